What follows belongs to an exercise in optimizing a design on an open flow for small area and a short achievable clock period; a production flow would make more cautious choices. At most, simulation tests tie the RTL to the original design; equivalence was not proved. The runs stand in the order in which they began. Some may have run side by side, so a run need not build on the results above it, and the first need not be the original design. The series may have gaps, and a smaller design here may also do less where the tests do not look. No functional check of the RTL was part of runs 2 to 6. Power figures rest on the tool's default switching activity, not on a simulated workload.

`flow/config.mk`:
```
export PLATFORM = sky130hd
export DESIGN_NAME = top_FFT
export DESIGN_NICKNAME = top_FFT
export VERILOG_FILES = /design/flow/design.v
export SDC_FILE = /design/flow/constraint.sdc
export NUM_CORES = 4
export LEC_CHECK = 0
export CAP_MARGIN = 20
export CORE_MARGIN = 2
export CORE_UTILIZATION = 40
export SLEW_MARGIN = 20
```
`flow/constraint.sdc`:
```
create_clock -name core_clock -period 10.0 [get_ports {clk}]
set_input_delay 2.0000 -clock core_clock [delete_from_list [all_inputs] [get_ports {clk}]]
set_output_delay 2.0000 -clock core_clock [all_outputs]
set_load 0.01 [all_outputs]
```
`flow/design.v`:
```
module counter_4bit(
    input clk, rstn,
    output reg [4-1:0] out
);
    always @ (posedge clk) begin
        if( !rstn) out <= 4'b0;
        else       out <= out + 1;
    end
endmodule
module counter_3bit(
    input clk, rstn,
    output reg [3-1:0] out
);
    always @ (posedge clk) begin
        if( !rstn) out <= 3'b0;
        else       out <= out + 1;
    end
endmodule
module counter_2bit(
    input clk, rstn,
    output reg [2-1:0] out
);
    always @ (posedge clk) begin
        if( !rstn) out <= 2'b0;
        else       out <= out + 1;
    end
endmodule
module Butterfly(
    output [24-1:0] C1, C2,
    input [24-1:0] A, B
);
    assign C1[23:12] = ({A[23], A[23:12]} + {B[23], B[23:12]}) >> 1;
    assign C1[11:0] = ({A[11], A[11:0]} + {B[11], B[11:0]}) >> 1;
    assign C2[23:12] = ({A[23], A[23:12]} - {B[23], B[23:12]}) >> 1;
    assign C2[11:0] = ({A[11], A[11:0]} - {B[11], B[11:0]}) >> 1;
endmodule
module Twiddle_Factor(
    output [24-1:0] out,
    input [24-1:0] C, T
);
    wire signed [12-1:0] Cr, Ci, Tr, Ti;
    assign Cr = C[23:12];
    assign Ci = C[11:0];
    assign Tr = T[23:12];
    assign Ti = T[11:0];
    wire signed [25-1:0] O_r, O_i;
    assign O_r = Cr * Tr - Ci * Ti;  
    assign O_i = Cr * Ti + Ci * Tr;  
    assign out[23:12] = O_r[21:10];
    assign out[11:0] = O_i[21:10];
endmodule
module top_FFT(
    output reg [24-1:0] out,
    input [24-1:0] in,
    input clk, reset
);
    reg [24-1:0] a_0, a_1, a_2, a_3, a_4, a_5, a_6, a_7;
    reg [24-1:0] b_0, b_1, b_2, b_3;
    reg [24-1:0] c_0, c_1;
    reg [24-1:0] d_0;
    reg [24-1:0] in_q0, in_q1, in_q2, in_q3, in_q4;
    reg [24-1:0] stage_out_0, stage_out_1, stage_out_2;
    reg [24-1:0] mux_out1, mux_out2, mux_out3, mux_out4, mux_out5, mux_out6, mux_out7, mux_out8;
    reg enable1, enable1_1, enable2, enable3;
    wire [4-1:0] mux_sel1;
    wire [3-1:0] mux_sel2;
    wire [2-1:0] mux_sel3;
    wire [24-1:0] but_out1, but_out2, but_out3, but_out4, but_out5, but_out6, but_out7, but_out8;
    wire [24-1:0] mul_out1, mul_out2, mul_out3;
    reg [24-1:0] twiddle_0, twiddle_1, twiddle_2;
    always @ (posedge clk) begin
        if (!reset) begin
            enable1 <= 1'b0;
        end else begin
            enable1 <= 1'b1;
        end
    end
    always @ (posedge clk) begin
        if (!reset) begin
            enable1_1 <= 1'b0;
        end else begin
            if (enable1 == 1'b1) 
                enable1_1 <= 1'b1;
        end
    end 
    counter_4bit counter1(.clk(clk), .rstn(enable1_1), .out(mux_sel1));  
    always @ (*) begin
        if ( mux_sel1[3] == 1'b0) begin
            mux_out1 = a_7;
            mux_out2 = in_q1;
            stage_out_0 = mul_out1;
        end else begin
            mux_out1 = but_out1;
            mux_out2 = but_out2;
            stage_out_0 = mux_out1;
        end
    end
    always @ (posedge clk) begin
        if (!reset) begin
            enable2 <= 1'b0;
        end else begin
           if (mux_sel1 == 4'b1000)
                enable2 <= 1'b1;
        end
    end
    counter_3bit counter2(.clk(clk), .rstn(enable2), .out(mux_sel2));
    always @ (*) begin
        if (mux_sel2[2] == 1'b0) begin
            mux_out3 = b_3;
            mux_out4 = in_q2;
            stage_out_1 = mul_out2;
        end else begin
            mux_out3 = but_out3;
            mux_out4 = but_out4;
            stage_out_1 = mux_out3;
        end
    end
    always @ (posedge clk) begin
        if (!reset) begin
            enable3 <= 1'b0;
        end else begin
            if ( mux_sel2 == 3'b100 )
                enable3 <= 1'b1;        
        end
    end
    counter_2bit counter3(.clk(clk), .rstn(enable3), .out(mux_sel3));
    always @ (*) begin
        if (mux_sel3[1] == 1'b0 ) begin
            mux_out5 = c_1;
            mux_out6 = in_q3;
            stage_out_2 = mul_out3;
        end else begin
            mux_out5 = but_out5;
            mux_out6 = but_out6;
            stage_out_2 = mux_out5;
        end
    end
    always @ (*) begin
        if (mux_sel3[0] == 1'b1) begin
            mux_out7 = d_0;
            mux_out8 = in_q4;
        end else begin
            mux_out7 = but_out7;
            mux_out8 = but_out8;
        end
    end
    Butterfly BU1(.C1(but_out1), .C2(but_out2), .A(a_7), .B(in_q1));
    Butterfly BU2(.C1(but_out3), .C2(but_out4), .A(b_3), .B(in_q2));
    Butterfly BU3(.C1(but_out5), .C2(but_out6), .A(c_1), .B(in_q3));
    Butterfly BU4(.C1(but_out7), .C2(but_out8), .A(d_0), .B(in_q4));
    Twiddle_Factor TU1(.out(mul_out1), .C(mux_out1), .T(twiddle_0));
    Twiddle_Factor TU2(.out(mul_out2), .C(mux_out3), .T(twiddle_1));
    Twiddle_Factor TU3(.out(mul_out3), .C(mux_out5), .T(twiddle_2));
    always @ (*) begin
        case (mux_sel1[2:0])
            3'b000: begin
                twiddle_0 = 24'h400000;
            end
            3'b001: begin
                twiddle_0 = 24'h3B2E78;
            end
            3'b010: begin
                twiddle_0 = 24'h2D4D2C;
            end
            3'b011: begin
                twiddle_0 = 24'h188C4E;
            end
            3'b100: begin
                twiddle_0 = 24'h000C00;
            end
            3'b101: begin
                twiddle_0 = 24'hE78C4E;
            end
            3'b110: begin
                twiddle_0 = 24'hD2CD2C;
            end
            3'b111: begin
                twiddle_0 = 24'hC4EE78;
            end
            default: begin
                twiddle_0 = 24'h400000;
            end
        endcase
    end
    always @ (*) begin
        case (mux_sel2[1:0]) 
            2'b00: begin
                twiddle_1 = 24'h400000;
            end
            2'b01: begin
                twiddle_1 = 24'h2D4D2C;
            end
            2'b10: begin
                twiddle_1 = 24'h000C00;
            end
            2'b11: begin
                twiddle_1 = 24'hD2CD2C;
            end
            default: begin
                twiddle_1 = 24'h400000;
            end
        endcase
    end
    always @ (*) begin
        case (mux_sel3[0])
            1'b0: begin
                twiddle_2 = 24'h400000;
            end
            1'b1: begin
                twiddle_2 = 24'h000C00;
            end
            default: begin
                twiddle_2 = 24'h400000;
            end
        endcase
    end
    always @ (posedge clk) begin
        if (!reset) begin
            in_q0 <= 24'b0;
        end else begin
            in_q0 <= in;
        end
    end
    always @ (posedge clk) begin
        if (!reset) begin
            in_q1 <= 24'b0;
        end else begin
            in_q1 <= in_q0;
        end
    end
    always @ (posedge clk) begin
        if (!reset) begin
            in_q2 <= 24'b0;
        end else begin
            in_q2 <= stage_out_0;
        end
    end
    always @ (posedge clk) begin
        if (!reset) begin
            in_q3 <= 24'b0;
        end else begin
            in_q3 <= stage_out_1;
        end
    end
    always @ (posedge clk) begin
        if (!reset) begin
            in_q4 <= 24'b0;
        end else begin
            in_q4 <= stage_out_2;
        end
    end
    always @ (posedge clk) begin
        if (!reset) begin
            a_0 <= 24'b0;
            a_1 <= 24'b0;
            a_2 <= 24'b0;
            a_3 <= 24'b0;
            a_4 <= 24'b0;
            a_5 <= 24'b0;
            a_6 <= 24'b0;
            a_7 <= 24'b0;
        end else begin
            a_0 <= mux_out2;
            a_1 <= a_0;
            a_2 <= a_1;
            a_3 <= a_2;
            a_4 <= a_3;
            a_5 <= a_4;
            a_6 <= a_5;
            a_7 <= a_6;
        end
    end
    always @ (posedge clk) begin
        if (!reset) begin
            b_0 <= 24'b0;
            b_1 <= 24'b0;
            b_2 <= 24'b0;
            b_3 <= 24'b0;
        end else begin
            b_0 <= mux_out4;
            b_1 <= b_0;
            b_2 <= b_1;
            b_3 <= b_2;
        end
    end
    always @ (posedge clk) begin
        if (!reset) begin
            c_0 <= 24'b0;
            c_1 <= 24'b0;
        end else begin
            c_0 <= mux_out6;
            c_1 <= c_0;
        end
    end
    always @ (posedge clk) begin
        if (!reset) begin
            d_0 <= 24'b0;
        end else begin
            d_0 <= mux_out8;
        end
    end
    assign out = mux_out7;
endmodule
```
`flow/run.sh`:
```
#!/bin/bash
# synth_recipe.tcl (not shown) runs the flow's synth.tcl, then flattens the netlist and writes it again
# the make line also repeats each setting of config.mk as NAME=value (left out here)
make -C /OpenROAD-flow-scripts/flow DESIGN_CONFIG=/design/flow/config.mk WORK_HOME=/design/flow/orfs CLKGATE_MAP_FILE= SYNTH_SCRIPT=/design/flow/synth_recipe.tcl finish
```
==> run summary, run 1 <==
- Hold Buf Count CTS: 0
- Gr usage total: 0.198
- Number of synthesized register bits: slightly above 500
- Critical path arrival: around 10 ns
- CP top delay family: adder cells
- Critical path's slowest cell: o21ai_1
- Nets@finish: 8114
- Clk latency of the worst-skew pair: ~0.7 ns
- Yosys cell types: 92
- RD Place Congestion: about 0.89
- First-pass GRT wire length: between 200000 and 250000 um
- CTS tree: yes
- Final Non-Filler Cells: approximately 8400
- CTS root buf: clkbuf_16
- CTS Buf Count: 54
- Worst path bufs/invs: 5
- Slew margin rel.: 0.268
- RSZ-0062 raised after global routing: no
- TNS Setup: 0 ns
- Cell Area, Synth: 0.0589 mm^2
- Site row count: 140
- Max-cap viol count: 0
- Final max-slew violation count: 0
- Wirelength per Cell: 17.3 um
- Area delta synth->final: 7.73%
- Detailed placement HPWL: 118000 um
- Clk_skew: between 0.07 and 0.08 ns
- Number of H-tree levels: 2
- Final Total Pwr: 6.50 mW
- Leakage: 31.8 nW
- Setup CP Type: reg2reg
- GRT overflow: 0
- Peak VDD IR: 0.138 mV
- Clk slew on worst S/H paths: 0.08 ns
- Worst Hold Depth: 1
- Synth Instances: 6516
- Ports: 50
- Pin count of the biggest net entering global routing: ~170
- Antenna Violating Nets Remaining: 0
- I/O Buffers: between 40 and 50
- Initial core utilization: 0.404
- Max stage delay on crit path: 0.59 ns
- Filler cell count: 14419
- Min Tclk post-route: 9.45 ns
- Startpoint types: flop
- Depth of the most critical reg-to-reg path: 32
- Vias in the first global route: 43086
- Drt total wl: 146000 um
- Vias: 41057
- CP Data Required Time: roughly 11 ns
- Cell depth of the worst setup path: 32
- Iter 0 DRT Violations: 2102
- Number of synthesized flops with an enable pin: 0
- Asr flop ratio synth: 0
- Fraction of layout cells with a size suffix above 1: 0.0353
- Routed vias/inst: about 5
- Worst slew pin tran: 1.10 ns
- Post-CTS Setup Bufs: 0
- TritonRoute pass-1 iters: 7
- Die H: between 300 and 400 um
- Yosys warns: 5
- Die Area: 0.150 mm^2
- Clock buffer depth: 3
- Syn Area/Cell: around 9.0 um^2
- Min-delay worst type: reg2reg
- DRC viols: 0
- FMAX: 106 MHz
- Placed insts: 8341
- Die width: just under 400 um
- Main synth FF type: dfxtp_1
- CP Max Fanout: 9
- Outcome: finished clean
- Power density cells: 102 mW/mm^2
- Initial antenna violation count: 5
- Final hold vios: 0
- CP Capture Type: flop
- Number of clock sinks: 510
- Final setup fails: 0
- Seq/Total Area, Yosys: 0.173
- Core Box Area: 0.146 mm^2
- Tcrit/Tclk final: 0.945
- CP dominant cell by count: fa_1
- PostCTS Resize Cnt: 0
-- kinds of logic (layout without fill, tap and decap cells) --
kind of cell	Yosys count	count (layout)	synth area share
XOR/XNOR	271	271	0.0408
adder cells (fa/ha/maj)	1608	1608	0.449
buffers and inverters	1688	1695	0.108
other	1	3	0.0000637
flip-flops	510	510	0.173
AND/OR/NAND/NOR	1697	1697	0.147
multiplexers	32	32	0.00620
AO/OA/AOI/OAI	709	709	0.0755
-- synthesized netlist by cell type, types with 9 or more instances --
cell type  instances  share of area
a211oi_1           9         0.0011
a21boi_0          20         0.0025
a21o_1            42         0.0054
a21oi_1          257          0.022
a221oi_1          11         0.0016
a31oi_1           20         0.0021
a41oi_1           10         0.0015
and2_1           570          0.061
and3_1            14         0.0015
buf_1             34         0.0022
clkbuf_1         185          0.012
dfxtp_1          510           0.17
fa_1             847           0.29
ha_1             761           0.16
inv_1           1460          0.093
mux2_2            12         0.0023
mux2i_1           17         0.0029
nand2_1          399          0.025
nand2b_1          57         0.0061
nand3_1           42         0.0036
nand3b_1          15         0.0019
nand4_1           14         0.0015
nor2_1           368          0.023
nor2b_1           74         0.0079
nor3_1            59         0.0050
nor3b_1           10         0.0013
o211ai_1          15         0.0019
o21a_1            30         0.0038
o21ai_0          142          0.012
o21ai_1           14         0.0012
o21bai_1          45         0.0057
o311ai_0          10         0.0015
o31a_1            11         0.0016
o31ai_1            9         0.0011
or2_2             19         0.0020
or3_1             22         0.0023
or4_1              9         0.0011
xnor2_1          222          0.033
xor2_1            47         0.0070
-- area by class of cell --
type / count / area (um^2) / area share
antenna: 1 / 2.50 / 0.0000394
clock buffer: 76 / 1540 / 0.0242
clock inverter: 24 / 327 / 0.00515
inverter: 1467 / 5510 / 0.0868
multi-input combinational: 4319 / 42400 / 0.668
sequential: 510 / 10200 / 0.161
tap: 1917 / 2400 / 0.0378
timing repair buffer: 128 / 1100 / 0.0173
-- power by group --
part	leakage, nW	total [mW]	switching [mW]	internal (mW)
combinational	26.7	2.08	1.17	0.915
sequential	4.15	2.31	0.135	2.18
clock	0.905	2.10	0.894	1.21
total	31.8	6.50	2.20	4.30
-- worst paths after layout --
path / start / slack [ns] / end
max: a_7[12] / 0.55 / in_q2[11]
min: a_5[9] / 0.38 / a_6[9]
max reg2reg: a_7[12] / 0.55 / in_q2[11]
min reg2reg: a_5[9] / 0.38 / a_6[9]
-- routing by layer --
layer  vias to the layer above  global-route usage  routed length (um)
met5                         -                   0                  25
met4                         4              0.0628                5380
met3                       199              0.0276                6600
met2                       791               0.336               69500
met1                     20231               0.261               64200
li1                      19832                   -                   -
-- metrics by stage --
stage / worst slack, ns / cell area [um^2] / util / hold WS (ns)
2_1_floorplan: 1.11 / 58900 / - / 0.411
3_3_place_gp: 0.651 / 61600 / 0.422 / 0.412
3_5_place_dp: 0.525 / 61600 / 0.422 / 0.417
4_1_cts: 0.534 / 63500 / 0.435 / 0.379
5_1_grt: 0.0833 / 63500 / 0.435 / 0.399
6_report: 0.548 / 63500 / 0.435 / 0.380
-- placed cells by master, fill, tap and decap left out, types with 22 or more instances in the layout --
master / synthesis / routed
buf_4: 0 / 78
nor3_1: 59 / 59
and2_1: 570 / 570
nor2_1: 368 / 368
nand3_1: 42 / 42
fa_1: 847 / 847
nor2b_1: 74 / 74
ha_1: 761 / 761
nand2_1: 399 / 399
a21o_1: 42 / 42
nand2b_1: 57 / 57
xnor2_1: 222 / 222
a21oi_1: 257 / 257
clkbuf_16: 0 / 55
o21ai_0: 142 / 141
dfxtp_1: 510 / 505
xor2_1: 47 / 47
o21bai_1: 45 / 45
or3_1: 22 / 22
o21a_1: 30 / 30
inv_1: 1460 / 1457
clkdlybuf4s50_1: 0 / 48
==> run 2, diff against run 1 <==
==> flow/design.v (replaced) <==
module fft_ctrl(
    input clk, reset,
    output reg [3:0] cnt,
    output reg u,
    output reg s1, s2, s3, s4,
    output s1n, s2n, s3n,
    output [2:0] t1n,
    output [1:0] t2n,
    output t3n
);
    reg f2n, f3n;
    wire [2:0] c2n = cnt[2:0] - 3'd1;
    assign s1n = cnt[3];
    assign t1n = cnt[2:0];
    assign s2n = f2n & c2n[2];
    assign t2n = f2n ? c2n[1:0] : 2'd0;
    assign s3n = f3n & ~cnt[1];
    assign t3n = f3n & cnt[0];
    wire s4n = t3n;
    always @(posedge clk) begin
        if (!reset) begin
            cnt <= 4'd0;
            u <= 1'b0;
            f2n <= 1'b0;
            f3n <= 1'b0;
        end else begin
            cnt <= cnt + 4'd1;
            if (cnt == 4'd6) u <= 1'b1;
            if (cnt == 4'd8) f2n <= 1'b1;
            if (cnt == 4'd13) f3n <= 1'b1;
        end
        s1 <= s1n; s2 <= s2n; s3 <= s3n; s4 <= s4n;
    end
endmodule
module Butterfly(
    output [24-1:0] C1, C2,
    input [24-1:0] A, B
);
    wire [12:0] sr = {A[23], A[23:12]} + {B[23], B[23:12]};
    wire [12:0] si = {A[11], A[11:0]} + {B[11], B[11:0]};
    wire [12:0] dr = {A[23], A[23:12]} - {B[23], B[23:12]};
    wire [12:0] di = {A[11], A[11:0]} - {B[11], B[11:0]};
    assign C1 = {sr[12:1], si[12:1]};
    assign C2 = {dr[12:1], di[12:1]};
endmodule
module Twiddle1(output [23:0] out, input [23:0] C, input [2:0] k);
    reg signed [11:0] Tr, Ti;
    always @(*) case (k)
        3'd0: begin Tr = 12'h400; Ti = 12'h000; end
        3'd1: begin Tr = 12'h3B2; Ti = 12'hE78; end
        3'd2: begin Tr = 12'h2D4; Ti = 12'hD2C; end
        3'd3: begin Tr = 12'h188; Ti = 12'hC4E; end
        3'd4: begin Tr = 12'h000; Ti = 12'hC00; end
        3'd5: begin Tr = 12'hE78; Ti = 12'hC4E; end
        3'd6: begin Tr = 12'hD2C; Ti = 12'hD2C; end
        default: begin Tr = 12'hC4E; Ti = 12'hE78; end
    endcase
    wire signed [11:0] Cr = C[23:12], Ci = C[11:0];
    wire signed [24:0] Or = Cr * Tr - Ci * Ti;
    wire signed [24:0] Oi = Cr * Ti + Ci * Tr;
    assign out = {Or[21:10], Oi[21:10]};
endmodule
module Twiddle2(output [23:0] out, input [23:0] C, input [1:0] k);
    reg signed [11:0] Tr, Ti;
    always @(*) case (k)
        2'd0: begin Tr = 12'h400; Ti = 12'h000; end
        2'd1: begin Tr = 12'h2D4; Ti = 12'hD2C; end
        2'd2: begin Tr = 12'h000; Ti = 12'hC00; end
        default: begin Tr = 12'hD2C; Ti = 12'hD2C; end
    endcase
    wire signed [11:0] Cr = C[23:12], Ci = C[11:0];
    wire signed [24:0] Or = Cr * Tr - Ci * Ti;
    wire signed [24:0] Oi = Cr * Ti + Ci * Tr;
    assign out = {Or[21:10], Oi[21:10]};
endmodule
module Twiddle3(output [23:0] out, input [23:0] C, input k);
    wire [11:0] Cr = C[23:12], Ci = C[11:0];
    assign out = k ? {Ci, 12'd0 - Cr} : C;
endmodule
module top_FFT(
    output [24-1:0] out,
    input  [24-1:0] in,
    input clk, reset
);
    wire [3:0] cnt;           
    wire       u;             
    wire       s1, s2, s3, s4;        
    wire       s1n, s2n, s3n;         
    wire [2:0] t1n;
    wire [1:0] t2n;
    wire       t3n;
    fft_ctrl ctrl(.clk(clk), .reset(reset), .cnt(cnt), .u(u),
                  .s1(s1), .s2(s2), .s3(s3), .s4(s4),
                  .s1n(s1n), .s2n(s2n), .s3n(s3n),
                  .t1n(t1n), .t2n(t2n), .t3n(t3n));
    wire m = reset & u;
    reg [23:0] r_in, r12, r23, r34, r_out;
    reg [23:0] a0, a1, a2, a3, a4, a5, a6, a7;
    reg [23:0] b0, b1, b2, b3;
    reg [23:0] c0, c1;
    reg [23:0] d0;
    wire [23:0] sum1, dif1, sum2, dif2, sum3, dif3, sum4, dif4;
    Butterfly bf1(.C1(sum1), .C2(dif1), .A(a7), .B(r_in));
    Butterfly bf2(.C1(sum2), .C2(dif2), .A(b3), .B(r12));
    Butterfly bf3(.C1(sum3), .C2(dif3), .A(c1), .B(r23));
    Butterfly bf4(.C1(sum4), .C2(dif4), .A(d0), .B(r34));
    wire [23:0] tw1, tw2, tw3;
    Twiddle1 mul1(.out(tw1), .C(a6), .k(t1n));
    Twiddle2 mul2(.out(tw2), .C(b2), .k(t2n));
    Twiddle3 mul3(.out(tw3), .C(c0), .k(t3n));
    always @(posedge clk) begin
        r_in <= reset ? in : 24'd0;
        r12 <= reset ? (s1 ? sum1 : a7) : 24'd0;
        a0 <= s1 ? dif1 : r_in;
        a1 <= a0; a2 <= a1; a3 <= a2; a4 <= a3; a5 <= a4; a6 <= a5;
        a7 <= m ? (s1n ? a6 : tw1) : 24'd0;
        r23 <= s2 ? sum2 : b3;
        b0 <= s2 ? dif2 : r12;
        b1 <= b0; b2 <= b1;
        b3 <= m ? (s2n ? b2 : tw2) : 24'd0;
        r34 <= s3 ? sum3 : c1;
        c0 <= s3 ? dif3 : r23;
        c1 <= m ? (s3n ? c0 : tw3) : 24'd0;
        r_out <= s4 ? d0 : sum4;
        d0 <= m ? (s4 ? r34 : dif4) : 24'd0;
    end
    assign out = r_out;
endmodule
==> run summary, run 2 <==
- Outcome: finished clean
- PostCTS Resize Cnt: 0 (unchanged)
- RD Place Congestion: 0.921 (+3.1%)
- First-pass GRT wire length: 211000 um (-11%)
- Final max-slew violation count: 0 (unchanged)
- Clk latency of the worst-skew pair: 0.61 ns (-0.07 ns)
- Area delta synth->final: 8.10%
- CTS root buf: clkbuf_16
- Ant. Diodes: 0 (-1)
- Syn Area/Cell: 9.25 um^2 (+2.3%)
- Clk slew on worst S/H paths: 0.08 ns (about the same)
- CP dominant cell by count: fa_1
- Detailed placement HPWL: 105000 um (-11%)
- Fraction of layout cells with a size suffix above 1: 0.0309 (-0.00432)
- RSZ-0062 raised after global routing: no
- TritonRoute pass-1 iters: 5 (-2)
- Gr usage total: 0.198 (-0.000786)
- Number of synthesized register bits: 491 (-3.7%)
- Seq/Total Area, Yosys: 0.186 (+0.0126)
- Initial core utilization: 0.403 (-0.000981)
- TNS Setup: 0 ns (unchanged)
- Max-cap viol count: 0 (unchanged)
- CP Max Fanout: 17 (+8)
- Number of clock sinks: 491 (-3.7%)
- Cell area after layout: 0.0572 mm^2 (-9.9%)
- CTS tree: yes
- Vias in the first global route: 38370 (-11%)
- I/O Buffers: 49 (unchanged)
- Clk_skew: 0.0379 ns (-0.0324 ns)
- Commonest non-fill, non-tap cell in the layout: inv_1
- Startpoint types: flop
- Tcrit/Tclk final: 0.876 (-0.0687)
- Hold path startpoint: a5[17]
- Min-delay worst type: reg2reg
- Ports: 50 (unchanged)
- Setup CP Type: reg2reg
- Max stage delay on crit path: 0.54 ns (-0.05 ns)
- Wirelength per Cell: 17.3 um (about the same)
- Drt total wl: 129000 um (-11%)
- Commonest cells after routing, fill and taps aside: inv_1, fa_1, ha_1
- CP Data Required Time: 10.49 ns (-0.09 ns)
- Number of synthesized flops with an enable pin: 0 (unchanged)
- Hold Buf Count CTS: 0 (unchanged)
- Dpl cell area: 0.0552 mm^2 (-10%)
- FMAX: 114 MHz (+7.8%)
- Worst slew pin tran: 1.15 ns (+0.0513 ns)
- Nets@finish: 7175 (-12%)
- Pin count of the biggest net entering global routing: 95 (-43%)
- Synth area leader: fa_1
- Largest cells by area after synthesis: fa_1, dfxtp_1, ha_1
- Cell Area, Synth: 0.0529 mm^2 (-10%)
- Vias: 36246 (-12%)
- Final hold vios: 0 (unchanged)
- Die H: 368 um (-5.2%)
- Yosys warns: 4 (-1)
- CTS Buf Count: 52 (-3.7%)
- Clock buffer depth: 3 (unchanged)
- Crit path launch: ctrl.cnt[0]
- Number of H-tree levels: 2 (unchanged)
- Synth cell count leaders: inv_1, fa_1, ha_1, dfxtp_1, nand2_1
- Yosys cell types: 77 (-16%)
- DRC viols: 0 (unchanged)
- Final setup fails: 0 (unchanged)
- Die Area: 0.135 mm^2 (-10%)
- Min Tclk post-route: 8.76 ns (-0.687 ns)
- Area share of the largest cell type after synthesis: 0.308 (+0.0203)
- Critical path arrival: 9.26 ns (-0.77 ns)
- Site row count: 133 (-5.0%)
- Most numerous cell in the Yosys netlist: inv_1
- Core Box Area: 0.131 mm^2 (-10%)
- CP Capture Type: flop
- Die width: 368 um (-5.2%)
- Min Hold Slack: 0.316 ns (-0.0650 ns)
- Iter 0 DRT Violations: 2141 (+1.9%)
- Critical path's slowest cell: a31oi_1
- Synth Instances: 5719 (-12%)
- Reg-to-Reg Start: ctrl.cnt[0]
- Initial antenna violation count: 5 (unchanged)
- Slew margin rel.: 0.233 (-0.0343)
- GRT overflow: 0 (unchanged)
- Post-CTS Setup Bufs: 0 (unchanged)
- Antenna Violating Nets Remaining: 0 (unchanged)
- Asr flop ratio synth: 0 (unchanged)
- Routed vias/inst: 4.85 (-0.32%)
- Main synth FF type: dfxtp_1
-- run 2: area by class of cell --
cell class / instances / area, um^2
sequential: 491 / 9840
clock inverter: 30 / 443
timing repair buffer: 98 / 853
clock buffer: 66 / 1480
multi-input combinational: 3762 / 37600
fill: 12699 / 74100
tap: 1755 / 2200
inverter: 1275 / 4790
-- run 2: metrics by stage --
| step | setup slack [ns] | util | std cells |
|---|---|---|---|
| 6_report | 1.24 | 0.435 | 7477 |
| 3_5_place_dp | 1.36 | 0.421 | 7381 |
| 2_1_floorplan | 2.26 | - | 5719 |
| 4_1_cts | 1.32 | 0.435 | 7477 |
| 5_1_grt | 0.750 | 0.435 | 7477 |
| 3_3_place_gp | 1.51 | 0.421 | 7381 |
-- run 2: worst paths after layout --
kind	to	slack, ns	cells past startpoint
setup / recovery	a7[11]	1.24	29
hold / removal	a6[17]	0.32	0
hold reg to reg	a6[17]	0.32	0
setup reg to reg	a7[11]	1.24	29
-- run 2: worst max-delay path: cells and delay by family (launching register included) --
family / cells / cell delay, ns
AND/OR/NAND/NOR: 4 / 1.06
buffers and inverters: 6 / 0.63
adder cells (fa/ha/maj): 10 / 4.27
AO/OA/AOI/OAI: 8 / 1.99
flip-flops: 1 / 0.50
XOR/XNOR: 1 / 0.16
-- run 2: layer usage --
layer,vias up,wire length (um),part of all wire,GRT usage
li1,17459,-,-,-
met1,17773,59400,0.46,0.277
met2,828,57900,0.45,0.314
met3,182,7150,0.055,0.0279
met4,4,4500,0.035,0.0627
met5,-,27,0.00021,0
-- run 2: kinds of logic (layout without fill, tap and decap cells) --
kind of cell,count (synthesis),after routing,share of synthesized area
AOI/OAI and AO/OA,683,683,0.0789
xor gates and xnor gates,250,250,0.0414
adders and majority gates,1469,1469,0.463
buffers and inverters,1466,1469,0.104
DFF,491,491,0.186
muxes,24,24,0.00457
and+or+nand+nor,1336,1336,0.122
Power of run 2 is not shown: the default activity estimate is doubtful for this run.
==> run 3, diff against run 2 <==
==> flow/design.v (replaced) <==
module fft_ctrl(
    input clk, reset,
    output m,                         
    output reg s1, s2, s3, s4,        
    output reg mul1t, mul1p,          
    output reg [2:0] k1t, k1p,
    output reg mul2t, mul2p,
    output reg [1:0] k2t, k2p,
    output reg mul3t                  
);
    reg [3:0] q;
    reg g6, g7, g8, g12, g13;
    assign m = reset & g6;
    wire [3:0] qm1 = q - 4'd1;
    wire [3:0] qp1 = q + 4'd1;
    wire [2:0] qm2 = q[2:0] - 3'd2;
    always @(posedge clk) begin
        if (!reset) begin
            q <= 4'd1;
            g6 <= 1'b0;
            g12 <= 1'b0;
        end else begin
            q <= q + 4'd1;
            if (q == 4'd7) g6 <= 1'b1;
            if (q == 4'd13) g12 <= 1'b1;
        end
        g7 <= g6; g8 <= g7; g13 <= g12;
        s1 <= qm1[3];
        mul1t <= ~q[3];  k1t <= q[2:0];
        mul1p <= ~qp1[3]; k1p <= qp1[2:0];
        s2 <= g8 & qm2[2];
        mul2t <= g7 & ~qm1[2];  k2t <= g7 ? qm1[1:0] : 2'd0;
        mul2p <= g6 & ~q[2];    k2p <= g6 ? q[1:0] : 2'd0;
        s3 <= g13 & qp1[1];
        s4 <= g13 & qp1[0];
        mul3t <= g12 & q[1] & q[0];
    end
endmodule
module Butterfly(
    output [24-1:0] C1, C2,
    input [24-1:0] A, B
);
    wire [12:0] sr = {A[23], A[23:12]} + {B[23], B[23:12]};
    wire [12:0] si = {A[11], A[11:0]} + {B[11], B[11:0]};
    wire [12:0] dr = {A[23], A[23:12]} - {B[23], B[23:12]};
    wire [12:0] di = {A[11], A[11:0]} - {B[11], B[11:0]};
    assign C1 = {sr[12:1], si[12:1]};
    assign C2 = {dr[12:1], di[12:1]};
endmodule
module TwPrep(output [27:0] out, input [23:0] C, input mul, input [2:0] k);
    wire signed [13:0] Cr = {{2{C[23]}}, C[23:12]};
    wire signed [13:0] Ci = {{2{C[11]}}, C[11:0]};
    reg  signed [13:0] U, V;
    always @(*) begin
        case (k)
            3'd0, 3'd1, 3'd2: begin U = Cr;  V = Ci;  end
            3'd3:             begin U = Ci;  V = Cr;  end
            3'd7:             begin U = -Cr; V = Ci;  end
            default:          begin U = Ci;  V = -Cr; end
        endcase
    end
    wire m2 = (k[1:0] == 2'd2);
    wire signed [13:0] S = U + V;
    wire signed [13:0] D = V - U;
    assign out = !mul ? {Cr, Ci} : m2 ? {S, D} : {U, V};
endmodule
module TwMul(output [23:0] out, input [27:0] P, input mul, input [2:0] k);
    wire [13:0] A = P[27:14], B = P[13:0];
    wire m1 = k[0];                  
    wire m2 = (k[1:0] == 2'd2);      
    wire neg = k[1] & k[0];          
    wire [21:0] a = {{8{A[13]}}, A};
    wire [21:0] b = {{8{B[13]}}, B};
    wire [21:0] r3 = m2 ? (a << 8) : (a << 4);
    wire [21:0] r4 = m2 ? (a << 4) : (a << 1);
    wire [21:0] r5 = m2 ? (a << 2) : (b << 9);
    wire [21:0] r6 = m2 ? 22'd0 : (b << 7);
    wire [21:0] r7 = m2 ? 22'd0 : (b << 3);
    wire [21:0] pr = (a << 10) - (a << 6) - r3 + r4 + r5 - r6 + r7;
    wire [21:0] x = m2 ? b : (b ^ {22{neg}});
    wire [21:0] y = a ^ {22{~neg}};
    wire [21:0] i3 = m2 ? (x << 8) : (x << 4);
    wire [21:0] i4 = m2 ? (x << 4) : (x << 1);
    wire [21:0] i5 = m2 ? (x << 2) : (y << 9);
    wire [21:0] i6 = m2 ? 22'd0 : (y << 7);
    wire [21:0] i7 = m2 ? 22'd0 : (y << 3);
    wire [21:0] corr = m2 ? 22'd0 : neg ? 22'd946 : 22'd392;
    wire [21:0] pi = (x << 10) - (x << 6) - i3 + i4 + i5 - i6 + i7 + corr;
    assign out = (mul & (m1 | m2)) ? {pr[21:10], pi[21:10]} : {A[11:0], B[11:0]};
endmodule
module Twiddle3(output [23:0] out, input [23:0] C, input k);
    wire [11:0] Cr = C[23:12], Ci = C[11:0];
    assign out = k ? {Ci, 12'd0 - Cr} : C;
endmodule
module top_FFT(
    output [24-1:0] out,
    input  [24-1:0] in,
    input clk, reset
);
    wire m, s1, s2, s3, s4, mul1t, mul1p, mul2t, mul2p, mul3t;
    wire [2:0] k1t, k1p;
    wire [1:0] k2t, k2p;
    fft_ctrl ctrl(.clk(clk), .reset(reset), .m(m),
                  .s1(s1), .s2(s2), .s3(s3), .s4(s4),
                  .mul1t(mul1t), .mul1p(mul1p), .k1t(k1t), .k1p(k1p),
                  .mul2t(mul2t), .mul2p(mul2p), .k2t(k2t), .k2p(k2p),
                  .mul3t(mul3t));
    reg [23:0] r_in, r12, r23, r34, r_out;
    reg [23:0] a0, a1, a2, a3, a4, a5, a7;
    reg [27:0] a6;
    reg [23:0] b0, b1, b3;
    reg [27:0] b2;
    reg [23:0] c0, c1;
    reg [23:0] d0;
    wire [23:0] sum1, dif1, sum2, dif2, sum3, dif3, sum4, dif4;
    Butterfly bf1(.C1(sum1), .C2(dif1), .A(a7), .B(r_in));
    Butterfly bf2(.C1(sum2), .C2(dif2), .A(b3), .B(r12));
    Butterfly bf3(.C1(sum3), .C2(dif3), .A(c1), .B(r23));
    Butterfly bf4(.C1(sum4), .C2(dif4), .A(d0), .B(r34));
    wire [27:0] p1, p2;
    wire [23:0] tw1, tw2, tw3;
    TwPrep prep1(.out(p1), .C(a5), .mul(mul1p), .k(k1p));
    TwMul  mult1(.out(tw1), .P(a6), .mul(mul1t), .k(k1t));
    TwPrep prep2(.out(p2), .C(b1), .mul(mul2p), .k({k2p, 1'b0}));
    TwMul  mult2(.out(tw2), .P(b2), .mul(mul2t), .k({k2t, 1'b0}));
    Twiddle3 mult3(.out(tw3), .C(c0), .k(mul3t));
    always @(posedge clk) begin
        r_in <= reset ? in : 24'd0;
        r12 <= reset ? (s1 ? sum1 : a7) : 24'd0;
        a0 <= s1 ? dif1 : r_in;
        a1 <= a0; a2 <= a1; a3 <= a2; a4 <= a3; a5 <= a4;
        a6 <= p1;
        a7 <= m ? tw1 : 24'd0;
        r23 <= s2 ? sum2 : b3;
        b0 <= s2 ? dif2 : r12;
        b1 <= b0;
        b2 <= p2;
        b3 <= m ? tw2 : 24'd0;
        r34 <= s3 ? sum3 : c1;
        c0 <= s3 ? dif3 : r23;
        c1 <= m ? tw3 : 24'd0;
        r_out <= s4 ? d0 : sum4;
        d0 <= m ? (s4 ? r34 : dif4) : 24'd0;
    end
    assign out = r_out;
endmodule
==> run summary, run 3 <==
- Final hold vios: 0 (unchanged)
- Startpoint types: flop
- Ports: 50 (unchanged)
- Vias: 28858 (-20%)
- CTS tree: yes
- DRC viols: 0 (unchanged)
- Clock buffer depth: 3 (unchanged)
- Seq/Total Area, Yosys: 0.270 (+0.0841)
- Clk latency of the worst-skew pair: 0.60 ns (about the same)
- Area delta synth->final: 8.68%
- Regs by FF count: a6 x28, b2 x28
- Fraction of layout cells with a size suffix above 1: 0.0354 (+0.00446)
- Hold Buf Count CTS: 0 (unchanged)
- Die Area: 0.0978 mm^2 (-28%)
- Commonest cells after routing, fill and taps aside: inv_1, dfxtp_1, nand2_1
- Number of synthesized flops with an enable pin: 0 (unchanged)
- Wirelength per Cell: 16.6 um (-3.9%)
- Detailed placement HPWL: 75300 um (-28%)
- Number of synthesized register bits: 514 (+4.7%)
- Asr flop ratio synth: 0 (unchanged)
- Min Tclk post-route: 6.56 ns (-2.20 ns)
- I/O Buffers: 49 (unchanged)
- RD Place Congestion: 0.874 (-5.1%)
- TritonRoute pass-1 iters: 6 (+1)
- Filler cell count: 9505 (-25%)
- Final setup fails: 0 (unchanged)
- CTS Buf Count: 51 (-1.9%)
- Cell Area, Synth: 0.0381 mm^2 (-28%)
- Min-delay worst type: reg2reg
- Die H: 313 um (-15%)
- Tcrit/Tclk final: 0.656 (-0.220)
- Outcome: finished clean
- Yosys warns: 3 (-1)
- Site row count: 113 (-15%)
- Nets@finish: 5087 (-29%)
- Core Box Area: 0.0947 mm^2 (-28%)
- Initial antenna violation count: 10 (+5)
- First-pass GRT wire length: 151000 um (-29%)
- Setup CP Type: reg2reg
- CP Max Fanout: 25 (+8)
- Die width: 313 um (-15%)
- Number of H-tree levels: 2 (unchanged)
- Multi-input combinational cell area: 0.0245 mm^2 (-35%)
- Yosys cell types: 78 (+1.3%)
- Final max-slew violation count: 0 (unchanged)
- GRT overflow: 0 (unchanged)
- FMAX: 152 MHz (+34%)
- Initial core utilization: 0.402 (about the same)
- Commonest non-fill, non-tap cell in the layout: inv_1
- Antenna Violating Nets Remaining: 0 (unchanged)
- Post-CTS Setup Bufs: 0 (unchanged)
- Clk slew on worst S/H paths: 0.07 ns (about the same)
- Synth cell count leaders: inv_1, dfxtp_1, nand2_1, ha_1, a21oi_1
- CP Data Required Time: 10.51 ns (+0.02 ns)
- Vias in the first global route: 28054 (-27%)
- CTS root buf: clkbuf_16
- TNS Setup: 0 ns (unchanged)
- Synth Instances: 4448 (-22%)
- Clk_skew: 0.0281 ns (-0.00982 ns)
- Iter 0 DRT Violations: 2015 (-5.9%)
- Number of clock sinks: 514 (+4.7%)
- Pin count of the biggest net entering global routing: 92 (-3.2%)
- Most numerous cell in the Yosys netlist: inv_1
- Main synth FF type: dfxtp_1
- Largest cells by area after synthesis: dfxtp_1, fa_1, ha_1
- Reg area: 0.0103 mm^2 (+4.7%)
- Worst slew pin tran: 1.02 ns (-0.127 ns)
- Drt total wl: 94600 um (-27%)
- Synth area leader: dfxtp_1
- Area share of the largest cell type after synthesis: 0.270 (-0.0382)
- Slew margin rel.: 0.319 (+0.0859)
- Critical path arrival: 7.08 ns (-2.18 ns)
- Min Hold Slack: 0.313 ns (-0.00215 ns)
- RSZ-0062 raised after global routing: no
- CP Capture Type: flop
- Syn Area/Cell: 8.57 um^2 (-7.3%)
- Gr usage total: 0.193 (-0.00447)
- Final core utilization: 0.437 (+0.00191)
- PostCTS Resize Cnt: 0 (unchanged)
- Max-cap viol count: 0 (unchanged)
- Routed vias/inst: 5.06 (+4.4%)
==> run 3: cell types whose count changed after synthesis, moves of 33 or more <==
| cell | before | now |
|---|---|---|
| fa_1 | 814 | 294 |
| nand2b_1 | 75 | 42 |
| inv_1 | 1269 | 707 |
| o211ai_1 | 8 | 41 |
| nor2b_1 | 76 | 40 |
| ha_1 | 655 | 365 |
| and2_1 | 245 | 45 |
| mux2i_1 | 23 | 64 |
| o21ai_0 | 90 | 179 |
| nand2_1 | 444 | 380 |
| clkbuf_1 | 179 | 143 |
| o21bai_1 | 40 | 81 |
| a21oi_1 | 238 | 349 |
==> run 3: cells by family (layout without fill, tap and decap cells) <==
logic type	Yosys count	count (layout)	synth area share
AOI/OAI and AO/OA	980	980	0.157
adders and majority gates	659	659	0.274
and+or+nand+nor	1071	1071	0.129
buffers and inverters	878	864	0.0869
xor gates and xnor gates	258	258	0.0593
other	1	5	0.0000984
muxes	87	87	0.0236
DFF	514	514	0.270
==> run 3: worst paths after layout <==
path	to	cells after the start	slack, ns	from
max	a7[11]	21	3.44	ctrl.k1t[1]
min	a5[7]	0	0.31	a4[7]
max reg2reg	a7[11]	21	3.44	ctrl.k1t[1]
min reg2reg	a5[7]	0	0.31	a4[7]
==> run 3: per-layer routing <==
metal  wire length [um]  vias up  track usage  part of all wire
met2              42700      620        0.313              0.45
met5                 13        -            0           0.00014
met1              43500    13635        0.262              0.46
li1                   -    14455            -                 -
met4               3680        2       0.0712             0.039
met3               4660      146       0.0276             0.049
==> run 3: worst max-delay path, stage by stage (launching register included) <==
cell and delay, ns:
dfxtp_1 0.83, and2_2 0.72, xnor2_1 0.36, nand2_1 0.18, o21ai_0 0.15, xor2_1 0.18
ha_1 0.23, a21o_1 0.17, fa_1 0.42, fa_1 0.54, fa_1 0.42, ha_1 0.36
a21oi_1 0.18, o21bai_1 0.08, a21o_1 0.19, a21oi_1 0.21, a2bb2oi_1 0.24, o311ai_1 0.21
a41o_1 0.30, a21oi_1 0.18, xnor2_1 0.08, a211oi_1 0.24
==> run 3: through the flow <==
step	area, um^2	std cells	setup WS, ns
3_3_place_gp	39700	5614	3.26
6_report	41400	5703	3.44
4_1_cts	41400	5701	3.05
5_1_grt	41400	5701	3.00
3_5_place_dp	39700	5614	3.11
2_1_floorplan	38100	4450	4.25
==> run 3: layout make-up <==
class | instances | area share
Antenna cell | 2 | 0.000121
Clock buffer | 61 | 0.0332
Clock inverter | 26 | 0.00800
Inverter | 708 | 0.0642
Multi-Input combinational cell | 3058 | 0.592
Sequential cell | 514 | 0.249
Tap cell | 1265 | 0.0382
Timing Repair Buffer | 69 | 0.0155
Power of run 3 is not shown: default switching activity piles up to over one toggle a cycle in this logic, so the estimate is an artifact.
==> run 4, diff against run 3 <==
==> flow/design.v (replaced) <==
module fft_ctrl(
    input clk, reset,
    output m,
    output reg s1, s2, s3, s4,
    output reg mul1t, mul1p,
    output reg [2:0] k1t, k1p,
    output reg mul2t, mul2p,
    output reg [1:0] k2t, k2p,
    output reg s3n, k3t
);
    reg [3:0] q;
    reg g6, g7, g8, g12, g13;
    assign m = reset & g6;            
    wire [3:0] qm1 = q - 4'd1;
    wire [3:0] qp1 = q + 4'd1;
    wire [2:0] qm2 = q[2:0] - 3'd2;
    always @(posedge clk) begin
        if (!reset) begin
            q <= 4'd1;
            g6 <= 1'b0;
            g12 <= 1'b0;
        end else begin
            q <= q + 4'd1;
            if (q == 4'd7) g6 <= 1'b1;
            if (q == 4'd13) g12 <= 1'b1;
        end
        g7 <= g6; g8 <= g7; g13 <= g12;
        s1 <= qm1[3];
        mul1t <= ~q[3];   k1t <= q[2:0];
        mul1p <= ~qp1[3]; k1p <= qp1[2:0];
        s2 <= g8 & qm2[2];
        mul2t <= ~(g7 & qm1[2]); k2t <= g7 ? qm1[1:0] : 2'd0;
        mul2p <= ~(g6 & q[2]);   k2p <= g6 ? q[1:0] : 2'd0;
        s3 <= g13 & qp1[1];
        s4 <= g13 & qp1[0];
        s3n <= g12 & ~q[1];
        k3t <= g12 & q[0];
    end
endmodule
module Butterfly(
    output [24-1:0] C1, C2,
    input [12:0] Xr, Xi, Yr, Yi,
    input [23:0] R
);
    wire [12:0] sr = Xr + Yr;
    wire [12:0] si = Xi + Yi;
    wire [12:0] dr = Xr - {R[23], R[23:12]};
    wire [12:0] di = Xi - {R[11], R[11:0]};
    assign C1 = {sr[12:1], si[12:1]};
    assign C2 = {dr[12:1], di[12:1]};
endmodule
module Butterfly4(
    output [24-1:0] C1, C2,
    input [24-1:0] A, B
);
    wire [12:0] sr = {A[23], A[23:12]} + {B[23], B[23:12]};
    wire [12:0] si = {A[11], A[11:0]} + {B[11], B[11:0]};
    wire [12:0] dr = {A[23], A[23:12]} - {B[23], B[23:12]};
    wire [12:0] di = {A[11], A[11:0]} - {B[11], B[11:0]};
    assign C1 = {sr[12:1], si[12:1]};
    assign C2 = {dr[12:1], di[12:1]};
endmodule
module TwPrep(output [25:0] out, input [23:0] C, input mul, input [2:0] k);
    wire [12:0] Cr = {C[23], C[23:12]};
    wire [12:0] Ci = {C[11], C[11:0]};
    wire [12:0] nCr = ~Cr;
    wire k6 = k[2];
    wire [12:0] S = (k6 ? nCr : Cr) + Ci + {12'd0, k6};
    wire [12:0] D = nCr + (k6 ? ~Ci : Ci) + 13'd1;
    reg [12:0] A, B;
    always @(*) begin
        if (!mul) begin A = Cr; B = Ci; end
        else case (k)
            3'd0, 3'd1: begin A = Cr;  B = Ci;  end
            3'd3:       begin A = Ci;  B = Cr;  end
            3'd4, 3'd5: begin A = Ci;  B = nCr; end
            3'd7:       begin A = nCr; B = Ci;  end
            default:    begin A = S;   B = D;   end
        endcase
    end
    assign out = {A, B};
endmodule
module TwTap1(output [49:0] out, input [25:0] P, input mul, input [2:0] k);
    wire [11:0] Sr, Cr, Si, Ci;
    wire cr, ci;
    tw1_tree t(.A(P[25:13]), .B(P[12:0]), .k(k), .Sr(Sr), .Cr(Cr), .cr(cr),
               .Si(Si), .Ci(Ci), .ci(ci));
    wire [12:0] xr = mul ? {Sr, cr} : P[25:13];
    wire [12:0] xi = mul ? {Si, ci} : P[12:0];
    assign out = {xr, Cr, xi, Ci};
endmodule
module TwTap2(output [49:0] out, input [25:0] P, input mul, input [2:0] k);
    wire [11:0] Sr, Cr, Si, Ci;
    wire cr, ci;
    tw2_tree t(.A(P[25:13]), .B(P[12:0]), .k(k), .Sr(Sr), .Cr(Cr), .cr(cr),
               .Si(Si), .Ci(Ci), .ci(ci));
    wire [12:0] xr = mul ? {Sr, cr} : P[25:13];
    wire [12:0] xi = mul ? {Si, ci} : P[12:0];
    assign out = {xr, Cr, xi, Ci};
endmodule
module TwTap3(output [25:0] out, input [23:0] C, input raw, input k);
    wire [11:0] Cr = C[23:12], Ci = C[11:0];
    assign out = raw ? {C[23], Cr, C[11], Ci} :
                 k   ? {Ci, 1'b0, ~Cr, 1'b1} : {Cr, 1'b0, Ci, 1'b0};
endmodule
module tw1_tree(input [12:0] A, B, input [2:0] k,
    output [11:0] Sr, Cr, output cr, output [11:0] Si, Ci, output ci);
    wire [12:0] nA = ~A, nB = ~B;
    wire mI = (k[1:0] == 2'd0);
    wire m1p = (k[1:0] == 2'd1);
    wire m1n = (k[1:0] == 2'd3);
    wire m2 = (k[1:0] == 2'd2);
    wire rp1 = (mI & A[0]) | (m1p & A[0]) | (m1n & A[0]) | (m2 & A[0]);
    wire rp2 = (mI & A[1]) | (m1p & A[1]) | (m1n & A[1]) | (m2 & A[1]);
    wire rp3 = (mI & A[2]) | (m1p & A[2]) | (m1n & A[2]) | (m2 & A[2]);
    wire rp4 = (mI & A[3]) | (m1p & A[3]) | (m1n & A[3]) | (m2 & A[3]);
    wire rp5 = (mI & A[4]) | (m1p & A[4]) | (m1n & A[4]) | (m2 & A[4]);
    wire rp6 = (mI & A[5]) | (m1p & A[5]) | (m1n & A[5]) | (m2 & A[5]);
    wire rp7 = (mI & A[6]) | (m1p & A[6]) | (m1n & A[6]) | (m2 & A[6]);
    wire rp8 = (mI & A[7]) | (m1p & A[7]) | (m1n & A[7]) | (m2 & A[7]);
    wire rp9 = (mI & A[8]) | (m1p & A[8]) | (m1n & A[8]) | (m2 & A[8]);
    wire rp10 = (mI & A[9]) | (m1p & A[9]) | (m1n & A[9]) | (m2 & A[9]);
    wire rp11 = (mI & A[10]) | (m1p & A[10]) | (m1n & A[10]) | (m2 & A[10]);
    wire rp12 = (mI & A[11]) | (m1p & A[11]) | (m1n & A[11]) | (m2 & A[11]);
    wire rp13 = (m1p & nA[0]) | (m1n & nA[0]);
    wire rp14 = (m1p & nA[1]) | (m1n & nA[1]);
    wire rp15 = (m1p & nA[2]) | (m1n & nA[2]) | (m2 & nA[0]);
    wire rp16 = (m1p & nA[3]) | (m1n & nA[3]) | (m2 & nA[1]);
    wire rp17 = (m1p & nA[4]) | (m1n & nA[4]) | (m2 & nA[2]);
    wire rp18 = (m1p & nA[5]) | (m1n & nA[5]) | (m2 & nA[3]);
    wire rp19 = (m1p & nA[6]) | (m1n & nA[6]) | (m2 & nA[4]);
    wire rp20 = (m1p & nA[7]) | (m1n & nA[7]) | (m2 & nA[5]);
    wire rp21 = (m1p & nA[8]) | (m1n & nA[8]) | (m2 & nA[6]);
    wire rp22 = (m1p & nA[9]) | (m1n & nA[9]) | (m2 & nA[7]);
    wire rp23 = (m1p & nA[10]) | (m1n & nA[10]) | (m2 & nA[8]);
    wire rp24 = (m1p & nA[11]) | (m1n & nA[11]) | (m2 & nA[9]);
    wire rp25 = (m1p & A[12]) | (m1n & A[12]) | (m2 & nA[10]);
    wire rp26 = (m2 & nA[11]);
    wire rp27 = (m2 & A[12]);
    wire rp28 = (m1p & nA[0]) | (m1n & nA[0]);
    wire rp29 = (m1p & nA[1]) | (m1n & nA[1]);
    wire rp30 = (m1p & nA[2]) | (m1n & nA[2]) | (m2 & nA[0]);
    wire rp31 = (m1p & nA[3]) | (m1n & nA[3]) | (m2 & nA[1]);
    wire rp32 = (m1p & nA[4]) | (m1n & nA[4]) | (m2 & nA[2]);
    wire rp33 = (m1p & nA[5]) | (m1n & nA[5]) | (m2 & nA[3]);
    wire rp34 = (m1p & nA[6]) | (m1n & nA[6]) | (m2 & nA[4]);
    wire rp35 = (m1p & nA[7]) | (m1n & nA[7]) | (m2 & nA[5]);
    wire rp36 = (m1p & nA[8]) | (m1n & nA[8]) | (m2 & nA[6]);
    wire rp37 = (m1p & nA[9]) | (m1n & nA[9]) | (m2 & nA[7]);
    wire rp38 = (m1p & nA[10]) | (m1n & nA[10]) | (m2 & nA[8]);
    wire rp39 = (m1p & nA[11]) | (m1n & nA[11]) | (m2 & nA[9]);
    wire rp40 = (m1p & A[12]) | (m1n & A[12]) | (m2 & nA[10]);
    wire rp41 = (m2 & nA[11]);
    wire rp42 = (m2 & A[12]);
    wire rp43 = (m1p & A[0]) | (m1n & A[0]);
    wire rp44 = (m1p & A[1]) | (m1n & A[1]);
    wire rp45 = (m1p & A[2]) | (m1n & A[2]);
    wire rp46 = (m1p & A[3]) | (m1n & A[3]) | (m2 & A[0]);
    wire rp47 = (m1p & A[4]) | (m1n & A[4]) | (m2 & A[1]);
    wire rp48 = (m1p & A[5]) | (m1n & A[5]) | (m2 & A[2]);
    wire rp49 = (m1p & A[6]) | (m1n & A[6]) | (m2 & A[3]);
    wire rp50 = (m1p & A[7]) | (m1n & A[7]) | (m2 & A[4]);
    wire rp51 = (m1p & A[8]) | (m1n & A[8]) | (m2 & A[5]);
    wire rp52 = (m1p & A[9]) | (m1n & A[9]) | (m2 & A[6]);
    wire rp53 = (m1p & A[10]) | (m1n & A[10]) | (m2 & A[7]);
    wire rp54 = (m1p & A[11]) | (m1n & A[11]) | (m2 & A[8]);
    wire rp55 = (m1p & nA[12]) | (m1n & nA[12]) | (m2 & A[9]);
    wire rp56 = (m2 & A[10]);
    wire rp57 = (m2 & A[11]);
    wire rp58 = (m2 & nA[12]);
    wire rp59 = (m2 & A[0]);
    wire rp60 = (m2 & A[1]);
    wire rp61 = (m2 & A[2]);
    wire rp62 = (m2 & A[3]);
    wire rp63 = (m2 & A[4]);
    wire rp64 = (m2 & A[5]);
    wire rp65 = (m2 & A[6]);
    wire rp66 = (m1p & B[0]) | (m1n & B[0]) | (m2 & A[7]);
    wire rp67 = (m1p & B[1]) | (m1n & B[1]) | (m2 & A[8]);
    wire rp68 = (m1p & B[2]) | (m1n & B[2]) | (m2 & A[9]);
    wire rp69 = (m1p & B[3]) | (m1n & B[3]) | (m2 & A[10]);
    wire rp70 = (m1p & B[4]) | (m1n & B[4]) | (m2 & A[11]);
    wire rp71 = (m1p & B[5]) | (m1n & B[5]) | (m2 & nA[12]);
    wire rp72 = (m1p & B[6]) | (m1n & B[6]);
    wire rp73 = (m1p & B[7]) | (m1n & B[7]);
    wire rp74 = (m1p & B[8]) | (m1n & B[8]);
    wire rp75 = (m1p & B[9]) | (m1n & B[9]);
    wire rp76 = (m1p & B[10]) | (m1n & B[10]);
    wire rp77 = (m1p & B[11]) | (m1n & B[11]);
    wire rp78 = (m1p & nB[12]) | (m1n & nB[12]);
    wire rp79 = (m1p & nB[0]) | (m1n & nB[0]);
    wire rp80 = (m1p & nB[1]) | (m1n & nB[1]);
    wire rp81 = (m1p & nB[2]) | (m1n & nB[2]);
    wire rp82 = (m1p & nB[3]) | (m1n & nB[3]);
    wire rp83 = (m1p & nB[4]) | (m1n & nB[4]);
    wire rp84 = (m1p & nB[5]) | (m1n & nB[5]);
    wire rp85 = (m1p & nB[6]) | (m1n & nB[6]);
    wire rp86 = (m1p & nB[7]) | (m1n & nB[7]);
    wire rp87 = (m1p & nB[8]) | (m1n & nB[8]);
    wire rp88 = (m1p & nB[9]) | (m1n & nB[9]);
    wire rp89 = (m1p & nB[10]) | (m1n & nB[10]);
    wire rp90 = (m1p & nB[11]) | (m1n & nB[11]);
    wire rp91 = (m1p & B[12]) | (m1n & B[12]);
    wire rp92 = (m1p & B[0]) | (m1n & B[0]);
    wire rp93 = (m1p & B[1]) | (m1n & B[1]);
    wire rp94 = (m1p & B[2]) | (m1n & B[2]);
    wire rp95 = (m1p & B[3]) | (m1n & B[3]);
    wire rp96 = (m1p & B[4]) | (m1n & B[4]);
    wire rp97 = (m1p & B[5]) | (m1n & B[5]);
    wire rp98 = (m1p & B[6]) | (m1n & B[6]);
    wire rp99 = (m1p & B[7]) | (m1n & B[7]);
    wire rp100 = (m1p & B[8]) | (m1n & B[8]);
    wire rp101 = (m1p & B[9]) | (m1n & B[9]);
    wire rp102 = (m1p & B[10]) | (m1n & B[10]);
    wire rp103 = (m1p & B[11]) | (m1n & B[11]);
    wire rp104 = (m1p & nB[12]) | (m1n & nB[12]);
    reg [21:0] rK105;
    always @(*) case (k)
        3'd0: rK105 = 22'd0;
        3'd1: rK105 = 22'd1204432;
        3'd2: rK105 = 22'd2801984;
        3'd3: rK105 = 22'd1204432;
        3'd4: rK105 = 22'd0;
        3'd5: rK105 = 22'd1204824;
        3'd6: rK105 = 22'd2801984;
        3'd7: rK105 = 22'd1205378;
        default: rK105 = 22'd0;
    endcase
    wire rs106 = rp14 ^ rp31;
    wire rc107 = rp14 & rp31;
    wire rs108 = rp15 ^ rp32 ^ rp50;
    wire rc109 = (rp15 & rp32) | (rp15 & rp50) | (rp32 & rp50);
    wire rs110 = rp16 ^ rp33 ^ rp51;
    wire rc111 = (rp16 & rp33) | (rp16 & rp51) | (rp33 & rp51);
    wire rs112 = rp1 ^ rp17 ^ rp34;
    wire rc113 = (rp1 & rp17) | (rp1 & rp34) | (rp17 & rp34);
    wire rs114 = rp52 ^ rp67;
    wire rc115 = rp52 & rp67;
    wire rs116 = rp2 ^ rp18 ^ rp35;
    wire rc117 = (rp2 & rp18) | (rp2 & rp35) | (rp18 & rp35);
    wire rs118 = rp53 ^ rp68;
    wire rc119 = rp53 & rp68;
    wire rs120 = rp3 ^ rp19 ^ rp36;
    wire rc121 = (rp3 & rp19) | (rp3 & rp36) | (rp19 & rp36);
    wire rs122 = rp54 ^ rp69;
    wire rc123 = rp54 & rp69;
    wire rs124 = rp4 ^ rp20 ^ rp37;
    wire rc125 = (rp4 & rp20) | (rp4 & rp37) | (rp20 & rp37);
    wire rs126 = rp55 ^ rp70 ^ rp85;
    wire rc127 = (rp55 & rp70) | (rp55 & rp85) | (rp70 & rp85);
    wire rs128 = rp5 ^ rp21 ^ rp38;
    wire rc129 = (rp5 & rp21) | (rp5 & rp38) | (rp21 & rp38);
    wire rs130 = rp56 ^ rp71 ^ rp86;
    wire rc131 = (rp56 & rp71) | (rp56 & rp86) | (rp71 & rp86);
    wire rs132 = rp6 ^ rp22 ^ rp39;
    wire rc133 = (rp6 & rp22) | (rp6 & rp39) | (rp22 & rp39);
    wire rs134 = rp57 ^ rp72 ^ rp87;
    wire rc135 = (rp57 & rp72) | (rp57 & rp87) | (rp72 & rp87);
    wire rs136 = rp7 ^ rp23 ^ rp40;
    wire rc137 = (rp7 & rp23) | (rp7 & rp40) | (rp23 & rp40);
    wire rs138 = rp8 ^ rp24;
    wire rc139 = rp8 & rp24;
    wire rs140 = rp28 ^ rp46;
    wire rc141 = rp28 & rp46;
    wire rs142 = rp29 ^ rp47;
    wire rc143 = rp29 & rp47;
    wire rs144 = rp13 ^ rp30 ^ rp48;
    wire rc145 = (rp13 & rp30) | (rp13 & rp48) | (rp30 & rp48);
    wire rs146 = rp63 ^ rp95;
    wire rc147 = rp63 & rp95;
    wire rs148 = rp49 ^ rp64 ^ rp79;
    wire rc149 = (rp49 & rp64) | (rp49 & rp79) | (rp64 & rp79);
    wire rs150 = rp96 ^ rK105[7] ^ rs106;
    wire rc151 = (rp96 & rK105[7]) | (rp96 & rs106) | (rK105[7] & rs106);
    wire rs152 = rp65 ^ rp80 ^ rp97;
    wire rc153 = (rp65 & rp80) | (rp65 & rp97) | (rp80 & rp97);
    wire rs154 = rK105[8] ^ rs108 ^ rc107;
    wire rc155 = (rK105[8] & rs108) | (rK105[8] & rc107) | (rs108 & rc107);
    wire rs156 = rp66 ^ rp81 ^ rp98;
    wire rc157 = (rp66 & rp81) | (rp66 & rp98) | (rp81 & rp98);
    wire rs158 = rK105[9] ^ rs110 ^ rc109;
    wire rc159 = (rK105[9] & rs110) | (rK105[9] & rc109) | (rs110 & rc109);
    wire rs160 = rp82 ^ rp99 ^ rK105[10];
    wire rc161 = (rp82 & rp99) | (rp82 & rK105[10]) | (rp99 & rK105[10]);
    wire rs162 = rs112 ^ rs114 ^ rc111;
    wire rc163 = (rs112 & rs114) | (rs112 & rc111) | (rs114 & rc111);
    wire rs164 = rp83 ^ rp100 ^ rs116;
    wire rc165 = (rp83 & rp100) | (rp83 & rs116) | (rp100 & rs116);
    wire rs166 = rs118 ^ rc113 ^ rc115;
    wire rc167 = (rs118 & rc113) | (rs118 & rc115) | (rc113 & rc115);
    wire rs168 = rp84 ^ rp101 ^ rs120;
    wire rc169 = (rp84 & rp101) | (rp84 & rs120) | (rp101 & rs120);
    wire rs170 = rs122 ^ rc117 ^ rc119;
    wire rc171 = (rs122 & rc117) | (rs122 & rc119) | (rc117 & rc119);
    wire rs172 = rp102 ^ rK105[13] ^ rs124;
    wire rc173 = (rp102 & rK105[13]) | (rp102 & rs124) | (rK105[13] & rs124);
    wire rs174 = rs126 ^ rc121 ^ rc123;
    wire rc175 = (rs126 & rc121) | (rs126 & rc123) | (rc121 & rc123);
    wire rs176 = rp103 ^ rK105[14] ^ rs128;
    wire rc177 = (rp103 & rK105[14]) | (rp103 & rs128) | (rK105[14] & rs128);
    wire rs178 = rs130 ^ rc125 ^ rc127;
    wire rc179 = (rs130 & rc125) | (rs130 & rc127) | (rc125 & rc127);
    wire rs180 = rp104 ^ rK105[15] ^ rs132;
    wire rc181 = (rp104 & rK105[15]) | (rp104 & rs132) | (rK105[15] & rs132);
    wire rs182 = rs134 ^ rc129 ^ rc131;
    wire rc183 = (rs134 & rc129) | (rs134 & rc131) | (rc129 & rc131);
    wire rs184 = rp58 ^ rp73 ^ rp88;
    wire rc185 = (rp58 & rp73) | (rp58 & rp88) | (rp73 & rp88);
    wire rs186 = rs136 ^ rc133 ^ rc135;
    wire rc187 = (rs136 & rc133) | (rs136 & rc135) | (rc133 & rc135);
    wire rs188 = rp41 ^ rp74 ^ rp89;
    wire rc189 = (rp41 & rp74) | (rp41 & rp89) | (rp74 & rp89);
    wire rs190 = rK105[17] ^ rs138 ^ rc137;
    wire rc191 = (rK105[17] & rs138) | (rK105[17] & rc137) | (rs138 & rc137);
    wire rs192 = rp9 ^ rp25 ^ rp42;
    wire rc193 = (rp9 & rp25) | (rp9 & rp42) | (rp25 & rp42);
    wire rs194 = rp75 ^ rp90 ^ rc139;
    wire rc195 = (rp75 & rp90) | (rp75 & rc139) | (rp90 & rc139);
    wire rs196 = rp10 ^ rp26 ^ rp76;
    wire rc197 = (rp10 & rp26) | (rp10 & rp76) | (rp26 & rp76);
    wire rs198 = rp91 ^ rK105[19];
    wire rc199 = rp91 & rK105[19];
    wire rs200 = rp11 ^ rp27 ^ rp77;
    wire rc201 = (rp11 & rp27) | (rp11 & rp77) | (rp27 & rp77);
    wire rs202 = rp45 ^ rp60;
    wire rc203 = rp45 & rp60;
    wire rs204 = rp61 ^ rp93 ^ rK105[4];
    wire rc205 = (rp61 & rp93) | (rp61 & rK105[4]) | (rp93 & rK105[4]);
    wire rs206 = rp62 ^ rp94 ^ rs142;
    wire rc207 = (rp62 & rp94) | (rp62 & rs142) | (rp94 & rs142);
    wire rs208 = rK105[6] ^ rs144 ^ rs146;
    wire rc209 = (rK105[6] & rs144) | (rK105[6] & rs146) | (rs144 & rs146);
    wire rs210 = rs148 ^ rs150 ^ rc145;
    wire rc211 = (rs148 & rs150) | (rs148 & rc145) | (rs150 & rc145);
    wire rs212 = rs152 ^ rs154 ^ rc149;
    wire rc213 = (rs152 & rs154) | (rs152 & rc149) | (rs154 & rc149);
    wire rs214 = rs156 ^ rs158 ^ rc153;
    wire rc215 = (rs156 & rs158) | (rs156 & rc153) | (rs158 & rc153);
    wire rs216 = rs160 ^ rs162 ^ rc157;
    wire rc217 = (rs160 & rs162) | (rs160 & rc157) | (rs162 & rc157);
    wire rs218 = rs164 ^ rs166 ^ rc161;
    wire rc219 = (rs164 & rs166) | (rs164 & rc161) | (rs166 & rc161);
    wire rs220 = rs168 ^ rs170 ^ rc165;
    wire rc221 = (rs168 & rs170) | (rs168 & rc165) | (rs170 & rc165);
    wire rs222 = rs172 ^ rs174 ^ rc169;
    wire rc223 = (rs172 & rs174) | (rs172 & rc169) | (rs174 & rc169);
    wire rs224 = rs176 ^ rs178 ^ rc173;
    wire rc225 = (rs176 & rs178) | (rs176 & rc173) | (rs178 & rc173);
    wire rs226 = rs180 ^ rs182 ^ rc177;
    wire rc227 = (rs180 & rs182) | (rs180 & rc177) | (rs182 & rc177);
    wire rs228 = rs184 ^ rs186 ^ rc181;
    wire rc229 = (rs184 & rs186) | (rs184 & rc181) | (rs186 & rc181);
    wire rs230 = rs188 ^ rs190 ^ rc185;
    wire rc231 = (rs188 & rs190) | (rs188 & rc185) | (rs190 & rc185);
    wire rs232 = rs192 ^ rs194 ^ rc189;
    wire rc233 = (rs192 & rs194) | (rs192 & rc189) | (rs194 & rc189);
    wire rs234 = rs196 ^ rs198 ^ rc193;
    wire rc235 = (rs196 & rs198) | (rs196 & rc193) | (rs198 & rc193);
    wire rs236 = rK105[20] ^ rs200 ^ rc197;
    wire rc237 = (rK105[20] & rs200) | (rK105[20] & rc197) | (rs200 & rc197);
    wire rs238 = rp12 ^ rp78 ^ rK105[21];
    wire rc239 = (rp12 & rp78) | (rp12 & rK105[21]) | (rp78 & rK105[21]);
    wire rs240 = rp92 ^ rK105[3];
    wire rc241 = rp92 & rK105[3];
    wire rs242 = rs140 ^ rs204 ^ rc203;
    wire rc243 = (rs140 & rs204) | (rs140 & rc203) | (rs204 & rc203);
    wire rs244 = rc141 ^ rs206 ^ rc205;
    wire rc245 = (rc141 & rs206) | (rc141 & rc205) | (rs206 & rc205);
    wire rs246 = rc143 ^ rs208 ^ rc207;
    wire rc247 = (rc143 & rs208) | (rc143 & rc207) | (rs208 & rc207);
    wire rs248 = rc147 ^ rs210 ^ rc209;
    wire rc249 = (rc147 & rs210) | (rc147 & rc209) | (rs210 & rc209);
    wire rs250 = rc151 ^ rs212 ^ rc211;
    wire rc251 = (rc151 & rs212) | (rc151 & rc211) | (rs212 & rc211);
    wire rs252 = rc155 ^ rs214 ^ rc213;
    wire rc253 = (rc155 & rs214) | (rc155 & rc213) | (rs214 & rc213);
    wire rs254 = rc159 ^ rs216 ^ rc215;
    wire rc255 = (rc159 & rs216) | (rc159 & rc215) | (rs216 & rc215);
    wire rs256 = rc163 ^ rs218 ^ rc217;
    wire rc257 = (rc163 & rs218) | (rc163 & rc217) | (rs218 & rc217);
    wire rs258 = rc167 ^ rs220 ^ rc219;
    wire rc259 = (rc167 & rs220) | (rc167 & rc219) | (rs220 & rc219);
    wire rs260 = rc171 ^ rs222 ^ rc221;
    wire rc261 = (rc171 & rs222) | (rc171 & rc221) | (rs222 & rc221);
    wire rs262 = rc175 ^ rs224 ^ rc223;
    wire rc263 = (rc175 & rs224) | (rc175 & rc223) | (rs224 & rc223);
    wire rs264 = rc179 ^ rs226 ^ rc225;
    wire rc265 = (rc179 & rs226) | (rc179 & rc225) | (rs226 & rc225);
    wire rs266 = rc183 ^ rs228 ^ rc227;
    wire rc267 = (rc183 & rs228) | (rc183 & rc227) | (rs228 & rc227);
    wire rs268 = rc187 ^ rs230 ^ rc229;
    wire rc269 = (rc187 & rs230) | (rc187 & rc229) | (rs230 & rc229);
    wire rs270 = rc191 ^ rs232 ^ rc231;
    wire rc271 = (rc191 & rs232) | (rc191 & rc231) | (rs232 & rc231);
    wire rs272 = rc195 ^ rs234 ^ rc233;
    wire rc273 = (rc195 & rs234) | (rc195 & rc233) | (rs234 & rc233);
    wire rs274 = rc199 ^ rs236 ^ rc235;
    wire rc275 = (rc199 & rs236) | (rc199 & rc235) | (rs236 & rc235);
    wire rs276 = rc201 ^ rs238 ^ rc237;
    wire rc277 = (rc201 & rs238) | (rc201 & rc237) | (rs238 & rc237);
    wire [10:0] rlo = {1'b0, {rs252, rs250, rs248, rs246, rs244, rs242, rs202, rp44, rp43, 1'b0}} + {1'b0, {rc251, rc249, rc247, rc245, rc243, rc241, rs240, rp59, rK105[1], 1'b0}};
    assign cr = rlo[10];
    assign Sr = {rs276, rs274, rs272, rs270, rs268, rs266, rs264, rs262, rs260, rs258, rs256, rs254};
    assign Cr = {rc275, rc273, rc271, rc269, rc267, rc265, rc263, rc261, rc259, rc257, rc255, rc253};
    wire ip278 = (mI & B[0]) | (m1p & B[0]) | (m1n & nB[0]) | (m2 & B[0]);
    wire ip279 = (mI & B[1]) | (m1p & B[1]) | (m1n & nB[1]) | (m2 & B[1]);
    wire ip280 = (mI & B[2]) | (m1p & B[2]) | (m1n & nB[2]) | (m2 & B[2]);
    wire ip281 = (mI & B[3]) | (m1p & B[3]) | (m1n & nB[3]) | (m2 & B[3]);
    wire ip282 = (mI & B[4]) | (m1p & B[4]) | (m1n & nB[4]) | (m2 & B[4]);
    wire ip283 = (mI & B[5]) | (m1p & B[5]) | (m1n & nB[5]) | (m2 & B[5]);
    wire ip284 = (mI & B[6]) | (m1p & B[6]) | (m1n & nB[6]) | (m2 & B[6]);
    wire ip285 = (mI & B[7]) | (m1p & B[7]) | (m1n & nB[7]) | (m2 & B[7]);
    wire ip286 = (mI & B[8]) | (m1p & B[8]) | (m1n & nB[8]) | (m2 & B[8]);
    wire ip287 = (mI & B[9]) | (m1p & B[9]) | (m1n & nB[9]) | (m2 & B[9]);
    wire ip288 = (mI & B[10]) | (m1p & B[10]) | (m1n & nB[10]) | (m2 & B[10]);
    wire ip289 = (mI & B[11]) | (m1p & B[11]) | (m1n & nB[11]) | (m2 & B[11]);
    wire ip290 = (m1p & nB[0]) | (m1n & B[0]);
    wire ip291 = (m1p & nB[1]) | (m1n & B[1]);
    wire ip292 = (m1p & nB[2]) | (m1n & B[2]) | (m2 & nB[0]);
    wire ip293 = (m1p & nB[3]) | (m1n & B[3]) | (m2 & nB[1]);
    wire ip294 = (m1p & nB[4]) | (m1n & B[4]) | (m2 & nB[2]);
    wire ip295 = (m1p & nB[5]) | (m1n & B[5]) | (m2 & nB[3]);
    wire ip296 = (m1p & nB[6]) | (m1n & B[6]) | (m2 & nB[4]);
    wire ip297 = (m1p & nB[7]) | (m1n & B[7]) | (m2 & nB[5]);
    wire ip298 = (m1p & nB[8]) | (m1n & B[8]) | (m2 & nB[6]);
    wire ip299 = (m1p & nB[9]) | (m1n & B[9]) | (m2 & nB[7]);
    wire ip300 = (m1p & nB[10]) | (m1n & B[10]) | (m2 & nB[8]);
    wire ip301 = (m1p & nB[11]) | (m1n & B[11]) | (m2 & nB[9]);
    wire ip302 = (m1p & B[12]) | (m1n & nB[12]) | (m2 & nB[10]);
    wire ip303 = (m2 & nB[11]);
    wire ip304 = (m2 & B[12]);
    wire ip305 = (m1p & nB[0]) | (m1n & B[0]);
    wire ip306 = (m1p & nB[1]) | (m1n & B[1]);
    wire ip307 = (m1p & nB[2]) | (m1n & B[2]) | (m2 & nB[0]);
    wire ip308 = (m1p & nB[3]) | (m1n & B[3]) | (m2 & nB[1]);
    wire ip309 = (m1p & nB[4]) | (m1n & B[4]) | (m2 & nB[2]);
    wire ip310 = (m1p & nB[5]) | (m1n & B[5]) | (m2 & nB[3]);
    wire ip311 = (m1p & nB[6]) | (m1n & B[6]) | (m2 & nB[4]);
    wire ip312 = (m1p & nB[7]) | (m1n & B[7]) | (m2 & nB[5]);
    wire ip313 = (m1p & nB[8]) | (m1n & B[8]) | (m2 & nB[6]);
    wire ip314 = (m1p & nB[9]) | (m1n & B[9]) | (m2 & nB[7]);
    wire ip315 = (m1p & nB[10]) | (m1n & B[10]) | (m2 & nB[8]);
    wire ip316 = (m1p & nB[11]) | (m1n & B[11]) | (m2 & nB[9]);
    wire ip317 = (m1p & B[12]) | (m1n & nB[12]) | (m2 & nB[10]);
    wire ip318 = (m2 & nB[11]);
    wire ip319 = (m2 & B[12]);
    wire ip320 = (m1p & B[0]) | (m1n & nB[0]);
    wire ip321 = (m1p & B[1]) | (m1n & nB[1]);
    wire ip322 = (m1p & B[2]) | (m1n & nB[2]);
    wire ip323 = (m1p & B[3]) | (m1n & nB[3]) | (m2 & B[0]);
    wire ip324 = (m1p & B[4]) | (m1n & nB[4]) | (m2 & B[1]);
    wire ip325 = (m1p & B[5]) | (m1n & nB[5]) | (m2 & B[2]);
    wire ip326 = (m1p & B[6]) | (m1n & nB[6]) | (m2 & B[3]);
    wire ip327 = (m1p & B[7]) | (m1n & nB[7]) | (m2 & B[4]);
    wire ip328 = (m1p & B[8]) | (m1n & nB[8]) | (m2 & B[5]);
    wire ip329 = (m1p & B[9]) | (m1n & nB[9]) | (m2 & B[6]);
    wire ip330 = (m1p & B[10]) | (m1n & nB[10]) | (m2 & B[7]);
    wire ip331 = (m1p & B[11]) | (m1n & nB[11]) | (m2 & B[8]);
    wire ip332 = (m1p & nB[12]) | (m1n & B[12]) | (m2 & B[9]);
    wire ip333 = (m2 & B[10]);
    wire ip334 = (m2 & B[11]);
    wire ip335 = (m2 & nB[12]);
    wire ip336 = (m2 & B[0]);
    wire ip337 = (m2 & B[1]);
    wire ip338 = (m2 & B[2]);
    wire ip339 = (m2 & B[3]);
    wire ip340 = (m2 & B[4]);
    wire ip341 = (m2 & B[5]);
    wire ip342 = (m2 & B[6]);
    wire ip343 = (m1p & nA[0]) | (m1n & A[0]) | (m2 & B[7]);
    wire ip344 = (m1p & nA[1]) | (m1n & A[1]) | (m2 & B[8]);
    wire ip345 = (m1p & nA[2]) | (m1n & A[2]) | (m2 & B[9]);
    wire ip346 = (m1p & nA[3]) | (m1n & A[3]) | (m2 & B[10]);
    wire ip347 = (m1p & nA[4]) | (m1n & A[4]) | (m2 & B[11]);
    wire ip348 = (m1p & nA[5]) | (m1n & A[5]) | (m2 & nB[12]);
    wire ip349 = (m1p & nA[6]) | (m1n & A[6]);
    wire ip350 = (m1p & nA[7]) | (m1n & A[7]);
    wire ip351 = (m1p & nA[8]) | (m1n & A[8]);
    wire ip352 = (m1p & nA[9]) | (m1n & A[9]);
    wire ip353 = (m1p & nA[10]) | (m1n & A[10]);
    wire ip354 = (m1p & nA[11]) | (m1n & A[11]);
    wire ip355 = (m1p & A[12]) | (m1n & nA[12]);
    wire ip356 = (m1p & A[0]) | (m1n & nA[0]);
    wire ip357 = (m1p & A[1]) | (m1n & nA[1]);
    wire ip358 = (m1p & A[2]) | (m1n & nA[2]);
    wire ip359 = (m1p & A[3]) | (m1n & nA[3]);
    wire ip360 = (m1p & A[4]) | (m1n & nA[4]);
    wire ip361 = (m1p & A[5]) | (m1n & nA[5]);
    wire ip362 = (m1p & A[6]) | (m1n & nA[6]);
    wire ip363 = (m1p & A[7]) | (m1n & nA[7]);
    wire ip364 = (m1p & A[8]) | (m1n & nA[8]);
    wire ip365 = (m1p & A[9]) | (m1n & nA[9]);
    wire ip366 = (m1p & A[10]) | (m1n & nA[10]);
    wire ip367 = (m1p & A[11]) | (m1n & nA[11]);
    wire ip368 = (m1p & nA[12]) | (m1n & A[12]);
    wire ip369 = (m1p & nA[0]) | (m1n & A[0]);
    wire ip370 = (m1p & nA[1]) | (m1n & A[1]);
    wire ip371 = (m1p & nA[2]) | (m1n & A[2]);
    wire ip372 = (m1p & nA[3]) | (m1n & A[3]);
    wire ip373 = (m1p & nA[4]) | (m1n & A[4]);
    wire ip374 = (m1p & nA[5]) | (m1n & A[5]);
    wire ip375 = (m1p & nA[6]) | (m1n & A[6]);
    wire ip376 = (m1p & nA[7]) | (m1n & A[7]);
    wire ip377 = (m1p & nA[8]) | (m1n & A[8]);
    wire ip378 = (m1p & nA[9]) | (m1n & A[9]);
    wire ip379 = (m1p & nA[10]) | (m1n & A[10]);
    wire ip380 = (m1p & nA[11]) | (m1n & A[11]);
    wire ip381 = (m1p & A[12]) | (m1n & nA[12]);
    reg [21:0] iK382;
    always @(*) case (k)
        3'd0: iK382 = 22'd0;
        3'd1: iK382 = 22'd1204824;
        3'd2: iK382 = 22'd2801984;
        3'd3: iK382 = 22'd1205378;
        3'd4: iK382 = 22'd1024;
        3'd5: iK382 = 22'd1205770;
        3'd6: iK382 = 22'd2802708;
        3'd7: iK382 = 22'd1205770;
        default: iK382 = 22'd0;
    endcase
    wire is383 = ip291 ^ ip308;
    wire ic384 = ip291 & ip308;
    wire is385 = ip292 ^ ip309 ^ ip327;
    wire ic386 = (ip292 & ip309) | (ip292 & ip327) | (ip309 & ip327);
    wire is387 = ip293 ^ ip310 ^ ip328;
    wire ic388 = (ip293 & ip310) | (ip293 & ip328) | (ip310 & ip328);
    wire is389 = ip278 ^ ip294 ^ ip311;
    wire ic390 = (ip278 & ip294) | (ip278 & ip311) | (ip294 & ip311);
    wire is391 = ip329 ^ ip344;
    wire ic392 = ip329 & ip344;
    wire is393 = ip279 ^ ip295 ^ ip312;
    wire ic394 = (ip279 & ip295) | (ip279 & ip312) | (ip295 & ip312);
    wire is395 = ip330 ^ ip345;
    wire ic396 = ip330 & ip345;
    wire is397 = ip280 ^ ip296 ^ ip313;
    wire ic398 = (ip280 & ip296) | (ip280 & ip313) | (ip296 & ip313);
    wire is399 = ip331 ^ ip346;
    wire ic400 = ip331 & ip346;
    wire is401 = ip281 ^ ip297 ^ ip314;
    wire ic402 = (ip281 & ip297) | (ip281 & ip314) | (ip297 & ip314);
    wire is403 = ip332 ^ ip347 ^ ip362;
    wire ic404 = (ip332 & ip347) | (ip332 & ip362) | (ip347 & ip362);
    wire is405 = ip282 ^ ip298 ^ ip315;
    wire ic406 = (ip282 & ip298) | (ip282 & ip315) | (ip298 & ip315);
    wire is407 = ip333 ^ ip348 ^ ip363;
    wire ic408 = (ip333 & ip348) | (ip333 & ip363) | (ip348 & ip363);
    wire is409 = ip283 ^ ip299 ^ ip316;
    wire ic410 = (ip283 & ip299) | (ip283 & ip316) | (ip299 & ip316);
    wire is411 = ip334 ^ ip349 ^ ip364;
    wire ic412 = (ip334 & ip349) | (ip334 & ip364) | (ip349 & ip364);
    wire is413 = ip284 ^ ip300 ^ ip317;
    wire ic414 = (ip284 & ip300) | (ip284 & ip317) | (ip300 & ip317);
    wire is415 = ip285 ^ ip301;
    wire ic416 = ip285 & ip301;
    wire is417 = ip305 ^ ip323;
    wire ic418 = ip305 & ip323;
    wire is419 = ip306 ^ ip324;
    wire ic420 = ip306 & ip324;
    wire is421 = ip290 ^ ip307 ^ ip325;
    wire ic422 = (ip290 & ip307) | (ip290 & ip325) | (ip307 & ip325);
    wire is423 = ip340 ^ ip372;
    wire ic424 = ip340 & ip372;
    wire is425 = ip326 ^ ip341 ^ ip356;
    wire ic426 = (ip326 & ip341) | (ip326 & ip356) | (ip341 & ip356);
    wire is427 = ip373 ^ iK382[7] ^ is383;
    wire ic428 = (ip373 & iK382[7]) | (ip373 & is383) | (iK382[7] & is383);
    wire is429 = ip342 ^ ip357 ^ ip374;
    wire ic430 = (ip342 & ip357) | (ip342 & ip374) | (ip357 & ip374);
    wire is431 = iK382[8] ^ is385 ^ ic384;
    wire ic432 = (iK382[8] & is385) | (iK382[8] & ic384) | (is385 & ic384);
    wire is433 = ip343 ^ ip358 ^ ip375;
    wire ic434 = (ip343 & ip358) | (ip343 & ip375) | (ip358 & ip375);
    wire is435 = iK382[9] ^ is387 ^ ic386;
    wire ic436 = (iK382[9] & is387) | (iK382[9] & ic386) | (is387 & ic386);
    wire is437 = ip359 ^ ip376 ^ iK382[10];
    wire ic438 = (ip359 & ip376) | (ip359 & iK382[10]) | (ip376 & iK382[10]);
    wire is439 = is389 ^ is391 ^ ic388;
    wire ic440 = (is389 & is391) | (is389 & ic388) | (is391 & ic388);
    wire is441 = ip360 ^ ip377 ^ is393;
    wire ic442 = (ip360 & ip377) | (ip360 & is393) | (ip377 & is393);
    wire is443 = is395 ^ ic390 ^ ic392;
    wire ic444 = (is395 & ic390) | (is395 & ic392) | (ic390 & ic392);
    wire is445 = ip361 ^ ip378 ^ is397;
    wire ic446 = (ip361 & ip378) | (ip361 & is397) | (ip378 & is397);
    wire is447 = is399 ^ ic394 ^ ic396;
    wire ic448 = (is399 & ic394) | (is399 & ic396) | (ic394 & ic396);
    wire is449 = ip379 ^ iK382[13] ^ is401;
    wire ic450 = (ip379 & iK382[13]) | (ip379 & is401) | (iK382[13] & is401);
    wire is451 = is403 ^ ic398 ^ ic400;
    wire ic452 = (is403 & ic398) | (is403 & ic400) | (ic398 & ic400);
    wire is453 = ip380 ^ iK382[14] ^ is405;
    wire ic454 = (ip380 & iK382[14]) | (ip380 & is405) | (iK382[14] & is405);
    wire is455 = is407 ^ ic402 ^ ic404;
    wire ic456 = (is407 & ic402) | (is407 & ic404) | (ic402 & ic404);
    wire is457 = ip381 ^ iK382[15] ^ is409;
    wire ic458 = (ip381 & iK382[15]) | (ip381 & is409) | (iK382[15] & is409);
    wire is459 = is411 ^ ic406 ^ ic408;
    wire ic460 = (is411 & ic406) | (is411 & ic408) | (ic406 & ic408);
    wire is461 = ip335 ^ ip350 ^ ip365;
    wire ic462 = (ip335 & ip350) | (ip335 & ip365) | (ip350 & ip365);
    wire is463 = is413 ^ ic410 ^ ic412;
    wire ic464 = (is413 & ic410) | (is413 & ic412) | (ic410 & ic412);
    wire is465 = ip318 ^ ip351 ^ ip366;
    wire ic466 = (ip318 & ip351) | (ip318 & ip366) | (ip351 & ip366);
    wire is467 = iK382[17] ^ is415 ^ ic414;
    wire ic468 = (iK382[17] & is415) | (iK382[17] & ic414) | (is415 & ic414);
    wire is469 = ip286 ^ ip302 ^ ip319;
    wire ic470 = (ip286 & ip302) | (ip286 & ip319) | (ip302 & ip319);
    wire is471 = ip352 ^ ip367 ^ ic416;
    wire ic472 = (ip352 & ip367) | (ip352 & ic416) | (ip367 & ic416);
    wire is473 = ip287 ^ ip303 ^ ip353;
    wire ic474 = (ip287 & ip303) | (ip287 & ip353) | (ip303 & ip353);
    wire is475 = ip368 ^ iK382[19];
    wire ic476 = ip368 & iK382[19];
    wire is477 = ip288 ^ ip304 ^ ip354;
    wire ic478 = (ip288 & ip304) | (ip288 & ip354) | (ip304 & ip354);
    wire is479 = ip322 ^ ip337;
    wire ic480 = ip322 & ip337;
    wire is481 = ip338 ^ ip370 ^ iK382[4];
    wire ic482 = (ip338 & ip370) | (ip338 & iK382[4]) | (ip370 & iK382[4]);
    wire is483 = ip339 ^ ip371 ^ is419;
    wire ic484 = (ip339 & ip371) | (ip339 & is419) | (ip371 & is419);
    wire is485 = iK382[6] ^ is421 ^ is423;
    wire ic486 = (iK382[6] & is421) | (iK382[6] & is423) | (is421 & is423);
    wire is487 = is425 ^ is427 ^ ic422;
    wire ic488 = (is425 & is427) | (is425 & ic422) | (is427 & ic422);
    wire is489 = is429 ^ is431 ^ ic426;
    wire ic490 = (is429 & is431) | (is429 & ic426) | (is431 & ic426);
    wire is491 = is433 ^ is435 ^ ic430;
    wire ic492 = (is433 & is435) | (is433 & ic430) | (is435 & ic430);
    wire is493 = is437 ^ is439 ^ ic434;
    wire ic494 = (is437 & is439) | (is437 & ic434) | (is439 & ic434);
    wire is495 = is441 ^ is443 ^ ic438;
    wire ic496 = (is441 & is443) | (is441 & ic438) | (is443 & ic438);
    wire is497 = is445 ^ is447 ^ ic442;
    wire ic498 = (is445 & is447) | (is445 & ic442) | (is447 & ic442);
    wire is499 = is449 ^ is451 ^ ic446;
    wire ic500 = (is449 & is451) | (is449 & ic446) | (is451 & ic446);
    wire is501 = is453 ^ is455 ^ ic450;
    wire ic502 = (is453 & is455) | (is453 & ic450) | (is455 & ic450);
    wire is503 = is457 ^ is459 ^ ic454;
    wire ic504 = (is457 & is459) | (is457 & ic454) | (is459 & ic454);
    wire is505 = is461 ^ is463 ^ ic458;
    wire ic506 = (is461 & is463) | (is461 & ic458) | (is463 & ic458);
    wire is507 = is465 ^ is467 ^ ic462;
    wire ic508 = (is465 & is467) | (is465 & ic462) | (is467 & ic462);
    wire is509 = is469 ^ is471 ^ ic466;
    wire ic510 = (is469 & is471) | (is469 & ic466) | (is471 & ic466);
    wire is511 = is473 ^ is475 ^ ic470;
    wire ic512 = (is473 & is475) | (is473 & ic470) | (is475 & ic470);
    wire is513 = iK382[20] ^ is477 ^ ic474;
    wire ic514 = (iK382[20] & is477) | (iK382[20] & ic474) | (is477 & ic474);
    wire is515 = ip289 ^ ip355 ^ iK382[21];
    wire ic516 = (ip289 & ip355) | (ip289 & iK382[21]) | (ip355 & iK382[21]);
    wire is517 = ip321 ^ ip336;
    wire ic518 = ip321 & ip336;
    wire is519 = ip369 ^ iK382[3] ^ is479;
    wire ic520 = (ip369 & iK382[3]) | (ip369 & is479) | (iK382[3] & is479);
    wire is521 = is417 ^ is481 ^ ic480;
    wire ic522 = (is417 & is481) | (is417 & ic480) | (is481 & ic480);
    wire is523 = ic418 ^ is483 ^ ic482;
    wire ic524 = (ic418 & is483) | (ic418 & ic482) | (is483 & ic482);
    wire is525 = ic420 ^ is485 ^ ic484;
    wire ic526 = (ic420 & is485) | (ic420 & ic484) | (is485 & ic484);
    wire is527 = ic424 ^ is487 ^ ic486;
    wire ic528 = (ic424 & is487) | (ic424 & ic486) | (is487 & ic486);
    wire is529 = ic428 ^ is489 ^ ic488;
    wire ic530 = (ic428 & is489) | (ic428 & ic488) | (is489 & ic488);
    wire is531 = ic432 ^ is491 ^ ic490;
    wire ic532 = (ic432 & is491) | (ic432 & ic490) | (is491 & ic490);
    wire is533 = ic436 ^ is493 ^ ic492;
    wire ic534 = (ic436 & is493) | (ic436 & ic492) | (is493 & ic492);
    wire is535 = ic440 ^ is495 ^ ic494;
    wire ic536 = (ic440 & is495) | (ic440 & ic494) | (is495 & ic494);
    wire is537 = ic444 ^ is497 ^ ic496;
    wire ic538 = (ic444 & is497) | (ic444 & ic496) | (is497 & ic496);
    wire is539 = ic448 ^ is499 ^ ic498;
    wire ic540 = (ic448 & is499) | (ic448 & ic498) | (is499 & ic498);
    wire is541 = ic452 ^ is501 ^ ic500;
    wire ic542 = (ic452 & is501) | (ic452 & ic500) | (is501 & ic500);
    wire is543 = ic456 ^ is503 ^ ic502;
    wire ic544 = (ic456 & is503) | (ic456 & ic502) | (is503 & ic502);
    wire is545 = ic460 ^ is505 ^ ic504;
    wire ic546 = (ic460 & is505) | (ic460 & ic504) | (is505 & ic504);
    wire is547 = ic464 ^ is507 ^ ic506;
    wire ic548 = (ic464 & is507) | (ic464 & ic506) | (is507 & ic506);
    wire is549 = ic468 ^ is509 ^ ic508;
    wire ic550 = (ic468 & is509) | (ic468 & ic508) | (is509 & ic508);
    wire is551 = ic472 ^ is511 ^ ic510;
    wire ic552 = (ic472 & is511) | (ic472 & ic510) | (is511 & ic510);
    wire is553 = ic476 ^ is513 ^ ic512;
    wire ic554 = (ic476 & is513) | (ic476 & ic512) | (is513 & ic512);
    wire is555 = ic478 ^ is515 ^ ic514;
    wire ic556 = (ic478 & is515) | (ic478 & ic514) | (is515 & ic514);
    wire [10:0] ilo = {1'b0, {is531, is529, is527, is525, is523, is521, is519, iK382[2], ip320, 1'b0}} + {1'b0, {ic530, ic528, ic526, ic524, ic522, ic520, ic518, is517, iK382[1], 1'b0}};
    assign ci = ilo[10];
    assign Si = {is555, is553, is551, is549, is547, is545, is543, is541, is539, is537, is535, is533};
    assign Ci = {ic554, ic552, ic550, ic548, ic546, ic544, ic542, ic540, ic538, ic536, ic534, ic532};
endmodule
module tw2_tree(input [12:0] A, B, input [2:0] k,
    output [11:0] Sr, Cr, output cr, output [11:0] Si, Ci, output ci);
    wire [12:0] nA = ~A, nB = ~B;
    wire mI = (k[1:0] == 2'd0);
    wire m2 = (k[1:0] == 2'd2);
    wire rp1 = (mI & A[0]) | (m2 & A[0]);
    wire rp2 = (mI & A[1]) | (m2 & A[1]);
    wire rp3 = (mI & A[2]) | (m2 & A[2]);
    wire rp4 = (mI & A[3]) | (m2 & A[3]);
    wire rp5 = (mI & A[4]) | (m2 & A[4]);
    wire rp6 = (mI & A[5]) | (m2 & A[5]);
    wire rp7 = (mI & A[6]) | (m2 & A[6]);
    wire rp8 = (mI & A[7]) | (m2 & A[7]);
    wire rp9 = (mI & A[8]) | (m2 & A[8]);
    wire rp10 = (mI & A[9]) | (m2 & A[9]);
    wire rp11 = (mI & A[10]) | (m2 & A[10]);
    wire rp12 = (mI & A[11]) | (m2 & A[11]);
    wire rp13 = (m2 & nA[0]);
    wire rp14 = (m2 & nA[1]);
    wire rp15 = (m2 & nA[2]);
    wire rp16 = (m2 & nA[3]);
    wire rp17 = (m2 & nA[4]);
    wire rp18 = (m2 & nA[5]);
    wire rp19 = (m2 & nA[6]);
    wire rp20 = (m2 & nA[7]);
    wire rp21 = (m2 & nA[8]);
    wire rp22 = (m2 & nA[9]);
    wire rp23 = (m2 & nA[10]);
    wire rp24 = (m2 & nA[11]);
    wire rp25 = (m2 & A[12]);
    wire rp26 = (m2 & nA[0]);
    wire rp27 = (m2 & nA[1]);
    wire rp28 = (m2 & nA[2]);
    wire rp29 = (m2 & nA[3]);
    wire rp30 = (m2 & nA[4]);
    wire rp31 = (m2 & nA[5]);
    wire rp32 = (m2 & nA[6]);
    wire rp33 = (m2 & nA[7]);
    wire rp34 = (m2 & nA[8]);
    wire rp35 = (m2 & nA[9]);
    wire rp36 = (m2 & nA[10]);
    wire rp37 = (m2 & nA[11]);
    wire rp38 = (m2 & A[12]);
    wire rp39 = (m2 & A[0]);
    wire rp40 = (m2 & A[1]);
    wire rp41 = (m2 & A[2]);
    wire rp42 = (m2 & A[3]);
    wire rp43 = (m2 & A[4]);
    wire rp44 = (m2 & A[5]);
    wire rp45 = (m2 & A[6]);
    wire rp46 = (m2 & A[7]);
    wire rp47 = (m2 & A[8]);
    wire rp48 = (m2 & A[9]);
    wire rp49 = (m2 & A[10]);
    wire rp50 = (m2 & A[11]);
    wire rp51 = (m2 & nA[12]);
    wire rp52 = (m2 & A[0]);
    wire rp53 = (m2 & A[1]);
    wire rp54 = (m2 & A[2]);
    wire rp55 = (m2 & A[3]);
    wire rp56 = (m2 & A[4]);
    wire rp57 = (m2 & A[5]);
    wire rp58 = (m2 & A[6]);
    wire rp59 = (m2 & A[7]);
    wire rp60 = (m2 & A[8]);
    wire rp61 = (m2 & A[9]);
    wire rp62 = (m2 & A[10]);
    wire rp63 = (m2 & A[11]);
    wire rp64 = (m2 & nA[12]);
    reg [21:0] rK65;
    always @(*) case (k)
        3'd0: rK65 = 22'd0;
        3'd2: rK65 = 22'd2801984;
        3'd4: rK65 = 22'd0;
        3'd6: rK65 = 22'd2801984;
        default: rK65 = 22'd0;
    endcase
    wire rs66 = rp13 ^ rp28;
    wire rc67 = rp13 & rp28;
    wire rs68 = rp14 ^ rp29;
    wire rc69 = rp14 & rp29;
    wire rs70 = rp1 ^ rp15 ^ rp30;
    wire rc71 = (rp1 & rp15) | (rp1 & rp30) | (rp15 & rp30);
    wire rs72 = rp2 ^ rp16 ^ rp31;
    wire rc73 = (rp2 & rp16) | (rp2 & rp31) | (rp16 & rp31);
    wire rs74 = rp3 ^ rp17 ^ rp32;
    wire rc75 = (rp3 & rp17) | (rp3 & rp32) | (rp17 & rp32);
    wire rs76 = rp4 ^ rp18 ^ rp33;
    wire rc77 = (rp4 & rp18) | (rp4 & rp33) | (rp18 & rp33);
    wire rs78 = rp5 ^ rp19 ^ rp34;
    wire rc79 = (rp5 & rp19) | (rp5 & rp34) | (rp19 & rp34);
    wire rs80 = rp49 ^ rp64;
    wire rc81 = rp49 & rp64;
    wire rs82 = rp6 ^ rp20 ^ rp35;
    wire rc83 = (rp6 & rp20) | (rp6 & rp35) | (rp20 & rp35);
    wire rs84 = rp50 ^ rK65[15];
    wire rc85 = rp50 & rK65[15];
    wire rs86 = rp7 ^ rp21 ^ rp36;
    wire rc87 = (rp7 & rp21) | (rp7 & rp36) | (rp21 & rp36);
    wire rs88 = rp8 ^ rp22;
    wire rc89 = rp8 & rp22;
    wire rs90 = rp26 ^ rp41;
    wire rc91 = rp26 & rp41;
    wire rs92 = rp27 ^ rp42;
    wire rc93 = rp27 & rp42;
    wire rs94 = rp43 ^ rp58 ^ rK65[8];
    wire rc95 = (rp43 & rp58) | (rp43 & rK65[8]) | (rp58 & rK65[8]);
    wire rs96 = rp44 ^ rp59 ^ rs68;
    wire rc97 = (rp44 & rp59) | (rp44 & rs68) | (rp59 & rs68);
    wire rs98 = rp45 ^ rp60 ^ rs70;
    wire rc99 = (rp45 & rp60) | (rp45 & rs70) | (rp60 & rs70);
    wire rs100 = rp46 ^ rp61 ^ rs72;
    wire rc101 = (rp46 & rp61) | (rp46 & rs72) | (rp61 & rs72);
    wire rs102 = rp47 ^ rp62 ^ rs74;
    wire rc103 = (rp47 & rp62) | (rp47 & rs74) | (rp62 & rs74);
    wire rs104 = rp48 ^ rp63 ^ rs76;
    wire rc105 = (rp48 & rp63) | (rp48 & rs76) | (rp63 & rs76);
    wire rs106 = rK65[14] ^ rs78 ^ rs80;
    wire rc107 = (rK65[14] & rs78) | (rK65[14] & rs80) | (rs78 & rs80);
    wire rs108 = rs82 ^ rs84 ^ rc79;
    wire rc109 = (rs82 & rs84) | (rs82 & rc79) | (rs84 & rc79);
    wire rs110 = rp51 ^ rs86 ^ rc83;
    wire rc111 = (rp51 & rs86) | (rp51 & rc83) | (rs86 & rc83);
    wire rs112 = rp37 ^ rK65[17] ^ rs88;
    wire rc113 = (rp37 & rK65[17]) | (rp37 & rs88) | (rK65[17] & rs88);
    wire rs114 = rp9 ^ rp23 ^ rp38;
    wire rc115 = (rp9 & rp23) | (rp9 & rp38) | (rp23 & rp38);
    wire rs116 = rp10 ^ rp24;
    wire rc117 = rp10 & rp24;
    wire rs118 = rp56 ^ rK65[6];
    wire rc119 = rp56 & rK65[6];
    wire rs120 = rp57 ^ rs92 ^ rc91;
    wire rc121 = (rp57 & rs92) | (rp57 & rc91) | (rs92 & rc91);
    wire rs122 = rs66 ^ rs94 ^ rc93;
    wire rc123 = (rs66 & rs94) | (rs66 & rc93) | (rs94 & rc93);
    wire rs124 = rc67 ^ rs96 ^ rc95;
    wire rc125 = (rc67 & rs96) | (rc67 & rc95) | (rs96 & rc95);
    wire rs126 = rc69 ^ rs98 ^ rc97;
    wire rc127 = (rc69 & rs98) | (rc69 & rc97) | (rs98 & rc97);
    wire rs128 = rc71 ^ rs100 ^ rc99;
    wire rc129 = (rc71 & rs100) | (rc71 & rc99) | (rs100 & rc99);
    wire rs130 = rc73 ^ rs102 ^ rc101;
    wire rc131 = (rc73 & rs102) | (rc73 & rc101) | (rs102 & rc101);
    wire rs132 = rc75 ^ rs104 ^ rc103;
    wire rc133 = (rc75 & rs104) | (rc75 & rc103) | (rs104 & rc103);
    wire rs134 = rc77 ^ rs106 ^ rc105;
    wire rc135 = (rc77 & rs106) | (rc77 & rc105) | (rs106 & rc105);
    wire rs136 = rc81 ^ rs108 ^ rc107;
    wire rc137 = (rc81 & rs108) | (rc81 & rc107) | (rs108 & rc107);
    wire rs138 = rc85 ^ rs110 ^ rc109;
    wire rc139 = (rc85 & rs110) | (rc85 & rc109) | (rs110 & rc109);
    wire rs140 = rc87 ^ rs112 ^ rc111;
    wire rc141 = (rc87 & rs112) | (rc87 & rc111) | (rs112 & rc111);
    wire rs142 = rc89 ^ rs114 ^ rc113;
    wire rc143 = (rc89 & rs114) | (rc89 & rc113) | (rs114 & rc113);
    wire rs144 = rK65[19] ^ rs116 ^ rc115;
    wire rc145 = (rK65[19] & rs116) | (rK65[19] & rc115) | (rs116 & rc115);
    wire rs146 = rp11 ^ rp25 ^ rc117;
    wire rc147 = (rp11 & rp25) | (rp11 & rc117) | (rp25 & rc117);
    wire rs148 = rp12 ^ rK65[21];
    wire rc149 = rp12 & rK65[21];
    wire [10:0] rlo = {1'b0, {rs124, rs122, rs120, rs90, rp40, rp39, rp53, rp52, 1'b0, 1'b0}} + {1'b0, {rc123, rc121, rc119, rs118, rp55, rp54, 1'b0, 1'b0, 1'b0, 1'b0}};
    assign cr = rlo[10];
    assign Sr = {rs148, rs146, rs144, rs142, rs140, rs138, rs136, rs134, rs132, rs130, rs128, rs126};
    assign Cr = {rc147, rc145, rc143, rc141, rc139, rc137, rc135, rc133, rc131, rc129, rc127, rc125};
    wire ip150 = (mI & B[0]) | (m2 & B[0]);
    wire ip151 = (mI & B[1]) | (m2 & B[1]);
    wire ip152 = (mI & B[2]) | (m2 & B[2]);
    wire ip153 = (mI & B[3]) | (m2 & B[3]);
    wire ip154 = (mI & B[4]) | (m2 & B[4]);
    wire ip155 = (mI & B[5]) | (m2 & B[5]);
    wire ip156 = (mI & B[6]) | (m2 & B[6]);
    wire ip157 = (mI & B[7]) | (m2 & B[7]);
    wire ip158 = (mI & B[8]) | (m2 & B[8]);
    wire ip159 = (mI & B[9]) | (m2 & B[9]);
    wire ip160 = (mI & B[10]) | (m2 & B[10]);
    wire ip161 = (mI & B[11]) | (m2 & B[11]);
    wire ip162 = (m2 & nB[0]);
    wire ip163 = (m2 & nB[1]);
    wire ip164 = (m2 & nB[2]);
    wire ip165 = (m2 & nB[3]);
    wire ip166 = (m2 & nB[4]);
    wire ip167 = (m2 & nB[5]);
    wire ip168 = (m2 & nB[6]);
    wire ip169 = (m2 & nB[7]);
    wire ip170 = (m2 & nB[8]);
    wire ip171 = (m2 & nB[9]);
    wire ip172 = (m2 & nB[10]);
    wire ip173 = (m2 & nB[11]);
    wire ip174 = (m2 & B[12]);
    wire ip175 = (m2 & nB[0]);
    wire ip176 = (m2 & nB[1]);
    wire ip177 = (m2 & nB[2]);
    wire ip178 = (m2 & nB[3]);
    wire ip179 = (m2 & nB[4]);
    wire ip180 = (m2 & nB[5]);
    wire ip181 = (m2 & nB[6]);
    wire ip182 = (m2 & nB[7]);
    wire ip183 = (m2 & nB[8]);
    wire ip184 = (m2 & nB[9]);
    wire ip185 = (m2 & nB[10]);
    wire ip186 = (m2 & nB[11]);
    wire ip187 = (m2 & B[12]);
    wire ip188 = (m2 & B[0]);
    wire ip189 = (m2 & B[1]);
    wire ip190 = (m2 & B[2]);
    wire ip191 = (m2 & B[3]);
    wire ip192 = (m2 & B[4]);
    wire ip193 = (m2 & B[5]);
    wire ip194 = (m2 & B[6]);
    wire ip195 = (m2 & B[7]);
    wire ip196 = (m2 & B[8]);
    wire ip197 = (m2 & B[9]);
    wire ip198 = (m2 & B[10]);
    wire ip199 = (m2 & B[11]);
    wire ip200 = (m2 & nB[12]);
    wire ip201 = (m2 & B[0]);
    wire ip202 = (m2 & B[1]);
    wire ip203 = (m2 & B[2]);
    wire ip204 = (m2 & B[3]);
    wire ip205 = (m2 & B[4]);
    wire ip206 = (m2 & B[5]);
    wire ip207 = (m2 & B[6]);
    wire ip208 = (m2 & B[7]);
    wire ip209 = (m2 & B[8]);
    wire ip210 = (m2 & B[9]);
    wire ip211 = (m2 & B[10]);
    wire ip212 = (m2 & B[11]);
    wire ip213 = (m2 & nB[12]);
    reg [21:0] iK214;
    always @(*) case (k)
        3'd0: iK214 = 22'd0;
        3'd2: iK214 = 22'd2801984;
        3'd4: iK214 = 22'd1024;
        3'd6: iK214 = 22'd2802708;
        default: iK214 = 22'd0;
    endcase
    wire is215 = ip162 ^ ip177;
    wire ic216 = ip162 & ip177;
    wire is217 = ip163 ^ ip178;
    wire ic218 = ip163 & ip178;
    wire is219 = ip150 ^ ip164 ^ ip179;
    wire ic220 = (ip150 & ip164) | (ip150 & ip179) | (ip164 & ip179);
    wire is221 = ip194 ^ ip209;
    wire ic222 = ip194 & ip209;
    wire is223 = ip151 ^ ip165 ^ ip180;
    wire ic224 = (ip151 & ip165) | (ip151 & ip180) | (ip165 & ip180);
    wire is225 = ip195 ^ ip210;
    wire ic226 = ip195 & ip210;
    wire is227 = ip152 ^ ip166 ^ ip181;
    wire ic228 = (ip152 & ip166) | (ip152 & ip181) | (ip166 & ip181);
    wire is229 = ip196 ^ ip211;
    wire ic230 = ip196 & ip211;
    wire is231 = ip153 ^ ip167 ^ ip182;
    wire ic232 = (ip153 & ip167) | (ip153 & ip182) | (ip167 & ip182);
    wire is233 = ip197 ^ ip212;
    wire ic234 = ip197 & ip212;
    wire is235 = ip154 ^ ip168 ^ ip183;
    wire ic236 = (ip154 & ip168) | (ip154 & ip183) | (ip168 & ip183);
    wire is237 = ip198 ^ ip213 ^ iK214[14];
    wire ic238 = (ip198 & ip213) | (ip198 & iK214[14]) | (ip213 & iK214[14]);
    wire is239 = ip155 ^ ip169 ^ ip184;
    wire ic240 = (ip155 & ip169) | (ip155 & ip184) | (ip169 & ip184);
    wire is241 = ip199 ^ iK214[15];
    wire ic242 = ip199 & iK214[15];
    wire is243 = ip156 ^ ip170 ^ ip185;
    wire ic244 = (ip156 & ip170) | (ip156 & ip185) | (ip170 & ip185);
    wire is245 = ip157 ^ ip171;
    wire ic246 = ip157 & ip171;
    wire is247 = ip175 ^ ip190;
    wire ic248 = ip175 & ip190;
    wire is249 = ip176 ^ ip191;
    wire ic250 = ip176 & ip191;
    wire is251 = ip192 ^ ip207 ^ iK214[8];
    wire ic252 = (ip192 & ip207) | (ip192 & iK214[8]) | (ip207 & iK214[8]);
    wire is253 = ip193 ^ ip208 ^ is217;
    wire ic254 = (ip193 & ip208) | (ip193 & is217) | (ip208 & is217);
    wire is255 = iK214[10] ^ is219 ^ is221;
    wire ic256 = (iK214[10] & is219) | (iK214[10] & is221) | (is219 & is221);
    wire is257 = is223 ^ is225 ^ ic220;
    wire ic258 = (is223 & is225) | (is223 & ic220) | (is225 & ic220);
    wire is259 = is227 ^ is229 ^ ic224;
    wire ic260 = (is227 & is229) | (is227 & ic224) | (is229 & ic224);
    wire is261 = is231 ^ is233 ^ ic228;
    wire ic262 = (is231 & is233) | (is231 & ic228) | (is233 & ic228);
    wire is263 = is235 ^ is237 ^ ic232;
    wire ic264 = (is235 & is237) | (is235 & ic232) | (is237 & ic232);
    wire is265 = is239 ^ is241 ^ ic236;
    wire ic266 = (is239 & is241) | (is239 & ic236) | (is241 & ic236);
    wire is267 = ip200 ^ is243 ^ ic240;
    wire ic268 = (ip200 & is243) | (ip200 & ic240) | (is243 & ic240);
    wire is269 = ip186 ^ iK214[17] ^ is245;
    wire ic270 = (ip186 & iK214[17]) | (ip186 & is245) | (iK214[17] & is245);
    wire is271 = ip158 ^ ip172 ^ ip187;
    wire ic272 = (ip158 & ip172) | (ip158 & ip187) | (ip172 & ip187);
    wire is273 = ip159 ^ ip173;
    wire ic274 = ip159 & ip173;
    wire is275 = ip188 ^ ip203;
    wire ic276 = ip188 & ip203;
    wire is277 = ip189 ^ ip204;
    wire ic278 = ip189 & ip204;
    wire is279 = ip205 ^ iK214[6] ^ is247;
    wire ic280 = (ip205 & iK214[6]) | (ip205 & is247) | (iK214[6] & is247);
    wire is281 = ip206 ^ is249 ^ ic248;
    wire ic282 = (ip206 & is249) | (ip206 & ic248) | (is249 & ic248);
    wire is283 = is215 ^ is251 ^ ic250;
    wire ic284 = (is215 & is251) | (is215 & ic250) | (is251 & ic250);
    wire is285 = ic216 ^ is253 ^ ic252;
    wire ic286 = (ic216 & is253) | (ic216 & ic252) | (is253 & ic252);
    wire is287 = ic218 ^ is255 ^ ic254;
    wire ic288 = (ic218 & is255) | (ic218 & ic254) | (is255 & ic254);
    wire is289 = ic222 ^ is257 ^ ic256;
    wire ic290 = (ic222 & is257) | (ic222 & ic256) | (is257 & ic256);
    wire is291 = ic226 ^ is259 ^ ic258;
    wire ic292 = (ic226 & is259) | (ic226 & ic258) | (is259 & ic258);
    wire is293 = ic230 ^ is261 ^ ic260;
    wire ic294 = (ic230 & is261) | (ic230 & ic260) | (is261 & ic260);
    wire is295 = ic234 ^ is263 ^ ic262;
    wire ic296 = (ic234 & is263) | (ic234 & ic262) | (is263 & ic262);
    wire is297 = ic238 ^ is265 ^ ic264;
    wire ic298 = (ic238 & is265) | (ic238 & ic264) | (is265 & ic264);
    wire is299 = ic242 ^ is267 ^ ic266;
    wire ic300 = (ic242 & is267) | (ic242 & ic266) | (is267 & ic266);
    wire is301 = ic244 ^ is269 ^ ic268;
    wire ic302 = (ic244 & is269) | (ic244 & ic268) | (is269 & ic268);
    wire is303 = ic246 ^ is271 ^ ic270;
    wire ic304 = (ic246 & is271) | (ic246 & ic270) | (is271 & ic270);
    wire is305 = iK214[19] ^ is273 ^ ic272;
    wire ic306 = (iK214[19] & is273) | (iK214[19] & ic272) | (is273 & ic272);
    wire is307 = ip160 ^ ip174 ^ ic274;
    wire ic308 = (ip160 & ip174) | (ip160 & ic274) | (ip174 & ic274);
    wire is309 = ip161 ^ iK214[21];
    wire ic310 = ip161 & iK214[21];
    wire [10:0] ilo = {1'b0, {is285, is283, is281, is279, is277, iK214[4], ip202, ip201, 1'b0, 1'b0}} + {1'b0, {ic284, ic282, ic280, ic278, ic276, is275, 1'b0, iK214[2], 1'b0, 1'b0}};
    assign ci = ilo[10];
    assign Si = {is309, is307, is305, is303, is301, is299, is297, is295, is293, is291, is289, is287};
    assign Ci = {ic308, ic306, ic304, ic302, ic300, ic298, ic296, ic294, ic292, ic290, ic288, ic286};
endmodule
module top_FFT(
    output [24-1:0] out,
    input  [24-1:0] in,
    input clk, reset
);
    wire m, s1, s2, s3, s4, mul1t, mul1p, mul2t, mul2p, s3n, k3t;
    wire [2:0] k1t, k1p;
    wire [1:0] k2t, k2p;
    fft_ctrl ctrl(.clk(clk), .reset(reset), .m(m),
                  .s1(s1), .s2(s2), .s3(s3), .s4(s4),
                  .mul1t(mul1t), .mul1p(mul1p), .k1t(k1t), .k1p(k1p),
                  .mul2t(mul2t), .mul2p(mul2p), .k2t(k2t), .k2p(k2p),
                  .s3n(s3n), .k3t(k3t));
    reg [23:0] r_in, r12, r23, r34, r_out;
    reg [23:0] a0, a1, a2, a3, a4, a5;
    reg [25:0] a6;
    reg [49:0] a7;
    reg [23:0] b0, b1;
    reg [25:0] b2;
    reg [49:0] b3;
    reg [23:0] c0;
    reg [25:0] c1;
    reg [23:0] d0;
    wire [12:0] a7xr = a7[49:37], a7xi = a7[24:12];
    wire [11:0] a7cr = a7[36:25], a7ci = a7[11:0];
    wire [12:0] b3xr = b3[49:37], b3xi = b3[24:12];
    wire [11:0] b3cr = b3[36:25], b3ci = b3[11:0];
    wire [12:0] c1xr = c1[25:13], c1xi = c1[12:0];
    wire [23:0] sum1, dif1, sum2, dif2, sum3, dif3, sum4, dif4;
    Butterfly bf1(.C1(sum1), .C2(dif1), .Xr(a7xr), .Xi(a7xi),
                  .Yr(s1 ? {r_in[23], r_in[23:12]} : {a7cr, a7xr[0]}),
                  .Yi(s1 ? {r_in[11], r_in[11:0]}  : {a7ci, a7xi[0]}), .R(r_in));
    Butterfly bf2(.C1(sum2), .C2(dif2), .Xr(b3xr), .Xi(b3xi),
                  .Yr(s2 ? {r12[23], r12[23:12]} : {b3cr, b3xr[0]}),
                  .Yi(s2 ? {r12[11], r12[11:0]}  : {b3ci, b3xi[0]}), .R(r12));
    Butterfly bf3(.C1(sum3), .C2(dif3), .Xr(c1xr), .Xi(c1xi),
                  .Yr(s3 ? {r23[23], r23[23:12]} : {12'd0, c1xr[0]}),
                  .Yi(s3 ? {r23[11], r23[11:0]}  : {12'd0, c1xi[0]}), .R(r23));
    Butterfly4 bf4(.C1(sum4), .C2(dif4), .A(d0), .B(r34));
    wire [25:0] p1, p2, t3;
    wire [49:0] t1, t2;
    TwPrep prep1(.out(p1), .C(a5), .mul(mul1p), .k(k1p));
    TwTap1 tap1(.out(t1), .P(a6), .mul(mul1t), .k(k1t));
    TwPrep prep2(.out(p2), .C(b1), .mul(mul2p), .k({k2p, 1'b0}));
    TwTap2 tap2(.out(t2), .P(b2), .mul(mul2t), .k({k2t, 1'b0}));
    TwTap3 tap3(.out(t3), .C(c0), .raw(s3n), .k(k3t));
    always @(posedge clk) begin
        r_in <= reset ? in : 24'd0;
        r12 <= reset ? sum1 : 24'd0;
        a0 <= s1 ? dif1 : r_in;
        a1 <= a0; a2 <= a1; a3 <= a2; a4 <= a3; a5 <= a4;
        a6 <= p1;
        a7 <= m ? t1 : 50'd0;
        r23 <= sum2;
        b0 <= s2 ? dif2 : r12;
        b1 <= b0;
        b2 <= p2;
        b3 <= m ? t2 : 50'd0;
        r34 <= sum3;
        c0 <= s3 ? dif3 : r23;
        c1 <= m ? t3 : 26'd0;
        r_out <= s4 ? d0 : sum4;
        d0 <= m ? (s4 ? r34 : dif4) : 24'd0;
    end
    assign out = r_out;
endmodule
==> run summary, run 4 <==
- Outcome: finished clean
- Regs by FF count: a7 x50, b3 x50
- Largest cells by area after synthesis: dfxtp_1, fa_1, ha_1
- Leakage: 18.6 nW
- Vias in the first global route: 26505 (-5.5%)
- Cell Int Power: 6.46 mW
- Die width: 307 um (-2.0%)
- Detailed placement HPWL: 71100 um (-5.6%)
- Clk slew on worst S/H paths: 0.07 ns (about the same)
- Crit path launch: tap1.t.rK105[20]
- Clk latency of the worst-skew pair: 0.61 ns (about the same)
- Syn Area/Cell: 8.96 um^2 (+4.5%)
- Most numerous cell in the Yosys netlist: dfxtp_1
- Cell Area, Synth: 0.0366 mm^2 (-3.9%)
- Hold path startpoint: a1[0]
- Peak VDD IR: roughly 0.19 mV
- Main synth FF type: dfxtp_1
- Area delta synth->final: 9.97%
- Fraction of layout cells with a size suffix above 1: 0.0566 (+0.0212)
- Tcrit/Tclk final: 0.534 (-0.123)
- Number of clock sinks: 581 (+13%)
- Critical path arrival: 5.80 ns (-1.28 ns)
- Pin count of the biggest net entering global routing: 73 (-21%)
- Power density cells: 272 mW/mm^2
- CTS tree: yes
- GRT overflow: 0 (unchanged)
- CP Data Required Time: 10.46 ns (-0.05 ns)
- Switch share: 0.410
- Die H: 307 um (-2.0%)
- PostCTS Resize Cnt: 0 (unchanged)
- Vias: 27055 (-6.2%)
- Power share of the clock group: 0.228
- Initial core utilization: 0.405 (+0.00263)
- Post-CTS Setup Bufs: 0 (unchanged)
- Iter 0 DRT Violations: 2255 (+12%)
- Logic pwr share: 0.481
- Initial antenna violation count: 2 (-8)
- Reg-to-Reg Start: tap1.t.rK105[20]
- Final max-slew violation count: 0 (unchanged)
- Ports: 50 (unchanged)
- Dpl cell area: 0.0380 mm^2 (-4.2%)
- Startpoint types: flop
- First-pass GRT wire length: 148000 um (-2.0%)
- Die Area: 0.0940 mm^2 (-3.9%)
- Yosys warns: 5 (+2)
- Setup CP Type: reg2reg
- Reg power frac: 0.290
- DRC viols: 0 (unchanged)
- FMAX: 187 MHz (+23%)
- Slew margin rel.: 0.242 (-0.0770)
- Switching power: 4.48 mW
- RSZ-0062 raised after global routing: no
- Min-delay worst type: reg2reg
- Ant. Diodes: 0 (-2)
- Clock buffer depth: 3 (unchanged)
- Synth cell count leaders: dfxtp_1, inv_1, nor2_1, ha_1, nand2_1
- TNS Setup: 0 ns (unchanged)
- Nets@finish: 4586 (-9.8%)
- Number of H-tree levels: 3 (+1)
- Max-cap viol count: 0 (unchanged)
- Site row count: 110 (-2.7%)
- Number of synthesized register bits: 581 (+13%)
- CTS root buf: clkbuf_16
- Filler cell count: 8721 (-8.2%)
- CP Capture Type: flop
- Drt total wl: 92900 um (-1.8%)
- Core Box Area: 0.0904 mm^2 (-4.5%)
- Hold Buf Count CTS: 0 (unchanged)
- Antenna Violating Nets Remaining: 0 (unchanged)
- Asr flop ratio synth: 0 (unchanged)
- Synth Instances: 4089 (-8.1%)
- CP Max Fanout: 61 (+140%)
- Final Non-Filler Cells: 5260 (-7.8%)
- Min Tclk post-route: 5.34 ns (-1.23 ns)
- Gr usage total: 0.198 (+0.00537)
- Clk_skew: 0.0201 ns (-0.00796 ns)
- I/O Buffers: 49 (unchanged)
- Seq/Total Area, Yosys: 0.318 (+0.0476)
- Number of synthesized flops with an enable pin: 0 (unchanged)
- Wirelength per Cell: 17.7 um (+6.5%)
- CTS Buf Count: 66 (+29%)
- Final setup fails: 0 (unchanged)
- Final Total Pwr: 10.9 mW
- Commonest non-fill, non-tap cell in the layout: dfxtp_1
- Area share of the largest cell type after synthesis: 0.318 (+0.0476)
- TritonRoute pass-1 iters: 5 (-1)
- RD Place Congestion: 0.882 (+0.86%)
- Cell area after layout: 0.0403 mm^2 (-2.8%)
- Commonest cells after routing, fill and taps aside: dfxtp_1, inv_1, nor2_1
- Placed insts: 5143 (-8.4%)
- Yosys cell types: 87 (+12%)
- Worst slew pin tran: 1.13 ns (+0.111 ns)
- Routed vias/inst: 5.14 (+1.6%)
- Final hold vios: 0 (unchanged)
- Synth area leader: dfxtp_1
-- run 4: cell types whose count changed in the layout (fill, tap and decap cells not counted), moves of 65 or more --
cell     change
a21oi_1    -116
fa_1        -69
inv_1      -204
ha_1        -65
nand2_1    -102
dfxtp_1     +65
-- run 4: critical path, cell delays in order (launching register included) --
cell	delay (ns)
dfxtp_2	0.77
buf_4	0.63
inv_2	0.45
nand3_1	0.18
o21ai_0	0.23
fa_1	0.61
inv_1	0.05
fa_1	0.52
inv_1	0.05
fa_1	0.50
inv_1	0.05
fa_1	0.49
inv_1	0.04
ha_1	0.27
o21ai_0	0.08
a21oi_1	0.06
nor2_1	0.09
a21oi_1	0.07
-- run 4: cells by family after synthesis --
group,count (synthesis),synth area share
AND/OR/NAND/NOR,1020,0.131
multiplexers,149,0.0424
XOR/XNOR,292,0.0698
AO/OA/AOI/OAI,816,0.141
flip-flops,581,0.318
adder cells (fa/ha/maj),526,0.226
buffers and inverters,705,0.0728
-- run 4: metrics by stage --
stage / hold slack (ns) / setup slack (ns) / utilization
global route: 0.320 / 4.40 / 0.445
global placement: 0.310 / 4.81 / 0.421
floorplan: 0.310 / 5.76 / -
finish: 0.320 / 4.66 / 0.445
CTS: 0.318 / 4.78 / 0.445
detailed placement: 0.312 / 4.78 / 0.421
-- run 4: metal layers --
layer	share of wire	up-vias	global-route usage
met3	0.059	99	0.0336
met5	0	-	0
met4	0.018	0	0.0465
met2	0.44	633	0.307
li1	-	13435	-
met1	0.49	12888	0.288
-- run 4: final cells by class --
type | instances | area, um^2 | area share
Clock buffer | 88 | 1880 | 0.0466
Clock inverter | 29 | 370 | 0.00920
Inverter | 510 | 1910 | 0.0475
Multi-Input combinational cell | 2803 | 22300 | 0.555
Sequential cell | 581 | 11600 | 0.289
Tap cell | 1176 | 1470 | 0.0365
Timing Repair Buffer | 73 | 666 | 0.0165
-- run 4: power by group through the flow --
| stage | clock, mW | combinational [mW] | sequential (mW) |
|---|---|---|---|
| after floorplan | 0 | 4.27 | 2.86 |
| after global placement | 0 | 5.20 | 3.21 |
| after detailed placement | 0 | 5.28 | 3.21 |
| after CTS | 2.55 | 5.32 | 3.16 |
| after global routing | 2.65 | 6.18 | 3.21 |
| final | 2.50 | 5.27 | 3.18 |
-- run 4: path summary, 6_finish.rpt --
check        endpoint  slack, ns  depth (start not counted)
max            a7[37]       4.66                         17
min             a2[0]       0.32                          0
max reg2reg    a7[37]       4.66                         17
min reg2reg     a2[0]       0.32                          0
==> run 5, diff against run 4 <==
--- a/flow/config.mk
+++ b/flow/config.mk
@@ -5,7 +5,8 @@
 export SDC_FILE = /design/flow/constraint.sdc
 export NUM_CORES = 4
 export LEC_CHECK = 0
-export CAP_MARGIN = 20
+export CAP_MARGIN = 40
 export CORE_MARGIN = 2
 export CORE_UTILIZATION = 40
-export SLEW_MARGIN = 20
+export SETUP_SLACK_MARGIN = 5
+export SLEW_MARGIN = 60
==> run summary, run 5 <==
- Regs by FF count: a7 x50, b3 x50
- RSZ-0062 raised after global routing: no
- CP Capture Type: flop
- Routed vias/inst: 5.14 (-0.12%)
- Nets@finish: 4586 (unchanged)
- Final max-slew violation count: 0 (unchanged)
- Seq/Total Area, Yosys: 0.318 (unchanged)
- Cell Area, Synth: 0.0366 mm^2 (unchanged)
- Filler cell count: 8723 (+0.023%)
- CP Data Required Time: 10.47 ns (about the same)
- Area share of the largest cell type after synthesis: 0.318 (unchanged)
- Synth Instances: 4089 (unchanged)
- First-pass GRT wire length: 148000 um (+0.43%)
- Hold path startpoint: b0[0]
- GRT overflow: 0 (unchanged)
- R2R setup slack: 5.25 ns (+0.59 ns)
- Drt total wl: 93100 um (+0.17%)
- Yosys warns: 5 (unchanged)
- Detailed placement HPWL: 71100 um (about the same)
- Area delta synth->final: 10.3%
- Crit path launch: tap1.t.rK105[20]
- Min-delay worst type: reg2reg
- Post-CTS Setup Bufs: 0 (unchanged)
- CTS tree: yes
- Min Hold Slack: 0.319 ns (-0.000949 ns)
- Asr flop ratio synth: 0 (unchanged)
- Main synth FF type: dfxtp_1
- Depth of the most critical reg-to-reg path: 17 (unchanged)
- Initial core utilization: 0.405 (unchanged)
- CP Max Fanout: 61 (unchanged)
- Site row count: 110 (unchanged)
- FMAX: 211 MHz (+12%)
- I/O Buffers: 49 (unchanged)
- Clock buffer depth: 3 (unchanged)
- Vias in the first global route: 26402 (-0.39%)
- Power density cells: 272 mW/mm^2 (+0.17%)
- Ports: 50 (unchanged)
- CTS root buf: clkbuf_16
- Slew margin rel.: 0.580 (+0.337)
- Most numerous cell in the Yosys netlist: dfxtp_1
- Gr usage total: 0.199 (+0.000769)
- Reg-to-reg critical path endpoint: a7[37]
- Syn Area/Cell: 8.96 um^2 (unchanged)
- Number of synthesized flops with an enable pin: 0 (unchanged)
- Synth cell count leaders: dfxtp_1, inv_1, nor2_1, ha_1, nand2_1
- Antenna Violating Nets Remaining: 0 (unchanged)
- TritonRoute pass-1 iters: 6 (+1)
- DRC viols: 0 (unchanged)
- Worst setup margin: 5.25 ns (+0.588 ns)
- Leakage: 18.6 nW (+0.24%)
- Clk_skew: 0.0303 ns (+0.0102 ns)
- Final setup fails: 0 (unchanged)
- Outcome: finished clean
- Cell area after layout: 0.0404 mm^2 (+0.34%)
- Critical path arrival: 5.21 ns (-0.59 ns)
- Number of H-tree levels: 3 (unchanged)
- Setup CP Type: reg2reg
- Commonest non-fill, non-tap cell in the layout: dfxtp_1
- Die H: 307 um (unchanged)
- Clk slew on worst S/H paths: 0.06 ns (about the same)
- Die Area: 0.0940 mm^2 (unchanged)
- Die width: 307 um (unchanged)
- Number of synthesized register bits: 581 (unchanged)
- Iter 0 DRT Violations: 2160 (-4.2%)
- Pin count of the biggest net entering global routing: 73 (unchanged)
- CTS Buf Count: 66 (unchanged)
- Dpl cell area: 0.0381 mm^2 (+0.21%)
- Min Tclk post-route: 4.75 ns (-0.588 ns)
- Initial antenna violation count: 2 (unchanged)
- Startpoint types: flop
- RD Place Congestion: 0.882 (unchanged)
- Worst slew pin tran: 0.629 ns (-0.503 ns)
- Number of clock sinks: 581 (unchanged)
- Synth area leader: dfxtp_1
- Final hold vios: 0 (unchanged)
- Yosys cell types: 87 (unchanged)
- Max-cap viol count: 0 (unchanged)
- Final Total Pwr: 11.0 mW (+0.51%)
- Commonest cells after routing, fill and taps aside: dfxtp_1, inv_1, nor2_1
- Fraction of layout cells with a size suffix above 1: 0.0629 (+0.00635)
- Hold Path End: b1[0]
- Tcrit/Tclk final: 0.475 (-0.0588)
- TNS Setup: 0 ns (unchanged)
- Reg-to-Reg Start: tap1.t.rK105[20]
- Placement Setup Slack: 5.01 ns (+0.223 ns)
- Core Box Area: 0.0904 mm^2 (unchanged)
- Peak VDD IR: 0.188 mV (-2.2%)
- Largest cells by area after synthesis: dfxtp_1, fa_1, ha_1
- Worst Hold Depth: 0 (unchanged)
- Clk latency of the worst-skew pair: 0.62 ns (about the same)
- Wirelength per Cell: 17.7 um (+0.13%)
- Vias: 27033 (-0.081%)
-- run 5: cell counts after synthesis --
Identical to the previous run, type by type.
-- run 5: power breakdown --
| part | internal [mW] | leakage (nW) | switching (mW) |
|---|---|---|---|
| registers | 2.68 | 4.77 | 0.503 |
| clock network | 1.53 | 1.11 | 1.01 |
| logic | 2.30 | 12.8 | 2.97 |
| total | 6.51 | 18.6 | 4.49 |
-- run 5: how the worst max path moves through the flow --
stage,depth (start not counted),endpoint
3_5_place_dp,17,a7[37]
4_1_cts,17,a7[37]
6_report,17,a7[37]
5_1_grt,17,a7[37]
3_3_place_gp,17,a7[37]
2_1_floorplan,18,a7[12]
-- run 5: layout make-up --
cell class                 instances  area, um^2  share of cell area
multi-input combinational       2803       22400               0.554
sequential                       581       11700               0.289
inverter                         510        1920              0.0475
clock buffer                      84        1810              0.0448
tap                             1176        1470              0.0364
timing repair buffer              73         693              0.0172
clock inverter                    34         464              0.0115
antenna                            1        2.50           0.0000619
-- run 5: worst max-delay path: stages (launching register included) --
cell and delay [ns]:
dfxtp_4 0.59, buf_6 0.45, inv_4 0.27, nand3_1 0.15
o21ai_0 0.21, fa_1 0.60, inv_1 0.06, fa_1 0.52
inv_1 0.05, fa_1 0.50, inv_1 0.05, fa_1 0.49
inv_1 0.04, ha_1 0.27, o21ai_0 0.07, a21oi_1 0.05
nor2_1 0.09, a21oi_1 0.07
-- run 5: stage by stage --
stage / util / cells
floorplan: - / 4089
global placement: 0.421 / 5143
detailed placement: 0.421 / 5143
CTS: 0.447 / 5261
global route: 0.447 / 5261
finish: 0.447 / 5262
-- run 5: timing repair --
action	4_1_cts	5_1_grt
setup endpoints to repair	1	6
hold buffers	0	0
cloned	0	0
resized for setup	1	1
-- run 5: kinds of logic (layout without fill, tap and decap cells) --
| logic type | Yosys count | after routing | share of synthesized area |
|---|---|---|---|
| muxes | 149 | 149 | 0.0424 |
| DFF | 581 | 581 | 0.318 |
| and+or+nand+nor | 1020 | 1020 | 0.131 |
| other | 0 | 1 | 0 |
| adders and majority gates | 526 | 526 | 0.226 |
| buffers and inverters | 705 | 701 | 0.0728 |
| xor gates and xnor gates | 292 | 292 | 0.0698 |
| AOI/OAI and AO/OA | 816 | 816 | 0.141 |
-- run 5: per-layer routing --
metal	wire [um]	vias to the layer above	global-route usage
met1	45800	12908	0.292
met5	0	-	0
met3	5240	105	0.0315
met2	40300	600	0.305
met4	1670	0	0.0506
li1	-	13420	-
==> run 6, diff against run 5 <==
==> flow/design.v (replaced) <==
module fft_ctrl(
    input clk, reset,
    output m,
    output reg s1, s2, s3, s4,
    output reg [2:0] k1t, k1p,
    output reg [1:0] k2t, k2p,
    output reg s3n, k3t
);
    reg [3:0] q;
    reg g6, g7, g8, g12, g13;
    assign m = reset & g6;            
    wire [3:0] qm1 = q - 4'd1;
    wire [3:0] qp1 = q + 4'd1;
    wire [2:0] qm2 = q[2:0] - 3'd2;
    always @(posedge clk) begin
        if (!reset) begin
            q <= 4'd1;
            g6 <= 1'b0;
            g12 <= 1'b0;
        end else begin
            q <= q + 4'd1;
            if (q == 4'd7) g6 <= 1'b1;
            if (q == 4'd13) g12 <= 1'b1;
        end
        g7 <= g6; g8 <= g7; g13 <= g12;
        s1 <= qm1[3];
        k1t <= q[3] ? 3'd0 : q[2:0];
        k1p <= qp1[3] ? 3'd0 : qp1[2:0];
        s2 <= g8 & qm2[2];
        k2t <= (g7 & ~qm1[2]) ? qm1[1:0] : 2'd0;
        k2p <= (g6 & ~q[2]) ? q[1:0] : 2'd0;
        s3 <= g13 & qp1[1];
        s4 <= g13 & qp1[0];
        s3n <= g12 & ~q[1];
        k3t <= g12 & q[0];
    end
endmodule
module Butterfly(
    output [24-1:0] C1, C2,
    input [12:0] Xr, Xi, Yr, Yi,
    input [23:0] R
);
    wire [12:0] sr = Xr + Yr;
    wire [12:0] si = Xi + Yi;
    wire [12:0] dr = Xr - {R[23], R[23:12]};
    wire [12:0] di = Xi - {R[11], R[11:0]};
    assign C1 = {sr[12:1], si[12:1]};
    assign C2 = {dr[12:1], di[12:1]};
endmodule
module Butterfly4(
    output [24-1:0] C1, C2,
    input [24-1:0] A, B
);
    wire [12:0] sr = {A[23], A[23:12]} + {B[23], B[23:12]};
    wire [12:0] si = {A[11], A[11:0]} + {B[11], B[11:0]};
    wire [12:0] dr = {A[23], A[23:12]} - {B[23], B[23:12]};
    wire [12:0] di = {A[11], A[11:0]} - {B[11], B[11:0]};
    assign C1 = {sr[12:1], si[12:1]};
    assign C2 = {dr[12:1], di[12:1]};
endmodule
module TwPrep(output [25:0] out, input [23:0] C, input [2:0] k);
    wire [12:0] Cr = {C[23], C[23:12]};
    wire [12:0] Ci = {C[11], C[11:0]};
    wire [12:0] nCr = ~Cr;
    wire k6 = k[2];
    wire [12:0] S = (k6 ? nCr : Cr) + Ci + {12'd0, k6};
    wire [12:0] D = nCr + (k6 ? ~Ci : Ci) + 13'd1;
    reg [12:0] A, B;
    always @(*) begin
        case (k)
            3'd0, 3'd1: begin A = Cr;  B = Ci;  end
            3'd3:       begin A = Ci;  B = Cr;  end
            3'd4, 3'd5: begin A = Ci;  B = nCr; end
            3'd7:       begin A = nCr; B = Ci;  end
            default:    begin A = S;   B = D;   end
        endcase
    end
    assign out = {A, B};
endmodule
module TwTap3(output [25:0] out, input [23:0] C, input raw, input k);
    wire [11:0] Cr = C[23:12], Ci = C[11:0];
    assign out = raw ? {C[23], Cr, C[11], Ci} :
                 k   ? {Ci, 1'b0, ~Cr, 1'b1} : {Cr, 1'b0, Ci, 1'b0};
endmodule
module FA(input a, b, c, output s, co);
    assign s = a ^ b ^ c;
    assign co = (a & b) | (a & c) | (b & c);
endmodule
module HA(input a, b, output s, co);
    assign s = a ^ b;
    assign co = a & b;
endmodule
module tw1_tree(input [12:0] A, B, input [2:0] k,
    output [11:0] Sr, Cr, output cr, output [11:0] Si, Ci, output ci);
    wire [12:0] nA = ~A, nB = ~B;
    wire mI = (k[1:0] == 2'd0);
    wire m1p = (k[1:0] == 2'd1);
    wire m1n = (k[1:0] == 2'd3);
    wire m2 = (k[1:0] == 2'd2);
    wire m1 = m1p | m1n;
    wire rp1 = A[0];
    wire rp2 = A[1];
    wire rp3 = A[2];
    wire rp4 = A[3];
    wire rp5 = A[4];
    wire rp6 = A[5];
    wire rp7 = A[6];
    wire rp8 = A[7];
    wire rp9 = A[8];
    wire rp10 = A[9];
    wire rp11 = A[10];
    wire rp12 = A[11];
    wire rp13 = (m1 & nA[0]);
    wire rp14 = (m1 & nA[1]);
    wire rp15 = (m1 & nA[2]) | (m2 & nA[0]);
    wire rp16 = (m1 & nA[3]) | (m2 & nA[1]);
    wire rp17 = (m1 & nA[4]) | (m2 & nA[2]);
    wire rp18 = (m1 & nA[5]) | (m2 & nA[3]);
    wire rp19 = (m1 & nA[6]) | (m2 & nA[4]);
    wire rp20 = (m1 & nA[7]) | (m2 & nA[5]);
    wire rp21 = (m1 & nA[8]) | (m2 & nA[6]);
    wire rp22 = (m1 & nA[9]) | (m2 & nA[7]);
    wire rp23 = (m1 & nA[10]) | (m2 & nA[8]);
    wire rp24 = (m1 & nA[11]) | (m2 & nA[9]);
    wire rp25 = (m1 & A[12]) | (m2 & nA[10]);
    wire rp26 = (m2 & nA[11]);
    wire rp27 = (m2 & A[12]);
    wire rp28 = (m1 & nA[0]);
    wire rp29 = (m1 & nA[1]);
    wire rp30 = (m1 & nA[2]) | (m2 & nA[0]);
    wire rp31 = (m1 & nA[3]) | (m2 & nA[1]);
    wire rp32 = (m1 & nA[4]) | (m2 & nA[2]);
    wire rp33 = (m1 & nA[5]) | (m2 & nA[3]);
    wire rp34 = (m1 & nA[6]) | (m2 & nA[4]);
    wire rp35 = (m1 & nA[7]) | (m2 & nA[5]);
    wire rp36 = (m1 & nA[8]) | (m2 & nA[6]);
    wire rp37 = (m1 & nA[9]) | (m2 & nA[7]);
    wire rp38 = (m1 & nA[10]) | (m2 & nA[8]);
    wire rp39 = (m1 & nA[11]) | (m2 & nA[9]);
    wire rp40 = (m1 & A[12]) | (m2 & nA[10]);
    wire rp41 = (m2 & nA[11]);
    wire rp42 = (m2 & A[12]);
    wire rp43 = (m1 & A[0]);
    wire rp44 = (m1 & A[1]);
    wire rp45 = (m1 & A[2]);
    wire rp46 = (m1 & A[3]) | (m2 & A[0]);
    wire rp47 = (m1 & A[4]) | (m2 & A[1]);
    wire rp48 = (m1 & A[5]) | (m2 & A[2]);
    wire rp49 = (m1 & A[6]) | (m2 & A[3]);
    wire rp50 = (m1 & A[7]) | (m2 & A[4]);
    wire rp51 = (m1 & A[8]) | (m2 & A[5]);
    wire rp52 = (m1 & A[9]) | (m2 & A[6]);
    wire rp53 = (m1 & A[10]) | (m2 & A[7]);
    wire rp54 = (m1 & A[11]) | (m2 & A[8]);
    wire rp55 = (m1 & nA[12]) | (m2 & A[9]);
    wire rp56 = (m2 & A[10]);
    wire rp57 = (m2 & A[11]);
    wire rp58 = (m2 & nA[12]);
    wire rp59 = (m2 & A[0]);
    wire rp60 = (m2 & A[1]);
    wire rp61 = (m2 & A[2]);
    wire rp62 = (m2 & A[3]);
    wire rp63 = (m2 & A[4]);
    wire rp64 = (m2 & A[5]);
    wire rp65 = (m2 & A[6]);
    wire rp66 = (m1 & B[0]) | (m2 & A[7]);
    wire rp67 = (m1 & B[1]) | (m2 & A[8]);
    wire rp68 = (m1 & B[2]) | (m2 & A[9]);
    wire rp69 = (m1 & B[3]) | (m2 & A[10]);
    wire rp70 = (m1 & B[4]) | (m2 & A[11]);
    wire rp71 = (m1 & B[5]) | (m2 & nA[12]);
    wire rp72 = (m1 & B[6]);
    wire rp73 = (m1 & B[7]);
    wire rp74 = (m1 & B[8]);
    wire rp75 = (m1 & B[9]);
    wire rp76 = (m1 & B[10]);
    wire rp77 = (m1 & B[11]);
    wire rp78 = (m1 & nB[12]);
    wire rp79 = (m1 & nB[0]);
    wire rp80 = (m1 & nB[1]);
    wire rp81 = (m1 & nB[2]);
    wire rp82 = (m1 & nB[3]);
    wire rp83 = (m1 & nB[4]);
    wire rp84 = (m1 & nB[5]);
    wire rp85 = (m1 & nB[6]);
    wire rp86 = (m1 & nB[7]);
    wire rp87 = (m1 & nB[8]);
    wire rp88 = (m1 & nB[9]);
    wire rp89 = (m1 & nB[10]);
    wire rp90 = (m1 & nB[11]);
    wire rp91 = (m1 & B[12]);
    wire rp92 = (m1 & B[0]);
    wire rp93 = (m1 & B[1]);
    wire rp94 = (m1 & B[2]);
    wire rp95 = (m1 & B[3]);
    wire rp96 = (m1 & B[4]);
    wire rp97 = (m1 & B[5]);
    wire rp98 = (m1 & B[6]);
    wire rp99 = (m1 & B[7]);
    wire rp100 = (m1 & B[8]);
    wire rp101 = (m1 & B[9]);
    wire rp102 = (m1 & B[10]);
    wire rp103 = (m1 & B[11]);
    wire rp104 = (m1 & nB[12]);
    wire rk105 = (k == 3'd7);
    wire rk106 = (k == 3'd5);
    wire rk107 = (k == 3'd1) | (k == 3'd3) | (k == 3'd5);
    wire rk108 = (k == 3'd1) | (k == 3'd2) | (k == 3'd3) | (k == 3'd5) | (k == 3'd6);
    wire rk109 = (k == 3'd1) | (k == 3'd3) | (k == 3'd7);
    wire rk110 = (k == 3'd2) | (k == 3'd6);
    wire rk111 = (k == 3'd5);
    wire rk112 = (k == 3'd7);
    wire rk113 = (k == 3'd1) | (k == 3'd3) | (k == 3'd5) | (k == 3'd7);
    wire rk114 = (k == 3'd1) | (k == 3'd2) | (k == 3'd3) | (k == 3'd5) | (k == 3'd6) | (k == 3'd7);
    wire rk115 = (k == 3'd2) | (k == 3'd6);
    wire rk116 = (k == 3'd1) | (k == 3'd2) | (k == 3'd3) | (k == 3'd5) | (k == 3'd6) | (k == 3'd7);
    wire rk117 = (k == 3'd2) | (k == 3'd6);
    wire rk118 = (k == 3'd1) | (k == 3'd3) | (k == 3'd5) | (k == 3'd7);
    wire rk119 = (k == 3'd2) | (k == 3'd6);
    wire rs120, rc121;
    HA urs120(.a(rp14), .b(rp31), .s(rs120), .co(rc121));
    wire rs122, rc123;
    FA urs122(.a(rp15), .b(rp32), .c(rp50), .s(rs122), .co(rc123));
    wire rs124, rc125;
    FA urs124(.a(rp16), .b(rp33), .c(rp51), .s(rs124), .co(rc125));
    wire rs126, rc127;
    FA urs126(.a(rp1), .b(rp17), .c(rp34), .s(rs126), .co(rc127));
    wire rs128, rc129;
    HA urs128(.a(rp52), .b(rp67), .s(rs128), .co(rc129));
    wire rs130, rc131;
    FA urs130(.a(rp2), .b(rp18), .c(rp35), .s(rs130), .co(rc131));
    wire rs132, rc133;
    HA urs132(.a(rp53), .b(rp68), .s(rs132), .co(rc133));
    wire rs134, rc135;
    FA urs134(.a(rp3), .b(rp19), .c(rp36), .s(rs134), .co(rc135));
    wire rs136, rc137;
    HA urs136(.a(rp54), .b(rp69), .s(rs136), .co(rc137));
    wire rs138, rc139;
    FA urs138(.a(rp4), .b(rp20), .c(rp37), .s(rs138), .co(rc139));
    wire rs140, rc141;
    FA urs140(.a(rp55), .b(rp70), .c(rp85), .s(rs140), .co(rc141));
    wire rs142, rc143;
    FA urs142(.a(rp5), .b(rp21), .c(rp38), .s(rs142), .co(rc143));
    wire rs144, rc145;
    FA urs144(.a(rp56), .b(rp71), .c(rp86), .s(rs144), .co(rc145));
    wire rs146, rc147;
    FA urs146(.a(rp6), .b(rp22), .c(rp39), .s(rs146), .co(rc147));
    wire rs148, rc149;
    FA urs148(.a(rp57), .b(rp72), .c(rp87), .s(rs148), .co(rc149));
    wire rs150, rc151;
    FA urs150(.a(rp7), .b(rp23), .c(rp40), .s(rs150), .co(rc151));
    wire rs152, rc153;
    HA urs152(.a(rp8), .b(rp24), .s(rs152), .co(rc153));
    wire rs154, rc155;
    HA urs154(.a(rp28), .b(rp46), .s(rs154), .co(rc155));
    wire rs156, rc157;
    HA urs156(.a(rp29), .b(rp47), .s(rs156), .co(rc157));
    wire rs158, rc159;
    FA urs158(.a(rp13), .b(rp30), .c(rp48), .s(rs158), .co(rc159));
    wire rs160, rc161;
    HA urs160(.a(rp63), .b(rp95), .s(rs160), .co(rc161));
    wire rs162, rc163;
    FA urs162(.a(rp49), .b(rp64), .c(rp79), .s(rs162), .co(rc163));
    wire rs164, rc165;
    FA urs164(.a(rp96), .b(rk109), .c(rs120), .s(rs164), .co(rc165));
    wire rs166, rc167;
    FA urs166(.a(rp65), .b(rp80), .c(rp97), .s(rs166), .co(rc167));
    wire rs168, rc169;
    FA urs168(.a(rk110), .b(rs122), .c(rc121), .s(rs168), .co(rc169));
    wire rs170, rc171;
    FA urs170(.a(rp66), .b(rp81), .c(rp98), .s(rs170), .co(rc171));
    wire rs172, rc173;
    FA urs172(.a(rk111), .b(rs124), .c(rc123), .s(rs172), .co(rc173));
    wire rs174, rc175;
    FA urs174(.a(rp82), .b(rp99), .c(rk112), .s(rs174), .co(rc175));
    wire rs176, rc177;
    FA urs176(.a(rs126), .b(rs128), .c(rc125), .s(rs176), .co(rc177));
    wire rs178, rc179;
    FA urs178(.a(rp83), .b(rp100), .c(rs130), .s(rs178), .co(rc179));
    wire rs180, rc181;
    FA urs180(.a(rs132), .b(rc127), .c(rc129), .s(rs180), .co(rc181));
    wire rs182, rc183;
    FA urs182(.a(rp84), .b(rp101), .c(rs134), .s(rs182), .co(rc183));
    wire rs184, rc185;
    FA urs184(.a(rs136), .b(rc131), .c(rc133), .s(rs184), .co(rc185));
    wire rs186, rc187;
    FA urs186(.a(rp102), .b(rk113), .c(rs138), .s(rs186), .co(rc187));
    wire rs188, rc189;
    FA urs188(.a(rs140), .b(rc135), .c(rc137), .s(rs188), .co(rc189));
    wire rs190, rc191;
    FA urs190(.a(rp103), .b(rk114), .c(rs142), .s(rs190), .co(rc191));
    wire rs192, rc193;
    FA urs192(.a(rs144), .b(rc139), .c(rc141), .s(rs192), .co(rc193));
    wire rs194, rc195;
    FA urs194(.a(rp104), .b(rk115), .c(rs146), .s(rs194), .co(rc195));
    wire rs196, rc197;
    FA urs196(.a(rs148), .b(rc143), .c(rc145), .s(rs196), .co(rc197));
    wire rs198, rc199;
    FA urs198(.a(rp58), .b(rp73), .c(rp88), .s(rs198), .co(rc199));
    wire rs200, rc201;
    FA urs200(.a(rs150), .b(rc147), .c(rc149), .s(rs200), .co(rc201));
    wire rs202, rc203;
    FA urs202(.a(rp41), .b(rp74), .c(rp89), .s(rs202), .co(rc203));
    wire rs204, rc205;
    FA urs204(.a(rk116), .b(rs152), .c(rc151), .s(rs204), .co(rc205));
    wire rs206, rc207;
    FA urs206(.a(rp9), .b(rp25), .c(rp42), .s(rs206), .co(rc207));
    wire rs208, rc209;
    FA urs208(.a(rp75), .b(rp90), .c(rc153), .s(rs208), .co(rc209));
    wire rs210, rc211;
    FA urs210(.a(rp10), .b(rp26), .c(rp76), .s(rs210), .co(rc211));
    wire rs212, rc213;
    HA urs212(.a(rp91), .b(rk117), .s(rs212), .co(rc213));
    wire rs214, rc215;
    FA urs214(.a(rp11), .b(rp27), .c(rp77), .s(rs214), .co(rc215));
    wire rs216, rc217;
    HA urs216(.a(rp45), .b(rp60), .s(rs216), .co(rc217));
    wire rs218, rc219;
    FA urs218(.a(rp61), .b(rp93), .c(rk107), .s(rs218), .co(rc219));
    wire rs220, rc221;
    FA urs220(.a(rp62), .b(rp94), .c(rs156), .s(rs220), .co(rc221));
    wire rs222, rc223;
    FA urs222(.a(rk108), .b(rs158), .c(rs160), .s(rs222), .co(rc223));
    wire rs224, rc225;
    FA urs224(.a(rs162), .b(rs164), .c(rc159), .s(rs224), .co(rc225));
    wire rs226, rc227;
    FA urs226(.a(rs166), .b(rs168), .c(rc163), .s(rs226), .co(rc227));
    wire rs228, rc229;
    FA urs228(.a(rs170), .b(rs172), .c(rc167), .s(rs228), .co(rc229));
    wire rs230, rc231;
    FA urs230(.a(rs174), .b(rs176), .c(rc171), .s(rs230), .co(rc231));
    wire rs232, rc233;
    FA urs232(.a(rs178), .b(rs180), .c(rc175), .s(rs232), .co(rc233));
    wire rs234, rc235;
    FA urs234(.a(rs182), .b(rs184), .c(rc179), .s(rs234), .co(rc235));
    wire rs236, rc237;
    FA urs236(.a(rs186), .b(rs188), .c(rc183), .s(rs236), .co(rc237));
    wire rs238, rc239;
    FA urs238(.a(rs190), .b(rs192), .c(rc187), .s(rs238), .co(rc239));
    wire rs240, rc241;
    FA urs240(.a(rs194), .b(rs196), .c(rc191), .s(rs240), .co(rc241));
    wire rs242, rc243;
    FA urs242(.a(rs198), .b(rs200), .c(rc195), .s(rs242), .co(rc243));
    wire rs244, rc245;
    FA urs244(.a(rs202), .b(rs204), .c(rc199), .s(rs244), .co(rc245));
    wire rs246, rc247;
    FA urs246(.a(rs206), .b(rs208), .c(rc203), .s(rs246), .co(rc247));
    wire rs248, rc249;
    FA urs248(.a(rs210), .b(rs212), .c(rc207), .s(rs248), .co(rc249));
    wire rs250, rc251;
    FA urs250(.a(rk118), .b(rs214), .c(rc211), .s(rs250), .co(rc251));
    wire rs252, rc253;
    FA urs252(.a(rp12), .b(rp78), .c(rk119), .s(rs252), .co(rc253));
    wire rs254, rc255;
    HA urs254(.a(rp92), .b(rk106), .s(rs254), .co(rc255));
    wire rs256, rc257;
    FA urs256(.a(rs154), .b(rs218), .c(rc217), .s(rs256), .co(rc257));
    wire rs258, rc259;
    FA urs258(.a(rc155), .b(rs220), .c(rc219), .s(rs258), .co(rc259));
    wire rs260, rc261;
    FA urs260(.a(rc157), .b(rs222), .c(rc221), .s(rs260), .co(rc261));
    wire rs262, rc263;
    FA urs262(.a(rc161), .b(rs224), .c(rc223), .s(rs262), .co(rc263));
    wire rs264, rc265;
    FA urs264(.a(rc165), .b(rs226), .c(rc225), .s(rs264), .co(rc265));
    wire rs266, rc267;
    FA urs266(.a(rc169), .b(rs228), .c(rc227), .s(rs266), .co(rc267));
    wire rs268, rc269;
    FA urs268(.a(rc173), .b(rs230), .c(rc229), .s(rs268), .co(rc269));
    wire rs270, rc271;
    FA urs270(.a(rc177), .b(rs232), .c(rc231), .s(rs270), .co(rc271));
    wire rs272, rc273;
    FA urs272(.a(rc181), .b(rs234), .c(rc233), .s(rs272), .co(rc273));
    wire rs274, rc275;
    FA urs274(.a(rc185), .b(rs236), .c(rc235), .s(rs274), .co(rc275));
    wire rs276, rc277;
    FA urs276(.a(rc189), .b(rs238), .c(rc237), .s(rs276), .co(rc277));
    wire rs278, rc279;
    FA urs278(.a(rc193), .b(rs240), .c(rc239), .s(rs278), .co(rc279));
    wire rs280, rc281;
    FA urs280(.a(rc197), .b(rs242), .c(rc241), .s(rs280), .co(rc281));
    wire rs282, rc283;
    FA urs282(.a(rc201), .b(rs244), .c(rc243), .s(rs282), .co(rc283));
    wire rs284, rc285;
    FA urs284(.a(rc205), .b(rs246), .c(rc245), .s(rs284), .co(rc285));
    wire rs286, rc287;
    FA urs286(.a(rc209), .b(rs248), .c(rc247), .s(rs286), .co(rc287));
    wire rs288, rc289;
    FA urs288(.a(rc213), .b(rs250), .c(rc249), .s(rs288), .co(rc289));
    wire rs290, rc291;
    FA urs290(.a(rc215), .b(rs252), .c(rc251), .s(rs290), .co(rc291));
    wire [10:0] rlo = {1'b0, {rs266, rs264, rs262, rs260, rs258, rs256, rs216, rp44, rp43, 1'b0}} + {1'b0, {rc265, rc263, rc261, rc259, rc257, rc255, rs254, rp59, rk105, 1'b0}};
    assign cr = rlo[10];
    assign Sr = {rs290, rs288, rs286, rs284, rs282, rs280, rs278, rs276, rs274, rs272, rs270, rs268};
    assign Cr = {rc289, rc287, rc285, rc283, rc281, rc279, rc277, rc275, rc273, rc271, rc269, rc267};
    wire ip292 = ((mI | m1p | m2) & B[0]) | (m1n & nB[0]);
    wire ip293 = ((mI | m1p | m2) & B[1]) | (m1n & nB[1]);
    wire ip294 = ((mI | m1p | m2) & B[2]) | (m1n & nB[2]);
    wire ip295 = ((mI | m1p | m2) & B[3]) | (m1n & nB[3]);
    wire ip296 = ((mI | m1p | m2) & B[4]) | (m1n & nB[4]);
    wire ip297 = ((mI | m1p | m2) & B[5]) | (m1n & nB[5]);
    wire ip298 = ((mI | m1p | m2) & B[6]) | (m1n & nB[6]);
    wire ip299 = ((mI | m1p | m2) & B[7]) | (m1n & nB[7]);
    wire ip300 = ((mI | m1p | m2) & B[8]) | (m1n & nB[8]);
    wire ip301 = ((mI | m1p | m2) & B[9]) | (m1n & nB[9]);
    wire ip302 = ((mI | m1p | m2) & B[10]) | (m1n & nB[10]);
    wire ip303 = ((mI | m1p | m2) & B[11]) | (m1n & nB[11]);
    wire ip304 = (m1p & nB[0]) | (m1n & B[0]);
    wire ip305 = (m1p & nB[1]) | (m1n & B[1]);
    wire ip306 = (m1p & nB[2]) | (m1n & B[2]) | (m2 & nB[0]);
    wire ip307 = (m1p & nB[3]) | (m1n & B[3]) | (m2 & nB[1]);
    wire ip308 = (m1p & nB[4]) | (m1n & B[4]) | (m2 & nB[2]);
    wire ip309 = (m1p & nB[5]) | (m1n & B[5]) | (m2 & nB[3]);
    wire ip310 = (m1p & nB[6]) | (m1n & B[6]) | (m2 & nB[4]);
    wire ip311 = (m1p & nB[7]) | (m1n & B[7]) | (m2 & nB[5]);
    wire ip312 = (m1p & nB[8]) | (m1n & B[8]) | (m2 & nB[6]);
    wire ip313 = (m1p & nB[9]) | (m1n & B[9]) | (m2 & nB[7]);
    wire ip314 = (m1p & nB[10]) | (m1n & B[10]) | (m2 & nB[8]);
    wire ip315 = (m1p & nB[11]) | (m1n & B[11]) | (m2 & nB[9]);
    wire ip316 = (m1p & B[12]) | (m1n & nB[12]) | (m2 & nB[10]);
    wire ip317 = (m2 & nB[11]);
    wire ip318 = (m2 & B[12]);
    wire ip319 = (m1p & nB[0]) | (m1n & B[0]);
    wire ip320 = (m1p & nB[1]) | (m1n & B[1]);
    wire ip321 = (m1p & nB[2]) | (m1n & B[2]) | (m2 & nB[0]);
    wire ip322 = (m1p & nB[3]) | (m1n & B[3]) | (m2 & nB[1]);
    wire ip323 = (m1p & nB[4]) | (m1n & B[4]) | (m2 & nB[2]);
    wire ip324 = (m1p & nB[5]) | (m1n & B[5]) | (m2 & nB[3]);
    wire ip325 = (m1p & nB[6]) | (m1n & B[6]) | (m2 & nB[4]);
    wire ip326 = (m1p & nB[7]) | (m1n & B[7]) | (m2 & nB[5]);
    wire ip327 = (m1p & nB[8]) | (m1n & B[8]) | (m2 & nB[6]);
    wire ip328 = (m1p & nB[9]) | (m1n & B[9]) | (m2 & nB[7]);
    wire ip329 = (m1p & nB[10]) | (m1n & B[10]) | (m2 & nB[8]);
    wire ip330 = (m1p & nB[11]) | (m1n & B[11]) | (m2 & nB[9]);
    wire ip331 = (m1p & B[12]) | (m1n & nB[12]) | (m2 & nB[10]);
    wire ip332 = (m2 & nB[11]);
    wire ip333 = (m2 & B[12]);
    wire ip334 = (m1p & B[0]) | (m1n & nB[0]);
    wire ip335 = (m1p & B[1]) | (m1n & nB[1]);
    wire ip336 = (m1p & B[2]) | (m1n & nB[2]);
    wire ip337 = (m1p & B[3]) | (m1n & nB[3]) | (m2 & B[0]);
    wire ip338 = (m1p & B[4]) | (m1n & nB[4]) | (m2 & B[1]);
    wire ip339 = (m1p & B[5]) | (m1n & nB[5]) | (m2 & B[2]);
    wire ip340 = (m1p & B[6]) | (m1n & nB[6]) | (m2 & B[3]);
    wire ip341 = (m1p & B[7]) | (m1n & nB[7]) | (m2 & B[4]);
    wire ip342 = (m1p & B[8]) | (m1n & nB[8]) | (m2 & B[5]);
    wire ip343 = (m1p & B[9]) | (m1n & nB[9]) | (m2 & B[6]);
    wire ip344 = (m1p & B[10]) | (m1n & nB[10]) | (m2 & B[7]);
    wire ip345 = (m1p & B[11]) | (m1n & nB[11]) | (m2 & B[8]);
    wire ip346 = (m1p & nB[12]) | (m1n & B[12]) | (m2 & B[9]);
    wire ip347 = (m2 & B[10]);
    wire ip348 = (m2 & B[11]);
    wire ip349 = (m2 & nB[12]);
    wire ip350 = (m2 & B[0]);
    wire ip351 = (m2 & B[1]);
    wire ip352 = (m2 & B[2]);
    wire ip353 = (m2 & B[3]);
    wire ip354 = (m2 & B[4]);
    wire ip355 = (m2 & B[5]);
    wire ip356 = (m2 & B[6]);
    wire ip357 = (m1p & nA[0]) | (m1n & A[0]) | (m2 & B[7]);
    wire ip358 = (m1p & nA[1]) | (m1n & A[1]) | (m2 & B[8]);
    wire ip359 = (m1p & nA[2]) | (m1n & A[2]) | (m2 & B[9]);
    wire ip360 = (m1p & nA[3]) | (m1n & A[3]) | (m2 & B[10]);
    wire ip361 = (m1p & nA[4]) | (m1n & A[4]) | (m2 & B[11]);
    wire ip362 = (m1p & nA[5]) | (m1n & A[5]) | (m2 & nB[12]);
    wire ip363 = (m1p & nA[6]) | (m1n & A[6]);
    wire ip364 = (m1p & nA[7]) | (m1n & A[7]);
    wire ip365 = (m1p & nA[8]) | (m1n & A[8]);
    wire ip366 = (m1p & nA[9]) | (m1n & A[9]);
    wire ip367 = (m1p & nA[10]) | (m1n & A[10]);
    wire ip368 = (m1p & nA[11]) | (m1n & A[11]);
    wire ip369 = (m1p & A[12]) | (m1n & nA[12]);
    wire ip370 = (m1p & A[0]) | (m1n & nA[0]);
    wire ip371 = (m1p & A[1]) | (m1n & nA[1]);
    wire ip372 = (m1p & A[2]) | (m1n & nA[2]);
    wire ip373 = (m1p & A[3]) | (m1n & nA[3]);
    wire ip374 = (m1p & A[4]) | (m1n & nA[4]);
    wire ip375 = (m1p & A[5]) | (m1n & nA[5]);
    wire ip376 = (m1p & A[6]) | (m1n & nA[6]);
    wire ip377 = (m1p & A[7]) | (m1n & nA[7]);
    wire ip378 = (m1p & A[8]) | (m1n & nA[8]);
    wire ip379 = (m1p & A[9]) | (m1n & nA[9]);
    wire ip380 = (m1p & A[10]) | (m1n & nA[10]);
    wire ip381 = (m1p & A[11]) | (m1n & nA[11]);
    wire ip382 = (m1p & nA[12]) | (m1n & A[12]);
    wire ip383 = (m1p & nA[0]) | (m1n & A[0]);
    wire ip384 = (m1p & nA[1]) | (m1n & A[1]);
    wire ip385 = (m1p & nA[2]) | (m1n & A[2]);
    wire ip386 = (m1p & nA[3]) | (m1n & A[3]);
    wire ip387 = (m1p & nA[4]) | (m1n & A[4]);
    wire ip388 = (m1p & nA[5]) | (m1n & A[5]);
    wire ip389 = (m1p & nA[6]) | (m1n & A[6]);
    wire ip390 = (m1p & nA[7]) | (m1n & A[7]);
    wire ip391 = (m1p & nA[8]) | (m1n & A[8]);
    wire ip392 = (m1p & nA[9]) | (m1n & A[9]);
    wire ip393 = (m1p & nA[10]) | (m1n & A[10]);
    wire ip394 = (m1p & nA[11]) | (m1n & A[11]);
    wire ip395 = (m1p & A[12]) | (m1n & nA[12]);
    wire ik396 = (k == 3'd3) | (k == 3'd5) | (k == 3'd7);
    wire ik397 = (k == 3'd6);
    wire ik398 = (k == 3'd1) | (k == 3'd5) | (k == 3'd7);
    wire ik399 = (k == 3'd1) | (k == 3'd6);
    wire ik400 = (k == 3'd1) | (k == 3'd2);
    wire ik401 = (k == 3'd3);
    wire ik402 = (k == 3'd2);
    wire ik403 = (k == 3'd1) | (k == 3'd5) | (k == 3'd7);
    wire ik404 = (k == 3'd3) | (k == 3'd4) | (k == 3'd5) | (k == 3'd6) | (k == 3'd7);
    wire ik405 = (k == 3'd1) | (k == 3'd3) | (k == 3'd5) | (k == 3'd7);
    wire ik406 = (k == 3'd1) | (k == 3'd2) | (k == 3'd3) | (k == 3'd5) | (k == 3'd6) | (k == 3'd7);
    wire ik407 = (k == 3'd2) | (k == 3'd6);
    wire ik408 = (k == 3'd1) | (k == 3'd2) | (k == 3'd3) | (k == 3'd5) | (k == 3'd6) | (k == 3'd7);
    wire ik409 = (k == 3'd2) | (k == 3'd6);
    wire ik410 = (k == 3'd1) | (k == 3'd3) | (k == 3'd5) | (k == 3'd7);
    wire ik411 = (k == 3'd2) | (k == 3'd6);
    wire is412, ic413;
    HA uis412(.a(ip305), .b(ip322), .s(is412), .co(ic413));
    wire is414, ic415;
    FA uis414(.a(ip306), .b(ip323), .c(ip341), .s(is414), .co(ic415));
    wire is416, ic417;
    FA uis416(.a(ip307), .b(ip324), .c(ip342), .s(is416), .co(ic417));
    wire is418, ic419;
    FA uis418(.a(ip292), .b(ip308), .c(ip325), .s(is418), .co(ic419));
    wire is420, ic421;
    HA uis420(.a(ip343), .b(ip358), .s(is420), .co(ic421));
    wire is422, ic423;
    FA uis422(.a(ip293), .b(ip309), .c(ip326), .s(is422), .co(ic423));
    wire is424, ic425;
    HA uis424(.a(ip344), .b(ip359), .s(is424), .co(ic425));
    wire is426, ic427;
    FA uis426(.a(ip294), .b(ip310), .c(ip327), .s(is426), .co(ic427));
    wire is428, ic429;
    HA uis428(.a(ip345), .b(ip360), .s(is428), .co(ic429));
    wire is430, ic431;
    FA uis430(.a(ip295), .b(ip311), .c(ip328), .s(is430), .co(ic431));
    wire is432, ic433;
    FA uis432(.a(ip346), .b(ip361), .c(ip376), .s(is432), .co(ic433));
    wire is434, ic435;
    FA uis434(.a(ip296), .b(ip312), .c(ip329), .s(is434), .co(ic435));
    wire is436, ic437;
    FA uis436(.a(ip347), .b(ip362), .c(ip377), .s(is436), .co(ic437));
    wire is438, ic439;
    FA uis438(.a(ip297), .b(ip313), .c(ip330), .s(is438), .co(ic439));
    wire is440, ic441;
    FA uis440(.a(ip348), .b(ip363), .c(ip378), .s(is440), .co(ic441));
    wire is442, ic443;
    FA uis442(.a(ip298), .b(ip314), .c(ip331), .s(is442), .co(ic443));
    wire is444, ic445;
    HA uis444(.a(ip299), .b(ip315), .s(is444), .co(ic445));
    wire is446, ic447;
    HA uis446(.a(ip319), .b(ip337), .s(is446), .co(ic447));
    wire is448, ic449;
    HA uis448(.a(ip320), .b(ip338), .s(is448), .co(ic449));
    wire is450, ic451;
    FA uis450(.a(ip304), .b(ip321), .c(ip339), .s(is450), .co(ic451));
    wire is452, ic453;
    HA uis452(.a(ip354), .b(ip386), .s(is452), .co(ic453));
    wire is454, ic455;
    FA uis454(.a(ip340), .b(ip355), .c(ip370), .s(is454), .co(ic455));
    wire is456, ic457;
    FA uis456(.a(ip387), .b(ik401), .c(is412), .s(is456), .co(ic457));
    wire is458, ic459;
    FA uis458(.a(ip356), .b(ip371), .c(ip388), .s(is458), .co(ic459));
    wire is460, ic461;
    FA uis460(.a(ik402), .b(is414), .c(ic413), .s(is460), .co(ic461));
    wire is462, ic463;
    FA uis462(.a(ip357), .b(ip372), .c(ip389), .s(is462), .co(ic463));
    wire is464, ic465;
    FA uis464(.a(ik403), .b(is416), .c(ic415), .s(is464), .co(ic465));
    wire is466, ic467;
    FA uis466(.a(ip373), .b(ip390), .c(ik404), .s(is466), .co(ic467));
    wire is468, ic469;
    FA uis468(.a(is418), .b(is420), .c(ic417), .s(is468), .co(ic469));
    wire is470, ic471;
    FA uis470(.a(ip374), .b(ip391), .c(is422), .s(is470), .co(ic471));
    wire is472, ic473;
    FA uis472(.a(is424), .b(ic419), .c(ic421), .s(is472), .co(ic473));
    wire is474, ic475;
    FA uis474(.a(ip375), .b(ip392), .c(is426), .s(is474), .co(ic475));
    wire is476, ic477;
    FA uis476(.a(is428), .b(ic423), .c(ic425), .s(is476), .co(ic477));
    wire is478, ic479;
    FA uis478(.a(ip393), .b(ik405), .c(is430), .s(is478), .co(ic479));
    wire is480, ic481;
    FA uis480(.a(is432), .b(ic427), .c(ic429), .s(is480), .co(ic481));
    wire is482, ic483;
    FA uis482(.a(ip394), .b(ik406), .c(is434), .s(is482), .co(ic483));
    wire is484, ic485;
    FA uis484(.a(is436), .b(ic431), .c(ic433), .s(is484), .co(ic485));
    wire is486, ic487;
    FA uis486(.a(ip395), .b(ik407), .c(is438), .s(is486), .co(ic487));
    wire is488, ic489;
    FA uis488(.a(is440), .b(ic435), .c(ic437), .s(is488), .co(ic489));
    wire is490, ic491;
    FA uis490(.a(ip349), .b(ip364), .c(ip379), .s(is490), .co(ic491));
    wire is492, ic493;
    FA uis492(.a(is442), .b(ic439), .c(ic441), .s(is492), .co(ic493));
    wire is494, ic495;
    FA uis494(.a(ip332), .b(ip365), .c(ip380), .s(is494), .co(ic495));
    wire is496, ic497;
    FA uis496(.a(ik408), .b(is444), .c(ic443), .s(is496), .co(ic497));
    wire is498, ic499;
    FA uis498(.a(ip300), .b(ip316), .c(ip333), .s(is498), .co(ic499));
    wire is500, ic501;
    FA uis500(.a(ip366), .b(ip381), .c(ic445), .s(is500), .co(ic501));
    wire is502, ic503;
    FA uis502(.a(ip301), .b(ip317), .c(ip367), .s(is502), .co(ic503));
    wire is504, ic505;
    HA uis504(.a(ip382), .b(ik409), .s(is504), .co(ic505));
    wire is506, ic507;
    FA uis506(.a(ip302), .b(ip318), .c(ip368), .s(is506), .co(ic507));
    wire is508, ic509;
    HA uis508(.a(ip336), .b(ip351), .s(is508), .co(ic509));
    wire is510, ic511;
    FA uis510(.a(ip352), .b(ip384), .c(ik399), .s(is510), .co(ic511));
    wire is512, ic513;
    FA uis512(.a(ip353), .b(ip385), .c(is448), .s(is512), .co(ic513));
    wire is514, ic515;
    FA uis514(.a(ik400), .b(is450), .c(is452), .s(is514), .co(ic515));
    wire is516, ic517;
    FA uis516(.a(is454), .b(is456), .c(ic451), .s(is516), .co(ic517));
    wire is518, ic519;
    FA uis518(.a(is458), .b(is460), .c(ic455), .s(is518), .co(ic519));
    wire is520, ic521;
    FA uis520(.a(is462), .b(is464), .c(ic459), .s(is520), .co(ic521));
    wire is522, ic523;
    FA uis522(.a(is466), .b(is468), .c(ic463), .s(is522), .co(ic523));
    wire is524, ic525;
    FA uis524(.a(is470), .b(is472), .c(ic467), .s(is524), .co(ic525));
    wire is526, ic527;
    FA uis526(.a(is474), .b(is476), .c(ic471), .s(is526), .co(ic527));
    wire is528, ic529;
    FA uis528(.a(is478), .b(is480), .c(ic475), .s(is528), .co(ic529));
    wire is530, ic531;
    FA uis530(.a(is482), .b(is484), .c(ic479), .s(is530), .co(ic531));
    wire is532, ic533;
    FA uis532(.a(is486), .b(is488), .c(ic483), .s(is532), .co(ic533));
    wire is534, ic535;
    FA uis534(.a(is490), .b(is492), .c(ic487), .s(is534), .co(ic535));
    wire is536, ic537;
    FA uis536(.a(is494), .b(is496), .c(ic491), .s(is536), .co(ic537));
    wire is538, ic539;
    FA uis538(.a(is498), .b(is500), .c(ic495), .s(is538), .co(ic539));
    wire is540, ic541;
    FA uis540(.a(is502), .b(is504), .c(ic499), .s(is540), .co(ic541));
    wire is542, ic543;
    FA uis542(.a(ik410), .b(is506), .c(ic503), .s(is542), .co(ic543));
    wire is544, ic545;
    FA uis544(.a(ip303), .b(ip369), .c(ik411), .s(is544), .co(ic545));
    wire is546, ic547;
    HA uis546(.a(ip335), .b(ip350), .s(is546), .co(ic547));
    wire is548, ic549;
    FA uis548(.a(ip383), .b(ik398), .c(is508), .s(is548), .co(ic549));
    wire is550, ic551;
    FA uis550(.a(is446), .b(is510), .c(ic509), .s(is550), .co(ic551));
    wire is552, ic553;
    FA uis552(.a(ic447), .b(is512), .c(ic511), .s(is552), .co(ic553));
    wire is554, ic555;
    FA uis554(.a(ic449), .b(is514), .c(ic513), .s(is554), .co(ic555));
    wire is556, ic557;
    FA uis556(.a(ic453), .b(is516), .c(ic515), .s(is556), .co(ic557));
    wire is558, ic559;
    FA uis558(.a(ic457), .b(is518), .c(ic517), .s(is558), .co(ic559));
    wire is560, ic561;
    FA uis560(.a(ic461), .b(is520), .c(ic519), .s(is560), .co(ic561));
    wire is562, ic563;
    FA uis562(.a(ic465), .b(is522), .c(ic521), .s(is562), .co(ic563));
    wire is564, ic565;
    FA uis564(.a(ic469), .b(is524), .c(ic523), .s(is564), .co(ic565));
    wire is566, ic567;
    FA uis566(.a(ic473), .b(is526), .c(ic525), .s(is566), .co(ic567));
    wire is568, ic569;
    FA uis568(.a(ic477), .b(is528), .c(ic527), .s(is568), .co(ic569));
    wire is570, ic571;
    FA uis570(.a(ic481), .b(is530), .c(ic529), .s(is570), .co(ic571));
    wire is572, ic573;
    FA uis572(.a(ic485), .b(is532), .c(ic531), .s(is572), .co(ic573));
    wire is574, ic575;
    FA uis574(.a(ic489), .b(is534), .c(ic533), .s(is574), .co(ic575));
    wire is576, ic577;
    FA uis576(.a(ic493), .b(is536), .c(ic535), .s(is576), .co(ic577));
    wire is578, ic579;
    FA uis578(.a(ic497), .b(is538), .c(ic537), .s(is578), .co(ic579));
    wire is580, ic581;
    FA uis580(.a(ic501), .b(is540), .c(ic539), .s(is580), .co(ic581));
    wire is582, ic583;
    FA uis582(.a(ic505), .b(is542), .c(ic541), .s(is582), .co(ic583));
    wire is584, ic585;
    FA uis584(.a(ic507), .b(is544), .c(ic543), .s(is584), .co(ic585));
    wire [10:0] ilo = {1'b0, {is560, is558, is556, is554, is552, is550, is548, ik397, ip334, 1'b0}} + {1'b0, {ic559, ic557, ic555, ic553, ic551, ic549, ic547, is546, ik396, 1'b0}};
    assign ci = ilo[10];
    assign Si = {is584, is582, is580, is578, is576, is574, is572, is570, is568, is566, is564, is562};
    assign Ci = {ic583, ic581, ic579, ic577, ic575, ic573, ic571, ic569, ic567, ic565, ic563, ic561};
endmodule
module tw2_tree(input [12:0] A, B, input [2:0] k,
    output [11:0] Sr, Cr, output cr, output [11:0] Si, Ci, output ci);
    wire [12:0] nA = ~A, nB = ~B;
    wire mI = (k[1:0] == 2'd0);
    wire m2 = (k[1:0] == 2'd2);
    wire rp586 = A[0];
    wire rp587 = A[1];
    wire rp588 = A[2];
    wire rp589 = A[3];
    wire rp590 = A[4];
    wire rp591 = A[5];
    wire rp592 = A[6];
    wire rp593 = A[7];
    wire rp594 = A[8];
    wire rp595 = A[9];
    wire rp596 = A[10];
    wire rp597 = A[11];
    wire rp598 = (m2 & nA[0]);
    wire rp599 = (m2 & nA[1]);
    wire rp600 = (m2 & nA[2]);
    wire rp601 = (m2 & nA[3]);
    wire rp602 = (m2 & nA[4]);
    wire rp603 = (m2 & nA[5]);
    wire rp604 = (m2 & nA[6]);
    wire rp605 = (m2 & nA[7]);
    wire rp606 = (m2 & nA[8]);
    wire rp607 = (m2 & nA[9]);
    wire rp608 = (m2 & nA[10]);
    wire rp609 = (m2 & nA[11]);
    wire rp610 = (m2 & A[12]);
    wire rp611 = (m2 & nA[0]);
    wire rp612 = (m2 & nA[1]);
    wire rp613 = (m2 & nA[2]);
    wire rp614 = (m2 & nA[3]);
    wire rp615 = (m2 & nA[4]);
    wire rp616 = (m2 & nA[5]);
    wire rp617 = (m2 & nA[6]);
    wire rp618 = (m2 & nA[7]);
    wire rp619 = (m2 & nA[8]);
    wire rp620 = (m2 & nA[9]);
    wire rp621 = (m2 & nA[10]);
    wire rp622 = (m2 & nA[11]);
    wire rp623 = (m2 & A[12]);
    wire rp624 = (m2 & A[0]);
    wire rp625 = (m2 & A[1]);
    wire rp626 = (m2 & A[2]);
    wire rp627 = (m2 & A[3]);
    wire rp628 = (m2 & A[4]);
    wire rp629 = (m2 & A[5]);
    wire rp630 = (m2 & A[6]);
    wire rp631 = (m2 & A[7]);
    wire rp632 = (m2 & A[8]);
    wire rp633 = (m2 & A[9]);
    wire rp634 = (m2 & A[10]);
    wire rp635 = (m2 & A[11]);
    wire rp636 = (m2 & nA[12]);
    wire rp637 = (m2 & A[0]);
    wire rp638 = (m2 & A[1]);
    wire rp639 = (m2 & A[2]);
    wire rp640 = (m2 & A[3]);
    wire rp641 = (m2 & A[4]);
    wire rp642 = (m2 & A[5]);
    wire rp643 = (m2 & A[6]);
    wire rp644 = (m2 & A[7]);
    wire rp645 = (m2 & A[8]);
    wire rp646 = (m2 & A[9]);
    wire rp647 = (m2 & A[10]);
    wire rp648 = (m2 & A[11]);
    wire rp649 = (m2 & nA[12]);
    wire rk650 = (k == 3'd2) | (k == 3'd6);
    wire rk651 = (k == 3'd2) | (k == 3'd6);
    wire rk652 = (k == 3'd2) | (k == 3'd6);
    wire rk653 = (k == 3'd2) | (k == 3'd6);
    wire rk654 = (k == 3'd2) | (k == 3'd6);
    wire rk655 = (k == 3'd2) | (k == 3'd6);
    wire rk656 = (k == 3'd2) | (k == 3'd6);
    wire rs657, rc658;
    HA urs657(.a(rp598), .b(rp613), .s(rs657), .co(rc658));
    wire rs659, rc660;
    HA urs659(.a(rp599), .b(rp614), .s(rs659), .co(rc660));
    wire rs661, rc662;
    FA urs661(.a(rp586), .b(rp600), .c(rp615), .s(rs661), .co(rc662));
    wire rs663, rc664;
    FA urs663(.a(rp587), .b(rp601), .c(rp616), .s(rs663), .co(rc664));
    wire rs665, rc666;
    FA urs665(.a(rp588), .b(rp602), .c(rp617), .s(rs665), .co(rc666));
    wire rs667, rc668;
    FA urs667(.a(rp589), .b(rp603), .c(rp618), .s(rs667), .co(rc668));
    wire rs669, rc670;
    FA urs669(.a(rp590), .b(rp604), .c(rp619), .s(rs669), .co(rc670));
    wire rs671, rc672;
    HA urs671(.a(rp634), .b(rp649), .s(rs671), .co(rc672));
    wire rs673, rc674;
    FA urs673(.a(rp591), .b(rp605), .c(rp620), .s(rs673), .co(rc674));
    wire rs675, rc676;
    HA urs675(.a(rp635), .b(rk653), .s(rs675), .co(rc676));
    wire rs677, rc678;
    FA urs677(.a(rp592), .b(rp606), .c(rp621), .s(rs677), .co(rc678));
    wire rs679, rc680;
    HA urs679(.a(rp593), .b(rp607), .s(rs679), .co(rc680));
    wire rs681, rc682;
    HA urs681(.a(rp611), .b(rp626), .s(rs681), .co(rc682));
    wire rs683, rc684;
    HA urs683(.a(rp612), .b(rp627), .s(rs683), .co(rc684));
    wire rs685, rc686;
    FA urs685(.a(rp628), .b(rp643), .c(rk651), .s(rs685), .co(rc686));
    wire rs687, rc688;
    FA urs687(.a(rp629), .b(rp644), .c(rs659), .s(rs687), .co(rc688));
    wire rs689, rc690;
    FA urs689(.a(rp630), .b(rp645), .c(rs661), .s(rs689), .co(rc690));
    wire rs691, rc692;
    FA urs691(.a(rp631), .b(rp646), .c(rs663), .s(rs691), .co(rc692));
    wire rs693, rc694;
    FA urs693(.a(rp632), .b(rp647), .c(rs665), .s(rs693), .co(rc694));
    wire rs695, rc696;
    FA urs695(.a(rp633), .b(rp648), .c(rs667), .s(rs695), .co(rc696));
    wire rs697, rc698;
    FA urs697(.a(rk652), .b(rs669), .c(rs671), .s(rs697), .co(rc698));
    wire rs699, rc700;
    FA urs699(.a(rs673), .b(rs675), .c(rc670), .s(rs699), .co(rc700));
    wire rs701, rc702;
    FA urs701(.a(rp636), .b(rs677), .c(rc674), .s(rs701), .co(rc702));
    wire rs703, rc704;
    FA urs703(.a(rp622), .b(rk654), .c(rs679), .s(rs703), .co(rc704));
    wire rs705, rc706;
    FA urs705(.a(rp594), .b(rp608), .c(rp623), .s(rs705), .co(rc706));
    wire rs707, rc708;
    HA urs707(.a(rp595), .b(rp609), .s(rs707), .co(rc708));
    wire rs709, rc710;
    HA urs709(.a(rp641), .b(rk650), .s(rs709), .co(rc710));
    wire rs711, rc712;
    FA urs711(.a(rp642), .b(rs683), .c(rc682), .s(rs711), .co(rc712));
    wire rs713, rc714;
    FA urs713(.a(rs657), .b(rs685), .c(rc684), .s(rs713), .co(rc714));
    wire rs715, rc716;
    FA urs715(.a(rc658), .b(rs687), .c(rc686), .s(rs715), .co(rc716));
    wire rs717, rc718;
    FA urs717(.a(rc660), .b(rs689), .c(rc688), .s(rs717), .co(rc718));
    wire rs719, rc720;
    FA urs719(.a(rc662), .b(rs691), .c(rc690), .s(rs719), .co(rc720));
    wire rs721, rc722;
    FA urs721(.a(rc664), .b(rs693), .c(rc692), .s(rs721), .co(rc722));
    wire rs723, rc724;
    FA urs723(.a(rc666), .b(rs695), .c(rc694), .s(rs723), .co(rc724));
    wire rs725, rc726;
    FA urs725(.a(rc668), .b(rs697), .c(rc696), .s(rs725), .co(rc726));
    wire rs727, rc728;
    FA urs727(.a(rc672), .b(rs699), .c(rc698), .s(rs727), .co(rc728));
    wire rs729, rc730;
    FA urs729(.a(rc676), .b(rs701), .c(rc700), .s(rs729), .co(rc730));
    wire rs731, rc732;
    FA urs731(.a(rc678), .b(rs703), .c(rc702), .s(rs731), .co(rc732));
    wire rs733, rc734;
    FA urs733(.a(rc680), .b(rs705), .c(rc704), .s(rs733), .co(rc734));
    wire rs735, rc736;
    FA urs735(.a(rk655), .b(rs707), .c(rc706), .s(rs735), .co(rc736));
    wire rs737, rc738;
    FA urs737(.a(rp596), .b(rp610), .c(rc708), .s(rs737), .co(rc738));
    wire rs739, rc740;
    HA urs739(.a(rp597), .b(rk656), .s(rs739), .co(rc740));
    wire [10:0] rlo = {1'b0, {rs715, rs713, rs711, rs681, rp625, rp624, rp638, rp637, 1'b0, 1'b0}} + {1'b0, {rc714, rc712, rc710, rs709, rp640, rp639, 1'b0, 1'b0, 1'b0, 1'b0}};
    assign cr = rlo[10];
    assign Sr = {rs739, rs737, rs735, rs733, rs731, rs729, rs727, rs725, rs723, rs721, rs719, rs717};
    assign Cr = {rc738, rc736, rc734, rc732, rc730, rc728, rc726, rc724, rc722, rc720, rc718, rc716};
    wire ip741 = B[0];
    wire ip742 = B[1];
    wire ip743 = B[2];
    wire ip744 = B[3];
    wire ip745 = B[4];
    wire ip746 = B[5];
    wire ip747 = B[6];
    wire ip748 = B[7];
    wire ip749 = B[8];
    wire ip750 = B[9];
    wire ip751 = B[10];
    wire ip752 = B[11];
    wire ip753 = (m2 & nB[0]);
    wire ip754 = (m2 & nB[1]);
    wire ip755 = (m2 & nB[2]);
    wire ip756 = (m2 & nB[3]);
    wire ip757 = (m2 & nB[4]);
    wire ip758 = (m2 & nB[5]);
    wire ip759 = (m2 & nB[6]);
    wire ip760 = (m2 & nB[7]);
    wire ip761 = (m2 & nB[8]);
    wire ip762 = (m2 & nB[9]);
    wire ip763 = (m2 & nB[10]);
    wire ip764 = (m2 & nB[11]);
    wire ip765 = (m2 & B[12]);
    wire ip766 = (m2 & nB[0]);
    wire ip767 = (m2 & nB[1]);
    wire ip768 = (m2 & nB[2]);
    wire ip769 = (m2 & nB[3]);
    wire ip770 = (m2 & nB[4]);
    wire ip771 = (m2 & nB[5]);
    wire ip772 = (m2 & nB[6]);
    wire ip773 = (m2 & nB[7]);
    wire ip774 = (m2 & nB[8]);
    wire ip775 = (m2 & nB[9]);
    wire ip776 = (m2 & nB[10]);
    wire ip777 = (m2 & nB[11]);
    wire ip778 = (m2 & B[12]);
    wire ip779 = (m2 & B[0]);
    wire ip780 = (m2 & B[1]);
    wire ip781 = (m2 & B[2]);
    wire ip782 = (m2 & B[3]);
    wire ip783 = (m2 & B[4]);
    wire ip784 = (m2 & B[5]);
    wire ip785 = (m2 & B[6]);
    wire ip786 = (m2 & B[7]);
    wire ip787 = (m2 & B[8]);
    wire ip788 = (m2 & B[9]);
    wire ip789 = (m2 & B[10]);
    wire ip790 = (m2 & B[11]);
    wire ip791 = (m2 & nB[12]);
    wire ip792 = (m2 & B[0]);
    wire ip793 = (m2 & B[1]);
    wire ip794 = (m2 & B[2]);
    wire ip795 = (m2 & B[3]);
    wire ip796 = (m2 & B[4]);
    wire ip797 = (m2 & B[5]);
    wire ip798 = (m2 & B[6]);
    wire ip799 = (m2 & B[7]);
    wire ip800 = (m2 & B[8]);
    wire ip801 = (m2 & B[9]);
    wire ip802 = (m2 & B[10]);
    wire ip803 = (m2 & B[11]);
    wire ip804 = (m2 & nB[12]);
    wire ik805 = (k == 3'd6);
    wire ik806 = (k == 3'd6);
    wire ik807 = (k == 3'd2);
    wire ik808 = (k == 3'd2);
    wire ik809 = (k == 3'd4) | (k == 3'd6);
    wire ik810 = (k == 3'd2) | (k == 3'd6);
    wire ik811 = (k == 3'd2) | (k == 3'd6);
    wire ik812 = (k == 3'd2) | (k == 3'd6);
    wire ik813 = (k == 3'd2) | (k == 3'd6);
    wire ik814 = (k == 3'd2) | (k == 3'd6);
    wire is815, ic816;
    HA uis815(.a(ip753), .b(ip768), .s(is815), .co(ic816));
    wire is817, ic818;
    HA uis817(.a(ip754), .b(ip769), .s(is817), .co(ic818));
    wire is819, ic820;
    FA uis819(.a(ip741), .b(ip755), .c(ip770), .s(is819), .co(ic820));
    wire is821, ic822;
    HA uis821(.a(ip785), .b(ip800), .s(is821), .co(ic822));
    wire is823, ic824;
    FA uis823(.a(ip742), .b(ip756), .c(ip771), .s(is823), .co(ic824));
    wire is825, ic826;
    HA uis825(.a(ip786), .b(ip801), .s(is825), .co(ic826));
    wire is827, ic828;
    FA uis827(.a(ip743), .b(ip757), .c(ip772), .s(is827), .co(ic828));
    wire is829, ic830;
    HA uis829(.a(ip787), .b(ip802), .s(is829), .co(ic830));
    wire is831, ic832;
    FA uis831(.a(ip744), .b(ip758), .c(ip773), .s(is831), .co(ic832));
    wire is833, ic834;
    HA uis833(.a(ip788), .b(ip803), .s(is833), .co(ic834));
    wire is835, ic836;
    FA uis835(.a(ip745), .b(ip759), .c(ip774), .s(is835), .co(ic836));
    wire is837, ic838;
    FA uis837(.a(ip789), .b(ip804), .c(ik810), .s(is837), .co(ic838));
    wire is839, ic840;
    FA uis839(.a(ip746), .b(ip760), .c(ip775), .s(is839), .co(ic840));
    wire is841, ic842;
    HA uis841(.a(ip790), .b(ik811), .s(is841), .co(ic842));
    wire is843, ic844;
    FA uis843(.a(ip747), .b(ip761), .c(ip776), .s(is843), .co(ic844));
    wire is845, ic846;
    HA uis845(.a(ip748), .b(ip762), .s(is845), .co(ic846));
    wire is847, ic848;
    HA uis847(.a(ip766), .b(ip781), .s(is847), .co(ic848));
    wire is849, ic850;
    HA uis849(.a(ip767), .b(ip782), .s(is849), .co(ic850));
    wire is851, ic852;
    FA uis851(.a(ip783), .b(ip798), .c(ik808), .s(is851), .co(ic852));
    wire is853, ic854;
    FA uis853(.a(ip784), .b(ip799), .c(is817), .s(is853), .co(ic854));
    wire is855, ic856;
    FA uis855(.a(ik809), .b(is819), .c(is821), .s(is855), .co(ic856));
    wire is857, ic858;
    FA uis857(.a(is823), .b(is825), .c(ic820), .s(is857), .co(ic858));
    wire is859, ic860;
    FA uis859(.a(is827), .b(is829), .c(ic824), .s(is859), .co(ic860));
    wire is861, ic862;
    FA uis861(.a(is831), .b(is833), .c(ic828), .s(is861), .co(ic862));
    wire is863, ic864;
    FA uis863(.a(is835), .b(is837), .c(ic832), .s(is863), .co(ic864));
    wire is865, ic866;
    FA uis865(.a(is839), .b(is841), .c(ic836), .s(is865), .co(ic866));
    wire is867, ic868;
    FA uis867(.a(ip791), .b(is843), .c(ic840), .s(is867), .co(ic868));
    wire is869, ic870;
    FA uis869(.a(ip777), .b(ik812), .c(is845), .s(is869), .co(ic870));
    wire is871, ic872;
    FA uis871(.a(ip749), .b(ip763), .c(ip778), .s(is871), .co(ic872));
    wire is873, ic874;
    HA uis873(.a(ip750), .b(ip764), .s(is873), .co(ic874));
    wire is875, ic876;
    HA uis875(.a(ip779), .b(ip794), .s(is875), .co(ic876));
    wire is877, ic878;
    HA uis877(.a(ip780), .b(ip795), .s(is877), .co(ic878));
    wire is879, ic880;
    FA uis879(.a(ip796), .b(ik807), .c(is847), .s(is879), .co(ic880));
    wire is881, ic882;
    FA uis881(.a(ip797), .b(is849), .c(ic848), .s(is881), .co(ic882));
    wire is883, ic884;
    FA uis883(.a(is815), .b(is851), .c(ic850), .s(is883), .co(ic884));
    wire is885, ic886;
    FA uis885(.a(ic816), .b(is853), .c(ic852), .s(is885), .co(ic886));
    wire is887, ic888;
    FA uis887(.a(ic818), .b(is855), .c(ic854), .s(is887), .co(ic888));
    wire is889, ic890;
    FA uis889(.a(ic822), .b(is857), .c(ic856), .s(is889), .co(ic890));
    wire is891, ic892;
    FA uis891(.a(ic826), .b(is859), .c(ic858), .s(is891), .co(ic892));
    wire is893, ic894;
    FA uis893(.a(ic830), .b(is861), .c(ic860), .s(is893), .co(ic894));
    wire is895, ic896;
    FA uis895(.a(ic834), .b(is863), .c(ic862), .s(is895), .co(ic896));
    wire is897, ic898;
    FA uis897(.a(ic838), .b(is865), .c(ic864), .s(is897), .co(ic898));
    wire is899, ic900;
    FA uis899(.a(ic842), .b(is867), .c(ic866), .s(is899), .co(ic900));
    wire is901, ic902;
    FA uis901(.a(ic844), .b(is869), .c(ic868), .s(is901), .co(ic902));
    wire is903, ic904;
    FA uis903(.a(ic846), .b(is871), .c(ic870), .s(is903), .co(ic904));
    wire is905, ic906;
    FA uis905(.a(ik813), .b(is873), .c(ic872), .s(is905), .co(ic906));
    wire is907, ic908;
    FA uis907(.a(ip751), .b(ip765), .c(ic874), .s(is907), .co(ic908));
    wire is909, ic910;
    HA uis909(.a(ip752), .b(ik814), .s(is909), .co(ic910));
    wire [10:0] ilo = {1'b0, {is885, is883, is881, is879, is877, ik806, ip793, ip792, 1'b0, 1'b0}} + {1'b0, {ic884, ic882, ic880, ic878, ic876, is875, 1'b0, ik805, 1'b0, 1'b0}};
    assign ci = ilo[10];
    assign Si = {is909, is907, is905, is903, is901, is899, is897, is895, is893, is891, is889, is887};
    assign Ci = {ic908, ic906, ic904, ic902, ic900, ic898, ic896, ic894, ic892, ic890, ic888, ic886};
endmodule
module top_FFT(
    output [24-1:0] out,
    input  [24-1:0] in,
    input clk, reset
);
    wire m, s1, s2, s3, s4, s3n, k3t;
    wire [2:0] k1t, k1p;
    wire [1:0] k2t, k2p;
    fft_ctrl ctrl(.clk(clk), .reset(reset), .m(m),
                  .s1(s1), .s2(s2), .s3(s3), .s4(s4),
                  .k1t(k1t), .k1p(k1p), .k2t(k2t), .k2p(k2p),
                  .s3n(s3n), .k3t(k3t));
    reg [23:0] r_in, r12, r23, r34, r_out;
    reg [23:0] a0, a1, a2, a3, a4, a5;
    reg [25:0] a6;
    reg [49:0] a7;
    reg [23:0] b0, b1;
    reg [25:0] b2;
    reg [49:0] b3;
    reg [23:0] c0;
    reg [25:0] c1;
    reg [23:0] d0;
    wire [11:0] a7sr = a7[49:38], a7cr = a7[36:25], a7si = a7[24:13], a7ci = a7[11:0];
    wire        a7nr = a7[37],    a7ni = a7[12];
    wire [11:0] b3sr = b3[49:38], b3cr = b3[36:25], b3si = b3[24:13], b3ci = b3[11:0];
    wire        b3nr = b3[37],    b3ni = b3[12];
    wire [12:0] c1xr = c1[25:13], c1xi = c1[12:0];
    wire [23:0] sum1, dif1, sum2, dif2, sum3, dif3, sum4, dif4;
    Butterfly bf1(.C1(sum1), .C2(dif1),
                  .Xr(s1 ? {a7sr[11], a7sr} : {a7sr, a7nr}),
                  .Xi(s1 ? {a7si[11], a7si} : {a7si, a7ni}),
                  .Yr(s1 ? {r_in[23], r_in[23:12]} : {a7cr, a7nr}),
                  .Yi(s1 ? {r_in[11], r_in[11:0]}  : {a7ci, a7ni}), .R(r_in));
    Butterfly bf2(.C1(sum2), .C2(dif2),
                  .Xr(s2 ? {b3sr[11], b3sr} : {b3sr, b3nr}),
                  .Xi(s2 ? {b3si[11], b3si} : {b3si, b3ni}),
                  .Yr(s2 ? {r12[23], r12[23:12]} : {b3cr, b3nr}),
                  .Yi(s2 ? {r12[11], r12[11:0]}  : {b3ci, b3ni}), .R(r12));
    Butterfly bf3(.C1(sum3), .C2(dif3), .Xr(c1xr), .Xi(c1xi),
                  .Yr(s3 ? {r23[23], r23[23:12]} : {12'd0, c1xr[0]}),
                  .Yi(s3 ? {r23[11], r23[11:0]}  : {12'd0, c1xi[0]}), .R(r23));
    Butterfly4 bf4(.C1(sum4), .C2(dif4), .A(d0), .B(r34));
    wire [25:0] p1, p2, t3;
    wire [11:0] t1sr, t1cr, t1si, t1ci, t2sr, t2cr, t2si, t2ci;
    wire t1nr, t1ni, t2nr, t2ni;
    TwPrep prep1(.out(p1), .C(m ? a5 : 24'd0), .k(k1p));
    tw1_tree tree1(.A(a6[25:13]), .B(a6[12:0]), .k(k1t),
                   .Sr(t1sr), .Cr(t1cr), .cr(t1nr), .Si(t1si), .Ci(t1ci), .ci(t1ni));
    TwPrep prep2(.out(p2), .C(m ? b1 : 24'd0), .k({k2p, 1'b0}));
    tw2_tree tree2(.A(b2[25:13]), .B(b2[12:0]), .k({k2t, 1'b0}),
                   .Sr(t2sr), .Cr(t2cr), .cr(t2nr), .Si(t2si), .Ci(t2ci), .ci(t2ni));
    TwTap3 tap3(.out(t3), .C(c0), .raw(s3n), .k(k3t));
    always @(posedge clk) begin
        r_in <= reset ? in : 24'd0;
        r12 <= sum1;
        a0 <= s1 ? dif1 : r_in;
        a1 <= a0; a2 <= a1; a3 <= a2; a4 <= a3; a5 <= a4;
        a6 <= p1;
        a7 <= {t1sr, t1nr, t1cr, t1si, t1ni, t1ci};
        r23 <= reset ? sum2 : 24'd0;
        b0 <= s2 ? dif2 : r12;
        b1 <= b0;
        b2 <= p2;
        b3 <= {t2sr, t2nr, t2cr, t2si, t2ni, t2ci};
        r34 <= sum3;
        c0 <= s3 ? dif3 : r23;
        c1 <= m ? t3 : 26'd0;
        r_out <= s4 ? d0 : sum4;
        d0 <= m ? (s4 ? r34 : dif4) : 24'd0;
    end
    assign out = r_out;
endmodule
==> run summary, run 6 <==
- Startpoint types: primary input
- Final core utilization: 0.446 (-0.00126)
- Mux share of post-synthesis cell area: 0.0467 (+0.00430)
- Initial antenna violation count: 3 (+1)
- Largest family of logic cells by synthesized area: adder cells
- Area delta synth->final: 10.3% (about the same)
- Placement Setup Slack: 4.10 ns (-0.908 ns)
- Clock buffer depth: 3 (unchanged)
- Number of synthesized flops with an enable pin: 0 (unchanged)
- Asr flop ratio synth: 0 (unchanged)
- Synth cell count leaders: dfxtp_1, inv_1, nand2_1, ha_1, nor2_1
- I/O Buffers: 49 (unchanged)
- CTS Buf Count: 59 (-11%)
- RSZ-0062 raised after global routing: yes
- Yosys cell types: 89 (+2.3%)
- Hold path startpoint: a0[8]
- Power density cells: 276 mW/mm^2 (+1.4%)
- Antenna Violating Nets Remaining: 0 (unchanged)
- RD Place Congestion: 0.878 (-0.41%)
- Adder-Cell Fraction of Synth Area: 0.229 (+0.00342)
- FMAX: 209 MHz (-0.68%)
- Reg-to-Reg Start: ctrl.k1t[1]
- Main synth FF type: dfxtp_1
- CTS root buf: clkbuf_16
- Worst setup margin: 5.22 ns (-0.0326 ns)
- Placed insts: 5118 (-0.49%)
- First-pass GRT wire length: 141000 um (-4.6%)
- Simple-gate share of the synthesized area: 0.140 (+0.00907)
- Gr usage total: 0.188 (-0.0110)
- R2R setup slack: 5.32 ns (+0.07 ns)
- Initial core utilization: 0.404 (-0.00106)
- Clk_skew: 0.0389 ns (+0.00858 ns)
- Xor-xnor portion of the synthesized cell area: 0.0619 (-0.00793)
- Ports: 50 (unchanged)
- Cell Area, Synth: 0.0364 mm^2 (-0.72%)
- Min Tclk post-route: 4.78 ns (+0.0326 ns)
- Clk slew on worst S/H paths: 0.06 ns (about the same)
- Vias in the first global route: 26973 (+2.2%)
- Tcrit/Tclk final: 0.478 (+0.00326)
- Pin count of the biggest net entering global routing: 83 (+14%)
- Vias: 27105 (+0.27%)
- Yosys warns: 3 (-2)
- Filler cell count: 8811 (+1.0%)
- Detailed placement HPWL: 68400 um (-3.8%)
- Die width: 306 um (-0.36%)
- DRC viols: 0 (unchanged)
- Seq/Total Area, Yosys: 0.310 (-0.00762)
- Number of H-tree levels: 2 (-1)
- Final hold vios: 0 (unchanged)
- Slew margin rel.: 0.598 (+0.0180)
- Clk latency of the worst-skew pair: 0.65 ns (+0.03 ns)
- Setup CP Type: in2reg
- Worst slew pin tran: 0.599 ns (-0.0304 ns)
- Drt total wl: 88000 um (-5.5%)
- Commonest non-fill, non-tap cell in the layout: dfxtp_1
- Commonest cells after routing, fill and taps aside: dfxtp_1, inv_1, nand2_1, ha_1, nor2_1
- Iter 0 DRT Violations: 1686 (-22%)
- Number of synthesized register bits: 563 (-3.1%)
- Outcome: finished clean
- CP Capture Type: flop
- CTS tree: yes
- Peak VDD IR: 0.266 mV (+41%)
- Site row count: 110 (unchanged)
- Wirelength per Cell: 16.8 um (-4.8%)
- TNS Setup: 0 ns (unchanged)
- Critical path arrival: 5.32 ns (+0.11 ns)
- Syn Area/Cell: 9.00 um^2 (+0.46%)
- Max-cap viol count: 0 (unchanged)
- Fraction of layout cells with a size suffix above 1: 0.0684 (+0.00545)
- Most numerous cell in the Yosys netlist: dfxtp_1
- Crit path launch: reset
- Synth area leader: dfxtp_1
- Area share of the largest cell type after synthesis: 0.310 (-0.00762)
- Post-CTS Setup Bufs: 0 (unchanged)
- Routed vias/inst: 5.18 (+0.92%)
- Min-delay worst type: reg2reg
- Final Non-Filler Cells: 5228 (-0.65%)
- Die H: 306 um (-0.36%)
- Synth Instances: 4041 (-1.2%)
- Ant. Diodes: 0 (-1)
- Die Area: 0.0933 mm^2 (-0.71%)
- Regs by FF count: a7 x50, b3 x50
- Nets@finish: 4560 (-0.57%)
- Number of clock sinks: 563 (-3.1%)
- CP Max Fanout: 53 (-13%)
- Leakage: 18.1 nW (-2.8%)
- GRT overflow: 0 (unchanged)
- Final setup fails: 0 (unchanged)
- Core Box Area: 0.0900 mm^2 (-0.46%)
- TritonRoute pass-1 iters: 6 (unchanged)
- Final max-slew violation count: 0 (unchanged)
- Largest cells by area after synthesis: dfxtp_1, fa_1, ha_1
- CP Data Required Time: 10.54 ns (+0.07 ns)
- Compound-Gate Fraction of Synth Area: 0.144 (+0.00294)
==> run 6: power by group <==
part	internal [mW]	switching, mW	total, mW
Sequential	2.95	0.493	3.44
Clock	1.38	0.958	2.34
Combinational	2.24	3.04	5.29
==> run 6: repair_timing <==
item,CTS,global route
hold buffers,0,0
resized for setup,2,4
pin swaps,0,1
setup endpoints to repair,10,13
gates cloned,0,1
endpoints found under the hold margin,0,0
==> run 6: metal layers <==
layer  up-vias  share of wire  track usage
met5         -        0.00015            0
met4         2          0.031       0.0619
met3       147          0.036       0.0200
met2       480           0.48        0.329
met1     12895           0.45        0.242
li1      13581              -            -
==> run 6: cell families (layout without fill, tap and decap cells) <==
family | after synthesis | after routing
DFF | 563 | 563
and+or+nand+nor | 1065 | 1066
muxes | 158 | 158
buffers and inverters | 661 | 671
adders and majority gates | 530 | 530
xor gates and xnor gates | 257 | 257
AOI/OAI and AO/OA | 807 | 807
==> run 6: worst max-delay path: stages <==
cell      delay (ns)
buf_2           0.08
clkbuf_8        0.36
and2_4          0.35
buf_8           0.31
nand2_1         0.13
xor2_1          0.16
ha_1            0.20
inv_1           0.07
fa_1            0.45
a21o_1          0.17
a21oi_1         0.22
o21bai_1        0.15
a31o_2          0.28
o311ai_0        0.30
==> run 6: stage by stage <==
| stage | instance area, um^2 | total power [mW] | hold WS (ns) |
|---|---|---|---|
| finish | 40100 | 11.1 | 0.323 |
| global route | 40100 | 12.1 | 0.326 |
| CTS | 40100 | 11.2 | 0.324 |
| detailed placement | 37900 | 8.82 | 0.312 |
| global placement | 37800 | 8.74 | 0.310 |
| floorplan | 36400 | 7.16 | 0.310 |
==> run 6: area by class of cell <==
cell class                 instances  area (um^2)  area share
timing repair buffer              72          746      0.0186
tap                             1176         1470      0.0367
multi-input combinational       2818        22700       0.565
clock inverter                    35          493      0.0123
sequential                       563        11300       0.281
inverter                         491         1850      0.0460
clock buffer                      73         1610      0.0401
==> run 6: worst paths after layout <==
check / endpoint / depth (start not counted)
max reg2reg: a7[37] / 15
min: a1[8] / 0
max: b2[8] / 14
min reg2reg: a1[8] / 0
==> run 7, diff against run 6 <==
--- a/flow/design.v
+++ b/flow/design.v
@@ -3,36 +3,49 @@
     output m,
     output reg s1, s2, s3, s4,
     output reg [2:0] k1t, k1p,
+    output reg mI1, m1p1, m1n1, m11, m21,
     output reg [1:0] k2t, k2p,
     output reg s3n, k3t
 );
     reg [3:0] q;
+    reg g5;
     reg g6, g7, g8, g12, g13;
-    assign m = reset & g6;            
+    assign m = reset & g5;            
     wire [3:0] qm1 = q - 4'd1;
     wire [3:0] qp1 = q + 4'd1;
     wire [2:0] qm2 = q[2:0] - 3'd2;
+    wire [2:0] n1t = q[3] ? 3'd0 : q[2:0];
     always @(posedge clk) begin
         if (!reset) begin
             q <= 4'd1;
-            g6 <= 1'b0;
+            g5 <= 1'b0;
             g12 <= 1'b0;
+            g6 <= 1'b0; g7 <= 1'b0; g8 <= 1'b0; g13 <= 1'b0;
+            s1 <= 1'b0; s2 <= 1'b0; s3 <= 1'b0; s4 <= 1'b0;
+            k1t <= 3'd0; k1p <= 3'd0; k2t <= 2'd0; k2p <= 2'd0;
+            mI1 <= 1'b1; m1p1 <= 1'b0; m1n1 <= 1'b0; m11 <= 1'b0; m21 <= 1'b0;
+            s3n <= 1'b0; k3t <= 1'b0;
         end else begin
             q <= q + 4'd1;
-            if (q == 4'd7) g6 <= 1'b1;
+            if (q == 4'd6) g5 <= 1'b1;
             if (q == 4'd13) g12 <= 1'b1;
+            g6 <= g5; g7 <= g6; g8 <= g7; g13 <= g12;
+            s1 <= qm1[3];
+            k1t <= n1t;
+            mI1 <= (n1t[1:0] == 2'd0);
+            m1p1 <= (n1t[1:0] == 2'd1);
+            m1n1 <= (n1t[1:0] == 2'd3);
+            m11 <= n1t[0];
+            m21 <= (n1t[1:0] == 2'd2);
+            k1p <= qp1[3] ? 3'd0 : qp1[2:0];
+            s2 <= g8 & qm2[2];
+            k2t <= (g7 & ~qm1[2]) ? qm1[1:0] : 2'd0;
+            k2p <= (g5 & ~qp1[2]) ? qp1[1:0] : 2'd0;
+            s3 <= g13 & qp1[1];
+            s4 <= g13 & qp1[0];
+            s3n <= g12 & ~q[1];
+            k3t <= g12 & q[0];
         end
-        g7 <= g6; g8 <= g7; g13 <= g12;
-        s1 <= qm1[3];
-        k1t <= q[3] ? 3'd0 : q[2:0];
-        k1p <= qp1[3] ? 3'd0 : qp1[2:0];
-        s2 <= g8 & qm2[2];
-        k2t <= (g7 & ~qm1[2]) ? qm1[1:0] : 2'd0;
-        k2p <= (g6 & ~q[2]) ? q[1:0] : 2'd0;
-        s3 <= g13 & qp1[1];
-        s4 <= g13 & qp1[0];
-        s3n <= g12 & ~q[1];
-        k3t <= g12 & q[0];
     end
 endmodule
 module Butterfly(
@@ -58,13 +71,17 @@
     assign C1 = {sr[12:1], si[12:1]};
     assign C2 = {dr[12:1], di[12:1]};
 endmodule
-module TwPrep(output [25:0] out, input [23:0] C, input [2:0] k);
+module PrepAdd(output [12:0] S, D, input [23:0] C, input k6);
+    wire [12:0] Cr = {C[23], C[23:12]};
+    wire [12:0] Ci = {C[11], C[11:0]};
+    assign S = (k6 ? ~Cr : Cr) + Ci + {12'd0, k6};
+    assign D = ~Cr + (k6 ? ~Ci : Ci) + 13'd1;
+endmodule
+module TwPrep(output [25:0] out, input [23:0] C, input [2:0] k,
+              input [12:0] S, D);
     wire [12:0] Cr = {C[23], C[23:12]};
     wire [12:0] Ci = {C[11], C[11:0]};
     wire [12:0] nCr = ~Cr;
-    wire k6 = k[2];
-    wire [12:0] S = (k6 ? nCr : Cr) + Ci + {12'd0, k6};
-    wire [12:0] D = nCr + (k6 ? ~Ci : Ci) + 13'd1;
     reg [12:0] A, B;
     always @(*) begin
         case (k)
@@ -90,14 +107,9 @@
     assign s = a ^ b;
     assign co = a & b;
 endmodule
-module tw1_tree(input [12:0] A, B, input [2:0] k,
+module tw1_tree(input [12:0] A, B, input [2:0] k, input mI, m1p, m1n, m2, m1,
     output [11:0] Sr, Cr, output cr, output [11:0] Si, Ci, output ci);
     wire [12:0] nA = ~A, nB = ~B;
-    wire mI = (k[1:0] == 2'd0);
-    wire m1p = (k[1:0] == 2'd1);
-    wire m1n = (k[1:0] == 2'd3);
-    wire m2 = (k[1:0] == 2'd2);
-    wire m1 = m1p | m1n;
     wire rp1 = A[0];
     wire rp2 = A[1];
     wire rp3 = A[2];
@@ -692,11 +704,9 @@
     assign Si = {is584, is582, is580, is578, is576, is574, is572, is570, is568, is566, is564, is562};
     assign Ci = {ic583, ic581, ic579, ic577, ic575, ic573, ic571, ic569, ic567, ic565, ic563, ic561};
 endmodule
-module tw2_tree(input [12:0] A, B, input [2:0] k,
+module tw2_tree(input [12:0] A, B, input [2:0] k, input mI, m2,
     output [11:0] Sr, Cr, output cr, output [11:0] Si, Ci, output ci);
     wire [12:0] nA = ~A, nB = ~B;
-    wire mI = (k[1:0] == 2'd0);
-    wire m2 = (k[1:0] == 2'd2);
     wire rp586 = A[0];
     wire rp587 = A[1];
     wire rp588 = A[2];
@@ -1036,19 +1046,20 @@
     input  [24-1:0] in,
     input clk, reset
 );
-    wire m, s1, s2, s3, s4, s3n, k3t;
+    wire m, s1, s2, s3, s4, s3n, k3t, mI1, m1p1, m1n1, m11, m21;
     wire [2:0] k1t, k1p;
     wire [1:0] k2t, k2p;
     fft_ctrl ctrl(.clk(clk), .reset(reset), .m(m),
                   .s1(s1), .s2(s2), .s3(s3), .s4(s4),
                   .k1t(k1t), .k1p(k1p), .k2t(k2t), .k2p(k2p),
+                  .mI1(mI1), .m1p1(m1p1), .m1n1(m1n1), .m11(m11), .m21(m21),
                   .s3n(s3n), .k3t(k3t));
     reg [23:0] r_in, r12, r23, r34, r_out;
     reg [23:0] a0, a1, a2, a3, a4, a5;
     reg [25:0] a6;
     reg [49:0] a7;
-    reg [23:0] b0, b1;
-    reg [25:0] b2;
+    reg [23:0] b0;
+    reg [25:0] b1, b2;
     reg [49:0] b3;
     reg [23:0] c0;
     reg [25:0] c1;
@@ -1076,24 +1087,29 @@
     wire [25:0] p1, p2, t3;
     wire [11:0] t1sr, t1cr, t1si, t1ci, t2sr, t2cr, t2si, t2ci;
     wire t1nr, t1ni, t2nr, t2ni;
-    TwPrep prep1(.out(p1), .C(m ? a5 : 24'd0), .k(k1p));
+    wire sel_a = (k1p[1:0] == 2'd2);
+    wire [12:0] pS, pD;
+    PrepAdd padd(.S(pS), .D(pD), .C(sel_a ? a5 : b0), .k6(sel_a ? k1p[2] : k2p[1]));
+    TwPrep prep1(.out(p1), .C(a5), .k(k1p), .S(pS), .D(pD));
     tw1_tree tree1(.A(a6[25:13]), .B(a6[12:0]), .k(k1t),
+                   .mI(mI1), .m1p(m1p1), .m1n(m1n1), .m1(m11), .m2(m21),
                    .Sr(t1sr), .Cr(t1cr), .cr(t1nr), .Si(t1si), .Ci(t1ci), .ci(t1ni));
-    TwPrep prep2(.out(p2), .C(m ? b1 : 24'd0), .k({k2p, 1'b0}));
+    TwPrep prep2(.out(p2), .C(b0), .k({k2p, 1'b0}), .S(pS), .D(pD));
     tw2_tree tree2(.A(b2[25:13]), .B(b2[12:0]), .k({k2t, 1'b0}),
+                   .mI(~k2t[0]), .m2(k2t[0]),
                    .Sr(t2sr), .Cr(t2cr), .cr(t2nr), .Si(t2si), .Ci(t2ci), .ci(t2ni));
     TwTap3 tap3(.out(t3), .C(c0), .raw(s3n), .k(k3t));
     always @(posedge clk) begin
         r_in <= reset ? in : 24'd0;
         r12 <= sum1;
         a0 <= s1 ? dif1 : r_in;
-        a1 <= a0; a2 <= a1; a3 <= a2; a4 <= a3; a5 <= a4;
+        a1 <= a0; a2 <= a1; a3 <= a2; a4 <= a3; a5 <= m ? a4 : 24'd0;
         a6 <= p1;
         a7 <= {t1sr, t1nr, t1cr, t1si, t1ni, t1ci};
-        r23 <= reset ? sum2 : 24'd0;
+        r23 <= sum2;
         b0 <= s2 ? dif2 : r12;
-        b1 <= b0;
-        b2 <= p2;
+        b1 <= p2;
+        b2 <= m ? b1 : 26'd0;
         b3 <= {t2sr, t2nr, t2cr, t2si, t2ni, t2ci};
         r34 <= sum3;
         c0 <= s3 ? dif3 : r23;
==> run summary, run 7 <==
- Outcome: finished clean
- Hold Buf Count CTS: 0 (unchanged)
- Number of synthesized register bits: 570 (+1.2%)
- Pin count of the biggest net entering global routing: 90 (+8.4%)
- Ports: 50 (unchanged)
- TNS Setup: 0 ns (unchanged)
- CP Max Fanout: 33 (-38%)
- Vias in the first global route: 25596 (-5.1%)
- Syn Area/Cell: 9.14 um^2 (+1.6%)
- Leakage: 18.1 nW (-0.23%)
- Filler cell count: 8678 (-1.5%)
- Number of H-tree levels: 3 (+1)
- First-pass GRT wire length: 139000 um (-1.5%)
- Final Total Pwr: 9.51 mW (-14%)
- Site row count: 109 (-0.91%)
- Clock buffer depth: 3 (unchanged)
- Worst slew pin tran: 0.593 ns (-0.00629 ns)
- Startpoint types: flop
- Post-CTS Setup Bufs: 0 (unchanged)
- Gr usage total: 0.193 (+0.00483)
- Area delta synth->final: 10.9%
- Die Area: 0.0911 mm^2 (-2.4%)
- Multi-input combinational cell area: 0.0215 mm^2 (-5.0%)
- Worst Hold Depth: 0 (unchanged)
- Number of synthesized flops with an enable pin: 0 (unchanged)
- Clk slew on worst S/H paths: 0.07 ns (about the same)
- Commonest cells after routing, fill and taps aside: dfxtp_1, inv_1, nor2_1
- GRT overflow: 0 (unchanged)
- Slew margin rel.: 0.602 (+0.00423)
- CP Capture Type: flop
- Peak VDD IR: 0.137 mV (-48%)
- Die width: 302 um (-1.2%)
- Core Box Area: 0.0881 mm^2 (-2.1%)
- RSZ-0062 raised after global routing: no
- RD Place Congestion: 0.902 (+2.7%)
- DRC viols: 0 (unchanged)
- Drt total wl: 86900 um (-1.2%)
- Power density cells: 242 mW/mm^2 (-12%)
- CTS tree: yes
- Final hold vios: 0 (unchanged)
- Wirelength per Cell: 17.1 um (+1.6%)
- Synth cell count leaders: dfxtp_1, inv_1, nor2_1, ha_1, nand2_1
- I/O Buffers: 49 (unchanged)
- Routed vias/inst: 5.09 (-1.9%)
- Max-cap viol count: 0 (unchanged)
- Setup CP Type: reg2reg
- Most numerous cell in the Yosys netlist: dfxtp_1
- Tcrit/Tclk final: 0.465 (-0.0127)
- Min-delay worst type: reg2reg
- Vias: 25854 (-4.6%)
- Min Hold Slack: 0.319 ns (-0.00390 ns)
- Yosys warns: 3 (unchanged)
- Synth Instances: 3882 (-3.9%)
- Synth area leader: dfxtp_1
- Initial core utilization: 0.403 (-0.00113)
- Initial antenna violation count: 2 (-1)
- Commonest non-fill, non-tap cell in the layout: dfxtp_1
- Clk latency of the worst-skew pair: 0.62 ns (-0.03 ns)
- Regs by FF count: a7 x50, b3 x50
- Die H: 302 um (-1.2%)
- Yosys cell types: 89 (unchanged)
- Largest cells by area after synthesis: dfxtp_1, fa_1, ha_1
- PostCTS Resize Cnt: 0 (-2)
- Final setup fails: 0 (unchanged)
- CTS root buf: clkbuf_16
- Iter 0 DRT Violations: 2068 (+23%)
- Fraction of layout cells with a size suffix above 1: 0.0715 (+0.00312)
- Main synth FF type: dfxtp_1
- CTS Buf Count: 66 (+12%)
- Cell Area, Synth: 0.0355 mm^2 (-2.4%)
- Final max-slew violation count: 0 (unchanged)
- Critical path arrival: 5.16 ns (-0.16 ns)
- Area share of the largest cell type after synthesis: 0.322 (+0.0116)
- Min Tclk post-route: 4.65 ns (-0.127 ns)
- Number of clock sinks: 570 (+1.2%)
- Antenna Violating Nets Remaining: 0 (unchanged)
- Seq/Total Area, Yosys: 0.322 (+0.0116)
- Clk_skew: 0.0521 ns (+0.0132 ns)
- Reg area: 0.0114 mm^2 (+1.2%)
- Asr flop ratio synth: 0 (unchanged)
- Detailed placement HPWL: 67000 um (-1.9%)
- Depth of the most critical reg-to-reg path: 16 (+1)
- CP Data Required Time: 10.51 ns (-0.03 ns)
- Nets@finish: 4398 (-3.6%)
- FMAX: 215 MHz (+2.7%)
- TritonRoute pass-1 iters: 6 (unchanged)
==> run 7: stage by stage <==
step	util	instance area, um^2	std cells	setup slack, ns
finish	0.447	39400	5083	5.35
CTS	0.447	39300	5081	5.40
global placement	0.420	37000	4958	5.45
global route	0.447	39400	5082	5.12
detailed placement	0.421	37100	4961	5.43
floorplan	-	35500	3882	5.96
==> run 7: logic make-up (layout without fill, tap and decap cells) <==
group           after synthesis  in the layout  synth area share
simple gates                973            973             0.131
compound gates              742            742             0.135
buf+inv                     681            716            0.0728
flops                       570            570             0.322
fa+ha+maj                   507            507             0.227
mux                         235            235            0.0702
xor+xnor                    174            174            0.0429
other cells                   0              1                 0
==> run 7: power by group <==
group / leakage, nW / internal (mW) / total, mW / switching (mW)
sequential: 4.69 / 2.78 / 3.17 / 0.394
combinational: 12.3 / 1.60 / 3.85 / 2.25
clock: 1.10 / 1.48 / 2.49 / 1.00
total: 18.1 / 5.86 / 9.51 / 3.65
==> run 7: worst paths after layout <==
| path | start | endpoint | slack (ns) |
|---|---|---|---|
| worst min-delay path | a2[9] | a3[9] | 0.32 |
| worst min register to register | a2[9] | a3[9] | 0.32 |
| worst max-delay path | ctrl.m21 | a7[37] | 5.35 |
| worst max register to register | ctrl.m21 | a7[37] | 5.35 |
==> run 7: worst max-delay path, stage by stage, from the launching register on <==
cell and delay [ns]:
dfxtp_1 0.31, buf_4 0.32, clkinv_1 0.33, buf_4 0.32, o22ai_1 0.29, inv_1 0.11
fa_1 0.52, inv_1 0.05, fa_1 0.48, fa_1 0.53, inv_1 0.06, fa_1 0.50
inv_1 0.04, ha_1 0.29, nor3_1 0.18, nor2_1 0.07, o41a_1 0.10
==> run 7: area by class of cell <==
type,instances,share of cell area
Multi-Input combinational cell,2631,0.547
Sequential cell,570,0.290
Inverter,519,0.0495
Clock buffer,91,0.0474
Tap cell,1165,0.0370
Timing Repair Buffer,77,0.0188
Clock inverter,29,0.0104
Antenna cell,1,0.0000636
==> run 7: layer usage <==
metal | track usage | vias up | part of all wire
li1 | - | 12972 | -
met1 | 0.264 | 12178 | 0.47
met2 | 0.316 | 573 | 0.46
met3 | 0.0238 | 131 | 0.042
met4 | 0.0653 | 0 | 0.029
met5 | 0 | - | 0
==> run 8, diff against run 7 <==
--- a/flow/design.v
+++ b/flow/design.v
@@ -3,49 +3,36 @@
     output m,
     output reg s1, s2, s3, s4,
     output reg [2:0] k1t, k1p,
-    output reg mI1, m1p1, m1n1, m11, m21,
-    output reg [1:0] k2t, k2p,
+    output reg [1:0] k2t, k2p,        
     output reg s3n, k3t
 );
     reg [3:0] q;
-    reg g5;
-    reg g6, g7, g8, g12, g13;
-    assign m = reset & g5;            
+    reg g5, g6, g7, g8, g12, g13;
+    assign m = reset & g6;            
     wire [3:0] qm1 = q - 4'd1;
     wire [3:0] qp1 = q + 4'd1;
     wire [2:0] qm2 = q[2:0] - 3'd2;
-    wire [2:0] n1t = q[3] ? 3'd0 : q[2:0];
     always @(posedge clk) begin
         if (!reset) begin
             q <= 4'd1;
             g5 <= 1'b0;
             g12 <= 1'b0;
-            g6 <= 1'b0; g7 <= 1'b0; g8 <= 1'b0; g13 <= 1'b0;
-            s1 <= 1'b0; s2 <= 1'b0; s3 <= 1'b0; s4 <= 1'b0;
-            k1t <= 3'd0; k1p <= 3'd0; k2t <= 2'd0; k2p <= 2'd0;
-            mI1 <= 1'b1; m1p1 <= 1'b0; m1n1 <= 1'b0; m11 <= 1'b0; m21 <= 1'b0;
-            s3n <= 1'b0; k3t <= 1'b0;
         end else begin
             q <= q + 4'd1;
             if (q == 4'd6) g5 <= 1'b1;
             if (q == 4'd13) g12 <= 1'b1;
-            g6 <= g5; g7 <= g6; g8 <= g7; g13 <= g12;
-            s1 <= qm1[3];
-            k1t <= n1t;
-            mI1 <= (n1t[1:0] == 2'd0);
-            m1p1 <= (n1t[1:0] == 2'd1);
-            m1n1 <= (n1t[1:0] == 2'd3);
-            m11 <= n1t[0];
-            m21 <= (n1t[1:0] == 2'd2);
-            k1p <= qp1[3] ? 3'd0 : qp1[2:0];
-            s2 <= g8 & qm2[2];
-            k2t <= (g7 & ~qm1[2]) ? qm1[1:0] : 2'd0;
-            k2p <= (g5 & ~qp1[2]) ? qp1[1:0] : 2'd0;
-            s3 <= g13 & qp1[1];
-            s4 <= g13 & qp1[0];
-            s3n <= g12 & ~q[1];
-            k3t <= g12 & q[0];
         end
+        g6 <= g5; g7 <= g6; g8 <= g7; g13 <= g12;
+        s1 <= qm1[3];
+        k1t <= q[3] ? 3'd0 : q[2:0];
+        k1p <= qp1[3] ? 3'd0 : qp1[2:0];
+        s2 <= g8 & qm2[2];
+        k2t <= (g7 & ~qm1[2]) ? qm1[1:0] : 2'd0;
+        k2p <= (g5 & ~qp1[2]) ? qp1[1:0] : 2'd0;
+        s3 <= g13 & qp1[1];
+        s4 <= g13 & qp1[0];
+        s3n <= g12 & ~q[1];
+        k3t <= g12 & q[0];
     end
 endmodule
 module Butterfly(
@@ -107,9 +94,14 @@
     assign s = a ^ b;
     assign co = a & b;
 endmodule
-module tw1_tree(input [12:0] A, B, input [2:0] k, input mI, m1p, m1n, m2, m1,
+module tw1_tree(input [12:0] A, B, input [2:0] k,
     output [11:0] Sr, Cr, output cr, output [11:0] Si, Ci, output ci);
     wire [12:0] nA = ~A, nB = ~B;
+    wire mI = (k[1:0] == 2'd0);
+    wire m1p = (k[1:0] == 2'd1);
+    wire m1n = (k[1:0] == 2'd3);
+    wire m2 = (k[1:0] == 2'd2);
+    wire m1 = m1p | m1n;
     wire rp1 = A[0];
     wire rp2 = A[1];
     wire rp3 = A[2];
@@ -704,9 +696,11 @@
     assign Si = {is584, is582, is580, is578, is576, is574, is572, is570, is568, is566, is564, is562};
     assign Ci = {ic583, ic581, ic579, ic577, ic575, ic573, ic571, ic569, ic567, ic565, ic563, ic561};
 endmodule
-module tw2_tree(input [12:0] A, B, input [2:0] k, input mI, m2,
+module tw2_tree(input [12:0] A, B, input [2:0] k,
     output [11:0] Sr, Cr, output cr, output [11:0] Si, Ci, output ci);
     wire [12:0] nA = ~A, nB = ~B;
+    wire mI = (k[1:0] == 2'd0);
+    wire m2 = (k[1:0] == 2'd2);
     wire rp586 = A[0];
     wire rp587 = A[1];
     wire rp588 = A[2];
@@ -1046,13 +1040,12 @@
     input  [24-1:0] in,
     input clk, reset
 );
-    wire m, s1, s2, s3, s4, s3n, k3t, mI1, m1p1, m1n1, m11, m21;
+    wire m, s1, s2, s3, s4, s3n, k3t;
     wire [2:0] k1t, k1p;
     wire [1:0] k2t, k2p;
     fft_ctrl ctrl(.clk(clk), .reset(reset), .m(m),
                   .s1(s1), .s2(s2), .s3(s3), .s4(s4),
                   .k1t(k1t), .k1p(k1p), .k2t(k2t), .k2p(k2p),
-                  .mI1(mI1), .m1p1(m1p1), .m1n1(m1n1), .m11(m11), .m21(m21),
                   .s3n(s3n), .k3t(k3t));
     reg [23:0] r_in, r12, r23, r34, r_out;
     reg [23:0] a0, a1, a2, a3, a4, a5;
@@ -1087,29 +1080,29 @@
     wire [25:0] p1, p2, t3;
     wire [11:0] t1sr, t1cr, t1si, t1ci, t2sr, t2cr, t2si, t2ci;
     wire t1nr, t1ni, t2nr, t2ni;
+    wire [23:0] a5m = m ? a5 : 24'd0;
+    wire [23:0] b0m = m ? b0 : 24'd0;
     wire sel_a = (k1p[1:0] == 2'd2);
     wire [12:0] pS, pD;
-    PrepAdd padd(.S(pS), .D(pD), .C(sel_a ? a5 : b0), .k6(sel_a ? k1p[2] : k2p[1]));
-    TwPrep prep1(.out(p1), .C(a5), .k(k1p), .S(pS), .D(pD));
+    PrepAdd padd(.S(pS), .D(pD), .C(sel_a ? a5m : b0m), .k6(sel_a ? k1p[2] : k2p[1]));
+    TwPrep prep1(.out(p1), .C(a5m), .k(k1p), .S(pS), .D(pD));
     tw1_tree tree1(.A(a6[25:13]), .B(a6[12:0]), .k(k1t),
-                   .mI(mI1), .m1p(m1p1), .m1n(m1n1), .m1(m11), .m2(m21),
                    .Sr(t1sr), .Cr(t1cr), .cr(t1nr), .Si(t1si), .Ci(t1ci), .ci(t1ni));
-    TwPrep prep2(.out(p2), .C(b0), .k({k2p, 1'b0}), .S(pS), .D(pD));
+    TwPrep prep2(.out(p2), .C(b0m), .k({k2p, 1'b0}), .S(pS), .D(pD));
     tw2_tree tree2(.A(b2[25:13]), .B(b2[12:0]), .k({k2t, 1'b0}),
-                   .mI(~k2t[0]), .m2(k2t[0]),
                    .Sr(t2sr), .Cr(t2cr), .cr(t2nr), .Si(t2si), .Ci(t2ci), .ci(t2ni));
     TwTap3 tap3(.out(t3), .C(c0), .raw(s3n), .k(k3t));
     always @(posedge clk) begin
         r_in <= reset ? in : 24'd0;
         r12 <= sum1;
         a0 <= s1 ? dif1 : r_in;
-        a1 <= a0; a2 <= a1; a3 <= a2; a4 <= a3; a5 <= m ? a4 : 24'd0;
+        a1 <= a0; a2 <= a1; a3 <= a2; a4 <= a3; a5 <= a4;
         a6 <= p1;
         a7 <= {t1sr, t1nr, t1cr, t1si, t1ni, t1ci};
-        r23 <= sum2;
+        r23 <= reset ? sum2 : 24'd0;
         b0 <= s2 ? dif2 : r12;
         b1 <= p2;
-        b2 <= m ? b1 : 26'd0;
+        b2 <= b1;
         b3 <= {t2sr, t2nr, t2cr, t2si, t2ni, t2ci};
         r34 <= sum3;
         c0 <= s3 ? dif3 : r23;
==> run summary, run 8 <==
- Final max-slew violation count: 0 (unchanged)
- Nets@finish: 4301 (-2.2%)
- Yosys cell types: 79 (-11%)
- CP dominant cell by count: fa_1
- Clk slew on worst S/H paths: 0.07 ns (about the same)
- FMAX: 212 MHz (-1.4%)
- Routed vias/inst: 5.08 (-0.14%)
- Worst slew pin tran: 0.608 ns (+0.0148 ns)
- TNS Setup: 0 ns (unchanged)
- Setup CP Type: reg2reg
- Synth cell count leaders: dfxtp_1, inv_1, nand2_1, ha_1, nor2_1
- Most numerous cell in the Yosys netlist: dfxtp_1
- Regs by FF count: a7 x50, b3 x50
- Number of synthesized flops with an enable pin: 0 (unchanged)
- Seq/Total Area, Yosys: 0.328 (+0.00656)
- CP Max Fanout: 54 (+64%)
- Placed insts: 4850 (-2.2%)
- Clk latency of the worst-skew pair: 0.64 ns (+0.02 ns)
- Yosys warns: 3 (unchanged)
- TritonRoute pass-1 iters: 6 (unchanged)
- Worst path bufs/invs: 4 (-3)
- Drt total wl: 85200 um (-2.0%)
- CP Capture Type: flop
- Min-delay worst type: reg2reg
- Initial core utilization: 0.404 (+0.00151)
- CTS Buf Count: 60 (-9.1%)
- Asr flop ratio synth: 0 (unchanged)
- Cell Area, Synth: 0.0345 mm^2 (-2.7%)
- Vias: 25203 (-2.5%)
- Die width: 298 um (-1.3%)
- Largest cells by area after synthesis: dfxtp_1, fa_1, ha_1
- Max-cap viol count: 0 (unchanged)
- I/O Buffers: 49 (unchanged)
- CP top delay family: adder cells
- Clk_skew: 0.0285 ns (-0.0236 ns)
- Ports: 50 (unchanged)
- Number of clock sinks: 566 (-0.70%)
- Critical path arrival: 5.22 ns (+0.06 ns)
- Syn Area/Cell: 9.12 um^2 (-0.19%)
- CTS root buf: clkbuf_16
- Die H: 298 um (-1.3%)
- Fraction of layout cells with a size suffix above 1: 0.0673 (-0.00417)
- Peak VDD IR: 0.262 mV (+91%)
- Slew margin rel.: 0.594 (-0.00758)
- Min Tclk post-route: 4.72 ns (+0.0637 ns)
- Wirelength per Cell: 17.2 um (+0.44%)
- Outcome: finished clean
- Main synth FF type: dfxtp_1
- Commonest cells after routing, fill and taps aside: dfxtp_1, inv_1, nand2_1
- Die Area: 0.0887 mm^2 (-2.7%)
- CTS tree: yes
- Final hold vios: 0 (unchanged)
- DRC viols: 0 (unchanged)
- Detailed placement HPWL: 65800 um (-1.9%)
- CP cell instances: buf_6, clkinv_1, or3_1, o21ai_0, ha_1, xor2_1, fa_1, fa_1, inv_1, fa_1, inv_1, ha_1, o21ai_0, a21oi_1
- RD Place Congestion: 0.895 (-0.73%)
- Iter 0 DRT Violations: 1589 (-23%)
- Clock buffer depth: 3 (unchanged)
- Core Box Area: 0.0854 mm^2 (-3.1%)
- Area share of the largest cell type after synthesis: 0.328 (+0.00656)
- Startpoint types: flop
- Final Total Pwr: 10.0 mW (+5.3%)
- Critical path's slowest cell: clkinv_1
- Antenna Violating Nets Remaining: 0 (unchanged)
- Number of synthesized register bits: 566 (-0.70%)
- Hold Buf Count CTS: 0 (unchanged)
- Synth Instances: 3785 (-2.5%)
- Pin count of the biggest net entering global routing: 84 (-6.7%)
- Synth area leader: dfxtp_1
- First-pass GRT wire length: 135000 um (-3.0%)
- Power density cells: 262 mW/mm^2 (+8.4%)
- Gr usage total: 0.191 (-0.00179)
- Min Hold Slack: 0.306 ns (-0.0132 ns)
- Site row count: 107 (-1.8%)
- Initial antenna violation count: 1 (-1)
- RSZ-0062 raised after global routing: no
- Commonest non-fill, non-tap cell in the layout: dfxtp_1
- Ant. Diodes: 0 (-1)
- Final Non-Filler Cells: 4962 (-2.4%)
- Final setup fails: 0 (unchanged)
- Tcrit/Tclk final: 0.472 (+0.00637)
- Vias in the first global route: 24592 (-3.9%)
- Leakage: 17.2 nW (-4.6%)
- GRT overflow: 0 (unchanged)
- CP Data Required Time: 10.50 ns (about the same)
- Number of H-tree levels: 2 (-1)
- Area delta synth->final: 10.8%
- Max stage delay on crit path: 0.58 ns (+0.05 ns)
[run 8: cell types whose count changed after synthesis, sizes merged, moves of 19 or more]
cell	before	now
inv	517	464
mux2i	128	66
mux2	107	86
and3	78	29
nor2	290	266
nand2	262	327
nand2b	50	69
nand3	47	28
o21ai	167	206
nor3	65	40
xnor2	120	165
[run 8: logic make-up (layout without fill, tap and decap cells)]
family | after synthesis | after routing | share of synthesized area
AND/OR/NAND/NOR | 944 | 944 | 0.127
AO/OA/AOI/OAI | 764 | 764 | 0.139
buffers and inverters | 621 | 654 | 0.0676
flip-flops | 566 | 566 | 0.328
adder cells (fa/ha/maj) | 506 | 506 | 0.232
XOR/XNOR | 232 | 232 | 0.0588
multiplexers | 152 | 152 | 0.0475
[run 8: through the flow]
step	util	area [um^2]	setup slack [ns]
after floorplan	-	34500	5.00
after global placement	0.422	36100	3.91
after detailed placement	0.423	36100	4.36
after CTS	0.447	38200	5.03
after global routing	0.448	38300	5.00
final	0.448	38300	5.28
[run 8: area by class of cell]
cell class                      instances  area (um^2)
Sequential cell                       566        11300
Fill cell                            8387        47200
Timing Repair Buffer                   75          772
Multi-Input combinational cell       2598        20900
Clock inverter                         27          298
Clock buffer                           83         1710
Inverter                              469         1760
Tap cell                             1144         1430
[run 8: repair_timing]
item / in CTS / in global routing
buffers inserted: 0 / 0
resized for setup: 0 / 10
setup endpoints to repair: 0 / 14
hold endpoints to repair: 0 / 0
[run 8: worst paths after layout]
path	start	endpoint	slack, ns	depth (start not counted)
worst max-delay path	ctrl.k1t[1]	a7[37]	5.28	14
worst min-delay path	a4[16]	a5[16]	0.31	0
worst max register to register	ctrl.k1t[1]	a7[37]	5.28	14
worst min register to register	a4[16]	a5[16]	0.31	0
[run 8: per-layer routing]
layer | track usage | wire, um
met5 | 0 | 0
met4 | 0.0638 | 2620
met3 | 0.0224 | 3770
met2 | 0.316 | 39700
met1 | 0.259 | 39100
[run 8: power by group]
part | internal, mW | switching (mW) | leakage, nW | total (mW)
registers | 2.88 | 0.517 | 4.66 | 3.40
logic | 1.88 | 2.51 | 11.6 | 4.38
clock network | 1.30 | 0.937 | 0.981 | 2.24
==> run 9, diff against run 8 <==
==> flow/design.v: back to that of run 7 <==
==> flow/flow/run.sh (new file) <==
#!/bin/bash
# Layout flow: standard.sh (unchanged synthesis and ORFS steps) with
#  - port buffers of a plain buffer cell instead of the default delay cell,
#  - clock tree synthesis without dummy loads,
#  - the resizer's setup repair aiming at a larger slack margin,
#  - after synthesis, inverters pushed through full adders (flow/bubble.py;
#    registers and all other cells untouched).
# Each tool's output goes to a log file in this folder.
set -euo pipefail
export BUFFER_PORTS_ARGS="-buffer_cell sky130_fd_sc_hd__buf_2"
export CTS_ARGS="-sink_clustering_enable -repair_clock_nets -dont_use_dummy_load"
export SETUP_SLACK_MARGIN=6.5
R=orfs/results/sky130hd/top_FFT/base
bash standard.sh synth > synth.log 2>&1
python3 flow/bubble.py $R/1_2_yosys.v $R/1_2_yosys_bub.v > bubble.log 2>&1
cp $R/1_2_yosys.v $R/1_2_yosys_presub.v
mv $R/1_2_yosys_bub.v $R/1_2_yosys.v
rm -f $R/1_synth.odb
bash standard.sh > standard.log 2>&1
==> flow/flow/bubble.py (new file) <==
#!/usr/bin/env python3
"""Push inverters through full adders in a synthesized sky130 netlist.

A full adder is self-dual: FA(~a, ~b, ~c) = (~sum, ~cout).  Yosys's adder
extraction leaves many inverters between full adders.  This pass chooses,
for every full adder, whether to implement it on complemented signals, so as
to minimize the number of distinct inverted signals, then rebuilds the data
inverters (one per signal that is needed inverted).  Registers, ports and
all other cells are left as they are.

usage: bubble.py IN.v OUT.v
"""
import re, sys, collections

OUTPINS = {'X', 'Y', 'Q', 'Q_N', 'SUM', 'COUT', 'HI', 'LO'}
src = open(sys.argv[1]).read()

m = re.search(r'^module\s+(\S+)\s*\(', src, re.M)
start = m.start()
body_start = src.index(';', m.end()) + 1
end = src.index('endmodule', body_start)
header = src[:body_start]
body = src[body_start:end]
tail = src[end:]

# statements
stmts = [s.strip() for s in body.split(';')]
decls, cells, others = [], [], []
cell_re = re.compile(r'^(sky130_fd_sc_hd__\w+)\s+(\S+)\s*\((.*)\)$', re.S)
pin_re = re.compile(r'\.(\w+)\(\s*((?:\\\S+\s*)|[^()\s]*(?:\[\d+\])?)\s*\)')
ports_in, ports_out = set(), set()
for s in stmts:
    if not s:
        continue
    cm = cell_re.match(s)
    if cm:
        pins = {}
        for p, n in pin_re.findall(cm.group(3)):
            pins[p] = n.strip()
        cells.append([cm.group(1), cm.group(2), pins])
        continue
    w = s.split()[0]
    if w in ('wire', 'input', 'output', 'inout', 'reg'):
        decls.append(s)
        if w in ('input', 'output'):
            # input [23:0] in  /  input clk
            mm = re.match(r'(input|output)\s*(\[(\d+):(\d+)\])?\s*(\S+)', s)
            name = mm.group(5)
            if mm.group(2):
                hi, lo = int(mm.group(3)), int(mm.group(4))
                names = [f"{name}[{i}]" for i in range(min(hi, lo), max(hi, lo) + 1)]
            else:
                names = [name]
            (ports_in if w == 'input' else ports_out).update(names)
            if not mm.group(2):
                (ports_in if w == 'input' else ports_out).add(name)
    else:
        others.append(s)

def is_inv(t):
    return re.fullmatch(r'sky130_fd_sc_hd__inv_\d+', t) is not None
def is_fa(t):
    return re.fullmatch(r'sky130_fd_sc_hd__fa_\d+', t) is not None

# nets referenced in assigns count as (fixed) loads of their RHS
assign_re = re.compile(r'^assign\s+(.*?)\s*=\s*(.*)$', re.S)
assign_rhs = []
for s in others:
    am = assign_re.match(s)
    if am:
        assign_rhs.append(am.group(2).strip())

driver = {}
for c in cells:
    for p, n in c[2].items():
        if p in OUTPINS:
            driver[n] = c

# removable inverters: output drives an internal net, not a port, not in assigns
assign_nets = set()
for s in others:
    for tok in re.findall(r'\\\S+|[A-Za-z_][\w$]*(?:\[\d+\])?', s):
        assign_nets.add(tok)
removable = set()
for c in cells:
    if is_inv(c[0]):
        y = c[2].get('Y')
        a = c[2].get('A')
        if y is None or a is None:
            continue
        if y in ports_out or y in assign_nets or y in ports_in:
            continue
        removable.add(id(c))

def base(net):
    pol = 0
    seen = 0
    while True:
        d = driver.get(net)
        if d is not None and id(d) in removable:
            net = d[2]['A']
            pol ^= 1
            seen += 1
            if seen > 50:
                raise SystemExit("inverter loop")
        else:
            return net, pol

# loads: (cell, pin) of every input pin of kept cells
loads = []   # entries: [cell, pin, base, pol]
for c in cells:
    if id(c) in removable:
        continue
    for p, n in c[2].items():
        if p in OUTPINS or n == '' or n.startswith("1'b"):
            continue
        b, pol = base(n)
        loads.append([c, p, b, pol])

fas = [c for c in cells if is_fa(c[0])]
fa_idx = {id(c): i for i, c in enumerate(fas)}
flip = [0] * len(fas)
fa_out_bases = [[c[2][p] for p in ('SUM', 'COUT') if p in c[2]] for c in fas]
fa_in_loads = [[] for _ in fas]
cnt = collections.defaultdict(lambda: [0, 0])
for L in loads:
    c, p, b, pol = L
    cnt[b][pol] += 1
    if id(c) in fa_idx:
        fa_in_loads[fa_idx[id(c)]].append(L)
def drv_flip(b):
    d = driver.get(b)
    if d is not None and id(d) in fa_idx:
        return flip[fa_idx[id(d)]]
    return 0
# physical polarity wanted = logical pol ^ flip(driver of base) ^ flip(load fa)
# cnt holds physical polarities; initially no flips
def cost_of(b):
    return 1 if cnt[b][1] > 0 else 0
before = sum(cost_of(b) for b in cnt)

def flip_delta(i, apply=False):
    touched = set()
    changes = []
    for L in fa_in_loads[i]:
        b = L[2]
        touched.add(b)
    for b in fa_out_bases[i]:
        touched.add(b)
    old = sum(cost_of(b) for b in touched)
    saved = {b: list(cnt[b]) for b in touched}
    for L in fa_in_loads[i]:
        b = L[2]
        cur = L[3] ^ drv_flip(b) ^ flip[i]
        cnt[b][cur] -= 1
        cnt[b][cur ^ 1] += 1
    for b in fa_out_bases[i]:
        cnt[b][0], cnt[b][1] = cnt[b][1], cnt[b][0]
    new = sum(cost_of(b) for b in touched)
    if not apply:
        for b in touched:
            cnt[b] = saved[b]
    return new - old

changed = True
passes = 0
while changed and passes < 20:
    changed = False
    passes += 1
    for i in range(len(fas)):
        d = flip_delta(i)
        if d < 0:
            flip_delta(i, apply=True)
            flip[i] ^= 1
            changed = True
after = sum(cost_of(b) for b in cnt)

# rebuild
newcells = []
invs = {}
k = 0
def inv_of(b):
    global k
    if b not in invs:
        k += 1
        nn = f"bub_n{k}"
        invs[b] = nn
    return invs[b]
for L in loads:
    c, p, b, pol = L
    phys = pol ^ drv_flip(b) ^ (flip[fa_idx[id(c)]] if id(c) in fa_idx else 0)
    c[2][p] = inv_of(b) if phys else b
out = [header]
for d in decls:
    out.append("  " + d + " ;")
for b, nn in invs.items():
    out.append(f"  wire {nn};")
for c in cells:
    if id(c) in removable:
        continue
    pins = ", ".join(f".{p}({n}{' ' if n.startswith(chr(92)) else ''})" for p, n in c[2].items())
    out.append(f"  {c[0]} {c[1]} ({pins});")
for b, nn in invs.items():
    bb = b + (' ' if b.startswith('\\') else '')
    out.append(f"  sky130_fd_sc_hd__inv_1 {nn}_i (.A({bb}), .Y({nn}));")
for s in others:
    out.append("  " + s + " ;")
out.append(tail)
open(sys.argv[2], 'w').write("\n".join(out))
nrem = len(removable)
print(f"full adders {len(fas)}, flipped {sum(flip)}; inverters {nrem} -> {len(invs)} "
      f"(cost before {before}, after {after}), passes {passes}")
==> flow/standard.sh (new file) <==
#!/bin/bash
# synth_recipe.tcl (not shown) runs the flow's synth.tcl, then flattens the netlist and writes it again
# the make line also repeats each setting of config.mk as NAME=value (left out here)
make -C /OpenROAD-flow-scripts/flow DESIGN_CONFIG=/design/flow/config.mk WORK_HOME=/design/flow/orfs CLKGATE_MAP_FILE= SYNTH_SCRIPT=/design/flow/synth_recipe.tcl "${@:-finish}"
--- a/flow/config.mk
+++ b/flow/config.mk
@@ -8,5 +8,4 @@
 export CAP_MARGIN = 40
 export CORE_MARGIN = 2
 export CORE_UTILIZATION = 40
-export SETUP_SLACK_MARGIN = 5
 export SLEW_MARGIN = 60
removed: flow/run.sh
==> run summary, run 9 <==
- Initial core utilization: 0.403 (-0.00133)
- Placed insts: 4792 (-1.2%)
- Detailed placement HPWL: 66800 um (+1.6%)
- Tcrit/Tclk final: 0.370 (-0.101)
- Number of clock sinks: 570 (+0.71%)
- Max-cap viol count: 0 (unchanged)
- Final setup fails: 0 (unchanged)
- RSZ-0062 raised after global routing: yes
- Worst slew pin tran: 0.638 ns (+0.0306 ns)
- Worst Hold Depth: 0 (unchanged)
- Clk latency of the worst-skew pair: 0.62 ns (-0.02 ns)
- Ant. Diodes: 0 (unchanged)
- Initial antenna violation count: 1 (unchanged)
- FMAX: 270 MHz (+27%)
- Gr usage total: 0.196 (+0.00517)
- CTS Buf Count: 69 (+15%)
- Slew margin rel.: 0.574 (-0.0204)
- Syn Area/Cell: 9.37 um^2 (+2.6%)
- Clock buffer depth: 3 (unchanged)
- Ports: 50 (unchanged)
- Regs by FF count: a7 x50, b3 x50
- Final max-slew violation count: 0 (unchanged)
- Depth of the most critical reg-to-reg path: 10 (-4)
- Antenna Violating Nets Remaining: 0 (unchanged)
- Filler cell count: 8281 (-1.3%)
- R2R setup slack: 6.30 ns (+1.01 ns)
- Yosys warns: 3 (unchanged)
- Nets@finish: 4282 (-0.44%)
- Outcome: finished clean
- Drt total wl: 88200 um (+3.5%)
- Leakage: 17.9 nW (+3.9%)
- Routed vias/inst: 5.21 (+2.6%)
- Die Area: 0.0896 mm^2 (+1.1%)
- Placement Setup Slack: 5.60 ns (+1.24 ns)
- Min Tclk post-route: 3.70 ns (-1.01 ns)
- TritonRoute pass-1 iters: 6 (unchanged)
- GRT overflow: 0 (unchanged)
- Setup CP Type: reg2reg
- Critical path arrival: 4.22 ns (-1.00 ns)
- CTS tree: yes
- Worst setup margin: 6.30 ns (+1.01 ns)
- Fraction of layout cells with a size suffix above 1: 0.103 (+0.0354)
- Peak VDD IR: 0.182 mV (-30%)
- Cell Area, Synth: 0.0349 mm^2 (+1.1%)
- Clk_skew: 0.115 ns (+0.0868 ns)
- CP Max Fanout: 8 (-85%)
- I/O Buffers: 49 (unchanged)
- Power density cells: 239 mW/mm^2 (-8.8%)
- Vias: 25557 (+1.4%)
- Dpl cell area: 0.0363 mm^2 (+0.31%)
- Commonest non-fill, non-tap cell in the layout: dfxtp_1
- Area delta synth->final: 11.1%
- Pin count of the biggest net entering global routing: 90 (+7.1%)
- Iter 0 DRT Violations: 1500 (-5.6%)
- Final Non-Filler Cells: 4902 (-1.2%)
- Clk slew on worst S/H paths: 0.07 ns (about the same)
- CTS root buf: clkbuf_16
- CP Data Required Time: 10.52 ns (+0.02 ns)
- First-pass GRT wire length: 139000 um (+3.2%)
- Core Box Area: 0.0866 mm^2 (+1.4%)
- RD Place Congestion: 0.873 (-2.5%)
- Number of H-tree levels: 3 (+1)
- Min Hold Slack: 0.302 ns (-0.00401 ns)
- Min-delay worst type: reg2reg
- Site row count: 108 (+0.93%)
- Synth Instances: 3727 (-1.5%)
- Die width: 299 um (+0.53%)
- Cell area after layout: 0.0388 mm^2 (+1.4%)
- Final hold vios: 0 (unchanged)
- CP Capture Type: flop
- Wirelength per Cell: 18.0 um (+4.8%)
- DRC viols: 0 (unchanged)
- Commonest cells after routing, fill and taps aside: dfxtp_1, inv_1, nor2_1
- Die H: 299 um (+0.53%)
- Hold Buf Count CTS: 0 (unchanged)
- Vias in the first global route: 25656 (+4.3%)
- Startpoint types: flop
- TNS Setup: 0 ns (unchanged)
==> run 9: through the flow <==
step	total power, mW	utilization
6_report	9.27	0.448
5_1_grt	9.95	0.448
4_1_cts	9.29	0.444
3_5_place_dp	7.11	0.419
2_1_floorplan	5.89	-
3_3_place_gp	7.06	0.418
==> run 9: timing repair <==
item	4_1_cts	5_1_grt
setup endpoints to repair	59	31
gates resized for setup	50	29
cloned	5	2
pin swaps	4	9
buffers inserted	17	17
==> run 9: layout make-up <==
class,instances,area [um^2],share of cell area
Inverter,364,1390,0.0358
Timing Repair Buffer,113,1050,0.0271
Tap cell,1155,1450,0.0373
Sequential cell,570,11500,0.296
Multi-Input combinational cell,2631,21700,0.560
Clock buffer,69,1730,0.0445
==> run 9: critical path, cell delays in order (launching register included) <==
cell and delay, ns:
dfxtp_1 0.73, a21oi_1 0.20, fa_1 0.56, inv_1 0.06, fa_1 0.51, fa_1 0.43
fa_1 0.47, ha_1 0.30, nor3_1 0.18, nor2_1 0.07, o41a_1 0.10
==> run 9: report_power, final <==
part	switching [mW]	internal [mW]
logic	2.27	1.72
clock network	0.872	1.20
registers	0.417	2.78
total	3.56	5.71
==> run 9: per-layer routing <==
layer	part of all wire	vias up	track usage	wire length, um
li1	-	12670	-	-
met1	0.45	12130	0.258	39400
met2	0.47	588	0.329	41700
met3	0.048	169	0.0288	4200
met4	0.034	0	0.0693	2960
met5	0	-	0	0
==> run 9: final timing paths <==
| check | from | endpoint |
|---|---|---|
| max | a6[20] | a7[37] |
| min | a0[10] | a1[10] |
| max reg2reg | a6[20] | a7[37] |
| min reg2reg | a0[10] | a1[10] |
==> run 10, diff against run 9 <==
--- a/flow/config.mk
+++ b/flow/config.mk
@@ -8,4 +8,6 @@
 export CAP_MARGIN = 40
 export CORE_MARGIN = 2
 export CORE_UTILIZATION = 40
+export CTS_CLUSTER_DIAMETER = 80
+export CTS_CLUSTER_SIZE = 24
 export SLEW_MARGIN = 60
==> run summary, run 10 <==
- Max-cap viol count: 0 (unchanged)
- CP Capture Type: flop
- Syn Area/Cell: 9.37 um^2 (unchanged)
- Detailed placement HPWL: 66800 um (unchanged)
- Placed insts: 4792 (unchanged)
- Tcrit/Tclk final: 0.370 (unchanged)
- Area delta synth->final: 11.1% (unchanged)
- TNS Setup: 0 ns (unchanged)
- Site row count: 108 (unchanged)
- Min-delay worst type: reg2reg
- Slew margin rel.: 0.574 (unchanged)
- Die Area: 0.0896 mm^2 (unchanged)
- Die H: 299 um (unchanged)
- Worst path bufs/invs: 1 (unchanged)
- CTS tree: yes
- Final Non-Filler Cells: 4902 (unchanged)
- Ant. Diodes: 0 (unchanged)
- Vias in the first global route: 25656 (unchanged)
- Initial core utilization: 0.403 (unchanged)
- Final max-slew violation count: 0 (unchanged)
- Leakage: 17.9 nW (unchanged)
- Outcome: finished clean
- Clk latency of the worst-skew pair: 0.62 ns (about the same)
- Setup CP Type: reg2reg
- TritonRoute pass-1 iters: 6 (unchanged)
- Startpoint types: flop
- Gr usage total: 0.196 (unchanged)
- Commonest cells after routing, fill and taps aside: dfxtp_1, inv_1, nor2_1
- Initial antenna violation count: 1 (unchanged)
- Critical path arrival: 4.22 ns (about the same)
- Drt total wl: 88200 um (unchanged)
- Core Box Area: 0.0866 mm^2 (unchanged)
- CTS Buf Count: 69 (unchanged)
- Max stage delay on crit path: 0.73 ns (about the same)
- Pin count of the biggest net entering global routing: 90 (unchanged)
- Wirelength per Cell: 18.0 um (unchanged)
- First-pass GRT wire length: 139000 um (unchanged)
- DRC viols: 0 (unchanged)
- Routed vias/inst: 5.21 (unchanged)
- Peak VDD IR: 0.182 mV (unchanged)
- Ports: 50 (unchanged)
- CP cell instances: a21oi_1, fa_1, inv_1, fa_1, fa_1, fa_1, ha_1, nor3_1, nor2_1, o41a_1
- Clock buffer depth: 3 (unchanged)
- Clk slew on worst S/H paths: 0.07 ns (about the same)
- Number of H-tree levels: 3 (unchanged)
- Final hold vios: 0 (unchanged)
- CP Data Required Time: 10.52 ns (about the same)
- Die width: 299 um (unchanged)
- Vias: 25557 (unchanged)
- RSZ-0062 raised after global routing: yes
- Worst slew pin tran: 0.638 ns (unchanged)
- Number of clock sinks: 570 (unchanged)
- Fraction of layout cells with a size suffix above 1: 0.103 (unchanged)
- Power density cells: 239 mW/mm^2 (unchanged)
- Critical path's slowest cell: dfxtp_1
- Min Tclk post-route: 3.70 ns (unchanged)
- FMAX: 270 MHz (unchanged)
- CP top delay family: adder cells
- Synth Instances: 3727 (unchanged)
- RD Place Congestion: 0.873 (unchanged)
- Final Total Pwr: 9.27 mW (unchanged)
- Final setup fails: 0 (unchanged)
- GRT overflow: 0 (unchanged)
- Commonest non-fill, non-tap cell in the layout: dfxtp_1
- Filler cell count: 8281 (unchanged)
- Iter 0 DRT Violations: 1500 (unchanged)
- Nets@finish: 4282 (unchanged)
- Clk_skew: 0.115 ns (unchanged)
- CTS root buf: clkbuf_16
- Antenna Violating Nets Remaining: 0 (unchanged)
- Yosys warns: 3 (unchanged)
- Cell Area, Synth: 0.0349 mm^2 (unchanged)
- CP dominant cell by count: fa_1
- Regs by FF count: a7 x50, b3 x50
- I/O Buffers: 49 (unchanged)
- CP Max Fanout: 8 (unchanged)
run 10: power breakdown:
| part | internal (mW) | switching (mW) |
|---|---|---|
| clock | 1.20 | 0.872 |
| combinational | 1.72 | 2.27 |
| sequential | 2.78 | 0.417 |
run 10: final cells by class:
class | count | area, um^2 | area share
Timing Repair Buffer | 113 | 1050 | 0.0271
Clock buffer | 69 | 1730 | 0.0445
Tap cell | 1155 | 1450 | 0.0373
Inverter | 364 | 1390 | 0.0358
Multi-Input combinational cell | 2631 | 21700 | 0.560
Sequential cell | 570 | 11500 | 0.296
run 10: final timing paths:
| kind | slack, ns | cells past startpoint | startpoint | endpoint |
|---|---|---|---|---|
| max | 6.30 | 10 | a6[20] | a7[37] |
| min | 0.30 | 0 | a0[10] | a1[10] |
| max reg2reg | 6.30 | 10 | a6[20] | a7[37] |
| min reg2reg | 0.30 | 0 | a0[10] | a1[10] |
run 10: routing by layer:
metal / vias to the layer above / part of all wire / global-route usage
met3: 169 / 0.048 / 0.0288
met4: 0 / 0.034 / 0.0693
met2: 588 / 0.47 / 0.329
met5: - / 0 / 0
li1: 12670 / - / -
met1: 12130 / 0.45 / 0.258
run 10: timing repair:
action,4_1_cts,5_1_grt
pin swaps,4,9
endpoints found under the setup margin,59,31
hold buffers,0,0
buffers inserted,17,17
resized for setup,50,29
gates cloned,5,2
run 10: stage by stage:
| stage | worst slack (ns) | hold WS [ns] | cell area, um^2 | util |
|---|---|---|---|---|
| after global placement | 5.36 | 0.310 | 36200 | 0.418 |
| final | 6.30 | 0.302 | 38800 | 0.448 |
| after CTS | 6.24 | 0.300 | 38500 | 0.444 |
| after global routing | 6.15 | 0.305 | 38800 | 0.448 |
| after floorplan | 6.35 | 0.310 | 35100 | - |
| after detailed placement | 5.60 | 0.312 | 36300 | 0.419 |
==> run 11, diff against run 10 <==
==> flow/config.mk (replaced) <==
export PLATFORM = sky130hd
export DESIGN_NAME = top_FFT
export DESIGN_NICKNAME = top_FFT
export VERILOG_FILES = /design/flow/design.v
export SDC_FILE = /design/flow/constraint.sdc
export NUM_CORES = 4
export LEC_CHECK = 0
export CAP_MARGIN = 20
export CORE_MARGIN = 2
export CORE_UTILIZATION = 40
export SLEW_MARGIN = 20
==> run summary, run 11 <==
- Outcome: finished clean
- Syn Area/Cell: 9.37 um^2 (unchanged)
- First-pass GRT wire length: 140000 um (+0.69%)
- Final setup fails: 0 (unchanged)
- Setup CP Type: reg2reg
- Clock buffer depth: 3 (unchanged)
- Initial core utilization: 0.403 (unchanged)
- Core Box Area: 0.0866 mm^2 (unchanged)
- Peak VDD IR: 0.221 mV (+21%)
- Max-cap viol count: 0 (unchanged)
- Fraction of layout cells with a size suffix above 1: 0.111 (+0.00824)
- Slew margin rel.: 0.362 (-0.212)
- Initial antenna violation count: 1 (unchanged)
- Cell Int Power: 5.71 mW (+0.10%)
- I/O Buffers: 49 (unchanged)
- Switch share: 0.385 (+0.00137)
- CP Max Fanout: 8 (unchanged)
- Nets@finish: 4310 (+0.65%)
- Vias in the first global route: 25598 (-0.23%)
- Iter 0 DRT Violations: 1749 (+17%)
- RD Place Congestion: 0.873 (unchanged)
- Commonest cells after routing, fill and taps aside: dfxtp_1, inv_1, nor2_1
- Yosys warns: 3 (unchanged)
- Pin count of the biggest net entering global routing: 90 (unchanged)
- Clk_skew: 0.0763 ns (-0.0389 ns)
- Min Hold Slack: 0.304 ns (+0.00202 ns)
- Vias: 25892 (+1.3%)
- Worst setup margin: 6.27 ns (-0.0270 ns)
- Max stage delay on crit path: 0.60 ns (-0.13 ns)
- Final max-slew violation count: 0 (unchanged)
- CP dominant cell by count: fa_1
- Cell area after layout: 0.0390 mm^2 (+0.59%)
- Detailed placement HPWL: 66700 um (about the same)
- Ports: 50 (unchanged)
- CTS root buf: clkbuf_16
- Die Area: 0.0896 mm^2 (unchanged)
- Placement Setup Slack: 5.30 ns (-0.302 ns)
- Min Tclk post-route: 3.73 ns (+0.0270 ns)
- Ant. Diodes: 0 (unchanged)
- RSZ-0062 raised after global routing: yes
- Clk latency of the worst-skew pair: 0.62 ns (about the same)
- Min-delay worst type: reg2reg
- Regs by FF count: a7 x50, b3 x50
- Leakage: 18.0 nW (+0.50%)
- Cell Area, Synth: 0.0349 mm^2 (unchanged)
- Final hold vios: 0 (unchanged)
- Tcrit/Tclk final: 0.373 (+0.00270)
- Placed insts: 4790 (-0.042%)
- DRC viols: 0 (unchanged)
- Clk slew on worst S/H paths: 0.06 ns (about the same)
- Wirelength per Cell: 18.2 um (+1.3%)
- Power density cells: 238 mW/mm^2 (-0.26%)
- Reg power frac: 0.345 (about the same)
- FMAX: 268 MHz (-0.72%)
- TNS Setup: 0 ns (unchanged)
- Die width: 299 um (unchanged)
- CTS Buf Count: 67 (-2.9%)
- Routed vias/inst: 5.25 (+0.74%)
- Gr usage total: 0.198 (+0.00164)
- GRT overflow: 0 (unchanged)
- Critical path arrival: 4.19 ns (-0.03 ns)
- Worst slew pin tran: 0.953 ns (+0.315 ns)
- Drt total wl: 89900 um (+1.9%)
- Number of clock sinks: 570 (unchanged)
- CP Capture Type: flop
- Logic pwr share: 0.435 (+0.005)
- Synth Instances: 3727 (unchanged)
- CP Data Required Time: 10.46 ns (-0.06 ns)
- Switching power: 3.58 mW (+0.69%)
- CP top delay family: adder cells
- Power share of the clock group: 0.220 (-0.004)
- Site row count: 108 (unchanged)
- Area delta synth->final: 11.8%
- CTS tree: yes
- Final Non-Filler Cells: 4930 (+0.57%)
- R2R setup slack: 6.27 ns (-0.03 ns)
- Startpoint types: flop
- CP cell instances: buf_12, a22o_1, a21oi_2, inv_1, fa_1, fa_1, fa_1, fa_1, ha_4, a21o_1, a31o_2
- Commonest non-fill, non-tap cell in the layout: dfxtp_1
- Critical path's slowest cell: fa_1
- Dpl cell area: 0.0362 mm^2 (-0.15%)
- Worst path bufs/invs: 2 (+1)
- Die H: 299 um (unchanged)
- Number of H-tree levels: 3 (unchanged)
- TritonRoute pass-1 iters: 7 (+1)
- Antenna Violating Nets Remaining: 0 (unchanged)
run 11: power groups by stage:
stage | logic (mW) | clock network, mW | registers (mW)
2_1_floorplan | 2.93 | 0 | 2.96
3_3_place_gp | 3.82 | 0 | 3.23
3_5_place_dp | 3.86 | 0 | 3.24
4_1_cts | 3.96 | 2.11 | 3.20
5_1_grt | 4.54 | 2.20 | 3.25
6_report | 4.04 | 2.05 | 3.21
run 11: path summary, 6_finish.rpt:
path,end,depth (start not counted),from
setup / recovery,a7[12],11,ctrl.m1p1
hold / removal,a1[10],0,a0[10]
setup reg to reg,a7[12],11,ctrl.m1p1
hold reg to reg,a1[10],0,a0[10]
run 11: routing by layer:
metal  routed length (um)  global-route usage
met4                 2880              0.0574
met2                42700               0.337
met5                    0                   0
met3                 4310              0.0285
met1                39900               0.261
run 11: area by class of cell:
class,count,area (um^2)
fill,8254,47600
multi-input combinational,2631,21700
sequential,570,11500
clock buffer,67,1680
tap,1155,1450
inverter,364,1400
timing repair buffer,138,1270
timing repair inverter,5,37.5
run 11: repair_timing:
action / in CTS / in global routing
endpoints found under the setup margin: 86 / 33
buffers inserted: 26 / 33
resized for setup: 60 / 52
cloned: 8 / 6
hold buffers: 0 / 0
pin swaps: 4 / 22
run 11: worst register-to-register path: stages, from the launching register on:
cell     delay (ns)
dfxtp_4        0.35
buf_12         0.14
a22o_1         0.23
a21oi_2        0.15
inv_1          0.08
fa_1           0.48
fa_1           0.60
fa_1           0.44
fa_1           0.55
ha_4           0.22
a21o_1         0.15
a31o_2         0.20
run 11: per-stage QoR:
step	util	power (mW)
4_1_cts	0.444	9.28
2_1_floorplan	-	5.89
6_report	0.450	9.30
3_5_place_dp	0.418	7.10
5_1_grt	0.450	9.99
3_3_place_gp	0.418	7.06
==> run 12, diff against run 11 <==
--- a/flow/design.v
+++ b/flow/design.v
@@ -108,7 +108,7 @@
     assign co = a & b;
 endmodule
 module tw1_tree(input [12:0] A, B, input [2:0] k, input mI, m1p, m1n, m2, m1,
-    output [11:0] Sr, Cr, output cr, output [11:0] Si, Ci, output ci);
+    output [11:0] Sr, Cr, output [2:0] cr, output [11:0] Si, Ci, output [2:0] ci);
     wire [12:0] nA = ~A, nB = ~B;
     wire rp1 = A[0];
     wire rp2 = A[1];
@@ -401,8 +401,10 @@
     FA urs288(.a(rc213), .b(rs250), .c(rc249), .s(rs288), .co(rc289));
     wire rs290, rc291;
     FA urs290(.a(rc215), .b(rs252), .c(rc251), .s(rs290), .co(rc291));
-    wire [10:0] rlo = {1'b0, {rs266, rs264, rs262, rs260, rs258, rs256, rs216, rp44, rp43, 1'b0}} + {1'b0, {rc265, rc263, rc261, rc259, rc257, rc255, rs254, rp59, rk105, 1'b0}};
-    assign cr = rlo[10];
+    wire [5:0] rlb = {1'b0, {rs256, rs216, rp44, rp43, 1'b0}} + {1'b0, {rc255, rs254, rp59, rk105, 1'b0}};
+    wire [5:0] rlg = {1'b0, {rs266, rs264, rs262, rs260, rs258}} + {1'b0, {rc265, rc263, rc261, rc259, rc257}};
+    wire [4:0] rlp = {rs266, rs264, rs262, rs260, rs258} ^ {rc265, rc263, rc261, rc259, rc257};
+    assign cr = {rlg[5], &rlp, rlb[5]};
     assign Sr = {rs290, rs288, rs286, rs284, rs282, rs280, rs278, rs276, rs274, rs272, rs270, rs268};
     assign Cr = {rc289, rc287, rc285, rc283, rc281, rc279, rc277, rc275, rc273, rc271, rc269, rc267};
     wire ip292 = ((mI | m1p | m2) & B[0]) | (m1n & nB[0]);
@@ -699,8 +701,10 @@
     FA uis582(.a(ic505), .b(is542), .c(ic541), .s(is582), .co(ic583));
     wire is584, ic585;
     FA uis584(.a(ic507), .b(is544), .c(ic543), .s(is584), .co(ic585));
-    wire [10:0] ilo = {1'b0, {is560, is558, is556, is554, is552, is550, is548, ik397, ip334, 1'b0}} + {1'b0, {ic559, ic557, ic555, ic553, ic551, ic549, ic547, is546, ik396, 1'b0}};
-    assign ci = ilo[10];
+    wire [5:0] ilb = {1'b0, {is550, is548, ik397, ip334, 1'b0}} + {1'b0, {ic549, ic547, is546, ik396, 1'b0}};
+    wire [5:0] ilg = {1'b0, {is560, is558, is556, is554, is552}} + {1'b0, {ic559, ic557, ic555, ic553, ic551}};
+    wire [4:0] ilp = {is560, is558, is556, is554, is552} ^ {ic559, ic557, ic555, ic553, ic551};
+    assign ci = {ilg[5], &ilp, ilb[5]};
     assign Si = {is584, is582, is580, is578, is576, is574, is572, is570, is568, is566, is564, is562};
     assign Ci = {ic583, ic581, ic579, ic577, ic575, ic573, ic571, ic569, ic567, ic565, ic563, ic561};
 endmodule
@@ -1057,15 +1061,16 @@
     reg [23:0] r_in, r12, r23, r34, r_out;
     reg [23:0] a0, a1, a2, a3, a4, a5;
     reg [25:0] a6;
-    reg [49:0] a7;
+    reg [53:0] a7;
     reg [23:0] b0;
     reg [25:0] b1, b2;
     reg [49:0] b3;
     reg [23:0] c0;
     reg [25:0] c1;
     reg [23:0] d0;
-    wire [11:0] a7sr = a7[49:38], a7cr = a7[36:25], a7si = a7[24:13], a7ci = a7[11:0];
-    wire        a7nr = a7[37],    a7ni = a7[12];
+    wire [11:0] a7sr = a7[53:42], a7cr = a7[38:27], a7si = a7[26:15], a7ci = a7[11:0];
+    wire        a7nr = a7[41] | (a7[40] & a7[39]);
+    wire        a7ni = a7[14] | (a7[13] & a7[12]);
     wire [11:0] b3sr = b3[49:38], b3cr = b3[36:25], b3si = b3[24:13], b3ci = b3[11:0];
     wire        b3nr = b3[37],    b3ni = b3[12];
     wire [12:0] c1xr = c1[25:13], c1xi = c1[12:0];
@@ -1086,7 +1091,8 @@
     Butterfly4 bf4(.C1(sum4), .C2(dif4), .A(d0), .B(r34));
     wire [25:0] p1, p2, t3;
     wire [11:0] t1sr, t1cr, t1si, t1ci, t2sr, t2cr, t2si, t2ci;
-    wire t1nr, t1ni, t2nr, t2ni;
+    wire [2:0] t1nr, t1ni;
+    wire t2nr, t2ni;
     wire sel_a = (k1p[1:0] == 2'd2);
     wire [12:0] pS, pD;
     PrepAdd padd(.S(pS), .D(pD), .C(sel_a ? a5 : b0), .k6(sel_a ? k1p[2] : k2p[1]));
--- a/flow/config.mk
+++ b/flow/config.mk
@@ -5,7 +5,7 @@
 export SDC_FILE = /design/flow/constraint.sdc
 export NUM_CORES = 4
 export LEC_CHECK = 0
-export CAP_MARGIN = 20
+export CAP_MARGIN = 40
 export CORE_MARGIN = 2
 export CORE_UTILIZATION = 40
-export SLEW_MARGIN = 20
+export SLEW_MARGIN = 60
==> run summary, run 12 <==
- Site row count: 107 (-0.93%)
- Leakage: 17.7 nW (-1.7%)
- Worst path bufs/invs: 2 (unchanged)
- Power density cells: 240 mW/mm^2 (+0.76%)
- Outcome: finished clean
- Switching power: 3.55 mW (-0.95%)
- Final setup fails: 0 (unchanged)
- Placed insts: 4669 (-2.5%)
- Vias in the first global route: 24514 (-4.2%)
- Reg power frac: 0.343 (-0.002)
- Vias: 24746 (-4.4%)
- CTS Buf Count: 67 (unchanged)
- Final Total Pwr: 9.33 mW (+0.35%)
- Clk_skew: 0.0834 ns (+0.00707 ns)
- RSZ-0062 raised after global routing: yes
- Startpoint types: flop
- Min Tclk post-route: 3.58 ns (-0.151 ns)
- Slew margin rel.: 0.601 (+0.239)
- Commonest non-fill, non-tap cell in the layout: dfxtp_1
- Nets@finish: 4205 (-2.4%)
- Clk latency of the worst-skew pair: 0.61 ns (about the same)
- Max-cap viol count: 0 (unchanged)
- Clock buffer depth: 3 (unchanged)
- Detailed placement HPWL: 64700 um (-3.0%)
- Cell Int Power: 5.78 mW (+1.2%)
- Number of clock sinks: 574 (+0.70%)
- Fraction of layout cells with a size suffix above 1: 0.127 (+0.0160)
- CP top delay family: adder cells
- First-pass GRT wire length: 135000 um (-3.5%)
- Iter 0 DRT Violations: 1589 (-9.1%)
- Initial antenna violation count: 3 (+2)
- Max reg flops: 54
- Logic pwr share: 0.439 (+0.004)
- GRT overflow: 0 (unchanged)
- Synth Instances: 3602 (-3.4%)
- Gr usage total: 0.192 (-0.00558)
- TritonRoute pass-1 iters: 6 (-1)
- CTS tree: yes
- CTS root buf: clkbuf_16
- FMAX: 279 MHz (+4.2%)
- Regs by FF count: a7 x54, b3 x50
- CP Capture Type: flop
- Peak VDD IR: 0.173 mV (-22%)
- CP cell instances: buf_12, nor2b_4, a211oi_2, inv_1, fa_1, fa_1, fa_1, fa_1, ha_4, a21o_1, a21oi_2, o21ai_1
- Antenna Violating Nets Remaining: 0 (unchanged)
- Commonest cells after routing, fill and taps aside: dfxtp_1, inv_1, nor2_1
- Drt total wl: 86400 um (-3.9%)
- Syn Area/Cell: 9.54 um^2 (+1.8%)
- DRC viols: 0 (unchanged)
- Setup CP Type: reg2reg
- Area delta synth->final: 13.1%
- Tcrit/Tclk final: 0.358 (-0.0151)
- Die Area: 0.0882 mm^2 (-1.6%)
- Initial core utilization: 0.403 (+0.000455)
- Cell Area, Synth: 0.0344 mm^2 (-1.6%)
- Yosys warns: 3 (unchanged)
- Routed vias/inst: 5.14 (-2.1%)
- Worst slew pin tran: 0.594 ns (-0.359 ns)
- CP dominant cell by count: fa_1
- Number of H-tree levels: 3 (unchanged)
- Die H: 297 um (-0.79%)
- Pin count of the biggest net entering global routing: 73 (-19%)
- Final hold vios: 0 (unchanged)
- Power share of the clock group: 0.218 (-0.002)
- TNS Setup: 0 ns (unchanged)
- Ports: 50 (unchanged)
- Critical path arrival: 4.07 ns (-0.12 ns)
- CP Max Fanout: 10 (+2)
- Wirelength per Cell: 17.9 um (-1.6%)
- Clk slew on worst S/H paths: 0.06 ns (about the same)
- Reg with most FFs: a7
- RD Place Congestion: 0.888 (+1.7%)
- Die width: 297 um (-0.79%)
- CP Data Required Time: 10.49 ns (+0.03 ns)
- Core Box Area: 0.0851 mm^2 (-1.7%)
- I/O Buffers: 49 (unchanged)
- Min-delay worst type: reg2reg
- Critical path's slowest cell: fa_1
- Final max-slew violation count: 0 (unchanged)
- Max stage delay on crit path: 0.55 ns (-0.05 ns)
- Switch share: 0.380 (-0.00499)
- Final Non-Filler Cells: 4815 (-2.3%)
==> run 12: path summary, 6_finish.rpt <==
| kind | cells past startpoint | slack [ns] | from | endpoint |
|---|---|---|---|---|
| setup / recovery | 12 | 6.42 | ctrl.m1n1 | a7[14] |
| hold reg to reg | 0 | 0.29 | a0[18] | a1[18] |
| hold / removal | 0 | 0.29 | a0[18] | a1[18] |
| setup reg to reg | 12 | 6.42 | ctrl.m1n1 | a7[14] |
==> run 12: timing repair <==
action / CTS / global route
hold buffers: 0 / 0
pin swaps: 20 / 38
endpoints found under the hold margin: 0 / 0
resized for setup: 84 / 62
buffers inserted: 27 / 36
endpoints found under the setup margin: 75 / 50
cloned: 7 / 8
==> run 12: metal layers <==
metal	global-route usage	routed length [um]	vias to the layer above
li1	-	-	12264
met1	0.263	39800	11720
met2	0.314	39800	598
met3	0.0228	3930	164
met4	0.0681	2850	0
met5	0	0	-
==> run 12: worst reg2reg max path, cell delays in order (launching register included) <==
cell and delay, ns:
dfxtp_4 0.35, buf_12 0.13, nor2b_4 0.13, a211oi_2 0.19
inv_1 0.08, fa_1 0.55, fa_1 0.44, fa_1 0.47
fa_1 0.54, ha_4 0.21, a21o_1 0.17, a21oi_2 0.12
o21ai_1 0.07
==> run 12: power groups by stage <==
stage          sequential [mW]  combinational, mW  clock (mW)
3_5_place_dp              3.23               3.77           0
5_1_grt                   3.24               4.59        2.18
2_1_floorplan             2.98               2.90           0
3_3_place_gp              3.24               3.72           0
4_1_cts                   3.19               3.91        2.10
6_report                  3.20               4.10        2.03
==> run 12: cell type report <==
cell class / instances / area, um^2
Clock buffer: 67 / 1680
Fill cell: 8164 / 46300
Tap cell: 1144 / 1430
Inverter: 347 / 1340
Sequential cell: 574 / 11500
Timing Repair Buffer: 152 / 1530
Multi-Input combinational cell: 2530 / 21300
Antenna cell: 1 / 2.50
==> run 12: stage by stage <==
step | hold slack, ns | cell area (um^2) | util | setup slack (ns)
3_3_place_gp | 0.310 | 35700 | 0.419 | 5.65
5_1_grt | 0.308 | 38900 | 0.456 | 6.31
6_report | 0.291 | 38900 | 0.456 | 6.42
4_1_cts | 0.292 | 38100 | 0.448 | 6.32
3_5_place_dp | 0.312 | 35700 | 0.419 | 5.81
2_1_floorplan | 0.310 | 34500 | - | 6.34
==> run 13, diff against run 12 <==
--- a/flow/config.mk
+++ b/flow/config.mk
@@ -5,6 +5,7 @@
 export SDC_FILE = /design/flow/constraint.sdc
 export NUM_CORES = 4
 export LEC_CHECK = 0
+export ABC_CLOCK_PERIOD_IN_PS = 3500
 export CAP_MARGIN = 40
 export CORE_MARGIN = 2
 export CORE_UTILIZATION = 40
==> run summary, run 13 <==
- Antenna Violating Nets Remaining: 0 (unchanged)
- Worst slew pin tran: 0.594 ns (unchanged)
- CP Capture Type: flop
- Syn Area/Cell: 9.54 um^2 (unchanged)
- Max stage delay on crit path: 0.55 ns (about the same)
- Max reg flops: 54 (unchanged)
- RSZ-0062 raised after global routing: yes
- CP dominant cell by count: fa_1
- Clk latency of the worst-skew pair: 0.61 ns (about the same)
- Tcrit/Tclk final: 0.358 (unchanged)
- Power density cells: 240 mW/mm^2 (unchanged)
- Min Tclk post-route: 3.58 ns (unchanged)
- CTS tree: yes
- CP Max Fanout: 10 (unchanged)
- First-pass GRT wire length: 135000 um (unchanged)
- TNS Setup: 0 ns (unchanged)
- Area delta synth->final: 13.1% (unchanged)
- Clock buffer depth: 3 (unchanged)
- Commonest non-fill, non-tap cell in the layout: dfxtp_1
- Core Box Area: 0.0851 mm^2 (unchanged)
- Peak VDD IR: 0.173 mV (unchanged)
- CP cell instances: buf_12, nor2b_4, a211oi_2, inv_1, fa_1, fa_1, fa_1, fa_1, ha_4, a21o_1, a21oi_2, o21ai_1
- Min-delay worst type: reg2reg
- Site row count: 107 (unchanged)
- Vias in the first global route: 24514 (unchanged)
- Die width: 297 um (unchanged)
- Clk_skew: 0.0834 ns (unchanged)
- Detailed placement HPWL: 64700 um (unchanged)
- Routed vias/inst: 5.14 (unchanged)
- Slew margin rel.: 0.601 (unchanged)
- Drt total wl: 86400 um (unchanged)
- CP Data Required Time: 10.49 ns (about the same)
- Final Non-Filler Cells: 4815 (unchanged)
- Setup CP Type: reg2reg
- FMAX: 279 MHz (unchanged)
- Gr usage total: 0.192 (unchanged)
- Max-cap viol count: 0 (unchanged)
- Filler cell count: 8164 (unchanged)
- RD Place Congestion: 0.888 (unchanged)
- Cell Area, Synth: 0.0344 mm^2 (unchanged)
- Leakage: 17.7 nW (unchanged)
- Regs by FF count: a7 x54, b3 x50
- Vias: 24746 (unchanged)
- Startpoint types: flop
- Nets@finish: 4205 (unchanged)
- Final max-slew violation count: 0 (unchanged)
- Initial antenna violation count: 3 (unchanged)
- Die H: 297 um (unchanged)
- I/O Buffers: 49 (unchanged)
- Commonest cells after routing, fill and taps aside: dfxtp_1, inv_1, nor2_1
- Fraction of layout cells with a size suffix above 1: 0.127 (unchanged)
- Initial core utilization: 0.403 (unchanged)
- Die Area: 0.0882 mm^2 (unchanged)
- Min Hold Slack: 0.291 ns (unchanged)
- Number of H-tree levels: 3 (unchanged)
- GRT overflow: 0 (unchanged)
- Worst path bufs/invs: 2 (unchanged)
- CP top delay family: adder cells
- Number of clock sinks: 574 (unchanged)
- Pin count of the biggest net entering global routing: 73 (unchanged)
- Ports: 50 (unchanged)
- Final setup fails: 0 (unchanged)
- TritonRoute pass-1 iters: 6 (unchanged)
- Clk slew on worst S/H paths: 0.06 ns (about the same)
- Synth Instances: 3602 (unchanged)
- Iter 0 DRT Violations: 1589 (unchanged)
- Final hold vios: 0 (unchanged)
- Critical path's slowest cell: fa_1
- CTS root buf: clkbuf_16
- Placed insts: 4669 (unchanged)
- Reg with most FFs: a7
- DRC viols: 0 (unchanged)
- Outcome: finished clean
- Yosys warns: 3 (unchanged)
- Wirelength per Cell: 17.9 um (unchanged)
- Critical path arrival: 4.07 ns (about the same)
- CTS Buf Count: 67 (unchanged)
[run 13: path summary, 6_finish.rpt]
path	endpoint	startpoint	slack [ns]	depth (start not counted)
setup / recovery	a7[14]	ctrl.m1n1	6.42	12
hold / removal	a1[18]	a0[18]	0.29	0
setup reg to reg	a7[14]	ctrl.m1n1	6.42	12
hold reg to reg	a1[18]	a0[18]	0.29	0
[run 13: cell type report]
type / instances / area [um^2] / area share
multi-input combinational: 2530 / 21300 / 0.549
sequential: 574 / 11500 / 0.297
clock buffer: 67 / 1680 / 0.0431
timing repair buffer: 152 / 1530 / 0.0394
tap: 1144 / 1430 / 0.0368
inverter: 347 / 1340 / 0.0346
antenna: 1 / 2.50 / 0.0000644
[run 13: power breakdown]
part	switching [mW]	internal, mW
Sequential	0.408	2.79
Combinational	2.28	1.82
Clock	0.862	1.17
[run 13: per-layer routing]
metal	track usage	wire (um)	vias to the layer above
li1	-	-	12264
met1	0.263	39800	11720
met2	0.314	39800	598
met3	0.0228	3930	164
met4	0.0681	2850	0
met5	0	0	-
[run 13: worst reg2reg max path, delay by kind of cell, from the launching register on]
kind,cells,cell delay (ns)
fa+ha+maj,5,2.21
buf+inv,2,0.21
simple gates,1,0.13
flops,1,0.35
compound gates,4,0.55
[run 13: repair_timing]
action                     CTS  global route
setup buffers               27            36
pin swaps                   20            38
gates cloned                 7             8
hold buffers                 0             0
resized for setup           84            62
setup endpoints to repair   75            50
[run 13: per-stage QoR]
stage | power (mW) | util | area (um^2) | setup slack (ns)
finish | 9.33 | 0.456 | 38900 | 6.42
global route | 10.0 | 0.456 | 38900 | 6.31
CTS | 9.21 | 0.448 | 38100 | 6.32
detailed placement | 7.00 | 0.419 | 35700 | 5.81
global placement | 6.96 | 0.419 | 35700 | 5.65
floorplan | 5.87 | - | 34500 | 6.34
==> run 14, diff against run 13 <==
--- a/flow/flow/run.sh
+++ b/flow/flow/run.sh
@@ -8,7 +8,7 @@
 # Each tool's output goes to a log file in this folder.
 set -euo pipefail
 export BUFFER_PORTS_ARGS="-buffer_cell sky130_fd_sc_hd__buf_2"
-export CTS_ARGS="-sink_clustering_enable -repair_clock_nets -dont_use_dummy_load"
+export CTS_ARGS="-sink_clustering_enable -repair_clock_nets -dont_use_dummy_load -sink_clustering_size 24 -sink_clustering_max_diameter 100"
 export SETUP_SLACK_MARGIN=6.5
 R=orfs/results/sky130hd/top_FFT/base
 bash standard.sh synth > synth.log 2>&1
--- a/flow/config.mk
+++ b/flow/config.mk
@@ -5,7 +5,6 @@
 export SDC_FILE = /design/flow/constraint.sdc
 export NUM_CORES = 4
 export LEC_CHECK = 0
-export ABC_CLOCK_PERIOD_IN_PS = 3500
 export CAP_MARGIN = 40
 export CORE_MARGIN = 2
 export CORE_UTILIZATION = 40
==> run summary, run 14 <==
- Outcome: finished clean
- Leakage: 17.2 nW (-2.7%)
- Die Area: 0.0882 mm^2 (unchanged)
- Setup CP Type: reg2reg
- Number of clock sinks: 574 (unchanged)
- Clk_skew: 0.0859 ns (+0.00244 ns)
- DRC viols: 0 (unchanged)
- CP Data Required Time: 10.53 ns (+0.04 ns)
- Die H: 297 um (unchanged)
- Commonest non-fill, non-tap cell in the layout: dfxtp_1
- Worst Hold Depth: 0 (unchanged)
- First-pass GRT wire length: 134000 um (-1.1%)
- Syn Area/Cell: 9.54 um^2 (unchanged)
- Final hold vios: 0 (unchanged)
- Final Non-Filler Cells: 4767 (-1.0%)
- Clk latency of the worst-skew pair: 0.64 ns (+0.03 ns)
- CP Max Fanout: 10 (unchanged)
- Worst slew pin tran: 0.631 ns (+0.0376 ns)
- Area delta synth->final: 10.2%
- Gr usage total: 0.188 (-0.00397)
- Site row count: 107 (unchanged)
- Final max-slew violation count: 0 (unchanged)
- Antenna Violating Nets Remaining: 0 (unchanged)
- Ant. Diodes: 0 (-1)
- Yosys warns: 3 (unchanged)
- Startpoint types: flop
- TNS Setup: 0 ns (unchanged)
- Tcrit/Tclk final: 0.359 (+0.00102)
- Initial antenna violation count: 3 (unchanged)
- Slew margin rel.: 0.576 (-0.0253)
- FMAX: 279 MHz (-0.28%)
- Number of H-tree levels: 1 (-2)
- Min-delay worst type: reg2reg
- Clock buffer depth: 3 (unchanged)
- Worst setup margin: 6.41 ns (-0.0102 ns)
- Nets@finish: 4158 (-1.1%)
- RSZ-0062 raised after global routing: yes
- Ports: 50 (unchanged)
- Pin count of the biggest net entering global routing: 73 (unchanged)
- Vias in the first global route: 24145 (-1.5%)
- Routed vias/inst: 5.12 (-0.34%)
- Fraction of layout cells with a size suffix above 1: 0.118 (-0.00939)
- GRT overflow: 0 (unchanged)
- Reg with most FFs: a7
- Depth of the most critical reg-to-reg path: 12 (unchanged)
- CTS Buf Count: 29 (-57%)
- Synth Instances: 3602 (unchanged)
- Max reg flops: 54 (unchanged)
- Critical path arrival: 4.12 ns (+0.05 ns)
- Placed insts: 4669 (unchanged)
- Peak VDD IR: 0.201 mV (+16%)
- RD Place Congestion: 0.888 (unchanged)
- Commonest cells after routing, fill and taps aside: dfxtp_1, inv_1, nor2_1
- Regs by FF count: a7 x54, b3 x50
- Detailed placement HPWL: 64700 um (unchanged)
- I/O Buffers: 49 (unchanged)
- CTS root buf: clkbuf_16
- Clk slew on worst S/H paths: 0.10 ns (+0.04 ns)
- Min Tclk post-route: 3.59 ns (+0.0102 ns)
- Die width: 297 um (unchanged)
- Iter 0 DRT Violations: 1541 (-3.0%)
- CP Capture Type: flop
- Vias: 24415 (-1.3%)
- Cell Area, Synth: 0.0344 mm^2 (unchanged)
- Max-cap viol count: 0 (unchanged)
- Initial core utilization: 0.403 (unchanged)
- Power density cells: 226 mW/mm^2 (-5.8%)
- Core Box Area: 0.0851 mm^2 (unchanged)
- CTS tree: yes
- Placement Setup Slack: 5.81 ns (unchanged)
- Final setup fails: 0 (unchanged)
- TritonRoute pass-1 iters: 5 (-1)
- Wirelength per Cell: 17.9 um (about the same)
- Drt total wl: 85500 um (-0.94%)
## run 14: where the power goes
part           internal, mW  switching (mW)  total, mW
registers              2.79           0.408       3.19
logic                  1.84            2.31       4.15
clock network         0.514           0.715       1.23
## run 14: area by class of cell
cell class	count	area [um^2]
clock buffer	29	726
fill	8266	47300
inverter	347	1320
multi-input combinational	2530	21400
sequential	574	11500
tap	1144	1430
timing repair buffer	143	1450
## run 14: metrics by stage
stage | hold WS (ns) | area [um^2] | power [mW] | utilization
after floorplan | 0.310 | 34500 | 5.87 | -
after global placement | 0.310 | 35700 | 6.96 | 0.419
after detailed placement | 0.312 | 35700 | 7.00 | 0.419
after CTS | 0.294 | 37100 | 8.38 | 0.436
after global routing | 0.288 | 37900 | 9.23 | 0.445
final | 0.285 | 37900 | 8.57 | 0.445
## run 14: per-layer routing
metal,up-vias,global-route usage,wire (um)
met4,0,0.0541,2530
li1,12150,-,-
met2,513,0.311,39700
met5,-,0,0
met3,136,0.0179,3390
met1,11616,0.263,39900
## run 14: final timing paths
path	from	to	slack (ns)
setup / recovery	ctrl.m1n1	a7[14]	6.41
hold / removal	a2[14]	a3[14]	0.28
setup reg to reg	ctrl.m1n1	a7[14]	6.41
hold reg to reg	a2[14]	a3[14]	0.28
## run 14: timing repair
item                                    CTS  global route
setup buffers                            25            29
resized for setup                        82            73
pin swaps                                20            43
gates cloned                              7             7
hold buffers                              0             0
endpoints found under the setup margin   76            51
## run 14: worst max-delay path, stage by stage, from the launching register on
cell and delay, ns:
dfxtp_4 0.36, buf_12 0.13, nor2b_4 0.13, a211oi_2 0.20, inv_1 0.08, fa_1 0.55, fa_1 0.44, fa_1 0.47
fa_1 0.54, ha_4 0.21, a21o_1 0.17, a21oi_2 0.12, o21ai_1 0.07
==> run 15, diff against run 14 <==
--- a/flow/design.v
+++ b/flow/design.v
@@ -108,7 +108,7 @@
     assign co = a & b;
 endmodule
 module tw1_tree(input [12:0] A, B, input [2:0] k, input mI, m1p, m1n, m2, m1,
-    output [11:0] Sr, Cr, output [2:0] cr, output [11:0] Si, Ci, output [2:0] ci);
+    output [11:0] Sr, Cr, output [4:0] cr, output [11:0] Si, Ci, output [4:0] ci);
     wire [12:0] nA = ~A, nB = ~B;
     wire rp1 = A[0];
     wire rp2 = A[1];
@@ -401,10 +401,12 @@
     FA urs288(.a(rc213), .b(rs250), .c(rc249), .s(rs288), .co(rc289));
     wire rs290, rc291;
     FA urs290(.a(rc215), .b(rs252), .c(rc251), .s(rs290), .co(rc291));
-    wire [5:0] rlb = {1'b0, {rs256, rs216, rp44, rp43, 1'b0}} + {1'b0, {rc255, rs254, rp59, rk105, 1'b0}};
-    wire [5:0] rlg = {1'b0, {rs266, rs264, rs262, rs260, rs258}} + {1'b0, {rc265, rc263, rc261, rc259, rc257}};
-    wire [4:0] rlp = {rs266, rs264, rs262, rs260, rs258} ^ {rc265, rc263, rc261, rc259, rc257};
-    assign cr = {rlg[5], &rlp, rlb[5]};
+    wire [3:0] rg0 = {1'b0, {rp44, rp43, 1'b0}} + {1'b0, {rp59, rk105, 1'b0}};
+    wire [3:0] rg1 = {1'b0, {rs258, rs256, rs216}} + {1'b0, {rc257, rc255, rs254}};
+    wire [2:0] rq1 = {rs258, rs256, rs216} ^ {rc257, rc255, rs254};
+    wire [4:0] rg2 = {1'b0, {rs266, rs264, rs262, rs260}} + {1'b0, {rc265, rc263, rc261, rc259}};
+    wire [3:0] rq2 = {rs266, rs264, rs262, rs260} ^ {rc265, rc263, rc261, rc259};
+    assign cr = {rg2[4], &rq2, rg1[3], &rq1, rg0[3]};
     assign Sr = {rs290, rs288, rs286, rs284, rs282, rs280, rs278, rs276, rs274, rs272, rs270, rs268};
     assign Cr = {rc289, rc287, rc285, rc283, rc281, rc279, rc277, rc275, rc273, rc271, rc269, rc267};
     wire ip292 = ((mI | m1p | m2) & B[0]) | (m1n & nB[0]);
@@ -701,10 +703,12 @@
     FA uis582(.a(ic505), .b(is542), .c(ic541), .s(is582), .co(ic583));
     wire is584, ic585;
     FA uis584(.a(ic507), .b(is544), .c(ic543), .s(is584), .co(ic585));
-    wire [5:0] ilb = {1'b0, {is550, is548, ik397, ip334, 1'b0}} + {1'b0, {ic549, ic547, is546, ik396, 1'b0}};
-    wire [5:0] ilg = {1'b0, {is560, is558, is556, is554, is552}} + {1'b0, {ic559, ic557, ic555, ic553, ic551}};
-    wire [4:0] ilp = {is560, is558, is556, is554, is552} ^ {ic559, ic557, ic555, ic553, ic551};
-    assign ci = {ilg[5], &ilp, ilb[5]};
+    wire [3:0] ig0 = {1'b0, {ik397, ip334, 1'b0}} + {1'b0, {is546, ik396, 1'b0}};
+    wire [3:0] ig1 = {1'b0, {is552, is550, is548}} + {1'b0, {ic551, ic549, ic547}};
+    wire [2:0] iq1 = {is552, is550, is548} ^ {ic551, ic549, ic547};
+    wire [4:0] ig2 = {1'b0, {is560, is558, is556, is554}} + {1'b0, {ic559, ic557, ic555, ic553}};
+    wire [3:0] iq2 = {is560, is558, is556, is554} ^ {ic559, ic557, ic555, ic553};
+    assign ci = {ig2[4], &iq2, ig1[3], &iq1, ig0[3]};
     assign Si = {is584, is582, is580, is578, is576, is574, is572, is570, is568, is566, is564, is562};
     assign Ci = {ic583, ic581, ic579, ic577, ic575, ic573, ic571, ic569, ic567, ic565, ic563, ic561};
 endmodule
@@ -1061,16 +1065,16 @@
     reg [23:0] r_in, r12, r23, r34, r_out;
     reg [23:0] a0, a1, a2, a3, a4, a5;
     reg [25:0] a6;
-    reg [53:0] a7;
+    reg [57:0] a7;
     reg [23:0] b0;
     reg [25:0] b1, b2;
     reg [49:0] b3;
     reg [23:0] c0;
     reg [25:0] c1;
     reg [23:0] d0;
-    wire [11:0] a7sr = a7[53:42], a7cr = a7[38:27], a7si = a7[26:15], a7ci = a7[11:0];
-    wire        a7nr = a7[41] | (a7[40] & a7[39]);
-    wire        a7ni = a7[14] | (a7[13] & a7[12]);
+    wire [11:0] a7sr = a7[57:46], a7cr = a7[40:29], a7si = a7[28:17], a7ci = a7[11:0];
+    wire        a7nr = a7[45] | (a7[44] & (a7[43] | (a7[42] & a7[41])));
+    wire        a7ni = a7[16] | (a7[15] & (a7[14] | (a7[13] & a7[12])));
     wire [11:0] b3sr = b3[49:38], b3cr = b3[36:25], b3si = b3[24:13], b3ci = b3[11:0];
     wire        b3nr = b3[37],    b3ni = b3[12];
     wire [12:0] c1xr = c1[25:13], c1xi = c1[12:0];
@@ -1091,7 +1095,7 @@
     Butterfly4 bf4(.C1(sum4), .C2(dif4), .A(d0), .B(r34));
     wire [25:0] p1, p2, t3;
     wire [11:0] t1sr, t1cr, t1si, t1ci, t2sr, t2cr, t2si, t2ci;
-    wire [2:0] t1nr, t1ni;
+    wire [4:0] t1nr, t1ni;
     wire t2nr, t2ni;
     wire sel_a = (k1p[1:0] == 2'd2);
     wire [12:0] pS, pD;
--- a/flow/flow/run.sh
+++ b/flow/flow/run.sh
@@ -8,7 +8,7 @@
 # Each tool's output goes to a log file in this folder.
 set -euo pipefail
 export BUFFER_PORTS_ARGS="-buffer_cell sky130_fd_sc_hd__buf_2"
-export CTS_ARGS="-sink_clustering_enable -repair_clock_nets -dont_use_dummy_load -sink_clustering_size 24 -sink_clustering_max_diameter 100"
+export CTS_ARGS="-sink_clustering_enable -repair_clock_nets -dont_use_dummy_load"
 export SETUP_SLACK_MARGIN=6.5
 R=orfs/results/sky130hd/top_FFT/base
 bash standard.sh synth > synth.log 2>&1
==> run summary, run 15 <==
- CTS root buf: clkbuf_16
- Fraction of layout cells with a size suffix above 1: 0.118 (+0.000162)
- Tcrit/Tclk final: 0.362 (+0.00304)
- RSZ-0062 raised after global routing: yes
- Iter 0 DRT Violations: 1594 (+3.4%)
- Clk latency of the worst-skew pair: 0.62 ns (-0.02 ns)
- Leakage: 17.7 nW (+2.6%)
- Depth of the most critical reg-to-reg path: 13 (+1)
- Drt total wl: 85700 um (+0.19%)
- Setup CP Type: reg2reg
- Core Box Area: 0.0853 mm^2 (+0.16%)
- Outcome: finished clean
- CP Data Required Time: 10.49 ns (-0.04 ns)
- DRT met1 WL: 38200 um (-4.5%)
- Vias: 24700 (+1.2%)
- DRC viols: 0 (unchanged)
- Min-delay worst type: reg2reg
- Hold Buf Count CTS: 0 (unchanged)
- CTS Buf Count: 68 (+130%)
- Met3 WL: 4000 um (+18%)
- CP Capture Type: flop
- Filler cell count: 8191 (-0.91%)
- Peak VDD IR: 0.186 mV (-7.7%)
- Synth Instances: 3598 (-0.11%)
- First-pass GRT wire length: 135000 um (+1.1%)
- Slew margin rel.: 0.639 (+0.0629)
- Ports: 50 (unchanged)
- Max reg flops: 58 (+7.4%)
- Hold Path End: a1[21]
- Min Tclk post-route: 3.62 ns (+0.0304 ns)
- Worst Hold Depth: 0 (unchanged)
- Reg area: 0.0116 mm^2 (+0.79%)
- Initial antenna violation count: 5 (+2)
- Die width: 297 um (+0.13%)
- Commonest cells after routing, fill and taps aside: dfxtp_1, inv_1, nor2_1
- Site row count: 107 (unchanged)
- Final hold vios: 0 (unchanged)
- Reg-to-reg critical path endpoint: a7[45]
- Power density cells: 238 mW/mm^2 (+5.1%)
- Routed vias/inst: 5.15 (+0.49%)
- Cell Area, Synth: 0.0344 mm^2 (+0.26%)
- Die Area: 0.0885 mm^2 (+0.26%)
- Regs by FF count: a7 x58, b3 x50
- Number of clock sinks: 578 (+0.70%)
- Final setup fails: 0 (unchanged)
- Worst slew pin tran: 0.541 ns (-0.0906 ns)
- Area delta synth->final: 12.3%
- Multi-input combinational cell area: 0.0213 mm^2 (-0.61%)
- Reg with most FFs: a7
- Reg-to-Reg Start: ctrl.m21
- Clk slew on worst S/H paths: 0.05 ns (-0.05 ns)
- Final Total Pwr: 9.20 mW (+7.3%)
- Yosys warns: 3 (unchanged)
- Vias in the first global route: 24563 (+1.7%)
- Max-cap viol count: 0 (unchanged)
- Critical path arrival: 4.11 ns (about the same)
- Detailed placement HPWL: 64300 um (-0.60%)
- GRT overflow: 0 (unchanged)
- I/O Buffers: 49 (unchanged)
- Initial core utilization: 0.404 (+0.000408)
- Final max-slew violation count: 0 (unchanged)
- Gr usage total: 0.192 (+0.00398)
- Commonest non-fill, non-tap cell in the layout: dfxtp_1
- Hold path startpoint: a0[21]
- Top Layer Used: met4
- CTS tree: yes
- RD Place Congestion: 0.881 (-0.75%)
- CP Max Fanout: 5 (-5)
- Nets@finish: 4187 (+0.70%)
- TritonRoute pass-1 iters: 8 (+3)
- FMAX: 276 MHz (-0.84%)
- Clock buffer depth: 3 (unchanged)
- Startpoint types: flop
- R2R setup slack: 6.38 ns (-0.03 ns)
- Met2 WL: 40700 um (+2.6%)
- Wirelength per Cell: 17.9 um (-0.48%)
- Antenna Violating Nets Remaining: 0 (unchanged)
- Pin count of the biggest net entering global routing: 65 (-11%)
- Die H: 297 um (+0.13%)
- Clk_skew: 0.0685 ns (-0.0174 ns)
- Number of H-tree levels: 3 (+2)
- TNS Setup: 0 ns (unchanged)
- Syn Area/Cell: 9.57 um^2 (+0.37%)
-- run 15: changes by cell type in the layout (fill, tap and decap cells not counted), sizes merged, moves of 6 or more --
cell     delta
and3        -8
nand2      -21
a2111oi     -7
mux2i       +7
nand3b      +6
a221oi      -7
o21bai      +7
clkbuf     +34
o21a        +6
inv         -6
a21o       +13
and2        +7
-- run 15: layout make-up --
class                           instances  share of cell area
Multi-Input combinational cell       2526               0.550
Sequential cell                       578               0.301
Clock buffer                           68              0.0440
Tap cell                             1144              0.0370
Timing Repair Buffer                  138              0.0343
Inverter                              340              0.0337
Timing Repair inverter                  2            0.000453
Antenna cell                            3            0.000194
-- run 15: per-layer routing --
layer / global-route usage / vias up
met2: 0.327 / 576
met1: 0.249 / 11734
met5: 0 / -
li1: - / 12222
met3: 0.0275 / 168
met4: 0.0660 / 0
-- run 15: worst max path at each step --
stage                start      to  slack, ns
2_1_floorplan    ctrl.m1p1  a7[16]       6.50
3_3_place_gp   ctrl.k1p[0]  a6[10]       5.56
3_5_place_dp   ctrl.k1p[0]  b1[10]       5.58
4_1_cts           ctrl.m21  a7[45]       6.37
5_1_grt           ctrl.m21  a7[45]       6.29
6_report          ctrl.m21  a7[45]       6.38
-- run 15: power breakdown --
part	total (mW)	leakage [nW]	internal [mW]	switching [mW]
Sequential	3.24	4.76	2.82	0.428
Clock	2.05	0.838	1.19	0.867
Combinational	3.90	12.1	1.74	2.16
Total	9.20	17.7	5.74	3.46
-- run 15: critical path, stage by stage (launching register included) --
cell and delay (ns):
dfxtp_2 0.34, buf_12 0.14, buf_4 0.14, buf_12 0.13
a22oi_2 0.17, fa_1 0.47, fa_1 0.56, fa_1 0.44
fa_1 0.49, inv_1 0.04, ha_1 0.27, nor2b_1 0.13
o21ai_1 0.12, nand2b_1 0.06
-- run 15: what timing repair did --
action                                  CTS  global route
pin swaps                                21            20
cloned                                   10             2
setup buffers                            25            24
endpoints found under the setup margin   75            52
gates resized for setup                  74            50
-- run 15: per-stage QoR --
stage | util | instance area (um^2) | cells | hold slack [ns] | setup WS [ns]
6_report | 0.454 | 38700 | 4799 | 0.297 | 6.38
5_1_grt | 0.454 | 38700 | 4799 | 0.302 | 6.29
4_1_cts | 0.448 | 38200 | 4770 | 0.299 | 6.37
3_5_place_dp | 0.420 | 35800 | 4667 | 0.312 | 5.58
3_3_place_gp | 0.419 | 35800 | 4662 | 0.310 | 5.56
2_1_floorplan | - | 34500 | 3598 | 0.310 | 6.50
==> run 16, diff against run 15 <==
==> flow/design.v: back to that of run 12 <==
--- a/flow/flow/run.sh
+++ b/flow/flow/run.sh
@@ -8,7 +8,7 @@
 # Each tool's output goes to a log file in this folder.
 set -euo pipefail
 export BUFFER_PORTS_ARGS="-buffer_cell sky130_fd_sc_hd__buf_2"
-export CTS_ARGS="-sink_clustering_enable -repair_clock_nets -dont_use_dummy_load"
+export CTS_ARGS="-sink_clustering_enable -repair_clock_nets -dont_use_dummy_load -sink_clustering_size 32 -sink_clustering_max_diameter 120"
 export SETUP_SLACK_MARGIN=6.5
 R=orfs/results/sky130hd/top_FFT/base
 bash standard.sh synth > synth.log 2>&1
==> run summary, run 16 <==
- Final setup fails: 0 (unchanged)
- Min-delay worst type: reg2reg
- Die H: 297 um (-0.13%)
- Critical path's slowest cell: fa_1
- Detailed placement HPWL: 64700 um (+0.60%)
- First-pass GRT wire length: 134000 um (-1.1%)
- Commonest cells after routing, fill and taps aside: dfxtp_1, inv_1, nor2_1
- CP Data Required Time: 10.51 ns (+0.02 ns)
- Depth of the most critical reg-to-reg path: 11 (-2)
- Yosys warns: 3 (unchanged)
- CP cell instances: clkinvlp_4, a221oi_4, inv_2, fa_1, fa_1, fa_1, fa_1, ha_4, a21o_1, a21oi_2, o21ai_1
- DRC viols: 0 (unchanged)
- Core Box Area: 0.0851 mm^2 (-0.16%)
- Iter 0 DRT Violations: 1491 (-6.5%)
- CP top delay family: adder cells
- CP dominant cell by count: fa_1
- Ports: 50 (unchanged)
- FMAX: 277 MHz (+0.33%)
- Syn Area/Cell: 9.54 um^2 (-0.37%)
- CTS root buf: clkbuf_16
- Power density cells: 223 mW/mm^2 (-6.0%)
- Reg with most FFs: a7
- Area delta synth->final: 9.84%
- Clk_skew: 0.0819 ns (+0.0134 ns)
- TNS Setup: 0 ns (unchanged)
- Leakage: 17.1 nW (-3.0%)
- CTS Buf Count: 24 (-65%)
- Placed insts: 4669 (+0.043%)
- Max reg flops: 54 (-6.9%)
- Nets@finish: 4161 (-0.62%)
- CP Capture Type: flop
- Commonest non-fill, non-tap cell in the layout: dfxtp_1
- Vias: 24305 (-1.6%)
- Tcrit/Tclk final: 0.361 (-0.00119)
- Clock buffer depth: 3 (unchanged)
- Critical path arrival: 4.12 ns (about the same)
- Final hold vios: 0 (unchanged)
- RD Place Congestion: 0.888 (+0.76%)
- Antenna Violating Nets Remaining: 0 (unchanged)
- Clk slew on worst S/H paths: 0.11 ns (+0.06 ns)
- Ant. Diodes: 0 (-3)
- Max stage delay on crit path: 0.54 ns (-0.02 ns)
- Peak VDD IR: 0.161 mV (-13%)
- Site row count: 107 (unchanged)
- Max-cap viol count: 0 (unchanged)
- Clk latency of the worst-skew pair: 0.61 ns (about the same)
- Filler cell count: 8259 (+0.83%)
- Worst path bufs/invs: 2 (-2)
- Outcome: finished clean
- Synth Instances: 3602 (+0.11%)
- Initial antenna violation count: 2 (-3)
- Vias in the first global route: 24189 (-1.5%)
- Initial core utilization: 0.403 (-0.000408)
- Setup CP Type: reg2reg
- Pin count of the biggest net entering global routing: 73 (+12%)
- Drt total wl: 85400 um (-0.36%)
- Number of H-tree levels: 1 (-2)
- Gr usage total: 0.189 (-0.00325)
- Slew margin rel.: 0.611 (-0.0284)
- Min Tclk post-route: 3.61 ns (-0.0119 ns)
- Cell Area, Synth: 0.0344 mm^2 (-0.26%)
- Die Area: 0.0882 mm^2 (-0.26%)
- Final Non-Filler Cells: 4770 (-0.60%)
- Fraction of layout cells with a size suffix above 1: 0.117 (-0.00109)
- Regs by FF count: a7 x54, b3 x50
- Final max-slew violation count: 0 (unchanged)
- Cell depth of the worst setup path: 11 (-2)
- Number of clock sinks: 574 (-0.69%)
- CP Max Fanout: 5 (unchanged)
- Wirelength per Cell: 17.9 um (+0.25%)
- Startpoint types: flop
- I/O Buffers: 49 (unchanged)
- RSZ-0062 raised after global routing: yes
- Routed vias/inst: 5.10 (-1.0%)
- Final core utilization: 0.443 (-0.0105)
- Die width: 297 um (-0.13%)
- CTS tree: yes
- GRT overflow: 0 (unchanged)
- Worst slew pin tran: 0.580 ns (+0.0392 ns)
- TritonRoute pass-1 iters: 5 (-3)
- Worst Hold Depth: 0 (unchanged)
## run 16: cell type report
type,instances,area (um^2),area share
Clock buffer,24,601,0.0159
Timing Repair Buffer,151,1460,0.0386
Sequential cell,574,11500,0.306
Tap cell,1144,1430,0.0379
Multi-Input combinational cell,2530,21400,0.566
Inverter,347,1330,0.0353
## run 16: timing repair
action,in CTS,in global routing
pin swaps,21,32
endpoints found under the hold margin,0,0
hold buffers,0,0
cloned,7,6
buffers inserted,35,28
resized for setup,86,62
setup endpoints to repair,75,51
## run 16: through the flow
step	worst slack [ns]	hold slack [ns]	cell area [um^2]	total power, mW
after floorplan	6.34	0.310	34500	5.87
after global placement	5.65	0.310	35700	6.96
after detailed placement	5.81	0.312	35700	7.00
after CTS	6.33	0.294	37100	8.29
after global routing	6.28	0.304	37700	9.11
final	6.39	0.298	37700	8.43
## run 16: worst paths after layout
| kind | start | endpoint | slack [ns] |
|---|---|---|---|
| worst max-delay path | a6[4] | a7[14] | 6.39 |
| worst min-delay path | a1[12] | a2[12] | 0.30 |
| worst max register to register | a6[4] | a7[14] | 6.39 |
| worst min register to register | a1[12] | a2[12] | 0.30 |
## run 16: worst reg2reg max path: stages, from the launching register on
cell and delay (ns):
dfxtp_4 0.42, clkinvlp_4 0.18, a221oi_4 0.31, inv_2 0.07
fa_1 0.47, fa_1 0.52, fa_1 0.44, fa_1 0.54
ha_4 0.21, a21o_1 0.17, a21oi_2 0.12, o21ai_1 0.07
## run 16: report_power, final
part           leakage (nW)  internal, mW  total [mW]  switching (mW)
Combinational          12.1          1.83        4.12            2.29
Clock                 0.296         0.432        1.12           0.690
Sequential             4.73          2.79        3.19           0.401
Total                  17.1          5.05        8.43            3.38
## run 16: layer usage
| metal | share of wire | up-vias | GRT usage |
|---|---|---|---|
| met4 | 0.037 | 0 | 0.0637 |
| met2 | 0.45 | 495 | 0.308 |
| met1 | 0.47 | 11507 | 0.262 |
| met3 | 0.043 | 131 | 0.0207 |
| li1 | - | 12172 | - |
| met5 | 0 | - | 0 |
==> run 17, diff against run 16 <==
==> flow/design.v: back to that of run 15 <==
==> flow/flow/run.sh (replaced) <==
#!/bin/bash
# Layout flow: standard.sh (unchanged synthesis and ORFS steps) with
#  - port buffers of a plain buffer cell instead of the default delay cell,
#  - clock tree synthesis without dummy loads and with larger sink clusters,
#  - the resizer's setup repair aiming at a larger slack margin,
#  - after synthesis, inverters pushed through full adders (flow/bubble.py;
#    registers and all other cells untouched).
# Each tool's output goes to a log file in this folder.
set -euo pipefail
export BUFFER_PORTS_ARGS="-buffer_cell sky130_fd_sc_hd__buf_2"
export CTS_ARGS="-sink_clustering_enable -repair_clock_nets -dont_use_dummy_load -sink_clustering_size 24 -sink_clustering_max_diameter 100"
export SETUP_SLACK_MARGIN=6.5
R=orfs/results/sky130hd/top_FFT/base
bash standard.sh synth > synth.log 2>&1
python3 flow/bubble.py $R/1_2_yosys.v $R/1_2_yosys_bub.v > bubble.log 2>&1
cp $R/1_2_yosys.v $R/1_2_yosys_presub.v
mv $R/1_2_yosys_bub.v $R/1_2_yosys.v
rm -f $R/1_synth.odb
bash standard.sh > standard.log 2>&1
==> run summary, run 17 <==
- FMAX: 285 MHz (+3.0%)
- Die Area: 0.0885 mm^2 (+0.26%)
- CTS tree: yes
- Peak VDD IR: 0.211 mV (+31%)
- Antenna Violating Nets Remaining: 0 (unchanged)
- Number of H-tree levels: 1 (unchanged)
- CP top delay family: adder cells
- CP Max Fanout: 7 (+2)
- Die width: 297 um (+0.13%)
- RD Place Congestion: 0.881 (-0.75%)
- Worst path bufs/invs: 2 (unchanged)
- Yosys warns: 3 (unchanged)
- Hold path startpoint: a3[13]
- Final max-slew violation count: 0 (unchanged)
- Pin count of the biggest net entering global routing: 65 (-11%)
- Clk slew on worst S/H paths: 0.09 ns (-0.02 ns)
- Critical path arrival: 4.00 ns (-0.12 ns)
- Area delta synth->final: 9.40%
- Hold Path End: a4[13]
- Reg power frac: 0.385 (+0.007)
- Max stage delay on crit path: 0.54 ns (about the same)
- Core Box Area: 0.0853 mm^2 (+0.16%)
- Ports: 50 (unchanged)
- Critical path's slowest cell: fa_1
- Top Layer Used: met4
- CP Capture Type: flop
- Worst slew pin tran: 0.532 ns (-0.0474 ns)
- Final setup fails: 0 (unchanged)
- Reg with most FFs: a7
- Setup CP Type: reg2reg
- Dpl cell area: 0.0358 mm^2 (+0.33%)
- I/O Buffers: 49 (unchanged)
- Switching power: 3.32 mW (-1.9%)
- Worst setup margin: 6.50 ns (+0.105 ns)
- RSZ-0062 raised after global routing: yes
- Drt total wl: 84400 um (-1.2%)
- Final hold vios: 0 (unchanged)
- Commonest cells after routing, fill and taps aside: dfxtp_1, inv_1, nor2_1
- Cell area after layout: 0.0377 mm^2 (-0.14%)
- Routed vias/inst: 5.12 (+0.52%)
- Switch share: 0.395 (-0.00574)
- Met3 WL: 3270 um (-11%)
- TritonRoute pass-1 iters: 5 (unchanged)
- Slew margin rel.: 0.635 (+0.0242)
- Depth of the most critical reg-to-reg path: 12 (+1)
- Clock buffer depth: 3 (unchanged)
- Commonest non-fill, non-tap cell in the layout: dfxtp_1
- GRT overflow: 0 (unchanged)
- Min-delay worst type: reg2reg
- Outcome: finished clean
- CTS Buf Count: 30 (+25%)
- Vias: 24318 (+0.053%)
- Wirelength per Cell: 17.8 um (-0.72%)
- TNS Setup: 0 ns (unchanged)
- Syn Area/Cell: 9.57 um^2 (+0.37%)
- R2R setup slack: 6.50 ns (+0.11 ns)
- Cell Int Power: 5.07 mW (+0.45%)
- Filler cell count: 8275 (+0.19%)
- Number of clock sinks: 578 (+0.70%)
- Clk_skew: 0.0458 ns (-0.0360 ns)
- Vias in the first global route: 24129 (-0.25%)
- Reg-to-reg critical path endpoint: a7[16]
- Leakage: 17.1 nW (about the same)
- Tcrit/Tclk final: 0.350 (-0.0105)
- Min Tclk post-route: 3.50 ns (-0.105 ns)
- Placed insts: 4667 (-0.043%)
- Final Non-Filler Cells: 4748 (-0.46%)
- Iter 0 DRT Violations: 1688 (+13%)
- Fraction of layout cells with a size suffix above 1: 0.106 (-0.0103)
- Reg-to-Reg Start: ctrl.m1n1
- Max-cap viol count: 0 (unchanged)
- Initial core utilization: 0.404 (+0.000408)
- Clk latency of the worst-skew pair: 0.63 ns (+0.02 ns)
- Worst Hold Depth: 0 (unchanged)
- Synth Instances: 3598 (-0.11%)
- Initial antenna violation count: 4 (+2)
- CP Data Required Time: 10.50 ns (about the same)
- Logic pwr share: 0.465 (-0.024)
- Die H: 297 um (+0.13%)
- DRT met1 WL: 38500 um (-3.2%)
- Site row count: 107 (unchanged)
- Cell Area, Synth: 0.0344 mm^2 (+0.26%)
- Startpoint types: flop
- Gr usage total: 0.188 (-0.00102)
- Power share of the clock group: 0.150 (+0.017)
- CTS root buf: clkbuf_16
- Max reg flops: 58 (+7.4%)
- Met2 WL: 40300 um (+3.7%)
- Power density cells: 223 mW/mm^2 (-0.36%)
- Detailed placement HPWL: 64300 um (-0.60%)
- CP dominant cell by count: fa_1
- Regs by FF count: a7 x58, b3 x50
- First-pass GRT wire length: 134000 um (-0.15%)
- Placement Setup Slack: 5.58 ns (-0.226 ns)
- CP cell instances: buf_12, nor2b_4, a211oi_2, inv_1, fa_1, fa_1, fa_1, fa_1, ha_4, nor2b_4, o21ai_1, nand2b_1
- Min Hold Slack: 0.307 ns (+0.00939 ns)
- DRC viols: 0 (unchanged)
- Nets@finish: 4136 (-0.60%)
## run 17: worst max-delay path by stage
stage	start	endpoint	cells past startpoint
6_report	ctrl.m1n1	a7[16]	12
5_1_grt	ctrl.k1t[0]	a7[45]	13
4_1_cts	ctrl.k1p[0]	b1[10]	17
3_5_place_dp	ctrl.k1p[0]	b1[10]	17
3_3_place_gp	ctrl.k1p[0]	a6[10]	14
2_1_floorplan	ctrl.m1p1	a7[16]	13
## run 17: worst register-to-register path: cells and delay by family, from the launching register on
kind                       cells  cell delay, ns
adders and majority gates      5            2.18
DFF                            1            0.38
and+or+nand+nor                3            0.31
AOI/OAI and AO/OA              2            0.31
buffers and inverters          2            0.22
## run 17: power by group through the flow
| stage | registers [mW] | clock network [mW] | logic [mW] |
|---|---|---|---|
| floorplan | 2.99 | 0 | 2.85 |
| finish | 3.23 | 1.26 | 3.90 |
| detailed placement | 3.27 | 0 | 3.65 |
| global placement | 3.27 | 0 | 3.62 |
| global route | 3.28 | 1.38 | 4.41 |
| CTS | 3.23 | 1.30 | 3.78 |
## run 17: per-stage QoR
step,total power [mW],util
finish,8.39,0.442
global route,9.06,0.442
CTS,8.32,0.437
detailed placement,6.92,0.420
global placement,6.89,0.419
floorplan,5.84,-
## run 17: area by class of cell
type | instances | area [um^2] | share of cell area
multi-input combinational | 2527 | 21300 | 0.565
sequential | 578 | 11600 | 0.309
tap | 1144 | 1430 | 0.0380
inverter | 340 | 1310 | 0.0348
timing repair buffer | 124 | 1250 | 0.0331
clock buffer | 30 | 751 | 0.0199
timing repair inverter | 2 | 17.5 | 0.000465
antenna | 3 | 7.51 | 0.000199
## run 17: timing repair
item	4_1_cts	5_1_grt
setup buffers	20	14
pin swaps	17	11
gates resized for setup	78	42
cloned	12	2
hold buffers	0	0
endpoints found under the setup margin	79	43
## run 17: routing by layer
metal  up-vias  GRT usage
met1     11566      0.250
met2       502      0.325
met3       141     0.0191
met5         -          0
met4         0     0.0499
li1      12109          -
==> run 18, diff against run 17 <==
--- a/flow/flow/run.sh
+++ b/flow/flow/run.sh
@@ -9,7 +9,7 @@
 set -euo pipefail
 export BUFFER_PORTS_ARGS="-buffer_cell sky130_fd_sc_hd__buf_2"
 export CTS_ARGS="-sink_clustering_enable -repair_clock_nets -dont_use_dummy_load -sink_clustering_size 24 -sink_clustering_max_diameter 100"
-export SETUP_SLACK_MARGIN=6.5
+export SETUP_SLACK_MARGIN=6.8
 R=orfs/results/sky130hd/top_FFT/base
 bash standard.sh synth > synth.log 2>&1
 python3 flow/bubble.py $R/1_2_yosys.v $R/1_2_yosys_bub.v > bubble.log 2>&1
==> run summary, run 18 <==
- Gr usage total: 0.192 (+0.00382)
- Startpoint types: flop
- Depth of the most critical reg-to-reg path: 13 (+1)
- Commonest cells after routing, fill and taps aside: dfxtp_1, inv_1, nor2_1
- Reg-to-Reg Start: ctrl.m21
- I/O Buffers: 49 (unchanged)
- First-pass GRT wire length: 136000 um (+2.0%)
- Min-delay worst type: reg2reg
- Yosys warns: 3 (unchanged)
- Fraction of layout cells with a size suffix above 1: 0.131 (+0.0243)
- Synth Instances: 3598 (unchanged)
- RD Place Congestion: 0.868 (-1.5%)
- Hold Path End: a2[13]
- Vias: 24582 (+1.1%)
- CTS tree: yes
- R2R setup slack: 6.44 ns (-0.05 ns)
- Tcrit/Tclk final: 0.356 (+0.00541)
- Max reg flops: 58 (unchanged)
- Max-cap viol count: 0 (unchanged)
- Nets@finish: 4179 (+1.0%)
- Hold Buf Count CTS: 0 (unchanged)
- Peak VDD IR: 0.161 mV (-24%)
- TritonRoute pass-1 iters: 7 (+2)
- Die width: 297 um (unchanged)
- Critical path arrival: 4.03 ns (+0.03 ns)
- Initial core utilization: 0.404 (unchanged)
- Min Tclk post-route: 3.56 ns (+0.0541 ns)
- Initial antenna violation count: 1 (-3)
- Slew margin rel.: 0.624 (-0.0108)
- Worst Hold Depth: 0 (unchanged)
- CP Max Fanout: 20 (+13)
- Vias in the first global route: 24405 (+1.1%)
- Final setup fails: 0 (unchanged)
- CP dominant cell by count: fa_1
- Wirelength per Cell: 18.0 um (+1.4%)
- Number of clock sinks: 578 (unchanged)
- Worst path bufs/invs: 4 (+2)
- Leakage: 17.5 nW (+1.9%)
- CP Data Required Time: 10.47 ns (-0.03 ns)
- Drt total wl: 86300 um (+2.3%)
- Final Total Pwr: 8.65 mW (+3.1%)
- Area delta synth->final: 11.5%
- Clock buffer depth: 3 (unchanged)
- Antenna Violating Nets Remaining: 0 (unchanged)
- Reg area: 0.0116 mm^2 (about the same)
- Detailed placement HPWL: 63900 um (-0.77%)
- CTS Buf Count: 30 (unchanged)
- Core Box Area: 0.0853 mm^2 (unchanged)
- Cell depth of the worst setup path: 13 (+1)
- Pin count of the biggest net entering global routing: 64 (-1.5%)
- DRC viols: 0 (unchanged)
- CP top delay family: adder cells
- Power density cells: 225 mW/mm^2 (+1.2%)
- Commonest non-fill, non-tap cell in the layout: dfxtp_1
- CP Capture Type: flop
- Filler cell count: 8148 (-1.5%)
- CP cell instances: buf_12, inv_16, o22ai_4, inv_2, fa_1, fa_1, fa_1, fa_1, inv_1, ha_1, nor2b_1, o21ai_1, nand2b_1
- Routed vias/inst: 5.13 (+0.22%)
- Site row count: 107 (unchanged)
- Iter 0 DRT Violations: 1655 (-2.0%)
- Hold path startpoint: a1[13]
- Regs by FF count: a7 x58, b3 x50
- Cell Area, Synth: 0.0344 mm^2 (unchanged)
- TNS Setup: 0 ns (unchanged)
- Number of H-tree levels: 1 (unchanged)
- Reg-to-reg critical path endpoint: a7[45]
- FMAX: 281 MHz (-1.5%)
- Die H: 297 um (unchanged)
- RSZ-0062 raised after global routing: yes
- Worst slew pin tran: 0.563 ns (+0.0306 ns)
- Outcome: finished clean
- Syn Area/Cell: 9.57 um^2 (unchanged)
- CTS root buf: clkbuf_16
- Clk slew on worst S/H paths: 0.09 ns (about the same)
- Clk latency of the worst-skew pair: 0.65 ns (+0.02 ns)
- Setup CP Type: reg2reg
- Clk_skew: 0.103 ns (+0.0570 ns)
- Multi-input combinational cell area: 0.0216 mm^2 (+1.5%)
- Critical path's slowest cell: fa_1
- Max stage delay on crit path: 0.55 ns (about the same)
- GRT overflow: 0 (unchanged)
- Final hold vios: 0 (unchanged)
- Reg with most FFs: a7
- Ports: 50 (unchanged)
- Die Area: 0.0885 mm^2 (unchanged)
- Final max-slew violation count: 0 (unchanged)
run 18: per-layer routing:
metal,routed length (um),global-route usage,vias to the layer above
li1,-,-,12190
met1,39200,0.258,11683
met2,40600,0.325,549
met3,3380,0.0188,160
met4,3170,0.0599,0
met5,0,0,-
run 18: metrics by stage:
stage	instance area [um^2]	utilization	hold slack (ns)	cells	setup WS, ns
finish	38400	0.450	0.311	4789	6.44
global route	38400	0.450	0.317	4788	6.28
CTS	38000	0.445	0.312	4774	6.45
detailed placement	35800	0.420	0.312	4664	5.62
global placement	35800	0.419	0.310	4661	5.55
floorplan	34600	-	0.310	3598	6.52
run 18: layout make-up:
type / count / share of cell area
clock buffer: 30 / 0.0196
timing repair inverter: 1 / 0.000228
timing repair buffer: 168 / 0.0435
antenna: 1 / 0.0000652
tap: 1144 / 0.0373
multi-input combinational: 2527 / 0.563
sequential: 578 / 0.303
inverter: 340 / 0.0340
run 18: worst max-delay path by stage:
stage	slack, ns	from	end
final	6.44	ctrl.m21	a7[45]
after global placement	5.55	ctrl.k1p[0]	a6[10]
after detailed placement	5.62	ctrl.k1p[0]	b1[10]
after CTS	6.45	ctrl.m21	a7[45]
after global routing	6.28	ctrl.m21	a7[16]
after floorplan	6.52	ctrl.m21	a7[45]
run 18: what timing repair did:
action | 4_1_cts | 5_1_grt
buffers inserted | 67 | 10
pin swaps | 59 | 24
cloned | 13 | 4
setup endpoints to repair | 126 | 87
gates resized for setup | 146 | 61
run 18: power by group:
group          internal, mW  switching [mW]  total, mW
Sequential             2.81           0.428       3.24
Combinational          1.88            2.28       4.15
Clock                 0.531           0.731       1.26
Total                  5.22            3.44       8.65
==> run 19, diff against run 18 <==
--- a/flow/design.v
+++ b/flow/design.v
@@ -4,6 +4,7 @@
     output reg s1, s2, s3, s4,
     output reg [2:0] k1t, k1p,
     output reg mI1, m1p1, m1n1, m11, m21,
+    output reg nmI1, nm1p1, nm1n1, nm11, nm21,    
     output reg [1:0] k2t, k2p,
     output reg s3n, k3t
 );
@@ -24,6 +25,7 @@
             s1 <= 1'b0; s2 <= 1'b0; s3 <= 1'b0; s4 <= 1'b0;
             k1t <= 3'd0; k1p <= 3'd0; k2t <= 2'd0; k2p <= 2'd0;
             mI1 <= 1'b1; m1p1 <= 1'b0; m1n1 <= 1'b0; m11 <= 1'b0; m21 <= 1'b0;
+            nmI1 <= 1'b0; nm1p1 <= 1'b1; nm1n1 <= 1'b1; nm11 <= 1'b1; nm21 <= 1'b1;
             s3n <= 1'b0; k3t <= 1'b0;
         end else begin
             q <= q + 4'd1;
@@ -37,6 +39,11 @@
             m1n1 <= (n1t[1:0] == 2'd3);
             m11 <= n1t[0];
             m21 <= (n1t[1:0] == 2'd2);
+            nmI1 <= ~(n1t[1:0] == 2'd0);
+            nm1p1 <= ~(n1t[1:0] == 2'd1);
+            nm1n1 <= ~(n1t[1:0] == 2'd3);
+            nm11 <= ~n1t[0];
+            nm21 <= ~(n1t[1:0] == 2'd2);
             k1p <= qp1[3] ? 3'd0 : qp1[2:0];
             s2 <= g8 & qm2[2];
             k2t <= (g7 & ~qm1[2]) ? qm1[1:0] : 2'd0;
@@ -107,7 +114,7 @@
     assign s = a ^ b;
     assign co = a & b;
 endmodule
-module tw1_tree(input [12:0] A, B, input [2:0] k, input mI, m1p, m1n, m2, m1,
+module tw1_tree(input [12:0] A, B, input [2:0] k, input mI, m1p, m1n, m2, m1, nmI, nm1p, nm1n, nm2, nm1,
     output [11:0] Sr, Cr, output [4:0] cr, output [11:0] Si, Ci, output [4:0] ci);
     wire [12:0] nA = ~A, nB = ~B;
     wire rp1 = A[0];
@@ -409,110 +416,110 @@
     assign cr = {rg2[4], &rq2, rg1[3], &rq1, rg0[3]};
     assign Sr = {rs290, rs288, rs286, rs284, rs282, rs280, rs278, rs276, rs274, rs272, rs270, rs268};
     assign Cr = {rc289, rc287, rc285, rc283, rc281, rc279, rc277, rc275, rc273, rc271, rc269, rc267};
-    wire ip292 = ((mI | m1p | m2) & B[0]) | (m1n & nB[0]);
-    wire ip293 = ((mI | m1p | m2) & B[1]) | (m1n & nB[1]);
-    wire ip294 = ((mI | m1p | m2) & B[2]) | (m1n & nB[2]);
-    wire ip295 = ((mI | m1p | m2) & B[3]) | (m1n & nB[3]);
-    wire ip296 = ((mI | m1p | m2) & B[4]) | (m1n & nB[4]);
-    wire ip297 = ((mI | m1p | m2) & B[5]) | (m1n & nB[5]);
-    wire ip298 = ((mI | m1p | m2) & B[6]) | (m1n & nB[6]);
-    wire ip299 = ((mI | m1p | m2) & B[7]) | (m1n & nB[7]);
-    wire ip300 = ((mI | m1p | m2) & B[8]) | (m1n & nB[8]);
-    wire ip301 = ((mI | m1p | m2) & B[9]) | (m1n & nB[9]);
-    wire ip302 = ((mI | m1p | m2) & B[10]) | (m1n & nB[10]);
-    wire ip303 = ((mI | m1p | m2) & B[11]) | (m1n & nB[11]);
-    wire ip304 = (m1p & nB[0]) | (m1n & B[0]);
-    wire ip305 = (m1p & nB[1]) | (m1n & B[1]);
-    wire ip306 = (m1p & nB[2]) | (m1n & B[2]) | (m2 & nB[0]);
-    wire ip307 = (m1p & nB[3]) | (m1n & B[3]) | (m2 & nB[1]);
-    wire ip308 = (m1p & nB[4]) | (m1n & B[4]) | (m2 & nB[2]);
-    wire ip309 = (m1p & nB[5]) | (m1n & B[5]) | (m2 & nB[3]);
-    wire ip310 = (m1p & nB[6]) | (m1n & B[6]) | (m2 & nB[4]);
-    wire ip311 = (m1p & nB[7]) | (m1n & B[7]) | (m2 & nB[5]);
-    wire ip312 = (m1p & nB[8]) | (m1n & B[8]) | (m2 & nB[6]);
-    wire ip313 = (m1p & nB[9]) | (m1n & B[9]) | (m2 & nB[7]);
-    wire ip314 = (m1p & nB[10]) | (m1n & B[10]) | (m2 & nB[8]);
-    wire ip315 = (m1p & nB[11]) | (m1n & B[11]) | (m2 & nB[9]);
-    wire ip316 = (m1p & B[12]) | (m1n & nB[12]) | (m2 & nB[10]);
-    wire ip317 = (m2 & nB[11]);
-    wire ip318 = (m2 & B[12]);
-    wire ip319 = (m1p & nB[0]) | (m1n & B[0]);
-    wire ip320 = (m1p & nB[1]) | (m1n & B[1]);
-    wire ip321 = (m1p & nB[2]) | (m1n & B[2]) | (m2 & nB[0]);
-    wire ip322 = (m1p & nB[3]) | (m1n & B[3]) | (m2 & nB[1]);
-    wire ip323 = (m1p & nB[4]) | (m1n & B[4]) | (m2 & nB[2]);
-    wire ip324 = (m1p & nB[5]) | (m1n & B[5]) | (m2 & nB[3]);
-    wire ip325 = (m1p & nB[6]) | (m1n & B[6]) | (m2 & nB[4]);
-    wire ip326 = (m1p & nB[7]) | (m1n & B[7]) | (m2 & nB[5]);
-    wire ip327 = (m1p & nB[8]) | (m1n & B[8]) | (m2 & nB[6]);
-    wire ip328 = (m1p & nB[9]) | (m1n & B[9]) | (m2 & nB[7]);
-    wire ip329 = (m1p & nB[10]) | (m1n & B[10]) | (m2 & nB[8]);
-    wire ip330 = (m1p & nB[11]) | (m1n & B[11]) | (m2 & nB[9]);
-    wire ip331 = (m1p & B[12]) | (m1n & nB[12]) | (m2 & nB[10]);
-    wire ip332 = (m2 & nB[11]);
-    wire ip333 = (m2 & B[12]);
-    wire ip334 = (m1p & B[0]) | (m1n & nB[0]);
-    wire ip335 = (m1p & B[1]) | (m1n & nB[1]);
-    wire ip336 = (m1p & B[2]) | (m1n & nB[2]);
-    wire ip337 = (m1p & B[3]) | (m1n & nB[3]) | (m2 & B[0]);
-    wire ip338 = (m1p & B[4]) | (m1n & nB[4]) | (m2 & B[1]);
-    wire ip339 = (m1p & B[5]) | (m1n & nB[5]) | (m2 & B[2]);
-    wire ip340 = (m1p & B[6]) | (m1n & nB[6]) | (m2 & B[3]);
-    wire ip341 = (m1p & B[7]) | (m1n & nB[7]) | (m2 & B[4]);
-    wire ip342 = (m1p & B[8]) | (m1n & nB[8]) | (m2 & B[5]);
-    wire ip343 = (m1p & B[9]) | (m1n & nB[9]) | (m2 & B[6]);
-    wire ip344 = (m1p & B[10]) | (m1n & nB[10]) | (m2 & B[7]);
-    wire ip345 = (m1p & B[11]) | (m1n & nB[11]) | (m2 & B[8]);
-    wire ip346 = (m1p & nB[12]) | (m1n & B[12]) | (m2 & B[9]);
-    wire ip347 = (m2 & B[10]);
-    wire ip348 = (m2 & B[11]);
-    wire ip349 = (m2 & nB[12]);
-    wire ip350 = (m2 & B[0]);
-    wire ip351 = (m2 & B[1]);
-    wire ip352 = (m2 & B[2]);
-    wire ip353 = (m2 & B[3]);
-    wire ip354 = (m2 & B[4]);
-    wire ip355 = (m2 & B[5]);
-    wire ip356 = (m2 & B[6]);
-    wire ip357 = (m1p & nA[0]) | (m1n & A[0]) | (m2 & B[7]);
-    wire ip358 = (m1p & nA[1]) | (m1n & A[1]) | (m2 & B[8]);
-    wire ip359 = (m1p & nA[2]) | (m1n & A[2]) | (m2 & B[9]);
-    wire ip360 = (m1p & nA[3]) | (m1n & A[3]) | (m2 & B[10]);
-    wire ip361 = (m1p & nA[4]) | (m1n & A[4]) | (m2 & B[11]);
-    wire ip362 = (m1p & nA[5]) | (m1n & A[5]) | (m2 & nB[12]);
-    wire ip363 = (m1p & nA[6]) | (m1n & A[6]);
-    wire ip364 = (m1p & nA[7]) | (m1n & A[7]);
-    wire ip365 = (m1p & nA[8]) | (m1n & A[8]);
-    wire ip366 = (m1p & nA[9]) | (m1n & A[9]);
-    wire ip367 = (m1p & nA[10]) | (m1n & A[10]);
-    wire ip368 = (m1p & nA[11]) | (m1n & A[11]);
-    wire ip369 = (m1p & A[12]) | (m1n & nA[12]);
-    wire ip370 = (m1p & A[0]) | (m1n & nA[0]);
-    wire ip371 = (m1p & A[1]) | (m1n & nA[1]);
-    wire ip372 = (m1p & A[2]) | (m1n & nA[2]);
-    wire ip373 = (m1p & A[3]) | (m1n & nA[3]);
-    wire ip374 = (m1p & A[4]) | (m1n & nA[4]);
-    wire ip375 = (m1p & A[5]) | (m1n & nA[5]);
-    wire ip376 = (m1p & A[6]) | (m1n & nA[6]);
-    wire ip377 = (m1p & A[7]) | (m1n & nA[7]);
-    wire ip378 = (m1p & A[8]) | (m1n & nA[8]);
-    wire ip379 = (m1p & A[9]) | (m1n & nA[9]);
-    wire ip380 = (m1p & A[10]) | (m1n & nA[10]);
-    wire ip381 = (m1p & A[11]) | (m1n & nA[11]);
-    wire ip382 = (m1p & nA[12]) | (m1n & A[12]);
-    wire ip383 = (m1p & nA[0]) | (m1n & A[0]);
-    wire ip384 = (m1p & nA[1]) | (m1n & A[1]);
-    wire ip385 = (m1p & nA[2]) | (m1n & A[2]);
-    wire ip386 = (m1p & nA[3]) | (m1n & A[3]);
-    wire ip387 = (m1p & nA[4]) | (m1n & A[4]);
-    wire ip388 = (m1p & nA[5]) | (m1n & A[5]);
-    wire ip389 = (m1p & nA[6]) | (m1n & A[6]);
-    wire ip390 = (m1p & nA[7]) | (m1n & A[7]);
-    wire ip391 = (m1p & nA[8]) | (m1n & A[8]);
-    wire ip392 = (m1p & nA[9]) | (m1n & A[9]);
-    wire ip393 = (m1p & nA[10]) | (m1n & A[10]);
-    wire ip394 = (m1p & nA[11]) | (m1n & A[11]);
-    wire ip395 = (m1p & A[12]) | (m1n & nA[12]);
+    wire ip292 = (~(nmI & nm1p & nm2) & B[0]) | (~nm1n & nB[0]);
+    wire ip293 = (~(nmI & nm1p & nm2) & B[1]) | (~nm1n & nB[1]);
+    wire ip294 = (~(nmI & nm1p & nm2) & B[2]) | (~nm1n & nB[2]);
+    wire ip295 = (~(nmI & nm1p & nm2) & B[3]) | (~nm1n & nB[3]);
+    wire ip296 = (~(nmI & nm1p & nm2) & B[4]) | (~nm1n & nB[4]);
+    wire ip297 = (~(nmI & nm1p & nm2) & B[5]) | (~nm1n & nB[5]);
+    wire ip298 = (~(nmI & nm1p & nm2) & B[6]) | (~nm1n & nB[6]);
+    wire ip299 = (~(nmI & nm1p & nm2) & B[7]) | (~nm1n & nB[7]);
+    wire ip300 = (~(nmI & nm1p & nm2) & B[8]) | (~nm1n & nB[8]);
+    wire ip301 = (~(nmI & nm1p & nm2) & B[9]) | (~nm1n & nB[9]);
+    wire ip302 = (~(nmI & nm1p & nm2) & B[10]) | (~nm1n & nB[10]);
+    wire ip303 = (~(nmI & nm1p & nm2) & B[11]) | (~nm1n & nB[11]);
+    wire ip304 = (~nm1p & nB[0]) | (~nm1n & B[0]);
+    wire ip305 = (~nm1p & nB[1]) | (~nm1n & B[1]);
+    wire ip306 = (~nm1p & nB[2]) | (~nm1n & B[2]) | (~nm2 & nB[0]);
+    wire ip307 = (~nm1p & nB[3]) | (~nm1n & B[3]) | (~nm2 & nB[1]);
+    wire ip308 = (~nm1p & nB[4]) | (~nm1n & B[4]) | (~nm2 & nB[2]);
+    wire ip309 = (~nm1p & nB[5]) | (~nm1n & B[5]) | (~nm2 & nB[3]);
+    wire ip310 = (~nm1p & nB[6]) | (~nm1n & B[6]) | (~nm2 & nB[4]);
+    wire ip311 = (~nm1p & nB[7]) | (~nm1n & B[7]) | (~nm2 & nB[5]);
+    wire ip312 = (~nm1p & nB[8]) | (~nm1n & B[8]) | (~nm2 & nB[6]);
+    wire ip313 = (~nm1p & nB[9]) | (~nm1n & B[9]) | (~nm2 & nB[7]);
+    wire ip314 = (~nm1p & nB[10]) | (~nm1n & B[10]) | (~nm2 & nB[8]);
+    wire ip315 = (~nm1p & nB[11]) | (~nm1n & B[11]) | (~nm2 & nB[9]);
+    wire ip316 = (~nm1p & B[12]) | (~nm1n & nB[12]) | (~nm2 & nB[10]);
+    wire ip317 = (~nm2 & nB[11]);
+    wire ip318 = (~nm2 & B[12]);
+    wire ip319 = (~nm1p & nB[0]) | (~nm1n & B[0]);
+    wire ip320 = (~nm1p & nB[1]) | (~nm1n & B[1]);
+    wire ip321 = (~nm1p & nB[2]) | (~nm1n & B[2]) | (~nm2 & nB[0]);
+    wire ip322 = (~nm1p & nB[3]) | (~nm1n & B[3]) | (~nm2 & nB[1]);
+    wire ip323 = (~nm1p & nB[4]) | (~nm1n & B[4]) | (~nm2 & nB[2]);
+    wire ip324 = (~nm1p & nB[5]) | (~nm1n & B[5]) | (~nm2 & nB[3]);
+    wire ip325 = (~nm1p & nB[6]) | (~nm1n & B[6]) | (~nm2 & nB[4]);
+    wire ip326 = (~nm1p & nB[7]) | (~nm1n & B[7]) | (~nm2 & nB[5]);
+    wire ip327 = (~nm1p & nB[8]) | (~nm1n & B[8]) | (~nm2 & nB[6]);
+    wire ip328 = (~nm1p & nB[9]) | (~nm1n & B[9]) | (~nm2 & nB[7]);
+    wire ip329 = (~nm1p & nB[10]) | (~nm1n & B[10]) | (~nm2 & nB[8]);
+    wire ip330 = (~nm1p & nB[11]) | (~nm1n & B[11]) | (~nm2 & nB[9]);
+    wire ip331 = (~nm1p & B[12]) | (~nm1n & nB[12]) | (~nm2 & nB[10]);
+    wire ip332 = (~nm2 & nB[11]);
+    wire ip333 = (~nm2 & B[12]);
+    wire ip334 = (~nm1p & B[0]) | (~nm1n & nB[0]);
+    wire ip335 = (~nm1p & B[1]) | (~nm1n & nB[1]);
+    wire ip336 = (~nm1p & B[2]) | (~nm1n & nB[2]);
+    wire ip337 = (~nm1p & B[3]) | (~nm1n & nB[3]) | (~nm2 & B[0]);
+    wire ip338 = (~nm1p & B[4]) | (~nm1n & nB[4]) | (~nm2 & B[1]);
+    wire ip339 = (~nm1p & B[5]) | (~nm1n & nB[5]) | (~nm2 & B[2]);
+    wire ip340 = (~nm1p & B[6]) | (~nm1n & nB[6]) | (~nm2 & B[3]);
+    wire ip341 = (~nm1p & B[7]) | (~nm1n & nB[7]) | (~nm2 & B[4]);
+    wire ip342 = (~nm1p & B[8]) | (~nm1n & nB[8]) | (~nm2 & B[5]);
+    wire ip343 = (~nm1p & B[9]) | (~nm1n & nB[9]) | (~nm2 & B[6]);
+    wire ip344 = (~nm1p & B[10]) | (~nm1n & nB[10]) | (~nm2 & B[7]);
+    wire ip345 = (~nm1p & B[11]) | (~nm1n & nB[11]) | (~nm2 & B[8]);
+    wire ip346 = (~nm1p & nB[12]) | (~nm1n & B[12]) | (~nm2 & B[9]);
+    wire ip347 = (~nm2 & B[10]);
+    wire ip348 = (~nm2 & B[11]);
+    wire ip349 = (~nm2 & nB[12]);
+    wire ip350 = (~nm2 & B[0]);
+    wire ip351 = (~nm2 & B[1]);
+    wire ip352 = (~nm2 & B[2]);
+    wire ip353 = (~nm2 & B[3]);
+    wire ip354 = (~nm2 & B[4]);
+    wire ip355 = (~nm2 & B[5]);
+    wire ip356 = (~nm2 & B[6]);
+    wire ip357 = (~nm1p & nA[0]) | (~nm1n & A[0]) | (~nm2 & B[7]);
+    wire ip358 = (~nm1p & nA[1]) | (~nm1n & A[1]) | (~nm2 & B[8]);
+    wire ip359 = (~nm1p & nA[2]) | (~nm1n & A[2]) | (~nm2 & B[9]);
+    wire ip360 = (~nm1p & nA[3]) | (~nm1n & A[3]) | (~nm2 & B[10]);
+    wire ip361 = (~nm1p & nA[4]) | (~nm1n & A[4]) | (~nm2 & B[11]);
+    wire ip362 = (~nm1p & nA[5]) | (~nm1n & A[5]) | (~nm2 & nB[12]);
+    wire ip363 = (~nm1p & nA[6]) | (~nm1n & A[6]);
+    wire ip364 = (~nm1p & nA[7]) | (~nm1n & A[7]);
+    wire ip365 = (~nm1p & nA[8]) | (~nm1n & A[8]);
+    wire ip366 = (~nm1p & nA[9]) | (~nm1n & A[9]);
+    wire ip367 = (~nm1p & nA[10]) | (~nm1n & A[10]);
+    wire ip368 = (~nm1p & nA[11]) | (~nm1n & A[11]);
+    wire ip369 = (~nm1p & A[12]) | (~nm1n & nA[12]);
+    wire ip370 = (~nm1p & A[0]) | (~nm1n & nA[0]);
+    wire ip371 = (~nm1p & A[1]) | (~nm1n & nA[1]);
+    wire ip372 = (~nm1p & A[2]) | (~nm1n & nA[2]);
+    wire ip373 = (~nm1p & A[3]) | (~nm1n & nA[3]);
+    wire ip374 = (~nm1p & A[4]) | (~nm1n & nA[4]);
+    wire ip375 = (~nm1p & A[5]) | (~nm1n & nA[5]);
+    wire ip376 = (~nm1p & A[6]) | (~nm1n & nA[6]);
+    wire ip377 = (~nm1p & A[7]) | (~nm1n & nA[7]);
+    wire ip378 = (~nm1p & A[8]) | (~nm1n & nA[8]);
+    wire ip379 = (~nm1p & A[9]) | (~nm1n & nA[9]);
+    wire ip380 = (~nm1p & A[10]) | (~nm1n & nA[10]);
+    wire ip381 = (~nm1p & A[11]) | (~nm1n & nA[11]);
+    wire ip382 = (~nm1p & nA[12]) | (~nm1n & A[12]);
+    wire ip383 = (~nm1p & nA[0]) | (~nm1n & A[0]);
+    wire ip384 = (~nm1p & nA[1]) | (~nm1n & A[1]);
+    wire ip385 = (~nm1p & nA[2]) | (~nm1n & A[2]);
+    wire ip386 = (~nm1p & nA[3]) | (~nm1n & A[3]);
+    wire ip387 = (~nm1p & nA[4]) | (~nm1n & A[4]);
+    wire ip388 = (~nm1p & nA[5]) | (~nm1n & A[5]);
+    wire ip389 = (~nm1p & nA[6]) | (~nm1n & A[6]);
+    wire ip390 = (~nm1p & nA[7]) | (~nm1n & A[7]);
+    wire ip391 = (~nm1p & nA[8]) | (~nm1n & A[8]);
+    wire ip392 = (~nm1p & nA[9]) | (~nm1n & A[9]);
+    wire ip393 = (~nm1p & nA[10]) | (~nm1n & A[10]);
+    wire ip394 = (~nm1p & nA[11]) | (~nm1n & A[11]);
+    wire ip395 = (~nm1p & A[12]) | (~nm1n & nA[12]);
     wire ik396 = (k == 3'd3) | (k == 3'd5) | (k == 3'd7);
     wire ik397 = (k == 3'd6);
     wire ik398 = (k == 3'd1) | (k == 3'd5) | (k == 3'd7);
@@ -1055,12 +1062,14 @@
     input clk, reset
 );
     wire m, s1, s2, s3, s4, s3n, k3t, mI1, m1p1, m1n1, m11, m21;
+    wire nmI1, nm1p1, nm1n1, nm11, nm21;
     wire [2:0] k1t, k1p;
     wire [1:0] k2t, k2p;
     fft_ctrl ctrl(.clk(clk), .reset(reset), .m(m),
                   .s1(s1), .s2(s2), .s3(s3), .s4(s4),
                   .k1t(k1t), .k1p(k1p), .k2t(k2t), .k2p(k2p),
                   .mI1(mI1), .m1p1(m1p1), .m1n1(m1n1), .m11(m11), .m21(m21),
+                  .nmI1(nmI1), .nm1p1(nm1p1), .nm1n1(nm1n1), .nm11(nm11), .nm21(nm21),
                   .s3n(s3n), .k3t(k3t));
     reg [23:0] r_in, r12, r23, r34, r_out;
     reg [23:0] a0, a1, a2, a3, a4, a5;
@@ -1103,6 +1112,7 @@
     TwPrep prep1(.out(p1), .C(a5), .k(k1p), .S(pS), .D(pD));
     tw1_tree tree1(.A(a6[25:13]), .B(a6[12:0]), .k(k1t),
                    .mI(mI1), .m1p(m1p1), .m1n(m1n1), .m1(m11), .m2(m21),
+                   .nmI(nmI1), .nm1p(nm1p1), .nm1n(nm1n1), .nm1(nm11), .nm2(nm21),
                    .Sr(t1sr), .Cr(t1cr), .cr(t1nr), .Si(t1si), .Ci(t1ci), .ci(t1ni));
     TwPrep prep2(.out(p2), .C(b0), .k({k2p, 1'b0}), .S(pS), .D(pD));
     tw2_tree tree2(.A(b2[25:13]), .B(b2[12:0]), .k({k2t, 1'b0}),
--- a/flow/flow/run.sh
+++ b/flow/flow/run.sh
@@ -9,7 +9,7 @@
 set -euo pipefail
 export BUFFER_PORTS_ARGS="-buffer_cell sky130_fd_sc_hd__buf_2"
 export CTS_ARGS="-sink_clustering_enable -repair_clock_nets -dont_use_dummy_load -sink_clustering_size 24 -sink_clustering_max_diameter 100"
-export SETUP_SLACK_MARGIN=6.8
+export SETUP_SLACK_MARGIN=6.5
 R=orfs/results/sky130hd/top_FFT/base
 bash standard.sh synth > synth.log 2>&1
 python3 flow/bubble.py $R/1_2_yosys.v $R/1_2_yosys_bub.v > bubble.log 2>&1
==> run summary, run 19 <==
- Outcome: finished clean
- Vias in the first global route: 23776 (-2.6%)
- TNS Setup: 0 ns (unchanged)
- Hold Buf Count CTS: 0 (unchanged)
- FMAX: 283 MHz (+0.77%)
- Reg-to-Reg Start: ctrl.nm1n1
- Power share of the clock group: 0.149 (+0.003)
- RSZ-0062 raised after global routing: yes
- Depth of the most critical reg-to-reg path: 16 (+3)
- Min Tclk post-route: 3.53 ns (-0.0270 ns)
- Reg area: 0.0117 mm^2 (+0.31%)
- Critical path arrival: 4.06 ns (+0.03 ns)
- Number of clock sinks: 579 (+0.17%)
- Startpoint types: flop
- Fraction of layout cells with a size suffix above 1: 0.110 (-0.0210)
- Drt total wl: 83400 um (-3.4%)
- I/O Buffers: 49 (unchanged)
- Initial antenna violation count: 0 (-1)
- Reg-to-reg critical path endpoint: a7[16]
- Switching power: 3.42 mW (-0.40%)
- Clk latency of the worst-skew pair: 0.64 ns (about the same)
- Iter 0 DRT Violations: 1598 (-3.4%)
- Reg power frac: 0.379 (+0.005)
- Setup CP Type: reg2reg
- Yosys warns: 3 (unchanged)
- First-pass GRT wire length: 131000 um (-3.7%)
- Routed vias/inst: 5.07 (-1.1%)
- Crit path launch: ctrl.nm1n1
- RD Place Congestion: 0.891 (+2.6%)
- Final hold vios: 0 (unchanged)
- Hold path startpoint: a2[12]
- Peak VDD IR: 0.265 mV (+64%)
- Min-delay worst type: reg2reg
- CP Capture Type: flop
- Tcrit/Tclk final: 0.353 (-0.00270)
- CP Max Fanout: 6 (-70%)
- Commonest non-fill, non-tap cell in the layout: dfxtp_1
- Ant. Diodes: 0 (-1)
- Ports: 50 (unchanged)
- Core Box Area: 0.0850 mm^2 (-0.31%)
- Syn Area/Cell: 9.56 um^2 (-0.12%)
- Worst setup margin: 6.47 ns (+0.0270 ns)
- Leakage: 17.1 nW (-2.3%)
- Die width: 297 um (-0.31%)
- Detailed placement HPWL: 64600 um (+1.2%)
- Power density cells: 229 mW/mm^2 (+1.7%)
- Clock buffer depth: 3 (unchanged)
- Vias: 23995 (-2.4%)
- Max-cap viol count: 0 (unchanged)
- Commonest cells after routing, fill and taps aside: dfxtp_1, inv_1, ha_1
- TritonRoute pass-1 iters: 5 (-2)
- Cell Int Power: 5.15 mW (-1.2%)
- Final max-slew violation count: 0 (unchanged)
- Hold Path End: a3[12]
- DRC viols: 0 (unchanged)
- Gr usage total: 0.190 (-0.00213)
- Wirelength per Cell: 17.6 um (-2.2%)
- Die H: 297 um (-0.31%)
- CTS tree: yes
- Worst Hold Depth: 0 (unchanged)
- Slew margin rel.: 0.632 (+0.00788)
- Min Hold Slack: 0.304 ns (-0.00754 ns)
- Filler cell count: 8190 (+0.52%)
- Die Area: 0.0879 mm^2 (-0.61%)
- Regs by FF count: a7 x58, b3 x50
- CP Data Required Time: 10.53 ns (+0.06 ns)
- Clk slew on worst S/H paths: 0.09 ns (about the same)
- Site row count: 107 (unchanged)
- Pin count of the biggest net entering global routing: 52 (-19%)
- Final setup fails: 0 (unchanged)
- Antenna Violating Nets Remaining: 0 (unchanged)
- Number of H-tree levels: 1 (unchanged)
- Placement Setup Slack: 5.65 ns (+0.0338 ns)
- Reg with most FFs: a7
- Synth Instances: 3580 (-0.50%)
- Switch share: 0.399 (+0.00204)
- Cell Area, Synth: 0.0342 mm^2 (-0.62%)
- Max reg flops: 58 (unchanged)
- Clk_skew: 0.101 ns (-0.00229 ns)
- Area delta synth->final: 9.27%
- CTS root buf: clkbuf_16
- CTS Buf Count: 31 (+3.3%)
- Worst slew pin tran: 0.551 ns (-0.0118 ns)
- Initial core utilization: 0.403 (-0.00124)
- Logic pwr share: 0.473 (-0.007)
- Nets@finish: 4120 (-1.4%)
- GRT overflow: 0 (unchanged)
- Multi-input combinational cell area: 0.0209 mm^2 (-3.0%)
- R2R setup slack: 6.47 ns (+0.03 ns)
run 19: worst max-delay path by stage:
stage,to,slack [ns],cells after the start
global placement,a7[45],5.70,13
finish,a7[16],6.47,16
global route,a7[16],6.37,16
floorplan,a7[15],6.48,14
detailed placement,a7[45],5.65,13
CTS,a7[45],6.46,11
run 19: area by class of cell:
type                            instances  share of cell area
Multi-Input combinational cell       2499               0.560
Sequential cell                       579               0.312
Tap cell                             1144              0.0383
Inverter                              343              0.0356
Timing Repair Buffer                  132              0.0331
Clock buffer                           31              0.0207
Timing Repair inverter                  1            0.000435
run 19: timing repair:
item,in CTS,in global routing
endpoints found under the setup margin,75,30
gates resized for setup,77,45
buffers inserted,34,16
pin swaps,21,28
cloned,8,2
run 19: power groups by stage:
stage	combinational, mW	clock (mW)	sequential [mW]
finish	4.05	1.27	3.25
global placement	3.79	0	3.29
global route	4.59	1.40	3.28
floorplan	3.02	0	2.99
detailed placement	3.85	0	3.28
CTS	3.98	1.33	3.24
run 19: stage by stage:
step,instance area [um^2],power (mW),util,cells
floorplan,34400,6.00,-,3580
global placement,35500,7.08,0.417,4635
detailed placement,35600,7.14,0.419,4638
CTS,37100,8.55,0.436,4711
global route,37400,9.28,0.440,4729
finish,37400,8.57,0.440,4729
run 19: layer usage:
layer	GRT usage	routed length (um)	vias to the layer above
met1	0.253	37800	11393
li1	-	-	11955
met3	0.0224	3670	125
met5	0	0	-
met4	0.0479	2200	0
met2	0.327	39700	522
run 19: critical path, stage by stage, from the launching register on:
cell      delay (ns)
dfxtp_4         0.38
inv_4           0.04
buf_12          0.12
nor2_4          0.11
a21oi_2         0.04
nor2_1          0.09
inv_1           0.06
fa_1            0.53
inv_1           0.05
fa_1            0.52
fa_1            0.44
fa_1            0.53
inv_2           0.05
ha_4            0.20
nor2b_1         0.12
o21ai_1         0.11
nand2b_1        0.07
==> run 20, diff against run 19 <==
==> flow/design.v: back to that of run 15 <==
--- a/flow/flow/run.sh
+++ b/flow/flow/run.sh
@@ -9,7 +9,7 @@
 set -euo pipefail
 export BUFFER_PORTS_ARGS="-buffer_cell sky130_fd_sc_hd__buf_2"
 export CTS_ARGS="-sink_clustering_enable -repair_clock_nets -dont_use_dummy_load -sink_clustering_size 24 -sink_clustering_max_diameter 100"
-export SETUP_SLACK_MARGIN=6.5
+export SETUP_SLACK_MARGIN=6.2
 R=orfs/results/sky130hd/top_FFT/base
 bash standard.sh synth > synth.log 2>&1
 python3 flow/bubble.py $R/1_2_yosys.v $R/1_2_yosys_bub.v > bubble.log 2>&1
==> run summary, run 20 <==
- Outcome: finished clean
- Commonest non-fill, non-tap cell in the layout: dfxtp_1
- CTS Buf Count: 31 (unchanged)
- CP Capture Type: flop
- Clock buffer depth: 3 (unchanged)
- Min Tclk post-route: 3.65 ns (+0.116 ns)
- I/O Buffers: 49 (unchanged)
- Site row count: 107 (unchanged)
- Syn Area/Cell: 9.57 um^2 (+0.12%)
- Detailed placement HPWL: 63900 um (-1.1%)
- Number of H-tree levels: 1 (unchanged)
- Setup CP Type: reg2reg
- Vias in the first global route: 24025 (+1.0%)
- Die width: 297 um (+0.31%)
- TNS Setup: 0 ns (unchanged)
- Final hold vios: 0 (unchanged)
- RSZ-0062 raised after global routing: yes
- Startpoint types: flop
- Commonest cells after routing, fill and taps aside: dfxtp_1, inv_1, nor2_1
- Area delta synth->final: 7.42%
- Tcrit/Tclk final: 0.365 (+0.0116)
- First-pass GRT wire length: 131000 um (-0.15%)
- Antenna Violating Nets Remaining: 0 (unchanged)
- Number of clock sinks: 578 (-0.17%)
- Reg-to-Reg Start: ctrl.m21
- CTS tree: yes
- CP Max Fanout: 12 (+6)
- FMAX: 274 MHz (-3.2%)
- Initial antenna violation count: 2 (+2)
- Clk slew on worst S/H paths: 0.09 ns (about the same)
- Regs by FF count: a7 x58, b3 x50
- Final core utilization: 0.434 (-0.00612)
- Clk_skew: 0.0555 ns (-0.0451 ns)
- Worst slew pin tran: 0.578 ns (+0.0269 ns)
- Gr usage total: 0.183 (-0.00639)
- Pin count of the biggest net entering global routing: 76 (+46%)
- Leakage: 16.8 nW (-1.3%)
- Die H: 297 um (+0.31%)
- Max reg flops: 58 (unchanged)
- Ports: 50 (unchanged)
- Wirelength per Cell: 17.4 um (-1.0%)
- GRT overflow: 0 (unchanged)
- Min-delay worst type: reg2reg
- Yosys warns: 3 (unchanged)
- DRC viols: 0 (unchanged)
- TritonRoute pass-1 iters: 6 (+1)
- Final max-slew violation count: 0 (unchanged)
- Synth Instances: 3598 (+0.50%)
- Cell Area, Synth: 0.0344 mm^2 (+0.63%)
- Slew margin rel.: 0.613 (-0.0187)
- Worst Hold Depth: 0 (unchanged)
- Clk latency of the worst-skew pair: 0.63 ns (about the same)
- Reg-to-reg critical path endpoint: a7[16]
- Max-cap viol count: 0 (unchanged)
- Iter 0 DRT Violations: 1577 (-1.3%)
- Hold Path End: a1[0]
- R2R setup slack: 6.35 ns (-0.12 ns)
- Initial core utilization: 0.404 (+0.00124)
- Hold path startpoint: a0[0]
- Drt total wl: 82200 um (-1.4%)
- CTS root buf: clkbuf_16
- Routed vias/inst: 5.09 (+0.28%)
- Vias: 23981 (-0.058%)
- Final setup fails: 0 (unchanged)
- Hold Buf Count CTS: 0 (unchanged)
- Core Box Area: 0.0853 mm^2 (+0.31%)
- RD Place Congestion: 0.864 (-3.0%)
- Depth of the most critical reg-to-reg path: 12 (-4)
- CP Data Required Time: 10.54 ns (about the same)
- Fraction of layout cells with a size suffix above 1: 0.0869 (-0.0227)
- Nets@finish: 4102 (-0.44%)
- Power density cells: 222 mW/mm^2 (-3.3%)
- Reg with most FFs: a7
- Critical path arrival: 4.18 ns (+0.12 ns)
- Peak VDD IR: 0.186 mV (-30%)
- Die Area: 0.0885 mm^2 (+0.61%)
-- run 20: worst max-delay path by stage --
stage / start / end / slack, ns / cells after the start
2_1_floorplan: ctrl.m1p1 / a7[16] / 6.22 / 13
3_3_place_gp: ctrl.m21 / a7[16] / 5.59 / 14
5_1_grt: ctrl.k1p[1] / a6[10] / 6.16 / 17
3_5_place_dp: ctrl.m21 / a7[16] / 5.73 / 12
6_report: ctrl.m21 / a7[16] / 6.35 / 12
4_1_cts: ctrl.k1t[0] / a7[45] / 6.20 / 11
-- run 20: final cells by class --
type                            count  area [um^2]
Antenna cell                        2         5.00
Clock buffer                       31          776
Fill cell                        8276        48300
Inverter                          340         1320
Multi-Input combinational cell   2526        21100
Sequential cell                   578        11600
Tap cell                         1144         1430
Timing Repair Buffer               91          786
Timing Repair inverter              1         6.26
-- run 20: worst max-delay path, stage by stage, from the launching register on --
cell      delay (ns)
dfxtp_2         0.37
buf_12          0.15
clkinv_8        0.09
buf_12          0.15
o21ai_1         0.28
fa_1            0.47
fa_1            0.51
fa_1            0.43
fa_1            0.47
ha_1            0.30
nor2b_1         0.14
o21ai_1         0.15
nand2b_1        0.07
-- run 20: per-stage QoR --
step	power (mW)	hold WS, ns	setup WS [ns]	instance area (um^2)	std cells
final	8.20	0.322	6.35	37000	4713
after global routing	8.87	0.338	6.16	37000	4711
after CTS	8.23	0.328	6.20	36600	4696
after detailed placement	6.89	0.312	5.73	35800	4664
after global placement	6.86	0.310	5.59	35700	4663
after floorplan	5.83	0.310	6.22	34400	3598
-- run 20: routing by layer --
metal	part of all wire	track usage	wire [um]	up-vias
met5	0	0	0	-
met4	0.026	0.0451	2150	0
met3	0.038	0.0185	3090	109
met2	0.47	0.313	38900	450
met1	0.46	0.249	38100	11388
li1	-	-	-	12034
-- run 20: power breakdown --
group          internal [mW]  leakage [nW]  switching, mW
combinational           1.62          11.7           2.07
clock                  0.549         0.382          0.745
sequential              2.80          4.76          0.415
-- run 20: repair_timing --
item	4_1_cts	5_1_grt
pin swaps	0	6
cloned	1	5
buffers inserted	0	10
gates resized for setup	26	39
endpoints found under the setup margin	30	30
==> run 21, diff against run 20 <==
--- a/flow/flow/run.sh
+++ b/flow/flow/run.sh
@@ -9,7 +9,7 @@
 set -euo pipefail
 export BUFFER_PORTS_ARGS="-buffer_cell sky130_fd_sc_hd__buf_2"
 export CTS_ARGS="-sink_clustering_enable -repair_clock_nets -dont_use_dummy_load -sink_clustering_size 24 -sink_clustering_max_diameter 100"
-export SETUP_SLACK_MARGIN=6.2
+export SETUP_SLACK_MARGIN=6.5
 R=orfs/results/sky130hd/top_FFT/base
 bash standard.sh synth > synth.log 2>&1
 python3 flow/bubble.py $R/1_2_yosys.v $R/1_2_yosys_bub.v > bubble.log 2>&1
--- a/flow/config.mk
+++ b/flow/config.mk
@@ -7,5 +7,5 @@
 export LEC_CHECK = 0
 export CAP_MARGIN = 40
 export CORE_MARGIN = 2
-export CORE_UTILIZATION = 40
+export CORE_UTILIZATION = 60
 export SLEW_MARGIN = 60
==> run summary, run 21 <==
- Clk latency of the worst-skew pair: 0.61 ns (-0.02 ns)
- DRC viols: 0 (unchanged)
- Wirelength per Cell: 20.6 um (+18%)
- Hold Buf Count CTS: 0 (unchanged)
- Slew margin rel.: 0.545 (-0.0684)
- Clk slew on worst S/H paths: 0.10 ns (about the same)
- CTS root buf: clkbuf_16
- CP Capture Type: flop
- Reg with most FFs: a7
- CP Data Required Time: 10.50 ns (-0.04 ns)
- Number of clock sinks: 578 (unchanged)
- RD Place Congestion: 0.943 (+9.1%)
- Syn Area/Cell: 9.57 um^2 (unchanged)
- Routed vias/inst: 5.79 (+14%)
- Max stage delay on crit path: 0.58 ns (+0.07 ns)
- Initial core utilization: 0.608 (+0.205)
- Number of H-tree levels: 1 (unchanged)
- Iter 0 DRT Violations: 1861 (+18%)
- Dpl cell area: 0.0354 mm^2 (-1.1%)
- Outcome: finished clean
- Critical path's slowest cell: fa_1
- Final hold vios: 0 (unchanged)
- Power density cells: 233 mW/mm^2 (+5.0%)
- Startpoint types: flop
- Clk_skew: 0.0609 ns (+0.00538 ns)
- Final max-slew violation count: 0 (unchanged)
- Gr usage total: 0.302 (+0.118)
- Tcrit/Tclk final: 0.352 (-0.0121)
- Drt total wl: 89900 um (+9.4%)
- GRT overflow: 0 (unchanged)
- Crit path launch: ctrl.m21
- Yosys warns: 3 (unchanged)
- Min Tclk post-route: 3.52 ns (-0.121 ns)
- CP Max Fanout: 26 (+14)
- Initial antenna violation count: 4 (+2)
- Detailed placement HPWL: 69000 um (+7.9%)
- Setup CP Type: reg2reg
- I/O Buffers: 49 (unchanged)
- Reg-to-Reg Start: ctrl.m21
- Core Box Area: 0.0566 mm^2 (-34%)
- Antenna Violating Nets Remaining: 0 (unchanged)
- Peak VDD IR: 0.199 mV (+7.0%)
- Die H: 244 um (-18%)
- Site row count: 87 (-19%)
- Max-cap viol count: 0 (unchanged)
- Clock buffer depth: 3 (unchanged)
- RSZ-0062 raised after global routing: yes
- Commonest non-fill, non-tap cell in the layout: dfxtp_1
- Nets@finish: 4139 (+0.90%)
- Cell Area, Synth: 0.0344 mm^2 (unchanged)
- Final setup fails: 0 (unchanged)
- Synth Instances: 3598 (unchanged)
- Filler cell count: 4640 (-44%)
- Vias in the first global route: 25776 (+7.3%)
- CTS tree: yes
- Area delta synth->final: 8.32%
- TritonRoute pass-1 iters: 5 (-1)
- TNS Setup: 0 ns (unchanged)
- FMAX: 284 MHz (+3.4%)
- Critical path arrival: 4.03 ns (-0.15 ns)
- Die Area: 0.0593 mm^2 (-33%)
- Min-delay worst type: reg2reg
- Commonest cells after routing, fill and taps aside: dfxtp_1, inv_1, nor2_1
- Regs by FF count: a7 x58, b3 x50
- Placement Setup Slack: 5.70 ns (-0.0258 ns)
- CTS Buf Count: 29 (-6.5%)
- First-pass GRT wire length: 141000 um (+7.7%)
- Cell area after layout: 0.0373 mm^2 (+0.84%)
- Fraction of layout cells with a size suffix above 1: 0.110 (+0.0235)
- Die width: 244 um (-18%)
- Leakage: 17.2 nW (+2.1%)
- Worst setup margin: 6.48 ns (+0.121 ns)
- Max reg flops: 58 (unchanged)
- Worst slew pin tran: 0.680 ns (+0.102 ns)
- Pin count of the biggest net entering global routing: 92 (+21%)
- CP cell instances: buf_12, a22oi_2, fa_1, fa_1, fa_1, fa_1, inv_2, ha_4, nor2b_4, o21ai_1, nand2b_1
- CP dominant cell by count: fa_1
- Vias: 25259 (+5.3%)
- Ports: 50 (unchanged)
- Hold path startpoint: a1[15]
## run 21: power breakdown
part	switching, mW	internal [mW]	leakage (nW)
Clock	0.717	0.515	0.357
Sequential	0.417	2.81	4.76
Combinational	2.44	1.79	12.1
Total	3.57	5.11	17.2
## run 21: metal layers
metal	vias up	track usage	wire length, um
li1	12095	-	-
met3	165	0.0245	3750
met1	12315	0.396	38900
met4	0	0.121	4060
met5	-	0	0
met2	684	0.517	43200
## run 21: metrics by stage
step                hold slack [ns]  power, mW  utilization  instances
floorplan                     0.310       5.84            -       3598
detailed placement            0.312       7.12        0.625       4276
finish                        0.270       8.68        0.659       4363
global route                  0.267       9.26        0.659       4361
CTS                           0.266       8.46        0.649       4329
global placement              0.310       6.97        0.623       4271
## run 21: cell type report
cell class	instances	area, um^2	area share
Multi-Input combinational cell	2526	21400	0.573
Sequential cell	578	11600	0.312
Inverter	340	1330	0.0355
Timing Repair Buffer	128	1250	0.0336
Tap cell	756	946	0.0254
Clock buffer	29	726	0.0195
Timing Repair inverter	3	33.8	0.000905
Antenna cell	3	7.51	0.000201
## run 21: timing repair
| action | in CTS | in global routing |
|---|---|---|
| setup buffers | 15 | 25 |
| setup endpoints to repair | 60 | 44 |
| resized for setup | 70 | 68 |
| cloned | 9 | 4 |
| pin swaps | 15 | 23 |
| hold endpoints to repair | 0 | 0 |
## run 21: worst paths after layout
path	end	slack, ns	depth (start not counted)
worst min register to register	a2[15]	0.27	0
worst max-delay path	a7[45]	6.48	11
worst min-delay path	a2[15]	0.27	0
worst max register to register	a7[45]	6.48	11
## run 21: critical path: cells and delay by family, from the launching register on
kind / cells / cell delay [ns]
adder cells (fa/ha/maj): 5 / 2.28
flip-flops: 1 / 0.40
AO/OA/AOI/OAI: 2 / 0.34
buffers and inverters: 2 / 0.23
AND/OR/NAND/NOR: 2 / 0.19

static timing again, ports no longer ideal:
The flow's constraints put no driver on any port. The routed layouts listed below were extracted and timed again, unchanged, in two steps.
Step 1: set_driving_cell puts a clkbuf_16 on clk and a buf_2 on each other input, an assumption about the parent block.
Step 2 also shifts input and output timing later by t, the mid clock arrival at the registers, as if the neighbouring blocks saw the same clock.
Three values: ideal ports, drivers, drivers and shift; two values: the first two.
run	t (ns)	setup slack, ns	slew at the worst register clock pin (ns)	worst slew at a driven data input, ns
run 1	0.719	0.548 / 0.548 / 0.548	0.08 / 0.08	0.05
run 2	0.647	1.235 / 1.235 / 1.235	0.08 / 0.08	0.08
run 3	0.664	3.436 / 3.436 / 3.436	0.07 / 0.07	0.04
run 4	0.662	4.665 / 4.665 / 4.665	0.07 / 0.07	0.05
run 5	0.672	5.252 / 5.252 / 5.252	0.06 / 0.06	0.05
run 6	0.709	5.220 / 5.274 / 4.565	0.07 / 0.07	0.10
run 7	0.664	5.347 / 5.347 / 5.347	0.07 / 0.07	0.08
run 8	0.690	5.283 / 5.283 / 4.648	0.07 / 0.07	0.05
run 9	0.633	6.297 / 6.297 / 6.052	0.07 / 0.07	0.07
run 10	0.633	6.297 / 6.297 / 6.052	0.07 / 0.07	0.07
run 11	0.649	6.270 / 6.270 / 6.086	0.07 / 0.07	0.07
run 12	0.640	6.421 / 6.421 / 6.026	0.07 / 0.07	0.07
run 13	0.640	6.421 / 6.421 / 6.026	0.07 / 0.07	0.07
run 14	0.667	6.410 / 6.410 / 6.067	0.10 / 0.10	0.07
run 15	0.655	6.380 / 6.380 / 6.290	0.06 / 0.06	0.10
run 16	0.647	6.392 / 6.392 / 5.999	0.12 / 0.12	0.08
run 17	0.673	6.497 / 6.497 / 6.324	0.10 / 0.10	0.10
run 18	0.666	6.443 / 6.443 / 6.316	0.10 / 0.10	0.06
run 19	0.660	6.470 / 6.470 / 6.464	0.10 / 0.10	0.07
run 20	0.671	6.354 / 6.354 / 6.097	0.10 / 0.10	0.08
run 21	0.637	6.476 / 6.476 / 6.037	0.10 / 0.10	0.09
After both steps every run listed still meets setup and hold. The setup slack of run 6, which loses most, moves by +0.054 ns with the drivers and by -0.655 ns with both steps.
